This is an optimization exercise on Yosys and OpenROAD, whose aim is small area, a short achievable clock period and few clock cycles, not a production implementation. At most, simulation tests tie the RTL to the original design; equivalence was not proved. The runs stand in the order in which they began. Some may have run side by side, so a run need not build on the results above it, and the first need not be the original design. Some runs may be left out. An edit can pass the tests and still lose a function that they never use. Function not checked in runs 2 to 12, 20, 29, 30 and 33: the RTL went through the layout flow alone. Power figures rest on the tool's default switching activity, not on a simulated workload.

[flow/design.v]
module jlc3_alu (
     input  wire [1:0]  op_i_w
    ,input  wire [15:0] s1_i_w
    ,input  wire [15:0] s2_i_w
    ,output reg  [15:0] out_o_r
);
    always @(*) begin
        case (op_i_w)
            2'd1:    out_o_r = s1_i_w & s2_i_w;
            2'd2:    out_o_r = ~s1_i_w;
            default: out_o_r = s1_i_w + s2_i_w;
        endcase
    end
endmodule
module jlc3_regs (
     input  wire        clk_i_w
    ,input  wire        rst_i_w
    ,input  wire [2:0]  r_addr1_i_w
    ,output wire [15:0] r_dat1_o_w
    ,input  wire [2:0]  r_addr2_i_w
    ,output wire [15:0] r_dat2_o_w
    ,input  wire        w_en_i_w
    ,input  wire [2:0]  w_addr_i_w
    ,input  wire [15:0] w_dat_i_w
    ,output reg  [2:0]  psr_nzp_o_r
);
    reg [15:0] reg_r [0:7];
    integer i;
    always @(posedge clk_i_w or negedge rst_i_w) begin
        if (!rst_i_w) begin
            for (i = 0; i < 8; i = i + 1)
                reg_r[i] <= 16'b0;
            psr_nzp_o_r <= 3'b010;
        end else if (w_en_i_w) begin
            reg_r[w_addr_i_w] <= w_dat_i_w;
            if (w_dat_i_w[15])
                psr_nzp_o_r <= 3'b100;
            else if (|w_dat_i_w)
                psr_nzp_o_r <= 3'b001;
            else
                psr_nzp_o_r <= 3'b010;
        end
    end
    assign r_dat1_o_w = reg_r[r_addr1_i_w];
    assign r_dat2_o_w = reg_r[r_addr2_i_w];
endmodule
module jlc3_core (
     input  wire        clk_i_w
    ,input  wire        rst_i_w       
    ,input  wire        en_i_w        
    ,output wire        mem_en_o_w
    ,output wire        mem_we_o_w
    ,output wire [15:0] mem_addr_o_w
    ,output wire [15:0] mem_wdat_o_w
    ,input  wire [15:0] mem_rdat_i_w
    ,input  wire        mem_rdy_i_w
);
    localparam OP_BR   = 4'b0000;
    localparam OP_ADD  = 4'b0001;
    localparam OP_LD   = 4'b0010;
    localparam OP_ST   = 4'b0011;
    localparam OP_JSR  = 4'b0100;
    localparam OP_AND  = 4'b0101;
    localparam OP_LDR  = 4'b0110;
    localparam OP_STR  = 4'b0111;
    localparam OP_RTI  = 4'b1000;
    localparam OP_NOT  = 4'b1001;
    localparam OP_LDI  = 4'b1010;
    localparam OP_STI  = 4'b1011;
    localparam OP_JMP  = 4'b1100;
    localparam OP_LEA  = 4'b1110;
    localparam OP_TRAP = 4'b1111;
    localparam S_INSTR = 3'd0;
    localparam S_ID    = 3'd1;
    localparam S_ALU   = 3'd2;
    localparam S_MEM1  = 3'd3;
    localparam S_MEM2  = 3'd4;
    localparam S_WREG  = 3'd5;
    localparam S_UPDPC = 3'd6;
    reg [2:0]  sta_r;
    reg [15:0] pc_r;
    reg [15:0] instr_r;
    reg [15:0] alu_out_r;
    reg [15:0] mdr_r;
    reg        jmp_r;
    wire [3:0] op_w   = instr_r[15:12];
    wire [2:0] r1_w   = instr_r[11:9];
    wire [2:0] r2_w   = instr_r[8:6];
    wire [2:0] r3_w   = instr_r[2:0];
    wire       isimm_w = instr_r[5];
    wire [15:0] imm5_w  = {{11{instr_r[4]}}, instr_r[4:0]};
    wire [15:0] off6_w  = {{10{instr_r[5]}}, instr_r[5:0]};
    wire [15:0] off9_w  = {{7{instr_r[8]}},  instr_r[8:0]};
    wire [15:0] off11_w = {{5{instr_r[10]}}, instr_r[10:0]};
    wire [15:0] vect_w  = {8'b0, instr_r[7:0]};
    wire [15:0] pc1_w   = pc_r + 16'd1;
    wire is_alu_op_w = (op_w == OP_ADD) || (op_w == OP_AND) || (op_w == OP_NOT);
    wire is_pcrel_mem_w = (op_w == OP_LD) || (op_w == OP_ST) ||
                          (op_w == OP_LDI) || (op_w == OP_STI);
    wire is_base_mem_w = (op_w == OP_LDR) || (op_w == OP_STR);
    wire is_store_w = (op_w == OP_ST) || (op_w == OP_STR) || (op_w == OP_STI);
    wire is_load_w  = (op_w == OP_LD) || (op_w == OP_LDR) || (op_w == OP_LDI);
    wire is_ind_w   = (op_w == OP_LDI) || (op_w == OP_STI);
    wire br_take_w  = |(instr_r[11:9] & psr_nzp_w);
    wire need_alu_w = is_alu_op_w || is_pcrel_mem_w || is_base_mem_w ||
                      (op_w == OP_LEA) || (op_w == OP_BR) ||
                      (op_w == OP_JMP) || (op_w == OP_JSR);
    wire need_mem1_w = is_load_w || is_store_w || (op_w == OP_TRAP);
    wire need_wreg_w = is_alu_op_w || is_load_w || (op_w == OP_LEA) ||
                       (op_w == OP_JSR) || (op_w == OP_TRAP);
    reg [2:0] ra1_w;
    reg [2:0] ra2_w;
    always @(*) begin
        ra1_w = r2_w;
        ra2_w = r3_w;
        if (is_store_w)
            ra2_w = r1_w;
    end
    wire [15:0] rd1_w;
    wire [15:0] rd2_w;
    wire [2:0]  psr_nzp_w;
    reg [15:0] s1_w;
    reg [15:0] s2_w;
    reg [1:0]  alu_op_w;
    always @(*) begin
        s1_w = pc1_w;
        s2_w = off9_w;
        alu_op_w = 2'd0;
        case (op_w)
            OP_ADD, OP_AND: begin
                s1_w = rd1_w;
                s2_w = isimm_w ? imm5_w : rd2_w;
                alu_op_w = (op_w == OP_AND) ? 2'd1 : 2'd0;
            end
            OP_NOT: begin
                s1_w = rd1_w;
                alu_op_w = 2'd2;
            end
            OP_LDR, OP_STR: begin
                s1_w = rd1_w;
                s2_w = off6_w;
            end
            OP_JMP: begin
                s1_w = rd1_w;
                s2_w = 16'd0;
            end
            OP_JSR: begin
                if (instr_r[11]) begin
                    s2_w = off11_w;
                end else begin
                    s1_w = rd1_w;
                    s2_w = 16'd0;
                end
            end
            default: begin
            end
        endcase
    end
    wire [15:0] alu_w;
    jlc3_alu u_alu (
         .op_i_w(alu_op_w)
        ,.s1_i_w(s1_w)
        ,.s2_i_w(s2_w)
        ,.out_o_r(alu_w)
    );
    wire        wreg_en_w = en_i_w && (sta_r == S_WREG);
    wire [2:0]  wreg_addr_w = ((op_w == OP_JSR) || (op_w == OP_TRAP)) ? 3'd7 : r1_w;
    reg  [15:0] wreg_dat_w;
    always @(*) begin
        if (is_load_w)
            wreg_dat_w = mdr_r;
        else if ((op_w == OP_JSR) || (op_w == OP_TRAP))
            wreg_dat_w = pc1_w;
        else
            wreg_dat_w = alu_out_r;
    end
    jlc3_regs u_regs (
         .clk_i_w(clk_i_w)
        ,.rst_i_w(rst_i_w)
        ,.r_addr1_i_w(ra1_w)
        ,.r_dat1_o_w(rd1_w)
        ,.r_addr2_i_w(ra2_w)
        ,.r_dat2_o_w(rd2_w)
        ,.w_en_i_w(wreg_en_w)
        ,.w_addr_i_w(wreg_addr_w)
        ,.w_dat_i_w(wreg_dat_w)
        ,.psr_nzp_o_r(psr_nzp_w)
    );
    reg        mem_en_w;
    reg        mem_we_w;
    reg [15:0] mem_addr_w;
    always @(*) begin
        mem_en_w = 1'b0;
        mem_we_w = 1'b0;
        mem_addr_w = pc_r;
        case (sta_r)
            S_INSTR: begin
                mem_en_w = 1'b1;
            end
            S_MEM1: begin
                mem_en_w = 1'b1;
                mem_we_w = is_store_w && !is_ind_w;
                mem_addr_w = (op_w == OP_TRAP) ? vect_w : alu_out_r;
            end
            S_MEM2: begin
                mem_en_w = 1'b1;
                mem_we_w = is_store_w;
                mem_addr_w = mdr_r;
            end
            default: begin
            end
        endcase
    end
    assign mem_en_o_w   = mem_en_w && en_i_w;
    assign mem_we_o_w   = mem_we_w;
    assign mem_addr_o_w = mem_addr_w;
    assign mem_wdat_o_w = rd2_w;
    wire mem_done_w = mem_rdy_i_w;
    reg [2:0] nxt_after_alu_w;
    always @(*) begin
        if (need_mem1_w)
            nxt_after_alu_w = S_MEM1;
        else if (need_wreg_w)
            nxt_after_alu_w = S_WREG;
        else
            nxt_after_alu_w = S_UPDPC;
    end
    always @(posedge clk_i_w or negedge rst_i_w) begin
        if (!rst_i_w) begin
            sta_r     <= S_INSTR;
            pc_r      <= 16'b0;
            instr_r   <= 16'b0;
            alu_out_r <= 16'b0;
            mdr_r     <= 16'b0;
            jmp_r     <= 1'b0;
        end else if (en_i_w) begin
            case (sta_r)
                S_INSTR: begin
                    if (mem_done_w) begin
                        instr_r <= mem_rdat_i_w;
                        sta_r <= S_ID;
                    end
                end
                S_ID: begin
                    jmp_r <= (op_w == OP_JMP) || (op_w == OP_JSR) ||
                             (op_w == OP_TRAP) || ((op_w == OP_BR) && br_take_w);
                    if (need_alu_w)
                        sta_r <= S_ALU;
                    else
                        sta_r <= nxt_after_alu_w;
                end
                S_ALU: begin
                    alu_out_r <= alu_w;
                    sta_r <= nxt_after_alu_w;
                end
                S_MEM1: begin
                    if (mem_done_w) begin
                        mdr_r <= mem_rdat_i_w;
                        if (is_ind_w)
                            sta_r <= S_MEM2;
                        else if (need_wreg_w)
                            sta_r <= S_WREG;
                        else
                            sta_r <= S_UPDPC;
                    end
                end
                S_MEM2: begin
                    if (mem_done_w) begin
                        mdr_r <= mem_rdat_i_w;
                        if (need_wreg_w)
                            sta_r <= S_WREG;
                        else
                            sta_r <= S_UPDPC;
                    end
                end
                S_WREG: begin
                    sta_r <= S_UPDPC;
                end
                S_UPDPC: begin
                    if (!jmp_r)
                        pc_r <= pc1_w;
                    else if (op_w == OP_TRAP)
                        pc_r <= mdr_r;
                    else
                        pc_r <= alu_out_r;
                    sta_r <= S_INSTR;
                end
                default: begin
                    sta_r <= S_INSTR;
                end
            endcase
        end
    end
endmodule
[flow/run.sh]
#!/bin/bash
# synth_recipe.tcl (not shown) runs the flow's synth.tcl, then flattens the netlist and writes it again
# the make line also repeats each setting of config.mk as NAME=value (left out here)
make -C /OpenROAD-flow-scripts/flow DESIGN_CONFIG=/design/flow/config.mk WORK_HOME=/design/flow/orfs CLKGATE_MAP_FILE= SYNTH_SCRIPT=/design/flow/synth_recipe.tcl finish
[flow/config.mk]
export PLATFORM = sky130hd
export DESIGN_NAME = jlc3_core
export DESIGN_NICKNAME = jlc3_core
export VERILOG_FILES = /design/flow/design.v
export SDC_FILE = /design/flow/constraint.sdc
export NUM_CORES = 4
export LEC_CHECK = 0
export CAP_MARGIN = 20
export CORE_MARGIN = 2
export CORE_UTILIZATION = 40
export PLACE_DENSITY = 0.6
export SLEW_MARGIN = 20
[flow/constraint.sdc]
create_clock -name core_clock -period 8.0 [get_ports {clk_i_w}]
set_input_delay 1.6000 -clock core_clock [delete_from_list [all_inputs] [get_ports {clk_i_w}]]
set_output_delay 1.6000 -clock core_clock [all_outputs]
set_load 0.01 [all_outputs]
==> out/qor.txt, run 1 <==
largest net degree at the start of global routing = 72
initial antenna violation count = 0
Max clock buf depth = 2
Critical Path Fanout Max = 30
CP Cell Sequence = nand2_1, o21ai_1, and2_1, nand2_1, o22ai_1, inv_1, clkdlybuf4s50_1
Total Wirelength = 47500 microns
dominant synthesized flop cell = dfrtp_1
row cnt = 65
drt initial violations = 1318
Max Cap Violations = 0
most used cell, CP = nand2_1
Post-Syn Area = 13000 sq um
Hold Violations, Final = 0
Reg2Reg Launch Point = instr_r[13]
synthesis-to-layout area growth = 11.1%
Final Critical Period = 6440 ps
pwr/cell area = 533 nW/um^2
GR Util All Layers = 0.286
warnings from Yosys = 4
CTS clk-pin slew, worst paths = 80 ps
outcome = no timing/DRC/antenna violations
Final #Nets = 1562
critical path class = register to output port
fill count = 3116
Final Util = 0.454
core box area = 31700 sq um
Post-synth EDFFs = 0
first-pass GRT wire length = 72200 microns
fin crit share = 0.805
commonest non-fill, non-tap cells in the layout = 284 x nand2_1, 196 x dfrtp_1, 193 x o21ai_0
Setup crit end = mem_wdat_o_w[1]
antenna cells = 0
die width = 184 microns
Syn Nets = 1570
worst-margin pin slew = 1160 ps
number of port buffers = 53
Max Slew Vio Count = 0
FF+latch area = 4980 sq um
Reg2Reg Depth = 16
Worst Setup SP = instr_r[13]
DR pass1 iterations = 8
arrival time at the worst endpoint = 4840 ps
Top Ports = 54
layout cell share with drive strength beyond 1 = 0.0984
Max IR drop VDD = 0.224 mV
GP Congestion = 0.966
clock sink total = 199
die area = 33900 sq um
slowest CP cell = dfrtp_1
setup TNS = 0 ps
Routed Antenna Nets = 0
CTS-repair resized insts = 0
via count = 12300
Slew headroom = 0.217
Pleak = 6.00 nW
CP max stage delay = 900 ps
Max H-tree Level = 4
Hold/Removal Path Class = register to register
Fmax achieved = 155 MHz
placed wire-length estimate = 33600 microns
final setup fails = 0
Yosys reg bits = 199
vias in the first global route = 11700
Skew-Pair Late Insertion Delay = 480 ps
FFs w/ async S/R, synth = 1.00
area of the multi-input gates = 7400 sq um
reg-to-reg endpoint = alu_out_r[14]
Initial Utilization = 0.409
cts hold-fix bufs = 0
CTS Root Cell = clkbuf_16
Avg WL per Cell = 24.5 microns
CP required = 6400 ps
Cell variety after synth = 93
hold slack = 489 ps
Setup crit start kind = register
Syn Area/Cell = 8.47 sq um
Post CTS Setup Buffer Count = 0
Post-route DRC = 0
TritonCTS clock tree = yes
unrepaired setup endpoints after global routing = false
Post-Synthesis Cells = 1530
Worst Skew = 16.2 ps
r2r setup slk = 2060 ps
most common cell after layout, fill and taps aside = nand2_1
TritonCTS Buffers = 17
gr ovfl total = 0
Seq/Total Area, Yosys = 0.384
vias per cell = 6.33
Die H = 184 microns
Worst setup EP type = output port
-- kinds of logic after synthesis --
| kind of cell | after synthesis | synth area share |
|---|---|---|
| compound gates | 537 | 0.272 |
| xor+xnor | 25 | 0.0169 |
| fa+ha+maj | 20 | 0.0199 |
| buf+inv | 142 | 0.0458 |
| flops | 199 | 0.384 |
| mux | 82 | 0.0754 |
| simple gates | 525 | 0.185 |
-- worst min-delay path by stage --
stage          cells past startpoint                    end                  start  slack [ps]
2_1_floorplan                      2    u_regs.reg_r[1][13]    u_regs.reg_r[1][13]         450
3_3_place_gp                       2    u_regs.reg_r[1][13]    u_regs.reg_r[1][13]         470
3_5_place_dp                       2  u_regs.psr_nzp_o_r[1]  u_regs.psr_nzp_o_r[1]         480
4_1_cts                            2  u_regs.psr_nzp_o_r[1]  u_regs.psr_nzp_o_r[1]         490
5_1_grt                            2  u_regs.psr_nzp_o_r[1]  u_regs.psr_nzp_o_r[1]         520
6_report                           2  u_regs.psr_nzp_o_r[1]  u_regs.psr_nzp_o_r[1]         490
-- power breakdown --
part | total, mW | internal [mW] | switching, mW
Sequential | 1.98 | 1.39 | 0.592
Clock | 0.944 | 0.466 | 0.478
Combinational | 4.75 | 1.84 | 2.91
-- layout make-up --
cell class	count	share of cell area
Clock buffer	18	0.0305
Inverter	33	0.00860
Timing Repair Buffer	82	0.0524
Clock inverter	14	0.0143
Tap cell	402	0.0349
Multi-Input combinational cell	1189	0.513
Sequential cell	199	0.346
-- per-stage QoR --
step           setup WS [ps]  total power, mW  instance area, sq um  cells
6_report                1560             7.68                 14400   1937
5_1_grt                 1400             8.14                 14400   1937
4_1_cts                 1620             7.57                 14400   1936
3_5_place_dp            2110             6.61                 13800   1904
3_3_place_gp            2300             6.56                 13800   1904
2_1_floorplan           3800             4.92                 13000   1530
-- critical path: cells and delay by family, from the launching register on --
| kind | cells | cell delay (ps) |
|---|---|---|
| buffers and inverters | 2 | 590 |
| flip-flops | 1 | 900 |
| AO/OA/AOI/OAI | 2 | 1030 |
| AND/OR/NAND/NOR | 3 | 1840 |
-- cells in the mapped netlist (11+ instances only) --
master    number  share of area
a31oi_1       11         0.0053
a22oi_1       29          0.017
dfrtp_1      198           0.38
nor2b_1       20         0.0097
a221oi_1      13         0.0088
o22a_1        12         0.0081
nand2_1      284          0.082
nand2b_1      25          0.012
xnor2_1       15          0.010
mux2_2        45          0.039
clkbuf_1      69          0.020
o22ai_1       21          0.010
o21ai_0      193          0.075
and2_1        12         0.0058
mux2i_1       29          0.022
nor3_1        14         0.0054
inv_1         32         0.0093
nand3_1       40          0.015
buf_2         27          0.010
nor2_1        75          0.022
a21oi_1       89          0.034
a22o_1        11         0.0074
o21a_1        26          0.015
ha_1          19          0.018
o31ai_1       11         0.0064
-- sequential cells by signal, indices dropped and copies added, names as in the netlist --
signal	cells
jmp_r	1
sta_r	3
u_regs.reg_r	128
instr_r	16
alu_out_r	16
pc_r	16
mdr_r	16
u_regs.psr_nzp_o_r	3
-- metal layers --
layer  track usage  routed length (microns)
met2         0.438                    21100
met1         0.394                    20400
met5             0                        0
met3        0.0674                     4470
met4         0.105                     1540
Testbench counts, summed over its fixed seeds: cycles 90,792.
==> inputs of run 2 (changes only) <==
==> flow/design.v (replaced) <==
module jlc3_core (
     input  wire        clk_i_w
    ,input  wire        rst_i_w       
    ,input  wire        en_i_w        
    ,output wire        mem_en_o_w
    ,output wire        mem_we_o_w
    ,output wire [15:0] mem_addr_o_w
    ,output wire [15:0] mem_wdat_o_w
    ,input  wire [15:0] mem_rdat_i_w
    ,input  wire        mem_rdy_i_w
);
    reg [15:0] addr_r;    
    reg [15:0] pc_r;      
    reg        dat_r;     
    reg        dld_r;     
    reg        dst_r;     
    reg        dptr_r;    
    reg [2:0]  dreg_r;    
    reg [2:0]  nzp_r;
    reg [15:0] rf_r [0:7];
    reg [7:0]  rv_r;      
    integer i;
    wire adv_w = en_i_w & mem_rdy_i_w;
    wire fet_w = ~dat_r;
    wire [15:0] ins_w = mem_rdat_i_w;
    wire [3:0]  op_w  = ins_w[15:12];
    wire i_br   = (op_w == 4'b0000);
    wire i_alu  = (op_w == 4'b0001) | (op_w == 4'b0101) | (op_w == 4'b1001);
    wire i_ld   = (op_w == 4'b0010);
    wire i_st   = (op_w == 4'b0011);
    wire i_jsr  = (op_w == 4'b0100);
    wire i_ldr  = (op_w == 4'b0110);
    wire i_str  = (op_w == 4'b0111);
    wire i_ldi  = (op_w == 4'b1010);
    wire i_sti  = (op_w == 4'b1011);
    wire i_jmp  = (op_w == 4'b1100);
    wire i_lea  = (op_w == 4'b1110);
    wire i_trap = (op_w == 4'b1111);
    wire br_take_w = |(ins_w[11:9] & nzp_r);
    wire [2:0] ra_w = ins_w[8:6];
    wire [2:0] rb_w = dat_r ? dreg_r : ins_w[2:0];
    reg  [15:0] rda_w;
    reg  [15:0] rdb_w;
    always @(*) begin
        rda_w = 16'b0;
        rdb_w = 16'b0;
        for (i = 0; i < 8; i = i + 1) begin
            rda_w = rda_w | ({16{rv_r[i] & (ra_w == i)}} & rf_r[i]);
            rdb_w = rdb_w | ({16{rv_r[i] & (rb_w == i)}} & rf_r[i]);
        end
    end
    wire [15:0] off9_w  = {{7{ins_w[8]}}, ins_w[8:0]};
    wire [15:0] off11_w = {{5{ins_w[10]}}, ins_w[10:0]};
    wire [15:0] off6_w  = {{10{ins_w[5]}}, ins_w[5:0]};
    wire [15:0] imm5_w  = {{11{ins_w[4]}}, ins_w[4:0]};
    wire [15:0] pcn_w   = addr_r + 16'd1;
    wire [15:0] pcoff_w = pcn_w + (i_jsr ? off11_w : off9_w);
    wire        isreg_w = ~op_w[1] & ~ins_w[5];          
    wire [15:0] s2_w  = isreg_w ? rdb_w : (op_w[1] ? off6_w : imm5_w);
    wire [15:0] sum_w = rda_w + s2_w;
    reg  [15:0] alu_w;
    always @(*) begin
        case (op_w[3:2])
            2'b01:   alu_w = rda_w & s2_w;     
            2'b10:   alu_w = ~rda_w;           
            default: alu_w = sum_w;            
        endcase
    end
    wire f_seq   = i_alu | i_lea | (i_br & ~br_take_w) | (op_w == 4'b1000) | (op_w == 4'b1101);
    wire f_pcoff = (i_br & br_take_w) | (i_jsr & ins_w[11]) | i_ld | i_st | i_ldi | i_sti;
    wire f_ra    = i_jmp | (i_jsr & ~ins_w[11]);
    wire f_sum   = i_ldr | i_str;
    wire f_trap  = i_trap;
    wire d_pc    = dld_r | dst_r;               
    wire d_rdat  = ~dld_r & ~dst_r;             
    wire [15:0] nxt_w = fet_w ? (({16{f_seq}}   & pcn_w)
                               | ({16{f_pcoff}} & pcoff_w)
                               | ({16{f_ra}}    & rda_w)
                               | ({16{f_sum}}   & sum_w)
                               | ({16{f_trap}}  & {8'b0, ins_w[7:0]}))
                              : (({16{d_pc}}    & pc_r)
                               | ({16{d_rdat}}  & mem_rdat_i_w));
    wire wr_alu  = fet_w & i_alu;
    wire wr_lea  = fet_w & i_lea;
    wire wr_link = fet_w & (i_jsr | i_trap);
    wire wr_mem  = dld_r;
    wire wen_w   = wr_alu | wr_lea | wr_link | wr_mem;
    wire [2:0]  wa_w = dat_r ? dreg_r : (wr_link ? 3'd7 : ins_w[11:9]);
    wire [15:0] wd_w = ({16{wr_alu}}  & alu_w)
                     | ({16{wr_lea}}  & pcoff_w)
                     | ({16{wr_link}} & pcn_w)
                     | ({16{wr_mem}}  & mem_rdat_i_w);
    always @(posedge clk_i_w) begin
        if (adv_w && wen_w)
            rf_r[wa_w] <= wd_w;
    end
    always @(posedge clk_i_w or negedge rst_i_w) begin
        if (!rst_i_w) begin
            rv_r  <= 8'b0;
            nzp_r <= 3'b010;
        end else if (adv_w && wen_w) begin
            rv_r[wa_w] <= 1'b1;
            nzp_r <= wd_w[15] ? 3'b100 : ((|wd_w) ? 3'b001 : 3'b010);
        end
    end
    always @(posedge clk_i_w or negedge rst_i_w) begin
        if (!rst_i_w) begin
            addr_r <= 16'b0;
            dat_r  <= 1'b0;
            dld_r  <= 1'b0;
            dst_r  <= 1'b0;
            dptr_r <= 1'b0;
        end else if (adv_w) begin
            addr_r <= nxt_w;
            if (fet_w) begin
                dat_r  <= i_ld | i_ldr | i_st | i_str | i_ldi | i_sti | i_trap;
                dld_r  <= i_ld | i_ldr;
                dst_r  <= i_st | i_str;
                dptr_r <= i_ldi | i_sti;
            end else begin
                dat_r  <= dptr_r;
                dld_r  <= dptr_r & ~dreg_st_w;
                dst_r  <= dptr_r & dreg_st_w;
                dptr_r <= 1'b0;
            end
        end
    end
    reg dreg_st_r;
    wire dreg_st_w = dreg_st_r;
    always @(posedge clk_i_w) begin
        if (adv_w && fet_w) begin
            pc_r      <= pcn_w;
            dreg_r    <= ins_w[11:9];
            dreg_st_r <= op_w[0];
        end
    end
    assign mem_en_o_w   = en_i_w;
    assign mem_we_o_w   = dst_r;
    assign mem_addr_o_w = addr_r;
    assign mem_wdat_o_w = rdb_w;
endmodule
--- a/flow/config.mk
+++ b/flow/config.mk
@@ -10,3 +10,5 @@
 export CORE_UTILIZATION = 40
 export PLACE_DENSITY = 0.6
+export SETUP_SLACK_MARGIN = 3.0
 export SLEW_MARGIN = 20
+export TNS_END_PERCENT = 100
==> run 2 against run 1 <==
  * Global-route usage shrank 1.6 points
  * Critical path depth grew 12
  * Design area is 0.89% lower
  * Highest routed layer unchanged
==> out/qor.txt, run 2 <==
Hold Path Sink = nzp_r[1]
via count = 10200 (-17%)
Final #Nets = 1260 (-19%)
pwr/cell area = 271 nW/um^2 (-49%)
FF+latch area = 5220 sq um (+4.8%)
area of the multi-input gates = 6050 sq um (-18%)
worst hold path startpoint = nzp_r[1]
layout cell share with drive strength beyond 1 = 0.257 (+0.158)
Max clock buf depth = 2 (unchanged)
most common cell after layout, fill and taps aside = edfxtp_1
Total Wirelength = 40000 microns (-16%)
Finished Layout Cells = 1552 (-20%)
warnings from Yosys = 1 (-3)
commonest non-fill, non-tap cells in the layout = 148 x edfxtp_1, 109 x nand2_1, 97 x buf_4
Worst Skew = 14.7 ps (-1.56 ps)
vias in the first global route = 9751 (-17%)
GP Congestion = 0.923 (-4.5%)
FFs w/ async S/R, synth = 0.173 (-0.827)
dominant synthesized flop cell = edfxtp_1
Hold/Removal Path Class = register to register
top-area cell type share of the netlist area = 0.403 (+0.0211)
die width = 170 microns (-7.6%)
Routed Antenna Nets = 0 (unchanged)
die area = 28900 sq um (-15%)
Critical Path Fanout Max = 7 (-77%)
Reg2Reg Depth = 19 (+3)
number of port buffers = 53 (unchanged)
Area contributors post-synth = edfxtp_1 40%, dfrtp_1 6.8%, a22o_1 4.9%
vias per cell = 6.54 (+3.3%)
Post-synth EDFFs = 148 (+148)
synthesis-to-layout area growth = 29.6%
Final Cell Area = 14300 sq um (-0.89%)
row cnt = 60 (-7.7%)
Top Ports = 54 (unchanged)
Post-Synthesis Cells = 1052 (-31%)
biggest regs = rf_r (128), addr_r (16), pc_r (16)
setup TNS = 0 ps (unchanged)
dpl ws = 443 ps (-1670 ps)
first-pass GRT wire length = 58800 microns (-18%)
Fmax achieved = 161 MHz (+3.4%)
CP required = 8360 ps (+1960 ps)
Slew headroom = 0.384 (+0.167)
Post-route DRC = 0 (unchanged)
Pleak = 5.54 nW (-7.6%)
final worst slack = 1770 ps (+211 ps)
core box area = 27000 sq um (-15%)
drt initial violations = 1221 (-7.4%)
Max Cap Violations = 0 (unchanged)
final setup fails = 0 (unchanged)
fill count = 2293 (-26%)
outcome = no timing/DRC/antenna violations
hold slack = 499 ps (+9.76 ps)
Max IR drop VDD = 0.152 mV (-32%)
placed wire-length estimate = 26300 microns (-22%)
DP Cell Count = 1418 (-26%)
antenna cells = 0 (unchanged)
CTS Root Cell = clkbuf_16
clock sink total = 179 (-10%)
DR pass1 iterations = 6 (-2)
Final Critical Period = 6230 ps (-211 ps)
Initial Utilization = 0.408 (-0.00103)
Hold Violations, Final = 0 (unchanged)
Post-Syn Area = 11000 sq um (-15%)
Tot Pwr = 3.87 mW (-50%)
Yosys reg bits = 179 (-10%)
Worst setup EP type = register
arrival time at the worst endpoint = 6590 ps (+1750 ps)
hold path cells = 2 (unchanged)
Max Slew Vio Count = 0 (unchanged)
critical path class = input port to register
fin crit share = 0.778 (-0.0264)
Seq/Total Area, Yosys = 0.474 (+0.0896)
placed cell areas = 12200 sq um (-11%)
Final Util = 0.528 (+0.0741)
Syn Nets = 1113 (-29%)
unrepaired setup endpoints after global routing = true
r2r setup slk = 2010 ps (-50 ps)
initial antenna violation count = 0 (unchanged)
cts hold-fix bufs = 0 (unchanged)
worst-margin pin slew = 914 ps (-248 ps)
Syn Area/Cell = 10.5 sq um (+24%)
Setup crit start kind = input port
gr ovfl total = 0 (unchanged)
Skew-Pair Late Insertion Delay = 440 ps (-40 ps)
Max H-tree Level = 4 (unchanged)
top-count cell post-synth = edfxtp_1
Die H = 170 microns (-7.6%)
Cell variety after synth = 75 (-19%)
Largest register FFs = 128 (unchanged)
Reg2Reg Launch Point = dat_r
TritonCTS clock tree = yes
largest register by flop count = rf_r
Avg WL per Cell = 25.7 microns (+4.9%)
Yosys top cell by area = edfxtp_1
most instantiated cells after synthesis = 148 x edfxtp_1, 113 x nand2_1, 65 x o21ai_0
reg-to-reg endpoint = nzp_r[1]
TritonCTS Buffers = 17 (unchanged)
GR Util All Layers = 0.270 (-0.0156)
largest net degree at the start of global routing = 46 (-36%)
CTS clk-pin slew, worst paths = 80 ps (about the same)
-- run 2: cell types whose count changed in the layout (fill, tap and decap cells not counted), sizes merged, moves of 51 or more --
cell	delta
a21oi	-58
a22o	+51
buf	+133
dfrtp	-168
edfxtp	+148
nand2	-172
o21ai	-133
-- run 2: cell families (layout without fill, tap and decap cells) --
family                     count (synthesis)  in the layout  share of synthesized area
DFF                                      179            179                      0.474
AOI/OAI and AO/OA                        365            365                      0.249
and+or+nand+nor                          302            302                      0.141
adders and majority gates                 41             41                     0.0479
xor gates and xnor gates                  42             42                     0.0334
muxes                                     13             13                     0.0127
buffers and inverters                    110            269                     0.0420
-- run 2: final cells by class --
| class | instances | area share |
|---|---|---|
| Multi-Input combinational cell | 763 | 0.424 |
| Sequential cell | 179 | 0.366 |
| Timing Repair Buffer | 201 | 0.128 |
| Tap cell | 341 | 0.0299 |
| Clock buffer | 17 | 0.0298 |
| Clock inverter | 14 | 0.0132 |
| Inverter | 37 | 0.00990 |
-- run 2: layer usage --
metal	vias to the layer above	share of wire	track usage
met5	-	0	0
met4	0	0.040	0.109
met3	114	0.091	0.0609
met2	603	0.46	0.432
met1	4988	0.41	0.357
li1	4448	-	-
-- run 2: worst max path at each step --
stage	start	endpoint	slack [ps]	cells past startpoint
after global placement	mem_rdat_i_w[1]	nzp_r[1]	580	19
after detailed placement	mem_rdat_i_w[1]	nzp_r[1]	440	19
final	mem_rdat_i_w[2]	nzp_r[1]	1770	19
after floorplan	mem_rdat_i_w[2]	nzp_r[1]	1640	18
after CTS	mem_rdat_i_w[1]	nzp_r[1]	1970	22
after global routing	mem_rdat_i_w[1]	nzp_r[1]	1640	20
-- run 2: where the power goes --
group          leakage [nW]  switching (mW)  internal (mW)
Combinational          3.51           0.973          0.794
Sequential             1.73          0.0899           1.14
Clock                 0.298           0.421          0.450
Total                  5.54            1.48           2.38
-- run 2: critical path, cell delays in order --
cell and delay [ps]:
buf_12 110, mux2_4 300, nand2_4 90, nor2_4 50
a22o_1 180, a221oi_2 190, nand4_1 220, mux2_4 340
ha_4 270, or4b_4 210, o311ai_2 80, or3_1 340
a222oi_1 310, o211ai_1 200, or4_1 460, or4b_1 480
or4b_4 510, or4_1 430, o31ai_2 190
-- run 2: timing repair --
item                       in CTS  in global routing
pin swaps                      43                 35
gates resized for setup       165                 86
cloned                          0                  2
buffers inserted               73                 28
setup endpoints to repair     153                 86
==> inputs of run 3 (changes only) <==
--- a/flow/config.mk
+++ b/flow/config.mk
@@ -10,5 +10,5 @@
 export CORE_UTILIZATION = 40
 export PLACE_DENSITY = 0.6
-export SETUP_SLACK_MARGIN = 3.0
+export SETUP_SLACK_MARGIN = 3.6
 export SLEW_MARGIN = 20
 export TNS_END_PERCENT = 100
==> run 3 against run 2 <==
  * Via count grew 1.5%
  * Count of clock-buffer cells in the layout up 1
  * Clock skew increased by 1.8 ps
  * Sequential power barely moved
  * Combinational power grew about 10%
  * Hold slack got worse by 5.6 ps
==> out/qor.txt, run 3 <==
outcome = no timing/DRC/antenna violations
CTS Root Cell = clkbuf_16
Reg2Reg Depth = 24 (+5)
Yosys top cell by area = edfxtp_1
Syn Area/Cell = 10.5 sq um (unchanged)
die width = 170 microns (unchanged)
Area contributors post-synth = edfxtp_1 40%, dfrtp_1 6.8%, a22o_1 4.9%
synthesis-to-layout area growth = 36.0%
CTS clk-pin slew, worst paths = 70 ps (about the same)
Avg WL per Cell = 26.2 microns (+1.7%)
die area = 28900 sq um (unchanged)
Reg2Reg Launch Point = dat_r
Max IR drop VDD = 0.128 mV (-16%)
Hold/Removal Path Class = register to register
most common cell after layout, fill and taps aside = edfxtp_1
setup TNS = 0 ps (unchanged)
final setup fails = 0 (unchanged)
DR pass1 iterations = 6 (unchanged)
Initial Utilization = 0.408 (unchanged)
Slew headroom = 0.364 (-0.0199)
Yosys reg bits = 179 (unchanged)
Post-synth EDFFs = 148 (unchanged)
Post-Syn Area = 11000 sq um (unchanged)
hold slack = 494 ps (-5.61 ps)
Hold Violations, Final = 0 (unchanged)
worst hold path startpoint = nzp_r[1]
FFs w/ async S/R, synth = 0.173 (unchanged)
reg-to-reg endpoint = nzp_r[0]
final worst slack = 1800 ps (+26.1 ps)
Worst Skew = 16.4 ps (+1.78 ps)
dominant synthesized flop cell = edfxtp_1
antenna cells = 0 (unchanged)
TritonCTS clock tree = yes
vias in the first global route = 9820 (+0.71%)
area of the multi-input gates = 6490 sq um (+7.3%)
fill count = 2173 (-5.2%)
clock sink total = 179 (unchanged)
GP Congestion = 0.892 (-3.3%)
Max H-tree Level = 4 (unchanged)
GR Util All Layers = 0.276 (+0.00557)
Post-route DRC = 0 (unchanged)
core box area = 27000 sq um (unchanged)
pwr/cell area = 270 nW/um^2 (-0.40%)
Largest register FFs = 128 (unchanged)
Post-Synthesis Cells = 1052 (unchanged)
initial antenna violation count = 0 (unchanged)
placed wire-length estimate = 26200 microns (-0.42%)
top-area cell type share of the netlist area = 0.403 (unchanged)
Die H = 170 microns (unchanged)
Final #Nets = 1274 (+1.1%)
largest register by flop count = rf_r
Pleak = 5.74 nW (+3.5%)
via count = 10300 (+1.5%)
Cell variety after synth = 75 (unchanged)
Max Slew Vio Count = 0 (unchanged)
biggest regs = rf_r (128), addr_r (16), pc_r (16)
Skew-Pair Late Insertion Delay = 450 ps (about the same)
number of port buffers = 53 (unchanged)
Top Ports = 54 (unchanged)
row cnt = 60 (unchanged)
most instantiated cells after synthesis = 148 x edfxtp_1, 113 x nand2_1, 65 x o21ai_0
drt initial violations = 1254 (+2.7%)
hold path cells = 2 (unchanged)
warnings from Yosys = 1 (unchanged)
Hold Path Sink = nzp_r[1]
Total Wirelength = 41000 microns (+2.7%)
Fmax achieved = 161 MHz (+0.42%)
Worst setup EP type = register
fin crit share = 0.775 (-0.00326)
FF+latch area = 5220 sq um (unchanged)
critical path class = input port to register
Seq/Total Area, Yosys = 0.474 (unchanged)
Max Cap Violations = 0 (unchanged)
first-pass GRT wire length = 59900 microns (+1.8%)
r2r setup slk = 1950 ps (-60 ps)
Final Critical Period = 6200 ps (-26.1 ps)
largest net degree at the start of global routing = 47 (+2.2%)
layout cell share with drive strength beyond 1 = 0.317 (+0.0605)
Max clock buf depth = 2 (unchanged)
vias per cell = 6.58 (+0.56%)
Syn Nets = 1113 (unchanged)
unrepaired setup endpoints after global routing = true
arrival time at the worst endpoint = 6510 ps (-80 ps)
Setup crit start kind = input port
TritonCTS Buffers = 17 (unchanged)
gr ovfl total = 0 (unchanged)
commonest non-fill, non-tap cells in the layout = 148 x edfxtp_1, 108 x nand2_1, 87 x buf_4
dpl ws = 506 ps (+63.5 ps)
Routed Antenna Nets = 0 (unchanged)
worst-margin pin slew = 954 ps (+39.6 ps)
Critical Path Fanout Max = 7 (unchanged)
cts hold-fix bufs = 0 (unchanged)
Tot Pwr = 4.04 mW (+4.5%)
CP required = 8310 ps (-50 ps)
top-count cell post-synth = edfxtp_1
## run 3: cell counts after synthesis
No cell type changed its count.
## run 3: cell type report
type | instances | share of cell area
Multi-Input combinational cell | 763 | 0.433
Tap cell | 341 | 0.0285
Sequential cell | 179 | 0.348
Clock inverter | 14 | 0.0107
Clock buffer | 18 | 0.0286
Inverter | 37 | 0.00927
Timing Repair Buffer | 215 | 0.141
## run 3: how the worst max path moves through the flow
stage / cells after the start / end / slack [ps] / startpoint
5_1_grt: 20 / nzp_r[1] / 1660 / mem_rdat_i_w[2]
4_1_cts: 20 / nzp_r[1] / 1970 / mem_rdat_i_w[2]
2_1_floorplan: 18 / nzp_r[1] / 1640 / mem_rdat_i_w[2]
3_3_place_gp: 20 / nzp_r[1] / 590 / mem_rdat_i_w[1]
6_report: 19 / nzp_r[0] / 1800 / mem_rdat_i_w[7]
3_5_place_dp: 19 / nzp_r[1] / 510 / mem_rdat_i_w[2]
## run 3: per-layer routing
layer	vias up	GRT usage	wire [microns]
met4	0	0.122	2040
met2	683	0.433	18500
li1	4487	-	-
met1	4985	0.371	16700
met3	154	0.0549	3800
met5	-	0	0
## run 3: where the power goes
part           internal (mW)  switching, mW
clock                  0.444          0.414
sequential              1.14         0.0994
combinational          0.899           1.05
total                   2.48           1.56
## run 3: worst max-delay path, cell delays in order
cell,delay [ps]
clkdlybuf4s15_2,290
buf_6,200
nor4bb_4,410
buf_4,270
a22oi_1,100
nand4_2,230
ha_1,300
a21o_1,210
nor4bb_1,160
or3_1,330
a222oi_1,210
o211ai_1,170
or4_4,450
or4b_4,500
or4b_4,500
buf_6,130
buf_6,100
nor4_4,230
o31ai_2,110
## run 3: logic make-up (layout without fill, tap and decap cells)
group / count (synthesis) / count (layout) / synth area share
XOR/XNOR: 42 / 42 / 0.0334
adder cells (fa/ha/maj): 41 / 41 / 0.0479
multiplexers: 13 / 13 / 0.0127
AND/OR/NAND/NOR: 302 / 302 / 0.141
flip-flops: 179 / 179 / 0.474
buffers and inverters: 110 / 284 / 0.0420
AO/OA/AOI/OAI: 365 / 365 / 0.249
## run 3: timing repair
action / 4_1_cts / 5_1_grt
pin swaps: 56 / 55
buffers inserted: 98 / 30
gates resized for setup: 253 / 95
setup endpoints to repair: 292 / 217
gates cloned: 0 / 0
## run 3: through the flow
stage	instance area, sq um	util	std cells
finish	15000	0.555	1567
global route	15000	0.555	1567
CTS	14400	0.531	1537
detailed placement	12300	0.454	1407
global placement	12200	0.453	1406
floorplan	11500	-	1052
==> inputs of run 4 (changes only) <==
--- a/flow/design.v
+++ b/flow/design.v
@@ -17,5 +17,6 @@
     reg        dptr_r;    
     reg [2:0]  dreg_r;    
-    reg [2:0]  nzp_r;
+    reg        n_r;       
+    reg        z_r;
     reg [15:0] rf_r [0:7];
     reg [7:0]  rv_r;      
@@ -37,5 +38,5 @@
     wire i_lea  = (op_w == 4'b1110);
     wire i_trap = (op_w == 4'b1111);
-    wire br_take_w = |(ins_w[11:9] & nzp_r);
+    wire br_take_w = (ins_w[11] & n_r) | (ins_w[10] & z_r) | (ins_w[9] & ~n_r & ~z_r);
     wire [2:0] ra_w = ins_w[8:6];
     wire [2:0] rb_w = dat_r ? dreg_r : ins_w[2:0];
@@ -50,19 +51,45 @@
         end
     end
+    function [15:0] add16(input [15:0] a, input [15:0] b, input cin);
+        reg [15:0] g, p, gg, pp, gn, pn;
+        integer l, k;
+        begin
+            g = a & b;
+            p = a ^ b;
+            gg = g;
+            gg[0] = g[0] | (p[0] & cin);
+            pp = p;
+            for (l = 1; l < 16; l = l * 2) begin
+                gn = gg;
+                pn = pp;
+                for (k = l; k < 16; k = k + 1) begin
+                    gn[k] = gg[k] | (pp[k] & gg[k-l]);
+                    pn[k] = pp[k] & pp[k-l];
+                end
+                gg = gn;
+                pp = pn;
+            end
+            add16 = p ^ {gg[14:0], cin};
+        end
+    endfunction
     wire [15:0] off9_w  = {{7{ins_w[8]}}, ins_w[8:0]};
     wire [15:0] off11_w = {{5{ins_w[10]}}, ins_w[10:0]};
     wire [15:0] off6_w  = {{10{ins_w[5]}}, ins_w[5:0]};
     wire [15:0] imm5_w  = {{11{ins_w[4]}}, ins_w[4:0]};
-    wire [15:0] pcn_w   = addr_r + 16'd1;
-    wire [15:0] pcoff_w = pcn_w + (i_jsr ? off11_w : off9_w);
+    wire [15:0] pcn_w   = add16(addr_r, 16'd0, 1'b1);
+    wire [15:0] pcoff_w = add16(addr_r, (i_jsr ? off11_w : off9_w), 1'b1);
     wire        isreg_w = ~op_w[1] & ~ins_w[5];          
     wire [15:0] s2_w  = isreg_w ? rdb_w : (op_w[1] ? off6_w : imm5_w);
-    wire [15:0] sum_w = rda_w + s2_w;
+    wire [15:0] sum_w = add16(rda_w, s2_w, 1'b0);
+    wire [15:0] and_w = rda_w & s2_w;
     reg  [15:0] alu_w;
+    reg         aluz_w;                       
+    wire [15:0] p_w = rda_w ^ s2_w;
+    wire        sumz_w = ~p_w[0] & (p_w[15:1] == (rda_w[14:0] | s2_w[14:0]));
     always @(*) begin
         case (op_w[3:2])
-            2'b01:   alu_w = rda_w & s2_w;     
-            2'b10:   alu_w = ~rda_w;           
-            default: alu_w = sum_w;            
+            2'b01: begin alu_w = and_w;  aluz_w = ~|and_w; end    
+            2'b10: begin alu_w = ~rda_w; aluz_w = &rda_w;  end    
+            default: begin alu_w = sum_w; aluz_w = sumz_w; end    
         endcase
     end
@@ -91,4 +118,8 @@
                      | ({16{wr_link}} & pcn_w)
                      | ({16{wr_mem}}  & mem_rdat_i_w);
+    wire        wz_w = (wr_alu  & aluz_w)
+                     | (wr_lea  & ~|pcoff_w)
+                     | (wr_link & ~|pcn_w)
+                     | (wr_mem  & ~|mem_rdat_i_w);
     always @(posedge clk_i_w) begin
         if (adv_w && wen_w)
@@ -97,9 +128,11 @@
     always @(posedge clk_i_w or negedge rst_i_w) begin
         if (!rst_i_w) begin
-            rv_r  <= 8'b0;
-            nzp_r <= 3'b010;
+            rv_r <= 8'b0;
+            n_r  <= 1'b0;
+            z_r  <= 1'b1;
         end else if (adv_w && wen_w) begin
             rv_r[wa_w] <= 1'b1;
-            nzp_r <= wd_w[15] ? 3'b100 : ((|wd_w) ? 3'b001 : 3'b010);
+            n_r <= wd_w[15];
+            z_r <= wz_w;
         end
     end
--- a/flow/config.mk
+++ b/flow/config.mk
@@ -10,5 +10,5 @@
 export CORE_UTILIZATION = 40
 export PLACE_DENSITY = 0.6
-export SETUP_SLACK_MARGIN = 3.6
+export SETUP_SLACK_MARGIN = 0
 export SLEW_MARGIN = 20
 export TNS_END_PERCENT = 100
==> run 4 against run 3 <==
  * First-iteration DRC count grew 19%
  * Sequential power about the same
  * Sequential cell count down 1
  * Clock skew is 4.0 ps lower
  * Largest power group unchanged
  * Critical path depth decreased by 3
  * Global-route usage shrank 1.2 points
  * Highest routed layer is now met5
  * Die area is 4.1% higher
  * Utilization shrank 9.6 points
  * Still clean on timing, DRC and antenna
==> out/qor.txt, run 4 <==
outcome = no timing/DRC/antenna violations
Syn Area/Cell = 10.0 sq um (-4.4%)
row cnt = 62 (+3.3%)
Hold Violations, Final = 0 (unchanged)
core box area = 28500 sq um (+5.3%)
Pleak = 4.83 nW (-16%)
CTS Root Cell = clkbuf_16
CP Cell Sequence = clkdlybuf4s50_1, inv_1, o21ai_0, and3_1, a22o_1, a221oi_1, and3_1, o21ai_0, ha_1, a211oi_1, o21ai_1, a41oi_2, o211ai_1, xnor2_1, a21o_1, o21ai_0
Max IR drop VDD = 0.140 mV (+9.3%)
DP Cell Count = 1531 (+8.8%)
Worst Skew = 12.5 ps (-3.95 ps)
vias in the first global route = 9894 (+0.75%)
adder-cell share of the synthesized area = 0.0634 (+0.0155)
CP top delay family = compound AO/OA/AOI/OAI gates
met3 wire len = 3120 microns (-18%)
Avg WL per Cell = 25.8 microns (-1.6%)
TritonCTS clock tree = yes
antenna cells = 0 (unchanged)
dpl ws = 753 ps (+247 ps)
largest register by flop count = rf_r
largest net degree at the start of global routing = 31 (-34%)
cts hold-fix bufs = 0 (unchanged)
clock sink total = 178 (-0.56%)
most instantiated cells after synthesis = 148 x edfxtp_1, 102 x nand2_1, 87 x a22oi_1
Post-Syn Area = 11500 sq um (+4.2%)
Yosys reg bits = 178 (-0.56%)
placed wire-length estimate = 29100 microns (+11%)
GR Util All Layers = 0.264 (-0.0119)
Skew-Pair Late Insertion Delay = 450 ps (about the same)
Post-route DRC = 0 (unchanged)
initial antenna violation count = 1 (+1)
Synth Area in Compound Gates = 0.239 (-0.0105)
Critical Path Fanout Max = 16 (+9)
slowest CP cell = o21ai_0
final worst slack = 1000 ps (-796 ps)
synthesis-to-layout area growth = 13.8%
gr ovfl total = 0 (unchanged)
Post-Synthesis Cells = 1147 (+9.0%)
Setup crit start kind = input port
Max Slew Vio Count = 0 (unchanged)
Fmax achieved = 143 MHz (-11%)
vias per cell = 6.47 (-1.6%)
Final Critical Period = 7000 ps (+796 ps)
CTS clk-pin slew, worst paths = 80 ps (about the same)
WL met1 = 16600 microns (-0.44%)
Post-Synth Simple-Gate Area = 0.145 (+0.00424)
Hold/Removal Path Class = register to register
CTS-repair resized insts = 0 (-100%)
r2r setup slk = 1790 ps (-160 ps)
final setup fails = 0 (unchanged)
Top Ports = 54 (unchanged)
mux cell area share after synthesis = 0.00545 (-0.00727)
unrepaired setup endpoints after global routing = false
Post-synth EDFFs = 148 (unchanged)
biggest regs = rf_r (128), addr_r (16), pc_r (16)
setup TNS = 0 ps (unchanged)
number of port buffers = 53 (unchanged)
Final #Nets = 1243 (-2.4%)
Syn Nets = 1224 (+10%)
CP max stage delay = 830 ps (+330 ps)
CP required = 8090 ps (-220 ps)
Initial Utilization = 0.403 (-0.00442)
via count = 10100 (-1.8%)
FFs w/ async S/R, synth = 0.169 (-0.00465)
Worst setup EP type = register
arrival time at the worst endpoint = 7080 ps (+570 ps)
Area contributors post-synth = edfxtp_1 39%, dfrtp_1 6.3%, ha_1 6.0%
Worst Path Buf+Inv = 2 (-3)
Cell variety after synth = 80 (+6.7%)
pwr/cell area = 270 nW/um^2 (+0.20%)
warnings from Yosys = 1 (unchanged)
largest family of logic cells by synthesized area = compound AO/OA/AOI/OAI gates
commonest non-fill, non-tap cells in the layout = 148 x edfxtp_1, 102 x nand2_1, 87 x a22oi_1
dominant synthesized flop cell = edfxtp_1
top-count cell post-synth = edfxtp_1
Slew headroom = 0.237 (-0.128)
Tot Pwr = 3.53 mW (-13%)
first-pass GRT wire length = 60700 microns (+1.3%)
Max Cap Violations = 0 (unchanged)
top sig layer = met5
Finished Layout Cells = 1563 (-0.26%)
Routed Antenna Nets = 0 (unchanged)
Max H-tree Level = 4 (unchanged)
die area = 30100 sq um (+4.1%)
most used cell, CP = o21ai_0
Max clock buf depth = 2 (unchanged)
WL met2 = 19000 microns (+2.5%)
most common cell after layout, fill and taps aside = edfxtp_1
Post CTS Setup Buffer Count = 0 (-100%)
Die H = 173 microns (+2.0%)
fin crit share = 0.874 (+0.0995)
die width = 173 microns (+2.0%)
Yosys top cell by area = edfxtp_1
TritonCTS Buffers = 17 (unchanged)
Seq/Total Area, Yosys = 0.453 (-0.0213)
layout cell share with drive strength beyond 1 = 0.0797 (-0.238)
GP Congestion = 0.934 (+4.7%)
Largest register FFs = 128 (unchanged)
DR pass1 iterations = 8 (+2)
drt initial violations = 1497 (+19%)
Post-Synth XOR/XNOR Area = 0.0432 (+0.00977)
critical path class = input port to register
Total Wirelength = 40300 microns (-1.8%)
top-area cell type share of the netlist area = 0.387 (-0.0163)
worst-margin pin slew = 1140 ps (+190 ps)
[run 4: cell types whose count changed in the layout (fill, tap and decap cells not counted), moves of 12 or more]
cell             previous run  this run
clkdlybuf4s50_1            30        52
inv_1                      32        69
a21oi_1                    23        54
buf_6                      73         0
ha_1                       30        55
a221oi_1                   13        32
nor4_4                     14         0
xnor2_1                    23        38
o221ai_1                    3        15
a22oi_1                    54        87
nor2_1                     29        50
a22o_1                     57        27
nor3_1                      3        17
buf_4                      87        28
[run 4: layer usage]
metal / GRT usage / vias up
met4: 0.110 / 2
met1: 0.350 / 4916
met3: 0.0357 / 115
li1: - / 4461
met2: 0.437 / 625
met5: 0 / -
[run 4: final timing paths]
check	from	endpoint	cells after the start
setup / recovery	mem_rdat_i_w[1]	rf_r[0][11]	16
hold / removal	dreg_st_r	dld_r	1
setup reg to reg	dat_r	rf_r[0][11]	14
hold reg to reg	dreg_st_r	dld_r	1
max in group asynchronous	rst_i_w	rv_r[5]	1
min in group asynchronous	rst_i_w	addr_r[4]	1
[run 4: where the power goes]
part / total [mW] / internal [mW] / switching (mW) / leakage, nW
combinational: 1.44 / 0.559 / 0.879 / 2.81
sequential: 1.23 / 1.12 / 0.110 / 1.74
clock: 0.859 / 0.425 / 0.435 / 0.284
total: 3.53 / 2.11 / 1.42 / 4.83
[run 4: area by class of cell]
type / count / area (sq um)
clock buffer: 17 / 425
multi-input combinational: 817 / 5770
timing repair buffer: 81 / 736
clock inverter: 15 / 185
sequential: 178 / 5200
fill: 2677 / 15400
tap: 384 / 480
inverter: 71 / 267
[run 4: logic make-up (layout without fill, tap and decap cells)]
logic type / after synthesis / in the layout
and+or+nand+nor: 320 / 320
xor gates and xnor gates: 55 / 55
buffers and inverters: 152 / 184
muxes: 6 / 6
AOI/OAI and AO/OA: 379 / 379
adders and majority gates: 57 / 57
DFF: 178 / 178
[run 4: metrics by stage]
step,util,area [sq um],hold WS [ps]
floorplan,-,11500,433
global placement,0.437,12500,483
detailed placement,0.437,12500,483
CTS,0.459,13100,493
global route,0.459,13100,517
finish,0.459,13100,493
==> inputs of run 5 (changes only) <==
--- a/flow/config.mk
+++ b/flow/config.mk
@@ -10,5 +10,5 @@
 export CORE_UTILIZATION = 40
 export PLACE_DENSITY = 0.6
-export SETUP_SLACK_MARGIN = 0
+export SETUP_SLACK_MARGIN = 3.5
 export SLEW_MARGIN = 20
 export TNS_END_PERCENT = 100
==> run 5 against run 4 <==
  * Wire length rose by 10%
  * Critical endpoint is now mem_wdat_o_w[0]
  * Via count rose by 8.3%
  * Fmax rose by 38%
  * Still clean on timing, DRC and antenna
  * Final cell count rose by 8.3%
  * Area after synthesis did not move
  * Highest routed layer is now met4
  * Utilization rose by 7.5 points
  * Clock power rose by 2.9%
  * Largest cell class unchanged
==> out/qor.txt, run 5 <==
outcome = no timing/DRC/antenna violations
Final #Nets = 1373 (+10%)
Post-synth EDFFs = 148 (unchanged)
die width = 173 microns (unchanged)
layout cell share with drive strength beyond 1 = 0.298 (+0.218)
FFs w/ async S/R, synth = 0.169 (unchanged)
most instantiated cells after synthesis = 148 x edfxtp_1, 102 x nand2_1, 87 x a22oi_1
Seq/Total Area, Yosys = 0.453 (unchanged)
via count = 11000 (+8.3%)
CP required = 6400 ps (-1690 ps)
Max clock buf depth = 2 (unchanged)
initial antenna violation count = 0 (-1)
placed wire-length estimate = 28400 microns (-2.7%)
largest register by flop count = rf_r
die area = 30100 sq um (unchanged)
CTS clk-pin slew, worst paths = 80 ps (about the same)
Finished Layout Cells = 1692 (+8.3%)
fin crit share = 0.632 (-0.243)
number of port buffers = 53 (unchanged)
Post-Synthesis Cells = 1147 (unchanged)
Area contributors post-synth = edfxtp_1 39%, dfrtp_1 6.3%, ha_1 6.0%
CTS Root Cell = clkbuf_16
commonest non-fill, non-tap cells in the layout = 148 x edfxtp_1, 114 x buf_4, 97 x nand2_1
Critical Path Fanout Max = 5 (-11)
TritonCTS clock tree = yes
Slew headroom = 0.279 (+0.0424)
Routed Antenna Nets = 0 (unchanged)
Total Wirelength = 44300 microns (+10%)
synthesis-to-layout area growth = 32.3%
Worst Skew = 11.1 ps (-1.41 ps)
top-count cell post-synth = edfxtp_1
DR pass1 iterations = 9 (+1)
Max IR drop VDD = 0.137 mV (-2.1%)
Max Slew Vio Count = 0 (unchanged)
Syn Nets = 1224 (unchanged)
Avg WL per Cell = 26.2 microns (+1.7%)
arrival time at the worst endpoint = 3450 ps (-3630 ps)
pwr/cell area = 263 nW/um^2 (-2.5%)
Hold/Removal Path Class = register to register
clock sink total = 178 (unchanged)
Hold Violations, Final = 0 (unchanged)
Yosys reg bits = 178 (unchanged)
unrepaired setup endpoints after global routing = true
critical path class = input port to output port
Yosys top cell by area = edfxtp_1
Setup crit start kind = input port
Initial Utilization = 0.403 (unchanged)
Die H = 173 microns (unchanged)
warnings from Yosys = 1 (unchanged)
Top Ports = 54 (unchanged)
Post-Syn Area = 11500 sq um (unchanged)
row cnt = 62 (unchanged)
Max H-tree Level = 4 (unchanged)
area of the multi-input gates = 6680 sq um (+16%)
biggest regs = rf_r (128), addr_r (16), pc_r (16)
GR Util All Layers = 0.285 (+0.0213)
Post-route DRC = 0 (unchanged)
Fmax achieved = 198 MHz (+38%)
dominant synthesized flop cell = edfxtp_1
Skew-Pair Late Insertion Delay = 450 ps (about the same)
gr ovfl total = 0 (unchanged)
Final Critical Period = 5050 ps (-1940 ps)
FF+latch area = 5200 sq um (about the same)
largest net degree at the start of global routing = 31 (unchanged)
Cell variety after synth = 80 (unchanged)
top-area cell type share of the netlist area = 0.387 (unchanged)
DP Cell Count = 1532 (+0.065%)
Syn Area/Cell = 10.0 sq um (unchanged)
final setup fails = 0 (unchanged)
core box area = 28500 sq um (unchanged)
GP Congestion = 0.925 (-0.99%)
setup TNS = 0 ps (unchanged)
TritonCTS Buffers = 17 (unchanged)
first-pass GRT wire length = 65300 microns (+7.6%)
Max Cap Violations = 0 (unchanged)
Largest register FFs = 128 (unchanged)
antenna cells = 0 (unchanged)
Worst setup EP type = output port
vias per cell = 6.48 (about the same)
drt initial violations = 1410 (-5.8%)
worst-margin pin slew = 1080 ps (-63.1 ps)
most common cell after layout, fill and taps aside = edfxtp_1
vias in the first global route = 10600 (+6.9%)
fill count = 2466 (-7.9%)
Pleak = 5.78 nW (+20%)
==> run 5: changes by cell type in the layout (fill, tap and decap cells not counted), moves of 10 or more <==
cell and change:
inv_1 -13, ha_1 -13, and3_1 -17, a22oi_1 -10, and3_4 +19, a221oi_1 -10, o21ai_0 -21, a22oi_2 +10
a21oi_1 -15, clkdlybuf4s50_1 -26, buf_12 +11, buf_6 +42, buf_4 +86
==> run 5: power breakdown <==
| group | switching, mW | total, mW | internal [mW] |
|---|---|---|---|
| clock network | 0.413 | 0.884 | 0.471 |
| logic | 1.05 | 1.88 | 0.830 |
| registers | 0.112 | 1.23 | 1.12 |
==> run 5: metrics by stage <==
step                      setup WS [ps]  power (mW)  cell area, sq um  hold WS, ps   util
after floorplan                    2960        2.17             11800          433      -
after global placement             1460        2.66             12600          480  0.443
after detailed placement           1310        2.67             12600          496  0.443
after CTS                          3120        3.81             14700          509  0.515
after global routing               2860        4.15             15200          533  0.534
final                              2950        4.00             15200          516  0.534
==> run 5: timing repair <==
action | 4_1_cts | 5_1_grt
pin swaps | 89 | 49
buffers inserted | 95 | 30
resized for setup | 306 | 66
hold buffers | 0 | 0
endpoints found under the setup margin | 172 | 149
gates cloned | 4 | 0
==> run 5: critical path: stages <==
cell	delay (ps)
buf_12	120
o32ai_4	370
and3_4	260
buf_6	130
a221oi_2	60
and3_4	210
buf_4	140
buf_6	110
buf_6	100
buf_6	100
buf_6	100
inv_1	40
buf_2	110
==> run 5: area by class of cell <==
type	instances	share of cell area
clock inverters	14	0.0114
flip-flops and latches	178	0.342
clock buffers	17	0.0280
inverters	71	0.0185
well taps	384	0.0316
repair buffers	208	0.129
multi-input cells	820	0.440
==> run 5: worst paths after layout <==
kind                                 start         endpoint  slack (ps)  depth (start not counted)
hold reg to reg                     dptr_r           dptr_r         520                          2
hold / removal                      dptr_r           dptr_r         520                          2
setup reg to reg                     dat_r      rf_r[7][12]        3350                         17
max in group asynchronous          rst_i_w              z_r        6070                          2
setup / recovery           mem_rdat_i_w[2]  mem_wdat_o_w[0]        2950                         13
min in group asynchronous          rst_i_w        addr_r[5]        1560                          2
==> run 5: metal layers <==
metal,GRT usage,vias to the layer above,share of wire
met2,0.457,731,0.46
met5,0,-,0
li1,-,4734,-
met4,0.125,0,0.044
met3,0.0601,156,0.10
met1,0.375,5339,0.40
==> run 5: kinds of logic after synthesis <==
family | count (synthesis) | synth area share
AOI/OAI and AO/OA | 379 | 0.239
and+or+nand+nor | 320 | 0.145
DFF | 178 | 0.453
buffers and inverters | 152 | 0.0515
adders and majority gates | 57 | 0.0634
xor gates and xnor gates | 55 | 0.0432
muxes | 6 | 0.00545
==> inputs of run 6 (changes only) <==
==> flow/design.v (replaced) <==
module jlc3_core (
     input  wire        clk_i_w
    ,input  wire        rst_i_w       
    ,input  wire        en_i_w        
    ,output wire        mem_en_o_w
    ,output wire        mem_we_o_w
    ,output wire [15:0] mem_addr_o_w
    ,output wire [15:0] mem_wdat_o_w
    ,input  wire [15:0] mem_rdat_i_w
    ,input  wire        mem_rdy_i_w
);
    reg [15:0] addr_r;    
    reg [15:0] pc_r;      
    reg        dat_r;     
    reg        dld_r;     
    reg        dst_r;     
    reg        dptr_r;    
    reg        dsti_r;    
    reg [2:0]  dreg_r;    
    reg        n_r;       
    reg        z_r;
    reg [15:0] rf_r [0:7];
    reg [7:0]  rv_r;      
    integer i;
    function [15:0] add16(input [15:0] a, input [15:0] b, input cin);
        reg [15:0] g, p, gg, pp, gn, pn;
        integer l, k;
        begin
            g = a & b;
            p = a ^ b;
            gg = g;
            gg[0] = g[0] | (p[0] & cin);
            pp = p;
            for (l = 1; l < 16; l = l * 2) begin
                gn = gg;
                pn = pp;
                for (k = l; k < 16; k = k + 1) begin
                    gn[k] = gg[k] | (pp[k] & gg[k-l]);
                    pn[k] = pp[k] & pp[k-l];
                end
                gg = gn;
                pp = pn;
            end
            add16 = p ^ {gg[14:0], cin};
        end
    endfunction
    wire adv_w = en_i_w & mem_rdy_i_w;
    wire fet_w = ~dat_r;
    wire [15:0] ins_w = mem_rdat_i_w;
    wire [3:0]  op_w  = ins_w[15:12];
    wire i_br   = (op_w == 4'b0000);
    wire i_add  = (op_w == 4'b0001);
    wire i_and  = (op_w == 4'b0101);
    wire i_not  = (op_w == 4'b1001);
    wire i_ld   = (op_w == 4'b0010);
    wire i_st   = (op_w == 4'b0011);
    wire i_jsr  = (op_w == 4'b0100);
    wire i_ldr  = (op_w == 4'b0110);
    wire i_str  = (op_w == 4'b0111);
    wire i_ldi  = (op_w == 4'b1010);
    wire i_sti  = (op_w == 4'b1011);
    wire i_jmp  = (op_w == 4'b1100);
    wire i_lea  = (op_w == 4'b1110);
    wire i_trap = (op_w == 4'b1111);
    wire i_nop  = (op_w == 4'b1000) | (op_w == 4'b1101);
    wire br_take_w = (ins_w[11] & n_r) | (ins_w[10] & z_r) | (ins_w[9] & ~n_r & ~z_r);
    wire i_jsri = i_jsr & ins_w[11];
    wire pcrel_w = i_br | i_ld | i_st | i_ldi | i_sti | i_lea | i_jsri;
    wire [2:0] ra_w = ins_w[8:6];
    wire [2:0] rb_w = dat_r ? dreg_r : ins_w[2:0];
    reg  [15:0] rda_w;      
    reg  [15:0] opa_w;      
    reg  [15:0] rdb_w;
    always @(*) begin
        rda_w = 16'b0;
        rdb_w = 16'b0;
        for (i = 0; i < 8; i = i + 1) begin
            rda_w = rda_w | ({16{rv_r[i] & (ra_w == i)}} & rf_r[i]);
            rdb_w = rdb_w | ({16{rv_r[i] & (rb_w == i)}} & rf_r[i]);
        end
        opa_w = pcrel_w ? addr_r : rda_w;
    end
    wire [15:0] off9_w  = {{7{ins_w[8]}}, ins_w[8:0]};
    wire [15:0] off11_w = {{5{ins_w[10]}}, ins_w[10:0]};
    wire [15:0] off6_w  = {{10{ins_w[5]}}, ins_w[5:0]};
    wire [15:0] imm5_w  = {{11{ins_w[4]}}, ins_w[4:0]};
    wire        isreg_w = (i_add | i_and) & ~ins_w[5];   
    reg  [15:0] opb_w;
    always @(*) begin
        if (isreg_w)
            opb_w = rdb_w;
        else if (i_ldr | i_str)
            opb_w = off6_w;
        else if (i_jsri)
            opb_w = off11_w;
        else if (pcrel_w)
            opb_w = off9_w;
        else
            opb_w = imm5_w;
    end
    wire [15:0] sum_w = add16(opa_w, opb_w, pcrel_w);
    wire [15:0] p_w = opa_w ^ opb_w;
    wire        sumz_w = (p_w[0] == pcrel_w) & (p_w[15:1] == (opa_w[14:0] | opb_w[14:0]));
    wire [15:0] and_w = rda_w & opb_w;
    wire [15:0] pcn_w = add16(addr_r, 16'd0, 1'b1);
    wire f_seq  = i_add | i_and | i_not | i_lea | (i_br & ~br_take_w) | i_nop;
    wire f_sum  = (i_br & br_take_w) | i_jsri | i_ld | i_st | i_ldi | i_sti | i_ldr | i_str;
    wire f_ra   = i_jmp | (i_jsr & ~ins_w[11]);
    wire f_trap = i_trap;
    wire d_pc   = dld_r | dst_r;                
    wire d_rdat = ~dld_r & ~dst_r;              
    wire [15:0] nxt_w = fet_w ? (({16{f_seq}}   & pcn_w)
                               | ({16{f_sum}}   & sum_w)
                               | ({16{f_ra}}    & rda_w)
                               | ({16{f_trap}}  & {8'b0, ins_w[7:0]}))
                              : (({16{d_pc}}    & pc_r)
                               | ({16{d_rdat}}  & mem_rdat_i_w));
    wire wr_sum  = fet_w & (i_add | i_lea);
    wire wr_and  = fet_w & i_and;
    wire wr_not  = fet_w & i_not;
    wire wr_link = fet_w & (i_jsr | i_trap);
    wire wr_mem  = dld_r;
    wire wen_w   = wr_sum | wr_and | wr_not | wr_link | wr_mem;
    wire [2:0]  wa_w = dat_r ? dreg_r : (wr_link ? 3'd7 : ins_w[11:9]);
    wire [15:0] wd_w = ({16{wr_sum}}  & sum_w)
                     | ({16{wr_and}}  & and_w)
                     | ({16{wr_not}}  & ~rda_w)
                     | ({16{wr_link}} & pcn_w)
                     | ({16{wr_mem}}  & mem_rdat_i_w);
    wire        wz_w = (wr_sum  & sumz_w)
                     | (wr_and  & ~|and_w)
                     | (wr_not  & &rda_w)
                     | (wr_link & ~|pcn_w)
                     | (wr_mem  & ~|mem_rdat_i_w);
    always @(posedge clk_i_w) begin
        if (adv_w && wen_w)
            rf_r[wa_w] <= wd_w;
    end
    always @(posedge clk_i_w or negedge rst_i_w) begin
        if (!rst_i_w) begin
            rv_r <= 8'b0;
            n_r  <= 1'b0;
            z_r  <= 1'b1;
        end else if (adv_w && wen_w) begin
            rv_r[wa_w] <= 1'b1;
            n_r <= wd_w[15];
            z_r <= wz_w;
        end
    end
    always @(posedge clk_i_w or negedge rst_i_w) begin
        if (!rst_i_w) begin
            addr_r <= 16'b0;
            dat_r  <= 1'b0;
            dld_r  <= 1'b0;
            dst_r  <= 1'b0;
            dptr_r <= 1'b0;
        end else if (adv_w) begin
            addr_r <= nxt_w;
            if (fet_w) begin
                dat_r  <= i_ld | i_ldr | i_st | i_str | i_ldi | i_sti | i_trap;
                dld_r  <= i_ld | i_ldr;
                dst_r  <= i_st | i_str;
                dptr_r <= i_ldi | i_sti;
            end else begin
                dat_r  <= dptr_r;
                dld_r  <= dptr_r & ~dsti_r;
                dst_r  <= dptr_r & dsti_r;
                dptr_r <= 1'b0;
            end
        end
    end
    always @(posedge clk_i_w) begin
        if (adv_w && fet_w) begin
            pc_r   <= pcn_w;
            dreg_r <= ins_w[11:9];
            dsti_r <= op_w[0];
        end
    end
    assign mem_en_o_w   = en_i_w;
    assign mem_we_o_w   = dst_r;
    assign mem_addr_o_w = addr_r;
    assign mem_wdat_o_w = rdb_w;
endmodule
==> flow/flow/run.sh (new file) <==
#!/bin/bash
set -euo pipefail
bash standard.sh ADDER_MAP_FILE= finish > standard.log 2>&1
==> flow/standard.sh (new file) <==
#!/bin/bash
# synth_recipe.tcl (not shown) runs the flow's synth.tcl, then flattens the netlist and writes it again
# the make line also repeats each setting of config.mk as NAME=value (left out here)
make -C /OpenROAD-flow-scripts/flow DESIGN_CONFIG=/design/flow/config.mk WORK_HOME=/design/flow/orfs CLKGATE_MAP_FILE= SYNTH_SCRIPT=/design/flow/synth_recipe.tcl "${@:-finish}"
--- a/flow/config.mk
+++ b/flow/config.mk
@@ -6,9 +6,10 @@
 export NUM_CORES = 4
 export LEC_CHECK = 0
+export ABC_AREA = 1
 export CAP_MARGIN = 20
 export CORE_MARGIN = 2
 export CORE_UTILIZATION = 40
 export PLACE_DENSITY = 0.6
-export SETUP_SLACK_MARGIN = 3.5
+export SETUP_SLACK_MARGIN = 3.0
 export SLEW_MARGIN = 20
 export TNS_END_PERCENT = 100
removed: flow/run.sh
==> run 6 against run 5 <==
  * Still clean
  * Non-clock buffer count is 105 lower
  * Count of clock-buffer cells in the layout is 1 higher
  * Final cell count increased by 20%
  * Critical path depth down 1
  * Die area grew 4.0%
  * Critical path type unchanged
  * Critical endpoint is now mem_wdat_o_w[12]
==> out/qor.txt, run 6 <==
outcome = no timing/DRC/antenna violations
Fmax achieved = 198 MHz (+0.18%)
Reg2Reg Depth = 21 (+4)
Max clock buf depth = 2 (unchanged)
Pleak = 6.26 nW (+8.3%)
most common cell after layout, fill and taps aside = nand2_1
row cnt = 63 (+1.6%)
hold slack = 533 ps (+17.7 ps)
DP Cell Count = 1961 (+28%)
FFs w/ async S/R, synth = 0.169 (unchanged)
Routed Antenna Nets = 0 (unchanged)
Max IR drop VDD = 0.153 mV (+12%)
Avg WL per Cell = 22.1 microns (-16%)
placed cell areas = 12800 sq um (+1.7%)
Hold Violations, Final = 0 (unchanged)
hold path cells = 1 (-1)
first-pass GRT wire length = 67100 microns (+2.7%)
drt initial violations = 1893 (+34%)
final setup fails = 0 (unchanged)
die width = 177 microns (+2.0%)
Worst Skew = 11.8 ps (+0.765 ps)
die area = 31300 sq um (+4.0%)
warnings from Yosys = 1 (unchanged)
most instantiated cells after synthesis = 419 x nand2_1, 187 x inv_1, 159 x nor2_1
DR pass1 iterations = 7 (-2)
Largest register FFs = 128 (unchanged)
Hold/Removal Path Class = register to register
Area contributors post-synth = edfxtp_1 37%, nand2_1 13%, dfrtp_1 6.1%
CTS clk-pin slew, worst paths = 70 ps (about the same)
Initial Utilization = 0.404 (+0.000919)
slowest CP cell = clkdlybuf4s50_1
arrival time at the worst endpoint = 3440 ps (about the same)
Die H = 177 microns (+2.0%)
Final Critical Period = 5040 ps (-9.14 ps)
synthesis-to-layout area growth = 17.1%
Finished Layout Cells = 2030 (+20%)
setup TNS = 0 ps (unchanged)
Yosys top cell by area = edfxtp_1
Final Cell Area = 14000 sq um (-7.9%)
Yosys reg bits = 178 (unchanged)
GP Congestion = 1.03 (+12%)
final worst slack = 2960 ps (+9.14 ps)
dominant synthesized flop cell = edfxtp_1
Max H-tree Level = 4 (unchanged)
Post-Synthesis Cells = 1543 (+35%)
CP max stage delay = 530 ps (+160 ps)
fill count = 2930 (+19%)
clock sink total = 178 (unchanged)
Post-Syn Area = 11900 sq um (+4.1%)
layout cell share with drive strength beyond 1 = 0.166 (-0.132)
gr ovfl total = 0 (unchanged)
pwr/cell area = 233 nW/um^2 (-12%)
biggest regs = rf_r (128), addr_r (16), pc_r (16)
M2 GR Usage = 0.439 (-0.0170)
GR Util All Layers = 0.291 (+0.00561)
initial antenna violation count = 0 (unchanged)
Post-route DRC = 0 (unchanged)
Cell variety after synth = 55 (-31%)
largest register by flop count = rf_r
TritonCTS Buffers = 17 (unchanged)
placed wire-length estimate = 31400 microns (+11%)
Skew-Pair Late Insertion Delay = 450 ps (about the same)
Syn Area/Cell = 7.74 sq um (-23%)
Post-synth EDFFs = 148 (unchanged)
number of port buffers = 53 (unchanged)
Seq/Total Area, Yosys = 0.435 (-0.0177)
CP Cell Sequence = clkdlybuf4s15_2, inv_2, nand2_2, nand2_4, nor2_4, nand2_4, inv_4, nand2_1, o21ai_0, nor2_1, nand2_1, clkdlybuf4s50_1
Worst setup EP type = output port
M1 GR Usage = 0.406 (+0.0317)
Max Slew Vio Count = 0 (unchanged)
Top Ports = 54 (unchanged)
Setup crit start kind = input port
Final #Nets = 1647 (+20%)
Syn Nets = 1563 (+28%)
Critical Path Fanout Max = 6 (+1)
Max Cap Violations = 0 (unchanged)
GR peak layer = met2
largest net degree at the start of global routing = 39 (+26%)
top-area cell type share of the netlist area = 0.372 (-0.0151)
worst-margin pin slew = 1190 ps (+106 ps)
core box area = 29600 sq um (+3.8%)
antenna cells = 0 (unchanged)
CP required = 6400 ps (about the same)
unrepaired setup endpoints after global routing = true
Slew headroom = 0.201 (-0.0781)
vias per cell = 5.74 (-11%)
via count = 11700 (+6.4%)
TritonCTS clock tree = yes
fin crit share = 0.630 (-0.00114)
CTS Root Cell = clkbuf_16
vias in the first global route = 11000 (+3.6%)
critical path class = input port to output port
commonest non-fill, non-tap cells in the layout = 416 x nand2_1, 184 x inv_1, 156 x nor2_1
dpl ws = 2120 ps (+812 ps)
top-count cell post-synth = nand2_1
Total Wirelength = 44800 microns (+1.1%)
grt met3 use = 0.0526 (-0.00747)
run 6: cell count changes in the layout (fill, tap and decap cells not counted), sizes merged, moves of 33 or more:
cell / before / now
a22oi: 87 / 2
nand2: 102 / 483
xnor2: 38 / 5
o22ai: 3 / 47
nand3: 26 / 157
ha: 55 / 0
inv: 77 / 218
buf: 180 / 52
nor2: 51 / 200
run 6: cell families after synthesis:
logic type | synth area share
DFF | 0.435
and+or+nand+nor | 0.343
xor gates and xnor gates | 0.0176
AOI/OAI and AO/OA | 0.112
buffers and inverters | 0.0917
run 6: metrics by stage:
step / total power, mW / util
after detailed placement: 2.28 / 0.434
after global routing: 3.41 / 0.473
final: 3.26 / 0.473
after floorplan: 1.89 / -
after global placement: 2.27 / 0.434
after CTS: 3.22 / 0.468
run 6: final cells by class:
| class | instances | area (sq um) | area share |
|---|---|---|---|
| inverter | 215 | 837 | 0.0598 |
| multi-input combinational | 1112 | 5870 | 0.420 |
| clock inverter | 14 | 166 | 0.0119 |
| sequential | 178 | 5200 | 0.371 |
| tap | 390 | 488 | 0.0349 |
| clock buffer | 18 | 429 | 0.0307 |
| timing repair buffer | 103 | 1000 | 0.0715 |
run 6: repair_timing:
action,in CTS,in global routing
pin swaps,13,7
buffers inserted,26,8
resized for setup,52,26
cloned,3,0
setup endpoints to repair,145,236
hold buffers,0,0
run 6: report_power, final:
part	switching [mW]	total, mW	internal (mW)
clock	0.448	0.869	0.422
combinational	0.812	1.23	0.419
sequential	0.0647	1.16	1.10
run 6: metal layers:
layer,routed length (microns),share of wire
met5,0,0
met4,2020,0.045
met3,4940,0.11
met2,19500,0.43
met1,18400,0.41
run 6: critical path, delay by kind of cell:
| family | cells | cell delay (ps) |
|---|---|---|
| buffers and inverters | 4 | 960 |
| and+or+nand+nor | 7 | 780 |
| AOI/OAI and AO/OA | 1 | 80 |
run 6: worst paths after layout:
kind | start | endpoint | slack [ps]
worst min-delay path | dsti_r | dld_r | 530
worst max-delay path | mem_rdat_i_w[2] | mem_wdat_o_w[12] | 2960
worst max register to register | dat_r | rf_r[1][2] | 3910
max in group asynchronous | rst_i_w | z_r | 6070
min in group asynchronous | rst_i_w | addr_r[1] | 1560
worst min register to register | dsti_r | dld_r | 530
==> inputs of run 7 (changes only) <==
==> flow/run.sh (new file) <==
#!/bin/bash
# synth_recipe.tcl (not shown) runs the flow's synth.tcl, then flattens the netlist and writes it again
# the make line also repeats each setting of config.mk as NAME=value (left out here)
make -C /OpenROAD-flow-scripts/flow DESIGN_CONFIG=/design/flow/config.mk WORK_HOME=/design/flow/orfs CLKGATE_MAP_FILE= SYNTH_SCRIPT=/design/flow/synth_recipe.tcl finish
--- a/flow/config.mk
+++ b/flow/config.mk
@@ -6,5 +6,4 @@
 export NUM_CORES = 4
 export LEC_CHECK = 0
-export ABC_AREA = 1
 export CAP_MARGIN = 20
 export CORE_MARGIN = 2
removed: flow/flow/run.sh
removed: flow/standard.sh
==> run 7 against run 6 <==
  * Fmax grew 0.14%
  * Clock skew grew 4.9 ps
  * Largest power group unchanged
  * Sequential power grew 7%
  * Highest routed layer unchanged
  * Worst setup slack gained 7.1 ps
  * Still clean
  * Largest cell class unchanged
  * Register-to-register slack lost 670 ps
  * Non-clock buffer count grew 108
==> out/qor.txt, run 7 <==
outcome = no timing/DRC/antenna violations
vias per cell = 6.64 (+16%)
synthesis-to-layout area growth = 30.2%
layout cell share with drive strength beyond 1 = 0.249 (+0.0830)
Routed Antenna Nets = 0 (unchanged)
Crit path depth = 19 (+7)
Post-Synthesis Cells = 1179 (-24%)
clock sink total = 178 (unchanged)
switching pwr = 1.45 mW (+9.7%)
GR Util All Layers = 0.322 (+0.0305)
Pleak = 5.84 nW (-6.6%)
Syn Area/Cell = 9.73 sq um (+26%)
Avg WL per Cell = 28.6 microns (+29%)
biggest regs = rf_r (128), addr_r (16), pc_r (16)
P_int = 2.17 mW (+12%)
combinational power share = 0.427 (+0.050)
drt initial violations = 2013 (+6.3%)
Top Ports = 54 (unchanged)
Syn Nets = 1235 (-21%)
Yosys reg bits = 178 (unchanged)
core box area = 28500 sq um (-3.7%)
CTS Root Cell = clkbuf_16
TritonCTS Buffers = 17 (unchanged)
Hold Violations, Final = 0 (unchanged)
first-pass GRT wire length = 71100 microns (+6.0%)
Max IR drop VDD = 0.146 mV (-4.7%)
Setup crit end = rf_r[4][12]
CP Cell Sequence = buf_12, or3b_4, a211oi_4, buf_12, a22oi_2, nand4_1, buf_4, mux2i_4, fa_2, fa_2, nor2b_2, o21ai_2, a21boi_2, o211ai_1, a21oi_2, nor3_2, xor2_1, buf_4, o221ai_4
antenna cells = 0 (unchanged)
cts hold-fix bufs = 0 (unchanged)
CP required = 8230 ps (+1830 ps)
warnings from Yosys = 1 (unchanged)
DP Cell Count = 1591 (-19%)
CP max stage delay = 460 ps (-70 ps)
Hold/Removal Path Class = register to register
Total Wirelength = 49400 microns (+10%)
Clock power frac = 0.231 (-0.036)
critical path class = input port to register
DR pass1 iterations = 6 (-1)
initial antenna violation count = 0 (unchanged)
Seq/Total Area, Yosys = 0.453 (+0.0180)
final setup fails = 0 (unchanged)
Worst Setup SP = mem_rdat_i_w[1]
Final Critical Period = 5040 ps (-7.14 ps)
Largest register FFs = 128 (unchanged)
top-area cell type share of the netlist area = 0.387 (+0.0154)
Max H-tree Level = 4 (unchanged)
power share of the sequential group = 0.342 (-0.014)
largest register by flop count = rf_r
setup TNS = 0 ps (unchanged)
Finished Layout Cells = 1731 (-15%)
Fmax achieved = 199 MHz (+0.14%)
Worst setup EP type = register
slowest CP cell = or3b_4
Area contributors post-synth = edfxtp_1 39%, dfrtp_1 6.3%, nand2_1 4.8%
Post-Syn Area = 11500 sq um (-4.0%)
Worst Path Buf+Inv = 4 (unchanged)
vias in the first global route = 10400 (-5.0%)
gr ovfl total = 0 (unchanged)
Max Cap Violations = 0 (unchanged)
Reg2Reg Launch Point = dat_r
Max clock buf depth = 2 (unchanged)
via count = 11500 (-1.4%)
sw frac = 0.401 (-0.00531)
die width = 173 microns (-2.0%)
largest net degree at the start of global routing = 38 (-2.6%)
Final #Nets = 1390 (-16%)
Critical Path Fanout Max = 8 (+2)
Post-route DRC = 0 (unchanged)
worst-margin pin slew = 1080 ps (-104 ps)
most instantiated cells after synthesis = 148 x edfxtp_1, 148 x nand2_1, 72 x nand3_1
CTS clk-pin slew, worst paths = 70 ps (about the same)
Die H = 173 microns (-2.0%)
FFs w/ async S/R, synth = 0.169 (unchanged)
die area = 30100 sq um (-3.9%)
Post-synth EDFFs = 148 (unchanged)
unrepaired setup endpoints after global routing = true
Worst Skew = 16.8 ps (+4.93 ps)
row cnt = 62 (-1.6%)
TritonCTS clock tree = yes
Setup crit start kind = input port
Max Slew Vio Count = 0 (unchanged)
Reg2Reg Depth = 18 (-14%)
Yosys top cell by area = edfxtp_1
dominant synthesized flop cell = edfxtp_1
commonest non-fill, non-tap cells in the layout = 148 x edfxtp_1, 143 x nand2_1, 131 x buf_4
Final Util = 0.525 (+0.0512)
Cell variety after synth = 77 (+40%)
fin crit share = 0.630 (-0.000892)
most common cell after layout, fill and taps aside = edfxtp_1
worst hold path startpoint = dptr_r
Skew-Pair Late Insertion Delay = 450 ps (about the same)
arrival time at the worst endpoint = 5270 ps (+1830 ps)
CP top delay family = compound AO/OA/AOI/OAI gates
Tot Pwr = 3.62 mW (+11%)
pwr/cell area = 243 nW/um^2 (+4.1%)
number of port buffers = 53 (unchanged)
placed wire-length estimate = 32600 microns (+3.9%)
GP Congestion = 0.997 (-3.5%)
r2r setup slk = 3240 ps (-670 ps)
Initial Utilization = 0.403 (-0.00123)
reg-to-reg endpoint = rf_r[7][9]
Slew headroom = 0.273 (+0.0716)
-- run 7: cell families (layout without fill, tap and decap cells) --
group / after synthesis / count (layout) / synth area share
simple gates: 419 / 420 / 0.182
compound gates: 343 / 343 / 0.215
flops: 178 / 178 / 0.453
buf+inv: 133 / 297 / 0.0502
xor+xnor: 38 / 38 / 0.0302
fa+ha+maj: 36 / 36 / 0.0406
mux: 32 / 35 / 0.0290
-- run 7: power by group through the flow --
stage	sequential, mW	combinational (mW)	clock, mW
2_1_floorplan	1.21	0.771	0
3_3_place_gp	1.25	1.26	0
3_5_place_dp	1.25	1.26	0
4_1_cts	1.23	1.40	0.849
5_1_grt	1.25	1.62	0.884
6_report	1.24	1.55	0.837
-- run 7: repair_timing --
item | 4_1_cts | 5_1_grt
buffers inserted | 57 | 43
setup endpoints to repair | 162 | 128
gates cloned | 7 | 1
hold endpoints to repair | 0 | 0
gates resized for setup | 138 | 64
pin swaps | 34 | 44
-- run 7: how the worst min path moves through the flow --
stage,to,cells past startpoint
2_1_floorplan,dptr_r,2
6_report,dptr_r,2
5_1_grt,z_r,2
3_3_place_gp,dptr_r,2
4_1_cts,dptr_r,2
3_5_place_dp,dptr_r,2
-- run 7: layer usage --
metal | part of all wire | up-vias | track usage | wire [microns]
li1 | - | 4818 | - | -
met1 | 0.40 | 5577 | 0.458 | 19900
met2 | 0.43 | 935 | 0.471 | 21100
met3 | 0.13 | 169 | 0.0735 | 6220
met4 | 0.044 | 0 | 0.135 | 2180
met5 | 0 | - | 0 | 0
-- run 7: metrics by stage --
stage / setup WS, ps / hold slack, ps / area [sq um]
5_1_grt: 2810 / 585 / 14900
6_report: 2960 / 539 / 14900
3_5_place_dp: 1080 / 518 / 12800
4_1_cts: 3000 / 536 / 14300
3_3_place_gp: 1120 / 526 / 12800
2_1_floorplan: 2880 / 488 / 11700
-- run 7: area by class of cell --
| class | instances | area [sq um] |
|---|---|---|
| timing repair buffer | 211 | 1930 |
| sequential | 178 | 5200 |
| inverter | 53 | 205 |
| fill | 2516 | 13500 |
| clock inverter | 15 | 160 |
| tap | 384 | 480 |
| timing repair inverter | 1 | 7.51 |
| clock buffer | 17 | 425 |
| multi-input combinational | 872 | 6530 |
-- run 7: worst reg2reg max path, stage by stage (launching register included) --
cell	delay (ps)
dfrtp_2	600
buf_4	470
mux2i_4	420
a211oi_4	80
buf_12	150
a22o_1	230
a221oi_2	210
a41o_1	290
inv_1	60
ha_1	310
o21a_1	230
o31ai_4	90
a21oi_2	120
a21o_1	220
a21o_1	200
a21oi_2	140
xor2_1	290
o211ai_1	180
buf_4	210
==> inputs of run 8 (changes only) <==
==> flow/flow/run.sh (new file) <==
#!/bin/bash
set -euo pipefail
bash standard.sh ADDER_MAP_FILE= finish > standard.log 2>&1
==> flow/standard.sh (new file) <==
#!/bin/bash
# synth_recipe.tcl (not shown) runs the flow's synth.tcl, then flattens the netlist and writes it again
# the make line also repeats each setting of config.mk as NAME=value (left out here)
make -C /OpenROAD-flow-scripts/flow DESIGN_CONFIG=/design/flow/config.mk WORK_HOME=/design/flow/orfs CLKGATE_MAP_FILE= SYNTH_SCRIPT=/design/flow/synth_recipe.tcl "${@:-finish}"
--- a/flow/config.mk
+++ b/flow/config.mk
@@ -6,9 +6,10 @@
 export NUM_CORES = 4
 export LEC_CHECK = 0
+export ABC_AREA = 1
 export CAP_MARGIN = 20
 export CORE_MARGIN = 2
 export CORE_UTILIZATION = 40
 export PLACE_DENSITY = 0.6
-export SETUP_SLACK_MARGIN = 3.0
+export SETUP_SLACK_MARGIN = 2.0
 export SLEW_MARGIN = 20
 export TNS_END_PERCENT = 100
removed: flow/run.sh
==> run 8 against run 7 <==
  * Synthesized cell count is 31% higher
  * Sequential power is 6% lower
  * Critical path depth is 9 lower
  * Die area is 4.0% higher
  * Clock power is 3.7% higher
  * Final cell count is 15% higher
  * Critical path type is now input port to output port
==> out/qor.txt, run 8 <==
GR peak layer = met2
outcome = no timing/DRC/antenna violations
Max IR drop VDD = 0.153 mV (+4.6%)
Post-Synthesis Cells = 1543 (+31%)
initial antenna violation count = 0 (unchanged)
Worst setup EP type = output port
Yosys reg bits = 178 (unchanged)
Routed Antenna Nets = 0 (unchanged)
DR pass1 iterations = 6 (unchanged)
CP required = 6400 ps (-1830 ps)
Worst Skew = 12.2 ps (-4.53 ps)
Syn Area/Cell = 7.74 sq um (-20%)
synthesis-to-layout area growth = 12.4%
number of port buffers = 53 (unchanged)
worst-margin pin slew = 1060 ps (-22.4 ps)
Fmax achieved = 171 MHz (-14%)
Seq/Total Area, Yosys = 0.435 (-0.0180)
drt initial violations = 1701 (-15%)
arrival time at the worst endpoint = 4240 ps (-1030 ps)
Post-Syn Area = 11900 sq um (+4.1%)
GR Util All Layers = 0.281 (-0.0402)
via count = 11400 (-1.0%)
Pleak = 5.90 nW (+0.93%)
Post-route DRC = 0 (unchanged)
GP Congestion = 1.03 (+3.6%)
Final Cell Area = 13400 sq um (-10%)
placed cell areas = 12800 sq um (+0.14%)
TritonCTS Buffers = 17 (unchanged)
placed wire-length estimate = 31400 microns (-3.7%)
die area = 31300 sq um (+4.0%)
CTS clk-pin slew, worst paths = 70 ps (about the same)
core box area = 29600 sq um (+3.8%)
CP Cell Sequence = clkdlybuf4s50_1, inv_2, nand2_1, nand2_2, nor2_8, nand2_2, o21ai_0, nor2_1, nand2_1, clkdlybuf4s50_1
most common cell after layout, fill and taps aside = nand2_1
CTS Root Cell = clkbuf_16
Die H = 177 microns (+2.0%)
Post-synth EDFFs = 148 (unchanged)
critical path class = input port to output port
vias in the first global route = 10700 (+2.7%)
CP max stage delay = 640 ps (+180 ps)
row cnt = 63 (+1.6%)
Final #Nets = 1610 (+16%)
warnings from Yosys = 1 (unchanged)
Hold/Removal Path Class = register to register
Setup crit start kind = input port
Largest register FFs = 128 (unchanged)
Total Wirelength = 43400 microns (-12%)
unrepaired setup endpoints after global routing = false
largest register by flop count = rf_r
Top Ports = 54 (unchanged)
top-area cell type share of the netlist area = 0.372 (-0.0154)
slowest CP cell = clkdlybuf4s50_1
Initial Utilization = 0.404 (+0.00123)
Critical Path Fanout Max = 18 (+10)
Final Critical Period = 5840 ps (+805 ps)
M2 GR Usage = 0.429 (-0.0416)
dominant synthesized flop cell = edfxtp_1
Tot Pwr = 3.16 mW (-13%)
Max clock buf depth = 2 (unchanged)
top-count cell post-synth = nand2_1
fin crit share = 0.730 (+0.101)
FFs w/ async S/R, synth = 0.169 (unchanged)
Max Cap Violations = 0 (unchanged)
antenna cells = 0 (unchanged)
biggest regs = rf_r (128), addr_r (16), pc_r (16)
pwr/cell area = 236 nW/um^2 (-2.9%)
commonest non-fill, non-tap cells in the layout = 419 x nand2_1, 187 x inv_1, 157 x nor2_1
Slew headroom = 0.286 (+0.0136)
Hold Violations, Final = 0 (unchanged)
vias per cell = 5.71 (-14%)
Cell variety after synth = 55 (-29%)
largest net degree at the start of global routing = 39 (+2.6%)
most instantiated cells after synthesis = 419 x nand2_1, 187 x inv_1, 159 x nor2_1
grt met3 use = 0.0623 (-0.0112)
Avg WL per Cell = 21.8 microns (-24%)
layout cell share with drive strength beyond 1 = 0.137 (-0.113)
first-pass GRT wire length = 65100 microns (-8.5%)
Max Slew Vio Count = 0 (unchanged)
TritonCTS clock tree = yes
final setup fails = 0 (unchanged)
gr ovfl total = 0 (unchanged)
Max H-tree Level = 4 (unchanged)
Syn Nets = 1563 (+27%)
Yosys top cell by area = edfxtp_1
clock sink total = 178 (unchanged)
die width = 177 microns (+2.0%)
setup TNS = 0 ps (unchanged)
M1 GR Usage = 0.393 (-0.0653)
Skew-Pair Late Insertion Delay = 450 ps (about the same)
Area contributors post-synth = edfxtp_1 37%, nand2_1 13%, dfrtp_1 6.1%
-- run 8: worst paths after layout --
check / endpoint / start / depth (start not counted) / slack (ps)
max in group asynchronous: z_r / rst_i_w / 2 / 6070
setup reg to reg: rf_r[1][2] / dat_r / 19 / 3770
hold reg to reg: dld_r / dsti_r / 1 / 530
min in group asynchronous: addr_r[2] / rst_i_w / 2 / 1570
setup / recovery: mem_wdat_o_w[6] / mem_rdat_i_w[1] / 10 / 2160
hold / removal: dld_r / dsti_r / 1 / 530
-- run 8: area by class of cell --
class,count,area (sq um)
Multi-Input combinational cell,1109,5680
Sequential cell,178,5200
Clock inverter,14,166
Fill cell,2988,16100
Clock buffer,18,429
Inverter,215,822
Timing Repair Buffer,69,651
Tap cell,390,488
-- run 8: cell families after synthesis --
logic type	Yosys count	share of synthesized area
AO/OA/AOI/OAI	216	0.112
flip-flops	178	0.435
XOR/XNOR	24	0.0176
buffers and inverters	256	0.0917
AND/OR/NAND/NOR	869	0.343
-- run 8: worst max-delay path: cells and delay by family --
kind	cells	cell delay, ps
buffers and inverters	3	1310
and+or+nand+nor	6	1070
AOI/OAI and AO/OA	1	240
-- run 8: power by group --
group          total, mW  internal (mW)  leakage [nW]  switching, mW
Sequential          1.16           1.10          1.71         0.0645
Combinational       1.14          0.365          3.90          0.770
Clock              0.868          0.422         0.285          0.446
-- run 8: timing repair --
action | in CTS | in global routing
gates resized for setup | 0 | 1
setup buffers | 0 | 0
hold buffers | 0 | 0
endpoints found under the setup margin | 0 | 3
-- run 8: per-layer routing --
metal	vias up	wire, microns
met2	752	19000
met4	0	1540
met3	112	4740
met1	5318	18200
li1	5202	-
met5	-	0
-- run 8: stage by stage --
step / hold slack [ps] / util / worst slack, ps / instances
2_1_floorplan: 459 / - / 3730 / 1543
3_3_place_gp: 508 / 0.434 / 2110 / 1961
3_5_place_dp: 524 / 0.434 / 2120 / 1961
4_1_cts: 534 / 0.454 / 2140 / 1993
5_1_grt: 565 / 0.454 / 2110 / 1993
6_report: 528 / 0.454 / 2160 / 1993
==> inputs of run 9 (changes only) <==
--- a/flow/config.mk
+++ b/flow/config.mk
@@ -11,5 +11,5 @@
 export CORE_UTILIZATION = 40
 export PLACE_DENSITY = 0.6
-export SETUP_SLACK_MARGIN = 2.0
+export SETUP_SLACK_MARGIN = 3.6
 export SLEW_MARGIN = 20
 export TNS_END_PERCENT = 100
==> run 9 against run 8 <==
  * Still clean on timing, DRC and antenna
  * Design area increased by 12%
  * Non-clock buffer count grew 110
  * Utilization increased by 5.5 points
  * Register-to-register slack improved by 190 ps
  * Area after synthesis unchanged
  * Clock power grew 0.6%
  * Wire length is 8.2% higher
  * Sequential share of layout area decreased by 4.2 points
  * Critical path depth rose by 3
  * Final cell count grew 5.7%
  * Via count grew 7.4%
  * Largest power group is now combinational cells
==> out/qor.txt, run 9 <==
Cell variety after synth = 55 (unchanged)
DP Cell Count = 1961 (unchanged)
initial antenna violation count = 0 (unchanged)
critical path class = input port to output port
GP Congestion = 1.03 (unchanged)
largest net degree at the start of global routing = 39 (unchanged)
Yosys reg bits = 178 (unchanged)
Post-Synthesis Cells = 1543 (unchanged)
Largest register FFs = 128 (unchanged)
hold path cells = 1 (unchanged)
Total Wirelength = 47000 microns (+8.2%)
CTS clk-pin slew, worst paths = 80 ps (about the same)
Clock power frac = 0.254 (-0.020)
arrival time at the worst endpoint = 2890 ps (-1350 ps)
CTS Root Cell = clkbuf_16
Tot Pwr = 3.43 mW (+8.5%)
largest register by flop count = rf_r
reg-to-reg endpoint = rf_r[2][12]
Worst setup EP type = output port
worst hold path startpoint = dsti_r
die width = 177 microns (unchanged)
Fmax achieved = 223 MHz (+30%)
Worst Skew = 13.0 ps (+0.771 ps)
Syn Nets = 1563 (unchanged)
fill count = 2810 (-6.0%)
top sig layer = met4
FFs w/ async S/R, synth = 0.169 (unchanged)
commonest non-fill, non-tap cells in the layout = 398 x nand2_1, 182 x inv_1, 148 x edfxtp_1
warnings from Yosys = 1 (unchanged)
core box area = 29600 sq um (unchanged)
Top Ports = 54 (unchanged)
Post-route DRC = 0 (unchanged)
vias per cell = 5.81 (+1.7%)
Final Cell Area = 15100 sq um (+12%)
DR pass1 iterations = 6 (unchanged)
area of the multi-input gates = 6250 sq um (+10%)
Max Cap Violations = 0 (unchanged)
via count = 12200 (+7.4%)
Routed Antenna Nets = 0 (unchanged)
synthesis-to-layout area growth = 26.1%
top-area cell type share of the netlist area = 0.372 (unchanged)
Max Slew Vio Count = 0 (unchanged)
TritonCTS clock tree = yes
Initial Utilization = 0.404 (unchanged)
most instantiated cells after synthesis = 419 x nand2_1, 187 x inv_1, 159 x nor2_1
Setup crit start kind = input port
Hold/Removal Path Class = register to register
antenna cells = 0 (unchanged)
Skew-Pair Late Insertion Delay = 450 ps (about the same)
sw frac = 0.406 (+0.00157)
TritonCTS Buffers = 17 (unchanged)
final setup fails = 0 (unchanged)
Reg2Reg Launch Point = dat_r
placed wire-length estimate = 31400 microns (unchanged)
cts hold-fix bufs = 0 (unchanged)
WL met1 = 18600 microns (+2.5%)
Post-synth EDFFs = 148 (unchanged)
setup TNS = 0 ps (unchanged)
CP required = 6400 ps (about the same)
vias in the first global route = 11400 (+6.4%)
Hold Path Sink = dld_r
Avg WL per Cell = 22.3 microns (+2.4%)
Finished Layout Cells = 2106 (+5.7%)
Max IR drop VDD = 0.154 mV (+0.45%)
Post-Syn Area = 11900 sq um (unchanged)
clock sink total = 178 (unchanged)
die area = 31300 sq um (unchanged)
biggest regs = rf_r (128), addr_r (16), pc_r (16)
Critical Path Fanout Max = 6 (-12)
row cnt = 63 (unchanged)
met3 wire len = 5570 microns (+17%)
P_int = 2.04 mW (+8.3%)
switching pwr = 1.40 mW (+9.0%)
power share of the sequential group = 0.338 (-0.029)
drt initial violations = 1810 (+6.4%)
top-count cell post-synth = nand2_1
Final #Nets = 1723 (+7.0%)
fin crit share = 0.561 (-0.169)
Final Critical Period = 4490 ps (-1350 ps)
Final Util = 0.510 (+0.0553)
placed cell areas = 12800 sq um (unchanged)
FF+latch area = 5200 sq um (unchanged)
worst-margin pin slew = 1010 ps (-50.8 ps)
first-pass GRT wire length = 69000 microns (+6.1%)
dominant synthesized flop cell = edfxtp_1
Max clock buf depth = 2 (unchanged)
number of port buffers = 53 (unchanged)
Hold Violations, Final = 0 (unchanged)
combinational power share = 0.408 (+0.049)
GR Util All Layers = 0.299 (+0.0172)
most common cell after layout, fill and taps aside = nand2_1
outcome = no timing/DRC/antenna violations
Area contributors post-synth = edfxtp_1 37%, nand2_1 13%, dfrtp_1 6.1%
Die H = 177 microns (unchanged)
Slew headroom = 0.328 (+0.0413)
r2r setup slk = 3960 ps (+190 ps)
gr ovfl total = 0 (unchanged)
Pleak = 6.71 nW (+14%)
Yosys top cell by area = edfxtp_1
WL met2 = 20200 microns (+6.6%)
Syn Area/Cell = 7.74 sq um (unchanged)
layout cell share with drive strength beyond 1 = 0.257 (+0.120)
Reg2Reg Depth = 25 (+6)
pwr/cell area = 228 nW/um^2 (-3.2%)
unrepaired setup endpoints after global routing = true
Max H-tree Level = 4 (unchanged)
Seq/Total Area, Yosys = 0.435 (unchanged)
==> run 9: cell types whose count changed in the layout (fill, tap and decap cells not counted), sizes merged <==
cell / delta
nor2: +1
buf: +130
inv: -3
clkdlybuf4s50: -28
nand3: +1
dlygate4sd2: +1
clkinvlp: +4
dlymetal6s2s: +1
clkbuf: +5
clkdlybuf4s15: +1
==> run 9: critical path: stages <==
cell	delay (ps)
buf_12	100
inv_8	30
nand2_4	80
nand2_8	80
nor2_4	250
nand2_4	150
inv_4	100
buf_4	100
nand2_1	50
nand2_2	90
nor2_2	40
nand2_1	70
buf_2	120
==> run 9: through the flow <==
stage                     hold WS (ps)  worst slack, ps
final                              529             3510
after global routing               565             3480
after CTS                          534             3460
after detailed placement           524             2120
after global placement             508             2110
after floorplan                    459             3730
==> run 9: kinds of logic after synthesis <==
family                 count (synthesis)  synth area share
buffers and inverters                256            0.0917
AND/OR/NAND/NOR                      869             0.343
AO/OA/AOI/OAI                        216             0.112
flip-flops                           178             0.435
XOR/XNOR                              24            0.0176
==> run 9: power by group through the flow <==
stage | combinational (mW) | sequential [mW] | clock (mW)
2_1_floorplan | 0.723 | 1.16 | 0
3_3_place_gp | 1.10 | 1.18 | 0
3_5_place_dp | 1.10 | 1.18 | 0
4_1_cts | 1.28 | 1.16 | 0.871
5_1_grt | 1.50 | 1.17 | 0.912
6_report | 1.40 | 1.16 | 0.873
==> run 9: what timing repair did <==
action                     CTS  global route
gates resized for setup    213            92
pin swaps                   57            41
cloned                       4             0
setup endpoints to repair  294           242
buffers inserted            81            28
==> run 9: cell type report <==
class                      count  share of cell area
clock buffer                  18              0.0285
sequential                   178               0.345
clock inverter                14              0.0110
tap                          390              0.0324
timing repair inverter         1            0.000498
inverter                     215              0.0573
timing repair buffer         179               0.110
multi-input combinational   1111               0.415
==> run 9: metal layers <==
layer | GRT usage | vias up
met5 | 0 | -
met4 | 0.139 | 0
met3 | 0.0625 | 194
met2 | 0.452 | 906
met1 | 0.409 | 5683
li1 | - | 5445
==> run 9: worst max path at each step <==
stage                startpoint                to  slack [ps]
2_1_floorplan  mem_rdat_i_w[15]        rf_r[1][0]        3730
3_3_place_gp    mem_rdat_i_w[2]  mem_wdat_o_w[12]        2110
3_5_place_dp    mem_rdat_i_w[8]        rf_r[1][3]        2120
4_1_cts         mem_rdat_i_w[0]  mem_wdat_o_w[12]        3460
5_1_grt         mem_rdat_i_w[0]  mem_wdat_o_w[14]        3480
6_report        mem_rdat_i_w[2]  mem_wdat_o_w[14]        3510
==> inputs of run 10 (changes only) <==
--- a/flow/config.mk
+++ b/flow/config.mk
@@ -11,5 +11,5 @@
 export CORE_UTILIZATION = 40
 export PLACE_DENSITY = 0.6
-export SETUP_SLACK_MARGIN = 3.6
+export SETUP_SLACK_MARGIN = 4.2
 export SLEW_MARGIN = 20
 export TNS_END_PERCENT = 100
==> run 10 against run 9 <==
  * Sequential share of layout area shrank 3.2 points
  * Sequential power is essentially flat
  * Final cell count grew 2.4%
  * Sequential cell count is the same
  * Synthesized cell count is the same
  * Worst setup slack lost 130 ps
  * Highest routed layer unchanged
  * Fmax shrank 2.8%
  * Power grew 10%
  * Non-clock buffer count grew 49
  * Critical path type is now input port to register
==> out/qor.txt, run 10 <==
warnings from Yosys = 1 (unchanged)
Largest register FFs = 128 (unchanged)
commonest non-fill, non-tap cells in the layout = 355 x nand2_1, 176 x inv_1, 148 x edfxtp_1
Slew headroom = 0.408 (+0.0799)
CP max stage delay = 200 ps (-50 ps)
Worst Path Buf+Inv = 15 (+10)
slowest CP cell = buf_4
critical path class = input port to register
Pleak = 7.25 nW (+8.0%)
cts hold-fix bufs = 0 (unchanged)
final setup fails = 0 (unchanged)
Top Ports = 54 (unchanged)
Yosys top cell by area = edfxtp_1
Clock power frac = 0.237 (-0.017)
Worst setup EP type = register
Final Critical Period = 4620 ps (+131 ps)
outcome = no timing/DRC/antenna violations
first-pass GRT wire length = 73200 microns (+6.1%)
switching pwr = 1.57 mW (+12%)
most instantiated cells after synthesis = 419 x nand2_1, 187 x inv_1, 159 x nor2_1
antenna cells = 0 (unchanged)
Setup crit start kind = input port
Worst Skew = 17.8 ps (+4.76 ps)
P_int = 2.21 mW (+8.6%)
Post-route DRC = 0 (unchanged)
setup TNS = 0 ps (unchanged)
core box area = 29600 sq um (unchanged)
CP top delay family = buffers and inverters
Max H-tree Level = 4 (unchanged)
vias in the first global route = 12300 (+8.5%)
top sig layer = met4
Avg WL per Cell = 23.0 microns (+3.1%)
Max clock buf depth = 2 (unchanged)
GP Congestion = 1.03 (-0.69%)
row cnt = 63 (unchanged)
TritonCTS clock tree = yes
Hold Violations, Final = 0 (unchanged)
area of the multi-input gates = 7170 sq um (+15%)
Routed Antenna Nets = 0 (unchanged)
Tot Pwr = 3.78 mW (+10%)
power share of the sequential group = 0.307 (-0.031)
biggest regs = rf_r (128), addr_r (16), pc_r (16)
Fmax achieved = 217 MHz (-2.8%)
Die H = 177 microns (unchanged)
drt initial violations = 1832 (+1.2%)
number of port buffers = 53 (unchanged)
CP required = 8210 ps (+1810 ps)
Cell variety after synth = 55 (unchanged)
most common cell after layout, fill and taps aside = nand2_1
Syn Area/Cell = 7.74 sq um (unchanged)
Skew-Pair Late Insertion Delay = 470 ps (+20 ps)
CTS clk-pin slew, worst paths = 80 ps (about the same)
dominant synthesized flop cell = edfxtp_1
top-area cell type share of the netlist area = 0.372 (unchanged)
TritonCTS Buffers = 17 (unchanged)
Yosys reg bits = 178 (unchanged)
arrival time at the worst endpoint = 4830 ps (+1940 ps)
Finished Layout Cells = 2156 (+2.4%)
hold slack = 543 ps (+14.1 ps)
pwr/cell area = 227 nW/um^2 (-0.19%)
Area contributors post-synth = edfxtp_1 37%, nand2_1 13%, dfrtp_1 6.1%
Post-Synthesis Cells = 1543 (unchanged)
via count = 12700 (+3.5%)
Critical Path Fanout Max = 8 (+2)
Initial Utilization = 0.404 (unchanged)
met3 wire len = 5720 microns (+2.7%)
Final #Nets = 1773 (+2.9%)
Post-synth EDFFs = 148 (unchanged)
initial antenna violation count = 0 (unchanged)
Syn Nets = 1563 (unchanged)
combinational power share = 0.456 (+0.048)
vias per cell = 5.87 (+1.1%)
sw frac = 0.414 (+0.00777)
Max Cap Violations = 0 (unchanged)
largest register by flop count = rf_r
WL met2 = 21600 microns (+7.1%)
FFs w/ async S/R, synth = 0.169 (unchanged)
unrepaired setup endpoints after global routing = true
DP Cell Count = 1955 (-0.31%)
Max IR drop VDD = 0.169 mV (+9.9%)
clock sink total = 178 (unchanged)
WL met1 = 19000 microns (+2.1%)
Seq/Total Area, Yosys = 0.435 (unchanged)
most used cell, CP = buf_6
FF+latch area = 5200 sq um (about the same)
placed cell areas = 13000 sq um (+1.1%)
worst-margin pin slew = 885 ps (-124 ps)
fill count = 2585 (-8.0%)
Final Cell Area = 16600 sq um (+10%)
CTS Root Cell = clkbuf_16
Hold/Removal Path Class = register to register
Post-Syn Area = 11900 sq um (unchanged)
top-count cell post-synth = nand2_1
GR Util All Layers = 0.317 (+0.0181)
fin crit share = 0.577 (+0.0164)
Max Slew Vio Count = 0 (unchanged)
synthesis-to-layout area growth = 39.0%
Total Wirelength = 49600 microns (+5.6%)
DR pass1 iterations = 6 (unchanged)
gr ovfl total = 0 (unchanged)
placed wire-length estimate = 31300 microns (about the same)
die width = 177 microns (unchanged)
largest net degree at the start of global routing = 39 (unchanged)
die area = 31300 sq um (unchanged)
layout cell share with drive strength beyond 1 = 0.352 (+0.0946)
-- run 10: cell counts after synthesis --
No cell type changed its count.
-- run 10: worst reg2reg max path: cells and delay by family (launching register included) --
family          cells  cell delay [ps]
simple gates       12             1130
compound gates      3              340
flops               1              680
buf+inv            15             1850
-- run 10: cells by family after synthesis --
family / share of synthesized area
AOI/OAI and AO/OA: 0.112
xor gates and xnor gates: 0.0176
buffers and inverters: 0.0917
DFF: 0.435
and+or+nand+nor: 0.343
-- run 10: power by group through the flow --
stage          sequential [mW]  clock (mW)  combinational (mW)
2_1_floorplan             1.16           0               0.746
3_3_place_gp              1.17           0                1.13
3_5_place_dp              1.18           0                1.13
4_1_cts                   1.16       0.896                1.48
5_1_grt                   1.17       0.932                1.82
6_report                  1.16       0.897                1.72
-- run 10: metrics by stage --
stage / utilization / setup WS [ps]
after detailed placement: 0.439 / 1900
after global routing: 0.562 / 3360
after CTS: 0.533 / 3530
after global placement: 0.439 / 1910
after floorplan: - / 3980
final: 0.562 / 3380
-- run 10: area by class of cell --
cell class,instances,share of cell area
clock inverters,15,0.0118
clock buffers,17,0.0256
repair buffers,228,0.136
well taps,390,0.0294
flip-flops and latches,178,0.313
multi-input cells,1113,0.432
inverters,215,0.0527
-- run 10: timing repair --
action | CTS | global route
gates cloned | 6 | 0
setup endpoints to repair | 299 | 258
resized for setup | 343 | 152
pin swaps | 87 | 75
buffers inserted | 136 | 27
endpoints found under the hold margin | 0 | 0
-- run 10: worst paths after layout --
| check | start | to | slack [ps] | cells after the start |
|---|---|---|---|---|
| worst max-delay path | mem_rdat_i_w[0] | rf_r[3][8] | 3380 | 30 |
| worst min-delay path | n_r | n_r | 540 | 2 |
| worst max register to register | dat_r | rf_r[3][8] | 3770 | 30 |
| worst min register to register | n_r | n_r | 540 | 2 |
| max in group asynchronous | rst_i_w | z_r | 6070 | 2 |
| min in group asynchronous | rst_i_w | addr_r[1] | 1570 | 2 |
-- run 10: routing by layer --
layer,GRT usage,vias up
li1,-,5552
met5,0,-
met4,0.180,0
met3,0.0743,260
met2,0.491,928
met1,0.406,5914
==> inputs of run 11 (changes only) <==
--- a/flow/config.mk
+++ b/flow/config.mk
@@ -11,5 +11,5 @@
 export CORE_UTILIZATION = 40
 export PLACE_DENSITY = 0.6
-export SETUP_SLACK_MARGIN = 4.2
+export SETUP_SLACK_MARGIN = 4.8
 export SLEW_MARGIN = 20
 export TNS_END_PERCENT = 100
==> run 11 against run 10 <==
  * First-iteration DRC count shrank 12%
  * Power shrank 1.8%
  * Global-route usage grew 0.67 points
  * Still clean
  * Clock skew shrank 4.6 ps
  * Combinational power shrank 4%
  * Sequential cell count is the same
==> out/qor.txt, run 11 <==
arrival time at the worst endpoint = 2870 ps (-1960 ps)
Syn Nets = 1563 (unchanged)
largest register by flop count = rf_r
Initial Utilization = 0.404 (unchanged)
Max Slew Vio Count = 0 (unchanged)
Critical Path Fanout Max = 5 (-3)
Avg WL per Cell = 23.8 microns (+3.2%)
placed wire-length estimate = 31900 microns (+1.7%)
Die H = 177 microns (unchanged)
vias per cell = 5.83 (-0.70%)
initial antenna violation count = 0 (unchanged)
Max Cap Violations = 0 (unchanged)
core box area = 29600 sq um (unchanged)
Max H-tree Level = 4 (unchanged)
die width = 177 microns (unchanged)
die area = 31300 sq um (unchanged)
CTS clk-pin slew, worst paths = 70 ps (about the same)
CP max stage delay = 260 ps (+60 ps)
Skew-Pair Late Insertion Delay = 450 ps (-20 ps)
most used cell, CP = nand2_8
Pleak = 7.19 nW (-0.86%)
top-count cell post-synth = nand2_1
Worst Setup SP = mem_rdat_i_w[2]
Hold Violations, Final = 0 (unchanged)
setup TNS = 0 ps (unchanged)
Top Ports = 54 (unchanged)
TritonCTS Buffers = 17 (unchanged)
Syn Area/Cell = 7.74 sq um (unchanged)
number of port buffers = 53 (unchanged)
Seq/Total Area, Yosys = 0.435 (unchanged)
pwr/cell area = 223 nW/um^2 (-2.0%)
GP Congestion = 0.964 (-6.1%)
gr ovfl total = 0 (unchanged)
via count = 12400 (-1.8%)
Final Critical Period = 4470 ps (-149 ps)
critical path class = input port to output port
worst hold path startpoint = dsti_r
Max clock buf depth = 2 (unchanged)
worst-margin pin slew = 900 ps (+15.2 ps)
Routed Antenna Nets = 0 (unchanged)
Total Wirelength = 50700 microns (+2.1%)
slowest CP cell = nor2_4
GR Util All Layers = 0.323 (+0.00666)
fill count = 2614 (+1.1%)
TritonCTS clock tree = yes
Worst setup EP type = output port
drt initial violations = 1620 (-12%)
Yosys top cell by area = edfxtp_1
outcome = no timing/DRC/antenna violations
Setup crit start kind = input port
warnings from Yosys = 1 (unchanged)
most common cell after layout, fill and taps aside = nand2_1
Max IR drop VDD = 0.125 mV (-26%)
Worst Skew = 13.2 ps (-4.59 ps)
dominant synthesized flop cell = edfxtp_1
vias in the first global route = 12200 (-1.5%)
clock sink total = 178 (unchanged)
final setup fails = 0 (unchanged)
Slew headroom = 0.397 (-0.0102)
Post-Syn Area = 11900 sq um (unchanged)
CTS Root Cell = clkbuf_16
Cell variety after synth = 55 (unchanged)
Fmax achieved = 224 MHz (+3.3%)
antenna cells = 0 (unchanged)
Hold/Removal Path Class = register to register
Largest register FFs = 128 (unchanged)
cts hold-fix bufs = 0 (unchanged)
top-area cell type share of the netlist area = 0.372 (unchanged)
Reg2Reg Launch Point = dat_r
largest net degree at the start of global routing = 39 (unchanged)
Final #Nets = 1750 (-1.3%)
Post-synth EDFFs = 148 (unchanged)
CP Cell Sequence = buf_12, inv_12, nand2_4, nand2_8, nor2_4, nand2_8, buf_4, o21ai_2, nor2_2, nand2_2, buf_6
FFs w/ async S/R, synth = 0.169 (unchanged)
DR pass1 iterations = 9 (+3)
hold slack = 551 ps (+8.10 ps)
row cnt = 63 (unchanged)
unrepaired setup endpoints after global routing = true
fin crit share = 0.559 (-0.0186)
Area contributors post-synth = edfxtp_1 37%, nand2_1 13%, dfrtp_1 6.1%
layout cell share with drive strength beyond 1 = 0.355 (+0.00349)
Post-Synthesis Cells = 1543 (unchanged)
commonest non-fill, non-tap cells in the layout = 355 x nand2_1, 172 x inv_1, 148 x edfxtp_1
Yosys reg bits = 178 (unchanged)
synthesis-to-layout area growth = 39.3%
first-pass GRT wire length = 74200 microns (+1.3%)
biggest regs = rf_r (128), addr_r (16), pc_r (16)
CP required = 6400 ps (-1810 ps)
most instantiated cells after synthesis = 419 x nand2_1, 187 x inv_1, 159 x nor2_1
Post-route DRC = 0 (unchanged)
## run 11: cell types whose count changed in the layout (fill, tap and decap cells not counted), sizes merged
cell           delta
clkinvlp          -3
clkinv            +1
clkdlybuf4s50     -2
clkdlybuf4s15     +1
inv               +3
buf              -25
nor2              -1
clkbuf            -1
nand2             +2
dlygate4sd2       +2
dlymetal6s2s      -1
o31ai             +1
## run 11: logic make-up after synthesis
family,Yosys count,synth area share
compound gates,216,0.112
buf+inv,256,0.0917
simple gates,869,0.343
xor+xnor,24,0.0176
flops,178,0.435
## run 11: layer usage
layer  GRT usage  wire (microns)
met1       0.405           19100
met3      0.0797            5890
met4       0.189            3420
met2       0.507           22300
met5           0               0
## run 11: final cells by class
type                    instances  area [sq um]  share of cell area
flip-flops and latches        178          5200               0.312
repair inverters                1          6.26            0.000376
clock inverters                15           201              0.0121
repair buffers                202          2120               0.127
clock buffers                  17           425              0.0256
multi-input cells            1115          7290               0.438
inverters                     215           915              0.0549
well taps                     390           488              0.0293
## run 11: power by group
part | leakage, nW | switching (mW) | internal [mW]
Clock | 0.301 | 0.465 | 0.433
Combinational | 5.18 | 1.01 | 0.634
Sequential | 1.71 | 0.0711 | 1.10
## run 11: repair_timing
action / CTS / global route
endpoints found under the setup margin: 302 / 298
gates cloned: 8 / 0
resized for setup: 339 / 76
pin swaps: 93 / 46
buffers inserted: 133 / 10
## run 11: worst paths after layout
check                           depth (start not counted)  slack, ps               to
max in group asynchronous                               2       6080            dat_r
worst min-delay path                                    1        550            dld_r
worst max register to register                         27       4050      rf_r[0][11]
worst min register to register                          1        550            dld_r
min in group asynchronous                               2       1560          rv_r[2]
worst max-delay path                                   11       3530  mem_wdat_o_w[2]
## run 11: metrics by stage
step                setup slack [ps]  total power, mW  utilization  instance area (sq um)  std cells
floorplan                       3980             1.97            -                  12600       1543
global placement                2030             2.36        0.452                  13300       1950
detailed placement              2020             2.37        0.452                  13400       1950
CTS                             3560             3.58        0.550                  16300       2123
global route                    3480             3.86        0.563                  16600       2133
finish                          3530             3.71        0.563                  16600       2133
## run 11: critical path: cells and delay by family
kind,cells,cell delay (ps)
AOI/OAI and AO/OA,1,120
buffers and inverters,4,410
and+or+nand+nor,6,710
==> inputs of run 12 (changes only) <==
==> flow/design.v (replaced) <==
module jlc3_core (
     input  wire        clk_i_w
    ,input  wire        rst_i_w       
    ,input  wire        en_i_w        
    ,output wire        mem_en_o_w
    ,output wire        mem_we_o_w
    ,output wire [15:0] mem_addr_o_w
    ,output wire [15:0] mem_wdat_o_w
    ,input  wire [15:0] mem_rdat_i_w
    ,input  wire        mem_rdy_i_w
);
    reg [15:0] addr_r;    
    reg        tk_r;      
    reg [15:0] ir_r;      
    reg [15:0] epc_r;     
    reg        ev_r;      
    reg        sp_r;      
    reg        dld_r;     
    reg        dst_r;     
    reg        dptr_r;    
    reg        dsti_r;    
    reg        dtrap_r;   
    reg [2:0]  dreg_r;
    reg        n_r;       
    reg        z_r;
    reg [15:0] rf_r [0:7];
    reg        clr_r;     
    integer i;
    function [15:0] add16(input [15:0] a, input [15:0] b, input cin);
        reg [15:0] g, p, gg, pp, gn, pn;
        integer l, k;
        begin
            g = a & b;
            p = a ^ b;
            gg = g;
            gg[0] = g[0] | (p[0] & cin);
            pp = p;
            for (l = 1; l < 16; l = l * 2) begin
                gn = gg;
                pn = pp;
                for (k = l; k < 16; k = k + 1) begin
                    gn[k] = gg[k] | (pp[k] & gg[k-l]);
                    pn[k] = pp[k] & pp[k-l];
                end
                gg = gn;
                pp = pn;
            end
            add16 = p ^ {gg[14:0], cin};
        end
    endfunction
    wire adv_w = en_i_w & mem_rdy_i_w;
    wire fc_w  = ~tk_r;
    wire [3:0] xop_w = ir_r[15:12];
    wire ex_w   = fc_w & ev_r;
    wire x_add  = ex_w & (xop_w == 4'b0001);
    wire x_and  = ex_w & (xop_w == 4'b0101);
    wire x_not  = ex_w & (xop_w == 4'b1001);
    wire x_lea  = ex_w & (xop_w == 4'b1110);
    wire x_jsr  = ex_w & (xop_w == 4'b0100);
    wire x_jmp  = ex_w & ((xop_w == 4'b1100) | ((xop_w == 4'b0100) & ~ir_r[11]));
    wire x_mem  = ex_w & ((xop_w == 4'b0110) | (xop_w == 4'b0111));    
    wire x_pri  = x_jmp | x_mem;      
    wire [2:0] ra_w = ir_r[8:6];
    wire [2:0] rb_w = tk_r ? dreg_r : ir_r[2:0];
    reg  [15:0] rda_w;
    reg  [15:0] rdb_w;
    always @(*) begin
        rda_w = 16'b0;
        rdb_w = 16'b0;
        for (i = 0; i < 8; i = i + 1) begin
            rda_w = rda_w | ({16{ra_w == i}} & rf_r[i]);
            rdb_w = rdb_w | ({16{rb_w == i}} & rf_r[i]);
        end
    end
    wire        xlea_w = (xop_w == 4'b1110);
    wire [15:0] opa_w  = xlea_w ? epc_r : rda_w;
    reg  [15:0] opb_w;
    always @(*) begin
        if (~xop_w[1] & ~ir_r[5])                     
            opb_w = rdb_w;
        else if (xop_w[1] & ~xop_w[3])                
            opb_w = {{10{ir_r[5]}}, ir_r[5:0]};
        else if (xlea_w)
            opb_w = {{7{ir_r[8]}}, ir_r[8:0]};
        else
            opb_w = {{11{ir_r[4]}}, ir_r[4:0]};
    end
    wire [15:0] sum_w = add16(opa_w, opb_w, 1'b0);
    wire [15:0] p_w    = opa_w ^ opb_w;
    wire        sumz_w = ~p_w[0] & (p_w[15:1] == (opa_w[14:0] | opb_w[14:0]));
    wire [15:0] and_w  = rda_w & opb_w;
    wire wr_sum  = x_add | x_lea;
    wire wr_and  = x_and;
    wire wr_not  = x_not;
    wire wr_link = x_jsr | (tk_r & dtrap_r);         
    wire wr_mem  = tk_r & dld_r;
    wire wen_w   = wr_sum | wr_and | wr_not | wr_link | wr_mem;
    wire [2:0]  wa_w = wr_mem ? dreg_r : (wr_link ? 3'd7 : ir_r[11:9]);
    wire [15:0] wd_w = ({16{wr_sum}}  & sum_w)
                     | ({16{wr_and}}  & and_w)
                     | ({16{wr_not}}  & ~rda_w)
                     | ({16{wr_link}} & epc_r)
                     | ({16{wr_mem}}  & mem_rdat_i_w);
    wire        wz_w = (wr_sum  & sumz_w)
                     | (wr_and  & ~|and_w)
                     | (wr_not  & &rda_w)
                     | (wr_link & ~|epc_r)
                     | (wr_mem  & ~|mem_rdat_i_w);
    wire fn_w = wen_w ? wd_w[15] : n_r;
    wire fz_w = wen_w ? wz_w : z_r;
    always @(posedge clk_i_w) begin
        for (i = 0; i < 8; i = i + 1)
            if (clr_r || (adv_w && wen_w && wa_w == i))
                rf_r[i] <= wd_w;
    end
    always @(posedge clk_i_w or negedge rst_i_w) begin
        if (!rst_i_w) begin
            clr_r <= 1'b1;
            n_r   <= 1'b0;
            z_r   <= 1'b1;
        end else begin
            clr_r <= 1'b0;
            if (adv_w && wen_w) begin
                n_r <= wd_w[15];
                z_r <= wz_w;
            end
        end
    end
    wire        d2_w   = tk_r & sp_r;
    wire [15:0] dins_w = d2_w ? ir_r : mem_rdat_i_w;
    wire [15:0] pcn_w  = add16(addr_r, 16'd0, 1'b1);
    wire [15:0] dpc_w  = d2_w ? epc_r : pcn_w;
    wire [3:0]  dop_w  = dins_w[15:12];
    wire d_br   = (dop_w == 4'b0000);
    wire d_jsri = (dop_w == 4'b0100) & dins_w[11];
    wire d_ld   = (dop_w == 4'b0010);
    wire d_st   = (dop_w == 4'b0011);
    wire d_ldi  = (dop_w == 4'b1010);
    wire d_sti  = (dop_w == 4'b1011);
    wire d_trap = (dop_w == 4'b1111);
    wire d_ex   = (dop_w == 4'b0001) | (dop_w == 4'b0101) | (dop_w == 4'b1001) |
                  (dop_w == 4'b1110) | (dop_w == 4'b0100) | (dop_w == 4'b1100) |
                  (dop_w == 4'b0110) | (dop_w == 4'b0111);
    wire d_take = d_br & ((dins_w[11] & fn_w) | (dins_w[10] & fz_w) |
                          (dins_w[9] & ~fn_w & ~fz_w));
    wire d_tgt  = d_take | d_jsri | d_ld | d_st | d_ldi | d_sti;
    wire d_data = d_ld | d_st | d_ldi | d_sti | d_trap;
    wire [15:0] dtgt_w = add16(dpc_w, d_jsri ? {{5{dins_w[10]}}, dins_w[10:0]}
                                             : {{7{dins_w[8]}}, dins_w[8:0]}, 1'b0);
    wire [15:0] dnxt_w = ({16{d_tgt}}  & dtgt_w)
                       | ({16{d_trap}} & {8'b0, dins_w[7:0]})
                       | ({16{~d_tgt & ~d_trap}} & dpc_w);
    wire dfin_w = tk_r & ~dptr_r & ~dtrap_r;       
    wire dec_w  = (fc_w & ~x_pri) | d2_w;          
    reg [15:0] nxt_w;
    always @(*) begin
        if (dec_w)
            nxt_w = dnxt_w;
        else if (x_mem)
            nxt_w = sum_w;
        else if (x_jmp)
            nxt_w = rda_w;
        else if (dfin_w)
            nxt_w = epc_r;
        else
            nxt_w = mem_rdat_i_w;                  
    end
    always @(posedge clk_i_w or negedge rst_i_w) begin
        if (!rst_i_w) begin
            addr_r  <= 16'b0;
            tk_r    <= 1'b0;
            ev_r    <= 1'b0;
            sp_r    <= 1'b0;
            dld_r   <= 1'b0;
            dst_r   <= 1'b0;
            dptr_r  <= 1'b0;
            dtrap_r <= 1'b0;
        end else if (adv_w) begin
            addr_r <= nxt_w;
            if (dec_w) begin
                tk_r    <= d_data;
                ev_r    <= d_ex;
                sp_r    <= 1'b0;
                dld_r   <= d_ld;
                dst_r   <= d_st;
                dptr_r  <= d_ldi | d_sti;
                dtrap_r <= d_trap;
            end else if (x_mem) begin
                tk_r    <= 1'b1;
                sp_r    <= 1'b1;
                dld_r   <= ~xop_w[0];
                dst_r   <= xop_w[0];
            end else if (x_jmp) begin
                ev_r    <= 1'b0;
            end else if (tk_r & dptr_r) begin
                dptr_r  <= 1'b0;
                dld_r   <= ~dsti_r;
                dst_r   <= dsti_r;
            end else begin                         
                tk_r    <= 1'b0;
                ev_r    <= 1'b0;
                dld_r   <= 1'b0;
                dst_r   <= 1'b0;
                dtrap_r <= 1'b0;
            end
        end
    end
    always @(posedge clk_i_w) begin
        if (adv_w) begin
            if (fc_w & ~x_jmp) begin               
                ir_r  <= mem_rdat_i_w;
                epc_r <= pcn_w;
            end
            if (dec_w) begin
                dreg_r <= dins_w[11:9];
                dsti_r <= dop_w[0];
            end else if (x_mem) begin
                dreg_r <= ir_r[11:9];
            end
        end
    end
    assign mem_en_o_w   = en_i_w;
    assign mem_we_o_w   = dst_r;
    assign mem_addr_o_w = addr_r;
    assign mem_wdat_o_w = rdb_w;
endmodule
--- a/flow/config.mk
+++ b/flow/config.mk
@@ -11,5 +11,5 @@
 export CORE_UTILIZATION = 40
 export PLACE_DENSITY = 0.6
-export SETUP_SLACK_MARGIN = 4.8
+export SETUP_SLACK_MARGIN = 3.6
 export SLEW_MARGIN = 20
 export TNS_END_PERCENT = 100
==> run 12 against run 11 <==
  * Largest cell class unchanged
  * Register-to-register slack got worse by 230 ps
  * Design area down 5.2%
  * Wire length rose by 12%
==> out/qor.txt, run 12 <==
outcome = no timing/DRC/antenna violations
Cell variety after synth = 51 (-7.3%)
Pleak = 7.10 nW (-1.2%)
Setup crit start kind = register
Max H-tree Level = 4 (unchanged)
most instantiated cells after synthesis = 625 x nand2_1, 193 x nand3_1, 170 x inv_1
Largest register FFs = 128 (unchanged)
fin crit share = 0.537 (-0.0217)
drt initial violations = 2049 (+26%)
arrival time at the worst endpoint = 2700 ps (-170 ps)
placed wire-length estimate = 39200 microns (+23%)
Final Critical Period = 4300 ps (-173 ps)
synthesis-to-layout area growth = 15.7%
placed cell areas = 14500 sq um (+8.5%)
largest register by flop count = rf_r
worst-margin pin slew = 1100 ps (+203 ps)
core box area = 33500 sq um (+13%)
die area = 35600 sq um (+14%)
setup TNS = 0 ps (unchanged)
Final Util = 0.471 (-0.0925)
CP top delay family = buffers and inverters
Post-Syn Area = 13600 sq um (+14%)
Tot Pwr = 4.02 mW (+8.3%)
Post-route DRC = 0 (unchanged)
commonest non-fill, non-tap cells in the layout = 618 x nand2_1, 186 x nand3_1, 168 x inv_1
CP max stage delay = 550 ps (+290 ps)
number of port buffers = 53 (unchanged)
top-count cell post-synth = nand2_1
dpl ws = 2940 ps (+918 ps)
Worst Skew = 21.3 ps (+8.11 ps)
Worst setup EP type = output port
Routed Antenna Nets = 0 (unchanged)
Total Wirelength = 56600 microns (+12%)
FFs w/ async S/R, synth = 0.137 (-0.0317)
critical path class = register to output port
DP Cell Count = 2352 (+21%)
most common cell after layout, fill and taps aside = nand2_1
final worst slack = 3700 ps (+174 ps)
TritonCTS clock tree = yes
Initial Utilization = 0.407 (+0.00241)
DR pass1 iterations = 9 (unchanged)
TritonCTS Buffers = 17 (unchanged)
Skew-Pair Late Insertion Delay = 460 ps (about the same)
antenna cells = 0 (unchanged)
warnings from Yosys = 2 (+1)
CP Cell Sequence = inv_4, nand2_2, nand2_8, buf_12, nand3_1, o21ai_0, nor2_1, nand2_1, clkdlybuf4s50_1
Max IR drop VDD = 0.176 mV (+41%)
Area contributors post-synth = edfxtp_1 36%, nand2_1 17%, nand3_1 7.1%
Max Slew Vio Count = 0 (unchanged)
slowest CP cell = clkdlybuf4s50_1
Die H = 189 microns (+6.7%)
die width = 189 microns (+6.7%)
Post-Synthesis Cells = 1908 (+24%)
GR Util All Layers = 0.310 (-0.0135)
dominant synthesized flop cell = edfxtp_1
Fmax achieved = 233 MHz (+4.0%)
clock sink total = 190 (+6.7%)
vias in the first global route = 13100 (+7.7%)
cts hold-fix bufs = 0 (unchanged)
Top Ports = 54 (unchanged)
Final Cell Area = 15800 sq um (-5.2%)
Worst Path Buf+Inv = 3 (-1)
via count = 14400 (+16%)
Yosys top cell by area = edfxtp_1
Hold/Removal Path Class = register to register
largest net degree at the start of global routing = 57 (+46%)
Hold Violations, Final = 0 (unchanged)
r2r setup slk = 3820 ps (-230 ps)
pwr/cell area = 255 nW/um^2 (+14%)
Finished Layout Cells = 2425 (+14%)
GP Congestion = 1.01 (+5.1%)
top-area cell type share of the netlist area = 0.361 (-0.0108)
final setup fails = 0 (unchanged)
layout cell share with drive strength beyond 1 = 0.115 (-0.240)
Avg WL per Cell = 23.4 microns (-1.7%)
Yosys reg bits = 190 (+6.7%)
Critical Path Fanout Max = 33 (+28)
unrepaired setup endpoints after global routing = true
initial antenna violation count = 1 (+1)
Syn Nets = 1928 (+23%)
Syn Area/Cell = 7.15 sq um (-7.7%)
CTS clk-pin slew, worst paths = 70 ps (about the same)
first-pass GRT wire length = 81800 microns (+10%)
Seq/Total Area, Yosys = 0.409 (-0.0258)
row cnt = 67 (+6.3%)
Max clock buf depth = 2 (unchanged)
Final #Nets = 1984 (+13%)
vias per cell = 5.96 (+2.2%)
CTS Root Cell = clkbuf_16
Post-synth EDFFs = 164 (+11%)
Max Cap Violations = 0 (unchanged)
CP required = 6400 ps (about the same)
Slew headroom = 0.264 (-0.134)
gr ovfl total = 0 (unchanged)
hold slack = 524 ps (-26.4 ps)
[run 12: worst register-to-register path, cell delays in order (launching register included)]
cell and delay (ps):
edfxtp_1 570, buf_4 250, nor2_2 750, nand3_1 400
nand3_2 240, nand2_2 130, nand2_1 110, o21ai_0 90
nor2_1 90, nand2_1 70, nor2_1 90, nand2_1 190
nand3_1 180, nor2_1 50, nand4_1 90, nand3_2 130
nand2_8 180, nand2_8 130, nand2_1 90, nand3_1 100
nand2_1 80, nand2_1 50
[run 12: cell type report]
cell class,count,area [sq um]
clock buffers,19,433
clock inverters,13,151
fillers,3346,17700
inverters,194,795
multi-input cells,1446,7100
flip-flops and latches,190,5580
well taps,448,561
repair buffers,113,1150
repair inverters,2,13.8
[run 12: path summary, 6_finish.rpt]
check | from | to | cells past startpoint
worst max-delay path | tk_r | mem_wdat_o_w[8] | 9
worst min-delay path | z_r | z_r | 1
worst max register to register | ir_r[13] | addr_r[1] | 21
worst min register to register | z_r | z_r | 1
max in group asynchronous | rst_i_w | clr_r | 2
min in group asynchronous | rst_i_w | addr_r[6] | 2
[run 12: metal layers]
metal	wire length, microns	GRT usage	vias to the layer above
li1	-	-	6593
met2	24200	0.454	1001
met4	2290	0.130	0
met5	0	0	-
met1	23600	0.442	6708
met3	6570	0.0657	139
[run 12: logic make-up after synthesis]
| kind of cell | share of synthesized area |
|---|---|
| simple gates | 0.386 |
| other cells | 0.000275 |
| buf+inv | 0.0883 |
| compound gates | 0.103 |
| xor+xnor | 0.0135 |
| flops | 0.409 |
[run 12: power breakdown]
group | total, mW | switching (mW) | leakage (nW) | internal (mW)
logic | 1.76 | 1.19 | 4.87 | 0.566
clock network | 0.887 | 0.418 | 0.288 | 0.470
registers | 1.37 | 0.112 | 1.94 | 1.26
[run 12: timing repair]
item | 4_1_cts | 5_1_grt
endpoints found under the setup margin | 120 | 86
buffers inserted | 9 | 25
cloned | 3 | 4
pin swaps | 3 | 5
resized for setup | 24 | 64
==> inputs of run 13 (changes only) <==
==> flow/design.v (replaced) <==
module jlc3_core (
     input  wire        clk_i_w
    ,input  wire        rst_i_w       
    ,input  wire        en_i_w        
    ,output wire        mem_en_o_w
    ,output wire        mem_we_o_w
    ,output wire [15:0] mem_addr_o_w
    ,output wire [15:0] mem_wdat_o_w
    ,input  wire [15:0] mem_rdat_i_w
    ,input  wire        mem_rdy_i_w
);
    reg [15:0] addr_r;    
    reg [15:0] pc_r;      
    reg        dat_r;     
    reg        dld_r;     
    reg        dst_r;     
    reg        dptr_r;    
    reg        dsti_r;    
    reg [2:0]  dreg_r;    
    reg        n_r;       
    reg        z_r;
    reg [15:0] rf_r [0:7];
    reg        clr_r;     
    integer i;
    function [15:0] add16(input [15:0] a, input [15:0] b, input cin);
        reg [15:0] g, p, gg, pp, gn, pn;
        integer l, k;
        begin
            g = a & b;
            p = a ^ b;
            gg = g;
            gg[0] = g[0] | (p[0] & cin);
            pp = p;
            for (l = 1; l < 16; l = l * 2) begin
                gn = gg;
                pn = pp;
                for (k = l; k < 16; k = k + 1) begin
                    gn[k] = gg[k] | (pp[k] & gg[k-l]);
                    pn[k] = pp[k] & pp[k-l];
                end
                gg = gn;
                pp = pn;
            end
            add16 = p ^ {gg[14:0], cin};
        end
    endfunction
    wire adv_w = en_i_w & mem_rdy_i_w;
    wire fet_w = ~dat_r & ~clr_r;
    wire [15:0] ins_w = mem_rdat_i_w;
    wire [3:0]  op_w  = ins_w[15:12];
    wire i_br   = (op_w == 4'b0000);
    wire i_add  = (op_w == 4'b0001);
    wire i_and  = (op_w == 4'b0101);
    wire i_not  = (op_w == 4'b1001);
    wire i_ld   = (op_w == 4'b0010);
    wire i_st   = (op_w == 4'b0011);
    wire i_jsr  = (op_w == 4'b0100);
    wire i_ldr  = (op_w == 4'b0110);
    wire i_str  = (op_w == 4'b0111);
    wire i_ldi  = (op_w == 4'b1010);
    wire i_sti  = (op_w == 4'b1011);
    wire i_jmp  = (op_w == 4'b1100);
    wire i_lea  = (op_w == 4'b1110);
    wire i_trap = (op_w == 4'b1111);
    wire i_nop  = (op_w == 4'b1000) | (op_w == 4'b1101);
    wire br_take_w = (ins_w[11] & n_r) | (ins_w[10] & z_r) | (ins_w[9] & ~n_r & ~z_r);
    wire i_jsri = i_jsr & ins_w[11];
    wire pcrel_w = i_br | i_ld | i_st | i_ldi | i_sti | i_lea | i_jsri;
    wire [2:0] ra_w = ins_w[8:6];
    wire [2:0] rb_w = dat_r ? dreg_r : ins_w[2:0];
    reg  [15:0] rda_w;      
    reg  [15:0] opa_w;      
    reg  [15:0] rdb_w;
    always @(*) begin
        rda_w = 16'b0;
        rdb_w = 16'b0;
        for (i = 0; i < 8; i = i + 1) begin
            rda_w = rda_w | ({16{ra_w == i}} & rf_r[i]);
            rdb_w = rdb_w | ({16{rb_w == i}} & rf_r[i]);
        end
        opa_w = pcrel_w ? addr_r : rda_w;
    end
    wire [15:0] off9_w  = {{7{ins_w[8]}}, ins_w[8:0]};
    wire [15:0] off11_w = {{5{ins_w[10]}}, ins_w[10:0]};
    wire [15:0] off6_w  = {{10{ins_w[5]}}, ins_w[5:0]};
    wire [15:0] imm5_w  = {{11{ins_w[4]}}, ins_w[4:0]};
    wire        isreg_w = (i_add | i_and) & ~ins_w[5];   
    reg  [15:0] opb_w;
    always @(*) begin
        if (isreg_w)
            opb_w = rdb_w;
        else if (i_ldr | i_str)
            opb_w = off6_w;
        else if (i_jsri)
            opb_w = off11_w;
        else if (pcrel_w)
            opb_w = off9_w;
        else
            opb_w = imm5_w;
    end
    wire [15:0] sum_w = add16(opa_w, opb_w, pcrel_w);
    wire [15:0] p_w = opa_w ^ opb_w;
    wire        sumz_w = (p_w[0] == pcrel_w) & (p_w[15:1] == (opa_w[14:0] | opb_w[14:0]));
    wire [15:0] and_w = rda_w & opb_w;
    wire [15:0] pcn_w = add16(addr_r, 16'd0, 1'b1);
    wire f_seq  = i_add | i_and | i_not | i_lea | (i_br & ~br_take_w) | i_nop;
    wire f_sum  = (i_br & br_take_w) | i_jsri | i_ld | i_st | i_ldi | i_sti | i_ldr | i_str;
    wire f_ra   = i_jmp | (i_jsr & ~ins_w[11]);
    wire f_trap = i_trap;
    wire d_pc   = dld_r | dst_r;                
    wire d_rdat = ~dld_r & ~dst_r;              
    wire [15:0] nxt_w = fet_w ? (({16{f_seq}}   & pcn_w)
                               | ({16{f_sum}}   & sum_w)
                               | ({16{f_ra}}    & rda_w)
                               | ({16{f_trap}}  & {8'b0, ins_w[7:0]}))
                              : (({16{d_pc}}    & pc_r)
                               | ({16{d_rdat}}  & mem_rdat_i_w));
    wire wr_sum  = fet_w & (i_add | i_lea);
    wire wr_and  = fet_w & i_and;
    wire wr_not  = fet_w & i_not;
    wire wr_link = fet_w & (i_jsr | i_trap);
    wire wr_mem  = dld_r;
    wire wen_w   = wr_sum | wr_and | wr_not | wr_link | wr_mem;
    wire [2:0]  wa_w = dat_r ? dreg_r : (wr_link ? 3'd7 : ins_w[11:9]);
    wire [15:0] wd_w = ({16{wr_sum}}  & sum_w)
                     | ({16{wr_and}}  & and_w)
                     | ({16{wr_not}}  & ~rda_w)
                     | ({16{wr_link}} & pcn_w)
                     | ({16{wr_mem}}  & mem_rdat_i_w);
    wire        wz_w = (wr_sum  & sumz_w)
                     | (wr_and  & ~|and_w)
                     | (wr_not  & &rda_w)
                     | (wr_link & ~|pcn_w)
                     | (wr_mem  & ~|mem_rdat_i_w);
    always @(posedge clk_i_w) begin
        for (i = 0; i < 8; i = i + 1)
            if (clr_r || (adv_w && wen_w && wa_w == i))
                rf_r[i] <= wd_w;
    end
    always @(posedge clk_i_w or negedge rst_i_w) begin
        if (!rst_i_w) begin
            clr_r <= 1'b1;
            n_r   <= 1'b0;
            z_r   <= 1'b1;
        end else begin
            clr_r <= 1'b0;
            if (adv_w && wen_w) begin
                n_r <= wd_w[15];
                z_r <= wz_w;
            end
        end
    end
    always @(posedge clk_i_w or negedge rst_i_w) begin
        if (!rst_i_w) begin
            addr_r <= 16'b0;
            dat_r  <= 1'b0;
            dld_r  <= 1'b0;
            dst_r  <= 1'b0;
            dptr_r <= 1'b0;
        end else if (adv_w && !clr_r) begin
            addr_r <= nxt_w;
            if (fet_w) begin
                dat_r  <= i_ld | i_ldr | i_st | i_str | i_ldi | i_sti | i_trap;
                dld_r  <= i_ld | i_ldr;
                dst_r  <= i_st | i_str;
                dptr_r <= i_ldi | i_sti;
            end else begin
                dat_r  <= dptr_r;
                dld_r  <= dptr_r & ~dsti_r;
                dst_r  <= dptr_r & dsti_r;
                dptr_r <= 1'b0;
            end
        end
    end
    always @(posedge clk_i_w) begin
        if (adv_w && fet_w) begin
            pc_r   <= pcn_w;
            dreg_r <= ins_w[11:9];
            dsti_r <= op_w[0];
        end
    end
    assign mem_en_o_w   = en_i_w;
    assign mem_we_o_w   = dst_r;
    assign mem_addr_o_w = addr_r;
    assign mem_wdat_o_w = rdb_w;
endmodule
==> run 13 against run 12 <==
  * Still clean on timing, DRC and antenna
  * Clock power rose by 2%
  * First-iteration DRC count fell by 0.88%
  * Die area fell by 18%
  * Utilization rose by 7.9 points
==> out/qor.txt, run 13 <==
warnings from Yosys = 2 (unchanged)
critical path class = input port to output port
Cell variety after synth = 51 (unchanged)
r2r setup slk = 3650 ps (-170 ps)
largest register by flop count = rf_r
via count = 12400 (-14%)
biggest regs = rf_r (128), addr_r (16), pc_r (16)
most instantiated cells after synthesis = 414 x nand2_1, 195 x inv_1, 148 x edfxtp_1
Yosys reg bits = 171 (-10%)
Post-Synthesis Cells = 1476 (-23%)
Critical Path Fanout Max = 5 (-85%)
die width = 171 microns (-9.2%)
top-area cell type share of the netlist area = 0.397 (+0.0362)
CTS clk-pin slew, worst paths = 70 ps (about the same)
Avg WL per Cell = 23.9 microns (+2.5%)
Largest register FFs = 128 (unchanged)
TritonCTS clock tree = yes
final setup fails = 0 (unchanged)
GP Congestion = 1.05 (+3.4%)
Finished Layout Cells = 2062 (-15%)
Initial Utilization = 0.405 (-0.00188)
top-count cell post-synth = nand2_1
most used cell, CP = buf_12
core box area = 27600 sq um (-18%)
DR pass1 iterations = 6 (-3)
CP max stage delay = 200 ps (-350 ps)
Pleak = 6.63 nW (-6.6%)
row cnt = 61 (-9.0%)
arrival time at the worst endpoint = 3000 ps (+300 ps)
Syn Nets = 1496 (-22%)
Seq/Total Area, Yosys = 0.449 (+0.0400)
Routed Antenna Nets = 0 (unchanged)
Final Critical Period = 4600 ps (+307 ps)
hold path cells = 2 (+1)
layout cell share with drive strength beyond 1 = 0.273 (+0.157)
Hold/Removal Path Class = register to register
Final #Nets = 1690 (-15%)
Fmax achieved = 217 MHz (-6.7%)
die area = 29300 sq um (-18%)
Slew headroom = 0.409 (+0.145)
Total Wirelength = 49300 microns (-13%)
placed wire-length estimate = 30400 microns (-22%)
Hold Path Sink = addr_r[8]
initial antenna violation count = 1 (unchanged)
GR Util All Layers = 0.329 (+0.0193)
largest net degree at the start of global routing = 32 (-44%)
Worst setup EP type = output port
Yosys top cell by area = edfxtp_1
Max Slew Vio Count = 0 (unchanged)
setup TNS = 0 ps (unchanged)
dominant synthesized flop cell = edfxtp_1
Setup crit start kind = input port
CP required = 6400 ps (about the same)
worst hold path startpoint = addr_r[8]
dpl ws = 1770 ps (-1170 ps)
TritonCTS Buffers = 17 (unchanged)
CTS Root Cell = clkbuf_16
final worst slack = 3400 ps (-307 ps)
clock sink total = 171 (-10%)
worst-margin pin slew = 881 ps (-222 ps)
Max H-tree Level = 4 (unchanged)
outcome = no timing/DRC/antenna violations
Max clock buf depth = 2 (unchanged)
first-pass GRT wire length = 70100 microns (-14%)
Max IR drop VDD = 0.160 mV (-8.9%)
most common cell after layout, fill and taps aside = nand2_1
vias per cell = 6.02 (+1.1%)
number of port buffers = 53 (unchanged)
Hold Violations, Final = 0 (unchanged)
Max Cap Violations = 0 (unchanged)
Post-Syn Area = 11200 sq um (-18%)
Top Ports = 54 (unchanged)
unrepaired setup endpoints after global routing = true
pwr/cell area = 232 nW/um^2 (-9.0%)
Area contributors post-synth = edfxtp_1 40%, nand2_1 14%, inv_1 6.5%
Reg2Reg Depth = 27 (+29%)
vias in the first global route = 11200 (-14%)
Tot Pwr = 3.52 mW (-12%)
FFs w/ async S/R, synth = 0.135 (-0.00234)
Final Util = 0.550 (+0.0791)
Post-route DRC = 0 (unchanged)
commonest non-fill, non-tap cells in the layout = 364 x nand2_1, 186 x inv_1, 148 x edfxtp_1
Skew-Pair Late Insertion Delay = 450 ps (about the same)
synthesis-to-layout area growth = 35.8%
DP Cell Count = 1876 (-20%)
fin crit share = 0.575 (+0.0384)
reg-to-reg endpoint = rf_r[3][6]
Syn Area/Cell = 7.58 sq um (+6.0%)
Reg2Reg Launch Point = dat_r
Die H = 171 microns (-9.2%)
CP Cell Sequence = buf_12, nand2_8, nand2_8, buf_12, buf_12, nand3_4, buf_6, o21ai_2, nor2_2, nand2_2, buf_6
drt initial violations = 2031 (-0.88%)
gr ovfl total = 0 (unchanged)
Post-synth EDFFs = 148 (-9.8%)
slowest CP cell = buf_12
Worst Skew = 17.3 ps (-4.01 ps)
-- run 13: layout make-up --
| cell class | count | area [sq um] |
|---|---|---|
| Antenna cell | 1 | 2.50 |
| Clock buffer | 17 | 425 |
| Clock inverter | 15 | 210 |
| Fill cell | 2510 | 12400 |
| Inverter | 217 | 885 |
| Multi-Input combinational cell | 1051 | 6170 |
| Sequential cell | 171 | 5020 |
| Tap cell | 378 | 473 |
| Timing Repair Buffer | 209 | 1970 |
| Timing Repair inverter | 3 | 38.8 |
-- run 13: metal layers --
metal | GRT usage | wire (microns) | vias up
met4 | 0.194 | 3850 | 0
met2 | 0.505 | 21400 | 990
li1 | - | - | 5403
met1 | 0.432 | 18100 | 5748
met5 | 0 | 0 | -
met3 | 0.0660 | 5980 | 276
-- run 13: where the power goes --
group | total [mW] | internal, mW | switching [mW]
clock network | 0.905 | 0.460 | 0.445
logic | 1.45 | 0.532 | 0.915
registers | 1.17 | 1.10 | 0.0710
-- run 13: worst max-delay path by stage --
stage | start | endpoint | depth (start not counted) | slack [ps]
after floorplan | mem_rdat_i_w[14] | rf_r[4][0] | 9 | 3310
after global placement | mem_rdat_i_w[1] | mem_wdat_o_w[15] | 9 | 1790
after detailed placement | mem_rdat_i_w[1] | mem_wdat_o_w[3] | 9 | 1770
after CTS | mem_rdat_i_w[1] | mem_wdat_o_w[3] | 11 | 3510
after global routing | mem_rdat_i_w[2] | mem_wdat_o_w[5] | 11 | 3380
final | mem_rdat_i_w[2] | mem_wdat_o_w[5] | 11 | 3400
-- run 13: critical path, delay by kind of cell --
family	cells	cell delay [ps]
AO/OA/AOI/OAI	1	60
AND/OR/NAND/NOR	5	590
buffers and inverters	5	750
-- run 13: kinds of logic after synthesis --
group                  after synthesis  share of synthesized area
AND/OR/NAND/NOR                    754                      0.296
other                                1                   0.000335
AO/OA/AOI/OAI                      261                      0.138
buffers and inverters              266                     0.0989
XOR/XNOR                            23                     0.0180
flip-flops                         171                      0.449
-- run 13: what timing repair did --
item,CTS,global route
gates resized for setup,235,185
hold buffers,0,0
pin swaps,53,59
setup buffers,102,35
setup endpoints to repair,290,267
cloned,15,1
-- run 13: through the flow --
stage,area [sq um],hold slack (ps)
after floorplan,11200,472
after global placement,12100,493
after detailed placement,12100,511
after CTS,14300,525
after global routing,15200,547
final,15200,521
Testbench counts for the RTL of run 13, summed over its fixed seeds: cycles 25,627.
==> inputs of run 14 (changes only) <==
--- a/flow/config.mk
+++ b/flow/config.mk
@@ -11,5 +11,5 @@
 export CORE_UTILIZATION = 40
 export PLACE_DENSITY = 0.6
-export SETUP_SLACK_MARGIN = 3.6
+export SETUP_SLACK_MARGIN = 4.0
 export SLEW_MARGIN = 20
 export TNS_END_PERCENT = 100
==> run 14 against run 13 <==
  * Count of clock-buffer cells in the layout is the same
  * Clock power decreased by 2%
  * Area after synthesis unchanged
  * First-iteration DRC count is 2.8% lower
  * Register-to-register slack better by 380 ps
  * Global-route usage grew 0.53 points
  * Synthesized cell count is the same
  * Die area stayed put
  * Sequential power hardly changed
  * Combinational power grew 6%
  * Sequential share of layout area is 1.1 points lower
  * Via count rose by 0.89%
==> out/qor.txt, run 14 <==
first-pass GRT wire length = 71400 microns (+1.9%)
pwr/cell area = 228 nW/um^2 (-1.8%)
CTS Root Cell = clkbuf_16
Hold/Removal Path Class = register to register
slowest CP cell = nor2_2
Worst Path Buf+Inv = 4 (-1)
Max IR drop VDD = 0.154 mV (-4.1%)
Hold Path Sink = dptr_r
TritonCTS clock tree = yes
die area = 29300 sq um (unchanged)
placed cell areas = 12100 sq um (-0.12%)
biggest regs = rf_r (128), addr_r (16), pc_r (16)
Critical Path Fanout Max = 6 (+1)
warnings from Yosys = 2 (unchanged)
TritonCTS Buffers = 17 (unchanged)
drt initial violations = 1975 (-2.8%)
layout cell share with drive strength beyond 1 = 0.319 (+0.0463)
vias in the first global route = 11800 (+5.2%)
Skew-Pair Late Insertion Delay = 450 ps (about the same)
antenna cells = 0 (-1)
Tot Pwr = 3.58 mW (+1.6%)
Worst setup EP type = output port
Final #Nets = 1706 (+0.95%)
Worst Skew = 13.3 ps (-3.97 ps)
Post-Syn Area = 11200 sq um (unchanged)
outcome = no timing/DRC/antenna violations
initial antenna violation count = 0 (-1)
Final Cell Area = 15700 sq um (+3.5%)
Cell variety after synth = 51 (unchanged)
setup TNS = 0 ps (unchanged)
top sig layer = met4
Routed Antenna Nets = 0 (unchanged)
clock sink total = 171 (unchanged)
CP top delay family = simple AND/OR/NAND/NOR gates
Pleak = 6.78 nW (+2.2%)
Post-Synthesis Cells = 1476 (unchanged)
Max H-tree Level = 4 (unchanged)
Post-synth EDFFs = 148 (unchanged)
CP required = 6400 ps (about the same)
largest register by flop count = rf_r
fin crit share = 0.563 (-0.0127)
vias per cell = 6.03 (+0.17%)
GR Util All Layers = 0.334 (+0.00525)
Syn Nets = 1496 (unchanged)
DR pass1 iterations = 6 (unchanged)
reg-to-reg endpoint = rf_r[6][14]
CP Cell Sequence = buf_12, clkinv_8, nand2_8, nand2_8, buf_6, nand3_4, o21ai_2, nor2_2, nand2_2, buf_2
largest net degree at the start of global routing = 32 (unchanged)
Fmax achieved = 222 MHz (+2.3%)
critical path class = input port to output port
Total Wirelength = 49600 microns (+0.51%)
Reg2Reg Launch Point = dat_r
worst-margin pin slew = 867 ps (-13.8 ps)
dominant synthesized flop cell = edfxtp_1
row cnt = 61 (unchanged)
Slew headroom = 0.421 (+0.0125)
Initial Utilization = 0.405 (unchanged)
WL met1 = 18200 microns (+0.76%)
hold path cells = 1 (-1)
Yosys top cell by area = edfxtp_1
r2r setup slk = 4030 ps (+380 ps)
die width = 171 microns (unchanged)
met3 wire len = 5650 microns (-5.5%)
Largest register FFs = 128 (unchanged)
WL met2 = 22100 microns (+3.2%)
unrepaired setup endpoints after global routing = true
Post-route DRC = 0 (unchanged)
Avg WL per Cell = 23.9 microns (-0.21%)
top-count cell post-synth = nand2_1
Max Slew Vio Count = 0 (unchanged)
Final Critical Period = 4500 ps (-101 ps)
Hold Violations, Final = 0 (unchanged)
Reg2Reg Depth = 20 (-26%)
top-area cell type share of the netlist area = 0.397 (unchanged)
Syn Area/Cell = 7.58 sq um (unchanged)
commonest non-fill, non-tap cells in the layout = 335 x nand2_1, 183 x inv_1, 148 x edfxtp_1
Max clock buf depth = 2 (unchanged)
Yosys reg bits = 171 (unchanged)
gr ovfl total = 0 (unchanged)
Area contributors post-synth = edfxtp_1 40%, nand2_1 14%, inv_1 6.5%
Top Ports = 54 (unchanged)
worst hold path startpoint = dptr_r
Die H = 171 microns (unchanged)
Setup crit start kind = input port
arrival time at the worst endpoint = 2900 ps (-100 ps)
Final Util = 0.569 (+0.0191)
core box area = 27600 sq um (unchanged)
most instantiated cells after synthesis = 414 x nand2_1, 195 x inv_1, 148 x edfxtp_1
FFs w/ async S/R, synth = 0.135 (unchanged)
number of port buffers = 53 (unchanged)
most used cell, CP = nand2_8
CTS clk-pin slew, worst paths = 80 ps (about the same)
CP max stage delay = 210 ps (about the same)
final setup fails = 0 (unchanged)
synthesis-to-layout area growth = 40.5%
Seq/Total Area, Yosys = 0.449 (unchanged)
GP Congestion = 1.00 (-4.4%)
via count = 12500 (+0.89%)
most common cell after layout, fill and taps aside = nand2_1
Max Cap Violations = 0 (unchanged)
placed wire-length estimate = 30400 microns (about the same)
## run 14: cell counts after synthesis
Identical to the previous run, type by type.
## run 14: stage by stage
step	std cells	setup slack [ps]	hold slack (ps)
2_1_floorplan	1476	3740	472
3_3_place_gp	1874	1770	490
3_5_place_dp	1874	1760	504
4_1_cts	2044	3550	523
5_1_grt	2077	3520	531
6_report	2077	3500	518
## run 14: final cells by class
class | count | area, sq um
clock inverter | 15 | 181
inverter | 217 | 920
multi-input combinational | 1054 | 6600
timing repair buffer | 224 | 2080
tap | 378 | 473
timing repair inverter | 1 | 8.76
clock buffer | 17 | 425
sequential | 171 | 5020
fill | 2471 | 11900
## run 14: cells by family after synthesis
| family | after synthesis | share of synthesized area |
|---|---|---|
| flip-flops | 171 | 0.449 |
| AND/OR/NAND/NOR | 754 | 0.296 |
| XOR/XNOR | 23 | 0.0180 |
| buffers and inverters | 266 | 0.0989 |
| other | 1 | 0.000335 |
| AO/OA/AOI/OAI | 261 | 0.138 |
## run 14: worst max-delay path by stage
| stage | start | endpoint | slack, ps | cells after the start |
|---|---|---|---|---|
| after floorplan | mem_rdat_i_w[14] | rf_r[5][0] | 3740 | 9 |
| after global placement | mem_rdat_i_w[1] | mem_wdat_o_w[15] | 1770 | 9 |
| final | mem_rdat_i_w[1] | mem_wdat_o_w[2] | 3500 | 10 |
| after global routing | mem_rdat_i_w[0] | mem_wdat_o_w[15] | 3520 | 11 |
| after CTS | mem_rdat_i_w[0] | mem_wdat_o_w[15] | 3550 | 11 |
| after detailed placement | mem_rdat_i_w[1] | mem_wdat_o_w[15] | 1760 | 9 |
## run 14: repair_timing
item | in CTS | in global routing
buffers inserted | 122 | 32
gates resized for setup | 352 | 196
hold buffers | 0 | 0
setup endpoints to repair | 291 | 275
gates cloned | 16 | 1
pin swaps | 67 | 64
## run 14: per-layer routing
metal / GRT usage / vias up
met5: 0 / -
met3: 0.0757 / 274
met1: 0.428 / 5850
met4: 0.195 / 0
li1: - / 5446
met2: 0.521 / 958
## run 14: where the power goes
| group | switching, mW | internal [mW] | leakage (nW) |
|---|---|---|---|
| clock | 0.457 | 0.429 | 0.297 |
| combinational | 0.960 | 0.566 | 4.69 |
| sequential | 0.0687 | 1.10 | 1.79 |
| total | 1.49 | 2.09 | 6.78 |
==> inputs of run 15 (changes only) <==
==> flow/run.sh (new file) <==
#!/bin/bash
# synth_recipe.tcl (not shown) runs the flow's synth.tcl, then flattens the netlist and writes it again
# the make line also repeats each setting of config.mk as NAME=value (left out here)
make -C /OpenROAD-flow-scripts/flow DESIGN_CONFIG=/design/flow/config.mk WORK_HOME=/design/flow/orfs CLKGATE_MAP_FILE= SYNTH_SCRIPT=/design/flow/synth_recipe.tcl finish
--- a/flow/config.mk
+++ b/flow/config.mk
@@ -11,5 +11,5 @@
 export CORE_UTILIZATION = 40
 export PLACE_DENSITY = 0.6
-export SETUP_SLACK_MARGIN = 4.0
+export SETUP_SLACK_MARGIN = 3.6
 export SLEW_MARGIN = 20
 export TNS_END_PERCENT = 100
removed: flow/flow/run.sh
removed: flow/standard.sh
==> run 15 against run 14 <==
  * Utilization is 1.4 points lower
  * Worst setup slack got worse by 20 ps
  * Critical endpoint is now mem_wdat_o_w[15]
  * Largest cell class unchanged
  * First-iteration DRC count fell by 11%
==> out/qor.txt, run 15 <==
outcome = no timing/DRC/antenna violations
top-area cell type share of the netlist area = 0.392 (-0.00548)
Cell variety after synth = 60 (+18%)
Hold/Removal Path Class = register to register
Fmax achieved = 221 MHz (-0.43%)
first-pass GRT wire length = 70700 microns (-1.0%)
unrepaired setup endpoints after global routing = true
dpl ws = 1500 ps (-254 ps)
DP Cell Count = 1771 (-5.5%)
Max Cap Violations = 0 (unchanged)
GP Congestion = 0.971 (-3.0%)
warnings from Yosys = 2 (unchanged)
placed cell areas = 12300 sq um (+2.2%)
TritonCTS clock tree = yes
commonest non-fill, non-tap cells in the layout = 217 x nand2_1, 182 x inv_1, 148 x edfxtp_1
fin crit share = 0.565 (+0.00244)
row cnt = 61 (unchanged)
fill count = 2423 (-1.9%)
area of the multi-input gates = 6430 sq um (-2.6%)
final setup fails = 0 (unchanged)
FF+latch area = 5020 sq um (unchanged)
Skew-Pair Late Insertion Delay = 460 ps (about the same)
Max Slew Vio Count = 0 (unchanged)
Total Wirelength = 49100 microns (-0.95%)
most common cell after layout, fill and taps aside = nand2_1
Syn Area/Cell = 8.28 sq um (+9.2%)
clock sink total = 171 (unchanged)
Syn Nets = 1423 (-4.9%)
Routed Antenna Nets = 0 (unchanged)
hold slack = 519 ps (+0.155 ps)
Largest register FFs = 128 (unchanged)
vias per cell = 6.14 (+1.8%)
Critical Path Fanout Max = 7 (+1)
Avg WL per Cell = 25.1 microns (+4.9%)
Max IR drop VDD = 0.143 mV (-7.0%)
Final #Nets = 1625 (-4.7%)
Hold Violations, Final = 0 (unchanged)
synthesis-to-layout area growth = 36.3%
number of port buffers = 53 (unchanged)
Post-Synthesis Cells = 1370 (-7.2%)
critical path class = input port to output port
largest net degree at the start of global routing = 34 (+6.3%)
Final Critical Period = 4520 ps (+19.5 ps)
dominant synthesized flop cell = edfxtp_1
largest register by flop count = rf_r
most instantiated cells after synthesis = 266 x nand2_1, 200 x inv_1, 148 x edfxtp_1
Post-Syn Area = 11300 sq um (+1.4%)
die area = 29700 sq um (+1.4%)
Max clock buf depth = 2 (unchanged)
Seq/Total Area, Yosys = 0.443 (-0.00619)
Setup crit start kind = input port
Post-route DRC = 0 (unchanged)
Die H = 172 microns (+0.68%)
Slew headroom = 0.298 (-0.123)
DR pass1 iterations = 6 (unchanged)
die width = 172 microns (+0.68%)
Pleak = 6.45 nW (-4.9%)
Top Ports = 54 (unchanged)
antenna cells = 0 (unchanged)
Worst Skew = 17.5 ps (+4.22 ps)
arrival time at the worst endpoint = 2920 ps (+20 ps)
layout cell share with drive strength beyond 1 = 0.315 (-0.00379)
CTS clk-pin slew, worst paths = 70 ps (about the same)
via count = 12000 (-3.9%)
Max H-tree Level = 4 (unchanged)
Tot Pwr = 3.53 mW (-1.2%)
biggest regs = rf_r (128), addr_r (16), pc_r (16)
Final Cell Area = 15500 sq um (-1.7%)
Finished Layout Cells = 1961 (-5.6%)
Yosys top cell by area = edfxtp_1
GR Util All Layers = 0.328 (-0.00599)
Initial Utilization = 0.407 (+0.00229)
Post-synth EDFFs = 148 (unchanged)
setup TNS = 0 ps (unchanged)
final worst slack = 3480 ps (-19.5 ps)
Area contributors post-synth = edfxtp_1 39%, nand2_1 8.8%, inv_1 6.6%
CP required = 6400 ps (about the same)
CTS Root Cell = clkbuf_16
TritonCTS Buffers = 17 (unchanged)
drt initial violations = 1760 (-11%)
placed wire-length estimate = 31300 microns (+3.1%)
vias in the first global route = 11500 (-2.8%)
initial antenna violation count = 0 (unchanged)
FFs w/ async S/R, synth = 0.135 (unchanged)
gr ovfl total = 0 (unchanged)
Yosys reg bits = 171 (unchanged)
core box area = 27900 sq um (+0.83%)
cts hold-fix bufs = 0 (unchanged)
pwr/cell area = 229 nW/um^2 (+0.45%)
top-count cell post-synth = nand2_1
Worst setup EP type = output port
Final Util = 0.555 (-0.0141)
worst-margin pin slew = 1050 ps (+180 ps)
[run 15: cell types whose count changed after synthesis, moves of 8 or more]
cell,before,now
o221ai_1,2,15
ha_1,0,31
nand2_2,18,7
o21ai_0,83,94
nand2_1,414,266
nor2_1,130,113
o211ai_1,16,8
nand3_1,99,73
[run 15: layout make-up]
| cell class | count | area share |
|---|---|---|
| Clock inverter | 11 | 0.00785 |
| Timing Repair Buffer | 220 | 0.132 |
| Clock buffer | 19 | 0.0280 |
| Multi-Input combinational cell | 944 | 0.416 |
| Timing Repair inverter | 1 | 0.000567 |
| Inverter | 217 | 0.0600 |
| Sequential cell | 171 | 0.325 |
| Tap cell | 378 | 0.0306 |
[run 15: path summary, 6_finish.rpt]
check | start | end | slack (ps) | cells past startpoint
max in group asynchronous | rst_i_w | z_r | 6180 | 2
setup / recovery | mem_rdat_i_w[0] | mem_wdat_o_w[15] | 3480 | 11
hold / removal | z_r | z_r | 520 | 2
hold reg to reg | z_r | z_r | 520 | 2
min in group asynchronous | rst_i_w | addr_r[3] | 1510 | 2
setup reg to reg | dat_r | rf_r[1][14] | 3650 | 22
[run 15: cell families (layout without fill, tap and decap cells)]
logic type | count (synthesis) | after routing | synth area share
and+or+nand+nor | 569 | 579 | 0.237
xor gates and xnor gates | 30 | 30 | 0.0232
DFF | 171 | 171 | 0.443
buffers and inverters | 265 | 468 | 0.0982
other | 1 | 1 | 0.000331
AOI/OAI and AO/OA | 301 | 301 | 0.161
adders and majority gates | 33 | 33 | 0.0377
[run 15: what timing repair did]
| item | CTS | global route |
|---|---|---|
| resized for setup | 334 | 116 |
| hold endpoints to repair | 0 | 0 |
| setup buffers | 114 | 35 |
| cloned | 11 | 0 |
| pin swaps | 90 | 70 |
| endpoints found under the setup margin | 290 | 233 |
[run 15: power by group]
part | switching [mW] | internal (mW)
clock network | 0.378 | 0.456
logic | 0.935 | 0.579
registers | 0.0809 | 1.10
[run 15: metal layers]
| layer | wire, microns | share of wire | GRT usage |
|---|---|---|---|
| met2 | 21600 | 0.44 | 0.494 |
| met1 | 19000 | 0.39 | 0.433 |
| met5 | 0 | 0 | 0 |
| met3 | 5470 | 0.11 | 0.0838 |
| met4 | 3120 | 0.063 | 0.179 |
[run 15: worst max-delay path, stage by stage]
cell and delay, ps:
buf_12 110, nand2_8 70, nand2_8 100, buf_12 180
nand3_4 150, buf_6 140, buf_4 120, o22ai_4 60
nor2_2 150, nand2_2 90, buf_6 130
==> inputs of run 16 (changes only) <==
==> flow/flow/run.sh (new file) <==
#!/bin/bash
set -euo pipefail
bash standard.sh ADDER_MAP_FILE= finish > standard.log 2>&1
==> flow/standard.sh (new file) <==
#!/bin/bash
# synth_recipe.tcl (not shown) runs the flow's synth.tcl, then flattens the netlist and writes it again
# the make line also repeats each setting of config.mk as NAME=value (left out here)
make -C /OpenROAD-flow-scripts/flow DESIGN_CONFIG=/design/flow/config.mk WORK_HOME=/design/flow/orfs CLKGATE_MAP_FILE= SYNTH_SCRIPT=/design/flow/synth_recipe.tcl "${@:-finish}"
--- a/flow/config.mk
+++ b/flow/config.mk
@@ -9,6 +9,6 @@
 export CAP_MARGIN = 20
 export CORE_MARGIN = 2
-export CORE_UTILIZATION = 40
-export PLACE_DENSITY = 0.6
+export CORE_UTILIZATION = 65
+export PLACE_DENSITY = 0.8
 export SETUP_SLACK_MARGIN = 3.6
 export SLEW_MARGIN = 20
removed: flow/run.sh
==> run 16 against run 15 <==
  * The flow now stops in 5_1_grt
  * Area after synthesis fell by 1.4%
  * Synthesized cell count rose by 7.7%
==> out/qor.txt, run 16 <==
outcome = stopped before the end
Failed at = 5_1_grt
Err = [ERROR GRT-0232] Routing congestion too high. Check the congestion heatmap in the GUI.
Seq/Total Area, Yosys = 0.449 (+0.00619)
die width = 135 microns (-22%)
Syn Area/Cell = 7.58 sq um (-8.5%)
GR Util All Layers = 0.754
Crit. endpoint post-GRT repair = mem_wdat_o_w[4]
Cell variety after synth = 51 (-15%)
Post-Synth XOR/XNOR Area = 0.0180 (-0.00516)
GP Congestion = 1.09 (+12%)
Top Ports = 54 (unchanged)
Max clock buf depth = 2 (unchanged)
Die H = 135 microns (-22%)
Area contributors post-synth = edfxtp_1 40%, nand2_1 14%, inv_1 6.5%
most instantiated cells after synthesis = 414 x nand2_1, 195 x inv_1, 148 x edfxtp_1
placed wire-length estimate = 28900 microns (-7.8%)
DP Cell Count = 1710 (-3.4%)
top-count cell post-synth = nand2_1
Post-Synthesis Cells = 1476 (+7.7%)
Max H-tree Level = 4 (unchanged)
number of port buffers = 53 (unchanged)
CTS Root Cell = clkbuf_16
largest net degree at the start of global routing = 32
Initial Utilization = 0.670 (+0.263)
cts hold-fix bufs = 0 (unchanged)
dominant synthesized flop cell = edfxtp_1
mux cell area share after synthesis = 0 (unchanged)
FFs w/ async S/R, synth = 0.135 (unchanged)
adder-cell share of the synthesized area = 0 (-0.0377)
gr ovfl total = 46
Post-Syn Area = 11200 sq um (-1.4%)
Yosys top cell by area = edfxtp_1
top-area cell type share of the netlist area = 0.397 (+0.00548)
worst endpoint type = output port
Post-Synth Simple-Gate Area = 0.296 (+0.0593)
Synth Area in Compound Gates = 0.138 (-0.0233)
Post-synth EDFFs = 148 (unchanged)
warnings from Yosys = 2 (unchanged)
Syn Nets = 1496 (+5.1%)
clock sink total = 171 (unchanged)
Yosys reg bits = 171 (unchanged)
largest family of logic cells by synthesized area = simple AND/OR/NAND/NOR gates
row cnt = 47 (-23%)
TritonCTS Buffers = 17 (unchanged)
[run 16: changes by cell type after synthesis, moves of 11 or more]
| cell | delta |
|---|---|
| o221ai_1 | -13 |
| nand3_1 | +26 |
| ha_1 | -31 |
| nand2_1 | +148 |
| o21ai_0 | -11 |
| nand2_2 | +11 |
| nor2_1 | +17 |
[run 16: worst min-delay path by stage]
stage	start	endpoint	slack [ps]	depth (start not counted)
CTS	addr_r[8]	addr_r[8]	520	2
detailed placement	addr_r[8]	addr_r[8]	500	2
floorplan	n_r	n_r	470	2
global placement	n_r	n_r	490	2
[run 16: per-stage QoR]
stage / setup slack, ps / total power [mW] / hold slack, ps / area [sq um]
CTS: 3500 / 3.19 / 525 / 14100
detailed placement: 1820 / 2.15 / 503 / 11800
global placement: 1840 / 2.14 / 493 / 11800
floorplan: 3310 / 1.80 / 472 / 11200
[run 16: routing by layer]
metal / track usage / overflow
met5: 0.228 / 0
met4: 0.679 / 24
met3: 0.655 / 2
met2: 0.897 / 20
met1: 0.773 / 0
[run 16: kinds of logic after synthesis]
group,after synthesis
and+or+nand+nor,754
buffers and inverters,266
AOI/OAI and AO/OA,261
DFF,171
xor gates and xnor gates,23
other,1
[run 16: timing repair]
item                                    CTS
pin swaps                                49
endpoints found under the setup margin  290
gates resized for setup                 237
setup buffers                            98
cloned                                   16
[run 16: power by group through the flow]
stage	sequential (mW)	combinational (mW)	clock (mW)
after detailed placement	1.18	0.973	0
after CTS	1.16	1.18	0.842
after global placement	1.18	0.962	0
after floorplan	1.17	0.636	0
==> inputs of run 17 (changes only) <==
--- a/flow/config.mk
+++ b/flow/config.mk
@@ -9,6 +9,6 @@
 export CAP_MARGIN = 20
 export CORE_MARGIN = 2
-export CORE_UTILIZATION = 65
-export PLACE_DENSITY = 0.8
+export CORE_UTILIZATION = 75
+export PLACE_DENSITY = 0.9
 export SETUP_SLACK_MARGIN = 3.6
 export SLEW_MARGIN = 20
==> run 17 against run 16 <==
  * The flow again stops in 5_1_grt
  * Area after synthesis did not move
  * Synthesized cell count did not move
==> out/qor.txt, run 17 <==
Yosys reg bits = 171 (unchanged)
Syn Nets = 1496 (unchanged)
outcome = stopped before the end
Yosys top cell by area = edfxtp_1
CTS Root Cell = clkbuf_16
top-count cell post-synth = nand2_1
Failed at = 5_1_grt
GP Congestion = 1.14 (+4.7%)
die width = 126 microns (-6.7%)
Area contributors post-synth = edfxtp_1 40%, nand2_1 14%, inv_1 6.5%
cts hold-fix bufs = 0 (unchanged)
TritonCTS Buffers = 17 (unchanged)
Initial Utilization = 0.769 (+0.0998)
GR Util All Layers = 0.808
Post-synth EDFFs = 148 (unchanged)
Post-Syn Area = 11200 sq um (unchanged)
first-pass GRT wire length = 96600 microns
number of port buffers = 53 (unchanged)
vias in the first global route = 16100
Seq/Total Area, Yosys = 0.449 (unchanged)
Syn Area/Cell = 7.58 sq um (unchanged)
Post-Synthesis Cells = 1476 (unchanged)
dominant synthesized flop cell = edfxtp_1
Err = [ERROR GRT-0116] Global routing finished with congestion. Check the congestion regions in the DRC Viewer.
largest net degree at the start of global routing = 30
DP Cell Count = 1678 (-1.9%)
most instantiated cells after synthesis = 414 x nand2_1, 195 x inv_1, 148 x edfxtp_1
Top Ports = 54 (unchanged)
clock sink total = 171 (unchanged)
Cell variety after synth = 51 (unchanged)
warnings from Yosys = 2 (unchanged)
top-area cell type share of the netlist area = 0.397 (unchanged)
Max H-tree Level = 4 (unchanged)
Max clock buf depth = 2 (unchanged)
FFs w/ async S/R, synth = 0.135 (unchanged)
row cnt = 44 (-6.4%)
gr ovfl total = 171
placed wire-length estimate = 27400 microns (-4.9%)
Die H = 126 microns (-6.7%)
run 17: cell counts after synthesis:
No cell type changed its count.
run 17: per-layer routing:
layer,GRT overflow,track usage
met3,2,0.632
met5,0,0.204
met2,97,0.979
met1,2,0.834
met4,70,0.793
run 17: how the worst max path moves through the flow:
stage                             to  slack [ps]  cells past startpoint
CTS                  mem_wdat_o_w[2]        3520                     10
global placement     mem_wdat_o_w[6]        2050                      9
floorplan                 rf_r[4][0]        3310                      9
detailed placement  mem_wdat_o_w[12]        2010                      9
run 17: logic make-up after synthesis:
| logic type | after synthesis | synth area share |
|---|---|---|
| compound gates | 261 | 0.138 |
| xor+xnor | 23 | 0.0180 |
| buf+inv | 266 | 0.0989 |
| flops | 171 | 0.449 |
| other cells | 1 | 0.000335 |
| simple gates | 754 | 0.296 |
run 17: what timing repair did:
action | in CTS
endpoints found under the setup margin | 288
cloned | 15
pin swaps | 40
resized for setup | 236
setup buffers | 82
run 17: power groups by stage:
stage	clock network (mW)	registers, mW	logic [mW]
2_1_floorplan	0	1.17	0.636
3_3_place_gp	0	1.18	0.933
3_5_place_dp	0	1.18	0.957
4_1_cts	0.889	1.16	1.17
run 17: stage by stage:
step	area, sq um	setup WS, ps	util	hold slack (ps)	total power, mW
after floorplan	11200	3310	-	472	1.80
after global placement	11800	2050	0.810	491	2.11
after detailed placement	11800	2010	0.811	500	2.14
after CTS	13900	3520	0.954	525	3.22
==> inputs of run 18 (changes only) <==
--- a/flow/config.mk
+++ b/flow/config.mk
@@ -9,6 +9,6 @@
 export CAP_MARGIN = 20
 export CORE_MARGIN = 2
-export CORE_UTILIZATION = 75
-export PLACE_DENSITY = 0.9
+export CORE_UTILIZATION = 55
+export PLACE_DENSITY = 0.75
 export SETUP_SLACK_MARGIN = 3.6
 export SLEW_MARGIN = 20
==> run 18 against run 17 <==
  * The run now finishes clean
  * Synthesized cell count did not move
  * Area after synthesis did not move
==> out/qor.txt, run 18 <==
reg-to-reg endpoint = rf_r[7][5]
CTS clk-pin slew, worst paths = 80 ps
arrival time at the worst endpoint = 2920 ps
Pleak = 6.47 nW
top-count cell post-synth = nand2_1
unrepaired setup endpoints after global routing = true
Initial Utilization = 0.556 (-0.213)
Final Critical Period = 4520 ps
fin crit share = 0.565
Top Ports = 54 (unchanged)
dominant synthesized flop cell = edfxtp_1
power share of the sequential group = 0.340
Cell variety after synth = 51 (unchanged)
r2r setup slk = 3830 ps
Routed Antenna Nets = 0
setup TNS = 0 ps
Worst Skew = 14.0 ps
TritonCTS clock tree = yes
Skew-Pair Late Insertion Delay = 450 ps
Critical Path Fanout Max = 6
layout cell share with drive strength beyond 1 = 0.233
most common cell after layout, fill and taps aside = nand2_1
Yosys top cell by area = edfxtp_1
warnings from Yosys = 2 (unchanged)
gr ovfl total = 0
drt initial violations = 1994
Yosys reg bits = 171 (unchanged)
Post-Synthesis Cells = 1476 (unchanged)
sw frac = 0.412
Setup crit start kind = input port
Max IR drop VDD = 0.174 mV
largest net degree at the start of global routing = 30
most instantiated cells after synthesis = 414 x nand2_1, 195 x inv_1, 148 x edfxtp_1
Reg2Reg Launch Point = dat_r
largest register by flop count = rf_r
placed wire-length estimate = 29500 microns (+7.4%)
Final #Nets = 1667
Worst setup EP type = output port
core box area = 20100 sq um
Setup crit end = mem_wdat_o_w[4]
TritonCTS Buffers = 17 (unchanged)
outcome = no timing/DRC/antenna violations
die width = 147 microns (+16%)
first-pass GRT wire length = 69100 microns
P_int = 2.01 mW
combinational power share = 0.400
vias in the first global route = 11700
via count = 12700
switching pwr = 1.41 mW
Clock power frac = 0.260
Max Cap Violations = 0
GP Congestion = 1.07 (-5.9%)
vias per cell = 6.57
number of port buffers = 53 (unchanged)
Largest register FFs = 128
Syn Area/Cell = 7.58 sq um (unchanged)
final setup fails = 0
synthesis-to-layout area growth = 30.5%
Post-route DRC = 0
Post-Syn Area = 11200 sq um (unchanged)
Reg2Reg Depth = 23
die area = 21500 sq um
Total Wirelength = 49000 microns
Max H-tree Level = 4 (unchanged)
Post-synth EDFFs = 148 (unchanged)
Hold Violations, Final = 0
Worst Setup SP = mem_rdat_i_w[2]
DR pass1 iterations = 8
Die H = 147 microns (+16%)
row cnt = 52 (+18%)
FFs w/ async S/R, synth = 0.135 (unchanged)
biggest regs = rf_r (128), addr_r (16), pc_r (16)
pwr/cell area = 235 nW/um^2
Seq/Total Area, Yosys = 0.449 (unchanged)
commonest non-fill, non-tap cells in the layout = 383 x nand2_1, 186 x inv_1, 148 x edfxtp_1
Hold/Removal Path Class = register to register
dpl ws = 1790 ps (-213 ps)
critical path class = input port to output port
Max Slew Vio Count = 0
Avg WL per Cell = 25.4 microns
final worst slack = 3480 ps
Area contributors post-synth = edfxtp_1 40%, nand2_1 14%, inv_1 6.5%
cts hold-fix bufs = 0 (unchanged)
Slew headroom = 0.311
GR Util All Layers = 0.434
CP required = 6400 ps
top-area cell type share of the netlist area = 0.397 (unchanged)
Max clock buf depth = 2 (unchanged)
Syn Nets = 1496 (unchanged)
initial antenna violation count = 1
CTS Root Cell = clkbuf_16
clock sink total = 171 (unchanged)
worst-margin pin slew = 1020 ps
Fmax achieved = 221 MHz
-- run 18: worst min-delay path by stage --
stage	startpoint	to	slack, ps	depth (start not counted)
finish	addr_r[8]	addr_r[8]	510	2
CTS	addr_r[8]	addr_r[8]	510	2
global placement	n_r	n_r	500	2
global route	addr_r[8]	addr_r[8]	560	2
floorplan	n_r	n_r	470	2
detailed placement	addr_r[8]	addr_r[8]	500	2
-- run 18: kinds of logic after synthesis --
| logic type | synth area share |
|---|---|
| compound gates | 0.138 |
| xor+xnor | 0.0180 |
| buf+inv | 0.0989 |
| flops | 0.449 |
| other cells | 0.000335 |
| simple gates | 0.296 |
-- run 18: area by class of cell --
class                           count  area, sq um
Multi-Input combinational cell   1051         5940
Fill cell                        1562         5510
Sequential cell                   171         5020
Timing Repair Buffer              188         1770
Inverter                          217          883
Clock buffer                       17          425
Tap cell                          270          338
Clock inverter                     15          205
Timing Repair inverter              1         8.76
Antenna cell                        1         2.50
-- run 18: power by group through the flow --
stage | sequential (mW) | combinational, mW | clock [mW]
after floorplan | 1.17 | 0.636 | 0
after global placement | 1.18 | 0.979 | 0
after detailed placement | 1.18 | 0.982 | 0
after CTS | 1.16 | 1.20 | 0.877
after global routing | 1.17 | 1.44 | 0.917
final | 1.17 | 1.37 | 0.890
-- run 18: metrics by stage --
step,power [mW],util,cell area (sq um),instances,hold WS [ps]
after floorplan,1.80,-,11200,1476,472
after global placement,2.16,0.593,11900,1765,495
after detailed placement,2.16,0.593,11900,1765,496
after CTS,3.23,0.696,14000,1897,514
after global routing,3.53,0.726,14600,1930,558
final,3.42,0.726,14600,1931,511
-- run 18: per-layer routing --
metal | vias to the layer above | GRT usage | routed length [microns]
li1 | 5382 | - | -
met1 | 5776 | 0.553 | 17000
met2 | 1168 | 0.669 | 21000
met3 | 366 | 0.115 | 7140
met4 | 2 | 0.252 | 3920
met5 | - | 0 | 10
-- run 18: repair_timing --
item | 4_1_cts | 5_1_grt
gates resized for setup | 237 | 116
setup endpoints to repair | 290 | 206
endpoints found under the hold margin | 0 | 0
buffers inserted | 87 | 32
pin swaps | 47 | 32
gates cloned | 13 | 1
-- run 18: worst max-delay path, cell delays in order --
cell and delay (ps):
buf_12 90, nand2_8 80, nand2_8 160, buf_12 160
nand3_4 170, buf_6 180, o21ai_2 120, nor2_1 80
nand2_1 120, buf_2 140
==> inputs of run 19 (changes only) <==
--- a/flow/config.mk
+++ b/flow/config.mk
@@ -6,5 +6,4 @@
 export NUM_CORES = 4
 export LEC_CHECK = 0
-export ABC_AREA = 1
 export CAP_MARGIN = 20
 export CORE_MARGIN = 2
==> run 19 against run 18 <==
  * Still clean
  * Sequential share of layout area shrank 2.0 points
  * Power grew 13%
  * Non-clock buffer count grew 23
  * Worst setup slack lost 220 ps
  * Combinational power grew 28%
  * Utilization grew 4.5 points
  * Via count shrank 13%
  * Largest power group unchanged
==> out/qor.txt, run 19 <==
critical path class = input port to output port
TritonCTS Buffers = 17 (unchanged)
Post-route DRC = 0 (unchanged)
outcome = no timing/DRC/antenna violations
cts hold-fix bufs = 0 (unchanged)
pwr/cell area = 250 nW/um^2 (+6.5%)
Skew-Pair Late Insertion Delay = 450 ps (about the same)
first-pass GRT wire length = 63700 microns (-7.8%)
antenna cells = 0 (-1)
DP Cell Count = 1346 (-24%)
Die H = 147 microns (about the same)
Syn Nets = 1092 (-27%)
gr ovfl total = 0 (unchanged)
Cell variety after synth = 90 (+76%)
final setup fails = 0 (unchanged)
row cnt = 52 (unchanged)
Hold/Removal Path Class = register to register
Hold Violations, Final = 0 (unchanged)
Post-Syn Area = 11200 sq um (-0.10%)
Max clock buf depth = 2 (unchanged)
Syn Area/Cell = 10.4 sq um (+38%)
TritonCTS clock tree = yes
FFs w/ async S/R, synth = 0.135 (unchanged)
GR Util All Layers = 0.398 (-0.0361)
number of port buffers = 53 (unchanged)
drt initial violations = 1924 (-3.5%)
Worst setup EP type = output port
CTS Root Cell = clkbuf_16
worst-margin pin slew = 1360 ps (+334 ps)
die area = 21500 sq um (-0.10%)
hold slack = 542 ps (+31.2 ps)
via count = 11100 (-13%)
synthesis-to-layout area growth = 38.7%
Reg2Reg Launch Point = dat_r
Final #Nets = 1259 (-24%)
Max H-tree Level = 4 (unchanged)
biggest regs = rf_r (128), addr_r (16), pc_r (16)
hold path cells = 2 (unchanged)
slowest CP cell = or4_4
arrival time at the worst endpoint = 3150 ps (+230 ps)
Top Ports = 54 (unchanged)
Reg2Reg Depth = 13 (-43%)
largest net degree at the start of global routing = 34 (+13%)
Setup crit start kind = input port
Fmax achieved = 211 MHz (-4.7%)
Area contributors post-synth = edfxtp_1 40%, mux2i_1 5.0%, dfrtp_1 4.7%
vias in the first global route = 10300 (-13%)
Routed Antenna Nets = 0 (unchanged)
DR pass1 iterations = 10 (+2)
top-area cell type share of the netlist area = 0.398 (+0.000401)
die width = 147 microns (about the same)
Final Critical Period = 4750 ps (+225 ps)
Critical Path Fanout Max = 5 (-1)
GP Congestion = 0.988 (-7.6%)
placed wire-length estimate = 26500 microns (-10%)
dominant synthesized flop cell = edfxtp_1
CTS clk-pin slew, worst paths = 90 ps (about the same)
top-count cell post-synth = edfxtp_1
Yosys reg bits = 171 (unchanged)
Avg WL per Cell = 29.9 microns (+18%)
Worst Skew = 17.5 ps (+3.50 ps)
Largest register FFs = 128 (unchanged)
Worst Path Buf+Inv = 3 (-1)
Hold Path Sink = dptr_r
clock sink total = 171 (unchanged)
reg-to-reg endpoint = rf_r[7][12]
initial antenna violation count = 0 (-1)
Max Slew Vio Count = 0 (unchanged)
layout cell share with drive strength beyond 1 = 0.389 (+0.156)
largest register by flop count = rf_r
Pleak = 5.81 nW (-10%)
r2r setup slk = 3690 ps (-140 ps)
warnings from Yosys = 2 (unchanged)
commonest non-fill, non-tap cells in the layout = 148 x edfxtp_1, 117 x buf_4, 90 x nand2_1
CP required = 6400 ps (about the same)
Max Cap Violations = 0 (unchanged)
Yosys top cell by area = edfxtp_1
setup TNS = 0 ps (unchanged)
fin crit share = 0.593 (+0.0281)
Max IR drop VDD = 0.190 mV (+9.2%)
CP max stage delay = 470 ps (+290 ps)
CP Cell Sequence = buf_12, mux2_4, buf_6, mux2i_2, nor3_1, or4_4, buf_6
Post-Synthesis Cells = 1072 (-27%)
Total Wirelength = 45500 microns (-7.2%)
unrepaired setup endpoints after global routing = true
most used cell, CP = buf_6
Initial Utilization = 0.556 (-0.000560)
Slew headroom = 0.0962 (-0.215)
most common cell after layout, fill and taps aside = edfxtp_1
Seq/Total Area, Yosys = 0.450 (+0.000453)
worst hold path startpoint = dptr_r
vias per cell = 7.28 (+11%)
CP top delay family = simple AND/OR/NAND/NOR gates
most instantiated cells after synthesis = 148 x edfxtp_1, 101 x nand2_1, 70 x nor2_1
Post-synth EDFFs = 148 (unchanged)
core box area = 20100 sq um (unchanged)
Finished Layout Cells = 1522 (-21%)
run 19: cell types whose count changed after synthesis, sizes merged, moves of 24 or more:
cell	before	now
mux2i	0	56
inv	214	32
nor2	143	72
o22ai	62	11
nand4	44	8
nand3	109	38
mux2	0	24
o21ai	101	77
xnor2	3	28
nand2	436	101
run 19: stage by stage:
stage | area, sq um | worst slack, ps | total power, mW | utilization
detailed placement | 12100 | 1430 | 2.41 | 0.602
floorplan | 11500 | 3340 | 2.01 | -
global route | 15500 | 3190 | 3.97 | 0.771
finish | 15500 | 3250 | 3.87 | 0.771
CTS | 14400 | 3320 | 3.53 | 0.718
global placement | 12100 | 1560 | 2.40 | 0.602
run 19: power breakdown:
| group | switching (mW) | internal (mW) |
|---|---|---|
| Combinational | 0.969 | 0.784 |
| Sequential | 0.127 | 1.14 |
| Clock | 0.413 | 0.441 |
run 19: cell families (layout without fill, tap and decap cells):
group	Yosys count	count (layout)	share of synthesized area
simple gates	327	328	0.145
compound gates	316	316	0.201
flops	171	171	0.450
mux	103	108	0.121
buf+inv	101	275	0.0403
xor+xnor	47	47	0.0375
fa+ha+maj	6	6	0.00549
other cells	1	1	0.000336
run 19: layout make-up:
type	instances	area (sq um)
Clock buffer	17	425
Multi-Input combinational cell	806	7280
Fill cell	1175	4600
Tap cell	270	338
Sequential cell	171	5020
Inverter	32	128
Timing Repair Buffer	211	2150
Clock inverter	15	159
run 19: worst register-to-register path: cells and delay by family, from the launching register on:
family	cells	cell delay [ps]
compound gates	5	1430
mux	3	1270
buf+inv	1	410
simple gates	2	340
flops	1	320
xor+xnor	2	310
run 19: worst max-delay path by stage:
stage | startpoint | end | cells after the start
finish | mem_rdat_i_w[1] | mem_wdat_o_w[2] | 7
global route | mem_rdat_i_w[11] | rf_r[7][12] | 15
detailed placement | mem_rdat_i_w[14] | rf_r[7][12] | 13
global placement | mem_rdat_i_w[14] | rf_r[1][12] | 13
floorplan | mem_rdat_i_w[1] | rf_r[0][15] | 12
CTS | mem_rdat_i_w[1] | mem_wdat_o_w[6] | 7
run 19: repair_timing:
action                                  CTS  global route
hold endpoints to repair                  0             0
endpoints found under the setup margin  290           205
resized for setup                       292           117
pin swaps                                50            55
gates cloned                             10             1
buffers inserted                         86            47
run 19: layer usage:
layer	vias up	global-route usage	part of all wire	wire length [microns]
li1	4502	-	-	-
met1	5216	0.518	0.34	15700
met2	1051	0.629	0.45	20300
met3	304	0.0741	0.12	5610
met4	0	0.228	0.086	3920
met5	-	0	0	0
==> inputs of run 20 (changes only) <==
==> flow/design.v: back to that of run 12 <==
--- a/flow/config.mk
+++ b/flow/config.mk
@@ -6,4 +6,5 @@
 export NUM_CORES = 4
 export LEC_CHECK = 0
+export ABC_AREA = 1
 export CAP_MARGIN = 20
 export CORE_MARGIN = 2
==> run 20 against run 19 <==
  * Clock power increased by 8.8%
  * Power increased by 4.0%
  * First-iteration DRC count increased by 20%
  * Sequential cell count increased by 19
  * Wire length increased by 14%
  * Non-clock buffer count decreased by 95
  * Design area increased by 1.4%
  * Register-to-register slack improved by 50 ps
  * Fmax increased by 7.7%
  * Utilization decreased by 12 points
  * Synthesized cell count increased by 78%
  * Critical path type is now register to output port
  * Critical endpoint is now mem_wdat_o_w[6]
  * Highest routed layer unchanged
==> out/qor.txt, run 20 <==
placed wire-length estimate = 34500 microns (+30%)
top-area cell type share of the netlist area = 0.361 (-0.0366)
Syn Area/Cell = 7.15 sq um (-31%)
layout cell share with drive strength beyond 1 = 0.116 (-0.273)
Final Critical Period = 4410 ps (-340 ps)
clock sink total = 190 (+11%)
Syn Nets = 1928 (+77%)
critical path class = register to output port
final worst slack = 3590 ps (+340 ps)
dpl ws = 2850 ps (+1420 ps)
Max Cap Violations = 0 (unchanged)
gr ovfl total = 0 (unchanged)
Worst Setup SP = tk_r
top-count cell post-synth = nand2_1
CTS Root Cell = clkbuf_16
GR Util All Layers = 0.380 (-0.0180)
placed cell areas = 14300 sq um (+18%)
largest register by flop count = rf_r
DR pass1 iterations = 6 (-4)
Largest register FFs = 128 (unchanged)
Yosys top cell by area = edfxtp_1
drt initial violations = 2314 (+20%)
Slew headroom = 0.223 (+0.127)
dominant synthesized flop cell = edfxtp_1
worst hold path startpoint = z_r
CP max stage delay = 550 ps (+80 ps)
Skew-Pair Late Insertion Delay = 460 ps (about the same)
Seq/Total Area, Yosys = 0.409 (-0.0405)
Die H = 161 microns (+10%)
Max IR drop VDD = 0.144 mV (-24%)
setup TNS = 0 ps (unchanged)
Final #Nets = 1988 (+58%)
Pleak = 7.16 nW (+23%)
Worst setup EP type = output port
first-pass GRT wire length = 75100 microns (+18%)
pwr/cell area = 256 nW/um^2 (+2.5%)
Max Slew Vio Count = 0 (unchanged)
most instantiated cells after synthesis = 625 x nand2_1, 193 x nand3_1, 170 x inv_1
hold slack = 513 ps (-29.4 ps)
outcome = no timing/DRC/antenna violations
worst-margin pin slew = 1170 ps (-190 ps)
Avg WL per Cell = 22.4 microns (-25%)
Worst Skew = 22.6 ps (+5.10 ps)
TritonCTS clock tree = yes
synthesis-to-layout area growth = 15.3%
Fmax achieved = 227 MHz (+7.7%)
Hold Violations, Final = 0 (unchanged)
Top Ports = 54 (unchanged)
row cnt = 57 (+9.6%)
vias in the first global route = 13200 (+28%)
Tot Pwr = 4.03 mW (+4.0%)
GP Congestion = 0.988 (about the same)
Post-synth EDFFs = 164 (+11%)
Setup crit start kind = register
arrival time at the worst endpoint = 2810 ps (-340 ps)
die width = 161 microns (+10%)
commonest non-fill, non-tap cells in the layout = 623 x nand2_1, 191 x nand3_1, 167 x inv_1
Final Cell Area = 15700 sq um (+1.4%)
Post-Syn Area = 13600 sq um (+22%)
unrepaired setup endpoints after global routing = false
Initial Utilization = 0.561 (+0.00498)
CP top delay family = buffers and inverters
Hold/Removal Path Class = register to register
number of port buffers = 53 (unchanged)
Critical Path Fanout Max = 16 (+11)
FFs w/ async S/R, synth = 0.137 (+0.00234)
fill count = 2157 (+84%)
Max clock buf depth = 2 (unchanged)
Max H-tree Level = 4 (unchanged)
most common cell after layout, fill and taps aside = nand2_1
CP required = 6400 ps (about the same)
final setup fails = 0 (unchanged)
CTS clk-pin slew, worst paths = 80 ps (about the same)
Total Wirelength = 51700 microns (+14%)
core box area = 24300 sq um (+21%)
warnings from Yosys = 2 (unchanged)
largest net degree at the start of global routing = 63 (+85%)
Worst Path Buf+Inv = 4 (+1)
Routed Antenna Nets = 0 (unchanged)
Post-Synthesis Cells = 1908 (+78%)
Area contributors post-synth = edfxtp_1 36%, nand2_1 17%, nand3_1 7.1%
Reg2Reg Launch Point = ir_r[7]
Yosys reg bits = 190 (+11%)
CP Cell Sequence = buf_4, nand2_4, nand2_8, buf_16, nor2_4, buf_12, nand3_1, o21ai_1, nor2_1, nand2_1, clkdlybuf4s50_1
TritonCTS Buffers = 17 (unchanged)
Post-route DRC = 0 (unchanged)
die area = 26100 sq um (+21%)
antenna cells = 0 (unchanged)
vias per cell = 6.32 (-13%)
initial antenna violation count = 0 (unchanged)
slowest CP cell = clkdlybuf4s50_1
via count = 14600 (+31%)
Cell variety after synth = 51 (-43%)
fin crit share = 0.551 (-0.0425)
run 20: what timing repair did:
item                                    CTS  global route
hold buffers                              0             0
endpoints found under the setup margin  173           110
hold endpoints to repair                  0             0
gates cloned                              2             7
resized for setup                        26            64
buffers inserted                          6            30
pin swaps                                 3             3
run 20: routing by layer:
metal	share of wire	track usage	vias to the layer above
li1	-	-	6615
met1	0.38	0.522	6622
met2	0.43	0.583	1114
met3	0.14	0.0886	207
met4	0.045	0.152	0
met5	0	0	-
run 20: kinds of logic after synthesis:
family,Yosys count,share of synthesized area
compound gates,246,0.103
xor+xnor,21,0.0135
buf+inv,275,0.0883
flops,190,0.409
other cells,1,0.000275
simple gates,1175,0.386
run 20: path summary, 6_finish.rpt:
check,to,slack [ps],depth (start not counted)
max,mem_wdat_o_w[6],3590,11
min,z_r,510,1
max reg2reg,addr_r[11],3740,26
min reg2reg,z_r,510,1
min in group asynchronous,addr_r[2],1530,2
max in group asynchronous,clr_r,6110,2
run 20: area by class of cell:
cell class                 instances  area, sq um  area share
timing repair inverter             2         16.3     0.00103
clock buffer                      17          425      0.0271
sequential                       190         5580       0.355
timing repair buffer             116         1170      0.0746
multi-input combinational       1447         7120       0.453
inverter                         194          787      0.0501
clock inverter                    15          221      0.0141
tap                              324          405      0.0258
run 20: per-stage QoR:
| stage | cells | utilization |
|---|---|---|
| floorplan | 1908 | - |
| global placement | 2227 | 0.589 |
| detailed placement | 2227 | 0.589 |
| CTS | 2267 | 0.624 |
| global route | 2305 | 0.647 |
| finish | 2305 | 0.647 |
run 20: power breakdown:
part / internal, mW / total, mW / leakage [nW] / switching (mW)
clock: 0.440 / 0.929 / 0.306 / 0.489
sequential: 1.26 / 1.37 / 1.94 / 0.111
combinational: 0.573 / 1.73 / 4.91 / 1.15
total: 2.27 / 4.03 / 7.16 / 1.75
==> inputs of run 21 (changes only) <==
==> flow/design.v (replaced) <==
module jlc3_core (
     input  wire        clk_i_w
    ,input  wire        rst_i_w       
    ,input  wire        en_i_w        
    ,output wire        mem_en_o_w
    ,output wire        mem_we_o_w
    ,output wire [15:0] mem_addr_o_w
    ,output wire [15:0] mem_wdat_o_w
    ,input  wire [15:0] mem_rdat_i_w
    ,input  wire        mem_rdy_i_w
);
    reg [15:0] addr_r;    
    reg [15:0] pc_r;      
    reg        dat_r;     
    reg        dld_r;     
    reg        dst_r;     
    reg        dptr_r;    
    reg        dsti_r;    
    reg [2:0]  dreg_r;    
    reg        n_r;       
    reg        z_r;
    reg [15:0] rf_r [0:7];
    reg        clr_r;     
    integer i;
    function [15:0] add16(input [15:0] a, input [15:0] b, input cin);
        reg [15:0] g, p, gg, pp, gn, pn;
        integer l, k;
        begin
            g = a & b;
            p = a ^ b;
            gg = g;
            gg[0] = g[0] | (p[0] & cin);
            pp = p;
            for (l = 1; l < 16; l = l * 2) begin
                gn = gg;
                pn = pp;
                for (k = l; k < 16; k = k + 1) begin
                    gn[k] = gg[k] | (pp[k] & gg[k-l]);
                    pn[k] = pp[k] & pp[k-l];
                end
                gg = gn;
                pp = pn;
            end
            add16 = p ^ {gg[14:0], cin};
        end
    endfunction
    wire adv_w = en_i_w & mem_rdy_i_w;
    wire fet_w = ~dat_r & ~clr_r;
    wire [15:0] ins_w = mem_rdat_i_w;
    wire [3:0]  op_w  = ins_w[15:12];
    wire i_br   = (op_w == 4'b0000);
    wire i_add  = (op_w == 4'b0001);
    wire i_and  = (op_w == 4'b0101);
    wire i_not  = (op_w == 4'b1001);
    wire i_ld   = (op_w == 4'b0010);
    wire i_st   = (op_w == 4'b0011);
    wire i_jsr  = (op_w == 4'b0100);
    wire i_ldr  = (op_w == 4'b0110);
    wire i_str  = (op_w == 4'b0111);
    wire i_ldi  = (op_w == 4'b1010);
    wire i_sti  = (op_w == 4'b1011);
    wire i_jmp  = (op_w == 4'b1100);
    wire i_lea  = (op_w == 4'b1110);
    wire i_trap = (op_w == 4'b1111);
    wire i_nop  = (op_w == 4'b1000) | (op_w == 4'b1101);
    wire br_take_w = (ins_w[11] & n_r) | (ins_w[10] & z_r) | (ins_w[9] & ~n_r & ~z_r);
    wire i_jsri = i_jsr & ins_w[11];
    wire pcrel_w = i_br | i_ld | i_st | i_ldi | i_sti | i_lea | i_jsri;
    wire [2:0] ra_w = ins_w[8:6];
    wire [2:0] rb_w = ins_w[2:0];
    reg  [15:0] rda_w;      
    reg  [15:0] opa_w;      
    reg  [15:0] rdb_w;
    reg  [15:0] rdc_w;      
    always @(*) begin
        rda_w = 16'b0;
        rdb_w = 16'b0;
        rdc_w = 16'b0;
        for (i = 0; i < 8; i = i + 1) begin
            rda_w = rda_w | ({16{ra_w == i}} & rf_r[i]);
            rdb_w = rdb_w | ({16{rb_w == i}} & rf_r[i]);
            rdc_w = rdc_w | ({16{dreg_r == i}} & rf_r[i]);
        end
        opa_w = pcrel_w ? addr_r : rda_w;
    end
    wire [15:0] off9_w  = {{7{ins_w[8]}}, ins_w[8:0]};
    wire [15:0] off11_w = {{5{ins_w[10]}}, ins_w[10:0]};
    wire [15:0] off6_w  = {{10{ins_w[5]}}, ins_w[5:0]};
    wire [15:0] imm5_w  = {{11{ins_w[4]}}, ins_w[4:0]};
    wire        isreg_w = (i_add | i_and) & ~ins_w[5];   
    reg  [15:0] opb_w;
    always @(*) begin
        if (isreg_w)
            opb_w = rdb_w;
        else if (i_ldr | i_str)
            opb_w = off6_w;
        else if (i_jsri)
            opb_w = off11_w;
        else if (pcrel_w)
            opb_w = off9_w;
        else
            opb_w = imm5_w;
    end
    wire [15:0] sum_w = add16(opa_w, opb_w, pcrel_w);
    wire [15:0] p_w = opa_w ^ opb_w;
    wire        sumz_w = (p_w[0] == pcrel_w) & (p_w[15:1] == (opa_w[14:0] | opb_w[14:0]));
    wire [15:0] and_w = rda_w & opb_w;
    wire [15:0] pcn_w = add16(addr_r, 16'd0, 1'b1);
    wire f_seq  = i_add | i_and | i_not | i_lea | (i_br & ~br_take_w) | i_nop;
    wire f_sum  = (i_br & br_take_w) | i_jsri | i_ld | i_st | i_ldi | i_sti | i_ldr | i_str;
    wire f_ra   = i_jmp | (i_jsr & ~ins_w[11]);
    wire f_trap = i_trap;
    wire d_pc   = dld_r | dst_r;                
    wire d_rdat = ~dld_r & ~dst_r;              
    wire [15:0] nxt_w = fet_w ? (({16{f_seq}}   & pcn_w)
                               | ({16{f_sum}}   & sum_w)
                               | ({16{f_ra}}    & rda_w)
                               | ({16{f_trap}}  & {8'b0, ins_w[7:0]}))
                              : (({16{d_pc}}    & pc_r)
                               | ({16{d_rdat}}  & mem_rdat_i_w));
    wire wr_sum  = fet_w & (i_add | i_lea);
    wire wr_and  = fet_w & i_and;
    wire wr_not  = fet_w & i_not;
    wire wr_link = fet_w & (i_jsr | i_trap);
    wire wr_mem  = dld_r;
    wire wen_w   = wr_sum | wr_and | wr_not | wr_link | wr_mem;
    wire [2:0]  wa_w = dat_r ? dreg_r : (wr_link ? 3'd7 : ins_w[11:9]);
    wire [15:0] wd_w = ({16{wr_sum}}  & sum_w)
                     | ({16{wr_and}}  & and_w)
                     | ({16{wr_not}}  & ~rda_w)
                     | ({16{wr_link}} & pcn_w)
                     | ({16{wr_mem}}  & mem_rdat_i_w);
    wire        wz_w = (wr_sum  & sumz_w)
                     | (wr_and  & ~|and_w)
                     | (wr_not  & &rda_w)
                     | (wr_link & ~|pcn_w)
                     | (wr_mem  & ~|mem_rdat_i_w);
    always @(posedge clk_i_w) begin
        for (i = 0; i < 8; i = i + 1)
            if (clr_r || (adv_w && wen_w && wa_w == i))
                rf_r[i] <= wd_w;
    end
    always @(posedge clk_i_w or negedge rst_i_w) begin
        if (!rst_i_w) begin
            clr_r <= 1'b1;
            n_r   <= 1'b0;
            z_r   <= 1'b1;
        end else begin
            clr_r <= 1'b0;
            if (adv_w && wen_w) begin
                n_r <= wd_w[15];
                z_r <= wz_w;
            end
        end
    end
    always @(posedge clk_i_w or negedge rst_i_w) begin
        if (!rst_i_w) begin
            addr_r <= 16'b0;
            dat_r  <= 1'b0;
            dld_r  <= 1'b0;
            dst_r  <= 1'b0;
            dptr_r <= 1'b0;
        end else if (adv_w && !clr_r) begin
            addr_r <= nxt_w;
            if (fet_w) begin
                dat_r  <= i_ld | i_ldr | i_st | i_str | i_ldi | i_sti | i_trap;
                dld_r  <= i_ld | i_ldr;
                dst_r  <= i_st | i_str;
                dptr_r <= i_ldi | i_sti;
            end else begin
                dat_r  <= dptr_r;
                dld_r  <= dptr_r & ~dsti_r;
                dst_r  <= dptr_r & dsti_r;
                dptr_r <= 1'b0;
            end
        end
    end
    always @(posedge clk_i_w) begin
        if (adv_w && fet_w) begin
            pc_r   <= pcn_w;
            dreg_r <= ins_w[11:9];
            dsti_r <= op_w[0];
        end
    end
    assign mem_en_o_w   = en_i_w;
    assign mem_we_o_w   = dst_r;
    assign mem_addr_o_w = addr_r;
    assign mem_wdat_o_w = rdc_w;
endmodule
==> run 21 against run 20 <==
  * Via count down 14%
  * Clock power is 5.8% lower
  * Register-to-register slack improved by 780 ps
  * Global-route usage is 4.8 points higher
  * Largest power group is now sequential cells
  * Combinational power decreased by 45%
  * Count of clock-buffer cells in the layout unchanged
  * Power shrank 25%
  * Utilization up 1.9 points
  * Die area decreased by 14%
==> out/qor.txt, run 21 <==
outcome = no timing/DRC/antenna violations
dominant synthesized flop cell = edfxtp_1
final setup fails = 0 (unchanged)
Hold/Removal Path Class = register to register
layout cell share with drive strength beyond 1 = 0.154 (+0.0382)
Skew-Pair Late Insertion Delay = 440 ps (-20 ps)
via count = 12600 (-14%)
fin crit share = 0.547 (-0.00392)
Hold Violations, Final = 0 (unchanged)
Cell variety after synth = 54 (+5.9%)
vias per cell = 6.69 (+5.9%)
switching pwr = 1.16 mW (-34%)
hold slack = 525 ps (+12.5 ps)
core box area = 20900 sq um (-14%)
critical path class = input port to register
P_int = 1.85 mW (-19%)
CTS clk-pin slew, worst paths = 80 ps (about the same)
Setup crit end = rf_r[3][12]
Fmax achieved = 229 MHz (+0.72%)
Final Critical Period = 4380 ps (-31.3 ps)
Yosys top cell by area = edfxtp_1
top-area cell type share of the netlist area = 0.383 (+0.0213)
Max IR drop VDD = 0.143 mV (-1.0%)
top-count cell post-synth = nand2_1
clock sink total = 171 (-10%)
Reg2Reg Depth = 10 (-62%)
arrival time at the worst endpoint = 4530 ps (+1720 ps)
DR pass1 iterations = 12 (+6)
Slew headroom = 0.396 (+0.173)
worst-margin pin slew = 905 ps (-260 ps)
pwr/cell area = 217 nW/um^2 (-15%)
Max clock buf depth = 2 (unchanged)
warnings from Yosys = 2 (unchanged)
Post-Syn Area = 11600 sq um (-15%)
cts hold-fix bufs = 0 (unchanged)
vias in the first global route = 11800 (-10%)
Top Ports = 54 (unchanged)
FF+latch area = 5020 sq um (-10%)
Critical Path Fanout Max = 12 (-4)
gr ovfl total = 0 (unchanged)
Avg WL per Cell = 25.2 microns (+13%)
synthesis-to-layout area growth = 19.7%
Seq/Total Area, Yosys = 0.432 (+0.0232)
FFs w/ async S/R, synth = 0.135 (-0.00234)
number of port buffers = 53 (unchanged)
Clock power frac = 0.290 (+0.059)
Max Cap Violations = 0 (unchanged)
Reg2Reg Launch Point = dat_r
Syn Area/Cell = 7.70 sq um (+7.7%)
Initial Utilization = 0.556 (-0.00447)
placed wire-length estimate = 32700 microns (-5.2%)
GP Congestion = 1.06 (+7.5%)
Yosys reg bits = 171 (-10%)
Total Wirelength = 47500 microns (-8.1%)
row cnt = 53 (-7.0%)
Syn Nets = 1529 (-21%)
combinational power share = 0.318 (-0.111)
Routed Antenna Nets = 0 (unchanged)
fill count = 1764 (-18%)
drt initial violations = 2095 (-9.5%)
Largest register FFs = 128 (unchanged)
sw frac = 0.386 (-0.0498)
TritonCTS clock tree = yes
Area contributors post-synth = edfxtp_1 38%, nand2_1 11%, inv_1 7.0%
CP required = 8150 ps (+1750 ps)
Max H-tree Level = 4 (unchanged)
r2r setup slk = 4520 ps (+780 ps)
TritonCTS Buffers = 17 (unchanged)
commonest non-fill, non-tap cells in the layout = 329 x nand2_1, 206 x inv_1, 148 x edfxtp_1
unrepaired setup endpoints after global routing = true
setup TNS = 0 ps (unchanged)
largest net degree at the start of global routing = 32 (-49%)
Final #Nets = 1614 (-19%)
first-pass GRT wire length = 70200 microns (-6.5%)
die area = 22300 sq um (-14%)
Post-route DRC = 0 (unchanged)
Max Slew Vio Count = 0 (unchanged)
power share of the sequential group = 0.392 (+0.051)
Setup crit start kind = input port
largest register by flop count = rf_r
Worst Skew = 12.7 ps (-9.86 ps)
Post-synth EDFFs = 148 (-9.8%)
biggest regs = rf_r (128), addr_r (16), pc_r (16)
initial antenna violation count = 1 (+1)
CTS Root Cell = clkbuf_16
most common cell after layout, fill and taps aside = nand2_1
die width = 149 microns (-7.5%)
reg-to-reg endpoint = rf_r[5][8]
GR Util All Layers = 0.428 (+0.0479)
Worst setup EP type = register
Pleak = 5.93 nW (-17%)
Post-Synthesis Cells = 1509 (-21%)
area of the multi-input gates = 5850 sq um (-18%)
Worst Setup SP = mem_rdat_i_w[2]
Die H = 149 microns (-7.5%)
most instantiated cells after synthesis = 344 x nand2_1, 217 x inv_1, 148 x edfxtp_1
run 21: cell types whose count changed in the layout (fill, tap and decap cells not counted), sizes merged, moves of 39 or more:
cell | before | now
o21ai | 149 | 83
nand2 | 653 | 369
nand3 | 206 | 89
o22ai | 1 | 95
inv | 192 | 231
nand4 | 121 | 26
run 21: stage by stage:
stage	instances	instance area (sq um)	power [mW]	worst slack [ps]	util
floorplan	1509	11600	1.73	3450	-
global placement	1798	12400	2.05	2230	0.591
detailed placement	1798	12400	2.05	2120	0.592
CTS	1861	13700	2.95	3610	0.654
global route	1881	13900	3.12	3570	0.666
finish	1882	13900	3.01	3620	0.666
run 21: logic make-up after synthesis:
logic type	count (synthesis)	synth area share
flip-flops	171	0.432
other	1	0.000323
multiplexers	1	0.000862
AND/OR/NAND/NOR	666	0.251
XOR/XNOR	26	0.0196
AO/OA/AOI/OAI	354	0.193
buffers and inverters	290	0.103
run 21: final cells by class:
| class | count | share of cell area |
|---|---|---|
| well taps | 275 | 0.0247 |
| repair buffers | 120 | 0.0825 |
| multi-input cells | 1049 | 0.421 |
| flip-flops and latches | 171 | 0.361 |
| diodes | 1 | 0.000180 |
| inverters | 235 | 0.0672 |
| clock buffers | 17 | 0.0306 |
| clock inverters | 14 | 0.0128 |
run 21: how the worst min path moves through the flow:
stage                       from  endpoint  slack [ps]  depth (start not counted)
after floorplan              n_r       n_r         470                          2
after global placement       n_r       n_r         490                          2
after detailed placement     n_r       n_r         500                          2
after CTS                    n_r       n_r         520                          2
after global routing         n_r       n_r         580                          2
final                     dptr_r    dptr_r         530                          1
run 21: power groups by stage:
| stage | registers [mW] | clock network (mW) | logic, mW |
|---|---|---|---|
| floorplan | 1.17 | 0 | 0.560 |
| global placement | 1.20 | 0 | 0.849 |
| CTS | 1.18 | 0.872 | 0.900 |
| global route | 1.19 | 0.901 | 1.02 |
| detailed placement | 1.20 | 0 | 0.852 |
| finish | 1.18 | 0.875 | 0.958 |
run 21: layer usage:
| metal | wire length (microns) | vias up | global-route usage |
|---|---|---|---|
| met5 | 11 | - | 0 |
| met4 | 3380 | 2 | 0.235 |
| met3 | 6230 | 285 | 0.101 |
| met2 | 20500 | 1118 | 0.646 |
| met1 | 17400 | 5789 | 0.569 |
| li1 | - | 5392 | - |
run 21: critical path: stages:
cell	delay, ps
clkbuf_4	230
inv_2	180
nand3_1	140
buf_6	210
clkinvlp_4	170
buf_4	160
a21oi_2	140
nand3_1	250
nand3_1	280
nand2_2	120
nor2_2	130
inv_1	80
nor2_1	90
nand2_1	60
nand2_1	140
nand2_1	110
nand2_1	80
nand2_1	60
nand3_1	120
nand3_4	140
run 21: what timing repair did:
item | CTS | global route
buffers inserted | 31 | 20
setup endpoints to repair | 289 | 272
gates resized for setup | 102 | 46
cloned | 1 | 0
pin swaps | 13 | 3
endpoints found under the hold margin | 0 | 0
Testbench counts for the RTL of run 21, summed over its fixed seeds: cycles 25,627.
==> inputs of run 22 (changes only) <==
--- a/flow/design.v
+++ b/flow/design.v
@@ -35,7 +35,9 @@
                 gn = gg;
                 pn = pp;
-                for (k = l; k < 16; k = k + 1) begin
-                    gn[k] = gg[k] | (pp[k] & gg[k-l]);
-                    pn[k] = pp[k] & pp[k-l];
+                for (k = 0; k < 16; k = k + 1) begin
+                    if (k & l) begin
+                        gn[k] = gg[k] | (pp[k] & gg[(k & ~(l - 1)) - 1]);
+                        pn[k] = pp[k] & pp[(k & ~(l - 1)) - 1];
+                    end
                 end
                 gg = gn;
--- a/flow/config.mk
+++ b/flow/config.mk
@@ -13,3 +13,3 @@
 export SETUP_SLACK_MARGIN = 3.6
 export SLEW_MARGIN = 20
-export TNS_END_PERCENT = 100
+export TNS_END_PERCENT = 10
==> run 22 against run 21 <==
  * Still clean
  * Global-route usage decreased by 1.6 points
  * Sequential cell count unchanged
  * Hold slack improved by 13 ps
  * Synthesized cell count fell by 1.9%
  * Critical path type is now register to output port
  * Largest cell class unchanged
==> out/qor.txt, run 22 <==
Max Slew Vio Count = 0 (unchanged)
switching pwr = 1.19 mW (+2.0%)
placed wire-length estimate = 31900 microns (-2.3%)
synthesis-to-layout area growth = 15.7%
vias in the first global route = 11400 (-4.0%)
die area = 22700 sq um (+1.7%)
largest net degree at the start of global routing = 33 (+3.1%)
CTS clk-pin slew, worst paths = 70 ps (about the same)
critical path class = register to output port
setup TNS = 0 ps (unchanged)
CTS Root Cell = clkbuf_16
final setup fails = 0 (unchanged)
Seq/Total Area, Yosys = 0.425 (-0.00723)
Area contributors post-synth = edfxtp_1 38%, nand2_1 9.1%, inv_1 6.5%
Worst Skew = 23.0 ps (+10.3 ps)
number of port buffers = 53 (unchanged)
Skew-Pair Late Insertion Delay = 460 ps (+20 ps)
TritonCTS clock tree = yes
Setup crit start kind = register
vias per cell = 6.69 (about the same)
die width = 151 microns (+0.82%)
Fmax achieved = 224 MHz (-2.1%)
GP Congestion = 0.987 (-7.1%)
Hold/Removal Path Class = register to register
Max Cap Violations = 0 (unchanged)
combinational power share = 0.318 (about the same)
Cell variety after synth = 65 (+20%)
Syn Nets = 1500 (-1.9%)
worst-margin pin slew = 1150 ps (+241 ps)
GR Util All Layers = 0.411 (-0.0161)
Initial Utilization = 0.562 (+0.00589)
CP Cell Sequence = buf_4, nand2_2, clkinv_2, a221oi_1, nand3_1, clkdlybuf4s50_1
fin crit share = 0.559 (+0.0116)
FFs w/ async S/R, synth = 0.135 (unchanged)
Post-route DRC = 0 (unchanged)
Avg WL per Cell = 25.3 microns (+0.24%)
most common cell after layout, fill and taps aside = nand2_1
Yosys reg bits = 171 (unchanged)
Post-Syn Area = 11800 sq um (+1.7%)
cts hold-fix bufs = 0 (unchanged)
Hold Violations, Final = 0 (unchanged)
unrepaired setup endpoints after global routing = true
Final Cell Area = 13700 sq um (-1.7%)
Syn Area/Cell = 7.98 sq um (+3.7%)
hold slack = 538 ps (+12.9 ps)
Clock power frac = 0.285 (-0.005)
TritonCTS Buffers = 17 (unchanged)
Yosys top cell by area = edfxtp_1
Routed Antenna Nets = 0 (unchanged)
Top Ports = 54 (unchanged)
Worst setup EP type = output port
sw frac = 0.390 (+0.00407)
warnings from Yosys = 2 (unchanged)
power share of the sequential group = 0.397 (+0.005)
Total Wirelength = 46700 microns (-1.7%)
most instantiated cells after synthesis = 286 x nand2_1, 205 x inv_1, 148 x edfxtp_1
Max IR drop VDD = 0.151 mV (+5.2%)
Final #Nets = 1578 (-2.2%)
top-area cell type share of the netlist area = 0.376 (-0.00640)
Final Critical Period = 4470 ps (+93.1 ps)
drt initial violations = 1882 (-10%)
Slew headroom = 0.236 (-0.160)
row cnt = 53 (unchanged)
largest register by flop count = rf_r
DR pass1 iterations = 6 (-6)
via count = 12400 (-1.9%)
first-pass GRT wire length = 68300 microns (-2.8%)
Largest register FFs = 128 (unchanged)
CP max stage delay = 520 ps (+240 ps)
P_int = 1.86 mW (+0.27%)
Post-synth EDFFs = 148 (unchanged)
layout cell share with drive strength beyond 1 = 0.172 (+0.0181)
commonest non-fill, non-tap cells in the layout = 279 x nand2_1, 200 x inv_1, 148 x edfxtp_1
top-count cell post-synth = nand2_1
biggest regs = rf_r (128), addr_r (16), pc_r (16)
Die H = 151 microns (+0.82%)
Post-Synthesis Cells = 1480 (-1.9%)
placed cell areas = 12600 sq um (+1.6%)
gr ovfl total = 0 (unchanged)
antenna cells = 0 (-1)
dominant synthesized flop cell = edfxtp_1
Max H-tree Level = 4 (unchanged)
clock sink total = 171 (unchanged)
Pleak = 5.83 nW (-1.7%)
CP required = 6400 ps (-1750 ps)
pwr/cell area = 223 nW/um^2 (+2.7%)
Critical Path Fanout Max = 9 (-3)
Max clock buf depth = 2 (unchanged)
outcome = no timing/DRC/antenna violations
arrival time at the worst endpoint = 2870 ps (-1660 ps)
initial antenna violation count = 0 (-1)
core box area = 21000 sq um (+0.63%)
slowest CP cell = edfxtp_1
run 22: kinds of logic (layout without fill, tap and decap cells):
| kind of cell | after synthesis | after routing | share of synthesized area |
|---|---|---|---|
| compound gates | 354 | 354 | 0.190 |
| xor+xnor | 22 | 22 | 0.0176 |
| buf+inv | 297 | 387 | 0.109 |
| flops | 171 | 171 | 0.425 |
| other cells | 1 | 1 | 0.000317 |
| simple gates | 635 | 636 | 0.258 |
run 22: power groups by stage:
stage / combinational [mW] / sequential, mW / clock [mW]
after CTS: 0.927 / 1.20 / 0.862
after floorplan: 0.601 / 1.20 / 0
after global routing: 1.04 / 1.22 / 0.895
after global placement: 0.901 / 1.22 / 0
after detailed placement: 0.903 / 1.22 / 0
final: 0.969 / 1.21 / 0.867
run 22: final timing paths:
path                                   end       from  cells past startpoint  slack (ps)
min in group asynchronous        addr_r[7]    rst_i_w                      1        1160
min                                    n_r        n_r                      2         540
max reg2reg                     rf_r[6][8]      dat_r                     11        4550
max                        mem_wdat_o_w[5]  dreg_r[2]                      6        3530
min reg2reg                            n_r        n_r                      2         540
max in group asynchronous       addr_r[15]    rst_i_w                      1        6430
run 22: metal layers:
layer / share of wire / vias to the layer above / global-route usage
met5: 0 / - / 0
met4: 0.065 / 0 / 0.214
met3: 0.14 / 267 / 0.0909
met2: 0.43 / 1071 / 0.609
met1: 0.37 / 5705 / 0.567
li1: - / 5310 / -
run 22: layout make-up:
cell class	count	area, sq um
multi-input cells	1013	5760
repair buffers	113	971
flip-flops and latches	171	5020
clock inverters	15	189
inverters	242	965
well taps	275	344
clock buffers	17	425
fillers	1793	7350
run 22: through the flow:
step                worst slack (ps)  std cells  power, mW  utilization
detailed placement              2010       1778       2.12        0.598
finish                          3530       1846       3.04        0.650
global placement                2020       1778       2.12        0.598
global route                    3550       1846       3.15        0.650
CTS                             3510       1825       2.99        0.640
floorplan                       3460       1480       1.80            -
run 22: critical path: cells and delay by family, from the launching register on:
kind | cells | cell delay [ps]
buf+inv | 3 | 1020
flops | 1 | 520
compound gates | 1 | 450
simple gates | 2 | 440
run 22: what timing repair did:
item / CTS / global route
endpoints found under the hold margin: 0 / 0
cloned: 1 / 0
pin swaps: 3 / 11
buffers inserted: 14 / 21
endpoints found under the setup margin: 207 / 177
gates resized for setup: 70 / 43
Testbench counts for the RTL of run 22, summed over its fixed seeds: cycles 25,627.
==> inputs of run 23 (changes only) <==
--- a/flow/config.mk
+++ b/flow/config.mk
@@ -13,3 +13,3 @@
 export SETUP_SLACK_MARGIN = 3.6
 export SLEW_MARGIN = 20
-export TNS_END_PERCENT = 10
+export TNS_END_PERCENT = 100
==> run 23 against run 22 <==
  * Non-clock buffer count decreased by 3
  * Wire length decreased by 0.33%
  * Largest power group unchanged
  * Power decreased by 0.18%
  * Sequential share of layout area decreased by 0.10 points
  * Clock skew decreased by 5.1 ps
  * Via count decreased by 1.7%
  * Register-to-register slack improved by 70 ps
  * Count of clock-buffer cells in the layout unchanged
  * Final cell count decreased by 0.16%
  * Combinational power about the same
  * Critical endpoint is now mem_wdat_o_w[14]
  * Hold slack got worse by 20 ps
==> out/qor.txt, run 23 <==
outcome = no timing/DRC/antenna violations
final setup fails = 0 (unchanged)
Max H-tree Level = 4 (unchanged)
number of port buffers = 53 (unchanged)
Total Wirelength = 46500 microns (-0.33%)
initial antenna violation count = 0 (unchanged)
M1 GR Usage = 0.567 (about the same)
largest family of logic cells by synthesized area = simple AND/OR/NAND/NOR gates
Hold Violations, Final = 0 (unchanged)
Post-Synthesis Cells = 1480 (unchanged)
fin crit share = 0.549 (-0.00980)
GR Util All Layers = 0.413 (+0.00143)
core box area = 21000 sq um (unchanged)
Worst setup EP type = output port
placed wire-length estimate = 31800 microns (-0.51%)
Pleak = 5.90 nW (+1.1%)
M2 GR Usage = 0.610 (+0.00159)
top-count cell post-synth = nand2_1
commonest non-fill, non-tap cells in the layout = 280 x nand2_1, 198 x inv_1, 148 x edfxtp_1
first-pass GRT wire length = 68300 microns (+0.12%)
Cell variety after synth = 65 (unchanged)
most used cell, CP = inv_1
Area contributors post-synth = edfxtp_1 38%, nand2_1 9.1%, inv_1 6.5%
warnings from Yosys = 2 (unchanged)
Die H = 151 microns (unchanged)
Setup crit start kind = register
Top Ports = 54 (unchanged)
CTS clk-pin slew, worst paths = 70 ps (about the same)
Yosys reg bits = 171 (unchanged)
CTS Root Cell = clkbuf_16
final worst slack = 3610 ps (+78.4 ps)
antenna cells = 0 (unchanged)
hold slack = 518 ps (-19.9 ps)
slowest CP cell = clkdlybuf4s50_1
Skew-Pair Late Insertion Delay = 450 ps (about the same)
Seq/Total Area, Yosys = 0.425 (unchanged)
via count = 12100 (-1.7%)
Syn Nets = 1500 (unchanged)
Worst Skew = 18.0 ps (-5.06 ps)
FFs w/ async S/R, synth = 0.135 (unchanged)
CP Cell Sequence = inv_1, nor3_1, buf_4, inv_1, o221ai_1, clkdlybuf4s50_1
gr ovfl total = 0 (unchanged)
Post-route DRC = 0 (unchanged)
most common cell after layout, fill and taps aside = nand2_1
Tot Pwr = 3.04 mW (-0.18%)
Fmax achieved = 228 MHz (+1.8%)
Yosys top cell by area = edfxtp_1
pwr/cell area = 222 nW/um^2 (-0.46%)
Syn Area/Cell = 7.98 sq um (unchanged)
adder-cell share of the synthesized area = 0 (unchanged)
GR peak layer = met2
DR pass1 iterations = 6 (unchanged)
largest register by flop count = rf_r
die width = 151 microns (unchanged)
biggest regs = rf_r (128), addr_r (16), pc_r (16)
Post-synth EDFFs = 148 (unchanged)
mux cell area share after synthesis = 0 (unchanged)
row cnt = 53 (unchanged)
vias per cell = 6.59 (-1.5%)
largest net degree at the start of global routing = 33 (unchanged)
TritonCTS Buffers = 17 (unchanged)
grt met3 use = 0.105 (+0.0142)
GP Congestion = 1.02 (+2.9%)
TritonCTS clock tree = yes
drt initial violations = 1638 (-13%)
critical path class = register to output port
CP max stage delay = 620 ps (+100 ps)
Max clock buf depth = 2 (unchanged)
Routed Antenna Nets = 0 (unchanged)
synthesis-to-layout area growth = 16.0%
top-area cell type share of the netlist area = 0.376 (unchanged)
Final Critical Period = 4390 ps (-78.4 ps)
Critical Path Fanout Max = 9 (unchanged)
Avg WL per Cell = 25.3 microns (-0.17%)
fill count = 1804 (+0.61%)
CP required = 6400 ps (about the same)
Largest register FFs = 128 (unchanged)
arrival time at the worst endpoint = 2790 ps (-80 ps)
Hold/Removal Path Class = register to register
Final #Nets = 1575 (-0.19%)
Max IR drop VDD = 0.161 mV (+6.9%)
layout cell share with drive strength beyond 1 = 0.172 (+0.000329)
dpl ws = 1990 ps (-17.5 ps)
Post-Synth XOR/XNOR Area = 0.0176 (unchanged)
Max Slew Vio Count = 0 (unchanged)
Initial Utilization = 0.562 (unchanged)
unrepaired setup endpoints after global routing = true
Slew headroom = 0.254 (+0.0175)
vias in the first global route = 11100 (-2.1%)
Max Cap Violations = 0 (unchanged)
Post-Syn Area = 11800 sq um (unchanged)
Post-Synth Simple-Gate Area = 0.258 (unchanged)
setup TNS = 0 ps (unchanged)
Synth Area in Compound Gates = 0.190 (unchanged)
dominant synthesized flop cell = edfxtp_1
clock sink total = 171 (unchanged)
most instantiated cells after synthesis = 286 x nand2_1, 205 x inv_1, 148 x edfxtp_1
die area = 22700 sq um (unchanged)
worst-margin pin slew = 1120 ps (-26.3 ps)
-- run 23: final cells by class --
type                    count  area (sq um)  share of cell area
repair buffers            110          1000              0.0732
clock inverters            15           193              0.0141
flip-flops and latches    171          5020               0.366
multi-input cells        1013          5770               0.421
inverters                 242           957              0.0698
well taps                 275           344              0.0251
clock buffers              17           425              0.0310
-- run 23: power breakdown --
group | internal (mW) | switching, mW
registers | 1.12 | 0.0841
clock network | 0.428 | 0.433
logic | 0.310 | 0.662
total | 1.86 | 1.18
-- run 23: routing by layer --
layer  share of wire  wire (microns)
met1            0.38           17600
met2            0.43           20100
met5               0               0
met3            0.14            6430
met4           0.051            2380
-- run 23: worst max-delay path: cells and delay by family, from the launching register on --
kind	cells	cell delay (ps)
AOI/OAI and AO/OA	1	410
DFF	1	470
and+or+nand+nor	1	180
buffers and inverters	4	1280
-- run 23: cells by family after synthesis --
family	count (synthesis)
other	1
xor gates and xnor gates	22
AOI/OAI and AO/OA	354
buffers and inverters	297
DFF	171
and+or+nand+nor	635
-- run 23: path summary, 6_finish.rpt --
kind	start	end	slack (ps)	depth (start not counted)
setup / recovery	dreg_r[2]	mem_wdat_o_w[14]	3610	6
hold / removal	n_r	n_r	520	2
setup reg to reg	addr_r[1]	rf_r[7][15]	4620	17
hold reg to reg	n_r	n_r	520	2
max in group asynchronous	rst_i_w	addr_r[8]	6450	1
min in group asynchronous	rst_i_w	addr_r[3]	1150	1
-- run 23: through the flow --
stage | cell area, sq um | utilization | std cells
finish | 13700 | 0.652 | 1843
global route | 13700 | 0.652 | 1843
CTS | 13500 | 0.644 | 1828
detailed placement | 12500 | 0.597 | 1775
global placement | 12500 | 0.597 | 1775
floorplan | 11800 | - | 1480
-- run 23: timing repair --
action	CTS	global route
hold buffers	0	0
hold endpoints to repair	0	0
gates resized for setup	75	44
gates cloned	1	0
pin swaps	5	3
setup buffers	20	15
endpoints found under the setup margin	286	187
==> inputs of run 24 (changes only) <==
--- a/flow/config.mk
+++ b/flow/config.mk
@@ -10,4 +10,5 @@
 export CORE_MARGIN = 2
 export CORE_UTILIZATION = 55
+export CTS_BUF_LIST = sky130_fd_sc_hd__clkbuf_4 sky130_fd_sc_hd__clkbuf_8
 export PLACE_DENSITY = 0.75
 export SETUP_SLACK_MARGIN = 3.6
==> run 24 against run 23 <==
  * Still clean on timing, DRC and antenna
  * Area after synthesis stayed put
  * Synthesized cell count did not move
  * Critical path depth rose by 1
  * Clock power down 24%
  * Sequential cell count unchanged
  * Critical path type unchanged
  * Critical endpoint is now mem_wdat_o_w[5]
==> out/qor.txt, run 24 <==
outcome = no timing/DRC/antenna violations
CTS Root Cell = clkbuf_8
Max Slew Vio Count = 0 (unchanged)
pwr/cell area = 209 nW/um^2 (-5.6%)
antenna cells = 0 (unchanged)
fin crit share = 0.553 (+0.00387)
Skew-Pair Late Insertion Delay = 500 ps (+50 ps)
commonest non-fill, non-tap cells in the layout = 278 x nand2_1, 197 x inv_1, 148 x edfxtp_1
gr ovfl total = 0 (unchanged)
Seq/Total Area, Yosys = 0.425 (unchanged)
most common cell after layout, fill and taps aside = nand2_1
adder-cell share of the synthesized area = 0 (unchanged)
Synth Area in Compound Gates = 0.190 (unchanged)
critical path class = register to output port
Post-synth EDFFs = 148 (unchanged)
Cell variety after synth = 65 (unchanged)
dominant synthesized flop cell = edfxtp_1
largest family of logic cells by synthesized area = simple AND/OR/NAND/NOR gates
Worst Setup SP = dreg_r[1]
Final Util = 0.643 (-0.00970)
biggest regs = rf_r (128), addr_r (16), pc_r (16)
final setup fails = 0 (unchanged)
Hold Violations, Final = 0 (unchanged)
Syn Area/Cell = 7.98 sq um (unchanged)
first-pass GRT wire length = 68200 microns (-0.19%)
DR pass1 iterations = 6 (unchanged)
Max IR drop VDD = 0.147 mV (-8.3%)
Area contributors post-synth = edfxtp_1 38%, nand2_1 9.1%, inv_1 6.5%
Reg2Reg Depth = 9 (-8)
TritonCTS clock tree = yes
CP required = 6400 ps (about the same)
Die H = 151 microns (unchanged)
Max clock buf depth = 2 (unchanged)
Top Ports = 54 (unchanged)
worst-margin pin slew = 1070 ps (-48.4 ps)
Initial Utilization = 0.562 (unchanged)
mux cell area share after synthesis = 0 (unchanged)
hold path cells = 2 (unchanged)
core box area = 21000 sq um (unchanged)
Slew headroom = 0.286 (+0.0323)
number of port buffers = 53 (unchanged)
die width = 151 microns (unchanged)
Post-Synthesis Cells = 1480 (unchanged)
Post-Synth XOR/XNOR Area = 0.0176 (unchanged)
Avg WL per Cell = 25.2 microns (about the same)
Total Wirelength = 46500 microns (-0.15%)
CTS clk-pin slew, worst paths = 100 ps (+30 ps)
setup TNS = 0 ps (unchanged)
Fmax achieved = 226 MHz (-0.70%)
GR Util All Layers = 0.412 (-0.000650)
top-count cell post-synth = nand2_1
largest register by flop count = rf_r
Final #Nets = 1574 (-0.063%)
row cnt = 53 (unchanged)
most instantiated cells after synthesis = 286 x nand2_1, 205 x inv_1, 148 x edfxtp_1
Worst Skew = 27.6 ps (+9.60 ps)
Yosys top cell by area = edfxtp_1
warnings from Yosys = 2 (unchanged)
vias in the first global route = 11200 (+0.58%)
GP Congestion = 1.02 (unchanged)
Pleak = 5.81 nW (-1.5%)
arrival time at the worst endpoint = 2820 ps (+30 ps)
synthesis-to-layout area growth = 14.3%
vias per cell = 6.62 (+0.38%)
largest net degree at the start of global routing = 33 (unchanged)
r2r setup slk = 4610 ps (about the same)
Post-Syn Area = 11800 sq um (unchanged)
Max H-tree Level = 4 (unchanged)
unrepaired setup endpoints after global routing = true
top-area cell type share of the netlist area = 0.376 (unchanged)
Worst setup EP type = output port
Syn Nets = 1500 (unchanged)
Hold/Removal Path Class = register to register
via count = 12200 (+0.32%)
TritonCTS Buffers = 17 (unchanged)
Max Cap Violations = 0 (unchanged)
clock sink total = 171 (unchanged)
placed wire-length estimate = 31800 microns (unchanged)
initial antenna violation count = 0 (unchanged)
Yosys reg bits = 171 (unchanged)
Routed Antenna Nets = 0 (unchanged)
drt initial violations = 1725 (+5.3%)
Reg2Reg Launch Point = dat_r
layout cell share with drive strength beyond 1 = 0.174 (+0.00202)
cts hold-fix bufs = 0 (unchanged)
Post-route DRC = 0 (unchanged)
Critical Path Fanout Max = 16 (+7)
Post-Synth Simple-Gate Area = 0.258 (unchanged)
Largest register FFs = 128 (unchanged)
Setup crit end = mem_wdat_o_w[5]
Setup crit start kind = register
FFs w/ async S/R, synth = 0.135 (unchanged)
reg-to-reg endpoint = rf_r[0][14]
Final Critical Period = 4420 ps (+31.0 ps)
die area = 22700 sq um (unchanged)
-- run 24: changes by cell type in the layout (fill, tap and decap cells not counted), moves of 2 or more --
cell	before	now
clkbuf_8	0	17
inv_6	5	3
buf_4	54	50
inv_2	26	29
clkbuf_16	17	0
nand2_2	35	37
nand2_1	280	278
-- run 24: final cells by class --
cell class                      count  area (sq um)
Fill cell                        1834          7510
Multi-Input combinational cell   1013          5770
Sequential cell                   171          5020
Timing Repair Buffer              109           996
Inverter                          242           952
Tap cell                          275           344
Clock buffer                       17           234
Clock inverter                     15           193
-- run 24: metal layers --
| metal | global-route usage | wire (microns) | vias up | share of wire |
|---|---|---|---|---|
| met4 | 0.205 | 2400 | 0 | 0.052 |
| met1 | 0.557 | 17600 | 5648 | 0.38 |
| li1 | - | - | 5309 | - |
| met5 | 0 | 0 | - | 0 |
| met2 | 0.609 | 20100 | 1035 | 0.43 |
| met3 | 0.115 | 6410 | 194 | 0.14 |
-- run 24: where the power goes --
| group | total, mW | internal (mW) | leakage, nW | switching, mW |
|---|---|---|---|---|
| Clock | 0.652 | 0.244 | 0.208 | 0.408 |
| Combinational | 0.970 | 0.309 | 3.84 | 0.661 |
| Sequential | 1.20 | 1.12 | 1.76 | 0.0829 |
| Total | 2.83 | 1.67 | 5.81 | 1.15 |
-- run 24: repair_timing --
action                                  in CTS  in global routing
pin swaps                                    5                  6
resized for setup                           66                 55
gates cloned                                 1                  0
endpoints found under the setup margin     286                191
setup buffers                               17                 17
-- run 24: cell families after synthesis --
kind of cell	after synthesis
buffers and inverters	297
AND/OR/NAND/NOR	635
AO/OA/AOI/OAI	354
XOR/XNOR	22
other	1
flip-flops	171
-- run 24: worst min path at each step --
stage | startpoint | endpoint | slack (ps)
CTS | n_r | n_r | 520
global placement | n_r | n_r | 490
global route | n_r | n_r | 560
floorplan | n_r | n_r | 470
detailed placement | n_r | n_r | 500
finish | n_r | n_r | 530
-- run 24: worst max-delay path, cell delays in order, from the launching register on --
cell	delay, ps
edfxtp_1	500
buf_4	190
buf_4	130
nand3_2	390
o22ai_1	180
a221oi_1	320
nand3_1	140
clkdlybuf4s50_1	500
-- run 24: per-stage QoR --
step                      std cells  worst slack (ps)  cell area [sq um]  hold slack, ps  power [mW]
final                          1842              3580              13500             528        2.83
after global routing           1842              3520              13500             555        2.94
after CTS                      1825              3600              13300             521        2.78
after detailed placement       1775              1990              12500             498        2.12
after global placement         1775              2090              12500             494        2.12
after floorplan                1480              3460              11800             472        1.80
==> inputs of run 25 (changes only) <==
==> flow/flow/run.sh (replaced) <==
#!/bin/bash
set -euo pipefail
bash standard.sh ADDER_MAP_FILE= "BUFFER_PORTS_ARGS=-buffer_cell sky130_fd_sc_hd__buf_1" finish > standard.log 2>&1
--- a/flow/config.mk
+++ b/flow/config.mk
@@ -10,7 +10,6 @@
 export CORE_MARGIN = 2
 export CORE_UTILIZATION = 55
-export CTS_BUF_LIST = sky130_fd_sc_hd__clkbuf_4 sky130_fd_sc_hd__clkbuf_8
 export PLACE_DENSITY = 0.75
-export SETUP_SLACK_MARGIN = 3.6
+export SETUP_SLACK_MARGIN = 3.9
 export SLEW_MARGIN = 20
 export TNS_END_PERCENT = 100
==> run 25 against run 24 <==
  * Register-to-register slack worse by 150 ps
  * Final cell count is 2.7% higher
  * Clock power is 29% higher
  * Count of clock-buffer cells in the layout is 1 higher
  * Utilization is 3.0 points higher
  * Synthesized cell count stayed put
  * First-iteration DRC count is 17% higher
  * Sequential power hardly changed
  * Fmax is 7.6% higher
  * Critical path depth is 8 higher
  * Design area is 4.7% higher
  * Largest power group unchanged
  * Global-route usage is 1.1 points lower
==> out/qor.txt, run 25 <==
Finished Layout Cells = 1891 (+2.7%)
clock sink total = 171 (unchanged)
Die H = 151 microns (unchanged)
Initial Utilization = 0.562 (unchanged)
CTS Root Cell = clkbuf_16
Avg WL per Cell = 25.1 microns (-0.70%)
antenna cells = 0 (unchanged)
placed wire-length estimate = 30900 microns (-2.6%)
largest net degree at the start of global routing = 33 (unchanged)
TritonCTS clock tree = yes
die width = 151 microns (unchanged)
via count = 12600 (+3.3%)
Total Wirelength = 47400 microns (+1.9%)
row cnt = 53 (unchanged)
number of port buffers = 53 (unchanged)
hold slack = 519 ps (-9.05 ps)
DR pass1 iterations = 9 (+3)
Area contributors post-synth = edfxtp_1 38%, nand2_1 9.1%, inv_1 6.5%
warnings from Yosys = 2 (unchanged)
Max Cap Violations = 0 (unchanged)
Cell variety after synth = 65 (unchanged)
synthesis-to-layout area growth = 19.7%
worst-margin pin slew = 1110 ps (+37.8 ps)
layout cell share with drive strength beyond 1 = 0.219 (+0.0448)
most common cell after layout, fill and taps aside = nand2_1
Hold/Removal Path Class = register to register
top-area cell type share of the netlist area = 0.376 (unchanged)
core box area = 21000 sq um (unchanged)
Skew-Pair Late Insertion Delay = 460 ps (-40 ps)
initial antenna violation count = 0 (unchanged)
reg-to-reg endpoint = rf_r[0][15]
cts hold-fix bufs = 0 (unchanged)
DP Cell Count = 1777 (+0.11%)
top-count cell post-synth = nand2_1
Final Critical Period = 4110 ps (-312 ps)
Max clock buf depth = 2 (unchanged)
CTS clk-pin slew, worst paths = 70 ps (-30 ps)
Final #Nets = 1623 (+3.1%)
final setup fails = 0 (unchanged)
r2r setup slk = 4460 ps (-150 ps)
Fmax achieved = 243 MHz (+7.6%)
Worst Skew = 21.1 ps (-6.46 ps)
GR Util All Layers = 0.401 (-0.0111)
fill count = 1738 (-5.2%)
Max H-tree Level = 4 (unchanged)
hold path cells = 2 (unchanged)
vias per cell = 6.65 (+0.59%)
Yosys reg bits = 171 (unchanged)
Syn Nets = 1500 (unchanged)
Max IR drop VDD = 0.160 mV (+8.2%)
fin crit share = 0.514 (-0.0390)
TritonCTS Buffers = 17 (unchanged)
drt initial violations = 2019 (+17%)
critical path class = input port to register
Syn Area/Cell = 7.98 sq um (unchanged)
Post-Syn Area = 11800 sq um (unchanged)
Setup crit start kind = input port
Post-Synthesis Cells = 1480 (unchanged)
dominant synthesized flop cell = edfxtp_1
unrepaired setup endpoints after global routing = true
setup TNS = 0 ps (unchanged)
die area = 22700 sq um (unchanged)
Post-route DRC = 0 (unchanged)
FF+latch area = 5020 sq um (unchanged)
Hold Path Sink = n_r
Hold Violations, Final = 0 (unchanged)
Reg2Reg Depth = 17 (+8)
Top Ports = 54 (unchanged)
FFs w/ async S/R, synth = 0.135 (unchanged)
outcome = no timing/DRC/antenna violations
Routed Antenna Nets = 0 (unchanged)
commonest non-fill, non-tap cells in the layout = 260 x nand2_1, 197 x inv_1, 148 x edfxtp_1
Worst setup EP type = register
Slew headroom = 0.261 (-0.0252)
Largest register FFs = 128 (unchanged)
vias in the first global route = 11200 (+0.20%)
Seq/Total Area, Yosys = 0.425 (unchanged)
Reg2Reg Launch Point = addr_r[1]
CP required = 8000 ps (+1600 ps)
area of the multi-input gates = 6050 sq um (+4.9%)
Max Slew Vio Count = 0 (unchanged)
arrival time at the worst endpoint = 4110 ps (+1290 ps)
first-pass GRT wire length = 66700 microns (-2.2%)
most instantiated cells after synthesis = 286 x nand2_1, 205 x inv_1, 148 x edfxtp_1
pwr/cell area = 215 nW/um^2 (+3.0%)
biggest regs = rf_r (128), addr_r (16), pc_r (16)
Critical Path Fanout Max = 13 (-3)
worst hold path startpoint = n_r
Yosys top cell by area = edfxtp_1
Pleak = 5.96 nW (+2.6%)
largest register by flop count = rf_r
gr ovfl total = 0 (unchanged)
GP Congestion = 0.988 (-2.7%)
Post-synth EDFFs = 148 (unchanged)
run 25: final cells by class:
| cell class | count | area share |
|---|---|---|
| Timing Repair Buffer | 155 | 0.0816 |
| Clock buffer | 18 | 0.0303 |
| Sequential cell | 171 | 0.355 |
| Inverter | 242 | 0.0704 |
| Multi-Input combinational cell | 1016 | 0.428 |
| Clock inverter | 14 | 0.0104 |
| Tap cell | 275 | 0.0243 |
run 25: per-layer routing:
metal | vias up | global-route usage | routed length [microns]
li1 | 5422 | - | -
met1 | 5724 | 0.541 | 17200
met2 | 1152 | 0.607 | 20300
met3 | 286 | 0.0827 | 6660
met4 | 0 | 0.217 | 3250
met5 | - | 0 | 0
run 25: through the flow:
step,util,instance area [sq um],power [mW],setup slack [ps]
floorplan,-,11800,1.80,3870
global placement,0.582,12200,2.07,2440
detailed placement,0.582,12200,2.07,2350
CTS,0.626,13200,2.92,3870
global route,0.673,14100,3.16,3830
finish,0.673,14100,3.05,3890
run 25: timing repair:
item | 4_1_cts | 5_1_grt
setup buffers | 15 | 62
resized for setup | 66 | 106
pin swaps | 6 | 34
cloned | 2 | 3
hold endpoints to repair | 0 | 0
endpoints found under the setup margin | 289 | 164
run 25: where the power goes:
part           switching (mW)  leakage, nW  internal, mW
Combinational           0.687         3.92         0.316
Sequential             0.0849         1.76          1.12
Clock                   0.421        0.282         0.417
run 25: kinds of logic after synthesis:
kind of cell,after synthesis,synth area share
and+or+nand+nor,635,0.258
AOI/OAI and AO/OA,354,0.190
buffers and inverters,297,0.109
DFF,171,0.425
xor gates and xnor gates,22,0.0176
other,1,0.000317
run 25: how the worst max path moves through the flow:
| stage | to | slack, ps | from | depth (start not counted) |
|---|---|---|---|---|
| 6_report | rf_r[3][4] | 3890 | mem_rdat_i_w[1] | 15 |
| 5_1_grt | rf_r[3][12] | 3830 | mem_rdat_i_w[0] | 21 |
| 3_5_place_dp | rf_r[5][2] | 2350 | mem_rdat_i_w[2] | 14 |
| 2_1_floorplan | rf_r[4][0] | 3870 | mem_rdat_i_w[15] | 10 |
| 3_3_place_gp | rf_r[0][2] | 2440 | mem_rdat_i_w[2] | 14 |
| 4_1_cts | mem_wdat_o_w[14] | 3870 | dreg_r[0] | 9 |
run 25: worst max-delay path: stages:
cell and delay, ps:
buf_6 190, inv_4 100, nand3_1 100, buf_6 180, clkinvlp_4 170, a21oi_1 150, nand4_1 270, nand2_2 190
inv_2 40, nand2_1 80, a21boi_1 210, nand2_2 130, xor2_1 180, nand2_1 80, o2111ai_1 430
==> inputs of run 26 (changes only) <==
==> flow/flow/run.sh (replaced) <==
#!/bin/bash
set -euo pipefail
bash standard.sh ADDER_MAP_FILE= finish > standard.log 2>&1
==> run 26 against run 25 <==
  * Sequential cell count is the same
  * Global-route usage rose by 1.9 points
  * Combinational power barely moved
  * Critical endpoint is now mem_wdat_o_w[11]
  * Critical path depth fell by 7
  * Area after synthesis is the same
  * Non-clock buffer count decreased by 13
  * Still clean
  * Fmax grew 2.0%
==> out/qor.txt, run 26 <==
outcome = no timing/DRC/antenna violations
row cnt = 53 (unchanged)
Area contributors post-synth = edfxtp_1 38%, nand2_1 9.1%, inv_1 6.5%
dominant synthesized flop cell = edfxtp_1
CTS Root Cell = clkbuf_16
Max clock buf depth = 2 (unchanged)
slowest CP cell = edfxtp_1
Initial Utilization = 0.562 (unchanged)
largest register by flop count = rf_r
Worst Skew = 17.3 ps (-3.76 ps)
CP max stage delay = 480 ps (+50 ps)
hold slack = 552 ps (+32.7 ps)
fin crit share = 0.503 (-0.0103)
placed wire-length estimate = 31700 microns (+2.4%)
top-area cell type share of the netlist area = 0.376 (unchanged)
Avg WL per Cell = 25.4 microns (+1.2%)
Post-synth EDFFs = 148 (unchanged)
Setup crit start kind = register
biggest regs = rf_r (128), addr_r (16), pc_r (16)
Cell variety after synth = 65 (unchanged)
antenna cells = 0 (unchanged)
Synth Area in Compound Gates = 0.190 (unchanged)
M1 GR Usage = 0.570 (+0.0292)
Max Slew Vio Count = 0 (unchanged)
Slew headroom = 0.304 (+0.0432)
CTS clk-pin slew, worst paths = 80 ps (about the same)
vias per cell = 6.64 (-0.23%)
final setup fails = 0 (unchanged)
Max H-tree Level = 4 (unchanged)
CP required = 6400 ps (-1600 ps)
Post-Synthesis Cells = 1480 (unchanged)
via count = 12500 (-0.91%)
unrepaired setup endpoints after global routing = true
Final #Nets = 1610 (-0.80%)
arrival time at the worst endpoint = 2430 ps (-1680 ps)
adder-cell share of the synthesized area = 0 (unchanged)
mux cell area share after synthesis = 0 (unchanged)
M2 GR Usage = 0.621 (+0.0136)
grt met3 use = 0.123 (+0.0406)
core box area = 21000 sq um (unchanged)
Routed Antenna Nets = 0 (unchanged)
pwr/cell area = 216 nW/um^2 (+0.24%)
layout cell share with drive strength beyond 1 = 0.208 (-0.0113)
warnings from Yosys = 2 (unchanged)
CP Cell Sequence = inv_2, nor3_1, buf_4, buf_4, buf_4, a221oi_1, o2111ai_1, dlygate4sd2_1
Syn Area/Cell = 7.98 sq um (unchanged)
FF+latch area = 5020 sq um (unchanged)
cts hold-fix bufs = 0 (unchanged)
area of the multi-input gates = 5990 sq um (-1.1%)
Die H = 151 microns (unchanged)
Critical Path Fanout Max = 5 (-8)
Worst Path Buf+Inv = 5 (unchanged)
Post-Synth Simple-Gate Area = 0.258 (unchanged)
GP Congestion = 1.02 (+3.6%)
worst-margin pin slew = 1040 ps (-64.7 ps)
critical path class = register to output port
most common cell after layout, fill and taps aside = nand2_1
die width = 151 microns (unchanged)
Yosys reg bits = 171 (unchanged)
Worst setup EP type = output port
number of port buffers = 53 (unchanged)
fill count = 1734 (-0.23%)
CP top delay family = buffers and inverters
FFs w/ async S/R, synth = 0.135 (unchanged)
largest net degree at the start of global routing = 24 (-27%)
TritonCTS Buffers = 17 (unchanged)
Post-route DRC = 0 (unchanged)
top-count cell post-synth = nand2_1
die area = 22700 sq um (unchanged)
DR pass1 iterations = 9 (unchanged)
initial antenna violation count = 0 (unchanged)
Skew-Pair Late Insertion Delay = 460 ps (about the same)
GR peak layer = met2
most instantiated cells after synthesis = 286 x nand2_1, 205 x inv_1, 148 x edfxtp_1
vias in the first global route = 11500 (+2.1%)
Post-Syn Area = 11800 sq um (unchanged)
synthesis-to-layout area growth = 20.9%
commonest non-fill, non-tap cells in the layout = 268 x nand2_1, 198 x inv_1, 148 x edfxtp_1
first-pass GRT wire length = 69400 microns (+3.9%)
Seq/Total Area, Yosys = 0.425 (unchanged)
Hold/Removal Path Class = register to register
Top Ports = 54 (unchanged)
TritonCTS clock tree = yes
Fmax achieved = 248 MHz (+2.0%)
Yosys top cell by area = edfxtp_1
clock sink total = 171 (unchanged)
most used cell, CP = buf_4
Max Cap Violations = 0 (unchanged)
Final Util = 0.679 (+0.00667)
Max IR drop VDD = 0.165 mV (+3.2%)
GR Util All Layers = 0.421 (+0.0194)
Final Critical Period = 4030 ps (-82.2 ps)
setup TNS = 0 ps (unchanged)
Post-Synth XOR/XNOR Area = 0.0176 (unchanged)
largest family of logic cells by synthesized area = simple AND/OR/NAND/NOR gates
Pleak = 6.12 nW (+2.6%)
gr ovfl total = 0 (unchanged)
drt initial violations = 2044 (+1.2%)
Syn Nets = 1500 (unchanged)
Total Wirelength = 47600 microns (+0.51%)
Hold Violations, Final = 0 (unchanged)
Largest register FFs = 128 (unchanged)
## run 26: cell counts after synthesis
No cell type changed its count.
## run 26: per-stage QoR
step	cells	setup slack, ps	total power [mW]	area (sq um)
2_1_floorplan	1480	3870	1.80	11800
3_3_place_gp	1775	2010	2.12	12500
3_5_place_dp	1775	2010	2.12	12500
4_1_cts	1841	3780	2.99	13700
5_1_grt	1878	3870	3.20	14300
6_report	1878	3970	3.08	14300
## run 26: where the power goes
group	switching, mW	internal (mW)	total, mW
Clock	0.435	0.427	0.862
Combinational	0.681	0.334	1.01
Sequential	0.0866	1.12	1.21
## run 26: final cells by class
| class | count | area share |
|---|---|---|
| clock buffers | 17 | 0.0298 |
| clock inverters | 15 | 0.0133 |
| inverters | 242 | 0.0694 |
| multi-input cells | 1016 | 0.419 |
| flip-flops and latches | 171 | 0.352 |
| well taps | 275 | 0.0241 |
| repair buffers | 142 | 0.0928 |
## run 26: final timing paths
path                                start                to  slack (ps)  depth (start not counted)
worst max-delay path            dreg_r[0]  mem_wdat_o_w[11]        3970                          8
worst min register to register        z_r               z_r         550                          2
max in group asynchronous         rst_i_w               n_r        6430                          1
min in group asynchronous         rst_i_w         addr_r[3]        1150                          1
worst max register to register  addr_r[1]       rf_r[0][15]        4600                         17
worst min-delay path                  z_r               z_r         550                          2
## run 26: worst register-to-register path, cell delays in order, from the launching register on
cell and delay [ps]:
dfrtp_1 410, nand2_1 110, inv_2 80, nand2_1 80, nor2_1 150, nand2_1 140, nor4_4 370, nand2_1 130
nor2_2 200, nand2_2 100, nor2_2 150, nand2_1 70, nor2_1 190, nand2_1 150, xor2_1 230, nor2_1 60
a211oi_1 270, nand2_2 220
## run 26: kinds of logic (layout without fill, tap and decap cells)
kind of cell | count (synthesis) | after routing
XOR/XNOR | 22 | 22
other | 1 | 1
AND/OR/NAND/NOR | 635 | 639
buffers and inverters | 297 | 416
flip-flops | 171 | 171
AO/OA/AOI/OAI | 354 | 354
## run 26: timing repair
| item | in CTS | in global routing |
|---|---|---|
| endpoints found under the setup margin | 291 | 219 |
| resized for setup | 129 | 90 |
| pin swaps | 10 | 26 |
| setup buffers | 31 | 36 |
| cloned | 3 | 1 |
## run 26: routing by layer
| metal | part of all wire | up-vias |
|---|---|---|
| met1 | 0.37 | 5719 |
| met5 | 0 | - |
| met4 | 0.057 | 0 |
| li1 | - | 5387 |
| met3 | 0.15 | 237 |
| met2 | 0.43 | 1126 |
==> inputs of run 27 (changes only) <==
--- a/flow/config.mk
+++ b/flow/config.mk
@@ -11,5 +11,5 @@
 export CORE_UTILIZATION = 55
 export PLACE_DENSITY = 0.75
-export SETUP_SLACK_MARGIN = 3.9
+export SETUP_SLACK_MARGIN = 4.1
 export SLEW_MARGIN = 20
 export TNS_END_PERCENT = 100
==> run 27 against run 26 <==
  * Still clean on timing, DRC and antenna
  * Largest power group unchanged
  * Register-to-register slack about the same
  * Fmax is 0.72% lower
  * Critical path depth grew 1
  * Sequential share of layout area decreased by 2.6 points
  * Synthesized cell count unchanged
  * Utilization increased by 5.4 points
  * First-iteration DRC count down 3.2%
  * Global-route usage grew 0.84 points
==> out/qor.txt, run 27 <==
Area contributors post-synth = edfxtp_1 38%, nand2_1 9.1%, inv_1 6.5%
via count = 13100 (+5.3%)
first-pass GRT wire length = 70900 microns (+2.2%)
largest net degree at the start of global routing = 24 (unchanged)
arrival time at the worst endpoint = 2460 ps (+30 ps)
Cell variety after synth = 65 (unchanged)
placed wire-length estimate = 31700 microns (unchanged)
die width = 151 microns (unchanged)
DR pass1 iterations = 12 (+3)
Tot Pwr = 3.21 mW (+4.2%)
Max H-tree Level = 4 (unchanged)
dominant synthesized flop cell = edfxtp_1
most used cell, CP = buf_4
vias in the first global route = 11700 (+2.2%)
GR peak layer = met2
Yosys top cell by area = edfxtp_1
Post-route DRC = 0 (unchanged)
Final #Nets = 1677 (+4.2%)
Yosys reg bits = 171 (unchanged)
largest family of logic cells by synthesized area = simple AND/OR/NAND/NOR gates
Post-Synthesis Cells = 1480 (unchanged)
TritonCTS Buffers = 17 (unchanged)
critical path class = register to output port
Total Wirelength = 50800 microns (+6.7%)
slowest CP cell = edfxtp_1
layout cell share with drive strength beyond 1 = 0.294 (+0.0863)
Largest register FFs = 128 (unchanged)
pwr/cell area = 208 nW/um^2 (-3.5%)
Max IR drop VDD = 0.168 mV (+1.8%)
placed cell areas = 12500 sq um (unchanged)
Max Cap Violations = 0 (unchanged)
grt met3 use = 0.122 (-0.00182)
Die H = 151 microns (unchanged)
Finished Layout Cells = 1946 (+3.6%)
top-area cell type share of the netlist area = 0.376 (unchanged)
CP Cell Sequence = inv_2, nor3_1, buf_4, buf_4, a221oi_1, o21ai_0, a21oi_1, o221ai_1, buf_2
TritonCTS clock tree = yes
Final Critical Period = 4060 ps (+29.1 ps)
CP required = 6400 ps (about the same)
unrepaired setup endpoints after global routing = true
Slew headroom = 0.286 (-0.0177)
gr ovfl total = 0 (unchanged)
mux cell area share after synthesis = 0 (unchanged)
Post-Synth Simple-Gate Area = 0.258 (unchanged)
commonest non-fill, non-tap cells in the layout = 245 x nand2_1, 189 x inv_1, 148 x edfxtp_1
Syn Nets = 1500 (unchanged)
GP Congestion = 1.02 (unchanged)
setup TNS = 0 ps (unchanged)
warnings from Yosys = 2 (unchanged)
Hold/Removal Path Class = register to register
die area = 22700 sq um (unchanged)
fin crit share = 0.507 (+0.00363)
clock sink total = 171 (unchanged)
Post-Syn Area = 11800 sq um (unchanged)
Initial Utilization = 0.562 (unchanged)
CTS clk-pin slew, worst paths = 80 ps (about the same)
Post-Synth XOR/XNOR Area = 0.0176 (unchanged)
Skew-Pair Late Insertion Delay = 460 ps (about the same)
Max Slew Vio Count = 0 (unchanged)
Avg WL per Cell = 26.1 microns (+3.0%)
M1 GR Usage = 0.580 (+0.00941)
biggest regs = rf_r (128), addr_r (16), pc_r (16)
Post-synth EDFFs = 148 (unchanged)
adder-cell share of the synthesized area = 0 (unchanged)
worst-margin pin slew = 1070 ps (+26.6 ps)
Max clock buf depth = 2 (unchanged)
Routed Antenna Nets = 0 (unchanged)
Hold Violations, Final = 0 (unchanged)
top-count cell post-synth = nand2_1
FF+latch area = 5020 sq um (unchanged)
final setup fails = 0 (unchanged)
GR Util All Layers = 0.429 (+0.00842)
Top Ports = 54 (unchanged)
M2 GR Usage = 0.635 (+0.0148)
most instantiated cells after synthesis = 286 x nand2_1, 205 x inv_1, 148 x edfxtp_1
Final Cell Area = 15400 sq um (+8.0%)
largest register by flop count = rf_r
Fmax achieved = 247 MHz (-0.72%)
Critical Path Fanout Max = 5 (unchanged)
DP Cell Count = 1775 (unchanged)
area of the multi-input gates = 6460 sq um (+8.0%)
CTS Root Cell = clkbuf_16
drt initial violations = 1978 (-3.2%)
FFs w/ async S/R, synth = 0.135 (unchanged)
cts hold-fix bufs = 0 (unchanged)
Worst Skew = 21.7 ps (+4.39 ps)
core box area = 21000 sq um (unchanged)
row cnt = 53 (unchanged)
most common cell after layout, fill and taps aside = nand2_1
vias per cell = 6.75 (+1.6%)
initial antenna violation count = 0 (unchanged)
Setup crit start kind = register
outcome = no timing/DRC/antenna violations
final worst slack = 3940 ps (-29.1 ps)
synthesis-to-layout area growth = 30.5%
CP max stage delay = 470 ps (about the same)
Pleak = 6.56 nW (+7.2%)
Seq/Total Area, Yosys = 0.425 (unchanged)
dpl ws = 2010 ps (unchanged)
Synth Area in Compound Gates = 0.190 (unchanged)
number of port buffers = 53 (unchanged)
Syn Area/Cell = 7.98 sq um (unchanged)
fill count = 1540 (-11%)
Worst setup EP type = output port
run 27: changes by cell type in the layout (fill, tap and decap cells not counted), moves of 9 or more:
cell | previous run | this run
inv_1 | 198 | 189
buf_2 | 2 | 13
nand2_4 | 14 | 26
buf_6 | 5 | 19
nand2_1 | 268 | 245
nand2_2 | 43 | 53
buf_4 | 77 | 123
nand3_1 | 55 | 45
run 27: through the flow:
step | hold WS [ps] | util
4_1_cts | 544 | 0.668
3_5_place_dp | 527 | 0.596
5_1_grt | 572 | 0.734
6_report | 544 | 0.734
3_3_place_gp | 492 | 0.597
2_1_floorplan | 472 | -
run 27: cells by family (layout without fill, tap and decap cells):
family                 Yosys count  after routing
flip-flops                     171            171
AO/OA/AOI/OAI                  354            354
XOR/XNOR                        22             22
buffers and inverters          297            483
other                            1              2
AND/OR/NAND/NOR                635            639
run 27: report_power, final:
part,leakage (nW),internal (mW),switching (mW),total [mW]
combinational,4.50,0.392,0.746,1.14
clock,0.294,0.427,0.439,0.866
sequential,1.76,1.12,0.0894,1.21
run 27: worst paths after layout:
check	start	to	slack (ps)	cells after the start
hold / removal	addr_r[13]	addr_r[13]	540	2
setup / recovery	dreg_r[0]	mem_wdat_o_w[15]	3940	9
max in group asynchronous	rst_i_w	addr_r[8]	6430	1
setup reg to reg	addr_r[1]	rf_r[6][15]	4600	17
min in group asynchronous	rst_i_w	addr_r[3]	1150	1
hold reg to reg	addr_r[13]	addr_r[13]	540	2
run 27: metal layers:
| layer | wire length (microns) | part of all wire |
|---|---|---|
| met5 | 0 | 0 |
| met4 | 3510 | 0.069 |
| met3 | 8250 | 0.16 |
| met2 | 21300 | 0.42 |
| met1 | 17800 | 0.35 |
run 27: layout make-up:
| class | count | area share |
|---|---|---|
| diodes | 1 | 0.000162 |
| repair buffers | 209 | 0.127 |
| flip-flops and latches | 171 | 0.326 |
| multi-input cells | 1016 | 0.419 |
| clock buffers | 17 | 0.0276 |
| inverters | 242 | 0.0662 |
| well taps | 275 | 0.0223 |
| clock inverters | 15 | 0.0123 |
run 27: worst max-delay path: cells and delay by family, from the launching register on:
family	cells	cell delay [ps]
DFF	1	470
buffers and inverters	4	690
and+or+nand+nor	1	80
AOI/OAI and AO/OA	4	770
run 27: what timing repair did:
item | CTS | global route
setup endpoints to repair | 291 | 248
cloned | 3 | 1
buffers inserted | 60 | 74
resized for setup | 205 | 206
pin swaps | 19 | 65
==> inputs of run 28 (changes only) <==
--- a/flow/config.mk
+++ b/flow/config.mk
@@ -10,6 +10,6 @@
 export CORE_MARGIN = 2
 export CORE_UTILIZATION = 55
-export PLACE_DENSITY = 0.75
-export SETUP_SLACK_MARGIN = 4.1
+export PLACE_DENSITY = 0.82
+export SETUP_SLACK_MARGIN = 3.9
 export SLEW_MARGIN = 20
 export TNS_END_PERCENT = 100
==> run 28 against run 27 <==
  * Clock power is 4.0% higher
  * Design area shrank 5.3%
  * Highest routed layer unchanged
  * Largest power group unchanged
  * Register-to-register slack better by 20 ps
  * Wire length decreased by 4.8%
  * Via count decreased by 3.6%
  * First-iteration DRC count up 7.5%
  * Largest cell class unchanged
==> out/qor.txt, run 28 <==
outcome = no timing/DRC/antenna violations
fin crit share = 0.527 (+0.0200)
core box area = 21000 sq um (unchanged)
warnings from Yosys = 2 (unchanged)
die area = 22700 sq um (unchanged)
most common cell after layout, fill and taps aside = nand2_1
placed wire-length estimate = 31700 microns (about the same)
Max IR drop VDD = 0.168 mV (+0.39%)
hold path cells = 2 (unchanged)
biggest regs = rf_r (128), addr_r (16), pc_r (16)
largest register by flop count = rf_r
Syn Nets = 1500 (unchanged)
Worst setup EP type = output port
DR pass1 iterations = 11 (-1)
Worst Skew = 17.5 ps (-4.19 ps)
Slew headroom = 0.276 (-0.00974)
Max Slew Vio Count = 0 (unchanged)
Die H = 151 microns (unchanged)
Hold/Removal Path Class = register to register
Yosys top cell by area = edfxtp_1
row cnt = 53 (unchanged)
Total Wirelength = 48400 microns (-4.8%)
Skew-Pair Late Insertion Delay = 450 ps (about the same)
area of the multi-input gates = 5970 sq um (-7.7%)
cts hold-fix bufs = 0 (unchanged)
gr ovfl total = 0 (unchanged)
die width = 151 microns (unchanged)
fill count = 1706 (+11%)
Reg2Reg Depth = 17 (unchanged)
critical path class = register to output port
worst hold path startpoint = n_r
Post-Synthesis Cells = 1480 (unchanged)
Syn Area/Cell = 7.98 sq um (unchanged)
worst-margin pin slew = 1090 ps (+14.6 ps)
final setup fails = 0 (unchanged)
Top Ports = 54 (unchanged)
top-area cell type share of the netlist area = 0.376 (unchanged)
Area contributors post-synth = edfxtp_1 38%, nand2_1 9.1%, inv_1 6.5%
largest net degree at the start of global routing = 33 (+38%)
DP Cell Count = 1776 (+0.056%)
Routed Antenna Nets = 0 (unchanged)
CTS Root Cell = clkbuf_16
CP required = 6400 ps (about the same)
vias per cell = 6.63 (-1.8%)
Initial Utilization = 0.562 (unchanged)
Max Cap Violations = 0 (unchanged)
Post-Syn Area = 11800 sq um (unchanged)
unrepaired setup endpoints after global routing = true
final worst slack = 3780 ps (-160 ps)
Finished Layout Cells = 1911 (-1.8%)
arrival time at the worst endpoint = 2620 ps (+160 ps)
Fmax achieved = 237 MHz (-3.8%)
Critical Path Fanout Max = 7 (+2)
Pleak = 6.29 nW (-4.1%)
Post-route DRC = 0 (unchanged)
vias in the first global route = 11600 (-0.79%)
Final Critical Period = 4220 ps (+160 ps)
dominant synthesized flop cell = edfxtp_1
GP Congestion = 0.991 (-3.2%)
Final #Nets = 1643 (-2.0%)
drt initial violations = 2127 (+7.5%)
Yosys reg bits = 171 (unchanged)
Reg2Reg Launch Point = addr_r[1]
Largest register FFs = 128 (unchanged)
layout cell share with drive strength beyond 1 = 0.232 (-0.0623)
Cell variety after synth = 65 (unchanged)
commonest non-fill, non-tap cells in the layout = 268 x nand2_1, 191 x inv_1, 148 x edfxtp_1
r2r setup slk = 4620 ps (+20 ps)
Avg WL per Cell = 25.3 microns (-3.0%)
Hold Path Sink = n_r
first-pass GRT wire length = 69700 microns (-1.6%)
FFs w/ async S/R, synth = 0.135 (unchanged)
initial antenna violation count = 1 (+1)
synthesis-to-layout area growth = 23.6%
number of port buffers = 53 (unchanged)
TritonCTS Buffers = 17 (unchanged)
via count = 12700 (-3.6%)
Post-synth EDFFs = 148 (unchanged)
Max H-tree Level = 4 (unchanged)
setup TNS = 0 ps (unchanged)
top-count cell post-synth = nand2_1
Seq/Total Area, Yosys = 0.425 (unchanged)
FF+latch area = 5020 sq um (unchanged)
Setup crit start kind = register
clock sink total = 171 (unchanged)
reg-to-reg endpoint = rf_r[7][14]
TritonCTS clock tree = yes
Final Util = 0.695 (-0.0392)
CTS clk-pin slew, worst paths = 70 ps (about the same)
dpl ws = 2010 ps (+0.280 ps)
antenna cells = 0 (-1)
Max clock buf depth = 2 (unchanged)
most instantiated cells after synthesis = 286 x nand2_1, 205 x inv_1, 148 x edfxtp_1
GR Util All Layers = 0.420 (-0.00915)
pwr/cell area = 215 nW/um^2 (+2.9%)
Hold Violations, Final = 0 (unchanged)
==> run 28: cell counts after synthesis <==
Identical to the previous run, type by type.
==> run 28: area by class of cell <==
class / count / share of cell area
Sequential cell: 171 / 0.344
Multi-Input combinational cell: 1013 / 0.409
Clock inverter: 15 / 0.0149
Inverter: 242 / 0.0686
Timing Repair Buffer: 178 / 0.111
Tap cell: 275 / 0.0236
Clock buffer: 17 / 0.0291
==> run 28: through the flow <==
step / total power, mW / hold WS [ps] / instance area, sq um
floorplan: 1.80 / 472 / 11800
global placement: 2.12 / 489 / 12500
detailed placement: 2.12 / 504 / 12500
CTS: 3.05 / 533 / 14000
global route: 3.24 / 563 / 14600
finish: 3.13 / 544 / 14600
==> run 28: timing repair <==
| item | 4_1_cts | 5_1_grt |
|---|---|---|
| gates resized for setup | 154 | 90 |
| setup buffers | 46 | 54 |
| cloned | 3 | 0 |
| setup endpoints to repair | 291 | 149 |
| pin swaps | 11 | 22 |
==> run 28: worst max-delay path, stage by stage, from the launching register on <==
cell	delay, ps
edfxtp_1	500
inv_2	140
nor3_2	50
buf_4	170
clkinvlp_4	100
buf_6	150
o22ai_1	90
a221oi_1	350
o2111ai_2	260
dlygate4sd2_1	350
==> run 28: worst max path at each step <==
stage | start | to
5_1_grt | dreg_r[0] | mem_wdat_o_w[7]
4_1_cts | dreg_r[0] | mem_wdat_o_w[6]
3_3_place_gp | mem_rdat_i_w[2] | rf_r[3][2]
2_1_floorplan | mem_rdat_i_w[15] | rf_r[4][0]
3_5_place_dp | mem_rdat_i_w[6] | rf_r[5][12]
6_report | dreg_r[0] | mem_wdat_o_w[7]
==> run 28: logic make-up (layout without fill, tap and decap cells) <==
| family | count (synthesis) | after routing | synth area share |
|---|---|---|---|
| DFF | 171 | 171 | 0.425 |
| buffers and inverters | 297 | 452 | 0.109 |
| AOI/OAI and AO/OA | 354 | 354 | 0.190 |
| other | 1 | 1 | 0.000317 |
| xor gates and xnor gates | 22 | 22 | 0.0176 |
| and+or+nand+nor | 635 | 636 | 0.258 |
==> run 28: power breakdown <==
part           leakage [nW]  internal, mW  total, mW  switching (mW)
clock                 0.309         0.459      0.901           0.442
sequential             1.76          1.12       1.21          0.0885
combinational          4.22         0.338       1.02           0.683
==> run 28: layer usage <==
layer,global-route usage,vias to the layer above,wire [microns]
met1,0.559,5797,17600
met2,0.630,1117,20600
met4,0.217,0,3170
met3,0.110,296,7020
li1,-,5455,-
met5,0,-,0
==> inputs of run 29 (changes only) <==
--- a/flow/design.v
+++ b/flow/design.v
@@ -20,5 +20,5 @@
     reg        n_r;       
     reg        z_r;
-    reg [15:0] rf_r [0:7];
+    reg [15:0] rf_r [0:7];    
     reg        clr_r;     
     integer i;
@@ -80,7 +80,7 @@
         rdc_w = 16'b0;
         for (i = 0; i < 8; i = i + 1) begin
-            rda_w = rda_w | ({16{ra_w == i}} & rf_r[i]);
-            rdb_w = rdb_w | ({16{rb_w == i}} & rf_r[i]);
-            rdc_w = rdc_w | ({16{dreg_r == i}} & rf_r[i]);
+            rda_w = rda_w | ({16{ra_w == i}} & ~rf_r[i]);
+            rdb_w = rdb_w | ({16{rb_w == i}} & ~rf_r[i]);
+            rdc_w = rdc_w | ({16{dreg_r == i}} & ~rf_r[i]);
         end
         opa_w = pcrel_w ? addr_r : rda_w;
@@ -141,5 +141,5 @@
         for (i = 0; i < 8; i = i + 1)
             if (clr_r || (adv_w && wen_w && wa_w == i))
-                rf_r[i] <= wd_w;
+                rf_r[i] <= ~wd_w;
     end
     always @(posedge clk_i_w or negedge rst_i_w) begin
--- a/flow/config.mk
+++ b/flow/config.mk
@@ -10,5 +10,5 @@
 export CORE_MARGIN = 2
 export CORE_UTILIZATION = 55
-export PLACE_DENSITY = 0.82
+export PLACE_DENSITY = 0.75
 export SETUP_SLACK_MARGIN = 3.9
 export SLEW_MARGIN = 20
==> run 29 against run 28 <==
  * Sequential cell count stayed put
  * Non-clock buffer count shrank 4
  * Register-to-register slack got worse by 650 ps
  * Clock skew is 5.5 ps lower
  * Design area is 2.0% lower
  * Combinational power shrank 16%
  * Critical path type is now input port to register
  * Largest cell class unchanged
  * Largest power group unchanged
==> out/qor.txt, run 29 <==
Yosys reg bits = 171 (unchanged)
most used cell, CP = nand2_1
CTS Root Cell = clkbuf_16
Avg WL per Cell = 25.1 microns (-0.78%)
Max IR drop VDD = 0.147 mV (-12%)
Hold/Removal Path Class = register to register
Worst Skew = 12.1 ps (-5.46 ps)
Cell variety after synth = 52 (-20%)
die width = 146 microns (-3.0%)
Initial Utilization = 0.565 (+0.00283)
Yosys top cell by area = edfxtp_1
largest net degree at the start of global routing = 32 (-3.0%)
Finished Layout Cells = 1844 (-3.5%)
Post-Syn Area = 11100 sq um (-6.0%)
Max clock buf depth = 2 (unchanged)
fin crit share = 0.523 (-0.00404)
Seq/Total Area, Yosys = 0.452 (+0.0273)
TritonCTS Buffers = 17 (unchanged)
CP max stage delay = 250 ps (-250 ps)
FFs w/ async S/R, synth = 0.135 (unchanged)
cts hold-fix bufs = 0 (unchanged)
Post-Synthesis Cells = 1422 (-3.9%)
Reg2Reg Launch Point = dat_r
Max Slew Vio Count = 0 (unchanged)
worst-margin pin slew = 1180 ps (+97.2 ps)
die area = 21300 sq um (-5.9%)
DP Cell Count = 1697 (-4.4%)
Routed Antenna Nets = 0 (unchanged)
core box area = 19700 sq um (-6.5%)
Worst Path Buf+Inv = 5 (unchanged)
gr ovfl total = 0 (unchanged)
GP Congestion = 0.981 (-1.0%)
TritonCTS clock tree = yes
placed wire-length estimate = 27500 microns (-13%)
CP top delay family = simple AND/OR/NAND/NOR gates
Total Wirelength = 46300 microns (-4.3%)
first-pass GRT wire length = 66100 microns (-5.2%)
hold path cells = 2 (unchanged)
clock sink total = 171 (unchanged)
Max H-tree Level = 4 (unchanged)
Final Critical Period = 4180 ps (-32.3 ps)
CTS clk-pin slew, worst paths = 70 ps (about the same)
Setup crit start kind = input port
row cnt = 51 (-3.8%)
pwr/cell area = 201 nW/um^2 (-6.3%)
Hold Violations, Final = 0 (unchanged)
Largest register FFs = 128 (unchanged)
initial antenna violation count = 0 (-1)
Skew-Pair Late Insertion Delay = 450 ps (about the same)
unrepaired setup endpoints after global routing = true
Top Ports = 54 (unchanged)
final setup fails = 0 (unchanged)
r2r setup slk = 3970 ps (-650 ps)
synthesis-to-layout area growth = 28.9%
dominant synthesized flop cell = edfxtp_1
Syn Nets = 1442 (-3.9%)
Slew headroom = 0.209 (-0.0677)
Reg2Reg Depth = 12 (-5)
vias in the first global route = 11700 (+0.34%)
Worst setup EP type = register
Critical Path Fanout Max = 15 (+8)
layout cell share with drive strength beyond 1 = 0.230 (-0.00177)
worst hold path startpoint = addr_r[14]
largest register by flop count = rf_r
reg-to-reg endpoint = rf_r[7][3]
GR Util All Layers = 0.405 (-0.0149)
vias per cell = 6.87 (+3.7%)
top-area cell type share of the netlist area = 0.400 (+0.0242)
drt initial violations = 2152 (+1.2%)
Die H = 146 microns (-3.0%)
critical path class = input port to register
Hold Path Sink = addr_r[14]
Post-route DRC = 0 (unchanged)
Post-synth EDFFs = 148 (unchanged)
setup TNS = 0 ps (unchanged)
Max Cap Violations = 0 (unchanged)
Fmax achieved = 239 MHz (+0.77%)
Pleak = 5.67 nW (-9.9%)
Worst Setup SP = mem_rdat_i_w[6]
biggest regs = rf_r (128), addr_r (16), pc_r (16)
most common cell after layout, fill and taps aside = nand2_1
Area contributors post-synth = edfxtp_1 40%, nand2_1 11%, o22ai_1 7.4%
slowest CP cell = nor2_2
arrival time at the worst endpoint = 4370 ps (+1750 ps)
via count = 12700 (+0.047%)
warnings from Yosys = 2 (unchanged)
top-count cell post-synth = nand2_1
number of port buffers = 53 (unchanged)
most instantiated cells after synthesis = 327 x nand2_1, 165 x nor2_1, 149 x inv_1
commonest non-fill, non-tap cells in the layout = 285 x nand2_1, 148 x edfxtp_1, 141 x nor2_1
outcome = no timing/DRC/antenna violations
CP Cell Sequence = clkbuf_4, inv_4, nor2_4, buf_12, nand2_8, o21ai_1, nor2_2, nand2_1, nand2_1, nand2_1, nand2_2, nand2_4, o21ai_4, nand2_1, nand2_2, inv_1, o21ai_1, xnor2_1, nand2_1, nand3_1, inv_2
CP required = 8180 ps (+1780 ps)
Syn Area/Cell = 7.81 sq um (-2.2%)
antenna cells = 0 (unchanged)
DR pass1 iterations = 12 (+1)
Final #Nets = 1586 (-3.5%)
Crit path depth = 21 (+12)
[run 29: cell families (layout without fill, tap and decap cells)]
group	after synthesis	after routing	synth area share
other	1	1	0.000338
xor gates and xnor gates	19	19	0.0150
and+or+nand+nor	676	681	0.261
buffers and inverters	219	371	0.0793
DFF	171	171	0.452
AOI/OAI and AO/OA	335	335	0.191
muxes	1	1	0.000902
[run 29: stage by stage]
step | util | cell area [sq um] | power [mW] | setup WS (ps) | hold WS [ps]
after CTS | 0.690 | 13600 | 2.76 | 3890 | 512
after floorplan | - | 11100 | 1.62 | 3570 | 472
final | 0.728 | 14300 | 2.88 | 3820 | 508
after global placement | 0.603 | 11800 | 1.87 | 2360 | 488
after detailed placement | 0.603 | 11900 | 1.87 | 2340 | 494
after global routing | 0.728 | 14300 | 2.96 | 3690 | 561
[run 29: per-layer routing]
metal | global-route usage | wire [microns] | up-vias
li1 | - | - | 5313
met1 | 0.520 | 15800 | 5743
met2 | 0.623 | 20000 | 1241
met3 | 0.110 | 6850 | 374
met4 | 0.229 | 3680 | 0
met5 | 0 | 0 | -
[run 29: area by class of cell]
class                           instances  area [sq um]
Clock inverter                         14           174
Timing Repair Buffer                  174          1660
Inverter                              165           657
Tap cell                              265           332
Clock buffer                           18           429
Sequential cell                       171          5020
Multi-Input combinational cell       1037          6040
Fill cell                            1477          5340
[run 29: power by group]
part,switching (mW),internal [mW]
registers,0.0799,1.08
clock network,0.415,0.449
logic,0.561,0.294
[run 29: what timing repair did]
action                                  CTS  global route
pin swaps                                22            19
buffers inserted                         64            46
endpoints found under the setup margin  291           164
cloned                                    2             3
gates resized for setup                 180           108
[run 29: worst min-delay path, cell delays in order (launching register included)]
cell	delay [ps]
dfrtp_1	370
nand2_1	60
nand2_1	50
[run 29: worst max path at each step]
stage,endpoint,slack (ps)
CTS,rf_r[3][9],3890
global route,rf_r[3][7],3690
floorplan,rf_r[4][0],3570
global placement,rf_r[6][9],2360
finish,rf_r[2][7],3820
detailed placement,rf_r[6][9],2340
==> inputs of run 30 (changes only) <==
--- a/flow/config.mk
+++ b/flow/config.mk
@@ -11,5 +11,5 @@
 export CORE_UTILIZATION = 55
 export PLACE_DENSITY = 0.75
-export SETUP_SLACK_MARGIN = 3.9
+export SETUP_SLACK_MARGIN = 3.6
 export SLEW_MARGIN = 20
 export TNS_END_PERCENT = 100
==> run 30 against run 29 <==
  * Still clean on timing, DRC and antenna
  * First-iteration DRC count shrank 9.0%
  * Sequential power is essentially flat
  * Die area is the same
  * Wire length shrank 8.2%
  * Combinational power shrank 8.8%
  * Count of clock-buffer cells in the layout shrank 1
  * Critical endpoint is now mem_wdat_o_w[6]
  * Largest power group unchanged
==> out/qor.txt, run 30 <==
outcome = no timing/DRC/antenna violations
placed wire-length estimate = 27100 microns (-1.2%)
layout cell share with drive strength beyond 1 = 0.150 (-0.0798)
Hold Violations, Final = 0 (unchanged)
Yosys top cell by area = edfxtp_1
Routed Antenna Nets = 0 (unchanged)
FFs w/ async S/R, synth = 0.135 (unchanged)
Setup crit start kind = register
clock sink total = 171 (unchanged)
Critical Path Fanout Max = 16 (+1)
synthesis-to-layout area growth = 20.5%
vias per cell = 6.75 (-1.8%)
fin crit share = 0.557 (+0.0337)
Max Cap Violations = 0 (unchanged)
initial antenna violation count = 0 (unchanged)
core box area = 19700 sq um (unchanged)
Finished Layout Cells = 1784 (-3.3%)
arrival time at the worst endpoint = 2850 ps (-1520 ps)
antenna cells = 0 (unchanged)
GR Util All Layers = 0.388 (-0.0165)
Post-Syn Area = 11100 sq um (unchanged)
die area = 21300 sq um (unchanged)
drt initial violations = 1958 (-9.0%)
Total Wirelength = 42600 microns (-8.2%)
top-area cell type share of the netlist area = 0.400 (unchanged)
Max Slew Vio Count = 0 (unchanged)
TritonCTS clock tree = yes
Pleak = 5.30 nW (-6.6%)
final setup fails = 0 (unchanged)
CP required = 6400 ps (-1780 ps)
Post-Synthesis Cells = 1422 (unchanged)
critical path class = register to output port
CTS Root Cell = clkbuf_16
vias in the first global route = 11100 (-5.0%)
Final Util = 0.681 (-0.0476)
Fmax achieved = 225 MHz (-6.1%)
top-count cell post-synth = nand2_1
Hold/Removal Path Class = register to register
row cnt = 51 (unchanged)
Max IR drop VDD = 0.198 mV (+35%)
Avg WL per Cell = 23.9 microns (-5.1%)
most common cell after layout, fill and taps aside = nand2_1
number of port buffers = 53 (unchanged)
Skew-Pair Late Insertion Delay = 450 ps (about the same)
DP Cell Count = 1700 (+0.18%)
Syn Area/Cell = 7.81 sq um (unchanged)
Post-route DRC = 0 (unchanged)
Yosys reg bits = 171 (unchanged)
Final #Nets = 1526 (-3.8%)
Die H = 146 microns (unchanged)
TritonCTS Buffers = 17 (unchanged)
CTS clk-pin slew, worst paths = 70 ps (about the same)
Tot Pwr = 2.77 mW (-3.6%)
largest register by flop count = rf_r
Slew headroom = 0.347 (+0.138)
Area contributors post-synth = edfxtp_1 40%, nand2_1 11%, o22ai_1 7.4%
worst-margin pin slew = 980 ps (-202 ps)
Max clock buf depth = 2 (unchanged)
Worst setup EP type = output port
Post-synth EDFFs = 148 (unchanged)
dominant synthesized flop cell = edfxtp_1
biggest regs = rf_r (128), addr_r (16), pc_r (16)
die width = 146 microns (unchanged)
commonest non-fill, non-tap cells in the layout = 311 x nand2_1, 155 x nor2_1, 148 x edfxtp_1
GP Congestion = 1.01 (+3.0%)
setup TNS = 0 ps (unchanged)
gr ovfl total = 0 (unchanged)
largest net degree at the start of global routing = 33 (+3.1%)
fill count = 1604 (+8.6%)
unrepaired setup endpoints after global routing = true
Initial Utilization = 0.565 (unchanged)
Syn Nets = 1442 (unchanged)
Max H-tree Level = 4 (unchanged)
Largest register FFs = 128 (unchanged)
pwr/cell area = 207 nW/um^2 (+3.2%)
Top Ports = 54 (unchanged)
most instantiated cells after synthesis = 327 x nand2_1, 165 x nor2_1, 149 x inv_1
Final Critical Period = 4450 ps (+269 ps)
first-pass GRT wire length = 63100 microns (-4.6%)
Worst Skew = 11.6 ps (-0.501 ps)
Seq/Total Area, Yosys = 0.452 (unchanged)
Cell variety after synth = 52 (unchanged)
warnings from Yosys = 2 (unchanged)
DR pass1 iterations = 7 (-5)
via count = 12000 (-5.0%)
[run 30: cell count changes in the layout (fill, tap and decap cells not counted), moves of 6 or more]
cell             delta
inv_2               -6
nand2_2            -21
nor2_2             -15
nand3_1             +7
nand2_1            +26
buf_4              -44
nor2_1             +14
clkdlybuf4s50_1    +14
buf_12              -9
inv_1              +11
dlygate4sd2_1      -18
[run 30: worst max-delay path: stages (launching register included)]
cell and delay [ps]:
edfxtp_1 530, buf_4 200, nor2_2 310, nand2_8 190
o22ai_1 220, nor2_1 70, o21ai_0 70, a21oi_1 70
o221ai_1 130, clkdlybuf4s50_1 610
[run 30: metal layers]
metal | share of wire | track usage | vias to the layer above
met5 | 0 | 0 | -
met1 | 0.35 | 0.512 | 5419
met3 | 0.15 | 0.103 | 280
li1 | - | - | 5187
met4 | 0.072 | 0.225 | 0
met2 | 0.43 | 0.582 | 1152
[run 30: power by group]
group	total [mW]	switching, mW	internal, mW	leakage, nW
clock	0.840	0.417	0.423	0.294
combinational	0.779	0.521	0.258	3.54
sequential	1.15	0.0763	1.08	1.47
total	2.77	1.01	1.76	5.30
[run 30: cell type report]
type	instances	area, sq um	share of cell area
clock buffers	17	425	0.0318
clock inverters	15	175	0.0131
inverters	165	638	0.0477
multi-input cells	1032	5650	0.422
flip-flops and latches	171	5020	0.375
well taps	265	332	0.0248
repair buffers	118	1130	0.0842
repair inverters	1	7.51	0.000561
[run 30: worst paths after layout]
kind,from,to,slack [ps],cells after the start
max,dreg_r[0],mem_wdat_o_w[6],3550,9
min in group asynchronous,rst_i_w,addr_r[1],1520,2
min,addr_r[14],addr_r[14],500,2
max reg2reg,dat_r,rf_r[5][15],4450,11
min reg2reg,addr_r[14],addr_r[14],500,2
max in group asynchronous,rst_i_w,z_r,6160,2
[run 30: cells by family (layout without fill, tap and decap cells)]
logic type                count (synthesis)  count (layout)  share of synthesized area
xor gates and xnor gates                 19              19                     0.0150
and+or+nand+nor                         676             676                      0.261
other                                     1               1                   0.000338
DFF                                     171             171                      0.452
muxes                                     1               1                   0.000902
AOI/OAI and AO/OA                       335             335                      0.191
buffers and inverters                   219             316                     0.0793
[run 30: timing repair]
action	in CTS	in global routing
setup endpoints to repair	286	193
pin swaps	11	8
endpoints found under the hold margin	0	0
gates resized for setup	78	69
buffers inserted	31	20
hold buffers	0	0
cloned	0	1
[run 30: metrics by stage]
stage | worst slack [ps] | area (sq um) | hold WS [ps]
final | 3550 | 13400 | 505
after CTS | 3600 | 13000 | 509
after detailed placement | 2290 | 11900 | 491
after floorplan | 3430 | 11100 | 472
after global routing | 3550 | 13400 | 526
after global placement | 2280 | 11900 | 489
==> inputs of run 31 (changes only) <==
--- a/flow/design.v
+++ b/flow/design.v
@@ -20,5 +20,5 @@
     reg        n_r;       
     reg        z_r;
-    reg [15:0] rf_r [0:7];    
+    reg [15:0] rf_r [0:7];
     reg        clr_r;     
     integer i;
@@ -80,7 +80,7 @@
         rdc_w = 16'b0;
         for (i = 0; i < 8; i = i + 1) begin
-            rda_w = rda_w | ({16{ra_w == i}} & ~rf_r[i]);
-            rdb_w = rdb_w | ({16{rb_w == i}} & ~rf_r[i]);
-            rdc_w = rdc_w | ({16{dreg_r == i}} & ~rf_r[i]);
+            rda_w = rda_w | ({16{ra_w == i}} & rf_r[i]);
+            rdb_w = rdb_w | ({16{rb_w == i}} & rf_r[i]);
+            rdc_w = rdc_w | ({16{dreg_r == i}} & rf_r[i]);
         end
         opa_w = pcrel_w ? addr_r : rda_w;
@@ -141,5 +141,5 @@
         for (i = 0; i < 8; i = i + 1)
             if (clr_r || (adv_w && wen_w && wa_w == i))
-                rf_r[i] <= ~wd_w;
+                rf_r[i] <= wd_w;
     end
     always @(posedge clk_i_w or negedge rst_i_w) begin
--- a/flow/config.mk
+++ b/flow/config.mk
@@ -9,7 +9,7 @@
 export CAP_MARGIN = 20
 export CORE_MARGIN = 2
-export CORE_UTILIZATION = 55
+export CORE_UTILIZATION = 60
 export PLACE_DENSITY = 0.75
-export SETUP_SLACK_MARGIN = 3.6
+export SETUP_SLACK_MARGIN = 3.9
 export SLEW_MARGIN = 20
 export TNS_END_PERCENT = 100
==> run 31 against run 30 <==
  * Still clean on timing, DRC and antenna
  * Hold slack improved by 12 ps
  * Die area decreased by 2.4%
  * Largest power group unchanged
  * Critical path depth stayed put
  * Worst setup slack better by 260 ps
  * Clock skew grew 2.2 ps
  * Sequential cell count did not move
  * Largest cell class unchanged
==> out/qor.txt, run 31 <==
pwr/cell area = 218 nW/um^2 (+5.1%)
warnings from Yosys = 2 (unchanged)
TritonCTS Buffers = 17 (unchanged)
Max clock buf depth = 2 (unchanged)
row cnt = 51 (unchanged)
GP Congestion = 1.04 (+3.3%)
Tot Pwr = 3.15 mW (+14%)
Post-synth EDFFs = 148 (unchanged)
Routed Antenna Nets = 0 (unchanged)
most common cell after layout, fill and taps aside = nand2_1
die width = 144 microns (-1.2%)
Slew headroom = 0.453 (+0.107)
FFs w/ async S/R, synth = 0.135 (unchanged)
commonest non-fill, non-tap cells in the layout = 273 x nand2_1, 189 x inv_1, 148 x edfxtp_1
core box area = 19400 sq um (-1.3%)
first-pass GRT wire length = 69300 microns (+9.9%)
synthesis-to-layout area growth = 22.4%
Skew-Pair Late Insertion Delay = 460 ps (about the same)
Hold/Removal Path Class = register to register
Area contributors post-synth = edfxtp_1 38%, nand2_1 9.1%, inv_1 6.5%
Setup crit start kind = register
CTS Root Cell = clkbuf_16
Total Wirelength = 47800 microns (+12%)
fin crit share = 0.524 (-0.0321)
worst hold path startpoint = n_r
Hold Path Sink = n_r
Syn Area/Cell = 7.98 sq um (+2.3%)
DR pass1 iterations = 12 (+5)
unrepaired setup endpoints after global routing = true
largest register by flop count = rf_r
Final Critical Period = 4200 ps (-257 ps)
Largest register FFs = 128 (unchanged)
Post-Synth XOR/XNOR Area = 0.0176 (+0.00259)
outcome = no timing/DRC/antenna violations
DP Cell Count = 1764 (+3.8%)
Max Slew Vio Count = 0 (unchanged)
Post-route DRC = 0 (unchanged)
placed cell areas = 12500 sq um (+5.3%)
clock sink total = 171 (unchanged)
Finished Layout Cells = 1898 (+6.4%)
via count = 13000 (+7.8%)
Post-Synth Simple-Gate Area = 0.258 (-0.00360)
initial antenna violation count = 0 (unchanged)
Final #Nets = 1640 (+7.5%)
Max IR drop VDD = 0.173 mV (-13%)
Cell variety after synth = 65 (+25%)
critical path class = register to output port
CP Cell Sequence = inv_4, buf_4, buf_4, nor3_1, buf_4, buf_4, a221oi_1, nand2_1, clkdlybuf4s50_1
most used cell, CP = buf_4
Synth Area in Compound Gates = 0.190 (-0.000496)
top-count cell post-synth = nand2_1
Syn Nets = 1500 (+4.0%)
gr ovfl total = 0 (unchanged)
Worst setup EP type = output port
final worst slack = 3800 ps (+257 ps)
Reg2Reg Depth = 5 (-6)
mux cell area share after synthesis = 0 (-0.000902)
fill count = 1464 (-8.7%)
most instantiated cells after synthesis = 286 x nand2_1, 205 x inv_1, 148 x edfxtp_1
top-area cell type share of the netlist area = 0.376 (-0.0242)
CP max stage delay = 530 ps (-80 ps)
Yosys top cell by area = edfxtp_1
Initial Utilization = 0.609 (+0.0442)
setup TNS = 0 ps (unchanged)
Final Cell Area = 14500 sq um (+8.2%)
Seq/Total Area, Yosys = 0.425 (-0.0273)
dominant synthesized flop cell = edfxtp_1
die area = 20800 sq um (-2.4%)
largest net degree at the start of global routing = 33 (unchanged)
Top Ports = 54 (unchanged)
Post-Syn Area = 11800 sq um (+6.4%)
adder-cell share of the synthesized area = 0 (unchanged)
dpl ws = 2030 ps (-263 ps)
slowest CP cell = clkdlybuf4s50_1
Die H = 144 microns (-1.2%)
Reg2Reg Launch Point = dat_r
Post-Synthesis Cells = 1480 (+4.1%)
TritonCTS clock tree = yes
Max Cap Violations = 0 (unchanged)
CP required = 6400 ps (about the same)
vias per cell = 6.84 (+1.3%)
Yosys reg bits = 171 (unchanged)
largest family of logic cells by synthesized area = simple AND/OR/NAND/NOR gates
vias in the first global route = 11700 (+5.9%)
worst-margin pin slew = 819 ps (-161 ps)
cts hold-fix bufs = 0 (unchanged)
Worst Skew = 13.7 ps (+2.16 ps)
GR Util All Layers = 0.456 (+0.0671)
arrival time at the worst endpoint = 2600 ps (-250 ps)
Worst Path Buf+Inv = 6 (+4)
biggest regs = rf_r (128), addr_r (16), pc_r (16)
layout cell share with drive strength beyond 1 = 0.228 (+0.0777)
Hold Violations, Final = 0 (unchanged)
hold path cells = 2 (unchanged)
r2r setup slk = 4530 ps (+80 ps)
antenna cells = 0 (unchanged)
Pleak = 6.18 nW (+17%)
CTS clk-pin slew, worst paths = 80 ps (about the same)
Max H-tree Level = 4 (unchanged)
Fmax achieved = 238 MHz (+6.1%)
CP top delay family = buffers and inverters
placed wire-length estimate = 30900 microns (+14%)
Critical Path Fanout Max = 5 (-11)
number of port buffers = 53 (unchanged)
reg-to-reg endpoint = rf_r[7][4]
Avg WL per Cell = 25.2 microns (+5.5%)
final setup fails = 0 (unchanged)
drt initial violations = 2479 (+27%)
-- run 31: cell types whose count changed after synthesis, moves of 9 or more --
cell,before,now
inv_2,15,28
buf_6,3,14
nand3_2,4,15
nand3_1,108,64
a221oi_1,13,30
nor2_1,165,140
inv_1,149,205
nand2_1,327,286
o22ai_1,132,92
nand2_2,24,34
o221ai_1,21,12
nand4_1,10,36
a21oi_1,42,87
-- run 31: metrics by stage --
step                      hold WS (ps)   util
after floorplan                    472      -
after global placement             488  0.645
after detailed placement           499  0.645
after CTS                          515  0.717
after global routing               557  0.746
final                              516  0.746
-- run 31: cell families (layout without fill, tap and decap cells) --
logic type / Yosys count / count (layout)
AO/OA/AOI/OAI: 354 / 354
XOR/XNOR: 22 / 22
buffers and inverters: 297 / 447
flip-flops: 171 / 171
other: 1 / 1
AND/OR/NAND/NOR: 635 / 638
-- run 31: area by class of cell --
type | instances | area [sq um] | share of cell area
Multi-Input combinational cell | 1015 | 5980 | 0.413
Sequential cell | 171 | 5020 | 0.347
Timing Repair Buffer | 173 | 1460 | 0.101
Inverter | 242 | 1000 | 0.0694
Clock buffer | 17 | 425 | 0.0294
Tap cell | 265 | 332 | 0.0229
Clock inverter | 15 | 239 | 0.0165
-- run 31: worst max path at each step --
stage                      from              end  slack, ps  cells after the start
5_1_grt               dreg_r[0]  mem_wdat_o_w[1]       3730                      9
3_3_place_gp    mem_rdat_i_w[6]      rf_r[5][12]       2060                     20
3_5_place_dp    mem_rdat_i_w[6]      rf_r[5][12]       2030                     20
2_1_floorplan  mem_rdat_i_w[15]       rf_r[4][0]       3870                     10
4_1_cts        mem_rdat_i_w[14]      rf_r[3][14]       3900                     20
6_report              dreg_r[0]  mem_wdat_o_w[1]       3800                      9
-- run 31: tightest hold or removal path: stages, from the launching register on --
cell     delay (ps)
dfrtp_1         360
nand2_1          60
nand2_1          60
-- run 31: per-layer routing --
metal,GRT usage,up-vias,part of all wire
met2,0.672,1275,0.42
met3,0.146,373,0.16
li1,-,5463,-
met4,0.240,0,0.074
met5,0,-,0
met1,0.601,5866,0.35
-- run 31: repair_timing --
item | CTS | global route
hold endpoints to repair | 0 | 0
pin swaps | 11 | 19
resized for setup | 138 | 80
cloned | 3 | 0
buffers inserted | 54 | 45
endpoints found under the setup margin | 291 | 203
-- run 31: where the power goes --
group / switching (mW) / internal, mW / leakage (nW)
Sequential: 0.0867 / 1.12 / 1.76
Combinational: 0.681 / 0.330 / 4.10
Clock: 0.442 / 0.490 / 0.319
Total: 1.21 / 1.94 / 6.18
Testbench counts for the RTL of run 31, summed over its fixed seeds: cycles 25,627.
==> inputs of run 32 (changes only) <==
--- a/flow/config.mk
+++ b/flow/config.mk
@@ -9,5 +9,6 @@
 export CAP_MARGIN = 20
 export CORE_MARGIN = 2
-export CORE_UTILIZATION = 60
+export CORE_UTILIZATION = 55
+export GPL_ROUTABILITY_DRIVEN = 0
 export PLACE_DENSITY = 0.75
 export SETUP_SLACK_MARGIN = 3.9
==> run 32 against run 31 <==
  * Design area is 1.5% lower
  * Via count hardly changed
  * Worst setup slack better by 44 ps
  * Sequential share of layout area is 0.54 points higher
  * Highest routed layer unchanged
  * Sequential power hardly changed
  * Sequential cell count stayed put
  * Largest power group unchanged
  * Non-clock buffer count is 30 lower
  * Critical path depth is 11 higher
  * Hold slack better by 7.3 ps
  * Power is 2.0% lower
  * Final cell count is 1.1% lower
==> out/qor.txt, run 32 <==
most common cell after layout, fill and taps aside = nand2_1
placed wire-length estimate = 29700 microns (-3.9%)
Hold/Removal Path Class = register to register
Slew headroom = 0.307 (-0.147)
Cell variety after synth = 65 (unchanged)
Pleak = 6.09 nW (-1.5%)
Die H = 151 microns (+4.3%)
CTS clk-pin slew, worst paths = 70 ps (about the same)
Fmax achieved = 241 MHz (+1.1%)
largest net degree at the start of global routing = 33 (unchanged)
Final #Nets = 1611 (-1.8%)
die width = 151 microns (+4.3%)
vias per cell = 6.90 (+0.98%)
Post-Syn Area = 11800 sq um (unchanged)
Post-Synthesis Cells = 1480 (unchanged)
final setup fails = 0 (unchanged)
Largest register FFs = 128 (unchanged)
Crit path depth = 20 (+11)
Post-synth EDFFs = 148 (unchanged)
CP top delay family = simple AND/OR/NAND/NOR gates
die area = 22700 sq um (+8.8%)
Initial Utilization = 0.562 (-0.0470)
GR Util All Layers = 0.395 (-0.0607)
most instantiated cells after synthesis = 286 x nand2_1, 205 x inv_1, 148 x edfxtp_1
Reg2Reg Depth = 9 (+4)
biggest regs = rf_r (128), addr_r (16), pc_r (16)
DR pass1 iterations = 12 (unchanged)
Syn Nets = 1500 (unchanged)
number of port buffers = 53 (unchanged)
critical path class = input port to register
r2r setup slk = 4570 ps (+40 ps)
clock sink total = 171 (unchanged)
Final Cell Area = 14200 sq um (-1.5%)
commonest non-fill, non-tap cells in the layout = 275 x nand2_1, 193 x inv_1, 148 x edfxtp_1
Max H-tree Level = 4 (unchanged)
Worst Skew = 16.3 ps (+2.53 ps)
arrival time at the worst endpoint = 4340 ps (+1740 ps)
final worst slack = 3850 ps (+44.1 ps)
initial antenna violation count = 0 (unchanged)
outcome = no timing/DRC/antenna violations
reg-to-reg endpoint = rf_r[0][6]
Max clock buf depth = 2 (unchanged)
Setup crit start kind = input port
synthesis-to-layout area growth = 20.6%
unrepaired setup endpoints after global routing = false
gr ovfl total = 0 (unchanged)
sw frac = 0.378 (-0.00556)
vias in the first global route = 11800 (+0.52%)
Skew-Pair Late Insertion Delay = 450 ps (about the same)
Post-route DRC = 0 (unchanged)
CP Cell Sequence = buf_8, nor2_4, nand2_8, clkinvlp_4, nand2_1, o21ai_0, nor2_1, nand2_1, o21ai_2, nand3b_1, nand2_2, nor2_1, nand2_2, nand2_4, nand2_1, nand2_1, nand2_1, nand3_1, o211ai_1, buf_4
power share of the sequential group = 0.392 (+0.009)
top-count cell post-synth = nand2_1
fin crit share = 0.519 (-0.00551)
drt initial violations = 3233 (+30%)
first-pass GRT wire length = 66900 microns (-3.5%)
Max Cap Violations = 0 (unchanged)
Setup crit end = rf_r[3][12]
Routed Antenna Nets = 0 (unchanged)
Yosys reg bits = 171 (unchanged)
placed cell areas = 12500 sq um (+0.15%)
pwr/cell area = 217 nW/um^2 (-0.51%)
fill count = 1630 (+11%)
TritonCTS Buffers = 17 (unchanged)
slowest CP cell = o21ai_2
Clock power frac = 0.279 (-0.017)
Max Slew Vio Count = 0 (unchanged)
Worst Setup SP = mem_rdat_i_w[6]
Total Wirelength = 46500 microns (-2.6%)
antenna cells = 0 (unchanged)
Reg2Reg Launch Point = dat_r
via count = 13000 (-0.085%)
top-area cell type share of the netlist area = 0.376 (unchanged)
core box area = 21000 sq um (+8.4%)
Critical Path Fanout Max = 18 (+13)
switching pwr = 1.17 mW (-3.4%)
CP max stage delay = 240 ps (-290 ps)
cts hold-fix bufs = 0 (unchanged)
row cnt = 53 (+3.9%)
largest register by flop count = rf_r
Hold Violations, Final = 0 (unchanged)
hold path cells = 2 (unchanged)
Syn Area/Cell = 7.98 sq um (unchanged)
Avg WL per Cell = 24.8 microns (-1.5%)
setup TNS = 0 ps (unchanged)
layout cell share with drive strength beyond 1 = 0.205 (-0.0226)
Worst setup EP type = register
dominant synthesized flop cell = edfxtp_1
Seq/Total Area, Yosys = 0.425 (unchanged)
CTS Root Cell = clkbuf_16
Final Critical Period = 4150 ps (-44.1 ps)
Max IR drop VDD = 0.188 mV (+8.4%)
worst-margin pin slew = 1040 ps (+221 ps)
Worst Path Buf+Inv = 3 (-3)
combinational power share = 0.329 (+0.008)
P_int = 1.92 mW (-1.1%)
Top Ports = 54 (unchanged)
dpl ws = 2020 ps (-6.04 ps)
CP required = 8190 ps (+1790 ps)
Area contributors post-synth = edfxtp_1 38%, nand2_1 9.1%, inv_1 6.5%
Yosys top cell by area = edfxtp_1
TritonCTS clock tree = yes
warnings from Yosys = 2 (unchanged)
FFs w/ async S/R, synth = 0.135 (unchanged)
most used cell, CP = nand2_1
-- run 32: how the worst min path moves through the flow --
| stage | from | end | slack (ps) |
|---|---|---|---|
| 2_1_floorplan | n_r | n_r | 470 |
| 3_3_place_gp | n_r | n_r | 490 |
| 3_5_place_dp | n_r | n_r | 490 |
| 4_1_cts | n_r | n_r | 510 |
| 5_1_grt | n_r | n_r | 540 |
| 6_report | n_r | n_r | 520 |
-- run 32: cell type report --
type	count	area [sq um]	share of cell area
inverters	242	991	0.0696
flip-flops and latches	171	5020	0.353
multi-input cells	1016	6010	0.422
repair buffers	143	1290	0.0905
clock inverters	13	158	0.0111
well taps	275	344	0.0242
clock buffers	18	429	0.0301
-- run 32: worst register-to-register path, cell delays in order, from the launching register on --
cell	delay [ps]
dfrtp_1	530
nor2_1	230
inv_2	260
a21oi_1	200
buf_4	310
inv_1	190
nand3_1	120
nand2_1	130
or2_2	410
o21ai_4	670
-- run 32: through the flow --
stage / util / hold WS, ps / cells / power (mW)
2_1_floorplan: - / 472 / 1480 / 1.80
3_3_place_gp: 0.595 / 490 / 1770 / 2.09
3_5_place_dp: 0.596 / 494 / 1771 / 2.11
4_1_cts: 0.652 / 512 / 1844 / 2.97
5_1_grt: 0.678 / 543 / 1878 / 3.19
6_report: 0.678 / 524 / 1878 / 3.09
-- run 32: metal layers --
| metal | vias to the layer above | global-route usage | part of all wire |
|---|---|---|---|
| met5 | - | 0 | 0 |
| met4 | 0 | 0.251 | 0.093 |
| met3 | 456 | 0.117 | 0.16 |
| met2 | 1357 | 0.575 | 0.41 |
| met1 | 5754 | 0.514 | 0.34 |
| li1 | 5399 | - | - |
-- run 32: cell families (layout without fill, tap and decap cells) --
family / Yosys count / in the layout / share of synthesized area
buffers and inverters: 297 / 416 / 0.109
AOI/OAI and AO/OA: 354 / 354 / 0.190
other: 1 / 1 / 0.000317
and+or+nand+nor: 635 / 639 / 0.258
DFF: 171 / 171 / 0.425
xor gates and xnor gates: 22 / 22 / 0.0176
-- run 32: repair_timing --
| item | 4_1_cts | 5_1_grt |
|---|---|---|
| endpoints found under the setup margin | 291 | 250 |
| gates resized for setup | 133 | 82 |
| buffers inserted | 39 | 33 |
| pin swaps | 6 | 15 |
| gates cloned | 3 | 1 |
-- run 32: power by group through the flow --
| stage | Clock [mW] | Sequential, mW | Combinational [mW] |
|---|---|---|---|
| finish | 0.863 | 1.21 | 1.02 |
| global route | 0.892 | 1.22 | 1.08 |
| CTS | 0.853 | 1.20 | 0.919 |
| detailed placement | 0 | 1.22 | 0.884 |
| global placement | 0 | 1.22 | 0.873 |
| floorplan | 0 | 1.20 | 0.602 |
==> inputs of run 33 (changes only) <==
--- a/flow/design.v
+++ b/flow/design.v
@@ -18,7 +18,8 @@
     reg        dsti_r;    
     reg [2:0]  dreg_r;    
+    reg [7:0]  dsel_r;    
     reg        n_r;       
     reg        z_r;
-    reg [15:0] rf_r [0:7];
+    reg [15:0] rf_r [0:7];    
     reg        clr_r;     
     integer i;
@@ -80,7 +81,7 @@
         rdc_w = 16'b0;
         for (i = 0; i < 8; i = i + 1) begin
-            rda_w = rda_w | ({16{ra_w == i}} & rf_r[i]);
-            rdb_w = rdb_w | ({16{rb_w == i}} & rf_r[i]);
-            rdc_w = rdc_w | ({16{dreg_r == i}} & rf_r[i]);
+            rda_w = rda_w | ({16{ra_w == i}} & ~rf_r[i]);
+            rdb_w = rdb_w | ({16{rb_w == i}} & ~rf_r[i]);
+            rdc_w = rdc_w | ({16{dsel_r[i]}} & ~rf_r[i]);
         end
         opa_w = pcrel_w ? addr_r : rda_w;
@@ -141,5 +142,5 @@
         for (i = 0; i < 8; i = i + 1)
             if (clr_r || (adv_w && wen_w && wa_w == i))
-                rf_r[i] <= wd_w;
+                rf_r[i] <= ~wd_w;
     end
     always @(posedge clk_i_w or negedge rst_i_w) begin
@@ -182,4 +183,6 @@
             pc_r   <= pcn_w;
             dreg_r <= ins_w[11:9];
+            for (i = 0; i < 8; i = i + 1)
+                dsel_r[i] <= (ins_w[11:9] == i);
             dsti_r <= op_w[0];
         end
--- a/flow/config.mk
+++ b/flow/config.mk
@@ -10,5 +10,4 @@
 export CORE_MARGIN = 2
 export CORE_UTILIZATION = 55
-export GPL_ROUTABILITY_DRIVEN = 0
 export PLACE_DENSITY = 0.75
 export SETUP_SLACK_MARGIN = 3.9
==> run 33 against run 32 <==
  * Largest cell class unchanged
  * Critical endpoint is now mem_wdat_o_w[7]
  * Sequential power increased by 5%
  * Global-route usage grew 1.4 points
  * Die area fell by 2.3%
  * Clock skew shrank 3.5 ps
  * Non-clock buffer count is 10 lower
  * Combinational power shrank 7%
  * First-iteration DRC count decreased by 30%
  * Sequential share of layout area grew 1.8 points
  * Wire length down 0.35%
  * Hold slack lost 36 ps
  * Clock power grew 1%
  * Highest routed layer unchanged
  * Still clean
  * Final cell count decreased by 2.8%
==> out/qor.txt, run 33 <==
most instantiated cells after synthesis = 327 x nand2_1, 159 x nor2_1, 156 x edfxtp_1
FF+latch area = 5260 sq um (+4.8%)
Final #Nets = 1562 (-3.0%)
gr ovfl total = 0 (unchanged)
placed wire-length estimate = 29900 microns (+0.64%)
Syn Area/Cell = 8.02 sq um (+0.44%)
commonest non-fill, non-tap cells in the layout = 304 x nand2_1, 156 x edfxtp_1, 141 x nor2_1
initial antenna violation count = 0 (unchanged)
layout cell share with drive strength beyond 1 = 0.199 (-0.00653)
Routed Antenna Nets = 0 (unchanged)
CP required = 6400 ps (-1790 ps)
Worst setup EP type = output port
warnings from Yosys = 2 (unchanged)
first-pass GRT wire length = 67400 microns (+0.86%)
synthesis-to-layout area growth = 23.0%
biggest regs = rf_r (128), addr_r (16), pc_r (16)
Yosys reg bits = 179 (+4.7%)
most common cell after layout, fill and taps aside = nand2_1
Avg WL per Cell = 25.4 microns (+2.5%)
CTS clk-pin slew, worst paths = 80 ps (about the same)
r2r setup slk = 4270 ps (-300 ps)
final setup fails = 0 (unchanged)
Total Wirelength = 46400 microns (-0.35%)
Hold Violations, Final = 0 (unchanged)
Largest register FFs = 128 (unchanged)
area of the multi-input gates = 5910 sq um (-1.7%)
Clock power frac = 0.283 (+0.004)
clock sink total = 179 (+4.7%)
Critical Path Fanout Max = 6 (-12)
vias in the first global route = 11600 (-1.3%)
unrepaired setup endpoints after global routing = false
top-area cell type share of the netlist area = 0.406 (+0.0298)
CTS Root Cell = clkbuf_16
Max H-tree Level = 4 (unchanged)
GP Congestion = 1.07
vias per cell = 6.80 (-1.6%)
switching pwr = 1.18 mW (+1.4%)
Post-Synthesis Cells = 1439 (-2.8%)
hold slack = 488 ps (-35.6 ps)
Setup crit end = mem_wdat_o_w[7]
Post-synth EDFFs = 156 (+5.4%)
via count = 12400 (-4.3%)
GR Util All Layers = 0.409 (+0.0144)
Max Cap Violations = 0 (unchanged)
sw frac = 0.383 (+0.00465)
pwr/cell area = 218 nW/um^2 (+0.51%)
largest net degree at the start of global routing = 33 (unchanged)
Final Critical Period = 4090 ps (-58.5 ps)
row cnt = 52 (-1.9%)
worst-margin pin slew = 750 ps (-290 ps)
core box area = 20400 sq um (-2.8%)
Fmax achieved = 244 MHz (+1.4%)
reg-to-reg endpoint = rf_r[6][15]
Max Slew Vio Count = 0 (unchanged)
Reg2Reg Depth = 12 (+3)
Area contributors post-synth = edfxtp_1 41%, nand2_1 11%, o22ai_1 7.3%
dominant synthesized flop cell = edfxtp_1
setup TNS = 0 ps (unchanged)
top sig layer = met4
Worst Setup SP = dsel_r[3]
largest register by flop count = rf_r
top-count cell post-synth = nand2_1
Seq/Total Area, Yosys = 0.456 (+0.0310)
Worst Skew = 12.8 ps (-3.48 ps)
Skew-Pair Late Insertion Delay = 450 ps (about the same)
power share of the sequential group = 0.410 (+0.018)
combinational power share = 0.308 (-0.021)
Pleak = 5.66 nW (-7.0%)
WL met1 = 16700 microns (+5.6%)
outcome = no timing/DRC/antenna violations
TritonCTS Buffers = 17 (unchanged)
fin crit share = 0.512 (-0.00731)
Yosys top cell by area = edfxtp_1
die area = 22200 sq um (-2.3%)
Post-route DRC = 0 (unchanged)
met3 wire len = 6500 microns (-12%)
antenna cells = 0 (unchanged)
placed cell areas = 12200 sq um (-2.3%)
Initial Utilization = 0.565 (+0.00275)
FFs w/ async S/R, synth = 0.128 (-0.00601)
Reg2Reg Launch Point = dat_r
Setup crit start kind = register
Final Cell Area = 14200 sq um (-0.36%)
drt initial violations = 2277 (-30%)
critical path class = register to output port
Post-Syn Area = 11500 sq um (-2.3%)
Hold/Removal Path Class = register to register
P_int = 1.91 mW (-0.61%)
Die H = 149 microns (-1.1%)
Top Ports = 54 (unchanged)
WL met2 = 20300 microns (+7.0%)
cts hold-fix bufs = 0 (unchanged)
TritonCTS clock tree = yes
Max IR drop VDD = 0.161 mV (-14%)
arrival time at the worst endpoint = 2490 ps (-1850 ps)
number of port buffers = 53 (unchanged)
Max clock buf depth = 2 (unchanged)
Cell variety after synth = 54 (-17%)
Slew headroom = 0.499 (+0.192)
DR pass1 iterations = 7 (-5)
die width = 149 microns (-1.1%)
fill count = 1649 (+1.2%)
Syn Nets = 1459 (-2.7%)
==> run 33: what timing repair did <==
item | in CTS | in global routing
gates resized for setup | 110 | 106
endpoints found under the setup margin | 289 | 266
gates cloned | 2 | 3
pin swaps | 18 | 23
setup buffers | 52 | 19
==> run 33: through the flow <==
| step | util | instances | worst slack (ps) | total power, mW |
|---|---|---|---|---|
| global route | 0.695 | 1825 | 3830 | 3.19 |
| floorplan | - | 1439 | 3720 | 1.80 |
| detailed placement | 0.599 | 1717 | 2080 | 2.10 |
| CTS | 0.669 | 1803 | 3910 | 3.00 |
| finish | 0.695 | 1825 | 3910 | 3.09 |
| global placement | 0.598 | 1717 | 2160 | 2.09 |
==> run 33: per-layer routing <==
| metal | up-vias | GRT usage |
|---|---|---|
| met5 | - | 0 |
| met1 | 5704 | 0.547 |
| met4 | 0 | 0.217 |
| met3 | 272 | 0.0911 |
| li1 | 5281 | - |
| met2 | 1147 | 0.626 |
==> run 33: worst max-delay path, stage by stage, from the launching register on <==
cell	delay (ps)
edfxtp_1	580
clkinvlp_4	230
buf_4	160
o22ai_1	70
or4_1	520
clkdlybuf4s50_1	490
==> run 33: worst min-delay path by stage <==
| stage | slack (ps) | start | depth (start not counted) | end |
|---|---|---|---|---|
| 2_1_floorplan | 450 | n_r | 2 | n_r |
| 3_3_place_gp | 480 | n_r | 2 | n_r |
| 3_5_place_dp | 470 | n_r | 2 | n_r |
| 4_1_cts | 490 | n_r | 2 | n_r |
| 5_1_grt | 530 | n_r | 2 | n_r |
| 6_report | 490 | n_r | 2 | n_r |
==> run 33: cell families (layout without fill, tap and decap cells) <==
family,Yosys count,in the layout,synth area share
other cells,1,1,0.000325
buf+inv,227,338,0.0831
xor+xnor,22,22,0.0180
flops,179,179,0.456
simple gates,681,686,0.262
compound gates,329,329,0.180
==> run 33: final cells by class <==
cell class,count,area share
Multi-Input combinational cell,1038,0.416
Tap cell,270,0.0238
Sequential cell,179,0.371
Inverter,173,0.0514
Timing Repair Buffer,133,0.0947
Clock inverter,15,0.0132
Clock buffer,17,0.0300
==> run 33: power by group through the flow <==
| stage | registers, mW | clock network (mW) | logic (mW) |
|---|---|---|---|
| finish | 1.27 | 0.874 | 0.951 |
| global route | 1.27 | 0.903 | 1.01 |
| CTS | 1.26 | 0.868 | 0.874 |
| detailed placement | 1.28 | 0 | 0.824 |
| global placement | 1.28 | 0 | 0.815 |
| floorplan | 1.25 | 0 | 0.549 |

## static timing again, ports no longer ideal
The flow's constraints put no driver on any port. The routed layouts listed below were extracted and timed again, unchanged, in two steps.
Step 1: set_driving_cell puts a clkbuf_16 on clk_i_w and a buf_2 on each other input, an assumption about the parent block.
Step 2 moves the port delays by t, midway between the first and last clock arrival at a register: inputs arrive t later, outputs are due t later. That takes back most of the time a late clock gives input paths.
a / b / c = ideal ports / drivers / drivers and shift; a / b = the first two.
run	t, ns	setup slack, ns	hold slack, ns	worst setup path at the end	pins driven straight from the clock port
run 1	0.515	1.564 / 1.516 / 2.031	0.489 / 0.489 / 0.489	register to output	1
run 2	0.489	1.775 / 1.726 / 1.237	0.499 / 0.499 / 0.499	input to register	1
run 3	0.488	1.801 / 1.805 / 1.317	0.494 / 0.494 / 0.494	input to register	1
run 4	0.489	1.005 / 1.003 / 0.514	0.493 / 0.493 / 0.493	input to register	1
run 5	0.493	2.947 / 2.867 / 2.555	0.516 / 0.516 / 0.516	input to register	1
run 6	0.499	2.956 / 2.926 / 2.516	0.533 / 0.533 / 0.533	input to register	1
run 7	0.496	2.964 / 2.948 / 2.452	0.539 / 0.539 / 0.539	input to register	1
run 8	0.495	2.159 / 2.137 / 1.923	0.528 / 0.528 / 0.528	input to register	1
run 9	0.494	3.513 / 3.444 / 3.234	0.529 / 0.529 / 0.529	input to register	1
run 10	0.510	3.382 / 3.350 / 2.874	0.543 / 0.543 / 0.543	input to register	1
run 11	0.494	3.531 / 3.461 / 3.152	0.551 / 0.551 / 0.551	input to register	1
run 12	0.508	3.705 / 3.650 / 3.292	0.524 / 0.524 / 0.524	input to register	1
run 13	0.492	3.398 / 3.349 / 3.076	0.521 / 0.521 / 0.521	input to register	1
run 14	0.497	3.499 / 3.434 / 3.299	0.518 / 0.518 / 0.518	input to register	1
run 15	0.497	3.480 / 3.418 / 3.008	0.519 / 0.519 / 0.519	input to register	1
run 18	0.487	3.478 / 3.405 / 3.093	0.511 / 0.511 / 0.511	input to register	1
run 19	0.495	3.254 / 3.164 / 2.753	0.542 / 0.542 / 0.542	input to register	1
run 20	0.500	3.594 / 3.539 / 3.330	0.513 / 0.513 / 0.513	input to register	1
run 21	0.489	3.625 / 3.581 / 3.164	0.525 / 0.525 / 0.525	input to register	1
run 22	0.491	3.532 / 3.485 / 3.227	0.538 / 0.538 / 0.538	input to register	1
run 23	0.490	3.610 / 3.563 / 3.279	0.518 / 0.518 / 0.518	input to register	1
run 24	0.532	3.579 / 3.531 / 3.194	0.528 / 0.528 / 0.528	input to register	1
run 25	0.494	3.891 / 3.853 / 3.398	0.519 / 0.519 / 0.519	input to register	1
run 26	0.498	3.973 / 3.923 / 3.507	0.552 / 0.552 / 0.552	input to register	1
run 27	0.500	3.944 / 3.894 / 3.591	0.544 / 0.544 / 0.544	input to register	1
run 28	0.492	3.784 / 3.736 / 3.486	0.544 / 0.544 / 0.544	input to register	1
run 29	0.488	3.816 / 3.833 / 3.345	0.508 / 0.508 / 0.508	input to register	1
run 30	0.487	3.547 / 3.500 / 3.216	0.505 / 0.505 / 0.505	input to register	1
run 31	0.505	3.804 / 3.753 / 3.424	0.516 / 0.516 / 0.516	input to register	1
run 32	0.491	3.848 / 3.801 / 3.354	0.524 / 0.524 / 0.524	input to register	1
run 33	0.492	3.907 / 3.857 / 3.482	0.488 / 0.488 / 0.488	input to register	1
After both steps every run listed still meets setup and hold. The setup slack of run 2, which loses most, moves by -0.049 ns with the drivers and by -0.538 ns with both steps.
